This design comes from an exercise in tuning for small area, a short achievable clock period and few clock cycles per item on the open sky130 flow, not from production work.
Where RTL was checked, it was by simulation tests only, not by an equivalence proof against the original.
Order is by start time. A run may have started before the one above it ended, and the first run may already hold edits.
Some runs may be left out. An edit can pass the tests and still lose a function that they never use.
Function not checked in runs 6 to 12, 18, 22 and 27: the RTL went through the layout flow alone.
No activity file was given, so power comes from the tool's default toggle rates.

<file path="run.sh">
#!/bin/bash
# synth_recipe.tcl (not shown) runs the flow's synth.tcl, then flattens the netlist and writes it again
# the make line also repeats each setting of config.mk as NAME=value (left out here)
make -C /OpenROAD-flow-scripts/flow DESIGN_CONFIG=/design/flow/config.mk WORK_HOME=/design/flow/orfs CLKGATE_MAP_FILE= SYNTH_SCRIPT=/design/flow/synth_recipe.tcl finish
</file>
<file path="config.mk">
export PLATFORM = sky130hd
export DESIGN_NAME = simple_modular_adder
export DESIGN_NICKNAME = simple_modular_adder
export VERILOG_FILES = /design/flow/design.v
export SDC_FILE = /design/flow/constraint.sdc
export NUM_CORES = 4
export LEC_CHECK = 0
export CAP_MARGIN = 20
export CORE_MARGIN = 2
export CORE_UTILIZATION = 40
export SLEW_MARGIN = 20
</file>
<file path="constraint.sdc">
create_clock -name core_clock -period 5.0 [get_ports {clk}]
set_input_delay 1.0000 -clock core_clock [delete_from_list [all_inputs] [get_ports {clk}]]
set_output_delay 1.0000 -clock core_clock [all_outputs]
set_load 0.01 [all_outputs]
</file>
<file path="design.v">
`timescale 1ns / 1ps
module adder_189(a,b,cin,sum,cout);
parameter w=64;
input [w-1:0] a,b;
input cin;
output [w-1:0] sum;
output cout;
wire [w:0] total;
assign total=a+b+cin;
assign sum=total[w-1:0];
assign cout=total[w];
endmodule
`timescale 1ns / 1ps
module subtractor_256_bit_old(a,b,cin,sum,cout);
parameter w=64;
input [w-1:0] a,b;
input cin;
output [w-1:0] sum;
output cout;
wire [w:0] diff;
assign diff=a-b-cin;
assign sum=diff[w-1:0];
assign cout=diff[w];
endmodule
`timescale 1ns / 1ps
module simple_modular_adder(a,b,clk,rst,out,done);
input [255:0] a,b;
input clk,rst;
output [255:0] out;
wire [255:0] prime;
wire [255:0] add_out,sub_out;
output done;
wire sign;
assign prime=256'h7fffffffffffffffffffffffffffffffffffffffffffffffffffffffffffffed;
reg [255:0] reg_a, reg_b;
wire [63:0] sum_3,sum_4;
wire cout_3,cout_4;
reg cin_3,cin_4,rst_r,rst_rr;
reg [255:0] reg_sum_3,reg_sum_4,reg_p;
wire sum_4_en,sum_3_en;
reg [4:0] count;
wire done;
always@(posedge clk)
begin
if(rst)
count<=0;
else if(count==4'd6)
count<=count;
else
count<=count+1;
end
assign done=(count==4'd5)?1:0;
assign sum_3_en=(count<4'd4)?1:0;
assign sum_4_en=(count<4'd5)?1:0;
always@(posedge clk)
begin
if(rst)
begin
reg_a<=a;reg_b<=b;
cin_3<=1'd0;
end
else
begin
reg_a<={64'd0,reg_a[255:64]};reg_b<={64'd0,reg_b[255:64]};
cin_3<=cout_3;
end
end
always@(posedge clk)
begin
if(rst)
begin
reg_sum_3<=0;
end
else if(sum_3_en)
begin
reg_sum_3<={sum_3,reg_sum_3[255:64]};
end
else
reg_sum_3<=reg_sum_3;
end
always@(posedge clk)
begin
if(rst)
begin
reg_sum_4<=0;
end
else if(sum_4_en)
begin
reg_sum_4<={sum_4,reg_sum_4[255:64]};
end
else
reg_sum_4<=reg_sum_4;
end
always@(posedge clk)
begin
rst_r<=rst;
rst_rr<=rst_r;
end
always@(posedge clk)
begin
if(rst|rst_r)
begin
reg_p<=prime;
cin_4<=1'd0;
end
else 
begin
reg_p<={64'h0,reg_p[255:64]};
cin_4<=cout_4;
end
end
adder_189 #(.w(64)) add2(reg_a[63:0],reg_b[63:0],cin_3,sum_3,cout_3);
subtractor_256_bit_old #(.w(64)) sub(reg_sum_3[255:192],reg_p[63:0],cin_4,sum_4,cout_4);
assign sign=cin_4;
assign add_out=reg_sum_3[255:0];
assign sub_out=reg_sum_4[255:0];
assign out=(sign)?add_out:sub_out;
endmodule
</file>
==> flow_summary_export.csv, run 1 <==
group,metric,value,unit
drt,vias,35700,
floorplanning,io_pins,771,
clocking,cts_setup_buffers,0,
setup_path,worstPathCellList,"inv_1 > fa_1 > inv_1 > ha_1 > or2_2 > fa_1 > nand2b_1 > a31o_2 > a211oi_1 > o21ai_0 > buf_4 > a31o_2 > a21o_1 > a211oi_2 > nor2_1 > a211oi_1 > xor2_1 > o21ai_0",
logic_synthesis,ys_types,69,
global_routing,first_global_vias,34900,
logic_synthesis,synth_edf_count,0,
sta,min_period_over_period,0.923,
finish,instances_no_fill,7128,
logic_synthesis,synth_area,45200,µm²
clocking,cts_buffer_depth,3,
clocking,root_buffer,"clkbuf_16",
clocking,h-tree-depth,3,
logic_synthesis,syn_nets,5617,
drt,wl,139,mm
logic_synthesis,ys_warn_count,1,
sta,setup-tns-final,0,ns
sta,worstMarginPinSlew,1.09,ns
placement,dp_cells,6914,
flow_run,max-cap-violations,0,
logic_synthesis,ys_seq_elements,1040,
logic_synthesis,async_flop_share,0,
sta,rsz0062_at_grt,"no",
setup_path,crit_fanout,4,
global_routing,grt_max_degree,200,
sta,fmax,217,MHz
clocking,cts.sinks,1040,
setup_path,cp.required,5.54,ns
power_and_ir_drop,power_density,485,nW/µm²
setup_path,worstSetupEndpointType,"flop",
global_routing,antenna_found_initial,17,
sta,maxSlewHeadroom,0.273,
setup_path,path_class,"reg -> reg",
floorplanning,die_w,340,µm
floorplanning,rows,123,
drt,antenna_left,0,
placement,io_buffers,770,
floorplanning,core_area,112000,µm²
sta,fin_skew,0.0246,ns
finish,utilization,0.517,
drt,drc_errors,0,
power_and_ir_drop,vdd_drop_max,0.268,mV
setup_path,cp.arrival,5.15,ns
global_routing,grt_pass1_wl,212,mm
drt,vias_per_cell,5.01,
logic_synthesis,synth_ff_type,"dfxtp_1",
clocking,clkLatencyLatePin,0.70,ns
worst_hold_path,hp-class,"reg -> reg",
global_routing,track_usage,0.233,
clocking,cts_resized,0,
drt,wl_per_cell,19.6,µm
drt,first_pass_iters,5,
run_status,status,"no timing/DRC/antenna violations",
floorplanning,fp.dieArea,116000,µm²
placement,dp_hpwl,101,mm
setup_path,crit_path_max_incr_delay,0.52,ns
sta,min_period,4.61,ns
logic_synthesis,seq_area_frac_synth,0.461,
sta,finalSetupViolations,0,
floorplanning,initial_core_util,0.403,
clocking,cts_tree,"built",
logic_synthesis,synthCells,4907,
power_and_ir_drop,power.leakage,23.3,nW
placement,place.gp.congestion,0.898,
sta,hold_viol,0,
finish,drive_gt1_frac,0.159,
setup_path,start_kind,"flop",
finish,post-route-cell-area,58000,µm²
setup_path,cpMaxStageDelayCell,"fa_1",
finish,fill_cells,10400,
placement,placed_cell_area,54100,µm²
clocking,clk_pin_slew_worst_paths,0.06,ns
sta,whs,0.402,ns
finish,area_growth,28.4,%
floorplanning,die_height,340,µm
logic_synthesis,synth_area_per_cell,9.21,µm²
drt,drtIter0Drc,2350,
clocking,numCtsBuffers,113,
sta,drv_slew,0,
finish,fin_nets,6239,
global_routing,grt_overflow_total,0,
clocking,holdBufCountCts,0,
## cells in the mapped netlist (all sizes together), types with 21 or more instances
| master | n | area (µm²) |
|---|---|---|
| o21ai | 96 | 480 |
| o21bai | 26 | 195 |
| clkbuf | 294 | 1100 |
| nand2 | 1031 | 3870 |
| xor2 | 44 | 385 |
| dfxtp | 1040 | 20800 |
| nor2 | 88 | 330 |
| nand3 | 35 | 175 |
| and2 | 139 | 870 |
| nor3 | 32 | 160 |
| a21o | 75 | 563 |
| inv | 218 | 818 |
| nand4 | 33 | 213 |
| ha | 192 | 2400 |
| a211oi | 21 | 158 |
| o21a | 24 | 180 |
| xnor2 | 67 | 587 |
| a21oi | 600 | 3000 |
| mux2 | 640 | 7210 |
## state kept, by name (all words and copies together), names as in the netlist
name and flops:
cin_3 1, reg_sum_3 256, reg_p 8, cin_4 1, reg_a 256, count 5
reg_sum_4 256, rst_r 1, reg_b 256
## placed cells by master (no fill, tap or decap), drive strengths merged, types with 88 or more instances in the layout
cell,instances
a21oi,600
and2,139
clkbuf,161
clkdlybuf4s50,769
dfxtp,1040
ha,192
inv,227
mux2,640
nand2,1031
nor2,88
o21ai,96
## worst max-delay path, delay by kind of cell, from the launching register on
family / cells / cell delay (ns)
adder cells (fa/ha/maj): 3 / 1.10
AND/OR/NAND/NOR: 3 / 0.55
flip-flops: 1 / 0.34
buffers and inverters: 3 / 0.30
XOR/XNOR: 1 / 0.18
AO/OA/AOI/OAI: 8 / 2.02
## cell type report
class                   instances  area [µm²]  area share
flip-flops and latches       1040       20800       0.359
well taps                    1500        1880      0.0324
clock inverters                52         673      0.0116
clock buffers                 160        3180      0.0549
repair buffers                812        8180       0.141
multi-input cells            3344       22400       0.387
inverters                     218         818      0.0141
diodes                          2        5.00   0.0000863
## per-stage QoR
stage                     worst slack, ns  total power, mW
after detailed placement            0.227             19.6
after CTS                           0.235             28.3
after floorplan                    0.0448             15.9
after global routing               0.0305             29.7
final                               0.386             28.1
after global placement              0.249             19.5
## path summary, 6_finish.rpt
check             startpoint  slack (ns)             end  depth (start not counted)
setup reg to reg       cin_4        0.39  reg_sum_4[228]                         18
hold reg to reg   reg_p[190]        0.40      reg_p[126]                          1
setup / recovery       cin_4        0.39  reg_sum_4[228]                         18
hold / removal    reg_p[190]        0.40      reg_p[126]                          1
## where the power goes
part / total (mW) / internal [mW] / switching [mW]
sequential: 10.2 / 9.38 / 0.868
combinational: 9.21 / 4.32 / 4.89
clock: 8.65 / 5.12 / 3.53
## logic make-up after synthesis
family                   Yosys count  share of synthesized area
AND/OR/NAND/NOR                 1442                      0.137
buffers and inverters            523                     0.0435
AO/OA/AOI/OAI                    954                      0.123
flip-flops                      1040                      0.461
XOR/XNOR                         111                     0.0215
multiplexers                     641                      0.160
adder cells (fa/ha/maj)          196                     0.0550
## metal layers
metal / share of wire / global-route usage / wire length, µm / up-vias
li1: - / - / - / 17900
met1: 0.46 / 0.320 / 63700 / 16700
met2: 0.46 / 0.376 / 64600 / 928
met3: 0.063 / 0.0500 / 8850 / 155
met4: 0.015 / 0.0510 / 2160 / 16
met5: 0.00063 / 0 / 88 / -
Testbench counts, summed over its fixed seeds: cycles 3,072, items 512.
==> run 2, diff against run 1 <==
==> design.v (replaced) <==
module ma_blk9(a, b, al, bl, hs, bg, bt);
  input [8:0] a, b;
  input al, bl;
  output [8:0] hs;
  output bg, bt;
  wire [8:0] x = a ^ b;
  wire [8:0] y = {a[7:0] & b[7:0], al & bl};
  wire [8:0] gp = x & y, tp = x | y, h = x ^ y;
  wire p0_1g = gp[1] | (tp[1] & gp[0]);
  wire p0_1t = tp[1] & tp[0];
  wire p0_3g = gp[3] | (tp[3] & gp[2]);
  wire p0_3t = tp[3] & tp[2];
  wire p0_5g = gp[5] | (tp[5] & gp[4]);
  wire p0_5t = tp[5] & tp[4];
  wire p0_7g = gp[7] | (tp[7] & gp[6]);
  wire p0_7t = tp[7] & tp[6];
  wire p1_2g = gp[2] | (tp[2] & p0_1g);
  wire p1_2t = tp[2] & p0_1t;
  wire p1_3g = p0_3g | (p0_3t & p0_1g);
  wire p1_3t = p0_3t & p0_1t;
  wire p1_6g = gp[6] | (tp[6] & p0_5g);
  wire p1_6t = tp[6] & p0_5t;
  wire p1_7g = p0_7g | (p0_7t & p0_5g);
  wire p1_7t = p0_7t & p0_5t;
  wire p2_4g = gp[4] | (tp[4] & p1_3g);
  wire p2_4t = tp[4] & p1_3t;
  wire p2_5g = p0_5g | (p0_5t & p1_3g);
  wire p2_5t = p0_5t & p1_3t;
  wire p2_6g = p1_6g | (p1_6t & p1_3g);
  wire p2_6t = p1_6t & p1_3t;
  wire p2_7g = p1_7g | (p1_7t & p1_3g);
  wire p2_7t = p1_7t & p1_3t;
  wire p3_8g = gp[8] | (tp[8] & p2_7g);
  wire p3_8t = tp[8] & p2_7t;
  assign hs[0] = h[0];
  assign hs[1] = h[1] ^ gp[0];
  assign hs[2] = h[2] ^ p0_1g;
  assign hs[3] = h[3] ^ p1_2g;
  assign hs[4] = h[4] ^ p1_3g;
  assign hs[5] = h[5] ^ p2_4g;
  assign hs[6] = h[6] ^ p2_5g;
  assign hs[7] = h[7] ^ p2_6g;
  assign hs[8] = h[8] ^ p2_7g;
  assign bg = p3_8g;
  assign bt = p3_8t;
endmodule
module mb_blk9(hs, cb, r);
  input [8:0] hs;
  input cb;
  output [8:0] r;
  wire f0_1 = hs[1] & hs[0];
  wire f0_3 = hs[3] & hs[2];
  wire f0_5 = hs[5] & hs[4];
  wire f0_7 = hs[7] & hs[6];
  wire f1_2 = hs[2] & f0_1;
  wire f1_3 = f0_3 & f0_1;
  wire f1_6 = hs[6] & f0_5;
  wire f1_7 = f0_7 & f0_5;
  wire f2_4 = hs[4] & f1_3;
  wire f2_5 = f0_5 & f1_3;
  wire f2_6 = f1_6 & f1_3;
  wire f2_7 = f1_7 & f1_3;
  wire f3_8 = hs[8] & f2_7;
  assign r[0] = hs[0] ^ cb;
  assign r[1] = hs[1] ^ (cb & hs[0]);
  assign r[2] = hs[2] ^ (cb & f0_1);
  assign r[3] = hs[3] ^ (cb & f1_2);
  assign r[4] = hs[4] ^ (cb & f1_3);
  assign r[5] = hs[5] ^ (cb & f2_4);
  assign r[6] = hs[6] ^ (cb & f2_5);
  assign r[7] = hs[7] ^ (cb & f2_6);
  assign r[8] = hs[8] ^ (cb & f2_7);
endmodule
module ma_blk16(a, b, al, bl, hs, bg, bt);
  input [15:0] a, b;
  input al, bl;
  output [15:0] hs;
  output bg, bt;
  wire [15:0] x = a ^ b;
  wire [15:0] y = {a[14:0] & b[14:0], al & bl};
  wire [15:0] gp = x & y, tp = x | y, h = x ^ y;
  wire p0_1g = gp[1] | (tp[1] & gp[0]);
  wire p0_1t = tp[1] & tp[0];
  wire p0_3g = gp[3] | (tp[3] & gp[2]);
  wire p0_3t = tp[3] & tp[2];
  wire p0_5g = gp[5] | (tp[5] & gp[4]);
  wire p0_5t = tp[5] & tp[4];
  wire p0_7g = gp[7] | (tp[7] & gp[6]);
  wire p0_7t = tp[7] & tp[6];
  wire p0_9g = gp[9] | (tp[9] & gp[8]);
  wire p0_9t = tp[9] & tp[8];
  wire p0_11g = gp[11] | (tp[11] & gp[10]);
  wire p0_11t = tp[11] & tp[10];
  wire p0_13g = gp[13] | (tp[13] & gp[12]);
  wire p0_13t = tp[13] & tp[12];
  wire p0_15g = gp[15] | (tp[15] & gp[14]);
  wire p0_15t = tp[15] & tp[14];
  wire p1_2g = gp[2] | (tp[2] & p0_1g);
  wire p1_2t = tp[2] & p0_1t;
  wire p1_3g = p0_3g | (p0_3t & p0_1g);
  wire p1_3t = p0_3t & p0_1t;
  wire p1_6g = gp[6] | (tp[6] & p0_5g);
  wire p1_6t = tp[6] & p0_5t;
  wire p1_7g = p0_7g | (p0_7t & p0_5g);
  wire p1_7t = p0_7t & p0_5t;
  wire p1_10g = gp[10] | (tp[10] & p0_9g);
  wire p1_10t = tp[10] & p0_9t;
  wire p1_11g = p0_11g | (p0_11t & p0_9g);
  wire p1_11t = p0_11t & p0_9t;
  wire p1_14g = gp[14] | (tp[14] & p0_13g);
  wire p1_14t = tp[14] & p0_13t;
  wire p1_15g = p0_15g | (p0_15t & p0_13g);
  wire p1_15t = p0_15t & p0_13t;
  wire p2_4g = gp[4] | (tp[4] & p1_3g);
  wire p2_4t = tp[4] & p1_3t;
  wire p2_5g = p0_5g | (p0_5t & p1_3g);
  wire p2_5t = p0_5t & p1_3t;
  wire p2_6g = p1_6g | (p1_6t & p1_3g);
  wire p2_6t = p1_6t & p1_3t;
  wire p2_7g = p1_7g | (p1_7t & p1_3g);
  wire p2_7t = p1_7t & p1_3t;
  wire p2_12g = gp[12] | (tp[12] & p1_11g);
  wire p2_12t = tp[12] & p1_11t;
  wire p2_13g = p0_13g | (p0_13t & p1_11g);
  wire p2_13t = p0_13t & p1_11t;
  wire p2_14g = p1_14g | (p1_14t & p1_11g);
  wire p2_14t = p1_14t & p1_11t;
  wire p2_15g = p1_15g | (p1_15t & p1_11g);
  wire p2_15t = p1_15t & p1_11t;
  wire p3_8g = gp[8] | (tp[8] & p2_7g);
  wire p3_8t = tp[8] & p2_7t;
  wire p3_9g = p0_9g | (p0_9t & p2_7g);
  wire p3_9t = p0_9t & p2_7t;
  wire p3_10g = p1_10g | (p1_10t & p2_7g);
  wire p3_10t = p1_10t & p2_7t;
  wire p3_11g = p1_11g | (p1_11t & p2_7g);
  wire p3_11t = p1_11t & p2_7t;
  wire p3_12g = p2_12g | (p2_12t & p2_7g);
  wire p3_12t = p2_12t & p2_7t;
  wire p3_13g = p2_13g | (p2_13t & p2_7g);
  wire p3_13t = p2_13t & p2_7t;
  wire p3_14g = p2_14g | (p2_14t & p2_7g);
  wire p3_14t = p2_14t & p2_7t;
  wire p3_15g = p2_15g | (p2_15t & p2_7g);
  wire p3_15t = p2_15t & p2_7t;
  assign hs[0] = h[0];
  assign hs[1] = h[1] ^ gp[0];
  assign hs[2] = h[2] ^ p0_1g;
  assign hs[3] = h[3] ^ p1_2g;
  assign hs[4] = h[4] ^ p1_3g;
  assign hs[5] = h[5] ^ p2_4g;
  assign hs[6] = h[6] ^ p2_5g;
  assign hs[7] = h[7] ^ p2_6g;
  assign hs[8] = h[8] ^ p2_7g;
  assign hs[9] = h[9] ^ p3_8g;
  assign hs[10] = h[10] ^ p3_9g;
  assign hs[11] = h[11] ^ p3_10g;
  assign hs[12] = h[12] ^ p3_11g;
  assign hs[13] = h[13] ^ p3_12g;
  assign hs[14] = h[14] ^ p3_13g;
  assign hs[15] = h[15] ^ p3_14g;
  assign bg = p3_15g;
  assign bt = p3_15t;
endmodule
module mb_blk16(hs, cb, r);
  input [15:0] hs;
  input cb;
  output [15:0] r;
  wire f0_1 = hs[1] & hs[0];
  wire f0_3 = hs[3] & hs[2];
  wire f0_5 = hs[5] & hs[4];
  wire f0_7 = hs[7] & hs[6];
  wire f0_9 = hs[9] & hs[8];
  wire f0_11 = hs[11] & hs[10];
  wire f0_13 = hs[13] & hs[12];
  wire f0_15 = hs[15] & hs[14];
  wire f1_2 = hs[2] & f0_1;
  wire f1_3 = f0_3 & f0_1;
  wire f1_6 = hs[6] & f0_5;
  wire f1_7 = f0_7 & f0_5;
  wire f1_10 = hs[10] & f0_9;
  wire f1_11 = f0_11 & f0_9;
  wire f1_14 = hs[14] & f0_13;
  wire f1_15 = f0_15 & f0_13;
  wire f2_4 = hs[4] & f1_3;
  wire f2_5 = f0_5 & f1_3;
  wire f2_6 = f1_6 & f1_3;
  wire f2_7 = f1_7 & f1_3;
  wire f2_12 = hs[12] & f1_11;
  wire f2_13 = f0_13 & f1_11;
  wire f2_14 = f1_14 & f1_11;
  wire f2_15 = f1_15 & f1_11;
  wire f3_8 = hs[8] & f2_7;
  wire f3_9 = f0_9 & f2_7;
  wire f3_10 = f1_10 & f2_7;
  wire f3_11 = f1_11 & f2_7;
  wire f3_12 = f2_12 & f2_7;
  wire f3_13 = f2_13 & f2_7;
  wire f3_14 = f2_14 & f2_7;
  wire f3_15 = f2_15 & f2_7;
  assign r[0] = hs[0] ^ cb;
  assign r[1] = hs[1] ^ (cb & hs[0]);
  assign r[2] = hs[2] ^ (cb & f0_1);
  assign r[3] = hs[3] ^ (cb & f1_2);
  assign r[4] = hs[4] ^ (cb & f1_3);
  assign r[5] = hs[5] ^ (cb & f2_4);
  assign r[6] = hs[6] ^ (cb & f2_5);
  assign r[7] = hs[7] ^ (cb & f2_6);
  assign r[8] = hs[8] ^ (cb & f2_7);
  assign r[9] = hs[9] ^ (cb & f3_8);
  assign r[10] = hs[10] ^ (cb & f3_9);
  assign r[11] = hs[11] ^ (cb & f3_10);
  assign r[12] = hs[12] ^ (cb & f3_11);
  assign r[13] = hs[13] ^ (cb & f3_12);
  assign r[14] = hs[14] ^ (cb & f3_13);
  assign r[15] = hs[15] ^ (cb & f3_14);
endmodule
module ma_low(a, b, x5, l0, l1, c0, c1);
  input [4:0] a, b;
  input x5;
  output [5:0] l0, l1;
  output c0, c1;
  wire [6:0] s0 = {2'b0, a} + {2'b0, b} + {1'b0, x5, 5'b0};
  wire [6:0] s1 = s0 + 7'd19;
  assign l0 = s0[5:0];
  assign l1 = s1[5:0];
  assign c0 = s0[6];
  assign c1 = s1[6];
endmodule
module mb_carry(bg, bt, c0, c1, y, sel, cb);
  input [15:0] bg, bt;
  input c0, c1, y;
  output sel;
  output [15:0] cb;
  wire q0_1g = bg[1] | (bt[1] & bg[0]);
  wire q0_1t = bt[1] & bt[0];
  wire q0_3g = bg[3] | (bt[3] & bg[2]);
  wire q0_3t = bt[3] & bt[2];
  wire q0_5g = bg[5] | (bt[5] & bg[4]);
  wire q0_5t = bt[5] & bt[4];
  wire q0_7g = bg[7] | (bt[7] & bg[6]);
  wire q0_7t = bt[7] & bt[6];
  wire q0_9g = bg[9] | (bt[9] & bg[8]);
  wire q0_9t = bt[9] & bt[8];
  wire q0_11g = bg[11] | (bt[11] & bg[10]);
  wire q0_11t = bt[11] & bt[10];
  wire q0_13g = bg[13] | (bt[13] & bg[12]);
  wire q0_13t = bt[13] & bt[12];
  wire q0_15g = bg[15] | (bt[15] & bg[14]);
  wire q0_15t = bt[15] & bt[14];
  wire q1_2g = bg[2] | (bt[2] & q0_1g);
  wire q1_2t = bt[2] & q0_1t;
  wire q1_3g = q0_3g | (q0_3t & q0_1g);
  wire q1_3t = q0_3t & q0_1t;
  wire q1_6g = bg[6] | (bt[6] & q0_5g);
  wire q1_6t = bt[6] & q0_5t;
  wire q1_7g = q0_7g | (q0_7t & q0_5g);
  wire q1_7t = q0_7t & q0_5t;
  wire q1_10g = bg[10] | (bt[10] & q0_9g);
  wire q1_10t = bt[10] & q0_9t;
  wire q1_11g = q0_11g | (q0_11t & q0_9g);
  wire q1_11t = q0_11t & q0_9t;
  wire q1_14g = bg[14] | (bt[14] & q0_13g);
  wire q1_14t = bt[14] & q0_13t;
  wire q1_15g = q0_15g | (q0_15t & q0_13g);
  wire q1_15t = q0_15t & q0_13t;
  wire q2_4g = bg[4] | (bt[4] & q1_3g);
  wire q2_4t = bt[4] & q1_3t;
  wire q2_5g = q0_5g | (q0_5t & q1_3g);
  wire q2_5t = q0_5t & q1_3t;
  wire q2_6g = q1_6g | (q1_6t & q1_3g);
  wire q2_6t = q1_6t & q1_3t;
  wire q2_7g = q1_7g | (q1_7t & q1_3g);
  wire q2_7t = q1_7t & q1_3t;
  wire q2_12g = bg[12] | (bt[12] & q1_11g);
  wire q2_12t = bt[12] & q1_11t;
  wire q2_13g = q0_13g | (q0_13t & q1_11g);
  wire q2_13t = q0_13t & q1_11t;
  wire q2_14g = q1_14g | (q1_14t & q1_11g);
  wire q2_14t = q1_14t & q1_11t;
  wire q2_15g = q1_15g | (q1_15t & q1_11g);
  wire q2_15t = q1_15t & q1_11t;
  wire q3_8g = bg[8] | (bt[8] & q2_7g);
  wire q3_8t = bt[8] & q2_7t;
  wire q3_9g = q0_9g | (q0_9t & q2_7g);
  wire q3_9t = q0_9t & q2_7t;
  wire q3_10g = q1_10g | (q1_10t & q2_7g);
  wire q3_10t = q1_10t & q2_7t;
  wire q3_11g = q1_11g | (q1_11t & q2_7g);
  wire q3_11t = q1_11t & q2_7t;
  wire q3_12g = q2_12g | (q2_12t & q2_7g);
  wire q3_12t = q2_12t & q2_7t;
  wire q3_13g = q2_13g | (q2_13t & q2_7g);
  wire q3_13t = q2_13t & q2_7t;
  wire q3_14g = q2_14g | (q2_14t & q2_7g);
  wire q3_14t = q2_14t & q2_7t;
  wire q3_15g = q2_15g | (q2_15t & q2_7g);
  wire q3_15t = q2_15t & q2_7t;
  assign sel = y | q3_15g | (q3_15t & c1);
  wire cin = c0 | (sel & c1);
  assign cb[0] = cin;
  assign cb[1] = bg[0] | (bt[0] & cin);
  assign cb[2] = q0_1g | (q0_1t & cin);
  assign cb[3] = q1_2g | (q1_2t & cin);
  assign cb[4] = q1_3g | (q1_3t & cin);
  assign cb[5] = q2_4g | (q2_4t & cin);
  assign cb[6] = q2_5g | (q2_5t & cin);
  assign cb[7] = q2_6g | (q2_6t & cin);
  assign cb[8] = q2_7g | (q2_7t & cin);
  assign cb[9] = q3_8g | (q3_8t & cin);
  assign cb[10] = q3_9g | (q3_9t & cin);
  assign cb[11] = q3_10g | (q3_10t & cin);
  assign cb[12] = q3_11g | (q3_11t & cin);
  assign cb[13] = q3_12g | (q3_12t & cin);
  assign cb[14] = q3_13g | (q3_13t & cin);
  assign cb[15] = q3_14g | (q3_14t & cin);
endmodule
module simple_modular_adder(a,b,clk,rst,out,done);
input [255:0] a,b;
input clk,rst;
output [255:0] out;
output done;
wire [254:6] hs;
wire [15:0] bg, bt;
wire [5:0] l0, l1;
wire c0, c1;
ma_low u_low(.a(a[4:0]), .b(b[4:0]), .x5(a[5] ^ b[5]), .l0(l0), .l1(l1), .c0(c0), .c1(c1));
ma_blk16 u_a0(.a(a[21:6]), .b(b[21:6]), .al(a[5]), .bl(b[5]), .hs(hs[21:6]), .bg(bg[0]), .bt(bt[0]));
ma_blk16 u_a1(.a(a[37:22]), .b(b[37:22]), .al(a[21]), .bl(b[21]), .hs(hs[37:22]), .bg(bg[1]), .bt(bt[1]));
ma_blk16 u_a2(.a(a[53:38]), .b(b[53:38]), .al(a[37]), .bl(b[37]), .hs(hs[53:38]), .bg(bg[2]), .bt(bt[2]));
ma_blk16 u_a3(.a(a[69:54]), .b(b[69:54]), .al(a[53]), .bl(b[53]), .hs(hs[69:54]), .bg(bg[3]), .bt(bt[3]));
ma_blk16 u_a4(.a(a[85:70]), .b(b[85:70]), .al(a[69]), .bl(b[69]), .hs(hs[85:70]), .bg(bg[4]), .bt(bt[4]));
ma_blk16 u_a5(.a(a[101:86]), .b(b[101:86]), .al(a[85]), .bl(b[85]), .hs(hs[101:86]), .bg(bg[5]), .bt(bt[5]));
ma_blk16 u_a6(.a(a[117:102]), .b(b[117:102]), .al(a[101]), .bl(b[101]), .hs(hs[117:102]), .bg(bg[6]), .bt(bt[6]));
ma_blk16 u_a7(.a(a[133:118]), .b(b[133:118]), .al(a[117]), .bl(b[117]), .hs(hs[133:118]), .bg(bg[7]), .bt(bt[7]));
ma_blk16 u_a8(.a(a[149:134]), .b(b[149:134]), .al(a[133]), .bl(b[133]), .hs(hs[149:134]), .bg(bg[8]), .bt(bt[8]));
ma_blk16 u_a9(.a(a[165:150]), .b(b[165:150]), .al(a[149]), .bl(b[149]), .hs(hs[165:150]), .bg(bg[9]), .bt(bt[9]));
ma_blk16 u_a10(.a(a[181:166]), .b(b[181:166]), .al(a[165]), .bl(b[165]), .hs(hs[181:166]), .bg(bg[10]), .bt(bt[10]));
ma_blk16 u_a11(.a(a[197:182]), .b(b[197:182]), .al(a[181]), .bl(b[181]), .hs(hs[197:182]), .bg(bg[11]), .bt(bt[11]));
ma_blk16 u_a12(.a(a[213:198]), .b(b[213:198]), .al(a[197]), .bl(b[197]), .hs(hs[213:198]), .bg(bg[12]), .bt(bt[12]));
ma_blk16 u_a13(.a(a[229:214]), .b(b[229:214]), .al(a[213]), .bl(b[213]), .hs(hs[229:214]), .bg(bg[13]), .bt(bt[13]));
ma_blk16 u_a14(.a(a[245:230]), .b(b[245:230]), .al(a[229]), .bl(b[229]), .hs(hs[245:230]), .bg(bg[14]), .bt(bt[14]));
ma_blk9 u_a15(.a(a[254:246]), .b(b[254:246]), .al(a[245]), .bl(b[245]), .hs(hs[254:246]), .bg(bg[15]), .bt(bt[15]));
reg [254:6] hs_r;
reg [15:0] bg_r, bt_r;
reg [5:0] l0_r, l1_r;
reg c0_r, c1_r, y_r;
always @(posedge clk) begin
  hs_r <= hs;
  bg_r <= bg;
  bt_r <= bt;
  l0_r <= l0;
  l1_r <= l1;
  c0_r <= c0;
  c1_r <= c1;
  y_r <= a[254] & b[254];
end
wire sel;
wire [15:0] cb;
wire [254:0] r;
mb_carry u_c(.bg(bg_r), .bt(bt_r), .c0(c0_r), .c1(c1_r), .y(y_r), .sel(sel), .cb(cb));
assign r[5:0] = sel ? l1_r : l0_r;
mb_blk16 u_b0(.hs(hs_r[21:6]), .cb(cb[0]), .r(r[21:6]));
mb_blk16 u_b1(.hs(hs_r[37:22]), .cb(cb[1]), .r(r[37:22]));
mb_blk16 u_b2(.hs(hs_r[53:38]), .cb(cb[2]), .r(r[53:38]));
mb_blk16 u_b3(.hs(hs_r[69:54]), .cb(cb[3]), .r(r[69:54]));
mb_blk16 u_b4(.hs(hs_r[85:70]), .cb(cb[4]), .r(r[85:70]));
mb_blk16 u_b5(.hs(hs_r[101:86]), .cb(cb[5]), .r(r[101:86]));
mb_blk16 u_b6(.hs(hs_r[117:102]), .cb(cb[6]), .r(r[117:102]));
mb_blk16 u_b7(.hs(hs_r[133:118]), .cb(cb[7]), .r(r[133:118]));
mb_blk16 u_b8(.hs(hs_r[149:134]), .cb(cb[8]), .r(r[149:134]));
mb_blk16 u_b9(.hs(hs_r[165:150]), .cb(cb[9]), .r(r[165:150]));
mb_blk16 u_b10(.hs(hs_r[181:166]), .cb(cb[10]), .r(r[181:166]));
mb_blk16 u_b11(.hs(hs_r[197:182]), .cb(cb[11]), .r(r[197:182]));
mb_blk16 u_b12(.hs(hs_r[213:198]), .cb(cb[12]), .r(r[213:198]));
mb_blk16 u_b13(.hs(hs_r[229:214]), .cb(cb[13]), .r(r[229:214]));
mb_blk16 u_b14(.hs(hs_r[245:230]), .cb(cb[14]), .r(r[245:230]));
mb_blk9 u_b15(.hs(hs_r[254:246]), .cb(cb[15]), .r(r[254:246]));
reg [254:0] res;
reg st, dn;
always @(posedge clk) begin
  res <= r;
  st <= rst;
  dn <= st & ~rst;
end
assign out = {1'b0, res};
assign done = dn;
endmodule
==> flow/run.sh (new file) <==
#!/bin/bash
# Layout flow: the standard ORFS flow (standard.sh) with two changes:
#  - the port buffers are the smallest plain buffer, sky130_fd_sc_hd__buf_1, instead of
#    the delay cell buffer_ports picks by default;
#  - synthesis maps no half/full adder cells (ADDER_MAP_FILE empty), so ABC maps all the
#    combinational logic itself.
# Registers are untouched: they come from the standard synthesis.
set -euo pipefail
export BUFFER_PORTS_ARGS="-buffer_cell sky130_fd_sc_hd__buf_1"
export ADDER_MAP_FILE=
bash standard.sh > standard.log 2>&1
==> standard.sh (new file) <==
#!/bin/bash
# synth_recipe.tcl (not shown) runs the flow's synth.tcl, then flattens the netlist and writes it again
# the make line also repeats each setting of config.mk as NAME=value (left out here)
make -C /OpenROAD-flow-scripts/flow DESIGN_CONFIG=/design/flow/config.mk WORK_HOME=/design/flow/orfs CLKGATE_MAP_FILE= SYNTH_SCRIPT=/design/flow/synth_recipe.tcl "${@:-finish}"
--- a/config.mk
+++ b/config.mk
@@ -10,2 +10,4 @@
 export CORE_UTILIZATION = 40
+export GPL_TIMING_DRIVEN = 0
 export SLEW_MARGIN = 20
+export SYNTH_HIERARCHICAL = 1
removed: run.sh
==> run 2 against run 1 <==
Still clean. Maximum frequency is 25% higher. Area after synthesis is 32% lower. Clock skew is 0.019 ns higher. Synthesized cell count is 33% lower. Clock-buffer cell count is 68 lower. Combinational power is 61% lower. Utilization is 3.2 points lower. Critical path type unchanged. Largest power group unchanged. Highest routed layer unchanged.
==> flow_summary_export.csv, run 2 <==
group,metric,value,unit
finish,drive_gt1_frac,0.108,
sta,setup-tns-final,0,ns
setup_path,ff2ff_path_depth,9,
clocking,cts_setup_buffers,0,
power_and_ir_drop,vdd_drop_max,0.224,mV
worst_hold_path,hp-class,"reg -> reg",
clocking,cts_resized,0,
logic_synthesis,synth_area,30900,µm²
logic_synthesis,synth_top_area_cell,"dfxtp_1",
power_and_ir_drop,power_density,391,nW/µm²
drt,drc_errors,0,
sta,min_period,3.68,ns
setup_path,reg2reg_from,"bt_r[9]",
global_routing,antenna_found_initial,42,
drt,vias,26800,
setup_path,crit_path_max_incr_delay,0.62,ns
sta,finalSetupViolations,0,
floorplanning,die_height,282,µm
sta,fin_skew,0.0436,ns
logic_synthesis,synthCells,3290,
finish,fin_nets,4576,
global_routing,grt_pass1_wl,139,mm
placement,place.gp.congestion,0.928,
finish,area_growth,19.7,%
global_routing,first_global_vias,24900,
setup_path,reg2reg_to,"res[148]",
worst_hold_path,hp-start,"hs_r[21]",
finish,largest_reg_flops,255,
logic_synthesis,ys_seq_elements,553,
logic_synthesis,synth_most_common_cell,"dfxtp_1",
setup_path,cp_top_family,"simple AND/OR/NAND/NOR gates",
sta,rsz0062_at_grt,"no",
clocking,cts.sinks,553,
logic_synthesis,syn_nets,3804,
logic_synthesis,netlist_top_cells_count,"553 x dfxtp_1, 427 x xnor2_1, 323 x nand2_1, 316 x xor2_1, 230 x a21oi_1",
setup_path,cpMaxStageDelayCell,"or4_1",
sta,drv_slew,0,
power_and_ir_drop,power.leakage,13.5,nW
placement,dp_hpwl,78.8,mm
clocking,root_buffer,"clkbuf_16",
clocking,cts_tree,"built",
clocking,h-tree-depth,3,
placement,place_ws,1.24,ns
drt,wl_per_cell,18.2,µm
sta,layout_setup_ws,1.32,ns
floorplanning,die_w,282,µm
worst_hold_path,worstHoldEndpoint,"res[21]",
drt,drtIter0Drc,1053,
finish,layout_commonest_cell,"buf_1",
drt,antenna_left,0,
sta,maxSlewHeadroom,0.450,
logic_synthesis,ys_top_cells_by_area,"dfxtp_1 36%, xnor2_1 12%, xor2_1 9.0%, nand2_1 3.9%, a21oi_1 3.7%",
sta,hold_viol,0,
global_routing,track_usage,0.225,
flow_run,max-cap-violations,0,
clocking,holdBufCountCts,0,
finish,instances_no_fill,5151,
worst_hold_path,hold_path_depth,1,
logic_synthesis,seq_area_frac_synth,0.359,
floorplanning,rows,101,
sta,fmax,272,MHz
run_status,status,"no timing/DRC/antenna violations",
clocking,cts_buffer_depth,3,
logic_synthesis,synth_edf_count,0,
drt,first_pass_iters,5,
clocking,numCtsBuffers,66,
floorplanning,fp.dieArea,79400,µm²
logic_synthesis,synth_top_area_share,0.359,
power_and_ir_drop,p_total,14.5,mW
clocking,clkLatencyLatePin,0.60,ns
placement,placed_cell_area,34800,µm²
logic_synthesis,synth_area_per_cell,9.39,µm²
floorplanning,initial_core_util,0.405,
setup_path,worstPathCellList,"nand4_1 > or4_1 > a22o_1 > a31oi_4 > nand2b_1 > a21o_1 > nand4_4 > nor4_1 > xor2_1",
global_routing,grt_overflow_total,0,
finish,largest_register,"res",
placement,dp_cells,5024,
setup_path,path_class,"reg -> reg",
placement,io_buffers,704,
logic_synthesis,ys_types,78,
sta,min_period_over_period,0.735,
finish,final_cell_mix,"704 x buf_1, 553 x dfxtp_1, 427 x xnor2_1, 323 x nand2_1, 316 x xor2_1",
setup_path,start_kind,"flop",
setup_path,cp.arrival,4.18,ns
finish,top_regs,"res x255, hs_r x249",
setup_path,crit_buf_inv,0,
finish,post-route-cell-area,37000,µm²
logic_synthesis,synth_ff_type,"dfxtp_1",
global_routing,grt_max_degree,14,
finish,fill_cells,7554,
setup_path,worstSetupEndpointType,"flop",
clocking,clk_pin_slew_worst_paths,0.06,ns
logic_synthesis,ys_warn_count,7,
setup_path,rrSetupSlack,1.32,ns
setup_path,cp.required,5.50,ns
drt,vias_per_cell,5.20,
setup_path,crit_fanout,10,
floorplanning,io_pins,771,
drt,wl,94.0,mm
floorplanning,core_area,76200,µm²
sta,worstMarginPinSlew,0.823,ns
logic_synthesis,async_flop_share,0,
## run 2: cell count changes after synthesis, moves of 46 or more
cell      previous run  this run
nand2_1           1031       323
mux2_2             640         0
dfxtp_1           1040       553
a21oi_1            600       230
xnor2_1             67       427
clkbuf_1           293         1
xor2_1              44       316
ha_1               192         0
inv_1              218        58
and2_1             139         5
nand3_1             35       129
nor4_1               7        93
maj3_1               0        47
buf_6                0        46
## run 2: kinds of logic after synthesis
kind of cell    Yosys count  share of synthesized area
compound gates          801                      0.191
xor+xnor                775                      0.228
fa+ha+maj                79                     0.0269
buf+inv                 124                     0.0284
flops                   553                      0.359
mux                       6                    0.00292
other cells               1                   0.000121
simple gates            951                      0.164
## run 2: final cells by class
class,instances,area (µm²),area share
Clock inverter,18,240,0.00650
Tap cell,1030,1290,0.0349
Antenna cell,17,42.5,0.00115
Inverter,58,218,0.00589
Buffer,66,659,0.0178
Clock buffer,92,1860,0.0504
Multi-Input combinational cell,2613,18900,0.512
Sequential cell,553,11100,0.300
Timing Repair Buffer,704,2640,0.0715
## run 2: modules after synthesis (local to each module, per instance)
module | area (µm²) | flops+latches | cells | copies in the design
ma_low | 343 | 0 | 43 | 1
mb_blk16 | 297 | 0 | 41 | 15
mb_carry | 435 | 0 | 69 | 1
ma_blk16 | 916 | 0 | 126 | 15
mb_blk9 | 155 | 0 | 21 | 1
simple_modular_adder | 11200 | 553 | 565 | 1
ma_blk9 | 553 | 0 | 87 | 1
## run 2: worst max-delay path by stage
stage | startpoint | endpoint | slack, ns | depth (start not counted)
after global placement | bt_r[8] | res[149] | 1.25 | 9
after detailed placement | bt_r[8] | res[149] | 1.24 | 9
after global routing | bt_r[8] | res[229] | 1.06 | 9
final | bt_r[9] | res[148] | 1.32 | 9
after floorplan | b[107] | hs_r[112] | 2.21 | 8
after CTS | bt_r[8] | res[148] | 1.24 | 9
## run 2: worst reg2reg max path: cells and delay by family (launching register included)
kind,cells,cell delay (ns)
DFF,1,0.42
AOI/OAI and AO/OA,3,0.90
xor gates and xnor gates,1,0.21
and+or+nand+nor,5,2.06
## run 2: power by group
part           switching (mW)  total, mW  internal (mW)
registers               0.707       6.13           5.43
clock network            1.86       4.71           2.85
logic                    2.11       3.61           1.49
## run 2: metal layers
metal	vias to the layer above	track usage	share of wire
met5	-	0	0.0034
met4	50	0.0893	0.034
met3	190	0.0689	0.073
met2	668	0.400	0.50
met1	12300	0.250	0.39
li1	13500	-	-
## run 2: stage by stage
step	hold WS, ns	util
floorplan	0.409	-
global placement	0.412	0.457
detailed placement	0.415	0.457
CTS	0.410	0.484
global route	0.434	0.485
finish	0.414	0.485
Testbench counts for the RTL of run 2, summed over its fixed seeds: cycles 1,024, items 512.
==> run 3, diff against run 2 <==
--- a/config.mk
+++ b/config.mk
@@ -10,3 +10,2 @@
 export CORE_UTILIZATION = 40
-export GPL_TIMING_DRIVEN = 0
 export SLEW_MARGIN = 20
==> run 3 against run 2 <==
Still clean. Combinational power is 2% lower. Clock-buffer cell count is 13 lower. Sequential cell count stayed put. Utilization is 0.40 points lower. Global-route usage is 0.33 points lower.
==> flow_summary_export.csv, run 3 <==
group,metric,value,unit
sta,drv_slew,0,
logic_synthesis,seq_area_frac_synth,0.359,
setup_path,crit_path_max_incr_delay,0.61,ns
setup_path,crit_buf_inv,0,
power_and_ir_drop,vdd_drop_max,0.260,mV
logic_synthesis,synth_most_common_cell,"dfxtp_1",
sta,fin_skew,0.0318,ns
power_and_ir_drop,power.leakage,13.2,nW
clocking,cts.sinks,553,
drt,drc_errors,0,
logic_synthesis,ys_seq_elements,553,
setup_path,worstSetupEndpointType,"flop",
finish,largest_register,"res",
worst_hold_path,hp-class,"reg -> reg",
logic_synthesis,ys_warn_count,7,
drt,vias,26700,
sta,whs,0.418,ns
finish,drive_gt1_frac,0.0958,
drt,first_pass_iters,5,
finish,instances_no_fill,5155,
clocking,clk_pin_slew_worst_paths,0.06,ns
clocking,holdBufCountCts,0,
logic_synthesis,synth_area,30900,µm²
finish,fin_nets,4567,
floorplanning,core_area,76200,µm²
clocking,h-tree-depth,2,
setup_path,worstPathCellList,"nand3_1 > or4_1 > a22o_1 > a31oi_4 > a21boi_2 > o21bai_1 > nand4_4 > nor4_1 > xor2_1",
logic_synthesis,syn_nets,3804,
finish,top_regs,"res x255, hs_r x249",
logic_synthesis,async_flop_share,0,
drt,drtIter0Drc,1137,
logic_synthesis,synth_edf_count,0,
sta,maxSlewHeadroom,0.393,
clocking,clkLatencyLatePin,0.62,ns
logic_synthesis,synth_area_per_cell,9.39,µm²
logic_synthesis,ys_types,78,
sta,min_period_over_period,0.693,
power_and_ir_drop,power_density,397,nW/µm²
logic_synthesis,synthCells,3290,
finish,post-route-cell-area,36600,µm²
placement,dp_hpwl,78.3,mm
logic_synthesis,synth_top_area_share,0.359,
power_and_ir_drop,p_total,14.6,mW
setup_path,cp.required,5.54,ns
sta,setup-tns-final,0,ns
drt,vias_per_cell,5.19,
global_routing,antenna_found_initial,46,
finish,area_growth,18.7,%
clocking,cts_tree,"built",
setup_path,path_class,"reg -> reg",
global_routing,grt_pass1_wl,138,mm
setup_path,start_kind,"flop",
placement,dp_cells,5021,
global_routing,grt_overflow_total,0,
floorplanning,fp.dieArea,79400,µm²
sta,worstMarginPinSlew,0.907,ns
placement,place.gp.congestion,0.946,
run_status,status,"no timing/DRC/antenna violations",
placement,io_buffers,767,
drt,antenna_left,0,
sta,finalSetupViolations,0,
logic_synthesis,synth_ff_type,"dfxtp_1",
setup_path,crit_fanout,10,
sta,hold_viol,0,
sta,rsz0062_at_grt,"no",
logic_synthesis,ys_top_cells_by_area,"dfxtp_1 36%, xnor2_1 12%, xor2_1 9.0%, nand2_1 3.9%, a21oi_1 3.7%",
setup_path,cpMaxStageDelayCell,"o21bai_1",
floorplanning,rows,101,
finish,fill_cells,7542,
sta,fmax,288,MHz
global_routing,track_usage,0.222,
clocking,cts_setup_buffers,0,
clocking,root_buffer,"clkbuf_16",
global_routing,grt_max_degree,16,
clocking,cts_buffer_depth,3,
floorplanning,initial_core_util,0.405,
setup_path,cp_top_family,"simple AND/OR/NAND/NOR gates",
flow_run,max-cap-violations,0,
global_routing,first_global_vias,24900,
placement,placed_cell_area,34400,µm²
drt,wl_per_cell,18.0,µm
floorplanning,die_height,282,µm
finish,final_cell_mix,"767 x buf_1, 553 x dfxtp_1, 427 x xnor2_1, 323 x nand2_1, 316 x xor2_1",
clocking,cts_resized,0,
floorplanning,die_w,282,µm
logic_synthesis,netlist_top_cells_count,"553 x dfxtp_1, 427 x xnor2_1, 323 x nand2_1, 316 x xor2_1, 230 x a21oi_1",
clocking,numCtsBuffers,60,
setup_path,cp.arrival,4.01,ns
floorplanning,io_pins,771,
logic_synthesis,synth_top_area_cell,"dfxtp_1",
finish,layout_commonest_cell,"buf_1",
finish,largest_reg_flops,255,
sta,min_period,3.47,ns
drt,wl,93.0,mm
-- run 3: worst register-to-register path, cell delays in order (launching register included) --
cell      delay, ns
dfxtp_1        0.38
nand3_1        0.26
or4_1          0.57
a22o_1         0.27
a31oi_4        0.23
a21boi_2       0.18
o21bai_1       0.61
nand4_4        0.29
nor4_1         0.41
xor2_1         0.19
-- run 3: routing by layer --
metal  vias to the layer above  track usage  wire [µm]
li1                      13500            -          -
met2                       677        0.403      46700
met5                         -            0        296
met3                       202       0.0641       6640
met4                        46       0.0816       3230
met1                     12300        0.244      36200
-- run 3: cell type report --
| type | count | area, µm² | area share |
|---|---|---|---|
| Multi-Input combinational cell | 2613 | 18900 | 0.517 |
| Clock inverter | 34 | 474 | 0.0129 |
| Inverter | 58 | 218 | 0.00594 |
| Clock buffer | 79 | 1730 | 0.0473 |
| Antenna cell | 21 | 52.6 | 0.00143 |
| Tap cell | 1030 | 1290 | 0.0352 |
| Timing Repair Buffer | 767 | 2880 | 0.0786 |
| Sequential cell | 553 | 11100 | 0.302 |
-- run 3: per-module statistics from Yosys, one instance, submodules excluded --
| module | cell area, µm² | cells | copies in the design | flip-flops and latches |
|---|---|---|---|---|
| mb_blk16 | 297 | 41 | 15 | 0 |
| ma_blk16 | 916 | 126 | 15 | 0 |
| mb_blk9 | 155 | 21 | 1 | 0 |
| ma_low | 343 | 43 | 1 | 0 |
| mb_carry | 435 | 69 | 1 | 0 |
| simple_modular_adder | 11200 | 565 | 1 | 553 |
| ma_blk9 | 553 | 87 | 1 | 0 |
-- run 3: worst paths after layout --
path,from,end,slack (ns),cells past startpoint
max reg2reg,bt_r[13],res[228],1.53,9
min reg2reg,hs_r[197],res[197],0.42,1
max,bt_r[13],res[228],1.53,9
min,hs_r[197],res[197],0.42,1
-- run 3: cells by family after synthesis --
family                     count (synthesis)  share of synthesized area
and+or+nand+nor                          951                      0.164
AOI/OAI and AO/OA                        801                      0.191
xor gates and xnor gates                 775                      0.228
DFF                                      553                      0.359
buffers and inverters                    124                     0.0284
adders and majority gates                 79                     0.0269
muxes                                      6                    0.00292
other                                      1                   0.000121
-- run 3: report_power, final --
part	switching, mW	total (mW)	internal [mW]
registers	0.747	6.17	5.43
logic	2.09	3.54	1.45
clock network	1.87	4.83	2.96
-- run 3: metrics by stage --
stage	worst slack (ns)	util
6_report	1.53	0.481
5_1_grt	1.27	0.481
4_1_cts	1.50	0.480
3_5_place_dp	1.53	0.451
3_3_place_gp	1.53	0.451
2_1_floorplan	2.21	-
==> run 4, diff against run 3 <==
--- a/config.mk
+++ b/config.mk
@@ -10,2 +10,3 @@
 export CORE_UTILIZATION = 40
+export SETUP_SLACK_MARGIN = 2.0
 export SLEW_MARGIN = 20
==> run 4 against run 3 <==
Still clean. Synthesized cell count stayed put. Hold slack worse by 0.0019 ns. Sequential share of layout area is 0.94 points lower. Area after synthesis stayed put. Wire length is 2.3% higher. Critical endpoint is now res[132]. Highest routed layer unchanged.
==> flow_summary_export.csv, run 4 <==
group,metric,value,unit
setup_path,crit_fanout,6,
power_and_ir_drop,power.leakage,13.9,nW
logic_synthesis,synth_edf_count,0,
clocking,cts.sinks,553,
clocking,cts_buffer_depth,3,
setup_path,ff2ff_path_depth,11,
logic_synthesis,async_flop_share,0,
power_and_ir_drop,cell_internal_pwr,9.90,mW
sta,finalSetupViolations,0,
sta,maxSlewHeadroom,0.433,
sta,fin_skew,0.0353,ns
power_and_ir_drop,sw_frac_of_total,0.329,
finish,largest_register,"res",
setup_path,worstSetupEndpointType,"flop",
logic_synthesis,synth_ff_type,"dfxtp_1",
placement,dp_cells,5021,
sta,rsz0062_at_grt,"yes",
power_and_ir_drop,seqPwrFrac,0.420,
drt,wl,95.2,mm
drt,drc_errors,0,
worst_hold_path,hp-start,"hs_r[197]",
clocking,numCtsBuffers,60,
sta,drv_slew,0,
finish,post-route-cell-area,37900,µm²
drt,wl_per_cell,18.3,µm
worst_hold_path,hp-class,"reg -> reg",
setup_path,cpMaxStageDelayCell,"or4_4",
logic_synthesis,ys_seq_elements,553,
logic_synthesis,netlist_top_cells_count,"553 x dfxtp_1, 427 x xnor2_1, 323 x nand2_1, 316 x xor2_1, 230 x a21oi_1",
floorplanning,rows,101,
global_routing,grt_max_degree,16,
finish,largest_reg_flops,255,
finish,top_regs,"res x255, hs_r x249",
sta,fmax,334,MHz
power_and_ir_drop,vdd_drop_max,0.262,mV
drt,first_pass_iters,5,
finish,drive_gt1_frac,0.123,
setup_path,crit_path_max_incr_delay,0.56,ns
sta,layout_setup_ws,2.01,ns
logic_synthesis,synth_most_common_cell,"dfxtp_1",
global_routing,first_global_vias,25200,
clocking,clk_pin_slew_worst_paths,0.06,ns
finish,area_growth,22.7,%
setup_path,path_class,"reg -> reg",
setup_path,start_kind,"flop",
logic_synthesis,synth_area,30900,µm²
run_status,status,"no timing/DRC/antenna violations",
power_and_ir_drop,p_total,14.8,mW
placement,place_ws,1.53,ns
setup_path,reg2reg_from,"bt_r[4]",
worst_hold_path,hold_path_depth,1,
finish,layout_commonest_cell,"buf_1",
sta,min_period,2.99,ns
logic_synthesis,synth_area_per_cell,9.39,µm²
finish,instances_no_fill,5195,
floorplanning,die_w,282,µm
setup_path,cp.required,5.53,ns
placement,place.gp.congestion,0.946,
clocking,h-tree-depth,2,
clocking,cts_tree,"built",
floorplanning,die_height,282,µm
logic_synthesis,synth_top_area_share,0.359,
setup_path,worstPathCellList,"nand4_1 > or4_4 > a22o_4 > a31oi_4 > buf_12 > a31o_4 > a21o_4 > nand4_4 > buf_4 > nor4_4 > xor2_1",
finish,fin_nets,4607,
sta,min_period_over_period,0.598,
placement,dp_hpwl,78.3,mm
setup_path,rrSetupSlack,2.01,ns
sta,worstMarginPinSlew,0.843,ns
floorplanning,core_area,76200,µm²
placement,placed_cell_area,34400,µm²
sta,hold_viol,0,
setup_path,cp.arrival,3.52,ns
finish,final_cell_mix,"767 x buf_1, 546 x dfxtp_1, 425 x xnor2_1, 322 x nand2_1, 316 x xor2_1",
power_and_ir_drop,power.switching,4.86,mW
floorplanning,io_pins,771,
floorplanning,initial_core_util,0.405,
worst_hold_path,worstHoldEndpoint,"res[197]",
sta,setup-tns-final,0,ns
logic_synthesis,ys_warn_count,7,
logic_synthesis,ys_top_cells_by_area,"dfxtp_1 36%, xnor2_1 12%, xor2_1 9.0%, nand2_1 3.9%, a21oi_1 3.7%",
clocking,clkLatencyLatePin,0.63,ns
global_routing,track_usage,0.224,
logic_synthesis,seq_area_frac_synth,0.359,
power_and_ir_drop,p_comb_frac,0.252,
logic_synthesis,ys_types,78,
floorplanning,fp.dieArea,79400,µm²
drt,vias_per_cell,5.21,
placement,io_buffers,767,
setup_path,reg2reg_to,"res[132]",
drt,vias,27000,
clocking,holdBufCountCts,0,
power_and_ir_drop,clockPowerShare,0.328,
logic_synthesis,syn_nets,3804,
logic_synthesis,synthCells,3290,
clocking,root_buffer,"clkbuf_16",
drt,drtIter0Drc,1060,
global_routing,grt_pass1_wl,139,mm
drt,antenna_left,0,
global_routing,grt_overflow_total,0,
logic_synthesis,synth_top_area_cell,"dfxtp_1",
power_and_ir_drop,power_density,390,nW/µm²
flow_run,max-cap-violations,0,
global_routing,antenna_found_initial,43,
[run 4: cell counts after synthesis]
No cell type changed its count.
[run 4: worst max-delay path by stage]
stage / start / to / slack [ns] / depth (start not counted)
3_3_place_gp: bt_r[13] / res[149] / 1.53 / 9
4_1_cts: bt_r[3] / res[213] / 1.97 / 9
3_5_place_dp: bt_r[13] / res[149] / 1.53 / 9
2_1_floorplan: b[107] / hs_r[112] / 2.21 / 8
6_report: bt_r[4] / res[132] / 2.01 / 11
5_1_grt: bt_r[4] / res[132] / 1.88 / 11
[run 4: timing repair]
| action | in CTS | in global routing |
|---|---|---|
| gates cloned | 1 | 4 |
| setup buffers | 7 | 28 |
| gates resized for setup | 45 | 96 |
| pin swaps | 3 | 42 |
| endpoints found under the setup margin | 158 | 103 |
| hold endpoints to repair | 0 | 0 |
[run 4: layout make-up]
| type | count | area, µm² |
|---|---|---|
| multi-input cells | 2618 | 19800 |
| clock inverters | 34 | 474 |
| well taps | 1030 | 1290 |
| diodes | 21 | 52.6 |
| repair buffers | 802 | 3220 |
| flip-flops and latches | 553 | 11100 |
| fillers | 7426 | 38300 |
| inverters | 58 | 218 |
| clock buffers | 79 | 1730 |
[run 4: power groups by stage]
stage	Combinational (mW)	Sequential, mW	Clock (mW)
after global routing	4.07	6.31	5.13
final	3.72	6.20	4.85
after floorplan	2.08	6.32	0
after detailed placement	3.55	6.26	0
after global placement	3.54	6.25	0
after CTS	3.62	6.18	4.95
[run 4: metrics by stage]
stage,util,hold slack [ns]
4_1_cts,0.485,0.411
6_report,0.497,0.416
5_1_grt,0.497,0.432
3_5_place_dp,0.451,0.414
3_3_place_gp,0.451,0.413
2_1_floorplan,-,0.409
[run 4: metal layers]
| layer | global-route usage | routed length [µm] |
|---|---|---|
| met5 | 0 | 264 |
| met4 | 0.0891 | 3670 |
| met3 | 0.0619 | 6440 |
| met2 | 0.404 | 47800 |
| met1 | 0.248 | 37000 |
[run 4: logic make-up (layout without fill, tap and decap cells)]
| family | after synthesis | count (layout) | share of synthesized area |
|---|---|---|---|
| multiplexers | 6 | 6 | 0.00292 |
| XOR/XNOR | 775 | 775 | 0.228 |
| other | 1 | 22 | 0.000121 |
| buffers and inverters | 124 | 973 | 0.0284 |
| AND/OR/NAND/NOR | 951 | 956 | 0.164 |
| adder cells (fa/ha/maj) | 79 | 79 | 0.0269 |
| flip-flops | 553 | 553 | 0.359 |
| AO/OA/AOI/OAI | 801 | 801 | 0.191 |
[run 4: critical path: cells and delay by family, from the launching register on]
kind | cells | cell delay [ns]
buffers and inverters | 2 | 0.36
DFF | 1 | 0.39
and+or+nand+nor | 4 | 1.01
AOI/OAI and AO/OA | 4 | 0.96
xor gates and xnor gates | 1 | 0.20
[run 4: Yosys stat by module, one instance, submodules excluded]
module	cells	cell area, µm²
mb_blk16	41	297
ma_low	43	343
ma_blk9	87	553
mb_blk9	21	155
ma_blk16	126	916
mb_carry	69	435
simple_modular_adder	565	11200
==> run 5, diff against run 4 <==
--- a/config.mk
+++ b/config.mk
@@ -10,3 +10,3 @@
 export CORE_UTILIZATION = 40
-export SETUP_SLACK_MARGIN = 2.0
+export SETUP_SLACK_MARGIN = 2.5
 export SLEW_MARGIN = 20
==> run 5 against run 4 <==
Sequential cell count stayed put. Hold slack better by 0.0017 ns. Sequential share of layout area is 2.7 points lower. Clock power is 4.1% lower. Critical path type unchanged.
==> flow_summary_export.csv, run 5 <==
group,metric,value,unit
setup_path,path_class,"reg -> reg",
finish,drive_gt1_frac,0.211,
global_routing,grt_use_met1,0.276,
finish,layout_commonest_cell,"buf_1",
floorplanning,fp.dieArea,79400,µm²
clocking,cts_buffer_depth,3,
logic_synthesis,synth_area,30900,µm²
drt,antenna_left,0,
clocking,root_buffer,"clkbuf_16",
power_and_ir_drop,p_comb_frac,0.283,
drt,drtIter0Drc,1334,
sta,finalSetupViolations,0,
finish,area_growth,34.9,%
setup_path,cpMaxStageDelayCell,"or4_4",
drt,vias_per_cell,5.30,
sta,worstMarginPinSlew,0.859,ns
setup_path,rrSetupSlack,2.11,ns
global_routing,use_met3,0.0571,
global_routing,use_met2,0.421,
placement,io_buffers,767,
sta,min_period,2.89,ns
power_and_ir_drop,sw_frac_of_total,0.342,
clocking,holdBufCountCts,0,
finish,largest_reg_flops,255,
power_and_ir_drop,cell_internal_pwr,10.0,mW
global_routing,grt_max_degree,15,
logic_synthesis,ys_warn_count,7,
global_routing,grt_pass1_wl,148,mm
worst_hold_path,hp-class,"reg -> reg",
sta,drv_slew,0,
power_and_ir_drop,power.switching,5.20,mW
clocking,clkLatencyLatePin,0.62,ns
finish,final_cell_mix,"713 x buf_1, 544 x dfxtp_1, 393 x xnor2_1, 311 x xor2_1, 294 x nand2_1",
finish,top_regs,"res x255, hs_r x249",
drt,vias,28200,
sta,maxSlewHeadroom,0.425,
setup_path,cp.required,5.53,ns
floorplanning,die_w,282,µm
drt,drc_errors,0,
global_routing,track_usage,0.238,
floorplanning,core_area,76200,µm²
worst_hold_path,hold_path_depth,1,
clocking,cts.sinks,553,
power_and_ir_drop,seqPwrFrac,0.412,
drt,wl,102,mm
logic_synthesis,async_flop_share,0,
setup_path,worstSetupEndpointType,"flop",
global_routing,grt.busiest_layer,"met2",
placement,place.gp.congestion,0.907,
logic_synthesis,ys_seq_elements,553,
logic_synthesis,synth_top_area_share,0.359,
logic_synthesis,seq_area_frac_synth,0.359,
setup_path,crit_fanout,5,
logic_synthesis,synth_most_common_cell,"dfxtp_1",
floorplanning,rows,101,
power_and_ir_drop,power.leakage,15.9,nW
sta,fin_skew,0.0164,ns
logic_synthesis,ys_top_cells_by_area,"dfxtp_1 36%, xnor2_1 12%, xor2_1 9.0%, nand2_1 3.9%, a21oi_1 3.7%",
setup_path,ff2ff_path_depth,11,
finish,largest_register,"res",
logic_synthesis,syn_nets,3804,
global_routing,grt_overflow_total,0,
clocking,numCtsBuffers,60,
floorplanning,initial_core_util,0.405,
clocking,h-tree-depth,2,
drt,wl_per_cell,19.1,µm
power_and_ir_drop,clockPowerShare,0.305,
drt,first_pass_iters,8,
sta,hold_viol,0,
setup_path,crit_path_max_incr_delay,0.57,ns
finish,fin_nets,4739,
placement,placed_cell_area,35200,µm²
global_routing,antenna_found_initial,31,
logic_synthesis,synth_edf_count,0,
sta,rsz0062_at_grt,"yes",
global_routing,first_global_vias,26200,
sta,setup-tns-final,0,ns
run_status,status,"no timing/DRC/antenna violations",
floorplanning,io_pins,771,
logic_synthesis,netlist_top_cells_count,"553 x dfxtp_1, 427 x xnor2_1, 323 x nand2_1, 316 x xor2_1, 230 x a21oi_1",
setup_path,start_kind,"flop",
sta,min_period_over_period,0.577,
power_and_ir_drop,power_density,366,nW/µm²
setup_path,cp.arrival,3.42,ns
logic_synthesis,ys_types,78,
logic_synthesis,synth_ff_type,"dfxtp_1",
power_and_ir_drop,vdd_drop_max,0.209,mV
logic_synthesis,synth_top_area_cell,"dfxtp_1",
clocking,cts_tree,"built",
logic_synthesis,synthCells,3290,
placement,dp_hpwl,79.4,mm
setup_path,worstPathCellList,"nand4_1 > or4_4 > a22o_4 > a31oi_4 > buf_12 > a21boi_4 > a21oi_4 > nand4_4 > buf_4 > nor4_4 > xor2_1",
sta,fmax,346,MHz
logic_synthesis,synth_area_per_cell,9.39,µm²
floorplanning,die_height,282,µm
clocking,clk_pin_slew_worst_paths,0.06,ns
flow_run,max-cap-violations,0,
finish,post-route-cell-area,41700,µm²
run 5: cell families after synthesis:
family / after synthesis / share of synthesized area
adders and majority gates: 79 / 0.0269
buffers and inverters: 124 / 0.0284
xor gates and xnor gates: 775 / 0.228
DFF: 553 / 0.359
and+or+nand+nor: 951 / 0.164
other: 1 / 0.000121
muxes: 6 / 0.00292
AOI/OAI and AO/OA: 801 / 0.191
run 5: metal layers:
metal | wire [µm] | part of all wire
met5 | 131 | 0.0013
met4 | 3880 | 0.038
met3 | 6480 | 0.064
met2 | 50600 | 0.50
met1 | 40600 | 0.40
run 5: area by class of cell:
cell class / count / area [µm²]
repair buffers: 928 / 4710
multi-input cells: 2624 / 22200
well taps: 1030 / 1290
inverters: 58 / 230
fillers: 6867 / 34500
diodes: 21 / 52.6
flip-flops and latches: 553 / 11100
clock buffers: 85 / 1770
clock inverters: 24 / 314
run 5: per-module statistics from Yosys, one instance, submodules excluded:
module                area (µm²)  flops+latches  copies in the design  cells
ma_blk16                     916              0                    15    126
ma_blk9                      553              0                     1     87
mb_carry                     435              0                     1     69
mb_blk9                      155              0                     1     21
simple_modular_adder       11200            553                     1    565
mb_blk16                     297              0                    15     41
ma_low                       343              0                     1     43
run 5: power by group through the flow:
stage               Combinational, mW  Sequential [mW]  Clock [mW]
floorplan                        2.19             6.33           0
global placement                 3.66             6.22           0
detailed placement               3.68             6.23           0
CTS                              4.06             6.23        4.75
global route                     4.66             6.39        4.92
finish                           4.31             6.28        4.65
run 5: timing repair:
item / 4_1_cts / 5_1_grt
pin swaps: 180 / 146
resized for setup: 310 / 246
gates cloned: 11 / 0
setup buffers: 92 / 69
setup endpoints to repair: 254 / 310
run 5: critical path, delay by kind of cell (launching register included):
| family | cells | cell delay, ns |
|---|---|---|
| and+or+nand+nor | 4 | 1.08 |
| AOI/OAI and AO/OA | 4 | 0.80 |
| buffers and inverters | 2 | 0.35 |
| xor gates and xnor gates | 1 | 0.21 |
| DFF | 1 | 0.36 |
run 5: path summary, 6_finish.rpt:
path | endpoint | from
worst max-delay path | res[242] | bt_r[9]
worst min-delay path | res[254] | hs_r[254]
worst max register to register | res[242] | bt_r[9]
worst min register to register | res[254] | hs_r[254]
run 5: metrics by stage:
stage | std cells | worst slack [ns] | utilization | hold slack (ns) | power (mW)
after floorplan | 3290 | 2.27 | - | 0.409 | 8.51
after global placement | 5021 | 1.63 | 0.462 | 0.411 | 9.89
after detailed placement | 5021 | 1.62 | 0.462 | 0.414 | 9.92
after CTS | 5233 | 2.12 | 0.525 | 0.416 | 15.0
after global routing | 5320 | 1.98 | 0.547 | 0.435 | 16.0
final | 5323 | 2.11 | 0.547 | 0.418 | 15.2
==> run 6, diff against run 5 <==
--- a/design.v
+++ b/design.v
@@ -229,7 +229,5 @@
 endmodule
-module mb_carry(bg, bt, c0, c1, y, sel, cb);
+module ma_pre(bg, bt, pg, pt);
   input [15:0] bg, bt;
-  input c0, c1, y;
-  output sel;
-  output [15:0] cb;
+  output [15:0] pg, pt;
   wire q0_1g = bg[1] | (bt[1] & bg[0]);
@@ -250,68 +248,106 @@
   wire q0_15t = bt[15] & bt[14];
-  wire q1_2g = bg[2] | (bt[2] & q0_1g);
-  wire q1_2t = bt[2] & q0_1t;
-  wire q1_3g = q0_3g | (q0_3t & q0_1g);
-  wire q1_3t = q0_3t & q0_1t;
-  wire q1_6g = bg[6] | (bt[6] & q0_5g);
-  wire q1_6t = bt[6] & q0_5t;
-  wire q1_7g = q0_7g | (q0_7t & q0_5g);
-  wire q1_7t = q0_7t & q0_5t;
-  wire q1_10g = bg[10] | (bt[10] & q0_9g);
-  wire q1_10t = bt[10] & q0_9t;
-  wire q1_11g = q0_11g | (q0_11t & q0_9g);
-  wire q1_11t = q0_11t & q0_9t;
-  wire q1_14g = bg[14] | (bt[14] & q0_13g);
-  wire q1_14t = bt[14] & q0_13t;
-  wire q1_15g = q0_15g | (q0_15t & q0_13g);
-  wire q1_15t = q0_15t & q0_13t;
-  wire q2_4g = bg[4] | (bt[4] & q1_3g);
-  wire q2_4t = bt[4] & q1_3t;
-  wire q2_5g = q0_5g | (q0_5t & q1_3g);
-  wire q2_5t = q0_5t & q1_3t;
-  wire q2_6g = q1_6g | (q1_6t & q1_3g);
-  wire q2_6t = q1_6t & q1_3t;
-  wire q2_7g = q1_7g | (q1_7t & q1_3g);
-  wire q2_7t = q1_7t & q1_3t;
-  wire q2_12g = bg[12] | (bt[12] & q1_11g);
-  wire q2_12t = bt[12] & q1_11t;
-  wire q2_13g = q0_13g | (q0_13t & q1_11g);
-  wire q2_13t = q0_13t & q1_11t;
-  wire q2_14g = q1_14g | (q1_14t & q1_11g);
-  wire q2_14t = q1_14t & q1_11t;
-  wire q2_15g = q1_15g | (q1_15t & q1_11g);
-  wire q2_15t = q1_15t & q1_11t;
-  wire q3_8g = bg[8] | (bt[8] & q2_7g);
-  wire q3_8t = bt[8] & q2_7t;
-  wire q3_9g = q0_9g | (q0_9t & q2_7g);
-  wire q3_9t = q0_9t & q2_7t;
-  wire q3_10g = q1_10g | (q1_10t & q2_7g);
-  wire q3_10t = q1_10t & q2_7t;
-  wire q3_11g = q1_11g | (q1_11t & q2_7g);
-  wire q3_11t = q1_11t & q2_7t;
-  wire q3_12g = q2_12g | (q2_12t & q2_7g);
-  wire q3_12t = q2_12t & q2_7t;
-  wire q3_13g = q2_13g | (q2_13t & q2_7g);
-  wire q3_13t = q2_13t & q2_7t;
-  wire q3_14g = q2_14g | (q2_14t & q2_7g);
-  wire q3_14t = q2_14t & q2_7t;
-  wire q3_15g = q2_15g | (q2_15t & q2_7g);
-  wire q3_15t = q2_15t & q2_7t;
-  assign sel = y | q3_15g | (q3_15t & c1);
+  assign pg[0] = bg[0];
+  assign pt[0] = bt[0];
+  assign pg[1] = q0_1g;
+  assign pt[1] = q0_1t;
+  assign pg[2] = bg[2];
+  assign pt[2] = bt[2];
+  assign pg[3] = q0_3g;
+  assign pt[3] = q0_3t;
+  assign pg[4] = bg[4];
+  assign pt[4] = bt[4];
+  assign pg[5] = q0_5g;
+  assign pt[5] = q0_5t;
+  assign pg[6] = bg[6];
+  assign pt[6] = bt[6];
+  assign pg[7] = q0_7g;
+  assign pt[7] = q0_7t;
+  assign pg[8] = bg[8];
+  assign pt[8] = bt[8];
+  assign pg[9] = q0_9g;
+  assign pt[9] = q0_9t;
+  assign pg[10] = bg[10];
+  assign pt[10] = bt[10];
+  assign pg[11] = q0_11g;
+  assign pt[11] = q0_11t;
+  assign pg[12] = bg[12];
+  assign pt[12] = bt[12];
+  assign pg[13] = q0_13g;
+  assign pt[13] = q0_13t;
+  assign pg[14] = bg[14];
+  assign pt[14] = bt[14];
+  assign pg[15] = q0_15g;
+  assign pt[15] = q0_15t;
+endmodule
+module mb_carry(pg, pt, c0, c1, y, sel, cb);
+  input [15:0] pg, pt;
+  input c0, c1, y;
+  output sel;
+  output [15:0] cb;
+  wire r1_2g = pg[2] | (pt[2] & pg[1]);
+  wire r1_2t = pt[2] & pt[1];
+  wire r1_3g = pg[3] | (pt[3] & pg[1]);
+  wire r1_3t = pt[3] & pt[1];
+  wire r1_6g = pg[6] | (pt[6] & pg[5]);
+  wire r1_6t = pt[6] & pt[5];
+  wire r1_7g = pg[7] | (pt[7] & pg[5]);
+  wire r1_7t = pt[7] & pt[5];
+  wire r1_10g = pg[10] | (pt[10] & pg[9]);
+  wire r1_10t = pt[10] & pt[9];
+  wire r1_11g = pg[11] | (pt[11] & pg[9]);
+  wire r1_11t = pt[11] & pt[9];
+  wire r1_14g = pg[14] | (pt[14] & pg[13]);
+  wire r1_14t = pt[14] & pt[13];
+  wire r1_15g = pg[15] | (pt[15] & pg[13]);
+  wire r1_15t = pt[15] & pt[13];
+  wire r2_4g = pg[4] | (pt[4] & r1_3g);
+  wire r2_4t = pt[4] & r1_3t;
+  wire r2_5g = pg[5] | (pt[5] & r1_3g);
+  wire r2_5t = pt[5] & r1_3t;
+  wire r2_6g = r1_6g | (r1_6t & r1_3g);
+  wire r2_6t = r1_6t & r1_3t;
+  wire r2_7g = r1_7g | (r1_7t & r1_3g);
+  wire r2_7t = r1_7t & r1_3t;
+  wire r2_12g = pg[12] | (pt[12] & r1_11g);
+  wire r2_12t = pt[12] & r1_11t;
+  wire r2_13g = pg[13] | (pt[13] & r1_11g);
+  wire r2_13t = pt[13] & r1_11t;
+  wire r2_14g = r1_14g | (r1_14t & r1_11g);
+  wire r2_14t = r1_14t & r1_11t;
+  wire r2_15g = r1_15g | (r1_15t & r1_11g);
+  wire r2_15t = r1_15t & r1_11t;
+  wire r3_8g = pg[8] | (pt[8] & r2_7g);
+  wire r3_8t = pt[8] & r2_7t;
+  wire r3_9g = pg[9] | (pt[9] & r2_7g);
+  wire r3_9t = pt[9] & r2_7t;
+  wire r3_10g = r1_10g | (r1_10t & r2_7g);
+  wire r3_10t = r1_10t & r2_7t;
+  wire r3_11g = r1_11g | (r1_11t & r2_7g);
+  wire r3_11t = r1_11t & r2_7t;
+  wire r3_12g = r2_12g | (r2_12t & r2_7g);
+  wire r3_12t = r2_12t & r2_7t;
+  wire r3_13g = r2_13g | (r2_13t & r2_7g);
+  wire r3_13t = r2_13t & r2_7t;
+  wire r3_14g = r2_14g | (r2_14t & r2_7g);
+  wire r3_14t = r2_14t & r2_7t;
+  wire r3_15g = r2_15g | (r2_15t & r2_7g);
+  wire r3_15t = r2_15t & r2_7t;
+  assign sel = y | r3_15g | (r3_15t & c1);
   wire cin = c0 | (sel & c1);
   assign cb[0] = cin;
-  assign cb[1] = bg[0] | (bt[0] & cin);
-  assign cb[2] = q0_1g | (q0_1t & cin);
-  assign cb[3] = q1_2g | (q1_2t & cin);
-  assign cb[4] = q1_3g | (q1_3t & cin);
-  assign cb[5] = q2_4g | (q2_4t & cin);
-  assign cb[6] = q2_5g | (q2_5t & cin);
-  assign cb[7] = q2_6g | (q2_6t & cin);
-  assign cb[8] = q2_7g | (q2_7t & cin);
-  assign cb[9] = q3_8g | (q3_8t & cin);
-  assign cb[10] = q3_9g | (q3_9t & cin);
-  assign cb[11] = q3_10g | (q3_10t & cin);
-  assign cb[12] = q3_11g | (q3_11t & cin);
-  assign cb[13] = q3_12g | (q3_12t & cin);
-  assign cb[14] = q3_13g | (q3_13t & cin);
-  assign cb[15] = q3_14g | (q3_14t & cin);
+  assign cb[1] = pg[0] | (pt[0] & cin);
+  assign cb[2] = pg[1] | (pt[1] & cin);
+  assign cb[3] = r1_2g | (r1_2t & cin);
+  assign cb[4] = r1_3g | (r1_3t & cin);
+  assign cb[5] = r2_4g | (r2_4t & cin);
+  assign cb[6] = r2_5g | (r2_5t & cin);
+  assign cb[7] = r2_6g | (r2_6t & cin);
+  assign cb[8] = r2_7g | (r2_7t & cin);
+  assign cb[9] = r3_8g | (r3_8t & cin);
+  assign cb[10] = r3_9g | (r3_9t & cin);
+  assign cb[11] = r3_10g | (r3_10t & cin);
+  assign cb[12] = r3_11g | (r3_11t & cin);
+  assign cb[13] = r3_12g | (r3_12t & cin);
+  assign cb[14] = r3_13g | (r3_13t & cin);
+  assign cb[15] = r3_14g | (r3_14t & cin);
 endmodule
@@ -324,2 +360,3 @@
 wire [15:0] bg, bt;
+wire [15:0] pg, pt;
 wire [5:0] l0, l1;
@@ -343,4 +380,5 @@
 ma_blk9 u_a15(.a(a[254:246]), .b(b[254:246]), .al(a[245]), .bl(b[245]), .hs(hs[254:246]), .bg(bg[15]), .bt(bt[15]));
+ma_pre u_p(.bg(bg), .bt(bt), .pg(pg), .pt(pt));
 reg [254:6] hs_r;
-reg [15:0] bg_r, bt_r;
+reg [15:0] pg_r, pt_r;
 reg [5:0] l0_r, l1_r;
@@ -349,4 +387,4 @@
   hs_r <= hs;
-  bg_r <= bg;
-  bt_r <= bt;
+  pg_r <= pg;
+  pt_r <= pt;
   l0_r <= l0;
@@ -360,3 +398,3 @@
 wire [254:0] r;
-mb_carry u_c(.bg(bg_r), .bt(bt_r), .c0(c0_r), .c1(c1_r), .y(y_r), .sel(sel), .cb(cb));
+mb_carry u_c(.pg(pg_r), .pt(pt_r), .c0(c0_r), .c1(c1_r), .y(y_r), .sel(sel), .cb(cb));
 assign r[5:0] = sel ? l1_r : l0_r;
==> flow/run.sh (replaced) <==
#!/bin/bash
# Layout flow: the standard ORFS flow (standard.sh) with three changes:
#  - the port buffers are the smallest plain buffer, sky130_fd_sc_hd__buf_1, instead of
#    the delay cell buffer_ports picks by default;
#  - synthesis maps no half/full adder cells (ADDER_MAP_FILE empty), so ABC maps all the
#    combinational logic itself;
#  - slow cells with long PMOS stacks (3- and 4-input OR/NOR and some complex gates) are
#    not used.
# Registers are untouched: they come from the standard synthesis.
set -euo pipefail
export BUFFER_PORTS_ARGS="-buffer_cell sky130_fd_sc_hd__buf_1"
export ADDER_MAP_FILE=
export DONT_USE_CELLS="sky130_fd_sc_hd__nor3_1 sky130_fd_sc_hd__nor3_2 sky130_fd_sc_hd__nor3_4 sky130_fd_sc_hd__nor3b_1 sky130_fd_sc_hd__nor3b_2 sky130_fd_sc_hd__nor3b_4 sky130_fd_sc_hd__nor4_1 sky130_fd_sc_hd__nor4_2 sky130_fd_sc_hd__nor4_4 sky130_fd_sc_hd__nor4b_1 sky130_fd_sc_hd__nor4b_2 sky130_fd_sc_hd__nor4b_4 sky130_fd_sc_hd__nor4bb_1 sky130_fd_sc_hd__nor4bb_2 sky130_fd_sc_hd__nor4bb_4 sky130_fd_sc_hd__or3_1 sky130_fd_sc_hd__or3_2 sky130_fd_sc_hd__or3_4 sky130_fd_sc_hd__or3b_1 sky130_fd_sc_hd__or3b_2 sky130_fd_sc_hd__or3b_4 sky130_fd_sc_hd__or4_1 sky130_fd_sc_hd__or4_2 sky130_fd_sc_hd__or4_4 sky130_fd_sc_hd__or4b_1 sky130_fd_sc_hd__or4b_2 sky130_fd_sc_hd__or4b_4 sky130_fd_sc_hd__or4bb_1 sky130_fd_sc_hd__or4bb_2 sky130_fd_sc_hd__or4bb_4  sky130_fd_sc_hd__a2111o_1 sky130_fd_sc_hd__a2111o_2 sky130_fd_sc_hd__a2111o_4 sky130_fd_sc_hd__a2111oi_0 sky130_fd_sc_hd__a2111oi_1 sky130_fd_sc_hd__a2111oi_2 sky130_fd_sc_hd__a2111oi_4 sky130_fd_sc_hd__a222oi_1 sky130_fd_sc_hd__a2bb2o_1 sky130_fd_sc_hd__a2bb2o_2 sky130_fd_sc_hd__a2bb2o_4 sky130_fd_sc_hd__a2bb2oi_1 sky130_fd_sc_hd__a2bb2oi_2 sky130_fd_sc_hd__a2bb2oi_4 sky130_fd_sc_hd__a311o_1 sky130_fd_sc_hd__a311o_2 sky130_fd_sc_hd__a311o_4 sky130_fd_sc_hd__a311oi_1 sky130_fd_sc_hd__a311oi_2 sky130_fd_sc_hd__a311oi_4 sky130_fd_sc_hd__a32o_1 sky130_fd_sc_hd__a32o_2 sky130_fd_sc_hd__a32o_4 sky130_fd_sc_hd__a32oi_1 sky130_fd_sc_hd__a32oi_2 sky130_fd_sc_hd__a32oi_4 sky130_fd_sc_hd__a41o_1 sky130_fd_sc_hd__a41o_2 sky130_fd_sc_hd__a41o_4 sky130_fd_sc_hd__a41oi_1 sky130_fd_sc_hd__a41oi_2 sky130_fd_sc_hd__a41oi_4 sky130_fd_sc_hd__o2111a_1 sky130_fd_sc_hd__o2111a_2 sky130_fd_sc_hd__o2111a_4 sky130_fd_sc_hd__o2111ai_1 sky130_fd_sc_hd__o2111ai_2 sky130_fd_sc_hd__o2111ai_4 sky130_fd_sc_hd__o2bb2a_1 sky130_fd_sc_hd__o2bb2a_2 sky130_fd_sc_hd__o2bb2a_4 sky130_fd_sc_hd__o2bb2ai_1 sky130_fd_sc_hd__o2bb2ai_2 sky130_fd_sc_hd__o2bb2ai_4 sky130_fd_sc_hd__o311a_1 sky130_fd_sc_hd__o311a_2 sky130_fd_sc_hd__o311a_4 sky130_fd_sc_hd__o311ai_0 sky130_fd_sc_hd__o311ai_1 sky130_fd_sc_hd__o311ai_2 sky130_fd_sc_hd__o311ai_4 sky130_fd_sc_hd__o32a_1 sky130_fd_sc_hd__o32a_2 sky130_fd_sc_hd__o32a_4 sky130_fd_sc_hd__o32ai_1 sky130_fd_sc_hd__o32ai_2 sky130_fd_sc_hd__o32ai_4 sky130_fd_sc_hd__o41a_1 sky130_fd_sc_hd__o41a_2 sky130_fd_sc_hd__o41a_4 sky130_fd_sc_hd__o41ai_1 sky130_fd_sc_hd__o41ai_2 sky130_fd_sc_hd__o41ai_4 "
bash standard.sh > standard.log 2>&1
--- a/config.mk
+++ b/config.mk
@@ -10,3 +10,2 @@
 export CORE_UTILIZATION = 40
-export SETUP_SLACK_MARGIN = 2.5
 export SLEW_MARGIN = 20
==> run 6 against run 5 <==
Still clean on timing, DRC and antenna. Combinational power fell by 16%. Sequential share of layout area rose by 3.4 points. Global-route usage fell by 1.6 points.
==> flow_summary_export.csv, run 6 <==
group,metric,value,unit
run_status,status,"no timing/DRC/antenna violations",
sta,rsz0062_at_grt,"no",
finish,layout_commonest_cell,"buf_1",
logic_synthesis,synth_area_per_cell,9.36,µm²
drt,vias,26900,
finish,fin_nets,4595,
clocking,cts_resized,0,
logic_synthesis,ys_seq_elements,553,
setup_path,path_class,"reg -> reg",
clocking,cts_buffer_depth,3,
sta,drv_slew,0,
drt,first_pass_iters,6,
power_and_ir_drop,p_total,14.7,mW
worst_hold_path,hp-class,"reg -> reg",
power_and_ir_drop,power.leakage,13.4,nW
logic_synthesis,synth_simple_gate_area_share,0.165,
logic_synthesis,synth_top_family_by_area,"XOR/XNOR gates",
clocking,holdBufCountCts,0,
floorplanning,die_height,284,µm
global_routing,track_usage,0.222,
sta,whs,0.417,ns
logic_synthesis,ys_top_cells_by_area,"dfxtp_1 35%, xnor2_1 12%, xor2_1 8.8%, nand2_1 3.9%, a21oi_1 3.7%",
setup_path,reg2reg_to,"res[117]",
flow_run,max-cap-violations,0,
clocking,clkLatencyLatePin,0.61,ns
clocking,h-tree-depth,3,
power_and_ir_drop,power_density,399,nW/µm²
setup_path,rrSetupSlack,2.05,ns
logic_synthesis,synth_ff_type,"dfxtp_1",
finish,multi_input_area,19100,µm²
logic_synthesis,synth_fa_ha_area_frac,0.0266,
logic_synthesis,synth_top_area_cell,"dfxtp_1",
clocking,cts_tree,"built",
logic_synthesis,seq_area_frac_synth,0.354,
setup_path,worstSetupEndpointType,"flop",
worst_hold_path,hp-start,"hs_r[69]",
floorplanning,fp.dieArea,80500,µm²
setup_path,start_kind,"flop",
clocking,cts_setup_buffers,0,
floorplanning,core_area,77500,µm²
drt,drc_errors,0,
finish,final_cell_mix,"767 x buf_1, 553 x dfxtp_1, 427 x xnor2_1, 321 x nand2_1, 316 x xor2_1",
logic_synthesis,synth_area,31300,µm²
sta,hold_viol,0,
logic_synthesis,synth_most_common_cell,"dfxtp_1",
global_routing,first_global_vias,25400,
setup_path,cp.required,5.53,ns
global_routing,antenna_found_initial,26,
logic_synthesis,ys_types,78,
global_routing,grt_overflow_total,0,
sta,worstMarginPinSlew,1.06,ns
finish,largest_register,"res",
finish,top_regs,"res x255, hs_r x249",
placement,io_buffers,767,
floorplanning,initial_core_util,0.404,
setup_path,ff2ff_path_depth,8,
finish,largest_reg_flops,255,
drt,drtIter0Drc,1061,
logic_synthesis,synth_xor_area_frac,0.225,
logic_synthesis,async_flop_share,0,
logic_synthesis,ys_warn_count,7,
clocking,numCtsBuffers,68,
placement,place.gp.congestion,0.962,
floorplanning,rows,102,
sta,layout_setup_ws,2.05,ns
sta,setup-tns-final,0,ns
drt,wl_per_cell,18.0,µm
placement,dp_hpwl,78.2,mm
placement,place_ws,1.68,ns
setup_path,crit_fanout,10,
logic_synthesis,synth_compound_area_frac,0.191,
sta,min_period_over_period,0.590,
logic_synthesis,netlist_top_cells_count,"553 x dfxtp_1, 427 x xnor2_1, 321 x nand2_1, 316 x xor2_1, 233 x a21oi_1",
finish,fill_cells,7744,
power_and_ir_drop,vdd_drop_max,0.288,mV
worst_hold_path,worstHoldEndpoint,"res[69]",
floorplanning,die_w,284,µm
logic_synthesis,syn_nets,3855,
logic_synthesis,synthCells,3341,
worst_hold_path,hold_path_depth,1,
finish,area_growth,18.0,%
clocking,clk_pin_slew_worst_paths,0.06,ns
clocking,root_buffer,"clkbuf_16",
sta,finalSetupViolations,0,
global_routing,grt_pass1_wl,142,mm
sta,maxSlewHeadroom,0.293,
drt,antenna_left,0,
finish,regArea,11100,µm²
drt,vias_per_cell,5.18,
floorplanning,io_pins,771,
sta,min_period,2.95,ns
drt,wl,93.5,mm
logic_synthesis,synth_top_area_share,0.354,
logic_synthesis,synth_mux_area_frac,0.00288,
finish,drive_gt1_frac,0.0975,
clocking,cts.sinks,553,
logic_synthesis,synth_edf_count,0,
sta,fmax,339,MHz
setup_path,cp.arrival,3.48,ns
setup_path,reg2reg_from,"pt_r[1]",
sta,fin_skew,0.0319,ns
global_routing,grt_max_degree,14,
run 6: cell types whose count changed after synthesis, moves of 3 or more:
cell / delta
a21oi_1: +3
buf_4: +32
o21ai_0: -5
a31oi_1: +6
and2_1: +7
a21o_2: +3
run 6: cell type report:
| class | count | area share |
|---|---|---|
| antenna | 19 | 0.00129 |
| multi-input combinational | 2630 | 0.517 |
| tap | 1040 | 0.0352 |
| inverter | 59 | 0.00600 |
| timing repair buffer | 769 | 0.0784 |
| clock inverter | 23 | 0.00864 |
| clock buffer | 98 | 0.0535 |
| sequential | 553 | 0.300 |
run 6: where the power goes:
part           switching, mW  internal [mW]
Clock                   1.92           3.07
Sequential             0.703           5.43
Combinational           2.13           1.47
Total                   4.76           9.97
run 6: how the worst max path moves through the flow:
stage | end | slack (ns) | depth (start not counted) | startpoint
after global placement | pt_r[11] | 1.67 | 6 | a[197]
after detailed placement | res[178] | 1.68 | 8 | pt_r[1]
after CTS | res[178] | 1.69 | 8 | pt_r[1]
after floorplan | hs_r[112] | 2.21 | 8 | b[107]
after global routing | res[195] | 1.74 | 8 | pt_r[1]
final | res[117] | 2.05 | 8 | pt_r[1]
run 6: cell families (layout without fill, tap and decap cells):
family | after synthesis | in the layout
other | 1 | 20
multiplexers | 6 | 6
AND/OR/NAND/NOR | 958 | 958
buffers and inverters | 158 | 949
AO/OA/AOI/OAI | 811 | 811
flip-flops | 553 | 553
adder cells (fa/ha/maj) | 79 | 79
XOR/XNOR | 775 | 775
run 6: through the flow:
step / std cells / util / cell area, µm²
after floorplan: 3341 / - / 31300
after global placement: 5051 / 0.446 / 34600
after detailed placement: 5051 / 0.446 / 34600
after CTS: 5172 / 0.476 / 36900
after global routing: 5190 / 0.477 / 36900
final: 5191 / 0.477 / 36900
run 6: per-module statistics from Yosys (local to each module, per instance):
| module | copies in the design | cells inside | cell area, µm² |
|---|---|---|---|
| ma_pre | 1 | 48 | 352 |
| ma_low | 1 | 43 | 343 |
| mb_blk16 | 15 | 41 | 297 |
| ma_blk16 | 15 | 126 | 916 |
| ma_blk9 | 1 | 87 | 553 |
| simple_modular_adder | 1 | 565 | 11200 |
| mb_blk9 | 1 | 21 | 155 |
| mb_carry | 1 | 72 | 494 |
run 6: critical path, stage by stage, from the launching register on:
cell and delay (ns):
dfxtp_1 0.47, nand4_4 0.20, o21ai_2 0.27, a211oi_4 0.12, buf_4 0.21, a31oi_1 0.65, nand4_4 0.33, nor4_1 0.46
xor2_1 0.17
run 6: layer usage:
| metal | share of wire | vias up | routed length, µm | global-route usage |
|---|---|---|---|---|
| li1 | - | 13600 | - | - |
| met1 | 0.41 | 12400 | 38400 | 0.255 |
| met2 | 0.49 | 673 | 46000 | 0.392 |
| met3 | 0.064 | 168 | 5960 | 0.0587 |
| met4 | 0.034 | 10 | 3170 | 0.0866 |
| met5 | 0.00073 | - | 68 | 0 |
==> run 7, diff against run 6 <==
--- a/design.v
+++ b/design.v
@@ -248,2 +248,18 @@
   wire q0_15t = bt[15] & bt[14];
+  wire q1_2g = bg[2] | (bt[2] & q0_1g);
+  wire q1_2t = bt[2] & q0_1t;
+  wire q1_3g = q0_3g | (q0_3t & q0_1g);
+  wire q1_3t = q0_3t & q0_1t;
+  wire q1_6g = bg[6] | (bt[6] & q0_5g);
+  wire q1_6t = bt[6] & q0_5t;
+  wire q1_7g = q0_7g | (q0_7t & q0_5g);
+  wire q1_7t = q0_7t & q0_5t;
+  wire q1_10g = bg[10] | (bt[10] & q0_9g);
+  wire q1_10t = bt[10] & q0_9t;
+  wire q1_11g = q0_11g | (q0_11t & q0_9g);
+  wire q1_11t = q0_11t & q0_9t;
+  wire q1_14g = bg[14] | (bt[14] & q0_13g);
+  wire q1_14t = bt[14] & q0_13t;
+  wire q1_15g = q0_15g | (q0_15t & q0_13g);
+  wire q1_15t = q0_15t & q0_13t;
   assign pg[0] = bg[0];
@@ -252,6 +268,6 @@
   assign pt[1] = q0_1t;
-  assign pg[2] = bg[2];
-  assign pt[2] = bt[2];
-  assign pg[3] = q0_3g;
-  assign pt[3] = q0_3t;
+  assign pg[2] = q1_2g;
+  assign pt[2] = q1_2t;
+  assign pg[3] = q1_3g;
+  assign pt[3] = q1_3t;
   assign pg[4] = bg[4];
@@ -260,6 +276,6 @@
   assign pt[5] = q0_5t;
-  assign pg[6] = bg[6];
-  assign pt[6] = bt[6];
-  assign pg[7] = q0_7g;
-  assign pt[7] = q0_7t;
+  assign pg[6] = q1_6g;
+  assign pt[6] = q1_6t;
+  assign pg[7] = q1_7g;
+  assign pt[7] = q1_7t;
   assign pg[8] = bg[8];
@@ -268,6 +284,6 @@
   assign pt[9] = q0_9t;
-  assign pg[10] = bg[10];
-  assign pt[10] = bt[10];
-  assign pg[11] = q0_11g;
-  assign pt[11] = q0_11t;
+  assign pg[10] = q1_10g;
+  assign pt[10] = q1_10t;
+  assign pg[11] = q1_11g;
+  assign pt[11] = q1_11t;
   assign pg[12] = bg[12];
@@ -276,6 +292,6 @@
   assign pt[13] = q0_13t;
-  assign pg[14] = bg[14];
-  assign pt[14] = bt[14];
-  assign pg[15] = q0_15g;
-  assign pt[15] = q0_15t;
+  assign pg[14] = q1_14g;
+  assign pt[14] = q1_14t;
+  assign pg[15] = q1_15g;
+  assign pt[15] = q1_15t;
 endmodule
@@ -286,34 +302,18 @@
   output [15:0] cb;
-  wire r1_2g = pg[2] | (pt[2] & pg[1]);
-  wire r1_2t = pt[2] & pt[1];
-  wire r1_3g = pg[3] | (pt[3] & pg[1]);
-  wire r1_3t = pt[3] & pt[1];
-  wire r1_6g = pg[6] | (pt[6] & pg[5]);
-  wire r1_6t = pt[6] & pt[5];
-  wire r1_7g = pg[7] | (pt[7] & pg[5]);
-  wire r1_7t = pt[7] & pt[5];
-  wire r1_10g = pg[10] | (pt[10] & pg[9]);
-  wire r1_10t = pt[10] & pt[9];
-  wire r1_11g = pg[11] | (pt[11] & pg[9]);
-  wire r1_11t = pt[11] & pt[9];
-  wire r1_14g = pg[14] | (pt[14] & pg[13]);
-  wire r1_14t = pt[14] & pt[13];
-  wire r1_15g = pg[15] | (pt[15] & pg[13]);
-  wire r1_15t = pt[15] & pt[13];
-  wire r2_4g = pg[4] | (pt[4] & r1_3g);
-  wire r2_4t = pt[4] & r1_3t;
-  wire r2_5g = pg[5] | (pt[5] & r1_3g);
-  wire r2_5t = pt[5] & r1_3t;
-  wire r2_6g = r1_6g | (r1_6t & r1_3g);
-  wire r2_6t = r1_6t & r1_3t;
-  wire r2_7g = r1_7g | (r1_7t & r1_3g);
-  wire r2_7t = r1_7t & r1_3t;
-  wire r2_12g = pg[12] | (pt[12] & r1_11g);
-  wire r2_12t = pt[12] & r1_11t;
-  wire r2_13g = pg[13] | (pt[13] & r1_11g);
-  wire r2_13t = pt[13] & r1_11t;
-  wire r2_14g = r1_14g | (r1_14t & r1_11g);
-  wire r2_14t = r1_14t & r1_11t;
-  wire r2_15g = r1_15g | (r1_15t & r1_11g);
-  wire r2_15t = r1_15t & r1_11t;
+  wire r2_4g = pg[4] | (pt[4] & pg[3]);
+  wire r2_4t = pt[4] & pt[3];
+  wire r2_5g = pg[5] | (pt[5] & pg[3]);
+  wire r2_5t = pt[5] & pt[3];
+  wire r2_6g = pg[6] | (pt[6] & pg[3]);
+  wire r2_6t = pt[6] & pt[3];
+  wire r2_7g = pg[7] | (pt[7] & pg[3]);
+  wire r2_7t = pt[7] & pt[3];
+  wire r2_12g = pg[12] | (pt[12] & pg[11]);
+  wire r2_12t = pt[12] & pt[11];
+  wire r2_13g = pg[13] | (pt[13] & pg[11]);
+  wire r2_13t = pt[13] & pt[11];
+  wire r2_14g = pg[14] | (pt[14] & pg[11]);
+  wire r2_14t = pt[14] & pt[11];
+  wire r2_15g = pg[15] | (pt[15] & pg[11]);
+  wire r2_15t = pt[15] & pt[11];
   wire r3_8g = pg[8] | (pt[8] & r2_7g);
@@ -322,6 +322,6 @@
   wire r3_9t = pt[9] & r2_7t;
-  wire r3_10g = r1_10g | (r1_10t & r2_7g);
-  wire r3_10t = r1_10t & r2_7t;
-  wire r3_11g = r1_11g | (r1_11t & r2_7g);
-  wire r3_11t = r1_11t & r2_7t;
+  wire r3_10g = pg[10] | (pt[10] & r2_7g);
+  wire r3_10t = pt[10] & r2_7t;
+  wire r3_11g = pg[11] | (pt[11] & r2_7g);
+  wire r3_11t = pt[11] & r2_7t;
   wire r3_12g = r2_12g | (r2_12t & r2_7g);
@@ -339,4 +339,4 @@
   assign cb[2] = pg[1] | (pt[1] & cin);
-  assign cb[3] = r1_2g | (r1_2t & cin);
-  assign cb[4] = r1_3g | (r1_3t & cin);
+  assign cb[3] = pg[2] | (pt[2] & cin);
+  assign cb[4] = pg[3] | (pt[3] & cin);
   assign cb[5] = r2_4g | (r2_4t & cin);
==> run 7 against run 6 <==
Still clean. Wire length about the same. Hold slack better by 0.0026 ns. Area after synthesis down 0.32%. Maximum frequency down 2.3%. Total power down 3.8%. Sequential share of layout area up 0.33 points. Critical path type unchanged.
==> flow_summary_export.csv, run 7 <==
group,metric,value,unit
logic_synthesis,synthCells,3327,
placement,place.gp.congestion,0.951,
floorplanning,fp.dieArea,80200,µm²
logic_synthesis,ys_types,74,
logic_synthesis,synth_area,31200,µm²
finish,largest_register,"res",
placement,placed_cell_area,34500,µm²
run_status,status,"no timing/DRC/antenna violations",
finish,final_cell_mix,"767 x buf_1, 553 x dfxtp_1, 427 x xnor2_1, 325 x nand2_1, 316 x xor2_1",
sta,setup-tns-final,0,ns
logic_synthesis,async_flop_share,0,
global_routing,grt_pass1_wl,141,mm
floorplanning,die_w,283,µm
global_routing,use_met3,0.0748,
logic_synthesis,netlist_top_cells_count,"553 x dfxtp_1, 427 x xnor2_1, 325 x nand2_1, 316 x xor2_1, 231 x a21oi_1",
clocking,root_buffer,"clkbuf_16",
sta,rsz0062_at_grt,"no",
global_routing,use_met2,0.383,
finish,layout_commonest_cell,"buf_1",
logic_synthesis,synth_top_area_share,0.355,
logic_synthesis,ys_top_cells_by_area,"dfxtp_1 35%, xnor2_1 12%, xor2_1 8.9%, nand2_1 3.9%, a21oi_1 3.7%",
logic_synthesis,ys_seq_elements,553,
finish,fill_cells,7718,
logic_synthesis,synth_ff_type,"dfxtp_1",
sta,maxSlewHeadroom,0.325,
clocking,clkLatencyLatePin,0.61,ns
global_routing,grt_overflow_total,0,
clocking,cts.sinks,553,
global_routing,grt_use_met1,0.250,
logic_synthesis,synth_edf_count,0,
finish,instances_no_fill,5169,
sta,worstMarginPinSlew,1.00,ns
power_and_ir_drop,power_density,388,nW/µm²
clocking,clk_pin_slew_worst_paths,0.06,ns
floorplanning,rows,102,
clocking,h-tree-depth,2,
setup_path,cp.arrival,3.54,ns
finish,top_regs,"res x255, hs_r x249",
sta,min_period_over_period,0.603,
finish,drive_gt1_frac,0.0942,
logic_synthesis,syn_nets,3841,
drt,vias,26900,
setup_path,crit_fanout,10,
finish,utilization,0.472,
drt,wl_per_cell,18.1,µm
worst_hold_path,hp-class,"reg -> reg",
clocking,cts_resized,0,
logic_synthesis,seq_area_frac_synth,0.355,
finish,post-route-cell-area,36500,µm²
power_and_ir_drop,p_total,14.2,mW
logic_synthesis,ys_warn_count,7,
drt,wl,93.5,mm
power_and_ir_drop,vdd_drop_max,0.183,mV
global_routing,grt_max_degree,15,
global_routing,first_global_vias,25100,
finish,area_growth,17.1,%
global_routing,grt.busiest_layer,"met2",
setup_path,path_class,"reg -> reg",
floorplanning,die_height,283,µm
logic_synthesis,synth_most_common_cell,"dfxtp_1",
floorplanning,initial_core_util,0.403,
sta,finalSetupViolations,0,
sta,min_period,3.02,ns
power_and_ir_drop,power.leakage,13.3,nW
global_routing,track_usage,0.222,
logic_synthesis,synth_area_per_cell,9.37,µm²
placement,dp_hpwl,78.2,mm
sta,fin_skew,0.0150,ns
clocking,cts_setup_buffers,0,
clocking,holdBufCountCts,0,
finish,largest_reg_flops,255,
sta,drv_slew,0,
placement,io_buffers,767,
placement,dp_cells,5037,
setup_path,cp.required,5.52,ns
flow_run,max-cap-violations,0,
sta,hold_viol,0,
drt,first_pass_iters,7,
floorplanning,io_pins,771,
drt,drtIter0Drc,1151,
clocking,cts_tree,"built",
clocking,cts_buffer_depth,3,
drt,antenna_left,0,
global_routing,antenna_found_initial,45,
clocking,numCtsBuffers,61,
drt,drc_errors,0,
drt,vias_per_cell,5.20,
floorplanning,core_area,77300,µm²
setup_path,rrSetupSlack,1.98,ns
setup_path,worstSetupEndpointType,"flop",
finish,fin_nets,4574,
setup_path,start_kind,"flop",
logic_synthesis,synth_top_area_cell,"dfxtp_1",
sta,fmax,331,MHz
-- run 7: changes by cell type after synthesis, moves of 3 or more --
cell / before / now
nor2_1: 128 / 121
nand2_1: 321 / 325
inv_1: 59 / 54
a31oi_1: 54 / 47
o21ai_1: 16 / 19
a21o_1: 56 / 67
a31o_1: 1 / 4
-- run 7: path summary, 6_finish.rpt --
| check | from | endpoint | cells past startpoint |
|---|---|---|---|
| hold reg to reg | hs_r[213] | res[213] | 1 |
| setup reg to reg | c0_r | res[225] | 7 |
| setup / recovery | c0_r | res[225] | 7 |
| hold / removal | hs_r[213] | res[213] | 1 |
-- run 7: cell type report --
class                   count  area, µm²  area share
inverters                  55        206     0.00565
multi-input cells        2621      19000       0.520
clock inverters            24        236     0.00647
repair buffers            768       2890      0.0790
diodes                     20       50.0     0.00137
clock buffers              88       1770      0.0484
flip-flops and latches    553      11100       0.303
well taps                1040       1300      0.0356
-- run 7: cells by family after synthesis --
logic type      synth area share
simple gates               0.163
compound gates             0.191
xor+xnor                   0.225
flops                      0.355
buf+inv                   0.0355
fa+ha+maj                 0.0266
mux                      0.00289
other cells             0.000120
-- run 7: critical path, stage by stage (launching register included) --
cell,delay (ns)
dfxtp_1,0.62
nor3_2,0.08
nand2_1,0.23
a31oi_4,0.19
o21ai_0,0.83
nand4_4,0.36
nor4_1,0.41
xor2_1,0.19
-- run 7: metal layers --
| metal | up-vias | routed length [µm] |
|---|---|---|
| li1 | 13500 | - |
| met3 | 221 | 8110 |
| met5 | - | 241 |
| met2 | 741 | 44900 |
| met4 | 38 | 3710 |
| met1 | 12300 | 36500 |
-- run 7: through the flow --
stage | worst slack, ns | hold WS, ns
floorplan | 2.16 | 0.409
global placement | 1.64 | 0.411
detailed placement | 1.63 | 0.418
CTS | 1.99 | 0.425
global route | 1.85 | 0.437
finish | 1.98 | 0.420
-- run 7: report_power, final --
| group | switching [mW] | internal [mW] |
|---|---|---|
| Combinational | 2.11 | 1.46 |
| Clock | 1.81 | 2.65 |
| Sequential | 0.703 | 5.43 |
-- run 7: per-module statistics from Yosys, one instance, submodules excluded --
module	cells	cell area [µm²]
ma_blk16	126	916
ma_blk9	87	553
ma_low	43	343
ma_pre	60	444
mb_blk16	41	297
mb_carry	46	300
simple_modular_adder	565	11200
mb_blk9	21	155
==> run 8, diff against run 7 <==
--- a/design.v
+++ b/design.v
@@ -6,22 +6,25 @@
   wire [8:0] x = a ^ b;
-  wire [8:0] y = {a[7:0] & b[7:0], al & bl};
-  wire [8:0] gp = x & y, tp = x | y, h = x ^ y;
-  wire p0_1g = gp[1] | (tp[1] & gp[0]);
-  wire p0_1t = tp[1] & tp[0];
-  wire p0_3g = gp[3] | (tp[3] & gp[2]);
-  wire p0_3t = tp[3] & tp[2];
-  wire p0_5g = gp[5] | (tp[5] & gp[4]);
-  wire p0_5t = tp[5] & tp[4];
-  wire p0_7g = gp[7] | (tp[7] & gp[6]);
-  wire p0_7t = tp[7] & tp[6];
-  wire p1_2g = gp[2] | (tp[2] & p0_1g);
-  wire p1_2t = tp[2] & p0_1t;
+  wire [8:0] g = a & b;
+  wire gl = al & bl;
+  wire [8:0] y = {g[7:0], gl};
+  wire p0_1g = g[0] | (x[0] & gl);
+  wire p0_1t = x[0] & 1'b0;
+  wire p0_3g = g[2] | (x[2] & g[1]);
+  wire p0_3t = x[2] & x[1];
+  wire p0_5g = g[4] | (x[4] & g[3]);
+  wire p0_5t = x[4] & x[3];
+  wire p0_7g = g[6] | (x[6] & g[5]);
+  wire p0_7t = x[6] & x[5];
+  wire p0_9g = g[8] | (x[8] & g[7]);
+  wire p0_9t = x[8] & x[7];
+  wire p1_2g = g[1] | (x[1] & p0_1g);
+  wire p1_2t = x[1] & p0_1t;
   wire p1_3g = p0_3g | (p0_3t & p0_1g);
   wire p1_3t = p0_3t & p0_1t;
-  wire p1_6g = gp[6] | (tp[6] & p0_5g);
-  wire p1_6t = tp[6] & p0_5t;
+  wire p1_6g = g[5] | (x[5] & p0_5g);
+  wire p1_6t = x[5] & p0_5t;
   wire p1_7g = p0_7g | (p0_7t & p0_5g);
   wire p1_7t = p0_7t & p0_5t;
-  wire p2_4g = gp[4] | (tp[4] & p1_3g);
-  wire p2_4t = tp[4] & p1_3t;
+  wire p2_4g = g[3] | (x[3] & p1_3g);
+  wire p2_4t = x[3] & p1_3t;
   wire p2_5g = p0_5g | (p0_5t & p1_3g);
@@ -32,15 +35,17 @@
   wire p2_7t = p1_7t & p1_3t;
-  wire p3_8g = gp[8] | (tp[8] & p2_7g);
-  wire p3_8t = tp[8] & p2_7t;
-  assign hs[0] = h[0];
-  assign hs[1] = h[1] ^ gp[0];
-  assign hs[2] = h[2] ^ p0_1g;
-  assign hs[3] = h[3] ^ p1_2g;
-  assign hs[4] = h[4] ^ p1_3g;
-  assign hs[5] = h[5] ^ p2_4g;
-  assign hs[6] = h[6] ^ p2_5g;
-  assign hs[7] = h[7] ^ p2_6g;
-  assign hs[8] = h[8] ^ p2_7g;
-  assign bg = p3_8g;
-  assign bt = p3_8t;
+  wire p3_8g = g[7] | (x[7] & p2_7g);
+  wire p3_8t = x[7] & p2_7t;
+  wire p3_9g = p0_9g | (p0_9t & p2_7g);
+  wire p3_9t = p0_9t & p2_7t;
+  assign hs[0] = x[0] ^ gl;
+  assign hs[1] = x[1] ^ p0_1g;
+  assign hs[2] = x[2] ^ p1_2g;
+  assign hs[3] = x[3] ^ p1_3g;
+  assign hs[4] = x[4] ^ p2_4g;
+  assign hs[5] = x[5] ^ p2_5g;
+  assign hs[6] = x[6] ^ p2_6g;
+  assign hs[7] = x[7] ^ p2_7g;
+  assign hs[8] = x[8] ^ p3_8g;
+  assign bg = p3_9g & ~g[8];
+  assign bt = &(x | y);
 endmodule
@@ -79,38 +84,39 @@
   wire [15:0] x = a ^ b;
-  wire [15:0] y = {a[14:0] & b[14:0], al & bl};
-  wire [15:0] gp = x & y, tp = x | y, h = x ^ y;
-  wire p0_1g = gp[1] | (tp[1] & gp[0]);
-  wire p0_1t = tp[1] & tp[0];
-  wire p0_3g = gp[3] | (tp[3] & gp[2]);
-  wire p0_3t = tp[3] & tp[2];
-  wire p0_5g = gp[5] | (tp[5] & gp[4]);
-  wire p0_5t = tp[5] & tp[4];
-  wire p0_7g = gp[7] | (tp[7] & gp[6]);
-  wire p0_7t = tp[7] & tp[6];
-  wire p0_9g = gp[9] | (tp[9] & gp[8]);
-  wire p0_9t = tp[9] & tp[8];
-  wire p0_11g = gp[11] | (tp[11] & gp[10]);
-  wire p0_11t = tp[11] & tp[10];
-  wire p0_13g = gp[13] | (tp[13] & gp[12]);
-  wire p0_13t = tp[13] & tp[12];
-  wire p0_15g = gp[15] | (tp[15] & gp[14]);
-  wire p0_15t = tp[15] & tp[14];
-  wire p1_2g = gp[2] | (tp[2] & p0_1g);
-  wire p1_2t = tp[2] & p0_1t;
+  wire [15:0] g = a & b;
+  wire gl = al & bl;
+  wire [15:0] y = {g[14:0], gl};
+  wire p0_1g = g[0] | (x[0] & gl);
+  wire p0_1t = x[0] & 1'b0;
+  wire p0_3g = g[2] | (x[2] & g[1]);
+  wire p0_3t = x[2] & x[1];
+  wire p0_5g = g[4] | (x[4] & g[3]);
+  wire p0_5t = x[4] & x[3];
+  wire p0_7g = g[6] | (x[6] & g[5]);
+  wire p0_7t = x[6] & x[5];
+  wire p0_9g = g[8] | (x[8] & g[7]);
+  wire p0_9t = x[8] & x[7];
+  wire p0_11g = g[10] | (x[10] & g[9]);
+  wire p0_11t = x[10] & x[9];
+  wire p0_13g = g[12] | (x[12] & g[11]);
+  wire p0_13t = x[12] & x[11];
+  wire p0_15g = g[14] | (x[14] & g[13]);
+  wire p0_15t = x[14] & x[13];
+  wire p1_2g = g[1] | (x[1] & p0_1g);
+  wire p1_2t = x[1] & p0_1t;
   wire p1_3g = p0_3g | (p0_3t & p0_1g);
   wire p1_3t = p0_3t & p0_1t;
-  wire p1_6g = gp[6] | (tp[6] & p0_5g);
-  wire p1_6t = tp[6] & p0_5t;
+  wire p1_6g = g[5] | (x[5] & p0_5g);
+  wire p1_6t = x[5] & p0_5t;
   wire p1_7g = p0_7g | (p0_7t & p0_5g);
   wire p1_7t = p0_7t & p0_5t;
-  wire p1_10g = gp[10] | (tp[10] & p0_9g);
-  wire p1_10t = tp[10] & p0_9t;
+  wire p1_10g = g[9] | (x[9] & p0_9g);
+  wire p1_10t = x[9] & p0_9t;
   wire p1_11g = p0_11g | (p0_11t & p0_9g);
   wire p1_11t = p0_11t & p0_9t;
-  wire p1_14g = gp[14] | (tp[14] & p0_13g);
-  wire p1_14t = tp[14] & p0_13t;
+  wire p1_14g = g[13] | (x[13] & p0_13g);
+  wire p1_14t = x[13] & p0_13t;
   wire p1_15g = p0_15g | (p0_15t & p0_13g);
   wire p1_15t = p0_15t & p0_13t;
-  wire p2_4g = gp[4] | (tp[4] & p1_3g);
-  wire p2_4t = tp[4] & p1_3t;
+  wire p2_4g = g[3] | (x[3] & p1_3g);
+  wire p2_4t = x[3] & p1_3t;
   wire p2_5g = p0_5g | (p0_5t & p1_3g);
@@ -121,4 +127,4 @@
   wire p2_7t = p1_7t & p1_3t;
-  wire p2_12g = gp[12] | (tp[12] & p1_11g);
-  wire p2_12t = tp[12] & p1_11t;
+  wire p2_12g = g[11] | (x[11] & p1_11g);
+  wire p2_12t = x[11] & p1_11t;
   wire p2_13g = p0_13g | (p0_13t & p1_11g);
@@ -129,4 +135,4 @@
   wire p2_15t = p1_15t & p1_11t;
-  wire p3_8g = gp[8] | (tp[8] & p2_7g);
-  wire p3_8t = tp[8] & p2_7t;
+  wire p3_8g = g[7] | (x[7] & p2_7g);
+  wire p3_8t = x[7] & p2_7t;
   wire p3_9g = p0_9g | (p0_9t & p2_7g);
@@ -145,20 +151,22 @@
   wire p3_15t = p2_15t & p2_7t;
-  assign hs[0] = h[0];
-  assign hs[1] = h[1] ^ gp[0];
-  assign hs[2] = h[2] ^ p0_1g;
-  assign hs[3] = h[3] ^ p1_2g;
-  assign hs[4] = h[4] ^ p1_3g;
-  assign hs[5] = h[5] ^ p2_4g;
-  assign hs[6] = h[6] ^ p2_5g;
-  assign hs[7] = h[7] ^ p2_6g;
-  assign hs[8] = h[8] ^ p2_7g;
-  assign hs[9] = h[9] ^ p3_8g;
-  assign hs[10] = h[10] ^ p3_9g;
-  assign hs[11] = h[11] ^ p3_10g;
-  assign hs[12] = h[12] ^ p3_11g;
-  assign hs[13] = h[13] ^ p3_12g;
-  assign hs[14] = h[14] ^ p3_13g;
-  assign hs[15] = h[15] ^ p3_14g;
-  assign bg = p3_15g;
-  assign bt = p3_15t;
+  wire p4_16g = g[15] | (x[15] & p3_15g);
+  wire p4_16t = x[15] & p3_15t;
+  assign hs[0] = x[0] ^ gl;
+  assign hs[1] = x[1] ^ p0_1g;
+  assign hs[2] = x[2] ^ p1_2g;
+  assign hs[3] = x[3] ^ p1_3g;
+  assign hs[4] = x[4] ^ p2_4g;
+  assign hs[5] = x[5] ^ p2_5g;
+  assign hs[6] = x[6] ^ p2_6g;
+  assign hs[7] = x[7] ^ p2_7g;
+  assign hs[8] = x[8] ^ p3_8g;
+  assign hs[9] = x[9] ^ p3_9g;
+  assign hs[10] = x[10] ^ p3_10g;
+  assign hs[11] = x[11] ^ p3_11g;
+  assign hs[12] = x[12] ^ p3_12g;
+  assign hs[13] = x[13] ^ p3_13g;
+  assign hs[14] = x[14] ^ p3_14g;
+  assign hs[15] = x[15] ^ p3_15g;
+  assign bg = p4_16g & ~g[15];
+  assign bt = &(x | y);
 endmodule
@@ -248,18 +256,2 @@
   wire q0_15t = bt[15] & bt[14];
-  wire q1_2g = bg[2] | (bt[2] & q0_1g);
-  wire q1_2t = bt[2] & q0_1t;
-  wire q1_3g = q0_3g | (q0_3t & q0_1g);
-  wire q1_3t = q0_3t & q0_1t;
-  wire q1_6g = bg[6] | (bt[6] & q0_5g);
-  wire q1_6t = bt[6] & q0_5t;
-  wire q1_7g = q0_7g | (q0_7t & q0_5g);
-  wire q1_7t = q0_7t & q0_5t;
-  wire q1_10g = bg[10] | (bt[10] & q0_9g);
-  wire q1_10t = bt[10] & q0_9t;
-  wire q1_11g = q0_11g | (q0_11t & q0_9g);
-  wire q1_11t = q0_11t & q0_9t;
-  wire q1_14g = bg[14] | (bt[14] & q0_13g);
-  wire q1_14t = bt[14] & q0_13t;
-  wire q1_15g = q0_15g | (q0_15t & q0_13g);
-  wire q1_15t = q0_15t & q0_13t;
   assign pg[0] = bg[0];
@@ -268,6 +260,6 @@
   assign pt[1] = q0_1t;
-  assign pg[2] = q1_2g;
-  assign pt[2] = q1_2t;
-  assign pg[3] = q1_3g;
-  assign pt[3] = q1_3t;
+  assign pg[2] = bg[2];
+  assign pt[2] = bt[2];
+  assign pg[3] = q0_3g;
+  assign pt[3] = q0_3t;
   assign pg[4] = bg[4];
@@ -276,6 +268,6 @@
   assign pt[5] = q0_5t;
-  assign pg[6] = q1_6g;
-  assign pt[6] = q1_6t;
-  assign pg[7] = q1_7g;
-  assign pt[7] = q1_7t;
+  assign pg[6] = bg[6];
+  assign pt[6] = bt[6];
+  assign pg[7] = q0_7g;
+  assign pt[7] = q0_7t;
   assign pg[8] = bg[8];
@@ -284,6 +276,6 @@
   assign pt[9] = q0_9t;
-  assign pg[10] = q1_10g;
-  assign pt[10] = q1_10t;
-  assign pg[11] = q1_11g;
-  assign pt[11] = q1_11t;
+  assign pg[10] = bg[10];
+  assign pt[10] = bt[10];
+  assign pg[11] = q0_11g;
+  assign pt[11] = q0_11t;
   assign pg[12] = bg[12];
@@ -292,6 +284,6 @@
   assign pt[13] = q0_13t;
-  assign pg[14] = q1_14g;
-  assign pt[14] = q1_14t;
-  assign pg[15] = q1_15g;
-  assign pt[15] = q1_15t;
+  assign pg[14] = bg[14];
+  assign pt[14] = bt[14];
+  assign pg[15] = q0_15g;
+  assign pt[15] = q0_15t;
 endmodule
@@ -302,18 +294,34 @@
   output [15:0] cb;
-  wire r2_4g = pg[4] | (pt[4] & pg[3]);
-  wire r2_4t = pt[4] & pt[3];
-  wire r2_5g = pg[5] | (pt[5] & pg[3]);
-  wire r2_5t = pt[5] & pt[3];
-  wire r2_6g = pg[6] | (pt[6] & pg[3]);
-  wire r2_6t = pt[6] & pt[3];
-  wire r2_7g = pg[7] | (pt[7] & pg[3]);
-  wire r2_7t = pt[7] & pt[3];
-  wire r2_12g = pg[12] | (pt[12] & pg[11]);
-  wire r2_12t = pt[12] & pt[11];
-  wire r2_13g = pg[13] | (pt[13] & pg[11]);
-  wire r2_13t = pt[13] & pt[11];
-  wire r2_14g = pg[14] | (pt[14] & pg[11]);
-  wire r2_14t = pt[14] & pt[11];
-  wire r2_15g = pg[15] | (pt[15] & pg[11]);
-  wire r2_15t = pt[15] & pt[11];
+  wire r1_2g = pg[2] | (pt[2] & pg[1]);
+  wire r1_2t = pt[2] & pt[1];
+  wire r1_3g = pg[3] | (pt[3] & pg[1]);
+  wire r1_3t = pt[3] & pt[1];
+  wire r1_6g = pg[6] | (pt[6] & pg[5]);
+  wire r1_6t = pt[6] & pt[5];
+  wire r1_7g = pg[7] | (pt[7] & pg[5]);
+  wire r1_7t = pt[7] & pt[5];
+  wire r1_10g = pg[10] | (pt[10] & pg[9]);
+  wire r1_10t = pt[10] & pt[9];
+  wire r1_11g = pg[11] | (pt[11] & pg[9]);
+  wire r1_11t = pt[11] & pt[9];
+  wire r1_14g = pg[14] | (pt[14] & pg[13]);
+  wire r1_14t = pt[14] & pt[13];
+  wire r1_15g = pg[15] | (pt[15] & pg[13]);
+  wire r1_15t = pt[15] & pt[13];
+  wire r2_4g = pg[4] | (pt[4] & r1_3g);
+  wire r2_4t = pt[4] & r1_3t;
+  wire r2_5g = pg[5] | (pt[5] & r1_3g);
+  wire r2_5t = pt[5] & r1_3t;
+  wire r2_6g = r1_6g | (r1_6t & r1_3g);
+  wire r2_6t = r1_6t & r1_3t;
+  wire r2_7g = r1_7g | (r1_7t & r1_3g);
+  wire r2_7t = r1_7t & r1_3t;
+  wire r2_12g = pg[12] | (pt[12] & r1_11g);
+  wire r2_12t = pt[12] & r1_11t;
+  wire r2_13g = pg[13] | (pt[13] & r1_11g);
+  wire r2_13t = pt[13] & r1_11t;
+  wire r2_14g = r1_14g | (r1_14t & r1_11g);
+  wire r2_14t = r1_14t & r1_11t;
+  wire r2_15g = r1_15g | (r1_15t & r1_11g);
+  wire r2_15t = r1_15t & r1_11t;
   wire r3_8g = pg[8] | (pt[8] & r2_7g);
@@ -322,6 +330,6 @@
   wire r3_9t = pt[9] & r2_7t;
-  wire r3_10g = pg[10] | (pt[10] & r2_7g);
-  wire r3_10t = pt[10] & r2_7t;
-  wire r3_11g = pg[11] | (pt[11] & r2_7g);
-  wire r3_11t = pt[11] & r2_7t;
+  wire r3_10g = r1_10g | (r1_10t & r2_7g);
+  wire r3_10t = r1_10t & r2_7t;
+  wire r3_11g = r1_11g | (r1_11t & r2_7g);
+  wire r3_11t = r1_11t & r2_7t;
   wire r3_12g = r2_12g | (r2_12t & r2_7g);
@@ -339,4 +347,4 @@
   assign cb[2] = pg[1] | (pt[1] & cin);
-  assign cb[3] = pg[2] | (pt[2] & cin);
-  assign cb[4] = pg[3] | (pt[3] & cin);
+  assign cb[3] = r1_2g | (r1_2t & cin);
+  assign cb[4] = r1_3g | (r1_3t & cin);
   assign cb[5] = r2_4g | (r2_4t & cin);
--- a/config.mk
+++ b/config.mk
@@ -10,2 +10,3 @@
 export CORE_UTILIZATION = 40
+export SETUP_SLACK_MARGIN = 2.0
 export SLEW_MARGIN = 20
==> run 8 against run 7 <==
Utilization grew 0.98 points. Clock skew grew 0.011 ns. Cell area shrank 1.9%. Hold slack gained 0.0021 ns. First-iteration DRC count grew 49%. Synthesized cell count grew 0.90%. Clock-buffer cell count shrank 4. Critical path depth is the same. Maximum frequency shrank 0.20%. Via count grew 1.1%. Largest power group unchanged. Highest routed layer unchanged.
==> flow_summary_export.csv, run 8 <==
group,metric,value,unit
logic_synthesis,synth_ff_type,"dfxtp_1",
global_routing,grt_pass1_wl,146,mm
clocking,holdBufCountCts,0,
logic_synthesis,ys_seq_elements,553,
finish,layout_commonest_cell,"buf_1",
logic_synthesis,syn_nets,3871,
sta,fin_skew,0.0256,ns
finish,final_cell_mix,"767 x buf_1, 553 x dfxtp_1, 457 x xnor2_1, 299 x xor2_1, 247 x nand2_1",
placement,place_ws,1.65,ns
drt,drc_errors,0,
drt,antenna_left,0,
sta,hold_viol,0,
floorplanning,die_height,278,µm
drt,wl_per_cell,18.9,µm
global_routing,grt_max_degree,16,
setup_path,reg2reg_to,"res[132]",
global_routing,first_global_vias,25300,
finish,top_regs,"res x255, hs_r x249",
run_status,status,"no timing/DRC/antenna violations",
drt,drtIter0Drc,1711,
finish,largest_register,"res",
logic_synthesis,seq_area_frac_synth,0.370,
power_and_ir_drop,power_density,398,nW/µm²
sta,drv_slew,0,
sta,min_period,3.02,ns
power_and_ir_drop,vdd_drop_max,0.240,mV
placement,dp_hpwl,81.0,mm
setup_path,rrSetupSlack,1.98,ns
placement,io_buffers,767,
logic_synthesis,ys_top_cells_by_area,"dfxtp_1 37%, xnor2_1 13%, xor2_1 8.7%, a21oi_1 3.8%, nand2_1 3.1%",
clocking,clk_pin_slew_worst_paths,0.06,ns
clocking,cts_tree,"built",
logic_synthesis,synth_most_common_cell,"dfxtp_1",
logic_synthesis,synth_top_area_share,0.370,
setup_path,worstSetupEndpointType,"flop",
floorplanning,die_w,278,µm
finish,fill_cells,7430,
setup_path,path_class,"reg -> reg",
worst_hold_path,hp-start,"hs_r[213]",
clocking,cts_buffer_depth,3,
logic_synthesis,netlist_top_cells_count,"553 x dfxtp_1, 457 x xnor2_1, 299 x xor2_1, 247 x nand2_1, 244 x nor2_1",
worst_hold_path,worstHoldEndpoint,"res[213]",
setup_path,cp.required,5.49,ns
logic_synthesis,synth_edf_count,0,
floorplanning,fp.dieArea,77100,µm²
sta,rsz0062_at_grt,"yes",
clocking,h-tree-depth,2,
sta,layout_setup_ws,1.98,ns
sta,whs,0.422,ns
setup_path,cp.arrival,3.52,ns
sta,setup-tns-final,0,ns
clocking,numCtsBuffers,61,
finish,area_growth,19.7,%
setup_path,crit_fanout,10,
drt,vias_per_cell,5.28,
setup_path,reg2reg_from,"pg_r[1]",
clocking,root_buffer,"clkbuf_16",
global_routing,track_usage,0.240,
sta,min_period_over_period,0.605,
sta,maxSlewHeadroom,0.452,
setup_path,start_kind,"flop",
clocking,clkLatencyLatePin,0.63,ns
worst_hold_path,hold_path_depth,1,
power_and_ir_drop,power.leakage,13.4,nW
setup_path,crit_start,"pg_r[1]",
logic_synthesis,synth_top_area_cell,"dfxtp_1",
finish,largest_reg_flops,255,
drt,vias,27200,
finish,fin_nets,4607,
logic_synthesis,synthCells,3357,
sta,worstMarginPinSlew,0.819,ns
clocking,cts.sinks,553,
floorplanning,initial_core_util,0.403,
floorplanning,rows,100,
drt,first_pass_iters,5,
finish,drive_gt1_frac,0.0683,
setup_path,ff2ff_path_depth,7,
floorplanning,core_area,74300,µm²
worst_hold_path,hp-class,"reg -> reg",
placement,place.gp.congestion,0.987,
power_and_ir_drop,p_total,14.3,mW
placement,placed_cell_area,33500,µm²
logic_synthesis,ys_warn_count,7,
finish,post-route-cell-area,35800,µm²
global_routing,antenna_found_initial,35,
logic_synthesis,ys_types,73,
logic_synthesis,synth_area_per_cell,8.92,µm²
floorplanning,io_pins,771,
drt,wl,97.0,mm
global_routing,grt_overflow_total,0,
logic_synthesis,synth_area,29900,µm²
flow_run,max-cap-violations,0,
sta,fmax,331,MHz
sta,finalSetupViolations,0,
logic_synthesis,async_flop_share,0,
-- run 8: where the power goes --
group,switching [mW],internal (mW)
clock,1.85,2.91
sequential,0.676,5.39
combinational,2.09,1.35
-- run 8: logic make-up (layout without fill, tap and decap cells) --
| kind of cell | after synthesis | count (layout) | share of synthesized area |
|---|---|---|---|
| xor+xnor | 761 | 761 | 0.224 |
| fa+ha+maj | 65 | 65 | 0.0231 |
| other cells | 1 | 32 | 0.000125 |
| mux | 6 | 6 | 0.00301 |
| flops | 553 | 553 | 0.370 |
| compound gates | 774 | 774 | 0.175 |
| simple gates | 1015 | 1015 | 0.177 |
| buf+inv | 182 | 969 | 0.0278 |
-- run 8: repair_timing --
item | CTS | global route
buffers inserted | 0 | 2
gates resized for setup | 5 | 2
pin swaps | 0 | 1
setup endpoints to repair | 23 | 49
-- run 8: worst max path at each step --
stage | end | slack (ns) | cells after the start
after floorplan | hs_r[111] | 2.31 | 7
after global placement | pg_r[7] | 1.65 | 9
after detailed placement | pg_r[7] | 1.65 | 9
after CTS | res[99] | 1.92 | 7
after global routing | res[65] | 1.76 | 7
final | res[132] | 1.98 | 7
-- run 8: Yosys stat by module, one instance, submodules excluded, a selection --
module	cells	flip-flops and latches	area [µm²]
ma_blk9	73	0	559
ma_pre	48	0	352
mb_blk16	41	0	297
mb_blk9	21	0	155
mb_carry	72	0	494
simple_modular_adder	565	553	11200
-- run 8: area by class of cell --
type | instances | area, µm² | share of cell area
antenna | 31 | 77.6 | 0.00217
sequential | 553 | 11100 | 0.309
clock inverter | 30 | 404 | 0.0113
multi-input combinational | 2622 | 18100 | 0.505
tap | 969 | 1210 | 0.0338
clock buffer | 84 | 1760 | 0.0490
inverter | 85 | 319 | 0.00890
timing repair buffer | 770 | 2900 | 0.0810
-- run 8: metal layers --
layer | share of wire | GRT usage | up-vias
li1 | - | - | 13500
met2 | 0.47 | 0.405 | 867
met5 | 0.00061 | 0 | -
met4 | 0.039 | 0.103 | 10
met1 | 0.41 | 0.285 | 12600
met3 | 0.079 | 0.0663 | 175
-- run 8: critical path, stage by stage (launching register included) --
cell,delay (ns)
dfxtp_1,0.49
a21oi_2,0.18
o21ai_4,0.26
nand4_4,0.28
a32oi_1,0.74
nand4_4,0.33
nor4_1,0.47
xor2_1,0.11
-- run 8: stage by stage --
| stage | instances | utilization |
|---|---|---|
| after global placement | 4997 | 0.451 |
| after global routing | 5141 | 0.482 |
| final | 5144 | 0.482 |
| after CTS | 5111 | 0.481 |
| after floorplan | 3357 | - |
| after detailed placement | 4997 | 0.451 |
==> run 9, diff against run 8 <==
==> flow/run.sh (replaced) <==
#!/bin/bash
# Layout flow: the standard ORFS flow (standard.sh, run on a config that includes
# the standard flow's config.mk) with three changes:
#  - the port buffers are the smallest plain buffer, sky130_fd_sc_hd__buf_1, instead of
#    the delay cell buffer_ports picks by default;
#  - synthesis maps no half/full adder cells (ADDER_MAP_FILE empty), so ABC maps all the
#    combinational logic itself;
#  - slow cells with long PMOS stacks (3- and 4-input OR/NOR and some complex gates) are
#    added to the don't-use list.
# Registers are untouched: they come from the standard synthesis.
set -euo pipefail
here=$(pwd)
cat > own.mk <<EOM
include $here/config.mk
export BUFFER_PORTS_ARGS = -buffer_cell sky130_fd_sc_hd__buf_1
export ADDER_MAP_FILE =
export DONT_USE_CELLS = sky130_fd_sc_hd__nor3_1 sky130_fd_sc_hd__nor3_2 sky130_fd_sc_hd__nor3_4 sky130_fd_sc_hd__nor3b_1 sky130_fd_sc_hd__nor3b_2 sky130_fd_sc_hd__nor3b_4 sky130_fd_sc_hd__nor4_1 sky130_fd_sc_hd__nor4_2 sky130_fd_sc_hd__nor4_4 sky130_fd_sc_hd__nor4b_1 sky130_fd_sc_hd__nor4b_2 sky130_fd_sc_hd__nor4b_4 sky130_fd_sc_hd__nor4bb_1 sky130_fd_sc_hd__nor4bb_2 sky130_fd_sc_hd__nor4bb_4 sky130_fd_sc_hd__or3_1 sky130_fd_sc_hd__or3_2 sky130_fd_sc_hd__or3_4 sky130_fd_sc_hd__or3b_1 sky130_fd_sc_hd__or3b_2 sky130_fd_sc_hd__or3b_4 sky130_fd_sc_hd__or4_1 sky130_fd_sc_hd__or4_2 sky130_fd_sc_hd__or4_4 sky130_fd_sc_hd__or4b_1 sky130_fd_sc_hd__or4b_2 sky130_fd_sc_hd__or4b_4 sky130_fd_sc_hd__or4bb_1 sky130_fd_sc_hd__or4bb_2 sky130_fd_sc_hd__or4bb_4  sky130_fd_sc_hd__a2111o_1 sky130_fd_sc_hd__a2111o_2 sky130_fd_sc_hd__a2111o_4 sky130_fd_sc_hd__a2111oi_0 sky130_fd_sc_hd__a2111oi_1 sky130_fd_sc_hd__a2111oi_2 sky130_fd_sc_hd__a2111oi_4 sky130_fd_sc_hd__a222oi_1 sky130_fd_sc_hd__a2bb2o_1 sky130_fd_sc_hd__a2bb2o_2 sky130_fd_sc_hd__a2bb2o_4 sky130_fd_sc_hd__a2bb2oi_1 sky130_fd_sc_hd__a2bb2oi_2 sky130_fd_sc_hd__a2bb2oi_4 sky130_fd_sc_hd__a311o_1 sky130_fd_sc_hd__a311o_2 sky130_fd_sc_hd__a311o_4 sky130_fd_sc_hd__a311oi_1 sky130_fd_sc_hd__a311oi_2 sky130_fd_sc_hd__a311oi_4 sky130_fd_sc_hd__a32o_1 sky130_fd_sc_hd__a32o_2 sky130_fd_sc_hd__a32o_4 sky130_fd_sc_hd__a32oi_1 sky130_fd_sc_hd__a32oi_2 sky130_fd_sc_hd__a32oi_4 sky130_fd_sc_hd__a41o_1 sky130_fd_sc_hd__a41o_2 sky130_fd_sc_hd__a41o_4 sky130_fd_sc_hd__a41oi_1 sky130_fd_sc_hd__a41oi_2 sky130_fd_sc_hd__a41oi_4 sky130_fd_sc_hd__o2111a_1 sky130_fd_sc_hd__o2111a_2 sky130_fd_sc_hd__o2111a_4 sky130_fd_sc_hd__o2111ai_1 sky130_fd_sc_hd__o2111ai_2 sky130_fd_sc_hd__o2111ai_4 sky130_fd_sc_hd__o2bb2a_1 sky130_fd_sc_hd__o2bb2a_2 sky130_fd_sc_hd__o2bb2a_4 sky130_fd_sc_hd__o2bb2ai_1 sky130_fd_sc_hd__o2bb2ai_2 sky130_fd_sc_hd__o2bb2ai_4 sky130_fd_sc_hd__o311a_1 sky130_fd_sc_hd__o311a_2 sky130_fd_sc_hd__o311a_4 sky130_fd_sc_hd__o311ai_0 sky130_fd_sc_hd__o311ai_1 sky130_fd_sc_hd__o311ai_2 sky130_fd_sc_hd__o311ai_4 sky130_fd_sc_hd__o32a_1 sky130_fd_sc_hd__o32a_2 sky130_fd_sc_hd__o32a_4 sky130_fd_sc_hd__o32ai_1 sky130_fd_sc_hd__o32ai_2 sky130_fd_sc_hd__o32ai_4 sky130_fd_sc_hd__o41a_1 sky130_fd_sc_hd__o41a_2 sky130_fd_sc_hd__o41a_4 sky130_fd_sc_hd__o41ai_1 sky130_fd_sc_hd__o41ai_2 sky130_fd_sc_hd__o41ai_4 
EOM
sed "s#DESIGN_CONFIG=[^ ]*#DESIGN_CONFIG=$here/own.mk#" standard.sh > own.sh
bash own.sh > standard.log 2>&1
==> run 9 against run 8 <==
Still clean on timing, DRC and antenna. First-iteration DRC count shrank 25%. Hold slack lost 0.0059 ns. Clock-buffer cell count grew 4. Maximum frequency grew 9.1%. Wire length grew 1.1%. Sequential cell count is the same. Largest cell class unchanged. Highest routed layer unchanged.
==> flow_summary_export.csv, run 9 <==
group,metric,value,unit
floorplanning,initial_core_util,0.404,
logic_synthesis,ys_top_cells_by_area,"dfxtp_1 36%, xnor2_1 13%, xor2_1 7.7%, a21oi_1 4.3%, nand2_1 2.8%",
power_and_ir_drop,power.leakage,13.3,nW
floorplanning,fp.dieArea,79100,µm²
logic_synthesis,async_flop_share,0,
logic_synthesis,ys_types,63,
sta,drv_slew,0,
flow_run,max-cap-violations,0,
finish,regArea,11100,µm²
setup_path,start_kind,"flop",
drt,first_pass_iters,5,
clocking,root_buffer,"clkbuf_16",
sta,rsz0062_at_grt,"no",
setup_path,cp.required,5.49,ns
finish,layout_commonest_cell,"buf_1",
clocking,cts_buffer_depth,3,
finish,multi_input_area,18700,µm²
finish,top_regs,"res x255, hs_r x249",
global_routing,track_usage,0.236,
logic_synthesis,synth_top_area_cell,"dfxtp_1",
logic_synthesis,ys_warn_count,7,
logic_synthesis,synthCells,3321,
floorplanning,die_w,281,µm
placement,io_buffers,767,
sta,layout_setup_ws,2.23,ns
clocking,clk_pin_slew_worst_paths,0.06,ns
setup_path,worstPathCellList,"nand4_2 > o21ai_2 > a211oi_4 > o31ai_1 > and4_4 > nand4_1 > xnor2_1",
run_status,status,"no timing/DRC/antenna violations",
sta,min_period,2.77,ns
setup_path,crit_fanout,13,
sta,fin_skew,0.0252,ns
sta,maxSlewHeadroom,0.388,
setup_path,crit_path_max_incr_delay,0.64,ns
logic_synthesis,netlist_top_cells_count,"553 x dfxtp_1, 457 x xnor2_1, 269 x xor2_1, 262 x a21oi_1, 227 x nand2_1",
sta,worstMarginPinSlew,0.915,ns
drt,wl,98.1,mm
logic_synthesis,synth_edf_count,0,
setup_path,worstSetupEndpointType,"flop",
floorplanning,core_area,76100,µm²
setup_path,cp_top_family,"compound AO/OA/AOI/OAI gates",
logic_synthesis,syn_nets,3835,
floorplanning,die_height,281,µm
setup_path,path_class,"reg -> reg",
finish,fill_cells,7579,
sta,hold_viol,0,
sta,setup-tns-final,0,ns
setup_path,crit_buf_inv,0,
global_routing,first_global_vias,25100,
clocking,cts_tree,"built",
placement,dp_hpwl,81.6,mm
drt,vias,26800,
floorplanning,rows,101,
finish,area_growth,18.7,%
finish,drive_gt1_frac,0.110,
logic_synthesis,synth_area_per_cell,9.26,µm²
global_routing,grt_max_degree,14,
placement,place.gp.congestion,0.944,
finish,post-route-cell-area,36500,µm²
finish,largest_reg_flops,255,
global_routing,grt_pass1_wl,144,mm
logic_synthesis,synth_top_area_share,0.360,
logic_synthesis,synth_most_common_cell,"dfxtp_1",
sta,fmax,361,MHz
setup_path,cp.arrival,3.26,ns
setup_path,cpMaxStageDelayCell,"o31ai_1",
drt,vias_per_cell,5.21,
drt,antenna_left,0,
drt,drc_errors,0,
logic_synthesis,synth_area,30800,µm²
drt,wl_per_cell,19.1,µm
placement,place_ws,1.82,ns
power_and_ir_drop,p_total,14.7,mW
finish,utilization,0.480,
power_and_ir_drop,vdd_drop_max,0.222,mV
power_and_ir_drop,power_density,403,nW/µm²
logic_synthesis,synth_ff_type,"dfxtp_1",
finish,final_cell_mix,"767 x buf_1, 553 x dfxtp_1, 457 x xnor2_1, 269 x xor2_1, 262 x a21oi_1",
logic_synthesis,ys_seq_elements,553,
logic_synthesis,seq_area_frac_synth,0.360,
global_routing,grt_overflow_total,0,
finish,largest_register,"res",
worst_hold_path,hp-class,"reg -> reg",
clocking,cts.sinks,553,
global_routing,antenna_found_initial,45,
placement,placed_cell_area,34000,µm²
sta,min_period_over_period,0.554,
finish,fin_nets,4545,
clocking,clkLatencyLatePin,0.60,ns
drt,drtIter0Drc,1278,
clocking,numCtsBuffers,67,
floorplanning,io_pins,771,
sta,finalSetupViolations,0,
clocking,h-tree-depth,3,
-- run 9: cell count changes in the layout (fill, tap and decap cells not counted), sizes merged, moves of 45 or more --
cell / before / now
a21oi: 228 / 308
nand4: 79 / 124
nor3: 96 / 0
o221ai: 16 / 61
and4: 16 / 78
nor4: 77 / 0
nor2: 245 / 183
a22oi: 46 / 0
inv: 86 / 28
-- run 9: repair_timing --
action / 4_1_cts / 5_1_grt
buffers inserted: 0 / 0
hold buffers: 0 / 0
resized for setup: 3 / 2
setup endpoints to repair: 20 / 42
-- run 9: final cells by class --
cell class / instances / area share
sequential: 553 / 0.303
antenna: 24 / 0.00165
tap: 1030 / 0.0353
clock inverter: 31 / 0.0140
timing repair buffer: 768 / 0.0791
clock buffer: 88 / 0.0526
multi-input combinational: 2617 / 0.512
inverter: 24 / 0.00247
-- run 9: final timing paths --
kind	endpoint	startpoint	slack, ns	cells after the start
worst min register to register	res[254]	hs_r[254]	0.42	1
worst max register to register	res[156]	pt_r[3]	2.23	7
worst max-delay path	res[156]	pt_r[3]	2.23	7
worst min-delay path	res[254]	hs_r[254]	0.42	1
-- run 9: worst reg2reg max path, stage by stage, from the launching register on --
cell and delay, ns:
dfxtp_1 0.46, nand4_2 0.24, o21ai_2 0.33, a211oi_4 0.25
o31ai_1 0.65, and4_4 0.48, nand4_1 0.14, xnor2_1 0.14
-- run 9: kinds of logic (layout without fill, tap and decap cells) --
family,Yosys count,count (layout),share of synthesized area
and+or+nand+nor,974,974,0.173
AOI/OAI and AO/OA,812,812,0.188
xor gates and xnor gates,730,730,0.209
DFF,553,553,0.360
buffers and inverters,151,911,0.0341
adders and majority gates,94,94,0.0331
muxes,6,6,0.00293
other,1,25,0.000122
-- run 9: per-stage QoR --
stage | hold slack, ns | cells
after global placement | 0.416 | 4992
final | 0.416 | 5135
after CTS | 0.416 | 5111
after floorplan | 0.412 | 3321
after global routing | 0.438 | 5132
after detailed placement | 0.419 | 4992
-- run 9: metal layers --
metal	up-vias	share of wire	GRT usage
met5	-	0.0024	0
met4	36	0.037	0.104
met3	208	0.084	0.0780
met2	802	0.48	0.398
met1	12300	0.40	0.270
li1	13400	-	-
-- run 9: Yosys stat by module, one instance, submodules excluded --
| module | flops+latches | times used |
|---|---|---|
| mb_blk9 | 0 | 1 |
| mb_blk16 | 0 | 15 |
| ma_blk16 | 0 | 15 |
| ma_blk9 | 0 | 1 |
| simple_modular_adder | 553 | 1 |
| mb_carry | 0 | 1 |
| ma_pre | 0 | 1 |
| ma_low | 0 | 1 |
-- run 9: power breakdown --
part / switching (mW) / internal, mW
combinational: 2.03 / 1.41
clock: 1.95 / 3.34
sequential: 0.592 / 5.38
total: 4.57 / 10.1
==> run 10: too many edits to list; what changed since run 9 <==
design.v: 434 -> 802 lines; modules unchanged: 1
  ma_blk1: new, 13 lines
  mb_blk1: new, 6 lines
  ma_blk4: new, 19 lines
  mb_blk4: new, 13 lines
  ma_pre: edited, 52 -> 254 lines, not shown
  mb_carry: edited, 72 -> 319 lines, not shown
  simple_modular_adder: edited, 73 -> 166 lines, not shown
  removed: ma_blk9, mb_blk9, ma_blk16, mb_blk16
==> module ma_blk1 as of run 10 <==
module ma_blk1(a, b, al, bl, hs, bg, bp);
  input [0:0] a, b;
  input al, bl;
  output [0:0] hs;
  output bg, bp;
  wire [1:0] c;
  assign c[0] = al & bl;
  assign hs[0] = a[0] ^ b[0] ^ c[0];
  assign c[1] = (a[0] & b[0]) | (c[0] & (a[0] ^ b[0]));
  wire ge = a[0] & b[0];
  assign bg = c[1] & ~ge;
  assign bp = (&hs) & ~(c[1] ^ ge);
endmodule
==> module mb_blk1 as of run 10 <==
module mb_blk1(hs, cb, r);
  input [0:0] hs;
  input cb;
  output [0:0] r;
  assign r[0] = hs[0] ^ cb;
endmodule
==> module ma_blk4 as of run 10 <==
module ma_blk4(a, b, al, bl, hs, bg, bp);
  input [3:0] a, b;
  input al, bl;
  output [3:0] hs;
  output bg, bp;
  wire [4:0] c;
  assign c[0] = al & bl;
  assign hs[0] = a[0] ^ b[0] ^ c[0];
  assign c[1] = (a[0] & b[0]) | (c[0] & (a[0] ^ b[0]));
  assign hs[1] = a[1] ^ b[1] ^ c[1];
  assign c[2] = (a[1] & b[1]) | (c[1] & (a[1] ^ b[1]));
  assign hs[2] = a[2] ^ b[2] ^ c[2];
  assign c[3] = (a[2] & b[2]) | (c[2] & (a[2] ^ b[2]));
  assign hs[3] = a[3] ^ b[3] ^ c[3];
  assign c[4] = (a[3] & b[3]) | (c[3] & (a[3] ^ b[3]));
  wire ge = a[3] & b[3];
  assign bg = c[4] & ~ge;
  assign bp = (&hs) & ~(c[4] ^ ge);
endmodule
==> module mb_blk4 as of run 10 <==
module mb_blk4(hs, cb, r);
  input [3:0] hs;
  input cb;
  output [3:0] r;
  wire f0_1 = hs[1] & hs[0];
  wire f0_3 = hs[3] & hs[2];
  wire f1_2 = hs[2] & f0_1;
  wire f1_3 = f0_3 & f0_1;
  assign r[0] = hs[0] ^ cb;
  assign r[1] = hs[1] ^ (cb & hs[0]);
  assign r[2] = hs[2] ^ (cb & f0_1);
  assign r[3] = hs[3] ^ (cb & f1_2);
endmodule
--- a/flow/run.sh
+++ b/flow/run.sh
@@ -2,7 +2,6 @@
 # Layout flow: the standard ORFS flow (standard.sh, run on a config that includes
-# the standard flow's config.mk) with three changes:
+# the standard flow's config.mk) with two changes:
 #  - the port buffers are the smallest plain buffer, sky130_fd_sc_hd__buf_1, instead of
 #    the delay cell buffer_ports picks by default;
-#  - synthesis maps no half/full adder cells (ADDER_MAP_FILE empty), so ABC maps all the
-#    combinational logic itself;
+#  - (adder cells are mapped as in the standard flow)
 #  - slow cells with long PMOS stacks (3- and 4-input OR/NOR and some complex gates) are
@@ -15,3 +14,2 @@
 export BUFFER_PORTS_ARGS = -buffer_cell sky130_fd_sc_hd__buf_1
-export ADDER_MAP_FILE =
 export DONT_USE_CELLS = sky130_fd_sc_hd__nor3_1 sky130_fd_sc_hd__nor3_2 sky130_fd_sc_hd__nor3_4 sky130_fd_sc_hd__nor3b_1 sky130_fd_sc_hd__nor3b_2 sky130_fd_sc_hd__nor3b_4 sky130_fd_sc_hd__nor4_1 sky130_fd_sc_hd__nor4_2 sky130_fd_sc_hd__nor4_4 sky130_fd_sc_hd__nor4b_1 sky130_fd_sc_hd__nor4b_2 sky130_fd_sc_hd__nor4b_4 sky130_fd_sc_hd__nor4bb_1 sky130_fd_sc_hd__nor4bb_2 sky130_fd_sc_hd__nor4bb_4 sky130_fd_sc_hd__or3_1 sky130_fd_sc_hd__or3_2 sky130_fd_sc_hd__or3_4 sky130_fd_sc_hd__or3b_1 sky130_fd_sc_hd__or3b_2 sky130_fd_sc_hd__or3b_4 sky130_fd_sc_hd__or4_1 sky130_fd_sc_hd__or4_2 sky130_fd_sc_hd__or4_4 sky130_fd_sc_hd__or4b_1 sky130_fd_sc_hd__or4b_2 sky130_fd_sc_hd__or4b_4 sky130_fd_sc_hd__or4bb_1 sky130_fd_sc_hd__or4bb_2 sky130_fd_sc_hd__or4bb_4  sky130_fd_sc_hd__a2111o_1 sky130_fd_sc_hd__a2111o_2 sky130_fd_sc_hd__a2111o_4 sky130_fd_sc_hd__a2111oi_0 sky130_fd_sc_hd__a2111oi_1 sky130_fd_sc_hd__a2111oi_2 sky130_fd_sc_hd__a2111oi_4 sky130_fd_sc_hd__a222oi_1 sky130_fd_sc_hd__a2bb2o_1 sky130_fd_sc_hd__a2bb2o_2 sky130_fd_sc_hd__a2bb2o_4 sky130_fd_sc_hd__a2bb2oi_1 sky130_fd_sc_hd__a2bb2oi_2 sky130_fd_sc_hd__a2bb2oi_4 sky130_fd_sc_hd__a311o_1 sky130_fd_sc_hd__a311o_2 sky130_fd_sc_hd__a311o_4 sky130_fd_sc_hd__a311oi_1 sky130_fd_sc_hd__a311oi_2 sky130_fd_sc_hd__a311oi_4 sky130_fd_sc_hd__a32o_1 sky130_fd_sc_hd__a32o_2 sky130_fd_sc_hd__a32o_4 sky130_fd_sc_hd__a32oi_1 sky130_fd_sc_hd__a32oi_2 sky130_fd_sc_hd__a32oi_4 sky130_fd_sc_hd__a41o_1 sky130_fd_sc_hd__a41o_2 sky130_fd_sc_hd__a41o_4 sky130_fd_sc_hd__a41oi_1 sky130_fd_sc_hd__a41oi_2 sky130_fd_sc_hd__a41oi_4 sky130_fd_sc_hd__o2111a_1 sky130_fd_sc_hd__o2111a_2 sky130_fd_sc_hd__o2111a_4 sky130_fd_sc_hd__o2111ai_1 sky130_fd_sc_hd__o2111ai_2 sky130_fd_sc_hd__o2111ai_4 sky130_fd_sc_hd__o2bb2a_1 sky130_fd_sc_hd__o2bb2a_2 sky130_fd_sc_hd__o2bb2a_4 sky130_fd_sc_hd__o2bb2ai_1 sky130_fd_sc_hd__o2bb2ai_2 sky130_fd_sc_hd__o2bb2ai_4 sky130_fd_sc_hd__o311a_1 sky130_fd_sc_hd__o311a_2 sky130_fd_sc_hd__o311a_4 sky130_fd_sc_hd__o311ai_0 sky130_fd_sc_hd__o311ai_1 sky130_fd_sc_hd__o311ai_2 sky130_fd_sc_hd__o311ai_4 sky130_fd_sc_hd__o32a_1 sky130_fd_sc_hd__o32a_2 sky130_fd_sc_hd__o32a_4 sky130_fd_sc_hd__o32ai_1 sky130_fd_sc_hd__o32ai_2 sky130_fd_sc_hd__o32ai_4 sky130_fd_sc_hd__o41a_1 sky130_fd_sc_hd__o41a_2 sky130_fd_sc_hd__o41a_4 sky130_fd_sc_hd__o41ai_1 sky130_fd_sc_hd__o41ai_2 sky130_fd_sc_hd__o41ai_4 
==> run 10 against run 9 <==
Still clean on timing, DRC and antenna. Clock skew is 0.0093 ns higher. Via count is 31% lower. Non-clock buffer count is 5 higher. Critical path depth is 3 higher. Critical path type is now in -> reg. Critical endpoint is now bp_r[19]. Largest power group unchanged.
==> flow_summary_export.csv, run 10 <==
group,metric,value,unit
run_status,status,"no timing/DRC/antenna violations",
logic_synthesis,netlist_top_cells_count,"647 x dfxtp_1, 322 x inv_1, 194 x ha_1, 187 x fa_1, 128 x buf_4",
clocking,numCtsBuffers,71,
finish,top_regs,"res x255, hs_r x249",
logic_synthesis,ys_seq_elements,647,
clocking,h-tree-depth,3,
drt,wl_per_cell,17.4,µm
sta,worstMarginPinSlew,0.716,ns
sta,rsz0062_at_grt,"yes",
sta,drv_slew,0,
floorplanning,core_area,69800,µm²
sta,maxSlewHeadroom,0.523,
setup_path,reg2reg_from,"bp_r[35]",
clocking,root_buffer,"clkbuf_16",
setup_path,path_class,"in -> reg",
floorplanning,die_height,269,µm
drt,wl,71.6,mm
logic_synthesis,ys_top_cells_by_area,"dfxtp_1 46%, fa_1 13%, ha_1 8.6%, inv_1 4.3%, xnor2_1 4.0%",
drt,drc_errors,0,
drt,vias,18500,
finish,area_growth,20.3,%
setup_path,worstPathCellList,"buf_1 > and2_1 > fa_2 > fa_1 > inv_1 > fa_1 > nand4b_1 > nor2_1 > and3_2 > and2_1",
logic_synthesis,synth_top_area_share,0.462,
logic_synthesis,synth_top_area_cell,"dfxtp_1",
clocking,cts.sinks,647,
logic_synthesis,syn_nets,3301,
setup_path,crit_path_max_incr_delay,0.42,ns
finish,fin_nets,4016,
global_routing,grt_overflow_total,0,
setup_path,cp.required,5.52,ns
flow_run,max-cap-violations,0,
worst_hold_path,hp-class,"reg -> reg",
placement,place.gp.congestion,0.865,
global_routing,grt_pass1_wl,104,mm
setup_path,reg2reg_to,"res[191]",
global_routing,grt_max_degree,14,
logic_synthesis,async_flop_share,0,
floorplanning,die_w,269,µm
sta,finalSetupViolations,0,
finish,final_cell_mix,"767 x buf_1, 647 x dfxtp_1, 298 x inv_1, 194 x ha_1, 127 x xnor2_1",
clocking,clk_pin_slew_worst_paths,0.06,ns
sta,setup-tns-final,0,ns
clocking,holdBufCountCts,0,
finish,largest_reg_flops,255,
sta,min_period,2.81,ns
power_and_ir_drop,power.leakage,14.9,nW
setup_path,start_kind,"input port",
logic_synthesis,synthCells,2406,
sta,layout_setup_ws,2.19,ns
setup_path,cpMaxStageDelayCell,"fa_1",
logic_synthesis,synth_area,28100,µm²
logic_synthesis,synth_most_common_cell,"dfxtp_1",
setup_path,rrSetupSlack,2.26,ns
finish,layout_commonest_cell,"buf_1",
drt,antenna_left,0,
worst_hold_path,hold_path_depth,1,
finish,largest_register,"res",
sta,fin_skew,0.0346,ns
setup_path,crit_fanout,3,
logic_synthesis,synth_edf_count,0,
sta,fmax,356,MHz
placement,dp_hpwl,61.0,mm
placement,place_ws,1.57,ns
drt,first_pass_iters,5,
finish,drive_gt1_frac,0.112,
placement,io_buffers,767,
power_and_ir_drop,vdd_drop_max,0.246,mV
floorplanning,rows,97,
setup_path,ff2ff_path_depth,8,
drt,vias_per_cell,4.49,
floorplanning,fp.dieArea,72300,µm²
logic_synthesis,synth_ff_type,"dfxtp_1",
clocking,cts_tree,"built",
logic_synthesis,ys_types,61,
logic_synthesis,synth_area_per_cell,11.7,µm²
setup_path,cp.arrival,3.33,ns
clocking,clkLatencyLatePin,0.60,ns
clocking,cts_buffer_depth,3,
power_and_ir_drop,power_density,428,nW/µm²
global_routing,antenna_found_initial,13,
setup_path,crit_start,"a[69]",
global_routing,track_usage,0.192,
floorplanning,initial_core_util,0.402,
floorplanning,io_pins,771,
logic_synthesis,ys_warn_count,7,
sta,hold_viol,0,
setup_path,worstSetupEndpointType,"flop",
setup_path,critPathCapture,"bp_r[19]",
global_routing,first_global_vias,18700,
drt,drtIter0Drc,590,
logic_synthesis,seq_area_frac_synth,0.462,
sta,min_period_over_period,0.563,
run 10: cell types whose count changed in the layout (fill, tap and decap cells not counted), sizes merged, moves of 68 or more:
| cell | previous run | this run |
|---|---|---|
| dfxtp | 553 | 647 |
| ha | 0 | 194 |
| nor2 | 183 | 115 |
| inv | 28 | 325 |
| o21ai | 100 | 20 |
| a21oi | 308 | 52 |
| and4 | 78 | 4 |
| maj3 | 94 | 0 |
| xnor2 | 457 | 127 |
| nand2 | 227 | 25 |
| xor2 | 273 | 66 |
| fa | 0 | 187 |
| a31oi | 87 | 10 |
run 10: cells by family (layout without fill, tap and decap cells):
logic type                 count (synthesis)  in the layout  share of synthesized area
DFF                                      647            647                      0.462
buffers and inverters                    453           1218                     0.0780
xor gates and xnor gates                 194            194                     0.0613
muxes                                      6              6                    0.00321
adders and majority gates                381            381                      0.220
and+or+nand+nor                          530            530                      0.127
other                                      1              6                   0.000134
AOI/OAI and AO/OA                        194            194                     0.0489
run 10: power breakdown:
group          total [mW]  switching, mW  internal, mW  leakage [nW]
clock                5.13           2.06          3.07          1.14
combinational        2.73           1.58          1.15          8.32
sequential           6.58          0.437          6.14          5.43
total                14.4           4.08          10.4          14.9
run 10: area by class of cell:
cell class	instances	area (µm²)
flip-flops and latches	647	13000
well taps	940	1180
inverters	322	1210
clock buffers	100	2020
multi-input cells	1306	13200
fillers	6552	36000
diodes	5	12.5
clock inverters	23	282
repair buffers	773	2920
run 10: per-stage QoR:
stage          cells  hold slack [ns]  power (mW)  utilization  instance area (µm²)
3_3_place_gp    3987            0.416        9.43        0.450                31400
6_report        4116            0.399        14.4        0.484                33800
4_1_cts         4111            0.406        14.6        0.483                33700
2_1_floorplan   2406            0.406        8.24            -                28300
3_5_place_dp    3987            0.419        9.45        0.450                31400
5_1_grt         4113            0.431        15.2        0.484                33800
run 10: how the worst min path moves through the flow:
stage / startpoint / endpoint / slack (ns)
3_5_place_dp: hs_r[225] / res[225] / 0.42
4_1_cts: hs_r[201] / res[201] / 0.41
2_1_floorplan: hs_r[254] / res[254] / 0.41
3_3_place_gp: hs_r[65] / res[65] / 0.42
6_report: hs_r[201] / res[201] / 0.40
5_1_grt: hs_r[201] / res[201] / 0.43
run 10: worst max-delay path, delay by kind of cell:
kind	cells	cell delay (ns)
and+or+nand+nor	5	1.04
adders and majority gates	3	1.14
buffers and inverters	2	0.15
run 10: what timing repair did:
| item | CTS | global route |
|---|---|---|
| endpoints found under the hold margin | 0 | 0 |
| buffers inserted | 1 | 0 |
| pin swaps | 1 | 0 |
| setup endpoints to repair | 37 | 3 |
| resized for setup | 3 | 2 |
run 10: metal layers:
metal	vias to the layer above	wire length [µm]	track usage
li1	9089	-	-
met1	8729	27900	0.211
met2	509	36900	0.355
met3	128	4770	0.0575
met4	16	1870	0.0578
met5	-	112	0
run 10: Yosys stat by module (local to each module, per instance):
| module | cells inside | times used | flops+latches | cell area [µm²] |
|---|---|---|---|---|
| simple_modular_adder | 659 | 1 | 647 | 13100 |
| ma_low | 47 | 1 | 0 | 404 |
| mb_blk4 | 6 | 62 | 0 | 50.0 |
| mb_carry | 219 | 1 | 0 | 1190 |
| ma_blk1 | 5 | 1 | 0 | 53.8 |
| mb_blk1 | 1 | 1 | 0 | 8.76 |
| ma_pre | 235 | 1 | 0 | 1760 |
| ma_blk4 | 14 | 62 | 0 | 136 |
==> run 11, diff against run 10 <==
--- a/design.v
+++ b/design.v
@@ -63,5 +63,7 @@
 endmodule
-module ma_pre(bg, bp, pg, pp);
+module mb_carry(bg, bp, c0, c1, y, sel, cb);
   input [62:0] bg, bp;
-  output [62:0] pg, pp;
+  input c0, c1, y;
+  output sel;
+  output [62:0] cb;
   wire q0_1g = bg[1] | (bp[1] & bg[0]);
@@ -190,383 +192,251 @@
   wire q1_62t = bp[62] & q0_61t;
-  assign pg[0] = bg[0];
-  assign pp[0] = bp[0];
-  assign pg[1] = q0_1g;
-  assign pp[1] = q0_1t;
-  assign pg[2] = q1_2g;
-  assign pp[2] = q1_2t;
-  assign pg[3] = q1_3g;
-  assign pp[3] = q1_3t;
-  assign pg[4] = bg[4];
-  assign pp[4] = bp[4];
-  assign pg[5] = q0_5g;
-  assign pp[5] = q0_5t;
-  assign pg[6] = q1_6g;
-  assign pp[6] = q1_6t;
-  assign pg[7] = q1_7g;
-  assign pp[7] = q1_7t;
-  assign pg[8] = bg[8];
-  assign pp[8] = bp[8];
-  assign pg[9] = q0_9g;
-  assign pp[9] = q0_9t;
-  assign pg[10] = q1_10g;
-  assign pp[10] = q1_10t;
-  assign pg[11] = q1_11g;
-  assign pp[11] = q1_11t;
-  assign pg[12] = bg[12];
-  assign pp[12] = bp[12];
-  assign pg[13] = q0_13g;
-  assign pp[13] = q0_13t;
-  assign pg[14] = q1_14g;
-  assign pp[14] = q1_14t;
-  assign pg[15] = q1_15g;
-  assign pp[15] = q1_15t;
-  assign pg[16] = bg[16];
-  assign pp[16] = bp[16];
-  assign pg[17] = q0_17g;
-  assign pp[17] = q0_17t;
-  assign pg[18] = q1_18g;
-  assign pp[18] = q1_18t;
-  assign pg[19] = q1_19g;
-  assign pp[19] = q1_19t;
-  assign pg[20] = bg[20];
-  assign pp[20] = bp[20];
-  assign pg[21] = q0_21g;
-  assign pp[21] = q0_21t;
-  assign pg[22] = q1_22g;
-  assign pp[22] = q1_22t;
-  assign pg[23] = q1_23g;
-  assign pp[23] = q1_23t;
-  assign pg[24] = bg[24];
-  assign pp[24] = bp[24];
-  assign pg[25] = q0_25g;
-  assign pp[25] = q0_25t;
-  assign pg[26] = q1_26g;
-  assign pp[26] = q1_26t;
-  assign pg[27] = q1_27g;
-  assign pp[27] = q1_27t;
-  assign pg[28] = bg[28];
-  assign pp[28] = bp[28];
-  assign pg[29] = q0_29g;
-  assign pp[29] = q0_29t;
-  assign pg[30] = q1_30g;
-  assign pp[30] = q1_30t;
-  assign pg[31] = q1_31g;
-  assign pp[31] = q1_31t;
-  assign pg[32] = bg[32];
-  assign pp[32] = bp[32];
-  assign pg[33] = q0_33g;
-  assign pp[33] = q0_33t;
-  assign pg[34] = q1_34g;
-  assign pp[34] = q1_34t;
-  assign pg[35] = q1_35g;
-  assign pp[35] = q1_35t;
-  assign pg[36] = bg[36];
-  assign pp[36] = bp[36];
-  assign pg[37] = q0_37g;
-  assign pp[37] = q0_37t;
-  assign pg[38] = q1_38g;
-  assign pp[38] = q1_38t;
-  assign pg[39] = q1_39g;
-  assign pp[39] = q1_39t;
-  assign pg[40] = bg[40];
-  assign pp[40] = bp[40];
-  assign pg[41] = q0_41g;
-  assign pp[41] = q0_41t;
-  assign pg[42] = q1_42g;
-  assign pp[42] = q1_42t;
-  assign pg[43] = q1_43g;
-  assign pp[43] = q1_43t;
-  assign pg[44] = bg[44];
-  assign pp[44] = bp[44];
-  assign pg[45] = q0_45g;
-  assign pp[45] = q0_45t;
-  assign pg[46] = q1_46g;
-  assign pp[46] = q1_46t;
-  assign pg[47] = q1_47g;
-  assign pp[47] = q1_47t;
-  assign pg[48] = bg[48];
-  assign pp[48] = bp[48];
-  assign pg[49] = q0_49g;
-  assign pp[49] = q0_49t;
-  assign pg[50] = q1_50g;
-  assign pp[50] = q1_50t;
-  assign pg[51] = q1_51g;
-  assign pp[51] = q1_51t;
-  assign pg[52] = bg[52];
-  assign pp[52] = bp[52];
-  assign pg[53] = q0_53g;
-  assign pp[53] = q0_53t;
-  assign pg[54] = q1_54g;
-  assign pp[54] = q1_54t;
-  assign pg[55] = q1_55g;
-  assign pp[55] = q1_55t;
-  assign pg[56] = bg[56];
-  assign pp[56] = bp[56];
-  assign pg[57] = q0_57g;
-  assign pp[57] = q0_57t;
-  assign pg[58] = q1_58g;
-  assign pp[58] = q1_58t;
-  assign pg[59] = q1_59g;
-  assign pp[59] = q1_59t;
-  assign pg[60] = bg[60];
-  assign pp[60] = bp[60];
-  assign pg[61] = q0_61g;
-  assign pp[61] = q0_61t;
-  assign pg[62] = q1_62g;
-  assign pp[62] = q1_62t;
-endmodule
-module mb_carry(bg, bp, c0, c1, y, sel, cb);
-  input [62:0] bg, bp;
-  input c0, c1, y;
-  output sel;
-  output [62:0] cb;
-  wire r2_4g = bg[4] | (bp[4] & bg[3]);
-  wire r2_4t = bp[4] & bp[3];
-  wire r2_5g = bg[5] | (bp[5] & bg[3]);
-  wire r2_5t = bp[5] & bp[3];
-  wire r2_6g = bg[6] | (bp[6] & bg[3]);
-  wire r2_6t = bp[6] & bp[3];
-  wire r2_7g = bg[7] | (bp[7] & bg[3]);
-  wire r2_7t = bp[7] & bp[3];
-  wire r2_12g = bg[12] | (bp[12] & bg[11]);
-  wire r2_12t = bp[12] & bp[11];
-  wire r2_13g = bg[13] | (bp[13] & bg[11]);
-  wire r2_13t = bp[13] & bp[11];
-  wire r2_14g = bg[14] | (bp[14] & bg[11]);
-  wire r2_14t = bp[14] & bp[11];
-  wire r2_15g = bg[15] | (bp[15] & bg[11]);
-  wire r2_15t = bp[15] & bp[11];
-  wire r2_20g = bg[20] | (bp[20] & bg[19]);
-  wire r2_20t = bp[20] & bp[19];
-  wire r2_21g = bg[21] | (bp[21] & bg[19]);
-  wire r2_21t = bp[21] & bp[19];
-  wire r2_22g = bg[22] | (bp[22] & bg[19]);
-  wire r2_22t = bp[22] & bp[19];
-  wire r2_23g = bg[23] | (bp[23] & bg[19]);
-  wire r2_23t = bp[23] & bp[19];
-  wire r2_28g = bg[28] | (bp[28] & bg[27]);
-  wire r2_28t = bp[28] & bp[27];
-  wire r2_29g = bg[29] | (bp[29] & bg[27]);
-  wire r2_29t = bp[29] & bp[27];
-  wire r2_30g = bg[30] | (bp[30] & bg[27]);
-  wire r2_30t = bp[30] & bp[27];
-  wire r2_31g = bg[31] | (bp[31] & bg[27]);
-  wire r2_31t = bp[31] & bp[27];
-  wire r2_36g = bg[36] | (bp[36] & bg[35]);
-  wire r2_36t = bp[36] & bp[35];
-  wire r2_37g = bg[37] | (bp[37] & bg[35]);
-  wire r2_37t = bp[37] & bp[35];
-  wire r2_38g = bg[38] | (bp[38] & bg[35]);
-  wire r2_38t = bp[38] & bp[35];
-  wire r2_39g = bg[39] | (bp[39] & bg[35]);
-  wire r2_39t = bp[39] & bp[35];
-  wire r2_44g = bg[44] | (bp[44] & bg[43]);
-  wire r2_44t = bp[44] & bp[43];
-  wire r2_45g = bg[45] | (bp[45] & bg[43]);
-  wire r2_45t = bp[45] & bp[43];
-  wire r2_46g = bg[46] | (bp[46] & bg[43]);
-  wire r2_46t = bp[46] & bp[43];
-  wire r2_47g = bg[47] | (bp[47] & bg[43]);
-  wire r2_47t = bp[47] & bp[43];
-  wire r2_52g = bg[52] | (bp[52] & bg[51]);
-  wire r2_52t = bp[52] & bp[51];
-  wire r2_53g = bg[53] | (bp[53] & bg[51]);
-  wire r2_53t = bp[53] & bp[51];
-  wire r2_54g = bg[54] | (bp[54] & bg[51]);
-  wire r2_54t = bp[54] & bp[51];
-  wire r2_55g = bg[55] | (bp[55] & bg[51]);
-  wire r2_55t = bp[55] & bp[51];
-  wire r2_60g = bg[60] | (bp[60] & bg[59]);
-  wire r2_60t = bp[60] & bp[59];
-  wire r2_61g = bg[61] | (bp[61] & bg[59]);
-  wire r2_61t = bp[61] & bp[59];
-  wire r2_62g = bg[62] | (bp[62] & bg[59]);
-  wire r2_62t = bp[62] & bp[59];
-  wire r3_8g = bg[8] | (bp[8] & r2_7g);
-  wire r3_8t = bp[8] & r2_7t;
-  wire r3_9g = bg[9] | (bp[9] & r2_7g);
-  wire r3_9t = bp[9] & r2_7t;
-  wire r3_10g = bg[10] | (bp[10] & r2_7g);
-  wire r3_10t = bp[10] & r2_7t;
-  wire r3_11g = bg[11] | (bp[11] & r2_7g);
-  wire r3_11t = bp[11] & r2_7t;
-  wire r3_12g = r2_12g | (r2_12t & r2_7g);
-  wire r3_12t = r2_12t & r2_7t;
-  wire r3_13g = r2_13g | (r2_13t & r2_7g);
-  wire r3_13t = r2_13t & r2_7t;
-  wire r3_14g = r2_14g | (r2_14t & r2_7g);
-  wire r3_14t = r2_14t & r2_7t;
-  wire r3_15g = r2_15g | (r2_15t & r2_7g);
-  wire r3_15t = r2_15t & r2_7t;
-  wire r3_24g = bg[24] | (bp[24] & r2_23g);
-  wire r3_24t = bp[24] & r2_23t;
-  wire r3_25g = bg[25] | (bp[25] & r2_23g);
-  wire r3_25t = bp[25] & r2_23t;
-  wire r3_26g = bg[26] | (bp[26] & r2_23g);
-  wire r3_26t = bp[26] & r2_23t;
-  wire r3_27g = bg[27] | (bp[27] & r2_23g);
-  wire r3_27t = bp[27] & r2_23t;
-  wire r3_28g = r2_28g | (r2_28t & r2_23g);
-  wire r3_28t = r2_28t & r2_23t;
-  wire r3_29g = r2_29g | (r2_29t & r2_23g);
-  wire r3_29t = r2_29t & r2_23t;
-  wire r3_30g = r2_30g | (r2_30t & r2_23g);
-  wire r3_30t = r2_30t & r2_23t;
-  wire r3_31g = r2_31g | (r2_31t & r2_23g);
-  wire r3_31t = r2_31t & r2_23t;
-  wire r3_40g = bg[40] | (bp[40] & r2_39g);
-  wire r3_40t = bp[40] & r2_39t;
-  wire r3_41g = bg[41] | (bp[41] & r2_39g);
-  wire r3_41t = bp[41] & r2_39t;
-  wire r3_42g = bg[42] | (bp[42] & r2_39g);
-  wire r3_42t = bp[42] & r2_39t;
-  wire r3_43g = bg[43] | (bp[43] & r2_39g);
-  wire r3_43t = bp[43] & r2_39t;
-  wire r3_44g = r2_44g | (r2_44t & r2_39g);
-  wire r3_44t = r2_44t & r2_39t;
-  wire r3_45g = r2_45g | (r2_45t & r2_39g);
-  wire r3_45t = r2_45t & r2_39t;
-  wire r3_46g = r2_46g | (r2_46t & r2_39g);
-  wire r3_46t = r2_46t & r2_39t;
-  wire r3_47g = r2_47g | (r2_47t & r2_39g);
-  wire r3_47t = r2_47t & r2_39t;
-  wire r3_56g = bg[56] | (bp[56] & r2_55g);
-  wire r3_56t = bp[56] & r2_55t;
-  wire r3_57g = bg[57] | (bp[57] & r2_55g);
-  wire r3_57t = bp[57] & r2_55t;
-  wire r3_58g = bg[58] | (bp[58] & r2_55g);
-  wire r3_58t = bp[58] & r2_55t;
-  wire r3_59g = bg[59] | (bp[59] & r2_55g);
-  wire r3_59t = bp[59] & r2_55t;
-  wire r3_60g = r2_60g | (r2_60t & r2_55g);
-  wire r3_60t = r2_60t & r2_55t;
-  wire r3_61g = r2_61g | (r2_61t & r2_55g);
-  wire r3_61t = r2_61t & r2_55t;
-  wire r3_62g = r2_62g | (r2_62t & r2_55g);
-  wire r3_62t = r2_62t & r2_55t;
-  wire r4_16g = bg[16] | (bp[16] & r3_15g);
-  wire r4_16t = bp[16] & r3_15t;
-  wire r4_17g = bg[17] | (bp[17] & r3_15g);
-  wire r4_17t = bp[17] & r3_15t;
-  wire r4_18g = bg[18] | (bp[18] & r3_15g);
-  wire r4_18t = bp[18] & r3_15t;
-  wire r4_19g = bg[19] | (bp[19] & r3_15g);
-  wire r4_19t = bp[19] & r3_15t;
-  wire r4_20g = r2_20g | (r2_20t & r3_15g);
-  wire r4_20t = r2_20t & r3_15t;
-  wire r4_21g = r2_21g | (r2_21t & r3_15g);
-  wire r4_21t = r2_21t & r3_15t;
-  wire r4_22g = r2_22g | (r2_22t & r3_15g);
-  wire r4_22t = r2_22t & r3_15t;
-  wire r4_23g = r2_23g | (r2_23t & r3_15g);
-  wire r4_23t = r2_23t & r3_15t;
-  wire r4_24g = r3_24g | (r3_24t & r3_15g);
-  wire r4_24t = r3_24t & r3_15t;
-  wire r4_25g = r3_25g | (r3_25t & r3_15g);
-  wire r4_25t = r3_25t & r3_15t;
-  wire r4_26g = r3_26g | (r3_26t & r3_15g);
-  wire r4_26t = r3_26t & r3_15t;
-  wire r4_27g = r3_27g | (r3_27t & r3_15g);
-  wire r4_27t = r3_27t & r3_15t;
-  wire r4_28g = r3_28g | (r3_28t & r3_15g);
-  wire r4_28t = r3_28t & r3_15t;
-  wire r4_29g = r3_29g | (r3_29t & r3_15g);
-  wire r4_29t = r3_29t & r3_15t;
-  wire r4_30g = r3_30g | (r3_30t & r3_15g);
-  wire r4_30t = r3_30t & r3_15t;
-  wire r4_31g = r3_31g | (r3_31t & r3_15g);
-  wire r4_31t = r3_31t & r3_15t;
-  wire r4_48g = bg[48] | (bp[48] & r3_47g);
-  wire r4_48t = bp[48] & r3_47t;
-  wire r4_49g = bg[49] | (bp[49] & r3_47g);
-  wire r4_49t = bp[49] & r3_47t;
-  wire r4_50g = bg[50] | (bp[50] & r3_47g);
-  wire r4_50t = bp[50] & r3_47t;
-  wire r4_51g = bg[51] | (bp[51] & r3_47g);
-  wire r4_51t = bp[51] & r3_47t;
-  wire r4_52g = r2_52g | (r2_52t & r3_47g);
-  wire r4_52t = r2_52t & r3_47t;
-  wire r4_53g = r2_53g | (r2_53t & r3_47g);
-  wire r4_53t = r2_53t & r3_47t;
-  wire r4_54g = r2_54g | (r2_54t & r3_47g);
-  wire r4_54t = r2_54t & r3_47t;
-  wire r4_55g = r2_55g | (r2_55t & r3_47g);
-  wire r4_55t = r2_55t & r3_47t;
-  wire r4_56g = r3_56g | (r3_56t & r3_47g);
-  wire r4_56t = r3_56t & r3_47t;
-  wire r4_57g = r3_57g | (r3_57t & r3_47g);
-  wire r4_57t = r3_57t & r3_47t;
-  wire r4_58g = r3_58g | (r3_58t & r3_47g);
-  wire r4_58t = r3_58t & r3_47t;
-  wire r4_59g = r3_59g | (r3_59t & r3_47g);
-  wire r4_59t = r3_59t & r3_47t;
-  wire r4_60g = r3_60g | (r3_60t & r3_47g);
-  wire r4_60t = r3_60t & r3_47t;
-  wire r4_61g = r3_61g | (r3_61t & r3_47g);
-  wire r4_61t = r3_61t & r3_47t;
-  wire r4_62g = r3_62g | (r3_62t & r3_47g);
-  wire r4_62t = r3_62t & r3_47t;
-  wire r5_32g = bg[32] | (bp[32] & r4_31g);
-  wire r5_32t = bp[32] & r4_31t;
-  wire r5_33g = bg[33] | (bp[33] & r4_31g);
-  wire r5_33t = bp[33] & r4_31t;
-  wire r5_34g = bg[34] | (bp[34] & r4_31g);
-  wire r5_34t = bp[34] & r4_31t;
-  wire r5_35g = bg[35] | (bp[35] & r4_31g);
-  wire r5_35t = bp[35] & r4_31t;
-  wire r5_36g = r2_36g | (r2_36t & r4_31g);
-  wire r5_36t = r2_36t & r4_31t;
-  wire r5_37g = r2_37g | (r2_37t & r4_31g);
-  wire r5_37t = r2_37t & r4_31t;
-  wire r5_38g = r2_38g | (r2_38t & r4_31g);
-  wire r5_38t = r2_38t & r4_31t;
-  wire r5_39g = r2_39g | (r2_39t & r4_31g);
-  wire r5_39t = r2_39t & r4_31t;
-  wire r5_40g = r3_40g | (r3_40t & r4_31g);
-  wire r5_40t = r3_40t & r4_31t;
-  wire r5_41g = r3_41g | (r3_41t & r4_31g);
-  wire r5_41t = r3_41t & r4_31t;
-  wire r5_42g = r3_42g | (r3_42t & r4_31g);
-  wire r5_42t = r3_42t & r4_31t;
-  wire r5_43g = r3_43g | (r3_43t & r4_31g);
-  wire r5_43t = r3_43t & r4_31t;
-  wire r5_44g = r3_44g | (r3_44t & r4_31g);
-  wire r5_44t = r3_44t & r4_31t;
-  wire r5_45g = r3_45g | (r3_45t & r4_31g);
-  wire r5_45t = r3_45t & r4_31t;
-  wire r5_46g = r3_46g | (r3_46t & r4_31g);
-  wire r5_46t = r3_46t & r4_31t;
-  wire r5_47g = r3_47g | (r3_47t & r4_31g);
-  wire r5_47t = r3_47t & r4_31t;
-  wire r5_48g = r4_48g | (r4_48t & r4_31g);
-  wire r5_48t = r4_48t & r4_31t;
-  wire r5_49g = r4_49g | (r4_49t & r4_31g);
-  wire r5_49t = r4_49t & r4_31t;
-  wire r5_50g = r4_50g | (r4_50t & r4_31g);
-  wire r5_50t = r4_50t & r4_31t;
-  wire r5_51g = r4_51g | (r4_51t & r4_31g);
-  wire r5_51t = r4_51t & r4_31t;
-  wire r5_52g = r4_52g | (r4_52t & r4_31g);
-  wire r5_52t = r4_52t & r4_31t;
-  wire r5_53g = r4_53g | (r4_53t & r4_31g);
-  wire r5_53t = r4_53t & r4_31t;
-  wire r5_54g = r4_54g | (r4_54t & r4_31g);
-  wire r5_54t = r4_54t & r4_31t;
-  wire r5_55g = r4_55g | (r4_55t & r4_31g);
-  wire r5_55t = r4_55t & r4_31t;
-  wire r5_56g = r4_56g | (r4_56t & r4_31g);
-  wire r5_56t = r4_56t & r4_31t;
-  wire r5_57g = r4_57g | (r4_57t & r4_31g);
-  wire r5_57t = r4_57t & r4_31t;
-  wire r5_58g = r4_58g | (r4_58t & r4_31g);
-  wire r5_58t = r4_58t & r4_31t;
-  wire r5_59g = r4_59g | (r4_59t & r4_31g);
-  wire r5_59t = r4_59t & r4_31t;
-  wire r5_60g = r4_60g | (r4_60t & r4_31g);
-  wire r5_60t = r4_60t & r4_31t;
-  wire r5_61g = r4_61g | (r4_61t & r4_31g);
-  wire r5_61t = r4_61t & r4_31t;
-  wire r5_62g = r4_62g | (r4_62t & r4_31g);
-  wire r5_62t = r4_62t & r4_31t;
-  assign sel = y | r5_62g | (r5_62t & c1);
+  wire q2_4g = bg[4] | (bp[4] & q1_3g);
+  wire q2_4t = bp[4] & q1_3t;
+  wire q2_5g = q0_5g | (q0_5t & q1_3g);
+  wire q2_5t = q0_5t & q1_3t;
+  wire q2_6g = q1_6g | (q1_6t & q1_3g);
+  wire q2_6t = q1_6t & q1_3t;
+  wire q2_7g = q1_7g | (q1_7t & q1_3g);
+  wire q2_7t = q1_7t & q1_3t;
+  wire q2_12g = bg[12] | (bp[12] & q1_11g);
+  wire q2_12t = bp[12] & q1_11t;
+  wire q2_13g = q0_13g | (q0_13t & q1_11g);
+  wire q2_13t = q0_13t & q1_11t;
+  wire q2_14g = q1_14g | (q1_14t & q1_11g);
+  wire q2_14t = q1_14t & q1_11t;
+  wire q2_15g = q1_15g | (q1_15t & q1_11g);
+  wire q2_15t = q1_15t & q1_11t;
+  wire q2_20g = bg[20] | (bp[20] & q1_19g);
+  wire q2_20t = bp[20] & q1_19t;
+  wire q2_21g = q0_21g | (q0_21t & q1_19g);
+  wire q2_21t = q0_21t & q1_19t;
+  wire q2_22g = q1_22g | (q1_22t & q1_19g);
+  wire q2_22t = q1_22t & q1_19t;
+  wire q2_23g = q1_23g | (q1_23t & q1_19g);
+  wire q2_23t = q1_23t & q1_19t;
+  wire q2_28g = bg[28] | (bp[28] & q1_27g);
+  wire q2_28t = bp[28] & q1_27t;
+  wire q2_29g = q0_29g | (q0_29t & q1_27g);
+  wire q2_29t = q0_29t & q1_27t;
+  wire q2_30g = q1_30g | (q1_30t & q1_27g);
+  wire q2_30t = q1_30t & q1_27t;
+  wire q2_31g = q1_31g | (q1_31t & q1_27g);
+  wire q2_31t = q1_31t & q1_27t;
+  wire q2_36g = bg[36] | (bp[36] & q1_35g);
+  wire q2_36t = bp[36] & q1_35t;
+  wire q2_37g = q0_37g | (q0_37t & q1_35g);
+  wire q2_37t = q0_37t & q1_35t;
+  wire q2_38g = q1_38g | (q1_38t & q1_35g);
+  wire q2_38t = q1_38t & q1_35t;
+  wire q2_39g = q1_39g | (q1_39t & q1_35g);
+  wire q2_39t = q1_39t & q1_35t;
+  wire q2_44g = bg[44] | (bp[44] & q1_43g);
+  wire q2_44t = bp[44] & q1_43t;
+  wire q2_45g = q0_45g | (q0_45t & q1_43g);
+  wire q2_45t = q0_45t & q1_43t;
+  wire q2_46g = q1_46g | (q1_46t & q1_43g);
+  wire q2_46t = q1_46t & q1_43t;
+  wire q2_47g = q1_47g | (q1_47t & q1_43g);
+  wire q2_47t = q1_47t & q1_43t;
+  wire q2_52g = bg[52] | (bp[52] & q1_51g);
+  wire q2_52t = bp[52] & q1_51t;
+  wire q2_53g = q0_53g | (q0_53t & q1_51g);
+  wire q2_53t = q0_53t & q1_51t;
+  wire q2_54g = q1_54g | (q1_54t & q1_51g);
+  wire q2_54t = q1_54t & q1_51t;
+  wire q2_55g = q1_55g | (q1_55t & q1_51g);
+  wire q2_55t = q1_55t & q1_51t;
+  wire q2_60g = bg[60] | (bp[60] & q1_59g);
+  wire q2_60t = bp[60] & q1_59t;
+  wire q2_61g = q0_61g | (q0_61t & q1_59g);
+  wire q2_61t = q0_61t & q1_59t;
+  wire q2_62g = q1_62g | (q1_62t & q1_59g);
+  wire q2_62t = q1_62t & q1_59t;
+  wire q3_8g = bg[8] | (bp[8] & q2_7g);
+  wire q3_8t = bp[8] & q2_7t;
+  wire q3_9g = q0_9g | (q0_9t & q2_7g);
+  wire q3_9t = q0_9t & q2_7t;
+  wire q3_10g = q1_10g | (q1_10t & q2_7g);
+  wire q3_10t = q1_10t & q2_7t;
+  wire q3_11g = q1_11g | (q1_11t & q2_7g);
+  wire q3_11t = q1_11t & q2_7t;
+  wire q3_12g = q2_12g | (q2_12t & q2_7g);
+  wire q3_12t = q2_12t & q2_7t;
+  wire q3_13g = q2_13g | (q2_13t & q2_7g);
+  wire q3_13t = q2_13t & q2_7t;
+  wire q3_14g = q2_14g | (q2_14t & q2_7g);
+  wire q3_14t = q2_14t & q2_7t;
+  wire q3_15g = q2_15g | (q2_15t & q2_7g);
+  wire q3_15t = q2_15t & q2_7t;
+  wire q3_24g = bg[24] | (bp[24] & q2_23g);
+  wire q3_24t = bp[24] & q2_23t;
+  wire q3_25g = q0_25g | (q0_25t & q2_23g);
+  wire q3_25t = q0_25t & q2_23t;
+  wire q3_26g = q1_26g | (q1_26t & q2_23g);
+  wire q3_26t = q1_26t & q2_23t;
+  wire q3_27g = q1_27g | (q1_27t & q2_23g);
+  wire q3_27t = q1_27t & q2_23t;
+  wire q3_28g = q2_28g | (q2_28t & q2_23g);
+  wire q3_28t = q2_28t & q2_23t;
+  wire q3_29g = q2_29g | (q2_29t & q2_23g);
+  wire q3_29t = q2_29t & q2_23t;
+  wire q3_30g = q2_30g | (q2_30t & q2_23g);
+  wire q3_30t = q2_30t & q2_23t;
+  wire q3_31g = q2_31g | (q2_31t & q2_23g);
+  wire q3_31t = q2_31t & q2_23t;
+  wire q3_40g = bg[40] | (bp[40] & q2_39g);
+  wire q3_40t = bp[40] & q2_39t;
+  wire q3_41g = q0_41g | (q0_41t & q2_39g);
+  wire q3_41t = q0_41t & q2_39t;
+  wire q3_42g = q1_42g | (q1_42t & q2_39g);
+  wire q3_42t = q1_42t & q2_39t;
+  wire q3_43g = q1_43g | (q1_43t & q2_39g);
+  wire q3_43t = q1_43t & q2_39t;
+  wire q3_44g = q2_44g | (q2_44t & q2_39g);
+  wire q3_44t = q2_44t & q2_39t;
+  wire q3_45g = q2_45g | (q2_45t & q2_39g);
+  wire q3_45t = q2_45t & q2_39t;
+  wire q3_46g = q2_46g | (q2_46t & q2_39g);
+  wire q3_46t = q2_46t & q2_39t;
+  wire q3_47g = q2_47g | (q2_47t & q2_39g);
+  wire q3_47t = q2_47t & q2_39t;
+  wire q3_56g = bg[56] | (bp[56] & q2_55g);
+  wire q3_56t = bp[56] & q2_55t;
+  wire q3_57g = q0_57g | (q0_57t & q2_55g);
+  wire q3_57t = q0_57t & q2_55t;
+  wire q3_58g = q1_58g | (q1_58t & q2_55g);
+  wire q3_58t = q1_58t & q2_55t;
+  wire q3_59g = q1_59g | (q1_59t & q2_55g);
+  wire q3_59t = q1_59t & q2_55t;
+  wire q3_60g = q2_60g | (q2_60t & q2_55g);
+  wire q3_60t = q2_60t & q2_55t;
+  wire q3_61g = q2_61g | (q2_61t & q2_55g);
+  wire q3_61t = q2_61t & q2_55t;
+  wire q3_62g = q2_62g | (q2_62t & q2_55g);
+  wire q3_62t = q2_62t & q2_55t;
+  wire q4_16g = bg[16] | (bp[16] & q3_15g);
+  wire q4_16t = bp[16] & q3_15t;
+  wire q4_17g = q0_17g | (q0_17t & q3_15g);
+  wire q4_17t = q0_17t & q3_15t;
+  wire q4_18g = q1_18g | (q1_18t & q3_15g);
+  wire q4_18t = q1_18t & q3_15t;
+  wire q4_19g = q1_19g | (q1_19t & q3_15g);
+  wire q4_19t = q1_19t & q3_15t;
+  wire q4_20g = q2_20g | (q2_20t & q3_15g);
+  wire q4_20t = q2_20t & q3_15t;
+  wire q4_21g = q2_21g | (q2_21t & q3_15g);
+  wire q4_21t = q2_21t & q3_15t;
+  wire q4_22g = q2_22g | (q2_22t & q3_15g);
+  wire q4_22t = q2_22t & q3_15t;
+  wire q4_23g = q2_23g | (q2_23t & q3_15g);
+  wire q4_23t = q2_23t & q3_15t;
+  wire q4_24g = q3_24g | (q3_24t & q3_15g);
+  wire q4_24t = q3_24t & q3_15t;
+  wire q4_25g = q3_25g | (q3_25t & q3_15g);
+  wire q4_25t = q3_25t & q3_15t;
+  wire q4_26g = q3_26g | (q3_26t & q3_15g);
+  wire q4_26t = q3_26t & q3_15t;
+  wire q4_27g = q3_27g | (q3_27t & q3_15g);
+  wire q4_27t = q3_27t & q3_15t;
+  wire q4_28g = q3_28g | (q3_28t & q3_15g);
+  wire q4_28t = q3_28t & q3_15t;
+  wire q4_29g = q3_29g | (q3_29t & q3_15g);
+  wire q4_29t = q3_29t & q3_15t;
+  wire q4_30g = q3_30g | (q3_30t & q3_15g);
+  wire q4_30t = q3_30t & q3_15t;
+  wire q4_31g = q3_31g | (q3_31t & q3_15g);
+  wire q4_31t = q3_31t & q3_15t;
+  wire q4_48g = bg[48] | (bp[48] & q3_47g);
+  wire q4_48t = bp[48] & q3_47t;
+  wire q4_49g = q0_49g | (q0_49t & q3_47g);
+  wire q4_49t = q0_49t & q3_47t;
+  wire q4_50g = q1_50g | (q1_50t & q3_47g);
+  wire q4_50t = q1_50t & q3_47t;
+  wire q4_51g = q1_51g | (q1_51t & q3_47g);
+  wire q4_51t = q1_51t & q3_47t;
+  wire q4_52g = q2_52g | (q2_52t & q3_47g);
+  wire q4_52t = q2_52t & q3_47t;
+  wire q4_53g = q2_53g | (q2_53t & q3_47g);
+  wire q4_53t = q2_53t & q3_47t;
+  wire q4_54g = q2_54g | (q2_54t & q3_47g);
+  wire q4_54t = q2_54t & q3_47t;
+  wire q4_55g = q2_55g | (q2_55t & q3_47g);
+  wire q4_55t = q2_55t & q3_47t;
+  wire q4_56g = q3_56g | (q3_56t & q3_47g);
+  wire q4_56t = q3_56t & q3_47t;
+  wire q4_57g = q3_57g | (q3_57t & q3_47g);
+  wire q4_57t = q3_57t & q3_47t;
+  wire q4_58g = q3_58g | (q3_58t & q3_47g);
+  wire q4_58t = q3_58t & q3_47t;
+  wire q4_59g = q3_59g | (q3_59t & q3_47g);
+  wire q4_59t = q3_59t & q3_47t;
+  wire q4_60g = q3_60g | (q3_60t & q3_47g);
+  wire q4_60t = q3_60t & q3_47t;
+  wire q4_61g = q3_61g | (q3_61t & q3_47g);
+  wire q4_61t = q3_61t & q3_47t;
+  wire q4_62g = q3_62g | (q3_62t & q3_47g);
+  wire q4_62t = q3_62t & q3_47t;
+  wire q5_32g = bg[32] | (bp[32] & q4_31g);
+  wire q5_32t = bp[32] & q4_31t;
+  wire q5_33g = q0_33g | (q0_33t & q4_31g);
+  wire q5_33t = q0_33t & q4_31t;
+  wire q5_34g = q1_34g | (q1_34t & q4_31g);
+  wire q5_34t = q1_34t & q4_31t;
+  wire q5_35g = q1_35g | (q1_35t & q4_31g);
+  wire q5_35t = q1_35t & q4_31t;
+  wire q5_36g = q2_36g | (q2_36t & q4_31g);
+  wire q5_36t = q2_36t & q4_31t;
+  wire q5_37g = q2_37g | (q2_37t & q4_31g);
+  wire q5_37t = q2_37t & q4_31t;
+  wire q5_38g = q2_38g | (q2_38t & q4_31g);
+  wire q5_38t = q2_38t & q4_31t;
+  wire q5_39g = q2_39g | (q2_39t & q4_31g);
+  wire q5_39t = q2_39t & q4_31t;
+  wire q5_40g = q3_40g | (q3_40t & q4_31g);
+  wire q5_40t = q3_40t & q4_31t;
+  wire q5_41g = q3_41g | (q3_41t & q4_31g);
+  wire q5_41t = q3_41t & q4_31t;
+  wire q5_42g = q3_42g | (q3_42t & q4_31g);
+  wire q5_42t = q3_42t & q4_31t;
+  wire q5_43g = q3_43g | (q3_43t & q4_31g);
+  wire q5_43t = q3_43t & q4_31t;
+  wire q5_44g = q3_44g | (q3_44t & q4_31g);
+  wire q5_44t = q3_44t & q4_31t;
+  wire q5_45g = q3_45g | (q3_45t & q4_31g);
+  wire q5_45t = q3_45t & q4_31t;
+  wire q5_46g = q3_46g | (q3_46t & q4_31g);
+  wire q5_46t = q3_46t & q4_31t;
+  wire q5_47g = q3_47g | (q3_47t & q4_31g);
+  wire q5_47t = q3_47t & q4_31t;
+  wire q5_48g = q4_48g | (q4_48t & q4_31g);
+  wire q5_48t = q4_48t & q4_31t;
+  wire q5_49g = q4_49g | (q4_49t & q4_31g);
+  wire q5_49t = q4_49t & q4_31t;
+  wire q5_50g = q4_50g | (q4_50t & q4_31g);
+  wire q5_50t = q4_50t & q4_31t;
+  wire q5_51g = q4_51g | (q4_51t & q4_31g);
+  wire q5_51t = q4_51t & q4_31t;
+  wire q5_52g = q4_52g | (q4_52t & q4_31g);
+  wire q5_52t = q4_52t & q4_31t;
+  wire q5_53g = q4_53g | (q4_53t & q4_31g);
+  wire q5_53t = q4_53t & q4_31t;
+  wire q5_54g = q4_54g | (q4_54t & q4_31g);
+  wire q5_54t = q4_54t & q4_31t;
+  wire q5_55g = q4_55g | (q4_55t & q4_31g);
+  wire q5_55t = q4_55t & q4_31t;
+  wire q5_56g = q4_56g | (q4_56t & q4_31g);
+  wire q5_56t = q4_56t & q4_31t;
+  wire q5_57g = q4_57g | (q4_57t & q4_31g);
+  wire q5_57t = q4_57t & q4_31t;
+  wire q5_58g = q4_58g | (q4_58t & q4_31g);
+  wire q5_58t = q4_58t & q4_31t;
+  wire q5_59g = q4_59g | (q4_59t & q4_31g);
+  wire q5_59t = q4_59t & q4_31t;
+  wire q5_60g = q4_60g | (q4_60t & q4_31g);
+  wire q5_60t = q4_60t & q4_31t;
+  wire q5_61g = q4_61g | (q4_61t & q4_31g);
+  wire q5_61t = q4_61t & q4_31t;
+  wire q5_62g = q4_62g | (q4_62t & q4_31g);
+  wire q5_62t = q4_62t & q4_31t;
+  assign sel = y | q5_62g | (q5_62t & c1);
   wire cin = c0 | (sel & c1);
@@ -574,63 +444,63 @@
   assign cb[1] = bg[0] | (bp[0] & cin);
-  assign cb[2] = bg[1] | (bp[1] & cin);
-  assign cb[3] = bg[2] | (bp[2] & cin);
-  assign cb[4] = bg[3] | (bp[3] & cin);
-  assign cb[5] = r2_4g | (r2_4t & cin);
-  assign cb[6] = r2_5g | (r2_5t & cin);
-  assign cb[7] = r2_6g | (r2_6t & cin);
-  assign cb[8] = r2_7g | (r2_7t & cin);
-  assign cb[9] = r3_8g | (r3_8t & cin);
-  assign cb[10] = r3_9g | (r3_9t & cin);
-  assign cb[11] = r3_10g | (r3_10t & cin);
-  assign cb[12] = r3_11g | (r3_11t & cin);
-  assign cb[13] = r3_12g | (r3_12t & cin);
-  assign cb[14] = r3_13g | (r3_13t & cin);
-  assign cb[15] = r3_14g | (r3_14t & cin);
-  assign cb[16] = r3_15g | (r3_15t & cin);
-  assign cb[17] = r4_16g | (r4_16t & cin);
-  assign cb[18] = r4_17g | (r4_17t & cin);
-  assign cb[19] = r4_18g | (r4_18t & cin);
-  assign cb[20] = r4_19g | (r4_19t & cin);
-  assign cb[21] = r4_20g | (r4_20t & cin);
-  assign cb[22] = r4_21g | (r4_21t & cin);
-  assign cb[23] = r4_22g | (r4_22t & cin);
-  assign cb[24] = r4_23g | (r4_23t & cin);
-  assign cb[25] = r4_24g | (r4_24t & cin);
-  assign cb[26] = r4_25g | (r4_25t & cin);
-  assign cb[27] = r4_26g | (r4_26t & cin);
-  assign cb[28] = r4_27g | (r4_27t & cin);
-  assign cb[29] = r4_28g | (r4_28t & cin);
-  assign cb[30] = r4_29g | (r4_29t & cin);
-  assign cb[31] = r4_30g | (r4_30t & cin);
-  assign cb[32] = r4_31g | (r4_31t & cin);
-  assign cb[33] = r5_32g | (r5_32t & cin);
-  assign cb[34] = r5_33g | (r5_33t & cin);
-  assign cb[35] = r5_34g | (r5_34t & cin);
-  assign cb[36] = r5_35g | (r5_35t & cin);
-  assign cb[37] = r5_36g | (r5_36t & cin);
-  assign cb[38] = r5_37g | (r5_37t & cin);
-  assign cb[39] = r5_38g | (r5_38t & cin);
-  assign cb[40] = r5_39g | (r5_39t & cin);
-  assign cb[41] = r5_40g | (r5_40t & cin);
-  assign cb[42] = r5_41g | (r5_41t & cin);
-  assign cb[43] = r5_42g | (r5_42t & cin);
-  assign cb[44] = r5_43g | (r5_43t & cin);
-  assign cb[45] = r5_44g | (r5_44t & cin);
-  assign cb[46] = r5_45g | (r5_45t & cin);
-  assign cb[47] = r5_46g | (r5_46t & cin);
-  assign cb[48] = r5_47g | (r5_47t & cin);
-  assign cb[49] = r5_48g | (r5_48t & cin);
-  assign cb[50] = r5_49g | (r5_49t & cin);
-  assign cb[51] = r5_50g | (r5_50t & cin);
-  assign cb[52] = r5_51g | (r5_51t & cin);
-  assign cb[53] = r5_52g | (r5_52t & cin);
-  assign cb[54] = r5_53g | (r5_53t & cin);
-  assign cb[55] = r5_54g | (r5_54t & cin);
-  assign cb[56] = r5_55g | (r5_55t & cin);
-  assign cb[57] = r5_56g | (r5_56t & cin);
-  assign cb[58] = r5_57g | (r5_57t & cin);
-  assign cb[59] = r5_58g | (r5_58t & cin);
-  assign cb[60] = r5_59g | (r5_59t & cin);
-  assign cb[61] = r5_60g | (r5_60t & cin);
-  assign cb[62] = r5_61g | (r5_61t & cin);
+  assign cb[2] = q0_1g | (q0_1t & cin);
+  assign cb[3] = q1_2g | (q1_2t & cin);
+  assign cb[4] = q1_3g | (q1_3t & cin);
+  assign cb[5] = q2_4g | (q2_4t & cin);
+  assign cb[6] = q2_5g | (q2_5t & cin);
+  assign cb[7] = q2_6g | (q2_6t & cin);
+  assign cb[8] = q2_7g | (q2_7t & cin);
+  assign cb[9] = q3_8g | (q3_8t & cin);
+  assign cb[10] = q3_9g | (q3_9t & cin);
+  assign cb[11] = q3_10g | (q3_10t & cin);
+  assign cb[12] = q3_11g | (q3_11t & cin);
+  assign cb[13] = q3_12g | (q3_12t & cin);
+  assign cb[14] = q3_13g | (q3_13t & cin);
+  assign cb[15] = q3_14g | (q3_14t & cin);
+  assign cb[16] = q3_15g | (q3_15t & cin);
+  assign cb[17] = q4_16g | (q4_16t & cin);
+  assign cb[18] = q4_17g | (q4_17t & cin);
+  assign cb[19] = q4_18g | (q4_18t & cin);
+  assign cb[20] = q4_19g | (q4_19t & cin);
+  assign cb[21] = q4_20g | (q4_20t & cin);
+  assign cb[22] = q4_21g | (q4_21t & cin);
+  assign cb[23] = q4_22g | (q4_22t & cin);
+  assign cb[24] = q4_23g | (q4_23t & cin);
+  assign cb[25] = q4_24g | (q4_24t & cin);
+  assign cb[26] = q4_25g | (q4_25t & cin);
+  assign cb[27] = q4_26g | (q4_26t & cin);
+  assign cb[28] = q4_27g | (q4_27t & cin);
+  assign cb[29] = q4_28g | (q4_28t & cin);
+  assign cb[30] = q4_29g | (q4_29t & cin);
+  assign cb[31] = q4_30g | (q4_30t & cin);
+  assign cb[32] = q4_31g | (q4_31t & cin);
+  assign cb[33] = q5_32g | (q5_32t & cin);
+  assign cb[34] = q5_33g | (q5_33t & cin);
+  assign cb[35] = q5_34g | (q5_34t & cin);
+  assign cb[36] = q5_35g | (q5_35t & cin);
+  assign cb[37] = q5_36g | (q5_36t & cin);
+  assign cb[38] = q5_37g | (q5_37t & cin);
+  assign cb[39] = q5_38g | (q5_38t & cin);
+  assign cb[40] = q5_39g | (q5_39t & cin);
+  assign cb[41] = q5_40g | (q5_40t & cin);
+  assign cb[42] = q5_41g | (q5_41t & cin);
+  assign cb[43] = q5_42g | (q5_42t & cin);
+  assign cb[44] = q5_43g | (q5_43t & cin);
+  assign cb[45] = q5_44g | (q5_44t & cin);
+  assign cb[46] = q5_45g | (q5_45t & cin);
+  assign cb[47] = q5_46g | (q5_46t & cin);
+  assign cb[48] = q5_47g | (q5_47t & cin);
+  assign cb[49] = q5_48g | (q5_48t & cin);
+  assign cb[50] = q5_49g | (q5_49t & cin);
+  assign cb[51] = q5_50g | (q5_50t & cin);
+  assign cb[52] = q5_51g | (q5_51t & cin);
+  assign cb[53] = q5_52g | (q5_52t & cin);
+  assign cb[54] = q5_53g | (q5_53t & cin);
+  assign cb[55] = q5_54g | (q5_54t & cin);
+  assign cb[56] = q5_55g | (q5_55t & cin);
+  assign cb[57] = q5_56g | (q5_56t & cin);
+  assign cb[58] = q5_57g | (q5_57t & cin);
+  assign cb[59] = q5_58g | (q5_58t & cin);
+  assign cb[60] = q5_59g | (q5_59t & cin);
+  assign cb[61] = q5_60g | (q5_60t & cin);
+  assign cb[62] = q5_61g | (q5_61t & cin);
 endmodule
@@ -642,3 +512,3 @@
 wire [254:6] hs;
-wire [62:0] bg, bp, pg, pp;
+wire [62:0] bg, bp;
 wire [5:0] l0, l1;
@@ -709,3 +579,2 @@
 ma_blk1 u_a62(.a(a[254:254]), .b(b[254:254]), .al(a[253]), .bl(b[253]), .hs(hs[254:254]), .bg(bg[62]), .bp(bp[62]));
-ma_pre u_p(.bg(bg), .bp(bp), .pg(pg), .pp(pp));
 reg [254:6] hs_r;
@@ -716,4 +585,4 @@
   hs_r <= hs;
-  bg_r <= pg;
-  bp_r <= pp;
+  bg_r <= bg;
+  bp_r <= bp;
   l0_r <= l0;
==> run 11 against run 10 <==
Sequential cell count unchanged. Final cell count decreased by 1.9%. Die area decreased by 4.2%. Total power increased by 3.7%. Critical endpoint is now res[85]. Synthesized cell count decreased by 7.2%. Clock-buffer cell count decreased by 3. Wire length increased by 7.9%.
==> flow_summary_export.csv, run 11 <==
group,metric,value,unit
finish,instances_no_fill,4038,
sta,layout_setup_ws,1.94,ns
clocking,cts_buffer_depth,3,
placement,io_buffers,767,
logic_synthesis,synthCells,2232,
finish,utilization,0.510,
placement,place_ws,1.06,ns
worst_hold_path,hp-class,"reg -> reg",
finish,largest_reg_flops,255,
sta,setup-tns-final,0,ns
finish,post-route-cell-area,34100,µm²
drt,drc_errors,0,
global_routing,grt_pass1_wl,115,mm
setup_path,crit_path_max_incr_delay,0.36,ns
finish,multi_input_area,13100,µm²
finish,top_regs,"res x255, hs_r x249",
finish,largest_register,"res",
logic_synthesis,synth_edf_count,0,
sta,worstMarginPinSlew,0.678,ns
logic_synthesis,synth_top_area_cell,"dfxtp_1",
setup_path,reg2reg_from,"bp_r[61]",
sta,fin_skew,0.0317,ns
logic_synthesis,ys_types,62,
power_and_ir_drop,sw_frac_of_total,0.284,
power_and_ir_drop,power.leakage,15.0,nW
logic_synthesis,synth_area_per_cell,12.0,µm²
floorplanning,fp.dieArea,69300,µm²
global_routing,grt_max_degree,15,
logic_synthesis,synth_area,26900,µm²
flow_run,max-cap-violations,0,
logic_synthesis,ys_warn_count,7,
placement,dp_hpwl,65.6,mm
clocking,holdBufCountCts,0,
global_routing,use_met2,0.390,
drt,wl,77.3,mm
power_and_ir_drop,power.switching,4.26,mW
finish,drive_gt1_frac,0.101,
drt,vias,18800,
setup_path,crit_fanout,4,
floorplanning,die_height,263,µm
finish,fin_nets,3992,
global_routing,antenna_found_initial,21,
global_routing,grt.busiest_layer,"met2",
power_and_ir_drop,p_total,15.0,mW
clocking,cts_tree,"built",
power_and_ir_drop,p_comb_frac,0.191,
logic_synthesis,synth_top_area_share,0.482,
floorplanning,rows,95,
logic_synthesis,netlist_top_cells_count,"647 x dfxtp_1, 329 x inv_1, 194 x ha_1, 187 x fa_1, 127 x xnor2_1",
logic_synthesis,ys_top_cells_by_area,"dfxtp_1 48%, fa_1 14%, ha_1 9.0%, inv_1 4.6%, xnor2_1 4.1%",
floorplanning,core_area,66800,µm²
clocking,numCtsBuffers,69,
global_routing,grt_overflow_total,0,
power_and_ir_drop,seqPwrFrac,0.449,
floorplanning,io_pins,771,
clocking,clk_pin_slew_worst_paths,0.06,ns
drt,wl_per_cell,19.1,µm
global_routing,track_usage,0.220,
sta,maxSlewHeadroom,0.547,
drt,first_pass_iters,5,
placement,dp_cells,3867,
setup_path,crit_start,"bp_r[61]",
setup_path,cp.arrival,3.58,ns
setup_path,cp_top_family,"compound AO/OA/AOI/OAI gates",
sta,min_period_over_period,0.612,
worst_hold_path,hp-start,"hs_r[169]",
floorplanning,die_w,263,µm
logic_synthesis,syn_nets,3127,
sta,drv_slew,0,
power_and_ir_drop,cell_internal_pwr,10.7,mW
global_routing,first_global_vias,20400,
drt,antenna_left,0,
logic_synthesis,seq_area_frac_synth,0.482,
global_routing,use_met3,0.0704,
clocking,root_buffer,"clkbuf_16",
finish,fill_cells,6113,
drt,drtIter0Drc,621,
sta,hold_viol,0,
placement,place.gp.congestion,1.00,
drt,vias_per_cell,4.66,
clocking,cts.sinks,647,
sta,finalSetupViolations,0,
finish,regArea,13000,µm²
finish,final_cell_mix,"767 x buf_1, 640 x dfxtp_1, 329 x inv_1, 187 x fa_1, 187 x ha_1",
sta,rsz0062_at_grt,"yes",
setup_path,start_kind,"flop",
global_routing,grt_use_met1,0.228,
power_and_ir_drop,vdd_drop_max,0.216,mV
finish,layout_commonest_cell,"buf_1",
finish,area_growth,26.8,%
logic_synthesis,synth_most_common_cell,"dfxtp_1",
setup_path,crit_top_cell,"buf_6",
floorplanning,initial_core_util,0.402,
clocking,h-tree-depth,3,
setup_path,crit_buf_inv,3,
placement,placed_cell_area,30800,µm²
setup_path,cp.required,5.51,ns
clocking,clkLatencyLatePin,0.60,ns
setup_path,worstPathCellList,"a21o_1 > a211oi_4 > a21boi_4 > a31oi_4 > a221oi_4 > o31ai_4 > buf_6 > buf_6 > a221o_1 > a31o_1 > buf_4 > nand4_1 > xnor2_1",
power_and_ir_drop,power_density,440,nW/µm²
sta,whs,0.423,ns
logic_synthesis,synth_ff_type,"dfxtp_1",
setup_path,path_class,"reg -> reg",
run_status,status,"no timing/DRC/antenna violations",
setup_path,worstSetupEndpointType,"flop",
sta,min_period,3.06,ns
setup_path,cpMaxStageDelayCell,"a211oi_4",
power_and_ir_drop,clockPowerShare,0.360,
logic_synthesis,async_flop_share,0,
logic_synthesis,ys_seq_elements,647,
sta,fmax,327,MHz
==> run 11: metal layers <==
metal	vias up	wire, µm
li1	9029	-
met1	8923	28300
met5	-	76
met4	14	4000
met3	190	5930
met2	643	39000
==> run 11: cell type report <==
cell class / count / share of cell area
tap: 873 / 0.0321
inverter: 329 / 0.0363
clock inverter: 28 / 0.0120
clock buffer: 97 / 0.0600
sequential: 647 / 0.380
antenna: 14 / 0.00103
timing repair buffer: 800 / 0.0928
multi-input combinational: 1250 / 0.385
==> run 11: timing repair <==
item	in CTS	in global routing
pin swaps	18	29
buffers inserted	19	13
resized for setup	51	56
endpoints found under the setup margin	219	163
==> run 11: cell families (layout without fill, tap and decap cells) <==
kind of cell,count (synthesis),after routing,share of synthesized area
AO/OA/AOI/OAI,171,171,0.0449
XOR/XNOR,194,194,0.0640
adder cells (fa/ha/maj),381,381,0.230
buffers and inverters,335,1254,0.0479
flip-flops,647,647,0.482
multiplexers,6,6,0.00335
other,1,15,0.000140
AND/OR/NAND/NOR,497,497,0.128
==> run 11: worst paths after layout <==
check,to,slack (ns),cells past startpoint
hold reg to reg,res[169],0.42,1
setup reg to reg,res[85],1.94,13
hold / removal,res[169],0.42,1
setup / recovery,res[85],1.94,13
==> run 11: power groups by stage <==
stage / sequential, mW / clock, mW / combinational (mW)
after global placement: 6.80 / 0 / 2.73
after global routing: 6.82 / 5.74 / 3.14
after CTS: 6.72 / 5.52 / 2.86
final: 6.73 / 5.40 / 2.85
after floorplan: 6.96 / 0 / 1.22
after detailed placement: 6.82 / 0 / 2.77
==> run 11: worst reg2reg max path, delay by kind of cell (launching register included) <==
kind,cells,cell delay [ns]
simple gates,1,0.10
buf+inv,3,0.41
xor+xnor,1,0.13
compound gates,8,2.02
flops,1,0.33
==> run 11: Yosys stat by module, one instance, submodules excluded, a selection <==
module	area (µm²)	cells inside	copies in the design	flip-flops and latches
mb_blk4	50.0	6	62	0
ma_blk1	53.8	5	1	0
mb_blk1	8.76	1	1	0
simple_modular_adder	13100	659	1	647
mb_carry	1760	280	1	0
ma_blk4	136	14	62	0
==> run 12: too many edits to list; what changed since run 11 <==
design.v: 671 -> 802 lines; modules unchanged: 3
  ma_blk1: edited, 13 -> 13 lines
  ma_blk4: edited, 19 -> 19 lines
  ma_pre: new, 254 lines, not shown
  mb_carry: edited, 443 -> 319 lines, shown in part
  simple_modular_adder: edited, 165 -> 166 lines
==> module ma_blk1, changes in run 12 <==
@@ -11,3 +11,3 @@
   assign bg = c[1] & ~ge;
-  assign bp = (&hs) & ~(c[1] ^ ge);
+  assign bp = &hs;
 endmodule
==> module ma_blk4, changes in run 12 <==
@@ -17,3 +17,3 @@
   assign bg = c[4] & ~ge;
-  assign bp = (&hs) & ~(c[4] ^ ge);
+  assign bp = &hs;
 endmodule
==> module mb_carry as of run 12, first 49 of 319 lines <==
module mb_carry(bg, bp, c0, c1, y, sel, cb);
  input [62:0] bg, bp;
  input c0, c1, y;
  output sel;
  output [62:0] cb;
  wire r2_4g = bg[4] | (bp[4] & bg[3]);
  wire r2_4t = bp[4] & bp[3];
  wire r2_5g = bg[5] | (bp[5] & bg[3]);
  wire r2_5t = bp[5] & bp[3];
  wire r2_6g = bg[6] | (bp[6] & bg[3]);
  wire r2_6t = bp[6] & bp[3];
  wire r2_7g = bg[7] | (bp[7] & bg[3]);
  wire r2_7t = bp[7] & bp[3];
  wire r2_12g = bg[12] | (bp[12] & bg[11]);
  wire r2_12t = bp[12] & bp[11];
  wire r2_13g = bg[13] | (bp[13] & bg[11]);
  wire r2_13t = bp[13] & bp[11];
  wire r2_14g = bg[14] | (bp[14] & bg[11]);
  wire r2_14t = bp[14] & bp[11];
  wire r2_15g = bg[15] | (bp[15] & bg[11]);
  wire r2_15t = bp[15] & bp[11];
  wire r2_20g = bg[20] | (bp[20] & bg[19]);
  wire r2_20t = bp[20] & bp[19];
  wire r2_21g = bg[21] | (bp[21] & bg[19]);
  wire r2_21t = bp[21] & bp[19];
  wire r2_22g = bg[22] | (bp[22] & bg[19]);
  wire r2_22t = bp[22] & bp[19];
  wire r2_23g = bg[23] | (bp[23] & bg[19]);
  wire r2_23t = bp[23] & bp[19];
  wire r2_28g = bg[28] | (bp[28] & bg[27]);
  wire r2_28t = bp[28] & bp[27];
  wire r2_29g = bg[29] | (bp[29] & bg[27]);
  wire r2_29t = bp[29] & bp[27];
  wire r2_30g = bg[30] | (bp[30] & bg[27]);
  wire r2_30t = bp[30] & bp[27];
  wire r2_31g = bg[31] | (bp[31] & bg[27]);
  wire r2_31t = bp[31] & bp[27];
  wire r2_36g = bg[36] | (bp[36] & bg[35]);
  wire r2_36t = bp[36] & bp[35];
  wire r2_37g = bg[37] | (bp[37] & bg[35]);
  wire r2_37t = bp[37] & bp[35];
  wire r2_38g = bg[38] | (bp[38] & bg[35]);
  wire r2_38t = bp[38] & bp[35];
  wire r2_39g = bg[39] | (bp[39] & bg[35]);
  wire r2_39t = bp[39] & bp[35];
  wire r2_44g = bg[44] | (bp[44] & bg[43]);
  wire r2_44t = bp[44] & bp[43];
  wire r2_45g = bg[45] | (bp[45] & bg[43]);
  wire r2_45t = bp[45] & bp[43];
==> module simple_modular_adder, changes in run 12 <==
@@ -6,3 +6,3 @@
 wire [254:6] hs;
-wire [62:0] bg, bp;
+wire [62:0] bg, bp, pg, pp;
 wire [5:0] l0, l1;
@@ -73,2 +73,3 @@
 ma_blk1 u_a62(.a(a[254:254]), .b(b[254:254]), .al(a[253]), .bl(b[253]), .hs(hs[254:254]), .bg(bg[62]), .bp(bp[62]));
+ma_pre u_p(.bg(bg), .bp(bp), .pg(pg), .pp(pp));
 reg [254:6] hs_r;
@@ -79,4 +80,4 @@
   hs_r <= hs;
-  bg_r <= bg;
-  bp_r <= bp;
+  bg_r <= pg;
+  bp_r <= pp;
   l0_r <= l0;
==> run 12 against run 11 <==
Critical path type unchanged. Cell area fell by 4.0%. Sequential share of layout area rose by 1.6 points. Setup slack improved by 0.15 ns.
==> flow_summary_export.csv, run 12 <==
group,metric,value,unit
setup_path,path_class,"reg -> reg",
clocking,cts_buffer_depth,3,
logic_synthesis,synth_edf_count,0,
floorplanning,core_area,64600,µm²
sta,rsz0062_at_grt,"yes",
setup_path,worstSetupEndpointType,"flop",
logic_synthesis,synth_area_per_cell,12.9,µm²
setup_path,reg2reg_from,"bg_r[51]",
setup_path,cp.arrival,3.40,ns
drt,drtIter0Drc,469,
sta,setup-tns-final,0,ns
finish,top_regs,"res x255, hs_r x249",
worst_hold_path,hold_path_depth,1,
logic_synthesis,ys_seq_elements,647,
finish,largest_register,"res",
drt,wl_per_cell,19.7,µm
finish,fin_nets,3639,
global_routing,first_global_vias,18800,
setup_path,start_kind,"flop",
logic_synthesis,syn_nets,2929,
drt,drc_errors,0,
drt,vias_per_cell,4.70,
setup_path,cpMaxStageDelayCell,"o211ai_1",
sta,maxSlewHeadroom,0.512,
power_and_ir_drop,power.leakage,13.0,nW
power_and_ir_drop,seqPwrFrac,0.456,
drt,antenna_left,0,
global_routing,grt_max_degree,15,
floorplanning,initial_core_util,0.406,
sta,fin_skew,0.0255,ns
clocking,root_buffer,"clkbuf_16",
power_and_ir_drop,power_density,443,nW/µm²
finish,fill_cells,5775,
drt,vias,17200,
logic_synthesis,ys_top_cells_by_area,"dfxtp_1 49%, fa_1 14%, ha_1 9.3%, xnor2_1 4.2%, buf_4 3.7%",
logic_synthesis,synth_top_area_share,0.494,
setup_path,reg2reg_to,"res[179]",
finish,multi_input_area,13400,µm²
logic_synthesis,synth_area,26200,µm²
placement,place_ws,1.58,ns
drt,first_pass_iters,4,
sta,layout_setup_ws,2.09,ns
finish,area_growth,24.8,%
logic_synthesis,async_flop_share,0,
sta,min_period_over_period,0.583,
sta,worstMarginPinSlew,0.727,ns
setup_path,crit_path_max_incr_delay,0.57,ns
power_and_ir_drop,cell_internal_pwr,10.5,mW
global_routing,track_usage,0.209,
setup_path,cp_num_cells,7,
floorplanning,rows,93,
logic_synthesis,netlist_top_cells_count,"647 x dfxtp_1, 194 x ha_1, 187 x fa_1, 129 x buf_4, 127 x xnor2_1",
flow_run,max-cap-violations,0,
sta,hold_viol,0,
clocking,cts.sinks,647,
floorplanning,fp.dieArea,67600,µm²
finish,drive_gt1_frac,0.150,
logic_synthesis,synth_ff_type,"dfxtp_1",
worst_hold_path,hp-class,"reg -> reg",
logic_synthesis,synth_most_common_cell,"dfxtp_1",
clocking,numCtsBuffers,69,
sta,finalSetupViolations,0,
floorplanning,die_height,260,µm
power_and_ir_drop,power.switching,4.04,mW
clocking,clkLatencyLatePin,0.59,ns
global_routing,antenna_found_initial,6,
setup_path,worstPathCellList,"a21o_1 > a211oi_1 > nand2_1 > o211ai_1 > a31oi_1 > ha_1 > xor2_1",
setup_path,rrSetupSlack,2.09,ns
clocking,clk_pin_slew_worst_paths,0.06,ns
logic_synthesis,seq_area_frac_synth,0.494,
finish,largest_reg_flops,255,
floorplanning,die_w,260,µm
finish,layout_commonest_cell,"buf_1",
setup_path,cp.required,5.48,ns
logic_synthesis,synthCells,2034,
setup_path,cp_top_family,"compound AO/OA/AOI/OAI gates",
power_and_ir_drop,vdd_drop_max,0.257,mV
logic_synthesis,synth_top_area_cell,"dfxtp_1",
power_and_ir_drop,p_comb_frac,0.189,
placement,place.gp.congestion,0.956,
finish,final_cell_mix,"767 x buf_1, 647 x dfxtp_1, 170 x fa_2, 148 x ha_1, 127 x xnor2_1",
run_status,status,"no timing/DRC/antenna violations",
clocking,cts_setup_buffers,0,
clocking,h-tree-depth,3,
placement,io_buffers,767,
sta,drv_slew,0,
sta,min_period,2.91,ns
setup_path,crit_buf_inv,0,
global_routing,grt_overflow_total,0,
logic_synthesis,ys_warn_count,7,
setup_path,crit_start,"bg_r[51]",
power_and_ir_drop,clockPowerShare,0.355,
drt,wl,71.8,mm
placement,dp_hpwl,61.6,mm
power_and_ir_drop,sw_frac_of_total,0.278,
logic_synthesis,ys_types,60,
finish,regArea,13000,µm²
setup_path,critPathCapture,"res[179]",
clocking,cts_tree,"built",
sta,fmax,343,MHz
setup_path,ff2ff_path_depth,7,
setup_path,crit_fanout,7,
floorplanning,io_pins,771,
global_routing,grt_pass1_wl,106,mm
## run 12: cell types whose count changed after synthesis, moves of 9 or more
cell      previous run  this run
and4_1              14        66
nand4_1             71        62
a21o_1              32        51
nor2_1              86        53
and3_2               0         9
inv_1              329        12
and2_1              69        89
a31o_1               4        15
nor2b_1              3        66
buf_4                2       129
nand4b_1            63         1
nor2b_4             63         1
a21o_2               1        10
and2_2               0         9
## run 12: worst reg2reg max path, stage by stage (launching register included)
cell and delay [ns]:
dfxtp_1 0.39, a21o_1 0.31, a211oi_1 0.47, nand2_1 0.31
o211ai_1 0.57, a31oi_1 0.27, ha_1 0.25, xor2_1 0.25
## run 12: cells by family (layout without fill, tap and decap cells)
group,Yosys count,in the layout,synth area share
other,1,4,0.000143
adders and majority gates,381,381,0.236
AOI/OAI and AO/OA,194,194,0.0524
DFF,647,647,0.494
muxes,6,6,0.00344
and+or+nand+nor,467,467,0.109
buffers and inverters,144,903,0.0394
xor gates and xnor gates,194,194,0.0657
## run 12: final cells by class
type                    instances  share of cell area
diodes                          3            0.000230
clock buffers                  95              0.0595
clock inverters                25              0.0116
inverters                      12             0.00138
multi-input cells            1243               0.409
flip-flops and latches        647               0.396
well taps                     855              0.0327
repair buffers                771              0.0890
## run 12: repair_timing
item / CTS / global route
setup endpoints to repair: 0 / 20
hold endpoints to repair: 0 / 0
hold buffers: 0 / 0
gates resized for setup: 0 / 4
## run 12: worst min-delay path by stage
| stage | start | endpoint |
|---|---|---|
| global placement | hs_r[254] | res[254] |
| global route | hs_r[125] | res[125] |
| CTS | hs_r[249] | res[249] |
| detailed placement | hs_r[254] | res[254] |
| floorplan | hs_r[254] | res[254] |
| finish | hs_r[249] | res[249] |
## run 12: power groups by stage
stage	clock network (mW)	logic (mW)	registers, mW
3_3_place_gp	0	2.71	6.69
4_1_cts	5.27	2.78	6.62
2_1_floorplan	0	1.25	6.89
6_report	5.15	2.73	6.61
3_5_place_dp	0	2.75	6.72
5_1_grt	5.50	3.00	6.71
## run 12: modules after synthesis, one instance, submodules excluded
module / times used / area, µm²
ma_blk4: 62 / 106
simple_modular_adder: 1 / 13100
ma_low: 1 / 404
mb_carry: 1 / 1190
ma_pre: 1 / 1760
ma_blk1: 1 / 52.6
mb_blk1: 1 / 8.76
mb_blk4: 62 / 50.0
## run 12: layer usage
layer	track usage	vias up	routed length (µm)	share of wire
met5	0	-	0	0
met4	0.0725	0	1960	0.027
met3	0.0501	102	4410	0.061
met2	0.382	506	37200	0.52
met1	0.236	8295	28200	0.39
li1	-	8264	-	-
## run 12: metrics by stage
| stage | area, µm² | hold WS, ns | power [mW] | std cells | util |
|---|---|---|---|---|---|
| after detailed placement | 30300 | 0.415 | 9.47 | 3528 | 0.470 |
| final | 32700 | 0.426 | 14.5 | 3651 | 0.506 |
| after global placement | 30300 | 0.409 | 9.40 | 3528 | 0.470 |
| after global routing | 32700 | 0.432 | 15.2 | 3651 | 0.506 |
| after CTS | 32700 | 0.426 | 14.7 | 3648 | 0.506 |
| after floorplan | 27400 | 0.406 | 8.14 | 2034 | - |
==> run 13, diff against run 12 <==
--- a/design.v
+++ b/design.v
@@ -128,64 +128,2 @@
   wire q0_61t = bp[61] & bp[60];
-  wire q1_2g = bg[2] | (bp[2] & q0_1g);
-  wire q1_2t = bp[2] & q0_1t;
-  wire q1_3g = q0_3g | (q0_3t & q0_1g);
-  wire q1_3t = q0_3t & q0_1t;
-  wire q1_6g = bg[6] | (bp[6] & q0_5g);
-  wire q1_6t = bp[6] & q0_5t;
-  wire q1_7g = q0_7g | (q0_7t & q0_5g);
-  wire q1_7t = q0_7t & q0_5t;
-  wire q1_10g = bg[10] | (bp[10] & q0_9g);
-  wire q1_10t = bp[10] & q0_9t;
-  wire q1_11g = q0_11g | (q0_11t & q0_9g);
-  wire q1_11t = q0_11t & q0_9t;
-  wire q1_14g = bg[14] | (bp[14] & q0_13g);
-  wire q1_14t = bp[14] & q0_13t;
-  wire q1_15g = q0_15g | (q0_15t & q0_13g);
-  wire q1_15t = q0_15t & q0_13t;
-  wire q1_18g = bg[18] | (bp[18] & q0_17g);
-  wire q1_18t = bp[18] & q0_17t;
-  wire q1_19g = q0_19g | (q0_19t & q0_17g);
-  wire q1_19t = q0_19t & q0_17t;
-  wire q1_22g = bg[22] | (bp[22] & q0_21g);
-  wire q1_22t = bp[22] & q0_21t;
-  wire q1_23g = q0_23g | (q0_23t & q0_21g);
-  wire q1_23t = q0_23t & q0_21t;
-  wire q1_26g = bg[26] | (bp[26] & q0_25g);
-  wire q1_26t = bp[26] & q0_25t;
-  wire q1_27g = q0_27g | (q0_27t & q0_25g);
-  wire q1_27t = q0_27t & q0_25t;
-  wire q1_30g = bg[30] | (bp[30] & q0_29g);
-  wire q1_30t = bp[30] & q0_29t;
-  wire q1_31g = q0_31g | (q0_31t & q0_29g);
-  wire q1_31t = q0_31t & q0_29t;
-  wire q1_34g = bg[34] | (bp[34] & q0_33g);
-  wire q1_34t = bp[34] & q0_33t;
-  wire q1_35g = q0_35g | (q0_35t & q0_33g);
-  wire q1_35t = q0_35t & q0_33t;
-  wire q1_38g = bg[38] | (bp[38] & q0_37g);
-  wire q1_38t = bp[38] & q0_37t;
-  wire q1_39g = q0_39g | (q0_39t & q0_37g);
-  wire q1_39t = q0_39t & q0_37t;
-  wire q1_42g = bg[42] | (bp[42] & q0_41g);
-  wire q1_42t = bp[42] & q0_41t;
-  wire q1_43g = q0_43g | (q0_43t & q0_41g);
-  wire q1_43t = q0_43t & q0_41t;
-  wire q1_46g = bg[46] | (bp[46] & q0_45g);
-  wire q1_46t = bp[46] & q0_45t;
-  wire q1_47g = q0_47g | (q0_47t & q0_45g);
-  wire q1_47t = q0_47t & q0_45t;
-  wire q1_50g = bg[50] | (bp[50] & q0_49g);
-  wire q1_50t = bp[50] & q0_49t;
-  wire q1_51g = q0_51g | (q0_51t & q0_49g);
-  wire q1_51t = q0_51t & q0_49t;
-  wire q1_54g = bg[54] | (bp[54] & q0_53g);
-  wire q1_54t = bp[54] & q0_53t;
-  wire q1_55g = q0_55g | (q0_55t & q0_53g);
-  wire q1_55t = q0_55t & q0_53t;
-  wire q1_58g = bg[58] | (bp[58] & q0_57g);
-  wire q1_58t = bp[58] & q0_57t;
-  wire q1_59g = q0_59g | (q0_59t & q0_57g);
-  wire q1_59t = q0_59t & q0_57t;
-  wire q1_62g = bg[62] | (bp[62] & q0_61g);
-  wire q1_62t = bp[62] & q0_61t;
   assign pg[0] = bg[0];
@@ -194,6 +132,6 @@
   assign pp[1] = q0_1t;
-  assign pg[2] = q1_2g;
-  assign pp[2] = q1_2t;
-  assign pg[3] = q1_3g;
-  assign pp[3] = q1_3t;
+  assign pg[2] = bg[2];
+  assign pp[2] = bp[2];
+  assign pg[3] = q0_3g;
+  assign pp[3] = q0_3t;
   assign pg[4] = bg[4];
@@ -202,6 +140,6 @@
   assign pp[5] = q0_5t;
-  assign pg[6] = q1_6g;
-  assign pp[6] = q1_6t;
-  assign pg[7] = q1_7g;
-  assign pp[7] = q1_7t;
+  assign pg[6] = bg[6];
+  assign pp[6] = bp[6];
+  assign pg[7] = q0_7g;
+  assign pp[7] = q0_7t;
   assign pg[8] = bg[8];
@@ -210,6 +148,6 @@
   assign pp[9] = q0_9t;
-  assign pg[10] = q1_10g;
-  assign pp[10] = q1_10t;
-  assign pg[11] = q1_11g;
-  assign pp[11] = q1_11t;
+  assign pg[10] = bg[10];
+  assign pp[10] = bp[10];
+  assign pg[11] = q0_11g;
+  assign pp[11] = q0_11t;
   assign pg[12] = bg[12];
@@ -218,6 +156,6 @@
   assign pp[13] = q0_13t;
-  assign pg[14] = q1_14g;
-  assign pp[14] = q1_14t;
-  assign pg[15] = q1_15g;
-  assign pp[15] = q1_15t;
+  assign pg[14] = bg[14];
+  assign pp[14] = bp[14];
+  assign pg[15] = q0_15g;
+  assign pp[15] = q0_15t;
   assign pg[16] = bg[16];
@@ -226,6 +164,6 @@
   assign pp[17] = q0_17t;
-  assign pg[18] = q1_18g;
-  assign pp[18] = q1_18t;
-  assign pg[19] = q1_19g;
-  assign pp[19] = q1_19t;
+  assign pg[18] = bg[18];
+  assign pp[18] = bp[18];
+  assign pg[19] = q0_19g;
+  assign pp[19] = q0_19t;
   assign pg[20] = bg[20];
@@ -234,6 +172,6 @@
   assign pp[21] = q0_21t;
-  assign pg[22] = q1_22g;
-  assign pp[22] = q1_22t;
-  assign pg[23] = q1_23g;
-  assign pp[23] = q1_23t;
+  assign pg[22] = bg[22];
+  assign pp[22] = bp[22];
+  assign pg[23] = q0_23g;
+  assign pp[23] = q0_23t;
   assign pg[24] = bg[24];
@@ -242,6 +180,6 @@
   assign pp[25] = q0_25t;
-  assign pg[26] = q1_26g;
-  assign pp[26] = q1_26t;
-  assign pg[27] = q1_27g;
-  assign pp[27] = q1_27t;
+  assign pg[26] = bg[26];
+  assign pp[26] = bp[26];
+  assign pg[27] = q0_27g;
+  assign pp[27] = q0_27t;
   assign pg[28] = bg[28];
@@ -250,6 +188,6 @@
   assign pp[29] = q0_29t;
-  assign pg[30] = q1_30g;
-  assign pp[30] = q1_30t;
-  assign pg[31] = q1_31g;
-  assign pp[31] = q1_31t;
+  assign pg[30] = bg[30];
+  assign pp[30] = bp[30];
+  assign pg[31] = q0_31g;
+  assign pp[31] = q0_31t;
   assign pg[32] = bg[32];
@@ -258,6 +196,6 @@
   assign pp[33] = q0_33t;
-  assign pg[34] = q1_34g;
-  assign pp[34] = q1_34t;
-  assign pg[35] = q1_35g;
-  assign pp[35] = q1_35t;
+  assign pg[34] = bg[34];
+  assign pp[34] = bp[34];
+  assign pg[35] = q0_35g;
+  assign pp[35] = q0_35t;
   assign pg[36] = bg[36];
@@ -266,6 +204,6 @@
   assign pp[37] = q0_37t;
-  assign pg[38] = q1_38g;
-  assign pp[38] = q1_38t;
-  assign pg[39] = q1_39g;
-  assign pp[39] = q1_39t;
+  assign pg[38] = bg[38];
+  assign pp[38] = bp[38];
+  assign pg[39] = q0_39g;
+  assign pp[39] = q0_39t;
   assign pg[40] = bg[40];
@@ -274,6 +212,6 @@
   assign pp[41] = q0_41t;
-  assign pg[42] = q1_42g;
-  assign pp[42] = q1_42t;
-  assign pg[43] = q1_43g;
-  assign pp[43] = q1_43t;
+  assign pg[42] = bg[42];
+  assign pp[42] = bp[42];
+  assign pg[43] = q0_43g;
+  assign pp[43] = q0_43t;
   assign pg[44] = bg[44];
@@ -282,6 +220,6 @@
   assign pp[45] = q0_45t;
-  assign pg[46] = q1_46g;
-  assign pp[46] = q1_46t;
-  assign pg[47] = q1_47g;
-  assign pp[47] = q1_47t;
+  assign pg[46] = bg[46];
+  assign pp[46] = bp[46];
+  assign pg[47] = q0_47g;
+  assign pp[47] = q0_47t;
   assign pg[48] = bg[48];
@@ -290,6 +228,6 @@
   assign pp[49] = q0_49t;
-  assign pg[50] = q1_50g;
-  assign pp[50] = q1_50t;
-  assign pg[51] = q1_51g;
-  assign pp[51] = q1_51t;
+  assign pg[50] = bg[50];
+  assign pp[50] = bp[50];
+  assign pg[51] = q0_51g;
+  assign pp[51] = q0_51t;
   assign pg[52] = bg[52];
@@ -298,6 +236,6 @@
   assign pp[53] = q0_53t;
-  assign pg[54] = q1_54g;
-  assign pp[54] = q1_54t;
-  assign pg[55] = q1_55g;
-  assign pp[55] = q1_55t;
+  assign pg[54] = bg[54];
+  assign pp[54] = bp[54];
+  assign pg[55] = q0_55g;
+  assign pp[55] = q0_55t;
   assign pg[56] = bg[56];
@@ -306,6 +244,6 @@
   assign pp[57] = q0_57t;
-  assign pg[58] = q1_58g;
-  assign pp[58] = q1_58t;
-  assign pg[59] = q1_59g;
-  assign pp[59] = q1_59t;
+  assign pg[58] = bg[58];
+  assign pp[58] = bp[58];
+  assign pg[59] = q0_59g;
+  assign pp[59] = q0_59t;
   assign pg[60] = bg[60];
@@ -314,4 +252,4 @@
   assign pp[61] = q0_61t;
-  assign pg[62] = q1_62g;
-  assign pp[62] = q1_62t;
+  assign pg[62] = bg[62];
+  assign pp[62] = bp[62];
 endmodule
@@ -322,64 +260,126 @@
   output [62:0] cb;
-  wire r2_4g = bg[4] | (bp[4] & bg[3]);
-  wire r2_4t = bp[4] & bp[3];
-  wire r2_5g = bg[5] | (bp[5] & bg[3]);
-  wire r2_5t = bp[5] & bp[3];
-  wire r2_6g = bg[6] | (bp[6] & bg[3]);
-  wire r2_6t = bp[6] & bp[3];
-  wire r2_7g = bg[7] | (bp[7] & bg[3]);
-  wire r2_7t = bp[7] & bp[3];
-  wire r2_12g = bg[12] | (bp[12] & bg[11]);
-  wire r2_12t = bp[12] & bp[11];
-  wire r2_13g = bg[13] | (bp[13] & bg[11]);
-  wire r2_13t = bp[13] & bp[11];
-  wire r2_14g = bg[14] | (bp[14] & bg[11]);
-  wire r2_14t = bp[14] & bp[11];
-  wire r2_15g = bg[15] | (bp[15] & bg[11]);
-  wire r2_15t = bp[15] & bp[11];
-  wire r2_20g = bg[20] | (bp[20] & bg[19]);
-  wire r2_20t = bp[20] & bp[19];
-  wire r2_21g = bg[21] | (bp[21] & bg[19]);
-  wire r2_21t = bp[21] & bp[19];
-  wire r2_22g = bg[22] | (bp[22] & bg[19]);
-  wire r2_22t = bp[22] & bp[19];
-  wire r2_23g = bg[23] | (bp[23] & bg[19]);
-  wire r2_23t = bp[23] & bp[19];
-  wire r2_28g = bg[28] | (bp[28] & bg[27]);
-  wire r2_28t = bp[28] & bp[27];
-  wire r2_29g = bg[29] | (bp[29] & bg[27]);
-  wire r2_29t = bp[29] & bp[27];
-  wire r2_30g = bg[30] | (bp[30] & bg[27]);
-  wire r2_30t = bp[30] & bp[27];
-  wire r2_31g = bg[31] | (bp[31] & bg[27]);
-  wire r2_31t = bp[31] & bp[27];
-  wire r2_36g = bg[36] | (bp[36] & bg[35]);
-  wire r2_36t = bp[36] & bp[35];
-  wire r2_37g = bg[37] | (bp[37] & bg[35]);
-  wire r2_37t = bp[37] & bp[35];
-  wire r2_38g = bg[38] | (bp[38] & bg[35]);
-  wire r2_38t = bp[38] & bp[35];
-  wire r2_39g = bg[39] | (bp[39] & bg[35]);
-  wire r2_39t = bp[39] & bp[35];
-  wire r2_44g = bg[44] | (bp[44] & bg[43]);
-  wire r2_44t = bp[44] & bp[43];
-  wire r2_45g = bg[45] | (bp[45] & bg[43]);
-  wire r2_45t = bp[45] & bp[43];
-  wire r2_46g = bg[46] | (bp[46] & bg[43]);
-  wire r2_46t = bp[46] & bp[43];
-  wire r2_47g = bg[47] | (bp[47] & bg[43]);
-  wire r2_47t = bp[47] & bp[43];
-  wire r2_52g = bg[52] | (bp[52] & bg[51]);
-  wire r2_52t = bp[52] & bp[51];
-  wire r2_53g = bg[53] | (bp[53] & bg[51]);
-  wire r2_53t = bp[53] & bp[51];
-  wire r2_54g = bg[54] | (bp[54] & bg[51]);
-  wire r2_54t = bp[54] & bp[51];
-  wire r2_55g = bg[55] | (bp[55] & bg[51]);
-  wire r2_55t = bp[55] & bp[51];
-  wire r2_60g = bg[60] | (bp[60] & bg[59]);
-  wire r2_60t = bp[60] & bp[59];
-  wire r2_61g = bg[61] | (bp[61] & bg[59]);
-  wire r2_61t = bp[61] & bp[59];
-  wire r2_62g = bg[62] | (bp[62] & bg[59]);
-  wire r2_62t = bp[62] & bp[59];
+  wire r1_2g = bg[2] | (bp[2] & bg[1]);
+  wire r1_2t = bp[2] & bp[1];
+  wire r1_3g = bg[3] | (bp[3] & bg[1]);
+  wire r1_3t = bp[3] & bp[1];
+  wire r1_6g = bg[6] | (bp[6] & bg[5]);
+  wire r1_6t = bp[6] & bp[5];
+  wire r1_7g = bg[7] | (bp[7] & bg[5]);
+  wire r1_7t = bp[7] & bp[5];
+  wire r1_10g = bg[10] | (bp[10] & bg[9]);
+  wire r1_10t = bp[10] & bp[9];
+  wire r1_11g = bg[11] | (bp[11] & bg[9]);
+  wire r1_11t = bp[11] & bp[9];
+  wire r1_14g = bg[14] | (bp[14] & bg[13]);
+  wire r1_14t = bp[14] & bp[13];
+  wire r1_15g = bg[15] | (bp[15] & bg[13]);
+  wire r1_15t = bp[15] & bp[13];
+  wire r1_18g = bg[18] | (bp[18] & bg[17]);
+  wire r1_18t = bp[18] & bp[17];
+  wire r1_19g = bg[19] | (bp[19] & bg[17]);
+  wire r1_19t = bp[19] & bp[17];
+  wire r1_22g = bg[22] | (bp[22] & bg[21]);
+  wire r1_22t = bp[22] & bp[21];
+  wire r1_23g = bg[23] | (bp[23] & bg[21]);
+  wire r1_23t = bp[23] & bp[21];
+  wire r1_26g = bg[26] | (bp[26] & bg[25]);
+  wire r1_26t = bp[26] & bp[25];
+  wire r1_27g = bg[27] | (bp[27] & bg[25]);
+  wire r1_27t = bp[27] & bp[25];
+  wire r1_30g = bg[30] | (bp[30] & bg[29]);
+  wire r1_30t = bp[30] & bp[29];
+  wire r1_31g = bg[31] | (bp[31] & bg[29]);
+  wire r1_31t = bp[31] & bp[29];
+  wire r1_34g = bg[34] | (bp[34] & bg[33]);
+  wire r1_34t = bp[34] & bp[33];
+  wire r1_35g = bg[35] | (bp[35] & bg[33]);
+  wire r1_35t = bp[35] & bp[33];
+  wire r1_38g = bg[38] | (bp[38] & bg[37]);
+  wire r1_38t = bp[38] & bp[37];
+  wire r1_39g = bg[39] | (bp[39] & bg[37]);
+  wire r1_39t = bp[39] & bp[37];
+  wire r1_42g = bg[42] | (bp[42] & bg[41]);
+  wire r1_42t = bp[42] & bp[41];
+  wire r1_43g = bg[43] | (bp[43] & bg[41]);
+  wire r1_43t = bp[43] & bp[41];
+  wire r1_46g = bg[46] | (bp[46] & bg[45]);
+  wire r1_46t = bp[46] & bp[45];
+  wire r1_47g = bg[47] | (bp[47] & bg[45]);
+  wire r1_47t = bp[47] & bp[45];
+  wire r1_50g = bg[50] | (bp[50] & bg[49]);
+  wire r1_50t = bp[50] & bp[49];
+  wire r1_51g = bg[51] | (bp[51] & bg[49]);
+  wire r1_51t = bp[51] & bp[49];
+  wire r1_54g = bg[54] | (bp[54] & bg[53]);
+  wire r1_54t = bp[54] & bp[53];
+  wire r1_55g = bg[55] | (bp[55] & bg[53]);
+  wire r1_55t = bp[55] & bp[53];
+  wire r1_58g = bg[58] | (bp[58] & bg[57]);
+  wire r1_58t = bp[58] & bp[57];
+  wire r1_59g = bg[59] | (bp[59] & bg[57]);
+  wire r1_59t = bp[59] & bp[57];
+  wire r1_62g = bg[62] | (bp[62] & bg[61]);
+  wire r1_62t = bp[62] & bp[61];
+  wire r2_4g = bg[4] | (bp[4] & r1_3g);
+  wire r2_4t = bp[4] & r1_3t;
+  wire r2_5g = bg[5] | (bp[5] & r1_3g);
+  wire r2_5t = bp[5] & r1_3t;
+  wire r2_6g = r1_6g | (r1_6t & r1_3g);
+  wire r2_6t = r1_6t & r1_3t;
+  wire r2_7g = r1_7g | (r1_7t & r1_3g);
+  wire r2_7t = r1_7t & r1_3t;
+  wire r2_12g = bg[12] | (bp[12] & r1_11g);
+  wire r2_12t = bp[12] & r1_11t;
+  wire r2_13g = bg[13] | (bp[13] & r1_11g);
+  wire r2_13t = bp[13] & r1_11t;
+  wire r2_14g = r1_14g | (r1_14t & r1_11g);
+  wire r2_14t = r1_14t & r1_11t;
+  wire r2_15g = r1_15g | (r1_15t & r1_11g);
+  wire r2_15t = r1_15t & r1_11t;
+  wire r2_20g = bg[20] | (bp[20] & r1_19g);
+  wire r2_20t = bp[20] & r1_19t;
+  wire r2_21g = bg[21] | (bp[21] & r1_19g);
+  wire r2_21t = bp[21] & r1_19t;
+  wire r2_22g = r1_22g | (r1_22t & r1_19g);
+  wire r2_22t = r1_22t & r1_19t;
+  wire r2_23g = r1_23g | (r1_23t & r1_19g);
+  wire r2_23t = r1_23t & r1_19t;
+  wire r2_28g = bg[28] | (bp[28] & r1_27g);
+  wire r2_28t = bp[28] & r1_27t;
+  wire r2_29g = bg[29] | (bp[29] & r1_27g);
+  wire r2_29t = bp[29] & r1_27t;
+  wire r2_30g = r1_30g | (r1_30t & r1_27g);
+  wire r2_30t = r1_30t & r1_27t;
+  wire r2_31g = r1_31g | (r1_31t & r1_27g);
+  wire r2_31t = r1_31t & r1_27t;
+  wire r2_36g = bg[36] | (bp[36] & r1_35g);
+  wire r2_36t = bp[36] & r1_35t;
+  wire r2_37g = bg[37] | (bp[37] & r1_35g);
+  wire r2_37t = bp[37] & r1_35t;
+  wire r2_38g = r1_38g | (r1_38t & r1_35g);
+  wire r2_38t = r1_38t & r1_35t;
+  wire r2_39g = r1_39g | (r1_39t & r1_35g);
+  wire r2_39t = r1_39t & r1_35t;
+  wire r2_44g = bg[44] | (bp[44] & r1_43g);
+  wire r2_44t = bp[44] & r1_43t;
+  wire r2_45g = bg[45] | (bp[45] & r1_43g);
+  wire r2_45t = bp[45] & r1_43t;
+  wire r2_46g = r1_46g | (r1_46t & r1_43g);
+  wire r2_46t = r1_46t & r1_43t;
+  wire r2_47g = r1_47g | (r1_47t & r1_43g);
+  wire r2_47t = r1_47t & r1_43t;
+  wire r2_52g = bg[52] | (bp[52] & r1_51g);
+  wire r2_52t = bp[52] & r1_51t;
+  wire r2_53g = bg[53] | (bp[53] & r1_51g);
+  wire r2_53t = bp[53] & r1_51t;
+  wire r2_54g = r1_54g | (r1_54t & r1_51g);
+  wire r2_54t = r1_54t & r1_51t;
+  wire r2_55g = r1_55g | (r1_55t & r1_51g);
+  wire r2_55t = r1_55t & r1_51t;
+  wire r2_60g = bg[60] | (bp[60] & r1_59g);
+  wire r2_60t = bp[60] & r1_59t;
+  wire r2_61g = bg[61] | (bp[61] & r1_59g);
+  wire r2_61t = bp[61] & r1_59t;
+  wire r2_62g = r1_62g | (r1_62t & r1_59g);
+  wire r2_62t = r1_62t & r1_59t;
   wire r3_8g = bg[8] | (bp[8] & r2_7g);
@@ -388,6 +388,6 @@
   wire r3_9t = bp[9] & r2_7t;
-  wire r3_10g = bg[10] | (bp[10] & r2_7g);
-  wire r3_10t = bp[10] & r2_7t;
-  wire r3_11g = bg[11] | (bp[11] & r2_7g);
-  wire r3_11t = bp[11] & r2_7t;
+  wire r3_10g = r1_10g | (r1_10t & r2_7g);
+  wire r3_10t = r1_10t & r2_7t;
+  wire r3_11g = r1_11g | (r1_11t & r2_7g);
+  wire r3_11t = r1_11t & r2_7t;
   wire r3_12g = r2_12g | (r2_12t & r2_7g);
@@ -404,6 +404,6 @@
   wire r3_25t = bp[25] & r2_23t;
-  wire r3_26g = bg[26] | (bp[26] & r2_23g);
-  wire r3_26t = bp[26] & r2_23t;
-  wire r3_27g = bg[27] | (bp[27] & r2_23g);
-  wire r3_27t = bp[27] & r2_23t;
+  wire r3_26g = r1_26g | (r1_26t & r2_23g);
+  wire r3_26t = r1_26t & r2_23t;
+  wire r3_27g = r1_27g | (r1_27t & r2_23g);
+  wire r3_27t = r1_27t & r2_23t;
   wire r3_28g = r2_28g | (r2_28t & r2_23g);
@@ -420,6 +420,6 @@
   wire r3_41t = bp[41] & r2_39t;
-  wire r3_42g = bg[42] | (bp[42] & r2_39g);
-  wire r3_42t = bp[42] & r2_39t;
-  wire r3_43g = bg[43] | (bp[43] & r2_39g);
-  wire r3_43t = bp[43] & r2_39t;
+  wire r3_42g = r1_42g | (r1_42t & r2_39g);
+  wire r3_42t = r1_42t & r2_39t;
+  wire r3_43g = r1_43g | (r1_43t & r2_39g);
+  wire r3_43t = r1_43t & r2_39t;
   wire r3_44g = r2_44g | (r2_44t & r2_39g);
@@ -436,6 +436,6 @@
   wire r3_57t = bp[57] & r2_55t;
-  wire r3_58g = bg[58] | (bp[58] & r2_55g);
-  wire r3_58t = bp[58] & r2_55t;
-  wire r3_59g = bg[59] | (bp[59] & r2_55g);
-  wire r3_59t = bp[59] & r2_55t;
+  wire r3_58g = r1_58g | (r1_58t & r2_55g);
+  wire r3_58t = r1_58t & r2_55t;
+  wire r3_59g = r1_59g | (r1_59t & r2_55g);
+  wire r3_59t = r1_59t & r2_55t;
   wire r3_60g = r2_60g | (r2_60t & r2_55g);
@@ -450,6 +450,6 @@
   wire r4_17t = bp[17] & r3_15t;
-  wire r4_18g = bg[18] | (bp[18] & r3_15g);
-  wire r4_18t = bp[18] & r3_15t;
-  wire r4_19g = bg[19] | (bp[19] & r3_15g);
-  wire r4_19t = bp[19] & r3_15t;
+  wire r4_18g = r1_18g | (r1_18t & r3_15g);
+  wire r4_18t = r1_18t & r3_15t;
+  wire r4_19g = r1_19g | (r1_19t & r3_15g);
+  wire r4_19t = r1_19t & r3_15t;
   wire r4_20g = r2_20g | (r2_20t & r3_15g);
@@ -482,6 +482,6 @@
   wire r4_49t = bp[49] & r3_47t;
-  wire r4_50g = bg[50] | (bp[50] & r3_47g);
-  wire r4_50t = bp[50] & r3_47t;
-  wire r4_51g = bg[51] | (bp[51] & r3_47g);
-  wire r4_51t = bp[51] & r3_47t;
+  wire r4_50g = r1_50g | (r1_50t & r3_47g);
+  wire r4_50t = r1_50t & r3_47t;
+  wire r4_51g = r1_51g | (r1_51t & r3_47g);
+  wire r4_51t = r1_51t & r3_47t;
   wire r4_52g = r2_52g | (r2_52t & r3_47g);
@@ -512,6 +512,6 @@
   wire r5_33t = bp[33] & r4_31t;
-  wire r5_34g = bg[34] | (bp[34] & r4_31g);
-  wire r5_34t = bp[34] & r4_31t;
-  wire r5_35g = bg[35] | (bp[35] & r4_31g);
-  wire r5_35t = bp[35] & r4_31t;
+  wire r5_34g = r1_34g | (r1_34t & r4_31g);
+  wire r5_34t = r1_34t & r4_31t;
+  wire r5_35g = r1_35g | (r1_35t & r4_31g);
+  wire r5_35t = r1_35t & r4_31t;
   wire r5_36g = r2_36g | (r2_36t & r4_31g);
@@ -575,4 +575,4 @@
   assign cb[2] = bg[1] | (bp[1] & cin);
-  assign cb[3] = bg[2] | (bp[2] & cin);
-  assign cb[4] = bg[3] | (bp[3] & cin);
+  assign cb[3] = r1_2g | (r1_2t & cin);
+  assign cb[4] = r1_3g | (r1_3t & cin);
   assign cb[5] = r2_4g | (r2_4t & cin);
==> run 13 against run 12 <==
Still clean. Clock-buffer cell count increased by 2. Via count decreased by 1.9%. Sequential power increased by 1%. Critical path depth increased by 4. Clock skew decreased by 0.0032 ns. Clock power decreased by 2%. Combinational power decreased by 5%. Maximum frequency increased by 1.5%. Final cell count decreased by 1.7%. Sequential cell count unchanged. Largest cell class is now registers. Largest power group unchanged.
==> flow_summary_export.csv, run 13 <==
group,metric,value,unit
run_status,status,"no timing/DRC/antenna violations",
floorplanning,rows,93,
finish,multi_input_area,12400,µm²
logic_synthesis,synth_compound_area_frac,0.0470,
logic_synthesis,ys_warn_count,7,
setup_path,cp.arrival,3.35,ns
floorplanning,initial_core_util,0.403,
sta,finalSetupViolations,0,
clocking,numCtsBuffers,69,
floorplanning,die_height,258,µm
sta,min_period_over_period,0.574,
drt,drtIter0Drc,634,
sta,rsz0062_at_grt,"no",
clocking,root_buffer,"clkbuf_16",
setup_path,crit_start,"bp_r[43]",
logic_synthesis,synth_area,25900,µm²
logic_synthesis,async_flop_share,0,
floorplanning,core_area,64200,µm²
power_and_ir_drop,power_density,451,nW/µm²
setup_path,path_class,"reg -> reg",
global_routing,grt_overflow_total,0,
placement,io_buffers,767,
logic_synthesis,synth_top_area_cell,"dfxtp_1",
sta,setup-tns-final,0,ns
finish,layout_commonest_cell,"buf_1",
setup_path,crit_buf_inv,2,
finish,drive_gt1_frac,0.121,
finish,area_growth,22.6,%
logic_synthesis,synth_fa_ha_area_frac,0.239,
logic_synthesis,synth_mux_area_frac,0.00348,
global_routing,antenna_found_initial,18,
logic_synthesis,synth_edf_count,0,
global_routing,first_global_vias,18400,
placement,place.gp.congestion,1.00,
setup_path,reg2reg_to,"res[251]",
clocking,cts.sinks,647,
clocking,h-tree-depth,3,
logic_synthesis,ys_top_cells_by_area,"dfxtp_1 50%, fa_1 14%, ha_1 9.4%, xnor2_1 4.3%, buf_4 3.7%",
setup_path,cp_top_family,"compound AO/OA/AOI/OAI gates",
logic_synthesis,synthCells,1959,
clocking,holdBufCountCts,0,
drt,antenna_left,0,
sta,worstMarginPinSlew,0.651,ns
finish,top_regs,"res x255, hs_r x249",
setup_path,worstPathCellList,"and4_4 > and4_4 > a211oi_4 > o22ai_2 > a211oi_4 > buf_12 > inv_2 > a221o_1 > a31o_1 > ha_1 > xor2_1",
setup_path,worstSetupEndpointType,"flop",
drt,wl,73.3,mm
worst_hold_path,worstHoldEndpoint,"res[85]",
global_routing,track_usage,0.217,
logic_synthesis,syn_nets,2854,
clocking,clkLatencyLatePin,0.60,ns
logic_synthesis,seq_area_frac_synth,0.501,
drt,wl_per_cell,20.4,µm
power_and_ir_drop,power.leakage,13.0,nW
logic_synthesis,synth_xor_area_frac,0.0665,
sta,fmax,348,MHz
power_and_ir_drop,p_total,14.3,mW
floorplanning,io_pins,771,
placement,dp_hpwl,62.8,mm
logic_synthesis,netlist_top_cells_count,"647 x dfxtp_1, 194 x ha_1, 187 x fa_1, 129 x buf_4, 127 x xnor2_1",
flow_run,max-cap-violations,0,
clocking,cts_buffer_depth,3,
logic_synthesis,synth_ff_type,"dfxtp_1",
logic_synthesis,ys_seq_elements,647,
sta,drv_slew,0,
clocking,cts_tree,"built",
sta,maxSlewHeadroom,0.564,
logic_synthesis,synth_top_area_share,0.501,
finish,fin_nets,3565,
floorplanning,fp.dieArea,66700,µm²
worst_hold_path,hp-class,"reg -> reg",
drt,drc_errors,0,
finish,regArea,13000,µm²
clocking,clk_pin_slew_worst_paths,0.06,ns
setup_path,crit_path_max_incr_delay,0.37,ns
sta,whs,0.410,ns
setup_path,ff2ff_path_depth,11,
logic_synthesis,synth_area_per_cell,13.2,µm²
setup_path,cpMaxStageDelayCell,"a221o_1",
drt,first_pass_iters,5,
setup_path,reg2reg_from,"bp_r[43]",
setup_path,rrSetupSlack,2.13,ns
power_and_ir_drop,vdd_drop_max,0.236,mV
sta,fin_skew,0.0223,ns
sta,min_period,2.87,ns
finish,largest_register,"res",
placement,place_ws,1.44,ns
setup_path,cp.required,5.48,ns
worst_hold_path,hold_path_depth,1,
setup_path,crit_fanout,8,
logic_synthesis,synth_simple_gate_area_share,0.104,
logic_synthesis,synth_top_family_by_area,"adder cells",
logic_synthesis,synth_most_common_cell,"dfxtp_1",
sta,layout_setup_ws,2.13,ns
global_routing,grt_pass1_wl,108,mm
sta,hold_viol,0,
worst_hold_path,hp-start,"hs_r[85]",
setup_path,start_kind,"flop",
floorplanning,die_w,258,µm
finish,final_cell_mix,"767 x buf_1, 647 x dfxtp_1, 192 x ha_1, 156 x fa_2, 127 x xnor2_1",
global_routing,grt_max_degree,15,
logic_synthesis,ys_types,56,
drt,vias_per_cell,4.69,
finish,largest_reg_flops,255,
finish,fill_cells,5877,
drt,vias,16800,
## run 13: final cells by class
cell class,count,share of cell area
inverters,7,0.000829
repair buffers,773,0.0927
diodes,15,0.00118
well taps,855,0.0338
clock buffers,97,0.0629
flip-flops and latches,647,0.409
clock inverters,24,0.00817
multi-input cells,1172,0.392
## run 13: stage by stage
step,cell area [µm²],instances,util
2_1_floorplan,26300,1959,-
3_3_place_gp,29200,3449,0.455
3_5_place_dp,29200,3449,0.455
4_1_cts,31600,3573,0.491
5_1_grt,31700,3586,0.493
6_report,31700,3590,0.493
## run 13: worst register-to-register path: stages (launching register included)
cell	delay (ns)
dfxtp_1	0.35
and4_4	0.25
and4_4	0.26
a211oi_4	0.27
o22ai_2	0.17
a211oi_4	0.22
buf_12	0.17
inv_2	0.11
a221o_1	0.37
a31o_1	0.25
ha_1	0.20
xor2_1	0.15
## run 13: worst max-delay path by stage
stage | endpoint | cells past startpoint
floorplan | bp_r[11] | 8
global placement | res[251] | 10
detailed placement | res[251] | 10
CTS | res[251] | 11
global route | res[251] | 11
finish | res[251] | 11
## run 13: cell families after synthesis
kind of cell | Yosys count
buf+inv | 140
mux | 6
other cells | 1
compound gates | 167
fa+ha+maj | 381
flops | 647
simple gates | 423
xor+xnor | 194
## run 13: layer usage
layer / GRT usage / vias to the layer above / part of all wire
li1: - / 8022 / -
met1: 0.253 / 8168 / 0.40
met2: 0.383 / 530 / 0.50
met3: 0.0557 / 114 / 0.063
met4: 0.0806 / 2 / 0.030
met5: 0 / - / 0.00018
## run 13: per-module statistics from Yosys, one instance, submodules excluded
| module | times used | flops+latches |
|---|---|---|
| ma_low | 1 | 0 |
| ma_pre | 1 | 0 |
| simple_modular_adder | 1 | 647 |
| ma_blk4 | 62 | 0 |
| mb_carry | 1 | 0 |
| mb_blk4 | 62 | 0 |
| ma_blk1 | 1 | 0 |
| mb_blk1 | 1 | 0 |
## run 13: what timing repair did
action,in CTS,in global routing
gates cloned,0,0
resized for setup,15,20
pin swaps,1,4
setup endpoints to repair,205,114
setup buffers,3,2
## run 13: power breakdown
group / internal [mW] / switching [mW] / leakage (nW)
sequential: 6.18 / 0.499 / 5.43
combinational: 1.08 / 1.50 / 6.45
clock: 3.00 / 2.03 / 1.12
total: 10.3 / 4.03 / 13.0
Testbench counts for the RTL of run 13, summed over its fixed seeds: cycles 1,024, items 512.
==> run 14, diff against run 13 <==
--- a/config.mk
+++ b/config.mk
@@ -9,3 +9,3 @@
 export CORE_MARGIN = 2
-export CORE_UTILIZATION = 40
+export CORE_UTILIZATION = 65
 export SETUP_SLACK_MARGIN = 2.0
==> run 14 against run 13 <==
The flow now stops in I/O pin placement (3_2_place_iop). Synthesized cell count stayed put. Area after synthesis is the same.
==> flow_summary_export.csv, run 14 <==
group,metric,value,unit
run_status,status,"stopped before the end",
run_status,haltStage,"I/O pin placement (3_2_place_iop)",
run_status,stop_error,"[ERROR PPL-0024] Number of IO pins (771) exceeds maximum number of available positions (730). Increase the die perimeter from 813.74um to 1048.56um.",
logic_synthesis,syn_nets,2854,
logic_synthesis,ys_warn_count,7,
floorplanning,die_height,203,µm
logic_synthesis,synth_area,25900,µm²
logic_synthesis,synthCells,1959,
floorplanning,initial_core_util,0.655,
logic_synthesis,netlist_top_cells_count,"647 x dfxtp_1, 194 x ha_1, 187 x fa_1, 129 x buf_4, 127 x xnor2_1",
logic_synthesis,ys_types,56,
floorplanning,rows,73,
logic_synthesis,synth_most_common_cell,"dfxtp_1",
logic_synthesis,ys_seq_elements,647,
logic_synthesis,synth_top_area_cell,"dfxtp_1",
logic_synthesis,synth_area_per_cell,13.2,µm²
logic_synthesis,ys_top_cells_by_area,"dfxtp_1 50%, fa_1 14%, ha_1 9.4%, xnor2_1 4.3%, buf_4 3.7%",
logic_synthesis,synth_edf_count,0,
logic_synthesis,async_flop_share,0,
logic_synthesis,synth_top_area_share,0.501,
logic_synthesis,synth_ff_type,"dfxtp_1",
floorplanning,die_w,203,µm
logic_synthesis,seq_area_frac_synth,0.501,
-- run 14: Yosys stat by module, one instance, submodules excluded --
module,flops+latches,copies in the design
ma_low,0,1
mb_blk4,0,62
ma_pre,0,1
mb_blk1,0,1
mb_carry,0,1
simple_modular_adder,647,1
ma_blk4,0,62
ma_blk1,0,1
-- run 14: kinds of logic after synthesis --
logic type	share of synthesized area
flip-flops	0.501
AND/OR/NAND/NOR	0.104
adder cells (fa/ha/maj)	0.239
XOR/XNOR	0.0665
AO/OA/AOI/OAI	0.0470
buffers and inverters	0.0396
multiplexers	0.00348
other	0.000145
==> run 15, diff against run 14 <==
--- a/config.mk
+++ b/config.mk
@@ -9,3 +9,4 @@
 export CORE_MARGIN = 2
-export CORE_UTILIZATION = 65
+export CORE_UTILIZATION = 40
+export CTS_BUF_LIST = sky130_fd_sc_hd__clkbuf_4 sky130_fd_sc_hd__clkbuf_8
 export SETUP_SLACK_MARGIN = 2.0
==> run 15 against run 14 <==
Area after synthesis unchanged. The run now finishes clean. Synthesized cell count unchanged.
==> flow_summary_export.csv, run 15 <==
group,metric,value,unit
setup_path,rrSetupSlack,2.12,ns
drt,vias,17100,
sta,fin_skew,0.0451,ns
setup_path,ff2ff_path_depth,11,
setup_path,crit_start,"bp_r[9]",
logic_synthesis,async_flop_share,0,
setup_path,crit_fanout,8,
power_and_ir_drop,vdd_drop_max,0.236,mV
finish,utilization,0.494,
logic_synthesis,netlist_top_cells_count,"647 x dfxtp_1, 194 x ha_1, 187 x fa_1, 129 x buf_4, 127 x xnor2_1",
setup_path,start_kind,"flop",
logic_synthesis,synth_edf_count,0,
setup_path,crit_path_max_incr_delay,0.37,ns
sta,maxSlewHeadroom,0.556,
global_routing,grt_max_degree,15,
sta,fmax,347,MHz
logic_synthesis,synth_area_per_cell,13.2,µm²
logic_synthesis,ys_top_cells_by_area,"dfxtp_1 50%, fa_1 14%, ha_1 9.4%, xnor2_1 4.3%, buf_4 3.7%",
setup_path,worstSetupEndpointType,"flop",
logic_synthesis,synth_top_family_by_area,"adder cells",
global_routing,grt_overflow_total,0,
logic_synthesis,synth_area,25900,µm²
global_routing,grt_pass1_wl,108,mm
drt,antenna_left,0,
logic_synthesis,seq_area_frac_synth,0.501,
drt,vias_per_cell,4.69,
clocking,root_buffer,"clkbuf_8",
global_routing,first_global_vias,18700,
setup_path,path_class,"reg -> reg",
clocking,h-tree-depth,3,
placement,dp_hpwl,62.8,mm
clocking,clk_pin_slew_worst_paths,0.06,ns
logic_synthesis,synth_top_area_cell,"dfxtp_1",
worst_hold_path,hp-start,"hs_r[69]",
placement,place.gp.congestion,1.00,
logic_synthesis,synth_simple_gate_area_share,0.104,
floorplanning,core_area,64200,µm²
finish,largest_register,"res",
clocking,clkLatencyLatePin,0.68,ns
power_and_ir_drop,power.leakage,13.1,nW
floorplanning,fp.dieArea,66700,µm²
setup_path,critPathCapture,"res[251]",
worst_hold_path,hp-class,"reg -> reg",
clocking,cts.sinks,647,
setup_path,cp.required,5.57,ns
finish,fill_cells,5907,
sta,worstMarginPinSlew,0.664,ns
setup_path,reg2reg_from,"bp_r[9]",
clocking,numCtsBuffers,106,
floorplanning,io_pins,771,
setup_path,cpMaxStageDelayCell,"a221o_1",
flow_run,max-cap-violations,0,
clocking,cts_buffer_depth,3,
floorplanning,initial_core_util,0.403,
logic_synthesis,ys_seq_elements,647,
setup_path,reg2reg_to,"res[251]",
finish,layout_commonest_cell,"buf_1",
global_routing,antenna_found_initial,16,
logic_synthesis,synth_most_common_cell,"dfxtp_1",
setup_path,worstPathCellList,"and4_1 > and2_1 > a221oi_4 > nand2_2 > a211oi_4 > buf_12 > inv_2 > a221o_1 > a31o_1 > ha_1 > xor2_1",
finish,final_cell_mix,"767 x buf_1, 647 x dfxtp_1, 192 x ha_1, 156 x fa_2, 131 x clkbuf_8",
sta,drv_slew,0,
sta,hold_viol,0,
sta,setup-tns-final,0,ns
finish,fin_nets,3602,
logic_synthesis,synth_fa_ha_area_frac,0.239,
sta,rsz0062_at_grt,"yes",
finish,area_growth,22.8,%
drt,drtIter0Drc,538,
floorplanning,rows,93,
logic_synthesis,synth_top_area_share,0.501,
global_routing,track_usage,0.217,
logic_synthesis,synthCells,1959,
sta,finalSetupViolations,0,
sta,min_period,2.88,ns
logic_synthesis,ys_warn_count,7,
drt,first_pass_iters,5,
sta,min_period_over_period,0.576,
logic_synthesis,syn_nets,2854,
drt,drc_errors,0,
finish,drive_gt1_frac,0.146,
logic_synthesis,ys_types,56,
floorplanning,die_w,258,µm
finish,top_regs,"res x255, hs_r x249",
logic_synthesis,synth_compound_area_frac,0.0470,
logic_synthesis,synth_ff_type,"dfxtp_1",
finish,largest_reg_flops,255,
placement,io_buffers,767,
clocking,cts_tree,"built",
drt,wl,73.8,mm
run_status,status,"no timing/DRC/antenna violations",
logic_synthesis,synth_mux_area_frac,0.00348,
setup_path,cp.arrival,3.45,ns
logic_synthesis,synth_xor_area_frac,0.0665,
floorplanning,die_height,258,µm
drt,wl_per_cell,20.2,µm
power_and_ir_drop,power_density,445,nW/µm²
-- run 15: cell counts after synthesis --
No cell type changed its count.
-- run 15: final cells by class --
cell class / count / area (µm²) / area share
sequential: 647 / 13000 / 0.408
clock buffer: 160 / 2020 / 0.0637
clock inverter: 22 / 275 / 0.00867
timing repair buffer: 773 / 2940 / 0.0925
tap: 855 / 1070 / 0.0337
antenna: 16 / 40.0 / 0.00126
inverter: 7 / 26.3 / 0.000828
multi-input combinational: 1172 / 12400 / 0.391
-- run 15: routing by layer --
layer / up-vias / part of all wire / GRT usage
met5: - / 0 / 0
met4: 0 / 0.043 / 0.105
met3: 156 / 0.068 / 0.0585
met2: 595 / 0.49 / 0.379
met1: 8252 / 0.39 / 0.247
li1: 8113 / - / -
-- run 15: modules after synthesis (local to each module, per instance) --
module	copies in the design	flops+latches	cells	area (µm²)
ma_low	1	0	47	404
ma_pre	1	0	188	1370
mb_blk4	62	0	6	50.0
ma_blk1	1	0	5	52.6
ma_blk4	62	0	8	106
mb_blk1	1	0	1	8.76
simple_modular_adder	1	647	659	13100
mb_carry	1	0	191	1230
-- run 15: repair_timing --
action	CTS	global route
gates resized for setup	14	23
hold buffers	0	0
setup buffers	3	2
setup endpoints to repair	202	111
cloned	0	0
pin swaps	3	4
-- run 15: worst min-delay path by stage --
| stage | endpoint | slack (ns) | cells after the start |
|---|---|---|---|
| after detailed placement | res[141] | 0.42 | 1 |
| after CTS | st | 0.38 | 1 |
| after floorplan | res[254] | 0.41 | 1 |
| final | res[69] | 0.39 | 1 |
| after global routing | st | 0.40 | 1 |
| after global placement | res[73] | 0.42 | 1 |
-- run 15: stage by stage --
stage,power [mW],instance area [µm²],std cells,setup slack [ns],hold slack (ns)
floorplan,8.07,26300,1959,2.00,0.406
global placement,9.30,29200,3449,1.44,0.416
detailed placement,9.36,29200,3449,1.44,0.420
CTS,14.3,31600,3634,1.92,0.377
global route,14.9,31700,3646,1.98,0.401
finish,14.1,31700,3652,2.12,0.394
-- run 15: cell families (layout without fill, tap and decap cells) --
group                      after synthesis  after routing
adders and majority gates              381            381
DFF                                    647            647
and+or+nand+nor                        423            423
buffers and inverters                  140            962
AOI/OAI and AO/OA                      167            167
xor gates and xnor gates               194            194
other                                    1             17
muxes                                    6              6
-- run 15: power breakdown --
part | switching, mW | internal (mW) | leakage [nW]
logic | 1.50 | 1.08 | 6.45
registers | 0.498 | 6.19 | 5.43
clock network | 2.04 | 2.83 | 1.20
total | 4.04 | 10.1 | 13.1
-- run 15: critical path: cells and delay by family, from the launching register on --
kind,cells,cell delay (ns)
simple gates,3,0.58
compound gates,4,1.20
buf+inv,2,0.29
flops,1,0.36
xor+xnor,1,0.15
fa+ha+maj,1,0.20
==> run 16, diff against run 15 <==
--- a/config.mk
+++ b/config.mk
@@ -10,4 +10,2 @@
 export CORE_UTILIZATION = 40
-export CTS_BUF_LIST = sky130_fd_sc_hd__clkbuf_4 sky130_fd_sc_hd__clkbuf_8
-export SETUP_SLACK_MARGIN = 2.0
 export SLEW_MARGIN = 20
==> run 16 against run 15 <==
Still clean. Synthesized cell count did not move. Sequential share of layout area rose by 0.68 points. Utilization fell by 0.81 points. Clock skew fell by 0.024 ns. Combinational power fell by 3%. Maximum frequency fell by 15%. Register-to-register slack got worse by 0.51 ns. Largest cell class unchanged. Highest routed layer is now met5.
==> flow_summary_export.csv, run 16 <==
group,metric,value,unit
sta,min_period_over_period,0.678,
logic_synthesis,async_flop_share,0,
sta,finalSetupViolations,0,
logic_synthesis,seq_area_frac_synth,0.501,
power_and_ir_drop,clockPowerShare,0.364,
logic_synthesis,syn_nets,2854,
clocking,cts_setup_buffers,0,
power_and_ir_drop,sw_frac_of_total,0.279,
setup_path,worstSetupEndpointType,"flop",
drt,wl,73.2,mm
logic_synthesis,synth_fa_ha_area_frac,0.239,
setup_path,start_kind,"flop",
floorplanning,die_height,258,µm
clocking,cts_tree,"built",
logic_synthesis,synth_edf_count,0,
sta,maxSlewHeadroom,0.410,
logic_synthesis,synth_compound_area_frac,0.0470,
sta,setup-tns-final,0,ns
floorplanning,core_area,64200,µm²
global_routing,track_usage,0.216,
setup_path,path_class,"reg -> reg",
placement,dp_hpwl,63.2,mm
finish,top_regs,"res x255, hs_r x249",
global_routing,grt_max_degree,15,
logic_synthesis,synth_mux_area_frac,0.00348,
logic_synthesis,synth_most_common_cell,"dfxtp_1",
floorplanning,fp.dieArea,66700,µm²
logic_synthesis,synth_area,25900,µm²
logic_synthesis,synth_top_family_by_area,"adder cells",
sta,min_period,3.39,ns
logic_synthesis,synth_simple_gate_area_share,0.104,
logic_synthesis,netlist_top_cells_count,"647 x dfxtp_1, 194 x ha_1, 187 x fa_1, 129 x buf_4, 127 x xnor2_1",
power_and_ir_drop,power_density,461,nW/µm²
sta,fmax,295,MHz
clocking,cts.sinks,647,
clocking,h-tree-depth,3,
sta,drv_slew,0,
drt,wl_per_cell,20.4,µm
drt,antenna_left,0,
finish,fin_nets,3560,
logic_synthesis,synth_top_area_share,0.501,
power_and_ir_drop,cell_internal_pwr,10.4,mW
clocking,cts_buffer_depth,3,
logic_synthesis,ys_seq_elements,647,
finish,area_growth,20.8,%
power_and_ir_drop,power.leakage,13.2,nW
drt,vias_per_cell,4.67,
logic_synthesis,synth_ff_type,"dfxtp_1",
floorplanning,io_pins,771,
finish,drive_gt1_frac,0.0577,
floorplanning,rows,93,
setup_path,crit_fanout,8,
worst_hold_path,hp-class,"reg -> reg",
global_routing,antenna_found_initial,7,
logic_synthesis,ys_types,56,
clocking,cts_resized,0,
power_and_ir_drop,vdd_drop_max,0.241,mV
global_routing,grt_overflow_total,0,
clocking,numCtsBuffers,69,
setup_path,cp.arrival,3.87,ns
setup_path,cp.required,5.47,ns
global_routing,first_global_vias,17800,
logic_synthesis,synthCells,1959,
floorplanning,initial_core_util,0.403,
sta,hold_viol,0,
logic_synthesis,ys_top_cells_by_area,"dfxtp_1 50%, fa_1 14%, ha_1 9.4%, xnor2_1 4.3%, buf_4 3.7%",
placement,io_buffers,767,
placement,place.gp.congestion,0.991,
power_and_ir_drop,power.switching,4.02,mW
power_and_ir_drop,p_total,14.4,mW
drt,first_pass_iters,4,
logic_synthesis,ys_warn_count,7,
finish,final_cell_mix,"767 x buf_1, 647 x dfxtp_1, 194 x ha_1, 187 x fa_1, 127 x xnor2_1",
power_and_ir_drop,p_comb_frac,0.174,
sta,rsz0062_at_grt,"no",
clocking,root_buffer,"clkbuf_16",
finish,layout_commonest_cell,"buf_1",
clocking,holdBufCountCts,0,
logic_synthesis,synth_area_per_cell,13.2,µm²
finish,largest_reg_flops,255,
run_status,status,"no timing/DRC/antenna violations",
power_and_ir_drop,seqPwrFrac,0.462,
finish,fill_cells,5942,
drt,vias,16700,
floorplanning,die_w,258,µm
finish,largest_register,"res",
logic_synthesis,synth_top_area_cell,"dfxtp_1",
sta,fin_skew,0.0212,ns
global_routing,grt_pass1_wl,107,mm
logic_synthesis,synth_xor_area_frac,0.0665,
flow_run,max-cap-violations,0,
clocking,clkLatencyLatePin,0.59,ns
clocking,clk_pin_slew_worst_paths,0.06,ns
sta,worstMarginPinSlew,0.876,ns
drt,drc_errors,0,
drt,drtIter0Drc,466,
run 16: cell counts after synthesis:
No cell type changed its count.
run 16: cell families (layout without fill, tap and decap cells):
| kind of cell | count (synthesis) | count (layout) |
|---|---|---|
| other | 1 | 6 |
| multiplexers | 6 | 6 |
| flip-flops | 647 | 647 |
| buffers and inverters | 140 | 900 |
| AND/OR/NAND/NOR | 423 | 423 |
| AO/OA/AOI/OAI | 167 | 167 |
| XOR/XNOR | 194 | 194 |
| adder cells (fa/ha/maj) | 381 | 381 |
run 16: per-module statistics from Yosys, one instance, submodules excluded:
module / flip-flops and latches / copies in the design / cell area [µm²]
simple_modular_adder: 647 / 1 / 13100
ma_pre: 0 / 1 / 1370
mb_carry: 0 / 1 / 1230
ma_low: 0 / 1 / 404
ma_blk4: 0 / 62 / 106
ma_blk1: 0 / 1 / 52.6
mb_blk4: 0 / 62 / 50.0
mb_blk1: 0 / 1 / 8.76
run 16: metrics by stage:
stage	util	area, µm²	hold slack, ns	setup WS, ns	cells
finish	0.486	31200	0.425	1.61	3579
global route	0.486	31200	0.428	1.29	3578
CTS	0.486	31200	0.424	1.42	3574
detailed placement	0.449	28800	0.415	1.42	3449
global placement	0.449	28800	0.416	1.41	3449
floorplan	-	25900	0.406	1.87	1959
run 16: area by class of cell:
cell class,instances,area (µm²),area share
timing repair buffer,768,2890,0.0925
clock buffer,98,2090,0.0669
inverter,7,26.3,0.000842
multi-input combinational,1172,11900,0.380
clock inverter,27,309,0.00990
sequential,647,13000,0.415
antenna,5,12.5,0.000401
tap,855,1070,0.0343
run 16: routing by layer:
metal,global-route usage,vias to the layer above,part of all wire
met5,0,-,0.00057
met4,0.0604,6,0.024
met3,0.0584,97,0.065
met2,0.402,509,0.53
met1,0.242,8077,0.38
li1,-,8012,-
run 16: worst max-delay path, cell delays in order, from the launching register on:
cell and delay (ns):
dfxtp_1 0.36, a21oi_1 0.16, o21ai_0 0.28, a221oi_2 0.44
nand2_1 0.21, a211oi_4 0.55, inv_2 0.24, a221o_1 0.42
a31o_1 0.26, ha_1 0.20, xor2_1 0.15
run 16: power groups by stage:
stage / clock [mW] / combinational (mW) / sequential [mW]
floorplan: 0 / 1.10 / 6.94
global placement: 0 / 2.50 / 6.73
detailed placement: 0 / 2.53 / 6.76
CTS: 5.38 / 2.55 / 6.66
global route: 5.61 / 2.77 / 6.75
finish: 5.25 / 2.51 / 6.65
run 16: path summary, 6_finish.rpt:
path                               start       end  slack (ns)  cells after the start
worst max register to register   bg_r[1]  res[251]        1.61                     10
worst min register to register  hs_r[93]   res[93]        0.42                      1
worst max-delay path             bg_r[1]  res[251]        1.61                     10
worst min-delay path            hs_r[93]   res[93]        0.42                      1
==> run 17, diff against run 16 <==
--- a/config.mk
+++ b/config.mk
@@ -10,2 +10,3 @@
 export CORE_UTILIZATION = 40
+export SETUP_SLACK_MARGIN = 2.3
 export SLEW_MARGIN = 20
==> run 17 against run 16 <==
Combinational power is 13% higher. Largest cell class is now multi-input gates. Utilization is 3.3 points higher. Global-route usage hardly changed. Wire length is 0.97% higher. Still clean. Critical endpoint unchanged. Maximum frequency is 26% higher.
==> flow_summary_export.csv, run 17 <==
group,metric,value,unit
global_routing,use_met2,0.384,
logic_synthesis,synth_edf_count,0,
floorplanning,rows,93,
placement,dp_cells,3449,
sta,rsz0062_at_grt,"yes",
global_routing,first_global_vias,18500,
floorplanning,core_area,64200,µm²
drt,drtIter0Drc,496,
setup_path,crit_fanout,8,
setup_path,ff2ff_path_depth,12,
clocking,holdBufCountCts,0,
drt,vias_per_cell,4.74,
global_routing,grt.busiest_layer,"met2",
setup_path,cp.required,5.46,ns
drt,drc_errors,0,
floorplanning,die_w,258,µm
global_routing,grt_overflow_total,0,
sta,hold_viol,0,
global_routing,grt_max_degree,15,
setup_path,path_class,"reg -> reg",
setup_path,cp.arrival,3.15,ns
logic_synthesis,synth_ff_type,"dfxtp_1",
logic_synthesis,synth_top_area_cell,"dfxtp_1",
drt,wl,73.9,mm
setup_path,crit_start,"bp_r[9]",
setup_path,reg2reg_to,"res[251]",
clocking,cts_tree,"built",
sta,worstMarginPinSlew,0.613,ns
worst_hold_path,hold_path_depth,1,
drt,vias,17100,
finish,fin_nets,3578,
finish,largest_reg_flops,255,
global_routing,grt_use_met1,0.245,
finish,instances_no_fill,3602,
sta,layout_setup_ws,2.31,ns
floorplanning,die_height,258,µm
setup_path,rrSetupSlack,2.31,ns
logic_synthesis,ys_warn_count,7,
drt,antenna_left,0,
placement,place.gp.congestion,0.997,
flow_run,max-cap-violations,0,
global_routing,use_met3,0.0626,
clocking,h-tree-depth,3,
power_and_ir_drop,power_density,449,nW/µm²
sta,maxSlewHeadroom,0.590,
clocking,cts_buffer_depth,3,
logic_synthesis,synthCells,1959,
logic_synthesis,ys_top_cells_by_area,"dfxtp_1 50%, fa_1 14%, ha_1 9.4%, xnor2_1 4.3%, buf_4 3.7%",
finish,area_growth,28.9,%
sta,whs,0.423,ns
clocking,clkLatencyLatePin,0.60,ns
logic_synthesis,synth_area_per_cell,13.2,µm²
logic_synthesis,synth_most_common_cell,"dfxtp_1",
finish,final_cell_mix,"767 x buf_1, 637 x dfxtp_1, 186 x fa_2, 131 x ha_1, 127 x xnor2_1",
placement,place_ws,1.48,ns
worst_hold_path,hp-class,"reg -> reg",
logic_synthesis,ys_types,56,
finish,regArea,13000,µm²
finish,drive_gt1_frac,0.202,
logic_synthesis,netlist_top_cells_count,"647 x dfxtp_1, 194 x ha_1, 187 x fa_1, 129 x buf_4, 127 x xnor2_1",
logic_synthesis,seq_area_frac_synth,0.501,
clocking,cts.sinks,647,
sta,fin_skew,0.0283,ns
worst_hold_path,worstHoldEndpoint,"res[17]",
logic_synthesis,synth_area,25900,µm²
clocking,root_buffer,"clkbuf_16",
sta,fmax,372,MHz
logic_synthesis,async_flop_share,0,
global_routing,track_usage,0.217,
placement,dp_hpwl,63.0,mm
floorplanning,initial_core_util,0.403,
floorplanning,fp.dieArea,66700,µm²
power_and_ir_drop,vdd_drop_max,0.250,mV
finish,fill_cells,5743,
sta,min_period_over_period,0.538,
drt,first_pass_iters,4,
finish,top_regs,"res x255, hs_r x249",
placement,io_buffers,767,
logic_synthesis,syn_nets,2854,
setup_path,worstSetupEndpointType,"flop",
global_routing,antenna_found_initial,21,
sta,min_period,2.69,ns
logic_synthesis,ys_seq_elements,647,
sta,finalSetupViolations,0,
setup_path,start_kind,"flop",
logic_synthesis,synth_top_area_share,0.501,
sta,setup-tns-final,0,ns
run_status,status,"no timing/DRC/antenna violations",
sta,drv_slew,0,
clocking,numCtsBuffers,70,
global_routing,grt_pass1_wl,108,mm
power_and_ir_drop,power.leakage,13.3,nW
finish,layout_commonest_cell,"buf_1",
finish,largest_register,"res",
worst_hold_path,hp-start,"hs_r[17]",
setup_path,reg2reg_from,"bp_r[9]",
clocking,clk_pin_slew_worst_paths,0.06,ns
floorplanning,io_pins,771,
finish,multi_input_area,13700,µm²
drt,wl_per_cell,20.5,µm
run 17: cell counts after synthesis:
No cell type changed its count.
run 17: area by class of cell:
type	count	area share
Sequential cell	647	0.389
Timing Repair Buffer	785	0.0906
Multi-Input combinational cell	1172	0.412
Clock buffer	95	0.0602
Inverter	7	0.00101
Antenna cell	12	0.000901
Tap cell	855	0.0321
Clock inverter	29	0.0139
run 17: metrics by stage:
step                 util  power (mW)  instance area, µm²
detailed placement  0.473        9.58               30400
global placement    0.473        9.53               30400
CTS                 0.515        15.1               33100
finish              0.519        15.0               33300
global route        0.519        15.7               33300
floorplan               -        8.26               27600
run 17: how the worst max path moves through the flow:
stage                to  slack [ns]
3_5_place_dp   res[251]        1.48
3_3_place_gp   res[251]        1.51
2_1_floorplan  bg_r[35]        2.02
4_1_cts        res[251]        2.25
5_1_grt        res[251]        2.24
6_report       res[251]        2.31
run 17: kinds of logic after synthesis:
family,Yosys count,share of synthesized area
buf+inv,140,0.0396
other cells,1,0.000145
compound gates,167,0.0470
simple gates,423,0.104
fa+ha+maj,381,0.239
mux,6,0.00348
xor+xnor,194,0.0665
flops,647,0.501
run 17: layer usage:
| layer | vias to the layer above | share of wire |
|---|---|---|
| met4 | 16 | 0.033 |
| met1 | 8314 | 0.39 |
| met2 | 535 | 0.50 |
| met5 | - | 0.0014 |
| met3 | 147 | 0.071 |
| li1 | 8057 | - |
run 17: repair_timing:
item	CTS	global route
buffers inserted	7	10
endpoints found under the setup margin	252	138
pin swaps	7	17
endpoints found under the hold margin	0	0
gates resized for setup	46	46
run 17: per-module statistics from Yosys (local to each module, per instance):
module	times used	cells inside	flops+latches	cell area, µm²
ma_pre	1	188	0	1370
mb_blk4	62	6	0	50.0
mb_blk1	1	1	0	8.76
ma_blk4	62	8	0	106
ma_low	1	47	0	404
simple_modular_adder	1	659	647	13100
mb_carry	1	191	0	1230
ma_blk1	1	5	0	52.6
run 17: power by group:
part	leakage [nW]	switching, mW	internal, mW
Combinational	6.67	1.62	1.23
Sequential	5.43	0.471	6.18
Clock	1.21	2.06	3.39
run 17: worst max-delay path, stage by stage (launching register included):
cell and delay [ns]:
dfxtp_2 0.33, and4_4 0.21, and2_4 0.16, a221oi_2 0.20, buf_4 0.18, nand2_4 0.06
a211oi_4 0.27, buf_6 0.16, inv_8 0.05, a221o_1 0.36, a31o_1 0.22, ha_2 0.19
xor2_1 0.15
==> run 18, diff against run 17 <==
--- a/design.v
+++ b/design.v
@@ -13,6 +13,7 @@
 endmodule
-module mb_blk1(hs, cb, r);
+module mb_blk1(hs, cz, cw, sel, r);
   input [0:0] hs;
-  input cb;
+  input cz, cw, sel;
   output [0:0] r;
+  wire cb = cz | (cw & sel);
   assign r[0] = hs[0] ^ cb;
@@ -38,6 +39,7 @@
 endmodule
-module mb_blk4(hs, cb, r);
+module mb_blk4(hs, cz, cw, sel, r);
   input [3:0] hs;
-  input cb;
+  input cz, cw, sel;
   output [3:0] r;
+  wire cb = cz | (cw & sel);
   wire f0_1 = hs[1] & hs[0];
@@ -255,3 +257,3 @@
 endmodule
-module mb_carry(bg, bp, c0, c1, y, sel, cb);
+module mb_carry(bg, bp, c0, c1, y, sel, cz, cw);
   input [62:0] bg, bp;
@@ -259,3 +261,3 @@
   output sel;
-  output [62:0] cb;
+  output [62:0] cz, cw;
   wire r1_2g = bg[2] | (bp[2] & bg[1]);
@@ -571,66 +573,128 @@
   assign sel = y | r5_62g | (r5_62t & c1);
-  wire cin = c0 | (sel & c1);
-  assign cb[0] = cin;
-  assign cb[1] = bg[0] | (bp[0] & cin);
-  assign cb[2] = bg[1] | (bp[1] & cin);
-  assign cb[3] = r1_2g | (r1_2t & cin);
-  assign cb[4] = r1_3g | (r1_3t & cin);
-  assign cb[5] = r2_4g | (r2_4t & cin);
-  assign cb[6] = r2_5g | (r2_5t & cin);
-  assign cb[7] = r2_6g | (r2_6t & cin);
-  assign cb[8] = r2_7g | (r2_7t & cin);
-  assign cb[9] = r3_8g | (r3_8t & cin);
-  assign cb[10] = r3_9g | (r3_9t & cin);
-  assign cb[11] = r3_10g | (r3_10t & cin);
-  assign cb[12] = r3_11g | (r3_11t & cin);
-  assign cb[13] = r3_12g | (r3_12t & cin);
-  assign cb[14] = r3_13g | (r3_13t & cin);
-  assign cb[15] = r3_14g | (r3_14t & cin);
-  assign cb[16] = r3_15g | (r3_15t & cin);
-  assign cb[17] = r4_16g | (r4_16t & cin);
-  assign cb[18] = r4_17g | (r4_17t & cin);
-  assign cb[19] = r4_18g | (r4_18t & cin);
-  assign cb[20] = r4_19g | (r4_19t & cin);
-  assign cb[21] = r4_20g | (r4_20t & cin);
-  assign cb[22] = r4_21g | (r4_21t & cin);
-  assign cb[23] = r4_22g | (r4_22t & cin);
-  assign cb[24] = r4_23g | (r4_23t & cin);
-  assign cb[25] = r4_24g | (r4_24t & cin);
-  assign cb[26] = r4_25g | (r4_25t & cin);
-  assign cb[27] = r4_26g | (r4_26t & cin);
-  assign cb[28] = r4_27g | (r4_27t & cin);
-  assign cb[29] = r4_28g | (r4_28t & cin);
-  assign cb[30] = r4_29g | (r4_29t & cin);
-  assign cb[31] = r4_30g | (r4_30t & cin);
-  assign cb[32] = r4_31g | (r4_31t & cin);
-  assign cb[33] = r5_32g | (r5_32t & cin);
-  assign cb[34] = r5_33g | (r5_33t & cin);
-  assign cb[35] = r5_34g | (r5_34t & cin);
-  assign cb[36] = r5_35g | (r5_35t & cin);
-  assign cb[37] = r5_36g | (r5_36t & cin);
-  assign cb[38] = r5_37g | (r5_37t & cin);
-  assign cb[39] = r5_38g | (r5_38t & cin);
-  assign cb[40] = r5_39g | (r5_39t & cin);
-  assign cb[41] = r5_40g | (r5_40t & cin);
-  assign cb[42] = r5_41g | (r5_41t & cin);
-  assign cb[43] = r5_42g | (r5_42t & cin);
-  assign cb[44] = r5_43g | (r5_43t & cin);
-  assign cb[45] = r5_44g | (r5_44t & cin);
-  assign cb[46] = r5_45g | (r5_45t & cin);
-  assign cb[47] = r5_46g | (r5_46t & cin);
-  assign cb[48] = r5_47g | (r5_47t & cin);
-  assign cb[49] = r5_48g | (r5_48t & cin);
-  assign cb[50] = r5_49g | (r5_49t & cin);
-  assign cb[51] = r5_50g | (r5_50t & cin);
-  assign cb[52] = r5_51g | (r5_51t & cin);
-  assign cb[53] = r5_52g | (r5_52t & cin);
-  assign cb[54] = r5_53g | (r5_53t & cin);
-  assign cb[55] = r5_54g | (r5_54t & cin);
-  assign cb[56] = r5_55g | (r5_55t & cin);
-  assign cb[57] = r5_56g | (r5_56t & cin);
-  assign cb[58] = r5_57g | (r5_57t & cin);
-  assign cb[59] = r5_58g | (r5_58t & cin);
-  assign cb[60] = r5_59g | (r5_59t & cin);
-  assign cb[61] = r5_60g | (r5_60t & cin);
-  assign cb[62] = r5_61g | (r5_61t & cin);
+  assign cz[0] = c0;
+  assign cw[0] = c1;
+  assign cz[1] = bg[0] | (bp[0] & c0);
+  assign cw[1] = bp[0] & c1;
+  assign cz[2] = bg[1] | (bp[1] & c0);
+  assign cw[2] = bp[1] & c1;
+  assign cz[3] = r1_2g | (r1_2t & c0);
+  assign cw[3] = r1_2t & c1;
+  assign cz[4] = r1_3g | (r1_3t & c0);
+  assign cw[4] = r1_3t & c1;
+  assign cz[5] = r2_4g | (r2_4t & c0);
+  assign cw[5] = r2_4t & c1;
+  assign cz[6] = r2_5g | (r2_5t & c0);
+  assign cw[6] = r2_5t & c1;
+  assign cz[7] = r2_6g | (r2_6t & c0);
+  assign cw[7] = r2_6t & c1;
+  assign cz[8] = r2_7g | (r2_7t & c0);
+  assign cw[8] = r2_7t & c1;
+  assign cz[9] = r3_8g | (r3_8t & c0);
+  assign cw[9] = r3_8t & c1;
+  assign cz[10] = r3_9g | (r3_9t & c0);
+  assign cw[10] = r3_9t & c1;
+  assign cz[11] = r3_10g | (r3_10t & c0);
+  assign cw[11] = r3_10t & c1;
+  assign cz[12] = r3_11g | (r3_11t & c0);
+  assign cw[12] = r3_11t & c1;
+  assign cz[13] = r3_12g | (r3_12t & c0);
+  assign cw[13] = r3_12t & c1;
+  assign cz[14] = r3_13g | (r3_13t & c0);
+  assign cw[14] = r3_13t & c1;
+  assign cz[15] = r3_14g | (r3_14t & c0);
+  assign cw[15] = r3_14t & c1;
+  assign cz[16] = r3_15g | (r3_15t & c0);
+  assign cw[16] = r3_15t & c1;
+  assign cz[17] = r4_16g | (r4_16t & c0);
+  assign cw[17] = r4_16t & c1;
+  assign cz[18] = r4_17g | (r4_17t & c0);
+  assign cw[18] = r4_17t & c1;
+  assign cz[19] = r4_18g | (r4_18t & c0);
+  assign cw[19] = r4_18t & c1;
+  assign cz[20] = r4_19g | (r4_19t & c0);
+  assign cw[20] = r4_19t & c1;
+  assign cz[21] = r4_20g | (r4_20t & c0);
+  assign cw[21] = r4_20t & c1;
+  assign cz[22] = r4_21g | (r4_21t & c0);
+  assign cw[22] = r4_21t & c1;
+  assign cz[23] = r4_22g | (r4_22t & c0);
+  assign cw[23] = r4_22t & c1;
+  assign cz[24] = r4_23g | (r4_23t & c0);
+  assign cw[24] = r4_23t & c1;
+  assign cz[25] = r4_24g | (r4_24t & c0);
+  assign cw[25] = r4_24t & c1;
+  assign cz[26] = r4_25g | (r4_25t & c0);
+  assign cw[26] = r4_25t & c1;
+  assign cz[27] = r4_26g | (r4_26t & c0);
+  assign cw[27] = r4_26t & c1;
+  assign cz[28] = r4_27g | (r4_27t & c0);
+  assign cw[28] = r4_27t & c1;
+  assign cz[29] = r4_28g | (r4_28t & c0);
+  assign cw[29] = r4_28t & c1;
+  assign cz[30] = r4_29g | (r4_29t & c0);
+  assign cw[30] = r4_29t & c1;
+  assign cz[31] = r4_30g | (r4_30t & c0);
+  assign cw[31] = r4_30t & c1;
+  assign cz[32] = r4_31g | (r4_31t & c0);
+  assign cw[32] = r4_31t & c1;
+  assign cz[33] = r5_32g | (r5_32t & c0);
+  assign cw[33] = r5_32t & c1;
+  assign cz[34] = r5_33g | (r5_33t & c0);
+  assign cw[34] = r5_33t & c1;
+  assign cz[35] = r5_34g | (r5_34t & c0);
+  assign cw[35] = r5_34t & c1;
+  assign cz[36] = r5_35g | (r5_35t & c0);
+  assign cw[36] = r5_35t & c1;
+  assign cz[37] = r5_36g | (r5_36t & c0);
+  assign cw[37] = r5_36t & c1;
+  assign cz[38] = r5_37g | (r5_37t & c0);
+  assign cw[38] = r5_37t & c1;
+  assign cz[39] = r5_38g | (r5_38t & c0);
+  assign cw[39] = r5_38t & c1;
+  assign cz[40] = r5_39g | (r5_39t & c0);
+  assign cw[40] = r5_39t & c1;
+  assign cz[41] = r5_40g | (r5_40t & c0);
+  assign cw[41] = r5_40t & c1;
+  assign cz[42] = r5_41g | (r5_41t & c0);
+  assign cw[42] = r5_41t & c1;
+  assign cz[43] = r5_42g | (r5_42t & c0);
+  assign cw[43] = r5_42t & c1;
+  assign cz[44] = r5_43g | (r5_43t & c0);
+  assign cw[44] = r5_43t & c1;
+  assign cz[45] = r5_44g | (r5_44t & c0);
+  assign cw[45] = r5_44t & c1;
+  assign cz[46] = r5_45g | (r5_45t & c0);
+  assign cw[46] = r5_45t & c1;
+  assign cz[47] = r5_46g | (r5_46t & c0);
+  assign cw[47] = r5_46t & c1;
+  assign cz[48] = r5_47g | (r5_47t & c0);
+  assign cw[48] = r5_47t & c1;
+  assign cz[49] = r5_48g | (r5_48t & c0);
+  assign cw[49] = r5_48t & c1;
+  assign cz[50] = r5_49g | (r5_49t & c0);
+  assign cw[50] = r5_49t & c1;
+  assign cz[51] = r5_50g | (r5_50t & c0);
+  assign cw[51] = r5_50t & c1;
+  assign cz[52] = r5_51g | (r5_51t & c0);
+  assign cw[52] = r5_51t & c1;
+  assign cz[53] = r5_52g | (r5_52t & c0);
+  assign cw[53] = r5_52t & c1;
+  assign cz[54] = r5_53g | (r5_53t & c0);
+  assign cw[54] = r5_53t & c1;
+  assign cz[55] = r5_54g | (r5_54t & c0);
+  assign cw[55] = r5_54t & c1;
+  assign cz[56] = r5_55g | (r5_55t & c0);
+  assign cw[56] = r5_55t & c1;
+  assign cz[57] = r5_56g | (r5_56t & c0);
+  assign cw[57] = r5_56t & c1;
+  assign cz[58] = r5_57g | (r5_57t & c0);
+  assign cw[58] = r5_57t & c1;
+  assign cz[59] = r5_58g | (r5_58t & c0);
+  assign cw[59] = r5_58t & c1;
+  assign cz[60] = r5_59g | (r5_59t & c0);
+  assign cw[60] = r5_59t & c1;
+  assign cz[61] = r5_60g | (r5_60t & c0);
+  assign cw[61] = r5_60t & c1;
+  assign cz[62] = r5_61g | (r5_61t & c0);
+  assign cw[62] = r5_61t & c1;
 endmodule
@@ -725,69 +789,69 @@
 wire sel;
-wire [62:0] cb;
+wire [62:0] cz, cw;
 wire [254:0] r;
-mb_carry u_c(.bg(bg_r), .bp(bp_r), .c0(c0_r), .c1(c1_r), .y(y_r), .sel(sel), .cb(cb));
+mb_carry u_c(.bg(bg_r), .bp(bp_r), .c0(c0_r), .c1(c1_r), .y(y_r), .sel(sel), .cz(cz), .cw(cw));
 assign r[5:0] = sel ? l1_r : l0_r;
-mb_blk4 u_b0(.hs(hs_r[9:6]), .cb(cb[0]), .r(r[9:6]));
-mb_blk4 u_b1(.hs(hs_r[13:10]), .cb(cb[1]), .r(r[13:10]));
-mb_blk4 u_b2(.hs(hs_r[17:14]), .cb(cb[2]), .r(r[17:14]));
-mb_blk4 u_b3(.hs(hs_r[21:18]), .cb(cb[3]), .r(r[21:18]));
-mb_blk4 u_b4(.hs(hs_r[25:22]), .cb(cb[4]), .r(r[25:22]));
-mb_blk4 u_b5(.hs(hs_r[29:26]), .cb(cb[5]), .r(r[29:26]));
-mb_blk4 u_b6(.hs(hs_r[33:30]), .cb(cb[6]), .r(r[33:30]));
-mb_blk4 u_b7(.hs(hs_r[37:34]), .cb(cb[7]), .r(r[37:34]));
-mb_blk4 u_b8(.hs(hs_r[41:38]), .cb(cb[8]), .r(r[41:38]));
-mb_blk4 u_b9(.hs(hs_r[45:42]), .cb(cb[9]), .r(r[45:42]));
-mb_blk4 u_b10(.hs(hs_r[49:46]), .cb(cb[10]), .r(r[49:46]));
-mb_blk4 u_b11(.hs(hs_r[53:50]), .cb(cb[11]), .r(r[53:50]));
-mb_blk4 u_b12(.hs(hs_r[57:54]), .cb(cb[12]), .r(r[57:54]));
-mb_blk4 u_b13(.hs(hs_r[61:58]), .cb(cb[13]), .r(r[61:58]));
-mb_blk4 u_b14(.hs(hs_r[65:62]), .cb(cb[14]), .r(r[65:62]));
-mb_blk4 u_b15(.hs(hs_r[69:66]), .cb(cb[15]), .r(r[69:66]));
-mb_blk4 u_b16(.hs(hs_r[73:70]), .cb(cb[16]), .r(r[73:70]));
-mb_blk4 u_b17(.hs(hs_r[77:74]), .cb(cb[17]), .r(r[77:74]));
-mb_blk4 u_b18(.hs(hs_r[81:78]), .cb(cb[18]), .r(r[81:78]));
-mb_blk4 u_b19(.hs(hs_r[85:82]), .cb(cb[19]), .r(r[85:82]));
-mb_blk4 u_b20(.hs(hs_r[89:86]), .cb(cb[20]), .r(r[89:86]));
-mb_blk4 u_b21(.hs(hs_r[93:90]), .cb(cb[21]), .r(r[93:90]));
-mb_blk4 u_b22(.hs(hs_r[97:94]), .cb(cb[22]), .r(r[97:94]));
-mb_blk4 u_b23(.hs(hs_r[101:98]), .cb(cb[23]), .r(r[101:98]));
-mb_blk4 u_b24(.hs(hs_r[105:102]), .cb(cb[24]), .r(r[105:102]));
-mb_blk4 u_b25(.hs(hs_r[109:106]), .cb(cb[25]), .r(r[109:106]));
-mb_blk4 u_b26(.hs(hs_r[113:110]), .cb(cb[26]), .r(r[113:110]));
-mb_blk4 u_b27(.hs(hs_r[117:114]), .cb(cb[27]), .r(r[117:114]));
-mb_blk4 u_b28(.hs(hs_r[121:118]), .cb(cb[28]), .r(r[121:118]));
-mb_blk4 u_b29(.hs(hs_r[125:122]), .cb(cb[29]), .r(r[125:122]));
-mb_blk4 u_b30(.hs(hs_r[129:126]), .cb(cb[30]), .r(r[129:126]));
-mb_blk4 u_b31(.hs(hs_r[133:130]), .cb(cb[31]), .r(r[133:130]));
-mb_blk4 u_b32(.hs(hs_r[137:134]), .cb(cb[32]), .r(r[137:134]));
-mb_blk4 u_b33(.hs(hs_r[141:138]), .cb(cb[33]), .r(r[141:138]));
-mb_blk4 u_b34(.hs(hs_r[145:142]), .cb(cb[34]), .r(r[145:142]));
-mb_blk4 u_b35(.hs(hs_r[149:146]), .cb(cb[35]), .r(r[149:146]));
-mb_blk4 u_b36(.hs(hs_r[153:150]), .cb(cb[36]), .r(r[153:150]));
-mb_blk4 u_b37(.hs(hs_r[157:154]), .cb(cb[37]), .r(r[157:154]));
-mb_blk4 u_b38(.hs(hs_r[161:158]), .cb(cb[38]), .r(r[161:158]));
-mb_blk4 u_b39(.hs(hs_r[165:162]), .cb(cb[39]), .r(r[165:162]));
-mb_blk4 u_b40(.hs(hs_r[169:166]), .cb(cb[40]), .r(r[169:166]));
-mb_blk4 u_b41(.hs(hs_r[173:170]), .cb(cb[41]), .r(r[173:170]));
-mb_blk4 u_b42(.hs(hs_r[177:174]), .cb(cb[42]), .r(r[177:174]));
-mb_blk4 u_b43(.hs(hs_r[181:178]), .cb(cb[43]), .r(r[181:178]));
-mb_blk4 u_b44(.hs(hs_r[185:182]), .cb(cb[44]), .r(r[185:182]));
-mb_blk4 u_b45(.hs(hs_r[189:186]), .cb(cb[45]), .r(r[189:186]));
-mb_blk4 u_b46(.hs(hs_r[193:190]), .cb(cb[46]), .r(r[193:190]));
-mb_blk4 u_b47(.hs(hs_r[197:194]), .cb(cb[47]), .r(r[197:194]));
-mb_blk4 u_b48(.hs(hs_r[201:198]), .cb(cb[48]), .r(r[201:198]));
-mb_blk4 u_b49(.hs(hs_r[205:202]), .cb(cb[49]), .r(r[205:202]));
-mb_blk4 u_b50(.hs(hs_r[209:206]), .cb(cb[50]), .r(r[209:206]));
-mb_blk4 u_b51(.hs(hs_r[213:210]), .cb(cb[51]), .r(r[213:210]));
-mb_blk4 u_b52(.hs(hs_r[217:214]), .cb(cb[52]), .r(r[217:214]));
-mb_blk4 u_b53(.hs(hs_r[221:218]), .cb(cb[53]), .r(r[221:218]));
-mb_blk4 u_b54(.hs(hs_r[225:222]), .cb(cb[54]), .r(r[225:222]));
-mb_blk4 u_b55(.hs(hs_r[229:226]), .cb(cb[55]), .r(r[229:226]));
-mb_blk4 u_b56(.hs(hs_r[233:230]), .cb(cb[56]), .r(r[233:230]));
-mb_blk4 u_b57(.hs(hs_r[237:234]), .cb(cb[57]), .r(r[237:234]));
-mb_blk4 u_b58(.hs(hs_r[241:238]), .cb(cb[58]), .r(r[241:238]));
-mb_blk4 u_b59(.hs(hs_r[245:242]), .cb(cb[59]), .r(r[245:242]));
-mb_blk4 u_b60(.hs(hs_r[249:246]), .cb(cb[60]), .r(r[249:246]));
-mb_blk4 u_b61(.hs(hs_r[253:250]), .cb(cb[61]), .r(r[253:250]));
-mb_blk1 u_b62(.hs(hs_r[254:254]), .cb(cb[62]), .r(r[254:254]));
+mb_blk4 u_b0(.hs(hs_r[9:6]), .cz(cz[0]), .cw(cw[0]), .sel(sel), .r(r[9:6]));
+mb_blk4 u_b1(.hs(hs_r[13:10]), .cz(cz[1]), .cw(cw[1]), .sel(sel), .r(r[13:10]));
+mb_blk4 u_b2(.hs(hs_r[17:14]), .cz(cz[2]), .cw(cw[2]), .sel(sel), .r(r[17:14]));
+mb_blk4 u_b3(.hs(hs_r[21:18]), .cz(cz[3]), .cw(cw[3]), .sel(sel), .r(r[21:18]));
+mb_blk4 u_b4(.hs(hs_r[25:22]), .cz(cz[4]), .cw(cw[4]), .sel(sel), .r(r[25:22]));
+mb_blk4 u_b5(.hs(hs_r[29:26]), .cz(cz[5]), .cw(cw[5]), .sel(sel), .r(r[29:26]));
+mb_blk4 u_b6(.hs(hs_r[33:30]), .cz(cz[6]), .cw(cw[6]), .sel(sel), .r(r[33:30]));
+mb_blk4 u_b7(.hs(hs_r[37:34]), .cz(cz[7]), .cw(cw[7]), .sel(sel), .r(r[37:34]));
+mb_blk4 u_b8(.hs(hs_r[41:38]), .cz(cz[8]), .cw(cw[8]), .sel(sel), .r(r[41:38]));
+mb_blk4 u_b9(.hs(hs_r[45:42]), .cz(cz[9]), .cw(cw[9]), .sel(sel), .r(r[45:42]));
+mb_blk4 u_b10(.hs(hs_r[49:46]), .cz(cz[10]), .cw(cw[10]), .sel(sel), .r(r[49:46]));
+mb_blk4 u_b11(.hs(hs_r[53:50]), .cz(cz[11]), .cw(cw[11]), .sel(sel), .r(r[53:50]));
+mb_blk4 u_b12(.hs(hs_r[57:54]), .cz(cz[12]), .cw(cw[12]), .sel(sel), .r(r[57:54]));
+mb_blk4 u_b13(.hs(hs_r[61:58]), .cz(cz[13]), .cw(cw[13]), .sel(sel), .r(r[61:58]));
+mb_blk4 u_b14(.hs(hs_r[65:62]), .cz(cz[14]), .cw(cw[14]), .sel(sel), .r(r[65:62]));
+mb_blk4 u_b15(.hs(hs_r[69:66]), .cz(cz[15]), .cw(cw[15]), .sel(sel), .r(r[69:66]));
+mb_blk4 u_b16(.hs(hs_r[73:70]), .cz(cz[16]), .cw(cw[16]), .sel(sel), .r(r[73:70]));
+mb_blk4 u_b17(.hs(hs_r[77:74]), .cz(cz[17]), .cw(cw[17]), .sel(sel), .r(r[77:74]));
+mb_blk4 u_b18(.hs(hs_r[81:78]), .cz(cz[18]), .cw(cw[18]), .sel(sel), .r(r[81:78]));
+mb_blk4 u_b19(.hs(hs_r[85:82]), .cz(cz[19]), .cw(cw[19]), .sel(sel), .r(r[85:82]));
+mb_blk4 u_b20(.hs(hs_r[89:86]), .cz(cz[20]), .cw(cw[20]), .sel(sel), .r(r[89:86]));
+mb_blk4 u_b21(.hs(hs_r[93:90]), .cz(cz[21]), .cw(cw[21]), .sel(sel), .r(r[93:90]));
+mb_blk4 u_b22(.hs(hs_r[97:94]), .cz(cz[22]), .cw(cw[22]), .sel(sel), .r(r[97:94]));
+mb_blk4 u_b23(.hs(hs_r[101:98]), .cz(cz[23]), .cw(cw[23]), .sel(sel), .r(r[101:98]));
+mb_blk4 u_b24(.hs(hs_r[105:102]), .cz(cz[24]), .cw(cw[24]), .sel(sel), .r(r[105:102]));
+mb_blk4 u_b25(.hs(hs_r[109:106]), .cz(cz[25]), .cw(cw[25]), .sel(sel), .r(r[109:106]));
+mb_blk4 u_b26(.hs(hs_r[113:110]), .cz(cz[26]), .cw(cw[26]), .sel(sel), .r(r[113:110]));
+mb_blk4 u_b27(.hs(hs_r[117:114]), .cz(cz[27]), .cw(cw[27]), .sel(sel), .r(r[117:114]));
+mb_blk4 u_b28(.hs(hs_r[121:118]), .cz(cz[28]), .cw(cw[28]), .sel(sel), .r(r[121:118]));
+mb_blk4 u_b29(.hs(hs_r[125:122]), .cz(cz[29]), .cw(cw[29]), .sel(sel), .r(r[125:122]));
+mb_blk4 u_b30(.hs(hs_r[129:126]), .cz(cz[30]), .cw(cw[30]), .sel(sel), .r(r[129:126]));
+mb_blk4 u_b31(.hs(hs_r[133:130]), .cz(cz[31]), .cw(cw[31]), .sel(sel), .r(r[133:130]));
+mb_blk4 u_b32(.hs(hs_r[137:134]), .cz(cz[32]), .cw(cw[32]), .sel(sel), .r(r[137:134]));
+mb_blk4 u_b33(.hs(hs_r[141:138]), .cz(cz[33]), .cw(cw[33]), .sel(sel), .r(r[141:138]));
+mb_blk4 u_b34(.hs(hs_r[145:142]), .cz(cz[34]), .cw(cw[34]), .sel(sel), .r(r[145:142]));
+mb_blk4 u_b35(.hs(hs_r[149:146]), .cz(cz[35]), .cw(cw[35]), .sel(sel), .r(r[149:146]));
+mb_blk4 u_b36(.hs(hs_r[153:150]), .cz(cz[36]), .cw(cw[36]), .sel(sel), .r(r[153:150]));
+mb_blk4 u_b37(.hs(hs_r[157:154]), .cz(cz[37]), .cw(cw[37]), .sel(sel), .r(r[157:154]));
+mb_blk4 u_b38(.hs(hs_r[161:158]), .cz(cz[38]), .cw(cw[38]), .sel(sel), .r(r[161:158]));
+mb_blk4 u_b39(.hs(hs_r[165:162]), .cz(cz[39]), .cw(cw[39]), .sel(sel), .r(r[165:162]));
+mb_blk4 u_b40(.hs(hs_r[169:166]), .cz(cz[40]), .cw(cw[40]), .sel(sel), .r(r[169:166]));
+mb_blk4 u_b41(.hs(hs_r[173:170]), .cz(cz[41]), .cw(cw[41]), .sel(sel), .r(r[173:170]));
+mb_blk4 u_b42(.hs(hs_r[177:174]), .cz(cz[42]), .cw(cw[42]), .sel(sel), .r(r[177:174]));
+mb_blk4 u_b43(.hs(hs_r[181:178]), .cz(cz[43]), .cw(cw[43]), .sel(sel), .r(r[181:178]));
+mb_blk4 u_b44(.hs(hs_r[185:182]), .cz(cz[44]), .cw(cw[44]), .sel(sel), .r(r[185:182]));
+mb_blk4 u_b45(.hs(hs_r[189:186]), .cz(cz[45]), .cw(cw[45]), .sel(sel), .r(r[189:186]));
+mb_blk4 u_b46(.hs(hs_r[193:190]), .cz(cz[46]), .cw(cw[46]), .sel(sel), .r(r[193:190]));
+mb_blk4 u_b47(.hs(hs_r[197:194]), .cz(cz[47]), .cw(cw[47]), .sel(sel), .r(r[197:194]));
+mb_blk4 u_b48(.hs(hs_r[201:198]), .cz(cz[48]), .cw(cw[48]), .sel(sel), .r(r[201:198]));
+mb_blk4 u_b49(.hs(hs_r[205:202]), .cz(cz[49]), .cw(cw[49]), .sel(sel), .r(r[205:202]));
+mb_blk4 u_b50(.hs(hs_r[209:206]), .cz(cz[50]), .cw(cw[50]), .sel(sel), .r(r[209:206]));
+mb_blk4 u_b51(.hs(hs_r[213:210]), .cz(cz[51]), .cw(cw[51]), .sel(sel), .r(r[213:210]));
+mb_blk4 u_b52(.hs(hs_r[217:214]), .cz(cz[52]), .cw(cw[52]), .sel(sel), .r(r[217:214]));
+mb_blk4 u_b53(.hs(hs_r[221:218]), .cz(cz[53]), .cw(cw[53]), .sel(sel), .r(r[221:218]));
+mb_blk4 u_b54(.hs(hs_r[225:222]), .cz(cz[54]), .cw(cw[54]), .sel(sel), .r(r[225:222]));
+mb_blk4 u_b55(.hs(hs_r[229:226]), .cz(cz[55]), .cw(cw[55]), .sel(sel), .r(r[229:226]));
+mb_blk4 u_b56(.hs(hs_r[233:230]), .cz(cz[56]), .cw(cw[56]), .sel(sel), .r(r[233:230]));
+mb_blk4 u_b57(.hs(hs_r[237:234]), .cz(cz[57]), .cw(cw[57]), .sel(sel), .r(r[237:234]));
+mb_blk4 u_b58(.hs(hs_r[241:238]), .cz(cz[58]), .cw(cw[58]), .sel(sel), .r(r[241:238]));
+mb_blk4 u_b59(.hs(hs_r[245:242]), .cz(cz[59]), .cw(cw[59]), .sel(sel), .r(r[245:242]));
+mb_blk4 u_b60(.hs(hs_r[249:246]), .cz(cz[60]), .cw(cw[60]), .sel(sel), .r(r[249:246]));
+mb_blk4 u_b61(.hs(hs_r[253:250]), .cz(cz[61]), .cw(cw[61]), .sel(sel), .r(r[253:250]));
+mb_blk1 u_b62(.hs(hs_r[254:254]), .cz(cz[62]), .cw(cw[62]), .sel(sel), .r(r[254:254]));
 reg [254:0] res;
--- a/config.mk
+++ b/config.mk
@@ -10,3 +10,3 @@
 export CORE_UTILIZATION = 40
-export SETUP_SLACK_MARGIN = 2.3
+export SETUP_SLACK_MARGIN = 2.0
 export SLEW_MARGIN = 20
==> run 18 against run 17 <==
Final cell count rose by 9.7%. Highest routed layer unchanged. Clock power fell by 3%. Wire length rose by 5.0%. Critical path depth rose by 1. Clock skew fell by 0.0011 ns. Sequential share of layout area fell by 0.73 points. Hold slack got worse by 0.014 ns. Combinational power fell by 2%. Non-clock buffer count fell by 8. Maximum frequency fell by 6.4%. Still clean. Die area rose by 7.3%. Utilization fell by 2.5 points.
==> flow_summary_export.csv, run 18 <==
group,metric,value,unit
setup_path,ff2ff_path_depth,13,
floorplanning,die_height,268,µm
setup_path,worstPathCellList,"a21oi_2 > o221ai_4 > a21boi_1 > buf_4 > o21a_2 > inv_4 > a21boi_4 > inv_2 > a31o_2 > a21oi_4 > inv_1 > ha_1 > xor2_1",
clocking,cts_buffer_depth,3,
setup_path,path_class,"reg -> reg",
floorplanning,rows,96,
worst_hold_path,hp-class,"reg -> reg",
setup_path,cp.required,5.49,ns
placement,placed_cell_area,31300,µm²
run_status,status,"no timing/DRC/antenna violations",
drt,drc_errors,0,
finish,fill_cells,6364,
setup_path,cp_top_family,"compound AO/OA/AOI/OAI gates",
sta,rsz0062_at_grt,"yes",
logic_synthesis,synth_ff_type,"dfxtp_1",
sta,layout_setup_ws,2.12,ns
setup_path,rrSetupSlack,2.12,ns
setup_path,cp.arrival,3.37,ns
sta,min_period_over_period,0.575,
worst_hold_path,worstHoldEndpoint,"res[57]",
logic_synthesis,ys_seq_elements,647,
logic_synthesis,synth_area_per_cell,12.3,µm²
placement,place.gp.congestion,0.971,
floorplanning,initial_core_util,0.404,
placement,io_buffers,767,
power_and_ir_drop,power_density,436,nW/µm²
logic_synthesis,ys_warn_count,7,
logic_synthesis,async_flop_share,0,
floorplanning,core_area,68700,µm²
finish,post-route-cell-area,33900,µm²
global_routing,grt_pass1_wl,111,mm
finish,final_cell_mix,"767 x buf_1, 644 x dfxtp_1, 190 x ha_1, 188 x xor2_1, 156 x fa_2",
finish,largest_reg_flops,255,
logic_synthesis,synth_top_area_share,0.466,
placement,place_ws,1.65,ns
drt,wl,77.6,mm
clocking,numCtsBuffers,70,
global_routing,grt_max_degree,36,
logic_synthesis,synth_edf_count,0,
clocking,holdBufCountCts,0,
sta,drv_slew,0,
finish,top_regs,"res x255, hs_r x249",
logic_synthesis,ys_types,59,
clocking,clk_pin_slew_worst_paths,0.06,ns
logic_synthesis,ys_top_cells_by_area,"dfxtp_1 47%, fa_1 13%, ha_1 8.7%, xor2_1 5.9%, buf_4 3.5%",
sta,hold_viol,0,
global_routing,track_usage,0.208,
drt,drtIter0Drc,555,
setup_path,reg2reg_to,"res[215]",
logic_synthesis,synthCells,2254,
setup_path,crit_buf_inv,4,
clocking,clkLatencyLatePin,0.61,ns
clocking,root_buffer,"clkbuf_16",
setup_path,crit_path_max_incr_delay,0.34,ns
logic_synthesis,netlist_top_cells_count,"647 x dfxtp_1, 194 x ha_1, 188 x xor2_1, 187 x fa_1, 130 x buf_4",
power_and_ir_drop,vdd_drop_max,0.266,mV
worst_hold_path,hold_path_depth,1,
floorplanning,io_pins,771,
power_and_ir_drop,power.leakage,14.7,nW
global_routing,first_global_vias,19500,
setup_path,worstSetupEndpointType,"flop",
floorplanning,fp.dieArea,71600,µm²
sta,whs,0.409,ns
sta,setup-tns-final,0,ns
worst_hold_path,hp-start,"hs_r[57]",
logic_synthesis,synth_most_common_cell,"dfxtp_1",
flow_run,max-cap-violations,0,
drt,antenna_left,0,
sta,worstMarginPinSlew,0.596,ns
setup_path,cpMaxStageDelayCell,"dfxtp_2",
logic_synthesis,syn_nets,3149,
logic_synthesis,synth_area,27800,µm²
setup_path,reg2reg_from,"bp_r[3]",
sta,min_period,2.88,ns
global_routing,antenna_found_initial,9,
global_routing,grt_overflow_total,0,
setup_path,start_kind,"flop",
finish,drive_gt1_frac,0.191,
drt,vias,18100,
clocking,h-tree-depth,3,
placement,dp_hpwl,64.5,mm
clocking,cts_tree,"built",
drt,vias_per_cell,4.59,
logic_synthesis,synth_top_area_cell,"dfxtp_1",
finish,layout_commonest_cell,"buf_1",
clocking,cts.sinks,647,
sta,finalSetupViolations,0,
sta,fmax,348,MHz
finish,area_growth,22.2,%
logic_synthesis,seq_area_frac_synth,0.466,
sta,maxSlewHeadroom,0.598,
power_and_ir_drop,p_total,14.8,mW
floorplanning,die_w,268,µm
sta,fin_skew,0.0272,ns
drt,first_pass_iters,4,
setup_path,crit_fanout,9,
finish,fin_nets,3860,
finish,largest_register,"res",
drt,wl_per_cell,19.6,µm
-- run 18: changes by cell type after synthesis, sizes merged, moves of 58 or more --
cell | previous run | this run
a21oi | 30 | 91
nor2 | 13 | 146
xnor2 | 127 | 4
inv | 7 | 80
nand4 | 65 | 2
xor2 | 66 | 189
nand2 | 19 | 77
-- run 18: cell type report --
class	instances	area (µm²)	area share
inverter	80	305	0.00900
clock buffer	97	2060	0.0606
tap	931	1160	0.0343
sequential	647	13000	0.382
multi-input combinational	1389	14100	0.415
timing repair buffer	777	3020	0.0890
clock inverter	26	348	0.0102
antenna	6	15.0	0.000442
-- run 18: worst max-delay path by stage --
stage	start	endpoint	slack [ns]	cells past startpoint
2_1_floorplan	bp_r[3]	res[0]	0.79	9
3_3_place_gp	a[193]	bp_r[47]	1.71	8
3_5_place_dp	b[45]	bp_r[11]	1.65	8
4_1_cts	bp_r[3]	res[215]	1.94	13
5_1_grt	bg_r[41]	res[79]	1.96	13
6_report	bp_r[3]	res[215]	2.12	13
-- run 18: what timing repair did --
item	4_1_cts	5_1_grt
gates resized for setup	14	19
pin swaps	2	2
endpoints found under the setup margin	141	84
buffers inserted	2	2
gates cloned	1	2
-- run 18: per-layer routing --
| metal | share of wire | track usage | vias to the layer above | routed length [µm] |
|---|---|---|---|---|
| met1 | 0.39 | 0.234 | 8704 | 30300 |
| met5 | 0.00027 | 0 | - | 21 |
| li1 | - | - | 8765 | - |
| met2 | 0.52 | 0.384 | 531 | 40500 |
| met4 | 0.028 | 0.0699 | 4 | 2190 |
| met3 | 0.059 | 0.0499 | 134 | 4610 |
-- run 18: worst register-to-register path: stages, from the launching register on --
cell and delay, ns:
dfxtp_2 0.34, a21oi_2 0.24, o221ai_4 0.21, a21boi_1 0.20
buf_4 0.19, o21a_2 0.21, inv_4 0.12, a21boi_4 0.27
inv_2 0.12, a31o_2 0.28, a21oi_4 0.19, inv_1 0.07
ha_1 0.19, xor2_1 0.15
-- run 18: metrics by stage --
step,cells,util
after floorplan,2254,-
after global placement,3817,0.455
after detailed placement,3817,0.455
after CTS,3943,0.492
after global routing,3951,0.494
final,3953,0.494
-- run 18: report_power, final --
part / internal (mW) / leakage (nW) / switching, mW / total [mW]
Sequential: 6.18 / 5.43 / 0.531 / 6.71
Clock: 3.16 / 1.17 / 2.11 / 5.28
Combinational: 1.11 / 8.07 / 1.68 / 2.79
Total: 10.5 / 14.7 / 4.32 / 14.8
-- run 18: cells by family after synthesis --
family	after synthesis	synth area share
flip-flops	647	0.466
AO/OA/AOI/OAI	211	0.0576
XOR/XNOR	194	0.0619
other	1	0.000135
buffers and inverters	218	0.0482
AND/OR/NAND/NOR	596	0.140
adder cells (fa/ha/maj)	381	0.222
multiplexers	6	0.00324
-- run 18: modules after synthesis, one instance, submodules excluded --
module	times used	cells	cell area (µm²)	flops+latches
ma_blk4	62	8	106	0
mb_carry	1	237	1440	0
mb_blk4	62	10	77.6	0
mb_blk1	1	2	17.5	0
simple_modular_adder	1	659	13100	647
ma_pre	1	188	1370	0
ma_low	1	47	404	0
ma_blk1	1	5	52.6	0
==> run 19, diff against run 18 <==
==> design.v: back to that of run 13 <==
--- a/config.mk
+++ b/config.mk
@@ -10,3 +10,3 @@
 export CORE_UTILIZATION = 40
-export SETUP_SLACK_MARGIN = 2.0
+export SETUP_SLACK_MARGIN = 2.6
 export SLEW_MARGIN = 20
==> run 19 against run 18 <==
Sequential cell count unchanged. First-iteration DRC count is 5.4% lower. Area after synthesis is 6.9% lower. Final cell count is 6.9% lower. Clock-buffer cell count is 1 lower. Critical path type unchanged. Critical endpoint is now res[251].
==> flow_summary_export.csv, run 19 <==
group,metric,value,unit
floorplanning,fp.dieArea,66700,µm²
floorplanning,die_height,258,µm
run_status,status,"no timing/DRC/antenna violations",
drt,wl,76.5,mm
clocking,cts.sinks,647,
global_routing,grt_overflow_total,0,
finish,regArea,13000,µm²
logic_synthesis,ys_seq_elements,647,
finish,largest_reg_flops,255,
logic_synthesis,synth_top_area_share,0.501,
logic_synthesis,ys_warn_count,7,
finish,largest_register,"res",
logic_synthesis,synthCells,1959,
clocking,h-tree-depth,3,
global_routing,antenna_found_initial,8,
setup_path,worstSetupEndpointType,"flop",
logic_synthesis,seq_area_frac_synth,0.501,
logic_synthesis,synth_ff_type,"dfxtp_1",
placement,placed_cell_area,30500,µm²
drt,drtIter0Drc,525,
logic_synthesis,synth_area_per_cell,13.2,µm²
global_routing,grt.busiest_layer,"met2",
sta,drv_slew,0,
floorplanning,core_area,64200,µm²
global_routing,grt_pass1_wl,111,mm
finish,area_growth,37.6,%
finish,fin_nets,3667,
sta,hold_viol,0,
power_and_ir_drop,vdd_drop_max,0.224,mV
logic_synthesis,syn_nets,2854,
sta,setup-tns-final,0,ns
clocking,clkLatencyLatePin,0.59,ns
sta,worstMarginPinSlew,0.682,ns
sta,fmax,381,MHz
finish,top_regs,"res x255, hs_r x249",
drt,drc_errors,0,
placement,place.gp.congestion,0.987,
finish,fill_cells,5479,
setup_path,cp.arrival,3.10,ns
clocking,numCtsBuffers,69,
floorplanning,die_w,258,µm
power_and_ir_drop,power_density,422,nW/µm²
global_routing,track_usage,0.222,
power_and_ir_drop,power.leakage,14.2,nW
sta,min_period,2.63,ns
clocking,cts_tree,"built",
clocking,root_buffer,"clkbuf_16",
clocking,clk_pin_slew_worst_paths,0.06,ns
global_routing,grt_max_degree,15,
sta,rsz0062_at_grt,"yes",
finish,multi_input_area,14900,µm²
logic_synthesis,async_flop_share,0,
floorplanning,initial_core_util,0.403,
global_routing,use_met2,0.403,
sta,fin_skew,0.0297,ns
clocking,cts_buffer_depth,3,
drt,wl_per_cell,20.8,µm
setup_path,start_kind,"flop",
logic_synthesis,ys_top_cells_by_area,"dfxtp_1 50%, fa_1 14%, ha_1 9.4%, xnor2_1 4.3%, buf_4 3.7%",
drt,vias_per_cell,4.75,
placement,dp_hpwl,63.9,mm
logic_synthesis,synth_edf_count,0,
finish,post-route-cell-area,35600,µm²
setup_path,cp.required,5.47,ns
floorplanning,io_pins,771,
drt,antenna_left,0,
finish,final_cell_mix,"705 x buf_1, 623 x dfxtp_1, 187 x fa_2, 113 x xnor2_1, 98 x ha_1",
worst_hold_path,hp-class,"reg -> reg",
setup_path,crit_fanout,4,
logic_synthesis,synth_most_common_cell,"dfxtp_1",
logic_synthesis,synth_area,25900,µm²
power_and_ir_drop,p_total,15.0,mW
logic_synthesis,synth_top_area_cell,"dfxtp_1",
finish,layout_commonest_cell,"buf_1",
sta,finalSetupViolations,0,
drt,vias,17500,
logic_synthesis,ys_types,56,
global_routing,use_met3,0.0563,
global_routing,first_global_vias,18800,
sta,min_period_over_period,0.525,
setup_path,path_class,"reg -> reg",
placement,io_buffers,767,
clocking,holdBufCountCts,0,
drt,first_pass_iters,4,
floorplanning,rows,93,
sta,maxSlewHeadroom,0.544,
finish,drive_gt1_frac,0.309,
logic_synthesis,netlist_top_cells_count,"647 x dfxtp_1, 194 x ha_1, 187 x fa_1, 129 x buf_4, 127 x xnor2_1",
global_routing,grt_use_met1,0.249,
flow_run,max-cap-violations,0,
## run 19: cell count changes after synthesis, sizes merged, moves of 31 or more
cell	before	now
and3	37	6
xor2	189	66
inv	80	7
nor2	146	13
nand2	77	19
xnor2	4	127
a21oi	91	30
nand4	2	65
## run 19: path summary, 6_finish.rpt
kind                                 from       end  slack [ns]  depth (start not counted)
worst max register to register   bp_r[47]  res[251]        2.37                         11
worst min-delay path            hs_r[165]  res[165]        0.42                          1
worst max-delay path             bp_r[47]  res[251]        2.37                         11
worst min register to register  hs_r[165]  res[165]        0.42                          1
## run 19: kinds of logic after synthesis
kind of cell	Yosys count	share of synthesized area
xor gates and xnor gates	194	0.0665
and+or+nand+nor	423	0.104
DFF	647	0.501
muxes	6	0.00348
AOI/OAI and AO/OA	167	0.0470
other	1	0.000145
adders and majority gates	381	0.239
buffers and inverters	140	0.0396
## run 19: critical path, stage by stage, from the launching register on
cell	delay, ns
dfxtp_2	0.34
and4_4	0.22
buf_4	0.15
a211oi_4	0.27
o22ai_4	0.13
a211oi_4	0.27
buf_6	0.16
inv_8	0.04
a221o_1	0.36
a31o_4	0.27
ha_4	0.16
xor2_1	0.13
## run 19: area by class of cell
type	count	area share
Tap cell	855	0.0301
Inverter	7	0.000950
Antenna cell	4	0.000281
Multi-Input combinational cell	1172	0.419
Timing Repair Buffer	875	0.120
Clock inverter	24	0.00982
Clock buffer	96	0.0551
Sequential cell	647	0.365
## run 19: through the flow
stage	util	worst slack, ns	hold WS, ns	std cells
after floorplan	-	2.03	0.406	1959
after global placement	0.474	1.65	0.418	3449
after detailed placement	0.474	1.66	0.419	3449
after CTS	0.533	2.32	0.424	3630
after global routing	0.554	2.26	0.436	3680
final	0.554	2.37	0.418	3680
## run 19: timing repair
action                                  in CTS  in global routing
endpoints found under the setup margin     304                276
pin swaps                                  191                197
gates cloned                                 0                  0
buffers inserted                            61                 46
gates resized for setup                    287                211
## run 19: layer usage
layer  share of wire  vias to the layer above
met5         0.00047                        -
met4           0.030                        6
met3           0.063                      124
met2            0.52                      535
met1            0.39                     8581
li1                -                     8225
## run 19: modules after synthesis (local to each module, per instance)
module / cells inside / flops+latches / times used / cell area, µm²
mb_blk4: 6 / 0 / 62 / 50.0
mb_carry: 191 / 0 / 1 / 1230
mb_blk1: 1 / 0 / 1 / 8.76
ma_low: 47 / 0 / 1 / 404
simple_modular_adder: 659 / 647 / 1 / 13100
ma_blk4: 8 / 0 / 62 / 106
ma_blk1: 5 / 0 / 1 / 52.6
ma_pre: 188 / 0 / 1 / 1370
## run 19: where the power goes
| part | internal (mW) | leakage (nW) | total [mW] | switching (mW) |
|---|---|---|---|---|
| Sequential | 6.18 | 5.44 | 6.72 | 0.537 |
| Clock | 3.11 | 1.13 | 5.15 | 2.04 |
| Combinational | 1.44 | 7.68 | 3.13 | 1.69 |
| Total | 10.7 | 14.2 | 15.0 | 4.26 |
Testbench counts for the RTL of run 19, summed over its fixed seeds: cycles 1,024, items 512.
==> run 20, diff against run 19 <==
--- a/config.mk
+++ b/config.mk
@@ -10,3 +10,3 @@
 export CORE_UTILIZATION = 40
-export SETUP_SLACK_MARGIN = 2.6
+export SETUP_SLACK_MARGIN = 2.45
 export SLEW_MARGIN = 20
==> run 20 against run 19 <==
Critical path type unchanged. Still clean. Setup slack better by 0.027 ns. Via count down 3.0%. Critical path depth up 1.
==> flow_summary_export.csv, run 20 <==
group,metric,value,unit
clocking,cts_tree,"built",
global_routing,grt_pass1_wl,108,mm
logic_synthesis,synth_area,25900,µm²
logic_synthesis,synth_edf_count,0,
worst_hold_path,hp-class,"reg -> reg",
finish,drive_gt1_frac,0.227,
clocking,cts_buffer_depth,3,
placement,place.gp.congestion,0.995,
drt,wl,74.7,mm
logic_synthesis,synth_top_area_cell,"dfxtp_1",
global_routing,grt_overflow_total,0,
logic_synthesis,synth_area_per_cell,13.2,µm²
clocking,numCtsBuffers,69,
sta,min_period_over_period,0.520,
setup_path,crit_fanout,8,
floorplanning,rows,93,
global_routing,track_usage,0.219,
sta,maxSlewHeadroom,0.560,
placement,place_ws,1.46,ns
drt,drc_errors,0,
logic_synthesis,synthCells,1959,
finish,final_cell_mix,"761 x buf_1, 635 x dfxtp_1, 186 x fa_2, 126 x xnor2_1, 121 x ha_1",
finish,layout_commonest_cell,"buf_1",
sta,finalSetupViolations,0,
setup_path,worstSetupEndpointType,"flop",
sta,fin_skew,0.0323,ns
flow_run,max-cap-violations,0,
placement,dp_hpwl,63.9,mm
floorplanning,core_area,64200,µm²
logic_synthesis,async_flop_share,0,
power_and_ir_drop,power.leakage,13.4,nW
logic_synthesis,synth_top_area_share,0.501,
clocking,h-tree-depth,3,
sta,setup-tns-final,0,ns
finish,fin_nets,3590,
logic_synthesis,ys_warn_count,7,
sta,hold_viol,0,
drt,drtIter0Drc,495,
sta,min_period,2.60,ns
logic_synthesis,syn_nets,2854,
finish,top_regs,"res x255, hs_r x249",
logic_synthesis,ys_types,56,
floorplanning,io_pins,771,
clocking,cts.sinks,647,
placement,io_buffers,767,
global_routing,first_global_vias,18400,
setup_path,path_class,"reg -> reg",
run_status,status,"no timing/DRC/antenna violations",
clocking,clk_pin_slew_worst_paths,0.06,ns
sta,layout_setup_ws,2.40,ns
clocking,root_buffer,"clkbuf_16",
global_routing,grt_max_degree,15,
drt,antenna_left,0,
finish,area_growth,30.2,%
logic_synthesis,seq_area_frac_synth,0.501,
floorplanning,die_height,258,µm
finish,largest_register,"res",
drt,vias_per_cell,4.70,
finish,largest_reg_flops,255,
clocking,clkLatencyLatePin,0.60,ns
setup_path,start_kind,"flop",
power_and_ir_drop,power_density,439,nW/µm²
finish,fill_cells,5662,
drt,wl_per_cell,20.7,µm
sta,worstMarginPinSlew,0.658,ns
setup_path,cp.arrival,3.06,ns
logic_synthesis,synth_most_common_cell,"dfxtp_1",
power_and_ir_drop,vdd_drop_max,0.216,mV
clocking,holdBufCountCts,0,
drt,first_pass_iters,6,
global_routing,antenna_found_initial,15,
floorplanning,fp.dieArea,66700,µm²
setup_path,cp.required,5.46,ns
logic_synthesis,ys_top_cells_by_area,"dfxtp_1 50%, fa_1 14%, ha_1 9.4%, xnor2_1 4.3%, buf_4 3.7%",
sta,fmax,385,MHz
sta,drv_slew,0,
sta,rsz0062_at_grt,"yes",
logic_synthesis,ys_seq_elements,647,
logic_synthesis,synth_ff_type,"dfxtp_1",
floorplanning,die_w,258,µm
logic_synthesis,netlist_top_cells_count,"647 x dfxtp_1, 194 x ha_1, 187 x fa_1, 129 x buf_4, 127 x xnor2_1",
drt,vias,16900,
floorplanning,initial_core_util,0.403,
-- run 20: critical path, stage by stage (launching register included) --
cell	delay, ns
dfxtp_1	0.33
a21oi_2	0.20
o21ai_2	0.09
buf_6	0.15
a211oi_4	0.24
o22ai_4	0.11
a211oi_4	0.24
buf_6	0.16
inv_8	0.05
a221o_1	0.34
a31o_4	0.25
ha_4	0.15
xor2_1	0.15
-- run 20: per-layer routing --
layer / wire [µm] / GRT usage / vias to the layer above
met4: 2550 / 0.0898 / 16
li1: - / - / 8078
met3: 5570 / 0.0681 / 127
met5: 99 / 0 / -
met1: 28500 / 0.241 / 8186
met2: 38000 / 0.390 / 539
-- run 20: power by group --
part	internal [mW]	leakage [nW]	switching, mW	total, mW
registers	6.18	5.43	0.487	6.67
clock network	3.11	1.14	2.07	5.18
logic	1.27	6.80	1.64	2.92
-- run 20: worst paths after layout --
| check | end | slack (ns) | startpoint | depth (start not counted) |
|---|---|---|---|---|
| worst min register to register | res[113] | 0.41 | hs_r[113] | 1 |
| worst min-delay path | res[113] | 0.41 | hs_r[113] | 1 |
| worst max register to register | res[251] | 2.40 | bg_r[33] | 12 |
| worst max-delay path | res[251] | 2.40 | bg_r[33] | 12 |
-- run 20: cell families (layout without fill, tap and decap cells) --
logic type               after synthesis  count (layout)  synth area share
flip-flops                           647             647             0.501
AND/OR/NAND/NOR                      423             423             0.104
adder cells (fa/ha/maj)              381             381             0.239
XOR/XNOR                             194             194            0.0665
AO/OA/AOI/OAI                        167             167            0.0470
buffers and inverters                140             927            0.0396
multiplexers                           6               6           0.00348
other                                  1               9          0.000145
-- run 20: timing repair --
| item | in CTS | in global routing |
|---|---|---|
| buffers inserted | 12 | 18 |
| setup endpoints to repair | 258 | 166 |
| pin swaps | 15 | 44 |
| resized for setup | 77 | 101 |
-- run 20: Yosys stat by module, one instance, submodules excluded --
module                copies in the design  cells
ma_pre                                   1    188
mb_carry                                 1    191
mb_blk4                                 62      6
simple_modular_adder                     1    659
ma_blk4                                 62      8
ma_low                                   1     47
mb_blk1                                  1      1
ma_blk1                                  1      5
-- run 20: layout make-up --
| type | count | area, µm² | share of cell area |
|---|---|---|---|
| tap | 855 | 1070 | 0.0318 |
| sequential | 647 | 13000 | 0.386 |
| inverter | 7 | 33.8 | 0.00100 |
| clock buffer | 91 | 1970 | 0.0586 |
| timing repair buffer | 798 | 3160 | 0.0938 |
| clock inverter | 31 | 363 | 0.0108 |
| antenna | 8 | 20.0 | 0.000595 |
| multi-input combinational | 1172 | 14100 | 0.418 |
-- run 20: through the flow --
step                power, mW  utilization  hold WS (ns)  instance area (µm²)  std cells
CTS                      14.9        0.515         0.407                33100       3583
detailed placement       9.61        0.473         0.420                30400       3449
floorplan                8.26            -         0.406                27600       1959
global route             15.5        0.524         0.421                33600       3604
finish                   14.8        0.524         0.411                33700       3609
global placement         9.55        0.473         0.417                30400       3449
==> run 21, diff against run 20 <==
--- a/config.mk
+++ b/config.mk
@@ -10,2 +10,4 @@
 export CORE_UTILIZATION = 40
+export CTS_CLUSTER_DIAMETER = 60
+export CTS_CLUSTER_SIZE = 25
 export SETUP_SLACK_MARGIN = 2.45
==> run 21 against run 20 <==
Highest routed layer unchanged. Setup slack got worse by 0.046 ns. Wire length fell by 1.1%. Non-clock buffer count did not move. Largest power group unchanged. Still clean on timing, DRC and antenna. Synthesized cell count did not move.
==> flow_summary_export.csv, run 21 <==
group,metric,value,unit
sta,maxSlewHeadroom,0.567,
placement,placed_cell_area,30400,µm²
clocking,clkLatencyLatePin,0.60,ns
logic_synthesis,synth_compound_area_frac,0.0470,
clocking,cts_buffer_depth,3,
floorplanning,initial_core_util,0.403,
logic_synthesis,synth_top_area_cell,"dfxtp_1",
global_routing,track_usage,0.216,
placement,io_buffers,767,
power_and_ir_drop,cell_internal_pwr,9.45,mW
logic_synthesis,synth_edf_count,0,
logic_synthesis,ys_top_cells_by_area,"dfxtp_1 50%, fa_1 14%, ha_1 9.4%, xnor2_1 4.3%, buf_4 3.7%",
drt,routed.top_layer,"met5",
sta,min_period_over_period,0.529,
logic_synthesis,syn_nets,2854,
logic_synthesis,seq_area_frac_synth,0.501,
clocking,cts.sinks,647,
power_and_ir_drop,power_density,415,nW/µm²
drt,first_pass_iters,4,
setup_path,cp.arrival,3.11,ns
finish,utilization,0.511,
clocking,h-tree-depth,2,
floorplanning,rows,93,
global_routing,grt_pass1_wl,107,mm
setup_path,start_kind,"flop",
logic_synthesis,ys_seq_elements,647,
logic_synthesis,synthCells,1959,
setup_path,cp.required,5.47,ns
clocking,cts_tree,"built",
power_and_ir_drop,seqPwrFrac,0.488,
floorplanning,fp.dieArea,66700,µm²
finish,fill_cells,5784,
logic_synthesis,async_flop_share,0,
finish,fin_nets,3566,
logic_synthesis,synth_most_common_cell,"dfxtp_1",
placement,dp_hpwl,63.9,mm
drt,wl_met2,37.7,mm
setup_path,path_class,"reg -> reg",
global_routing,first_global_vias,18100,
setup_path,worstPathCellList,"and4_4 > and4_4 > a211oi_4 > o22ai_4 > a211oi_4 > buf_6 > inv_8 > a221o_1 > a31o_1 > ha_1 > xor2_1",
drt,wl,73.9,mm
flow_run,max-cap-violations,0,
drt,antenna_left,0,
run_status,status,"no timing/DRC/antenna violations",
sta,setup-tns-final,0,ns
power_and_ir_drop,clockPowerShare,0.299,
setup_path,crit_fanout,8,
floorplanning,core_area,64200,µm²
sta,fmax,378,MHz
setup_path,crit_path_max_incr_delay,0.36,ns
global_routing,grt_overflow_total,0,
drt,drtIter0Drc,523,
logic_synthesis,ys_warn_count,7,
floorplanning,die_w,258,µm
power_and_ir_drop,power.leakage,13.0,nW
clocking,numCtsBuffers,45,
clocking,root_buffer,"clkbuf_16",
logic_synthesis,synth_simple_gate_area_share,0.104,
logic_synthesis,synth_area,25900,µm²
clocking,clk_pin_slew_worst_paths,0.09,ns
logic_synthesis,synth_area_per_cell,13.2,µm²
finish,top_regs,"res x255, hs_r x249",
logic_synthesis,synth_top_area_share,0.501,
logic_synthesis,synth_xor_area_frac,0.0665,
finish,layout_commonest_cell,"buf_1",
logic_synthesis,synth_top_family_by_area,"adder cells",
sta,drv_slew,0,
power_and_ir_drop,vdd_drop_max,0.227,mV
setup_path,worstSetupEndpointType,"flop",
placement,place.gp.congestion,0.995,
sta,rsz0062_at_grt,"yes",
setup_path,cpMaxStageDelayCell,"dfxtp_2",
power_and_ir_drop,p_total,13.6,mW
sta,worstMarginPinSlew,0.647,ns
power_and_ir_drop,p_comb_frac,0.213,
floorplanning,io_pins,771,
drt,drc_errors,0,
drt,vias_per_cell,4.69,
sta,min_period,2.64,ns
finish,largest_reg_flops,255,
logic_synthesis,ys_types,56,
global_routing,antenna_found_initial,15,
sta,hold_viol,0,
setup_path,cp_top_family,"compound AO/OA/AOI/OAI gates",
finish,largest_register,"res",
finish,drive_gt1_frac,0.210,
drt,wl_per_cell,20.7,µm
clocking,holdBufCountCts,0,
drt,met1_length,27.9,mm
drt,met3WireLength,5.56,mm
sta,fin_skew,0.0359,ns
logic_synthesis,synth_ff_type,"dfxtp_1",
finish,area_growth,27.1,%
setup_path,crit_buf_inv,2,
finish,final_cell_mix,"766 x buf_1, 634 x dfxtp_1, 186 x fa_2, 126 x xnor2_1, 125 x ha_1",
worst_hold_path,hp-class,"reg -> reg",
power_and_ir_drop,sw_frac_of_total,0.307,
finish,post-route-cell-area,32900,µm²
floorplanning,die_height,258,µm
drt,vias,16800,
sta,finalSetupViolations,0,
global_routing,grt_max_degree,26,
logic_synthesis,synth_mux_area_frac,0.00348,
power_and_ir_drop,power.switching,4.18,mW
logic_synthesis,synth_fa_ha_area_frac,0.239,
logic_synthesis,netlist_top_cells_count,"647 x dfxtp_1, 194 x ha_1, 187 x fa_1, 129 x buf_4, 127 x xnor2_1",
==> run 21: Yosys stat by module, one instance, submodules excluded <==
| module | cells inside | cell area (µm²) | flops+latches | copies in the design |
|---|---|---|---|---|
| ma_low | 47 | 404 | 0 | 1 |
| mb_carry | 191 | 1230 | 0 | 1 |
| simple_modular_adder | 659 | 13100 | 647 | 1 |
| ma_blk4 | 8 | 106 | 0 | 62 |
| mb_blk1 | 1 | 8.76 | 0 | 1 |
| mb_blk4 | 6 | 50.0 | 0 | 62 |
| ma_blk1 | 5 | 52.6 | 0 | 1 |
| ma_pre | 188 | 1370 | 0 | 1 |
==> run 21: final timing paths <==
check | start | endpoint | slack, ns | cells after the start
min reg2reg | hs_r[254] | res[254] | 0.41 | 1
max | bp_r[43] | res[251] | 2.36 | 11
max reg2reg | bp_r[43] | res[251] | 2.36 | 11
min | hs_r[254] | res[254] | 0.41 | 1
==> run 21: cells by family after synthesis <==
kind of cell	count (synthesis)
XOR/XNOR	194
multiplexers	6
adder cells (fa/ha/maj)	381
buffers and inverters	140
AO/OA/AOI/OAI	167
other	1
flip-flops	647
AND/OR/NAND/NOR	423
==> run 21: layout make-up <==
class | instances | area, µm² | area share
multi-input cells | 1172 | 13900 | 0.424
flip-flops and latches | 647 | 13000 | 0.395
repair buffers | 798 | 3140 | 0.0955
clock buffers | 48 | 1180 | 0.0359
well taps | 855 | 1070 | 0.0326
clock inverters | 35 | 493 | 0.0150
inverters | 7 | 33.8 | 0.00103
diodes | 8 | 20.0 | 0.000609
==> run 21: per-layer routing <==
metal  vias to the layer above  track usage
li1                       8017            -
met3                       133       0.0625
met1                      8064        0.240
met2                       521        0.390
met5                         -            0
met4                        16       0.0816
==> run 21: power groups by stage <==
stage / combinational [mW] / sequential, mW / clock [mW]
floorplan: 1.32 / 6.94 / 0
global placement: 2.80 / 6.74 / 0
detailed placement: 2.84 / 6.77 / 0
CTS: 2.91 / 6.66 / 4.19
global route: 3.18 / 6.76 / 4.38
finish: 2.90 / 6.66 / 4.08
==> run 21: worst register-to-register path, cell delays in order (launching register included) <==
cell,delay [ns]
dfxtp_2,0.36
and4_4,0.21
and4_4,0.18
a211oi_4,0.26
o22ai_4,0.12
a211oi_4,0.24
buf_6,0.16
inv_8,0.05
a221o_1,0.34
a31o_1,0.23
ha_1,0.20
xor2_1,0.16
==> run 21: through the flow <==
stage / instances / worst slack, ns / hold WS (ns)
2_1_floorplan: 1959 / 2.03 / 0.406
3_3_place_gp: 3449 / 1.52 / 0.417
4_1_cts: 3548 / 2.39 / 0.417
3_5_place_dp: 3449 / 1.46 / 0.420
6_report: 3570 / 2.36 / 0.413
5_1_grt: 3565 / 2.25 / 0.427
==> run 21: repair_timing <==
item,4_1_cts,5_1_grt
gates cloned,0,0
setup endpoints to repair,257,155
buffers inserted,16,14
resized for setup,83,60
pin swaps,18,27
## Run 22: large edit since run 21, in outline
design.v: 802 -> 734 lines; modules unchanged: 1
  ma_blk1: edited, 13 -> 11 lines
  mo_blk1: new, 6 lines
  ma_blk4: edited, 19 -> 17 lines
  mo_blk4: new, 13 lines
  mb_carry: edited, 381 -> 507 lines, shown in part
  simple_modular_adder: edited, 166 -> 168 lines, not shown
  removed: mb_blk1, mb_blk4, ma_pre
==> module ma_blk1 as of run 22 <==
module ma_blk1(a, b, al, bl, hs, bg);
  input [0:0] a, b;
  input al, bl;
  output [0:0] hs;
  output bg;
  wire [1:0] c;
  assign c[0] = al & bl;
  assign hs[0] = a[0] ^ b[0] ^ c[0];
  assign c[1] = (a[0] & b[0]) | (c[0] & (a[0] ^ b[0]));
  assign bg = c[1] & ~(a[0] & b[0]);
endmodule
==> module mo_blk1 as of run 22 <==
module mo_blk1(hs, cb, r);
  input [0:0] hs;
  input cb;
  output [0:0] r;
  assign r[0] = hs[0] ^ cb;
endmodule
==> module ma_blk4 as of run 22 <==
module ma_blk4(a, b, al, bl, hs, bg);
  input [3:0] a, b;
  input al, bl;
  output [3:0] hs;
  output bg;
  wire [4:0] c;
  assign c[0] = al & bl;
  assign hs[0] = a[0] ^ b[0] ^ c[0];
  assign c[1] = (a[0] & b[0]) | (c[0] & (a[0] ^ b[0]));
  assign hs[1] = a[1] ^ b[1] ^ c[1];
  assign c[2] = (a[1] & b[1]) | (c[1] & (a[1] ^ b[1]));
  assign hs[2] = a[2] ^ b[2] ^ c[2];
  assign c[3] = (a[2] & b[2]) | (c[2] & (a[2] ^ b[2]));
  assign hs[3] = a[3] ^ b[3] ^ c[3];
  assign c[4] = (a[3] & b[3]) | (c[3] & (a[3] ^ b[3]));
  assign bg = c[4] & ~(a[3] & b[3]);
endmodule
==> module mo_blk4 as of run 22 <==
module mo_blk4(hs, cb, r);
  input [3:0] hs;
  input cb;
  output [3:0] r;
  wire f0_1 = hs[1] & hs[0];
  wire f0_3 = hs[3] & hs[2];
  wire f1_2 = hs[2] & f0_1;
  wire f1_3 = f0_3 & f0_1;
  assign r[0] = hs[0] ^ cb;
  assign r[1] = hs[1] ^ (cb & hs[0]);
  assign r[2] = hs[2] ^ (cb & f0_1);
  assign r[3] = hs[3] ^ (cb & f1_2);
endmodule
==> module mb_carry as of run 22, first 67 of 507 lines <==
module mb_carry(bg, hs, c0, c1, y, sel, cb);
  input [62:0] bg;
  input [254:6] hs;
  input c0, c1, y;
  output sel;
  output [62:0] cb;
  wire bt0 = &hs[9:6];
  wire bt1 = &hs[13:10];
  wire bt2 = &hs[17:14];
  wire bt3 = &hs[21:18];
  wire bt4 = &hs[25:22];
  wire bt5 = &hs[29:26];
  wire bt6 = &hs[33:30];
  wire bt7 = &hs[37:34];
  wire bt8 = &hs[41:38];
  wire bt9 = &hs[45:42];
  wire bt10 = &hs[49:46];
  wire bt11 = &hs[53:50];
  wire bt12 = &hs[57:54];
  wire bt13 = &hs[61:58];
  wire bt14 = &hs[65:62];
  wire bt15 = &hs[69:66];
  wire bt16 = &hs[73:70];
  wire bt17 = &hs[77:74];
  wire bt18 = &hs[81:78];
  wire bt19 = &hs[85:82];
  wire bt20 = &hs[89:86];
  wire bt21 = &hs[93:90];
  wire bt22 = &hs[97:94];
  wire bt23 = &hs[101:98];
  wire bt24 = &hs[105:102];
  wire bt25 = &hs[109:106];
  wire bt26 = &hs[113:110];
  wire bt27 = &hs[117:114];
  wire bt28 = &hs[121:118];
  wire bt29 = &hs[125:122];
  wire bt30 = &hs[129:126];
  wire bt31 = &hs[133:130];
  wire bt32 = &hs[137:134];
  wire bt33 = &hs[141:138];
  wire bt34 = &hs[145:142];
  wire bt35 = &hs[149:146];
  wire bt36 = &hs[153:150];
  wire bt37 = &hs[157:154];
  wire bt38 = &hs[161:158];
  wire bt39 = &hs[165:162];
  wire bt40 = &hs[169:166];
  wire bt41 = &hs[173:170];
  wire bt42 = &hs[177:174];
  wire bt43 = &hs[181:178];
  wire bt44 = &hs[185:182];
  wire bt45 = &hs[189:186];
  wire bt46 = &hs[193:190];
  wire bt47 = &hs[197:194];
  wire bt48 = &hs[201:198];
  wire bt49 = &hs[205:202];
  wire bt50 = &hs[209:206];
  wire bt51 = &hs[213:210];
  wire bt52 = &hs[217:214];
  wire bt53 = &hs[221:218];
  wire bt54 = &hs[225:222];
  wire bt55 = &hs[229:226];
  wire bt56 = &hs[233:230];
  wire bt57 = &hs[237:234];
  wire bt58 = &hs[241:238];
  wire bt59 = &hs[245:242];
  wire bt60 = &hs[249:246];
--- a/config.mk
+++ b/config.mk
@@ -10,4 +10,2 @@
 export CORE_UTILIZATION = 40
-export CTS_CLUSTER_DIAMETER = 60
-export CTS_CLUSTER_SIZE = 25
 export SETUP_SLACK_MARGIN = 2.45
==> run 22 against run 21 <==
Global-route usage grew 3.0 points. Critical endpoint is now cb_r[14]. Critical path type unchanged. Via count increased by 9.3%. Final cell count increased by 4.1%. Still clean. Highest routed layer unchanged. Sequential power is 34% lower.
==> flow_summary_export.csv, run 22 <==
group,metric,value,unit
sta,finalSetupViolations,0,
logic_synthesis,ys_warn_count,7,
floorplanning,die_height,249,µm
sta,hold_viol,0,
logic_synthesis,synth_top_area_share,0.326,
drt,first_pass_iters,7,
setup_path,reg2reg_from,"hs_r[139]",
power_and_ir_drop,clockPowerShare,0.309,
finish,final_cell_mix,"560 x buf_1, 265 x inv_1, 261 x edfxtp_1, 187 x fa_2, 143 x ha_1",
sta,maxSlewHeadroom,0.449,
setup_path,crit_buf_inv,2,
sta,min_period,3.01,ns
setup_path,start_kind,"flop",
setup_path,reg2reg_to,"cb_r[14]",
floorplanning,core_area,59200,µm²
setup_path,path_class,"reg -> reg",
setup_path,ff2ff_path_depth,12,
finish,layout_commonest_cell,"buf_1",
power_and_ir_drop,p_comb_frac,0.287,
global_routing,grt_overflow_total,0,
worst_hold_path,hp-start,"bg_r[50]",
clocking,numCtsBuffers,47,
setup_path,cp.required,5.46,ns
placement,dp_hpwl,64.8,mm
drt,vias,18300,
finish,multi_input_area,14300,µm²
setup_path,worstSetupEndpointType,"flop",
logic_synthesis,seq_area_frac_synth,0.436,
floorplanning,die_w,249,µm
global_routing,grt_pass1_wl,114,mm
drt,wl_per_cell,21.3,µm
finish,regArea,10500,µm²
finish,largest_reg_flops,249,
sta,fin_skew,0.0207,ns
finish,fin_nets,3782,
logic_synthesis,synth_top_area_cell,"edfxtp_1",
setup_path,rrSetupSlack,1.99,ns
clocking,clk_pin_slew_worst_paths,0.06,ns
global_routing,antenna_found_initial,32,
logic_synthesis,syn_nets,2798,
sta,fmax,332,MHz
clocking,cts_buffer_depth,3,
setup_path,cp_top_family,"compound AO/OA/AOI/OAI gates",
global_routing,grt_max_degree,91,
setup_path,crit_fanout,4,
drt,wl,79.1,mm
sta,worstMarginPinSlew,0.826,ns
setup_path,crit_path_max_incr_delay,0.42,ns
finish,fill_cells,5139,
power_and_ir_drop,cell_internal_pwr,7.49,mW
clocking,cts_tree,"built",
setup_path,worstPathCellList,"and4_4 > a211oi_2 > nor2_2 > a221o_2 > a21o_1 > a22oi_2 > buf_6 > a21boi_4 > a21o_4 > a221o_1 > buf_4 > a21o_1",
floorplanning,initial_core_util,0.406,
power_and_ir_drop,power.leakage,14.0,nW
finish,top_regs,"hs_r x249, bg_r x63, cb_r x63",
setup_path,crit_top_cell,"a21o_1",
run_status,status,"no timing/DRC/antenna violations",
clocking,h-tree-depth,2,
logic_synthesis,ys_seq_elements,393,
drt,antenna_left,0,
clocking,root_buffer,"clkbuf_16",
sta,rsz0062_at_grt,"yes",
setup_path,cp.arrival,3.46,ns
sta,whs,0.428,ns
logic_synthesis,synthCells,1903,
setup_path,cpMaxStageDelayCell,"a221o_2",
logic_synthesis,synth_ff_type,"edfxtp_1",
logic_synthesis,ys_types,60,
clocking,holdBufCountCts,0,
logic_synthesis,synth_most_common_cell,"inv_1",
clocking,cts.sinks,393,
sta,drv_slew,0,
clocking,clkLatencyLatePin,0.58,ns
placement,place.gp.congestion,1.00,
worst_hold_path,worstHoldEndpoint,"cb_r[51]",
drt,drtIter0Drc,794,
sta,min_period_over_period,0.602,
finish,drive_gt1_frac,0.341,
logic_synthesis,synth_edf_count,261,
floorplanning,fp.dieArea,62100,µm²
worst_hold_path,hp-class,"reg -> reg",
worst_hold_path,hold_path_depth,1,
power_and_ir_drop,sw_frac_of_total,0.311,
power_and_ir_drop,power_density,324,nW/µm²
power_and_ir_drop,seqPwrFrac,0.404,
power_and_ir_drop,vdd_drop_max,0.229,mV
drt,vias_per_cell,4.93,
finish,area_growth,39.4,%
logic_synthesis,synth_area_per_cell,12.6,µm²
global_routing,first_global_vias,19400,
logic_synthesis,netlist_top_cells_count,"327 x inv_1, 261 x edfxtp_1, 194 x ha_1, 187 x fa_1, 132 x dfxtp_1",
flow_run,max-cap-violations,0,
finish,largest_register,"hs_r",
logic_synthesis,synth_area,24000,µm²
logic_synthesis,ys_top_cells_by_area,"edfxtp_1 33%, fa_1 16%, dfxtp_1 11%, ha_1 10%, inv_1 5.1%",
placement,io_buffers,767,
floorplanning,io_pins,771,
sta,setup-tns-final,0,ns
logic_synthesis,async_flop_share,0,
drt,drc_errors,0,
global_routing,track_usage,0.246,
power_and_ir_drop,power.switching,3.38,mW
floorplanning,rows,89,
run 22: cell types whose count changed in the layout (fill, tap and decap cells not counted), sizes merged, moves of 18 or more:
cell / delta
dfxtp: -515
a21o: -48
buf: +101
and2: -28
nand4: +18
clkbuf: +55
edfxtp: +261
inv: +307
run 22: layout make-up:
class | instances | area share
antenna | 18 | 0.00134
clock buffer | 61 | 0.0394
clock inverter | 25 | 0.00582
inverter | 328 | 0.0368
multi-input combinational | 1176 | 0.426
sequential | 393 | 0.313
tap | 773 | 0.0289
timing repair buffer | 941 | 0.149
run 22: worst register-to-register path: stages, from the launching register on:
cell and delay [ns]:
edfxtp_1 0.39, and4_4 0.22, a211oi_2 0.21, nor2_2 0.10
a221o_2 0.42, a21o_1 0.26, a22oi_2 0.19, buf_6 0.14
a21boi_4 0.07, a21o_4 0.25, a221o_1 0.33, buf_4 0.15
a21o_1 0.15
run 22: stage by stage:
| stage | utilization | cells | total power [mW] | setup slack (ns) | cell area [µm²] |
|---|---|---|---|---|---|
| final | 0.566 | 3715 | 10.9 | 1.99 | 33500 |
| after global routing | 0.566 | 3710 | 11.4 | 1.92 | 33500 |
| after CTS | 0.537 | 3623 | 10.6 | 2.03 | 31800 |
| after detailed placement | 0.480 | 3441 | 6.84 | 1.56 | 28400 |
| after global placement | 0.480 | 3441 | 6.78 | 1.59 | 28400 |
| after floorplan | - | 1903 | 5.66 | 2.27 | 24600 |
run 22: per-module statistics from Yosys (local to each module, per instance):
| module | cell area (µm²) | cells inside |
|---|---|---|
| ma_blk1 | 45.0 | 4 |
| ma_blk4 | 124 | 12 |
| ma_low | 404 | 47 |
| mb_carry | 2180 | 330 |
| mo_blk1 | 8.76 | 1 |
| mo_blk4 | 50.0 | 6 |
| simple_modular_adder | 10600 | 405 |
run 22: per-layer routing:
metal | up-vias | part of all wire | wire [µm] | GRT usage
met4 | 32 | 0.045 | 3580 | 0.111
met1 | 8926 | 0.36 | 28600 | 0.266
met3 | 210 | 0.075 | 5960 | 0.0780
met2 | 641 | 0.51 | 40700 | 0.440
met5 | - | 0.0035 | 274 | 0.00618
li1 | 8492 | - | - | -
run 22: cell families after synthesis:
kind of cell	synth area share
compound gates	0.0454
simple gates	0.133
mux	0.00375
flops	0.436
xor+xnor	0.0716
buf+inv	0.0529
fa+ha+maj	0.257
other cells	0.000156
run 22: how the worst max path moves through the flow:
stage | startpoint | end | cells after the start
6_report | hs_r[139] | cb_r[14] | 12
3_3_place_gp | hs_r[43] | cb_r[61] | 11
5_1_grt | hs_r[171] | cb_r[15] | 11
2_1_floorplan | hs_r[244] | cb_r[15] | 11
4_1_cts | hs_r[139] | cb_r[15] | 11
3_5_place_dp | hs_r[43] | cb_r[55] | 11
run 22: timing repair:
item                                   CTS  global route
endpoints found under the hold margin    0             0
buffers inserted                        96            74
gates resized for setup                342           327
pin swaps                               77            68
setup endpoints to repair              201           271
gates cloned                             0             0
run 22: power by group through the flow:
stage	logic (mW)	clock network, mW	registers [mW]
5_1_grt	3.39	3.58	4.45
3_3_place_gp	2.37	0	4.41
3_5_place_dp	2.40	0	4.44
6_report	3.12	3.36	4.39
4_1_cts	2.80	3.45	4.36
2_1_floorplan	1.33	0	4.33
==> run 23, diff against run 22 <==
==> design.v: back to that of run 13 <==
--- a/config.mk
+++ b/config.mk
@@ -10,2 +10,5 @@
 export CORE_UTILIZATION = 40
+export CTS_CLUSTER_DIAMETER = 60
+export CTS_CLUSTER_SIZE = 25
+export GPL_TIMING_DRIVEN = 0
 export SETUP_SLACK_MARGIN = 2.45
==> run 23 against run 22 <==
Maximum frequency grew 13%. Non-clock buffer count grew 12. Synthesized cell count grew 2.9%. Critical path depth is the same. Hold slack lost 0.0090 ns. Cell area grew 3.4%. Area after synthesis grew 7.6%. Die area grew 7.4%. Sequential cell count grew 254. Sequential power grew 52%. Critical path type unchanged.
==> flow_summary_export.csv, run 23 <==
group,metric,value,unit
run_status,status,"no timing/DRC/antenna violations",
drt,antenna_left,0,
sta,fin_skew,0.0299,ns
clocking,clkLatencyLatePin,0.60,ns
floorplanning,rows,93,
placement,io_buffers,767,
floorplanning,die_height,258,µm
power_and_ir_drop,power.leakage,14.1,nW
placement,place_ws,1.42,ns
floorplanning,core_area,64200,µm²
drt,drtIter0Drc,570,
finish,multi_input_area,14200,µm²
setup_path,worstSetupEndpointType,"flop",
setup_path,cpMaxStageDelayCell,"dfxtp_4",
drt,wl,76.0,mm
sta,drv_slew,0,
global_routing,grt_pass1_wl,110,mm
setup_path,crit_top_cell,"and4_4",
sta,min_period_over_period,0.532,
sta,worstMarginPinSlew,0.514,ns
logic_synthesis,seq_area_frac_synth,0.501,
placement,place.gp.congestion,0.967,
global_routing,antenna_found_initial,21,
global_routing,grt_overflow_total,0,
setup_path,ff2ff_path_depth,12,
sta,rsz0062_at_grt,"yes",
sta,layout_setup_ws,2.34,ns
setup_path,worstPathCellList,"and4_4 > and4_4 > buf_8 > a211oi_2 > o22ai_2 > a211oi_4 > buf_6 > inv_8 > a221o_1 > a31o_1 > ha_2 > xor2_1",
logic_synthesis,ys_top_cells_by_area,"dfxtp_1 50%, fa_1 14%, ha_1 9.4%, xnor2_1 4.3%, buf_4 3.7%",
logic_synthesis,synth_top_area_cell,"dfxtp_1",
floorplanning,initial_core_util,0.403,
finish,area_growth,34.1,%
clocking,numCtsBuffers,47,
finish,final_cell_mix,"724 x buf_1, 626 x dfxtp_1, 186 x fa_2, 143 x buf_4, 126 x ha_1",
logic_synthesis,ys_types,56,
logic_synthesis,synthCells,1959,
setup_path,cp.required,5.46,ns
global_routing,track_usage,0.220,
clocking,root_buffer,"clkbuf_16",
setup_path,crit_path_max_incr_delay,0.37,ns
clocking,cts_tree,"built",
logic_synthesis,synth_edf_count,0,
sta,setup-tns-final,0,ns
drt,drc_errors,0,
finish,fin_nets,3723,
drt,vias_per_cell,4.71,
logic_synthesis,async_flop_share,0,
clocking,holdBufCountCts,0,
clocking,cts_buffer_depth,3,
setup_path,rrSetupSlack,2.34,ns
worst_hold_path,hp-class,"reg -> reg",
flow_run,max-cap-violations,0,
finish,regArea,13000,µm²
finish,utilization,0.540,
finish,largest_reg_flops,255,
finish,fill_cells,5573,
setup_path,cp.arrival,3.12,ns
finish,layout_commonest_cell,"buf_1",
floorplanning,die_w,258,µm
floorplanning,io_pins,771,
logic_synthesis,synth_area_per_cell,13.2,µm²
drt,vias,17600,
clocking,cts.sinks,647,
power_and_ir_drop,vdd_drop_max,0.283,mV
logic_synthesis,synth_ff_type,"dfxtp_1",
sta,finalSetupViolations,0,
clocking,clk_pin_slew_worst_paths,0.09,ns
sta,min_period,2.66,ns
setup_path,path_class,"reg -> reg",
finish,post-route-cell-area,34700,µm²
floorplanning,fp.dieArea,66700,µm²
finish,drive_gt1_frac,0.293,
logic_synthesis,syn_nets,2854,
drt,first_pass_iters,4,
placement,dp_hpwl,65.3,mm
worst_hold_path,hold_path_depth,1,
sta,fmax,376,MHz
power_and_ir_drop,power_density,401,nW/µm²
placement,placed_cell_area,31500,µm²
global_routing,grt_max_degree,25,
logic_synthesis,synth_most_common_cell,"dfxtp_1",
finish,top_regs,"res x255, hs_r x249",
logic_synthesis,netlist_top_cells_count,"647 x dfxtp_1, 194 x ha_1, 187 x fa_1, 129 x buf_4, 127 x xnor2_1",
clocking,h-tree-depth,2,
global_routing,first_global_vias,18900,
sta,maxSlewHeadroom,0.659,
setup_path,crit_fanout,5,
logic_synthesis,synth_top_area_share,0.501,
finish,largest_register,"res",
drt,wl_per_cell,20.4,µm
logic_synthesis,ys_warn_count,7,
sta,whs,0.419,ns
logic_synthesis,synth_area,25900,µm²
setup_path,start_kind,"flop",
logic_synthesis,ys_seq_elements,647,
sta,hold_viol,0,
==> run 23: path summary, 6_finish.rpt <==
kind / start / end
setup / recovery: bp_r[43] / res[251]
hold / removal: hs_r[254] / res[254]
setup reg to reg: bp_r[43] / res[251]
hold reg to reg: hs_r[254] / res[254]
==> run 23: area by class of cell <==
class / instances / area share
Tap cell: 855 / 0.0309
Timing Repair Buffer: 820 / 0.102
Clock inverter: 33 / 0.0123
Sequential cell: 647 / 0.374
Multi-Input combinational cell: 1172 / 0.409
Buffer: 133 / 0.0329
Clock buffer: 54 / 0.0362
Antenna cell: 12 / 0.000866
Inverter: 7 / 0.000974
==> run 23: power by group <==
part | switching, mW | internal, mW
Sequential | 0.488 | 6.17
Combinational | 1.69 | 1.44
Clock | 2.09 | 2.02
Total | 4.27 | 9.63
==> run 23: per-layer routing <==
metal  track usage  vias up  share of wire
li1              -     8344              -
met1         0.242     8562           0.38
met2         0.403      518           0.52
met3        0.0613      141          0.068
met4        0.0822       20          0.034
met5             0        -         0.0018
==> run 23: cells by family (layout without fill, tap and decap cells) <==
kind of cell / after synthesis / in the layout / synth area share
AO/OA/AOI/OAI: 167 / 167 / 0.0470
XOR/XNOR: 194 / 194 / 0.0665
adder cells (fa/ha/maj): 381 / 381 / 0.239
buffers and inverters: 140 / 1047 / 0.0396
flip-flops: 647 / 647 / 0.501
multiplexers: 6 / 6 / 0.00348
other: 1 / 13 / 0.000145
AND/OR/NAND/NOR: 423 / 423 / 0.104
==> run 23: through the flow <==
stage	cells	power, mW
6_report	3733	13.9
5_1_grt	3727	14.6
4_1_cts	3692	14.0
3_5_place_dp	3581	9.73
3_3_place_gp	3581	9.66
2_1_floorplan	1959	8.26
==> run 23: worst max-delay path, delay by kind of cell (launching register included) <==
kind	cells	cell delay, ns
AND/OR/NAND/NOR	2	0.35
adder cells (fa/ha/maj)	1	0.18
buffers and inverters	3	0.34
AO/OA/AOI/OAI	5	1.11
XOR/XNOR	1	0.17
flip-flops	1	0.37
==> run 23: per-module statistics from Yosys (local to each module, per instance) <==
module	cell area, µm²	flops+latches	times used
mb_blk4	50.0	0	62
ma_blk1	52.6	0	1
ma_pre	1370	0	1
mb_blk1	8.76	0	1
simple_modular_adder	13100	647	1
ma_low	404	0	1
mb_carry	1230	0	1
ma_blk4	106	0	62
==> run 23: repair_timing <==
action | 4_1_cts | 5_1_grt
pin swaps | 82 | 157
setup endpoints to repair | 284 | 174
cloned | 0 | 0
gates resized for setup | 160 | 162
buffers inserted | 24 | 29
Testbench counts for the RTL of run 23, summed over its fixed seeds: cycles 1,024, items 512.
==> run 24, diff against run 23 <==
==> flow/run.sh (replaced) <==
#!/bin/bash
# Layout flow: the standard ORFS flow (standard.sh, run on a config that includes
# the standard flow's config.mk) with two changes:
#  - the port buffers are the smallest plain buffer, sky130_fd_sc_hd__buf_1, instead of
#    the delay cell buffer_ports picks by default;
#  - (adder cells are mapped as in the standard flow)
#  - slow cells with long PMOS stacks (3- and 4-input OR/NOR and some complex gates) are
#    added to the don't-use list.
# Registers are untouched: they come from the standard synthesis.
set -euo pipefail
here=$(pwd)
cat > own.mk <<EOM
include $here/config.mk
export BUFFER_PORTS_ARGS = -buffer_cell sky130_fd_sc_hd__buf_1
export DONT_USE_CELLS = sky130_fd_sc_hd__nor3_1 sky130_fd_sc_hd__nor3_2 sky130_fd_sc_hd__nor3_4 sky130_fd_sc_hd__nor3b_1 sky130_fd_sc_hd__nor3b_2 sky130_fd_sc_hd__nor3b_4 sky130_fd_sc_hd__nor4_1 sky130_fd_sc_hd__nor4_2 sky130_fd_sc_hd__nor4_4 sky130_fd_sc_hd__nor4b_1 sky130_fd_sc_hd__nor4b_2 sky130_fd_sc_hd__nor4b_4 sky130_fd_sc_hd__nor4bb_1 sky130_fd_sc_hd__nor4bb_2 sky130_fd_sc_hd__nor4bb_4 sky130_fd_sc_hd__or3_1 sky130_fd_sc_hd__or3_2 sky130_fd_sc_hd__or3_4 sky130_fd_sc_hd__or3b_1 sky130_fd_sc_hd__or3b_2 sky130_fd_sc_hd__or3b_4 sky130_fd_sc_hd__or4_1 sky130_fd_sc_hd__or4_2 sky130_fd_sc_hd__or4_4 sky130_fd_sc_hd__or4b_1 sky130_fd_sc_hd__or4b_2 sky130_fd_sc_hd__or4b_4 sky130_fd_sc_hd__or4bb_1 sky130_fd_sc_hd__or4bb_2 sky130_fd_sc_hd__or4bb_4 
EOM
sed "s#DESIGN_CONFIG=[^ ]*#DESIGN_CONFIG=$here/own.mk#" standard.sh > own.sh
bash own.sh > standard.log 2>&1
--- a/config.mk
+++ b/config.mk
@@ -12,3 +12,2 @@
 export CTS_CLUSTER_SIZE = 25
-export GPL_TIMING_DRIVEN = 0
 export SETUP_SLACK_MARGIN = 2.45
==> run 24 against run 23 <==
Register-to-register slack gained 0.07 ns. Sequential cell count is the same. Die area is essentially flat. Setup slack gained 0.069 ns. Wire length shrank 1.8%. Final cell count shrank 3.6%. Global-route usage shrank 0.11 points. Critical path depth is the same. Utilization shrank 1.6 points. Via count shrank 3.3%. Combinational power shrank 6%. Sequential share of layout area grew 1.2 points.
==> flow_summary_export.csv, run 24 <==
group,metric,value,unit
power_and_ir_drop,seqPwrFrac,0.484,
logic_synthesis,synth_edf_count,0,
power_and_ir_drop,p_comb_frac,0.214,
power_and_ir_drop,power_density,410,nW/µm²
sta,fin_skew,0.0311,ns
global_routing,antenna_found_initial,14,
setup_path,start_kind,"flop",
logic_synthesis,syn_nets,2861,
global_routing,grt_pass1_wl,109,mm
drt,wl_per_cell,20.7,µm
sta,rsz0062_at_grt,"yes",
global_routing,grt_max_degree,26,
clocking,h-tree-depth,2,
logic_synthesis,synthCells,1966,
clocking,numCtsBuffers,46,
power_and_ir_drop,clockPowerShare,0.302,
setup_path,cp.arrival,3.07,ns
setup_path,crit_fanout,5,
power_and_ir_drop,vdd_drop_max,0.234,mV
finish,largest_reg_flops,255,
setup_path,crit_start,"bp_r[51]",
worst_hold_path,hp-class,"reg -> reg",
logic_synthesis,ys_top_cells_by_area,"dfxtp_1 50%, fa_1 14%, ha_1 9.4%, xnor2_1 4.3%, buf_4 3.7%",
placement,dp_hpwl,64.0,mm
floorplanning,rows,93,
finish,final_cell_mix,"763 x buf_1, 636 x dfxtp_1, 187 x fa_2, 126 x xnor2_1, 93 x ha_1",
logic_synthesis,async_flop_share,0,
setup_path,path_class,"reg -> reg",
logic_synthesis,synth_top_area_cell,"dfxtp_1",
clocking,holdBufCountCts,0,
finish,largest_register,"res",
power_and_ir_drop,cell_internal_pwr,9.53,mW
drt,wl,74.6,mm
floorplanning,fp.dieArea,66700,µm²
finish,top_regs,"res x255, hs_r x249",
finish,layout_commonest_cell,"buf_1",
flow_run,max-cap-violations,0,
floorplanning,initial_core_util,0.403,
logic_synthesis,ys_warn_count,7,
sta,maxSlewHeadroom,0.439,
clocking,cts_tree,"built",
sta,fmax,386,MHz
logic_synthesis,synth_area,25800,µm²
logic_synthesis,ys_seq_elements,647,
sta,drv_slew,0,
clocking,clk_pin_slew_worst_paths,0.09,ns
floorplanning,io_pins,771,
clocking,cts.sinks,647,
sta,setup-tns-final,0,ns
sta,worstMarginPinSlew,0.839,ns
logic_synthesis,seq_area_frac_synth,0.501,
placement,place.gp.congestion,0.974,
global_routing,first_global_vias,18600,
sta,min_period_over_period,0.518,
global_routing,track_usage,0.219,
logic_synthesis,synth_most_common_cell,"dfxtp_1",
floorplanning,die_w,258,µm
logic_synthesis,netlist_top_cells_count,"647 x dfxtp_1, 194 x ha_1, 187 x fa_1, 129 x buf_4, 128 x xnor2_1",
drt,antenna_left,0,
sta,layout_setup_ws,2.41,ns
drt,vias,17000,
logic_synthesis,ys_types,54,
drt,first_pass_iters,5,
setup_path,reg2reg_from,"bp_r[51]",
drt,vias_per_cell,4.73,
clocking,clkLatencyLatePin,0.61,ns
setup_path,cp.required,5.48,ns
finish,drive_gt1_frac,0.231,
sta,hold_viol,0,
logic_synthesis,synth_top_area_share,0.501,
finish,fin_nets,3595,
power_and_ir_drop,power.switching,4.24,mW
power_and_ir_drop,p_total,13.8,mW
clocking,root_buffer,"clkbuf_16",
setup_path,worstSetupEndpointType,"flop",
worst_hold_path,hp-start,"hs_r[105]",
global_routing,grt_overflow_total,0,
sta,min_period,2.59,ns
drt,drc_errors,0,
drt,drtIter0Drc,498,
logic_synthesis,synth_ff_type,"dfxtp_1",
placement,io_buffers,767,
run_status,status,"no timing/DRC/antenna violations",
sta,finalSetupViolations,0,
power_and_ir_drop,sw_frac_of_total,0.308,
floorplanning,die_height,258,µm
placement,place_ws,1.20,ns
logic_synthesis,synth_area_per_cell,13.1,µm²
floorplanning,core_area,64100,µm²
clocking,cts_buffer_depth,3,
finish,area_growth,30.0,%
power_and_ir_drop,power.leakage,13.1,nW
## run 24: worst paths after layout
check / endpoint / slack [ns] / depth (start not counted)
worst max-delay path: res[163] / 2.41 / 12
worst min-delay path: res[105] / 0.42 / 1
worst max register to register: res[163] / 2.41 / 12
worst min register to register: res[105] / 0.42 / 1
## run 24: final cells by class
class | instances | area [µm²]
Fill cell | 5653 | 30500
Multi-Input combinational cell | 1174 | 14400
Sequential cell | 647 | 13000
Timing Repair Buffer | 818 | 3350
Clock buffer | 49 | 1180
Tap cell | 855 | 1070
Clock inverter | 36 | 526
Inverter | 13 | 51.3
Antenna cell | 5 | 12.5
## run 24: modules after synthesis (local to each module, per instance)
module                flip-flops and latches  cells inside  copies in the design  area [µm²]
ma_blk1                                    0             5                     1        52.6
simple_modular_adder                     647           659                     1       13100
mb_blk4                                    0             6                    62        50.0
ma_pre                                     0           188                     1        1370
ma_low                                     0            46                     1         383
mb_blk1                                    0             1                     1        8.76
mb_carry                                   0           199                     1        1240
ma_blk4                                    0             8                    62         106
## run 24: timing repair
action / in CTS / in global routing
cloned: 0 / 0
gates resized for setup: 138 / 111
pin swaps: 52 / 65
buffers inserted: 29 / 21
setup endpoints to repair: 256 / 177
## run 24: metal layers
metal / vias up / share of wire / global-route usage
met2: 489 / 0.52 / 0.404
met1: 8277 / 0.39 / 0.248
met3: 134 / 0.066 / 0.0588
met5: - / 0.0018 / 0
met4: 20 / 0.028 / 0.0605
li1: 8091 / - / -
## run 24: power groups by stage
stage	sequential (mW)	clock (mW)	combinational [mW]
final	6.67	4.16	2.95
after global routing	6.77	4.46	3.24
after CTS	6.65	4.27	2.91
after detailed placement	6.75	0	2.80
after global placement	6.73	0	2.76
after floorplan	6.94	0	1.31
## run 24: critical path, stage by stage (launching register included)
cell       delay [ns]
dfxtp_4          0.36
a21oi_4          0.18
o21ai_4          0.11
a2111oi_4        0.31
buf_6            0.17
o22ai_4          0.08
a211oi_4         0.30
buf_6            0.21
o21ai_4          0.07
buf_6            0.14
a31o_4           0.25
ha_4             0.16
xor2_1           0.13
## run 24: per-stage QoR
stage	utilization	instances	hold WS, ns	instance area, µm²
global placement	0.474	3457	0.414	30400
detailed placement	0.474	3457	0.419	30400
finish	0.524	3597	0.420	33600
floorplan	-	1966	0.406	27600
CTS	0.513	3571	0.426	32900
global route	0.524	3595	0.435	33600
## run 24: kinds of logic after synthesis
kind of cell,Yosys count,synth area share
simple gates,422,0.103
buf+inv,145,0.0404
other cells,1,0.000145
fa+ha+maj,381,0.239
compound gates,170,0.0467
xor+xnor,194,0.0666
flops,647,0.501
mux,6,0.00349
## Run 25: large edit since run 24, in outline
design.v: 802 -> 594 lines; modules unchanged: 5
  ma_pre: edited, 192 -> 100 lines, not shown
  mb_carry: edited, 381 -> 263 lines, shown in part
  simple_modular_adder: edited, 166 -> 168 lines
==> module mb_carry as of run 25, first 50 of 263 lines <==
module mb_carry(pg, pp, eg, hs, c0, c1, y, sel, cb);
  input [31:0] pg, pp, eg;
  input [254:6] hs;
  input c0, c1, y;
  output sel;
  output [62:0] cb;
  wire r0_1g = pg[1] | (pp[1] & pg[0]);
  wire r0_1t = pp[1] & pp[0];
  wire r0_3g = pg[3] | (pp[3] & pg[2]);
  wire r0_3t = pp[3] & pp[2];
  wire r0_5g = pg[5] | (pp[5] & pg[4]);
  wire r0_5t = pp[5] & pp[4];
  wire r0_7g = pg[7] | (pp[7] & pg[6]);
  wire r0_7t = pp[7] & pp[6];
  wire r0_9g = pg[9] | (pp[9] & pg[8]);
  wire r0_9t = pp[9] & pp[8];
  wire r0_11g = pg[11] | (pp[11] & pg[10]);
  wire r0_11t = pp[11] & pp[10];
  wire r0_13g = pg[13] | (pp[13] & pg[12]);
  wire r0_13t = pp[13] & pp[12];
  wire r0_15g = pg[15] | (pp[15] & pg[14]);
  wire r0_15t = pp[15] & pp[14];
  wire r0_17g = pg[17] | (pp[17] & pg[16]);
  wire r0_17t = pp[17] & pp[16];
  wire r0_19g = pg[19] | (pp[19] & pg[18]);
  wire r0_19t = pp[19] & pp[18];
  wire r0_21g = pg[21] | (pp[21] & pg[20]);
  wire r0_21t = pp[21] & pp[20];
  wire r0_23g = pg[23] | (pp[23] & pg[22]);
  wire r0_23t = pp[23] & pp[22];
  wire r0_25g = pg[25] | (pp[25] & pg[24]);
  wire r0_25t = pp[25] & pp[24];
  wire r0_27g = pg[27] | (pp[27] & pg[26]);
  wire r0_27t = pp[27] & pp[26];
  wire r0_29g = pg[29] | (pp[29] & pg[28]);
  wire r0_29t = pp[29] & pp[28];
  wire r0_31g = pg[31] | (pp[31] & pg[30]);
  wire r0_31t = pp[31] & pp[30];
  wire r1_2g = pg[2] | (pp[2] & r0_1g);
  wire r1_2t = pp[2] & r0_1t;
  wire r1_3g = r0_3g | (r0_3t & r0_1g);
  wire r1_3t = r0_3t & r0_1t;
  wire r1_6g = pg[6] | (pp[6] & r0_5g);
  wire r1_6t = pp[6] & r0_5t;
  wire r1_7g = r0_7g | (r0_7t & r0_5g);
  wire r1_7t = r0_7t & r0_5t;
  wire r1_10g = pg[10] | (pp[10] & r0_9g);
  wire r1_10t = pp[10] & r0_9t;
  wire r1_11g = r0_11g | (r0_11t & r0_9g);
  wire r1_11t = r0_11t & r0_9t;
==> module simple_modular_adder, changes in run 25 <==
@@ -6,3 +6,4 @@
 wire [254:6] hs;
-wire [62:0] bg, bp, pg, pp;
+wire [62:0] bg, bp;
+wire [31:0] pg, pp, eg;
 wire [5:0] l0, l1;
@@ -73,5 +74,5 @@
 ma_blk1 u_a62(.a(a[254:254]), .b(b[254:254]), .al(a[253]), .bl(b[253]), .hs(hs[254:254]), .bg(bg[62]), .bp(bp[62]));
-ma_pre u_p(.bg(bg), .bp(bp), .pg(pg), .pp(pp));
+ma_pre u_p(.bg(bg), .bp(bp), .pg(pg), .pp(pp), .eg(eg));
 reg [254:6] hs_r;
-reg [62:0] bg_r, bp_r;
+reg [31:0] pg_r, pp_r, eg_r;
 reg [5:0] l0_r, l1_r;
@@ -80,4 +81,5 @@
   hs_r <= hs;
-  bg_r <= pg;
-  bp_r <= pp;
+  pg_r <= pg;
+  pp_r <= pp;
+  eg_r <= eg;
   l0_r <= l0;
@@ -91,3 +93,3 @@
 wire [254:0] r;
-mb_carry u_c(.bg(bg_r), .bp(bp_r), .c0(c0_r), .c1(c1_r), .y(y_r), .sel(sel), .cb(cb));
+mb_carry u_c(.pg(pg_r), .pp(pp_r), .eg(eg_r), .hs(hs_r), .c0(c0_r), .c1(c1_r), .y(y_r), .sel(sel), .cb(cb));
 assign r[5:0] = sel ? l1_r : l0_r;
==> flow/run.sh (replaced) <==
#!/bin/bash
# Layout flow: the standard ORFS flow (standard.sh), run on a config (own.mk) that
# includes the standard flow's config.mk and adds two settings:
#  - the port buffers are the smallest plain buffer, sky130_fd_sc_hd__buf_1, instead of
#    the delay cell buffer_ports picks by default (every port still gets its buffer);
#  - slow cells with long PMOS stacks (3- and 4-input OR/NOR and some complex AOI/OAI
#    gates) are added to the platform's don't-use list.
# Synthesis, registers, floorplan, power grid, tap cells, CTS and routing are the standard
# flow's. The make output goes to standard.log; ORFS keeps each step's log under orfs/logs.
set -euo pipefail
here=$(pwd)
cat > own.mk <<EOM
include $here/config.mk
export BUFFER_PORTS_ARGS = -buffer_cell sky130_fd_sc_hd__buf_1
export DONT_USE_CELLS = sky130_fd_sc_hd__nor3_1 sky130_fd_sc_hd__nor3_2 sky130_fd_sc_hd__nor3_4 sky130_fd_sc_hd__nor3b_1 sky130_fd_sc_hd__nor3b_2 sky130_fd_sc_hd__nor3b_4 sky130_fd_sc_hd__nor4_1 sky130_fd_sc_hd__nor4_2 sky130_fd_sc_hd__nor4_4 sky130_fd_sc_hd__nor4b_1 sky130_fd_sc_hd__nor4b_2 sky130_fd_sc_hd__nor4b_4 sky130_fd_sc_hd__nor4bb_1 sky130_fd_sc_hd__nor4bb_2 sky130_fd_sc_hd__nor4bb_4 sky130_fd_sc_hd__or3_1 sky130_fd_sc_hd__or3_2 sky130_fd_sc_hd__or3_4 sky130_fd_sc_hd__or3b_1 sky130_fd_sc_hd__or3b_2 sky130_fd_sc_hd__or3b_4 sky130_fd_sc_hd__or4_1 sky130_fd_sc_hd__or4_2 sky130_fd_sc_hd__or4_4 sky130_fd_sc_hd__or4b_1 sky130_fd_sc_hd__or4b_2 sky130_fd_sc_hd__or4b_4 sky130_fd_sc_hd__or4bb_1 sky130_fd_sc_hd__or4bb_2 sky130_fd_sc_hd__or4bb_4  sky130_fd_sc_hd__a2111o_1 sky130_fd_sc_hd__a2111o_2 sky130_fd_sc_hd__a2111o_4 sky130_fd_sc_hd__a2111oi_0 sky130_fd_sc_hd__a2111oi_1 sky130_fd_sc_hd__a2111oi_2 sky130_fd_sc_hd__a2111oi_4 sky130_fd_sc_hd__a222oi_1 sky130_fd_sc_hd__a2bb2o_1 sky130_fd_sc_hd__a2bb2o_2 sky130_fd_sc_hd__a2bb2o_4 sky130_fd_sc_hd__a2bb2oi_1 sky130_fd_sc_hd__a2bb2oi_2 sky130_fd_sc_hd__a2bb2oi_4 sky130_fd_sc_hd__a311o_1 sky130_fd_sc_hd__a311o_2 sky130_fd_sc_hd__a311o_4 sky130_fd_sc_hd__a311oi_1 sky130_fd_sc_hd__a311oi_2 sky130_fd_sc_hd__a311oi_4 sky130_fd_sc_hd__a32o_1 sky130_fd_sc_hd__a32o_2 sky130_fd_sc_hd__a32o_4 sky130_fd_sc_hd__a32oi_1 sky130_fd_sc_hd__a32oi_2 sky130_fd_sc_hd__a32oi_4 sky130_fd_sc_hd__a41o_1 sky130_fd_sc_hd__a41o_2 sky130_fd_sc_hd__a41o_4 sky130_fd_sc_hd__a41oi_1 sky130_fd_sc_hd__a41oi_2 sky130_fd_sc_hd__a41oi_4 sky130_fd_sc_hd__o2111a_1 sky130_fd_sc_hd__o2111a_2 sky130_fd_sc_hd__o2111a_4 sky130_fd_sc_hd__o2111ai_1 sky130_fd_sc_hd__o2111ai_2 sky130_fd_sc_hd__o2111ai_4 sky130_fd_sc_hd__o2bb2a_1 sky130_fd_sc_hd__o2bb2a_2 sky130_fd_sc_hd__o2bb2a_4 sky130_fd_sc_hd__o2bb2ai_1 sky130_fd_sc_hd__o2bb2ai_2 sky130_fd_sc_hd__o2bb2ai_4 sky130_fd_sc_hd__o311a_1 sky130_fd_sc_hd__o311a_2 sky130_fd_sc_hd__o311a_4 sky130_fd_sc_hd__o311ai_0 sky130_fd_sc_hd__o311ai_1 sky130_fd_sc_hd__o311ai_2 sky130_fd_sc_hd__o311ai_4 sky130_fd_sc_hd__o32a_1 sky130_fd_sc_hd__o32a_2 sky130_fd_sc_hd__o32a_4 sky130_fd_sc_hd__o32ai_1 sky130_fd_sc_hd__o32ai_2 sky130_fd_sc_hd__o32ai_4 sky130_fd_sc_hd__o41a_1 sky130_fd_sc_hd__o41a_2 sky130_fd_sc_hd__o41a_4 sky130_fd_sc_hd__o41ai_1 sky130_fd_sc_hd__o41ai_2 sky130_fd_sc_hd__o41ai_4 
EOM
sed "s#DESIGN_CONFIG=[^ ]*#DESIGN_CONFIG=$here/own.mk#" standard.sh > own.sh
bash own.sh > standard.log 2>&1
==> run 25 against run 24 <==
Still clean. First-iteration DRC count grew 3.6%. Via count grew 0.37%. Wire length shrank 1.0%. Synthesized cell count shrank 5.4%. Total power shrank 3.8%. Clock skew grew 0.0019 ns. Utilization grew 1.8 points. Sequential cell count shrank 31.
==> flow_summary_export.csv, run 25 <==
group,metric,value,unit
power_and_ir_drop,power.switching,4.21,mW
finish,fill_cells,5317,
drt,first_pass_iters,4,
drt,vias,17100,
logic_synthesis,synthCells,1860,
power_and_ir_drop,p_comb_frac,0.230,
clocking,cts_tree,"built",
sta,fmax,378,MHz
placement,place_ws,1.44,ns
worst_hold_path,hp-class,"reg -> reg",
setup_path,crit_top_cell,"o21bai_4",
sta,fin_skew,0.0330,ns
sta,rsz0062_at_grt,"yes",
setup_path,worstSetupEndpointType,"flop",
setup_path,cpMaxStageDelayCell,"dfxtp_2",
global_routing,track_usage,0.223,
floorplanning,die_height,253,µm
power_and_ir_drop,p_total,13.3,mW
floorplanning,fp.dieArea,63900,µm²
logic_synthesis,ys_warn_count,7,
logic_synthesis,synth_area_per_cell,13.3,µm²
sta,finalSetupViolations,0,
sta,layout_setup_ws,2.36,ns
power_and_ir_drop,power_density,398,nW/µm²
global_routing,grt_max_degree,26,
drt,vias_per_cell,4.85,
finish,final_cell_mix,"765 x buf_1, 592 x dfxtp_1, 186 x fa_2, 119 x xnor2_1, 96 x ha_1",
clocking,cts.sinks,616,
run_status,status,"no timing/DRC/antenna violations",
sta,maxSlewHeadroom,0.484,
power_and_ir_drop,cell_internal_pwr,9.05,mW
finish,fin_nets,3588,
worst_hold_path,hp-start,"hs_r[133]",
logic_synthesis,synth_area,24700,µm²
setup_path,start_kind,"flop",
finish,largest_register,"res",
finish,layout_commonest_cell,"buf_1",
setup_path,cp.arrival,3.15,ns
setup_path,crit_fanout,5,
global_routing,grt_pass1_wl,107,mm
sta,worstMarginPinSlew,0.771,ns
power_and_ir_drop,clockPowerShare,0.282,
clocking,clk_pin_slew_worst_paths,0.09,ns
setup_path,worstPathCellList,"and4_4 > nand4_1 > or2_4 > o21ai_4 > a211oi_4 > buf_4 > o21bai_4 > buf_12 > a31oi_4 > buf_6 > o21bai_4 > ha_4 > xor2_4",
clocking,clkLatencyLatePin,0.59,ns
sta,setup-tns-final,0,ns
global_routing,first_global_vias,18400,
global_routing,antenna_found_initial,11,
power_and_ir_drop,seqPwrFrac,0.488,
clocking,holdBufCountCts,0,
finish,top_regs,"res x255, hs_r x249",
placement,io_buffers,767,
floorplanning,initial_core_util,0.402,
logic_synthesis,syn_nets,2755,
clocking,cts_buffer_depth,3,
flow_run,max-cap-violations,0,
setup_path,reg2reg_from,"pp_r[16]",
clocking,root_buffer,"clkbuf_16",
finish,multi_input_area,14900,µm²
sta,drv_slew,0,
placement,place.gp.congestion,1.01,
sta,min_period,2.64,ns
finish,regArea,12400,µm²
setup_path,cp.required,5.51,ns
drt,drc_errors,0,
power_and_ir_drop,sw_frac_of_total,0.317,
floorplanning,rows,91,
drt,antenna_left,0,
global_routing,grt_overflow_total,0,
floorplanning,die_w,253,µm
setup_path,crit_start,"pp_r[16]",
drt,wl_per_cell,21.0,µm
finish,largest_reg_flops,255,
sta,min_period_over_period,0.529,
setup_path,crit_path_max_incr_delay,0.38,ns
floorplanning,core_area,61500,µm²
sta,hold_viol,0,
drt,wl,73.9,mm
clocking,h-tree-depth,2,
floorplanning,io_pins,771,
placement,dp_hpwl,63.0,mm
power_and_ir_drop,vdd_drop_max,0.208,mV
clocking,numCtsBuffers,43,
setup_path,path_class,"reg -> reg",
drt,drtIter0Drc,516,
finish,area_growth,34.7,%
finish,drive_gt1_frac,0.241,
power_and_ir_drop,power.leakage,12.9,nW
[run 25: cell count changes in the layout (fill, tap and decap cells not counted), moves of 6 or more]
cell,change
ha_2,-12
o21ai_2,-6
xnor2_2,+6
a21oi_2,-6
dfxtp_1,-44
nand3_1,-12
ha_4,+9
dfxtp_2,+11
nand3_2,+7
a21o_1,-8
and4_1,+27
buf_6,+9
xnor2_1,-7
[run 25: critical path: cells and delay by family, from the launching register on]
kind	cells	cell delay (ns)
XOR/XNOR	1	0.18
AND/OR/NAND/NOR	3	0.69
AO/OA/AOI/OAI	5	0.69
buffers and inverters	3	0.43
adder cells (fa/ha/maj)	1	0.18
flip-flops	1	0.38
[run 25: repair_timing]
item / CTS / global route
endpoints found under the setup margin: 249 / 196
setup buffers: 39 / 21
pin swaps: 65 / 106
cloned: 0 / 0
resized for setup: 148 / 138
[run 25: final cells by class]
| type | count | area share |
|---|---|---|
| Timing Repair Buffer | 827 | 0.105 |
| Antenna cell | 8 | 0.000601 |
| Clock inverter | 30 | 0.0116 |
| Inverter | 16 | 0.00210 |
| Tap cell | 790 | 0.0297 |
| Multi-Input combinational cell | 1189 | 0.446 |
| Clock buffer | 47 | 0.0333 |
| Sequential cell | 616 | 0.371 |
[run 25: worst paths after layout]
path,end,slack [ns],depth (start not counted)
setup / recovery,res[155],2.36,13
hold reg to reg,res[133],0.41,1
setup reg to reg,res[155],2.36,13
hold / removal,res[133],0.41,1
[run 25: power groups by stage]
stage	combinational, mW	clock (mW)	sequential (mW)
after floorplan	1.26	0	6.68
after global placement	2.78	0	6.51
after detailed placement	2.83	0	6.54
after CTS	2.98	3.84	6.44
after global routing	3.35	4.03	6.58
final	3.05	3.73	6.47
[run 25: layer usage]
metal | up-vias | wire (µm) | track usage
met3 | 111 | 5250 | 0.0648
met4 | 8 | 2180 | 0.0681
li1 | 8100 | - | -
met5 | - | 45 | 0
met2 | 480 | 38700 | 0.417
met1 | 8375 | 27700 | 0.241
[run 25: metrics by stage]
| stage | util | hold WS, ns | std cells | instance area (µm²) |
|---|---|---|---|---|
| final | 0.542 | 0.414 | 3523 | 33300 |
| after floorplan | - | 0.406 | 1860 | 26500 |
| after CTS | 0.526 | 0.417 | 3494 | 32400 |
| after global routing | 0.542 | 0.422 | 3520 | 33300 |
| after global placement | 0.487 | 0.417 | 3378 | 29900 |
| after detailed placement | 0.487 | 0.420 | 3378 | 29900 |
Testbench counts for the RTL of run 25, summed over its fixed seeds: cycles 1,024, items 512.
==> run 26, diff against run 25 <==
--- a/config.mk
+++ b/config.mk
@@ -12,3 +12,3 @@
 export CTS_CLUSTER_SIZE = 25
-export SETUP_SLACK_MARGIN = 2.45
+export SETUP_SLACK_MARGIN = 2.3
 export SLEW_MARGIN = 20
==> run 26 against run 25 <==
Still clean on timing, DRC and antenna. Hold slack improved by 0.0062 ns. Synthesized cell count unchanged. Sequential share of layout area rose by 1.3 points. Clock-buffer cell count rose by 2. Register-to-register slack worse by 0.05 ns. Wire length fell by 2.6%. Area after synthesis stayed put. Clock skew up 0.0067 ns. Die area stayed put. Sequential power is 0.8% lower. Utilization fell by 1.9 points. Largest power group unchanged. Highest routed layer unchanged.
==> flow_summary_export.csv, run 26 <==
group,metric,value,unit
run_status,status,"no timing/DRC/antenna violations",
clocking,numCtsBuffers,44,
worst_hold_path,hold_path_depth,1,
logic_synthesis,synth_area,24700,µm²
finish,largest_register,"res",
power_and_ir_drop,power_density,411,nW/µm²
worst_hold_path,hp-class,"reg -> reg",
worst_hold_path,hp-start,"hs_r[205]",
power_and_ir_drop,p_total,13.2,mW
setup_path,worstSetupEndpointType,"flop",
finish,final_cell_mix,"767 x buf_1, 602 x dfxtp_1, 186 x fa_2, 126 x xnor2_1, 125 x ha_1",
power_and_ir_drop,vdd_drop_max,0.282,mV
sta,drv_slew,0,
setup_path,crit_top_cell,"a21o_1",
clocking,clk_pin_slew_worst_paths,0.09,ns
drt,vias,16800,
sta,maxSlewHeadroom,0.488,
logic_synthesis,ys_warn_count,7,
finish,layout_commonest_cell,"buf_1",
logic_synthesis,syn_nets,2755,
sta,rsz0062_at_grt,"yes",
setup_path,rrSetupSlack,2.31,ns
global_routing,grt_pass1_wl,105,mm
setup_path,cp.arrival,3.18,ns
power_and_ir_drop,power.leakage,12.7,nW
finish,drive_gt1_frac,0.192,
floorplanning,core_area,61500,µm²
placement,dp_hpwl,62.4,mm
setup_path,reg2reg_from,"pp_r[21]",
drt,drc_errors,0,
finish,area_growth,29.9,%
setup_path,crit_buf_inv,3,
setup_path,worstPathCellList,"a21o_1 > a31o_4 > a21oi_4 > nor2_4 > a211oi_2 > buf_4 > o21bai_4 > buf_12 > buf_6 > a21o_4 > a21o_1 > ha_2 > xor2_1",
sta,finalSetupViolations,0,
drt,wl_per_cell,20.6,µm
placement,place.gp.congestion,0.982,
clocking,h-tree-depth,2,
worst_hold_path,worstHoldEndpoint,"res[205]",
drt,first_pass_iters,5,
setup_path,start_kind,"flop",
setup_path,ff2ff_path_depth,13,
sta,min_period,2.69,ns
drt,drtIter0Drc,589,
drt,antenna_left,0,
sta,layout_setup_ws,2.31,ns
setup_path,cp_top_family,"compound AO/OA/AOI/OAI gates",
finish,top_regs,"res x255, hs_r x249",
finish,fin_nets,3554,
sta,setup-tns-final,0,ns
global_routing,grt_overflow_total,0,
floorplanning,die_w,253,µm
flow_run,max-cap-violations,0,
setup_path,cp.required,5.49,ns
clocking,clkLatencyLatePin,0.61,ns
global_routing,track_usage,0.221,
placement,io_buffers,767,
finish,largest_reg_flops,255,
clocking,cts_tree,"built",
sta,hold_viol,0,
setup_path,cpMaxStageDelayCell,"dfxtp_4",
global_routing,first_global_vias,18200,
clocking,cts_buffer_depth,3,
drt,wl,72.0,mm
clocking,cts.sinks,616,
floorplanning,die_height,253,µm
setup_path,crit_fanout,5,
sta,min_period_over_period,0.538,
sta,fmax,372,MHz
logic_synthesis,synthCells,1860,
global_routing,grt_max_degree,26,
placement,place_ws,1.46,ns
floorplanning,fp.dieArea,63900,µm²
sta,fin_skew,0.0398,ns
drt,vias_per_cell,4.81,
setup_path,reg2reg_to,"res[147]",
clocking,root_buffer,"clkbuf_16",
floorplanning,rows,91,
setup_path,crit_path_max_incr_delay,0.37,ns
sta,worstMarginPinSlew,0.765,ns
setup_path,path_class,"reg -> reg",
logic_synthesis,synth_area_per_cell,13.3,µm²
floorplanning,initial_core_util,0.402,
floorplanning,io_pins,771,
global_routing,antenna_found_initial,15,
run 26: how the worst max path moves through the flow:
stage	from	to	slack, ns	cells past startpoint
2_1_floorplan	a[105]	pg_r[12]	2.13	7
3_3_place_gp	pp_r[1]	res[67]	1.61	11
3_5_place_dp	pp_r[2]	res[101]	1.46	11
4_1_cts	pp_r[5]	res[55]	2.27	11
5_1_grt	pp_r[2]	res[245]	2.21	11
6_report	pp_r[21]	res[147]	2.31	13
run 26: final cells by class:
| class | instances | area (µm²) |
|---|---|---|
| tap | 790 | 988 |
| antenna | 7 | 17.5 |
| timing repair buffer | 792 | 3100 |
| multi-input combinational | 1189 | 14000 |
| clock inverter | 33 | 448 |
| fill | 5459 | 29300 |
| clock buffer | 49 | 1160 |
| sequential | 616 | 12400 |
| inverter | 16 | 67.6 |
run 26: power by group:
part	internal, mW	leakage (nW)	total, mW	switching [mW]
Combinational	1.26	6.71	2.88	1.62
Clock	1.89	0.780	3.90	2.01
Sequential	5.90	5.18	6.42	0.523
Total	9.05	12.7	13.2	4.15
run 26: what timing repair did:
action                     CTS  global route
setup buffers               12            13
pin swaps                   14            23
gates resized for setup     66            46
hold buffers                 0             0
setup endpoints to repair  236           128
run 26: stage by stage:
step           instance area [µm²]   util  hold slack (ns)  cells
2_1_floorplan                26400      -            0.406   1860
3_3_place_gp                 29900  0.486            0.417   3378
3_5_place_dp                 29900  0.486            0.419   3378
4_1_cts                      31900  0.518            0.425   3472
5_1_grt                      32100  0.523            0.436   3489
6_report                     32100  0.523            0.420   3492
run 26: metal layers:
| metal | part of all wire | routed length (µm) | vias to the layer above | track usage |
|---|---|---|---|---|
| met5 | 0.0015 | 109 | - | 0 |
| met4 | 0.046 | 3330 | 18 | 0.105 |
| met3 | 0.079 | 5700 | 160 | 0.0752 |
| met2 | 0.50 | 36200 | 551 | 0.391 |
| met1 | 0.37 | 26700 | 8027 | 0.236 |
| li1 | - | - | 8036 | - |
==> run 27, diff against run 26 <==
--- a/design.v
+++ b/design.v
@@ -1,4 +1,4 @@
-module ma_blk1(a, b, al, bl, hs, bg, bp);
+module ma_blk1(a, b, gl, ge, hs, bg, bp);
   input [0:0] a, b;
-  input al, bl;
+  input gl, ge;
   output [0:0] hs;
@@ -6,6 +6,5 @@
   wire [1:0] c;
-  assign c[0] = al & bl;
+  assign c[0] = gl;
   assign hs[0] = a[0] ^ b[0] ^ c[0];
   assign c[1] = (a[0] & b[0]) | (c[0] & (a[0] ^ b[0]));
-  wire ge = a[0] & b[0];
   assign bg = c[1] & ~ge;
@@ -19,5 +18,5 @@
 endmodule
-module ma_blk4(a, b, al, bl, hs, bg, bp);
+module ma_blk4(a, b, gl, ge, hs, bg, bp);
   input [3:0] a, b;
-  input al, bl;
+  input gl, ge;
   output [3:0] hs;
@@ -25,3 +24,3 @@
   wire [4:0] c;
-  assign c[0] = al & bl;
+  assign c[0] = gl;
   assign hs[0] = a[0] ^ b[0] ^ c[0];
@@ -34,3 +33,2 @@
   assign c[4] = (a[3] & b[3]) | (c[3] & (a[3] ^ b[3]));
-  wire ge = a[3] & b[3];
   assign bg = c[4] & ~ge;
@@ -437,65 +435,130 @@
 ma_low u_low(.a(a[4:0]), .b(b[4:0]), .x5(a[5] ^ b[5]), .l0(l0), .l1(l1), .c0(c0), .c1(c1));
-ma_blk4 u_a0(.a(a[9:6]), .b(b[9:6]), .al(a[5]), .bl(b[5]), .hs(hs[9:6]), .bg(bg[0]), .bp(bp[0]));
-ma_blk4 u_a1(.a(a[13:10]), .b(b[13:10]), .al(a[9]), .bl(b[9]), .hs(hs[13:10]), .bg(bg[1]), .bp(bp[1]));
-ma_blk4 u_a2(.a(a[17:14]), .b(b[17:14]), .al(a[13]), .bl(b[13]), .hs(hs[17:14]), .bg(bg[2]), .bp(bp[2]));
-ma_blk4 u_a3(.a(a[21:18]), .b(b[21:18]), .al(a[17]), .bl(b[17]), .hs(hs[21:18]), .bg(bg[3]), .bp(bp[3]));
-ma_blk4 u_a4(.a(a[25:22]), .b(b[25:22]), .al(a[21]), .bl(b[21]), .hs(hs[25:22]), .bg(bg[4]), .bp(bp[4]));
-ma_blk4 u_a5(.a(a[29:26]), .b(b[29:26]), .al(a[25]), .bl(b[25]), .hs(hs[29:26]), .bg(bg[5]), .bp(bp[5]));
-ma_blk4 u_a6(.a(a[33:30]), .b(b[33:30]), .al(a[29]), .bl(b[29]), .hs(hs[33:30]), .bg(bg[6]), .bp(bp[6]));
-ma_blk4 u_a7(.a(a[37:34]), .b(b[37:34]), .al(a[33]), .bl(b[33]), .hs(hs[37:34]), .bg(bg[7]), .bp(bp[7]));
-ma_blk4 u_a8(.a(a[41:38]), .b(b[41:38]), .al(a[37]), .bl(b[37]), .hs(hs[41:38]), .bg(bg[8]), .bp(bp[8]));
-ma_blk4 u_a9(.a(a[45:42]), .b(b[45:42]), .al(a[41]), .bl(b[41]), .hs(hs[45:42]), .bg(bg[9]), .bp(bp[9]));
-ma_blk4 u_a10(.a(a[49:46]), .b(b[49:46]), .al(a[45]), .bl(b[45]), .hs(hs[49:46]), .bg(bg[10]), .bp(bp[10]));
-ma_blk4 u_a11(.a(a[53:50]), .b(b[53:50]), .al(a[49]), .bl(b[49]), .hs(hs[53:50]), .bg(bg[11]), .bp(bp[11]));
-ma_blk4 u_a12(.a(a[57:54]), .b(b[57:54]), .al(a[53]), .bl(b[53]), .hs(hs[57:54]), .bg(bg[12]), .bp(bp[12]));
-ma_blk4 u_a13(.a(a[61:58]), .b(b[61:58]), .al(a[57]), .bl(b[57]), .hs(hs[61:58]), .bg(bg[13]), .bp(bp[13]));
-ma_blk4 u_a14(.a(a[65:62]), .b(b[65:62]), .al(a[61]), .bl(b[61]), .hs(hs[65:62]), .bg(bg[14]), .bp(bp[14]));
-ma_blk4 u_a15(.a(a[69:66]), .b(b[69:66]), .al(a[65]), .bl(b[65]), .hs(hs[69:66]), .bg(bg[15]), .bp(bp[15]));
-ma_blk4 u_a16(.a(a[73:70]), .b(b[73:70]), .al(a[69]), .bl(b[69]), .hs(hs[73:70]), .bg(bg[16]), .bp(bp[16]));
-ma_blk4 u_a17(.a(a[77:74]), .b(b[77:74]), .al(a[73]), .bl(b[73]), .hs(hs[77:74]), .bg(bg[17]), .bp(bp[17]));
-ma_blk4 u_a18(.a(a[81:78]), .b(b[81:78]), .al(a[77]), .bl(b[77]), .hs(hs[81:78]), .bg(bg[18]), .bp(bp[18]));
-ma_blk4 u_a19(.a(a[85:82]), .b(b[85:82]), .al(a[81]), .bl(b[81]), .hs(hs[85:82]), .bg(bg[19]), .bp(bp[19]));
-ma_blk4 u_a20(.a(a[89:86]), .b(b[89:86]), .al(a[85]), .bl(b[85]), .hs(hs[89:86]), .bg(bg[20]), .bp(bp[20]));
-ma_blk4 u_a21(.a(a[93:90]), .b(b[93:90]), .al(a[89]), .bl(b[89]), .hs(hs[93:90]), .bg(bg[21]), .bp(bp[21]));
-ma_blk4 u_a22(.a(a[97:94]), .b(b[97:94]), .al(a[93]), .bl(b[93]), .hs(hs[97:94]), .bg(bg[22]), .bp(bp[22]));
-ma_blk4 u_a23(.a(a[101:98]), .b(b[101:98]), .al(a[97]), .bl(b[97]), .hs(hs[101:98]), .bg(bg[23]), .bp(bp[23]));
-ma_blk4 u_a24(.a(a[105:102]), .b(b[105:102]), .al(a[101]), .bl(b[101]), .hs(hs[105:102]), .bg(bg[24]), .bp(bp[24]));
-ma_blk4 u_a25(.a(a[109:106]), .b(b[109:106]), .al(a[105]), .bl(b[105]), .hs(hs[109:106]), .bg(bg[25]), .bp(bp[25]));
-ma_blk4 u_a26(.a(a[113:110]), .b(b[113:110]), .al(a[109]), .bl(b[109]), .hs(hs[113:110]), .bg(bg[26]), .bp(bp[26]));
-ma_blk4 u_a27(.a(a[117:114]), .b(b[117:114]), .al(a[113]), .bl(b[113]), .hs(hs[117:114]), .bg(bg[27]), .bp(bp[27]));
-ma_blk4 u_a28(.a(a[121:118]), .b(b[121:118]), .al(a[117]), .bl(b[117]), .hs(hs[121:118]), .bg(bg[28]), .bp(bp[28]));
-ma_blk4 u_a29(.a(a[125:122]), .b(b[125:122]), .al(a[121]), .bl(b[121]), .hs(hs[125:122]), .bg(bg[29]), .bp(bp[29]));
-ma_blk4 u_a30(.a(a[129:126]), .b(b[129:126]), .al(a[125]), .bl(b[125]), .hs(hs[129:126]), .bg(bg[30]), .bp(bp[30]));
-ma_blk4 u_a31(.a(a[133:130]), .b(b[133:130]), .al(a[129]), .bl(b[129]), .hs(hs[133:130]), .bg(bg[31]), .bp(bp[31]));
-ma_blk4 u_a32(.a(a[137:134]), .b(b[137:134]), .al(a[133]), .bl(b[133]), .hs(hs[137:134]), .bg(bg[32]), .bp(bp[32]));
-ma_blk4 u_a33(.a(a[141:138]), .b(b[141:138]), .al(a[137]), .bl(b[137]), .hs(hs[141:138]), .bg(bg[33]), .bp(bp[33]));
-ma_blk4 u_a34(.a(a[145:142]), .b(b[145:142]), .al(a[141]), .bl(b[141]), .hs(hs[145:142]), .bg(bg[34]), .bp(bp[34]));
-ma_blk4 u_a35(.a(a[149:146]), .b(b[149:146]), .al(a[145]), .bl(b[145]), .hs(hs[149:146]), .bg(bg[35]), .bp(bp[35]));
-ma_blk4 u_a36(.a(a[153:150]), .b(b[153:150]), .al(a[149]), .bl(b[149]), .hs(hs[153:150]), .bg(bg[36]), .bp(bp[36]));
-ma_blk4 u_a37(.a(a[157:154]), .b(b[157:154]), .al(a[153]), .bl(b[153]), .hs(hs[157:154]), .bg(bg[37]), .bp(bp[37]));
-ma_blk4 u_a38(.a(a[161:158]), .b(b[161:158]), .al(a[157]), .bl(b[157]), .hs(hs[161:158]), .bg(bg[38]), .bp(bp[38]));
-ma_blk4 u_a39(.a(a[165:162]), .b(b[165:162]), .al(a[161]), .bl(b[161]), .hs(hs[165:162]), .bg(bg[39]), .bp(bp[39]));
-ma_blk4 u_a40(.a(a[169:166]), .b(b[169:166]), .al(a[165]), .bl(b[165]), .hs(hs[169:166]), .bg(bg[40]), .bp(bp[40]));
-ma_blk4 u_a41(.a(a[173:170]), .b(b[173:170]), .al(a[169]), .bl(b[169]), .hs(hs[173:170]), .bg(bg[41]), .bp(bp[41]));
-ma_blk4 u_a42(.a(a[177:174]), .b(b[177:174]), .al(a[173]), .bl(b[173]), .hs(hs[177:174]), .bg(bg[42]), .bp(bp[42]));
-ma_blk4 u_a43(.a(a[181:178]), .b(b[181:178]), .al(a[177]), .bl(b[177]), .hs(hs[181:178]), .bg(bg[43]), .bp(bp[43]));
-ma_blk4 u_a44(.a(a[185:182]), .b(b[185:182]), .al(a[181]), .bl(b[181]), .hs(hs[185:182]), .bg(bg[44]), .bp(bp[44]));
-ma_blk4 u_a45(.a(a[189:186]), .b(b[189:186]), .al(a[185]), .bl(b[185]), .hs(hs[189:186]), .bg(bg[45]), .bp(bp[45]));
-ma_blk4 u_a46(.a(a[193:190]), .b(b[193:190]), .al(a[189]), .bl(b[189]), .hs(hs[193:190]), .bg(bg[46]), .bp(bp[46]));
-ma_blk4 u_a47(.a(a[197:194]), .b(b[197:194]), .al(a[193]), .bl(b[193]), .hs(hs[197:194]), .bg(bg[47]), .bp(bp[47]));
-ma_blk4 u_a48(.a(a[201:198]), .b(b[201:198]), .al(a[197]), .bl(b[197]), .hs(hs[201:198]), .bg(bg[48]), .bp(bp[48]));
-ma_blk4 u_a49(.a(a[205:202]), .b(b[205:202]), .al(a[201]), .bl(b[201]), .hs(hs[205:202]), .bg(bg[49]), .bp(bp[49]));
-ma_blk4 u_a50(.a(a[209:206]), .b(b[209:206]), .al(a[205]), .bl(b[205]), .hs(hs[209:206]), .bg(bg[50]), .bp(bp[50]));
-ma_blk4 u_a51(.a(a[213:210]), .b(b[213:210]), .al(a[209]), .bl(b[209]), .hs(hs[213:210]), .bg(bg[51]), .bp(bp[51]));
-ma_blk4 u_a52(.a(a[217:214]), .b(b[217:214]), .al(a[213]), .bl(b[213]), .hs(hs[217:214]), .bg(bg[52]), .bp(bp[52]));
-ma_blk4 u_a53(.a(a[221:218]), .b(b[221:218]), .al(a[217]), .bl(b[217]), .hs(hs[221:218]), .bg(bg[53]), .bp(bp[53]));
-ma_blk4 u_a54(.a(a[225:222]), .b(b[225:222]), .al(a[221]), .bl(b[221]), .hs(hs[225:222]), .bg(bg[54]), .bp(bp[54]));
-ma_blk4 u_a55(.a(a[229:226]), .b(b[229:226]), .al(a[225]), .bl(b[225]), .hs(hs[229:226]), .bg(bg[55]), .bp(bp[55]));
-ma_blk4 u_a56(.a(a[233:230]), .b(b[233:230]), .al(a[229]), .bl(b[229]), .hs(hs[233:230]), .bg(bg[56]), .bp(bp[56]));
-ma_blk4 u_a57(.a(a[237:234]), .b(b[237:234]), .al(a[233]), .bl(b[233]), .hs(hs[237:234]), .bg(bg[57]), .bp(bp[57]));
-ma_blk4 u_a58(.a(a[241:238]), .b(b[241:238]), .al(a[237]), .bl(b[237]), .hs(hs[241:238]), .bg(bg[58]), .bp(bp[58]));
-ma_blk4 u_a59(.a(a[245:242]), .b(b[245:242]), .al(a[241]), .bl(b[241]), .hs(hs[245:242]), .bg(bg[59]), .bp(bp[59]));
-ma_blk4 u_a60(.a(a[249:246]), .b(b[249:246]), .al(a[245]), .bl(b[245]), .hs(hs[249:246]), .bg(bg[60]), .bp(bp[60]));
-ma_blk4 u_a61(.a(a[253:250]), .b(b[253:250]), .al(a[249]), .bl(b[249]), .hs(hs[253:250]), .bg(bg[61]), .bp(bp[61]));
-ma_blk1 u_a62(.a(a[254:254]), .b(b[254:254]), .al(a[253]), .bl(b[253]), .hs(hs[254:254]), .bg(bg[62]), .bp(bp[62]));
+wire [63:0] gb;
+assign gb[0] = a[5] & b[5];
+assign gb[1] = a[9] & b[9];
+assign gb[2] = a[13] & b[13];
+assign gb[3] = a[17] & b[17];
+assign gb[4] = a[21] & b[21];
+assign gb[5] = a[25] & b[25];
+assign gb[6] = a[29] & b[29];
+assign gb[7] = a[33] & b[33];
+assign gb[8] = a[37] & b[37];
+assign gb[9] = a[41] & b[41];
+assign gb[10] = a[45] & b[45];
+assign gb[11] = a[49] & b[49];
+assign gb[12] = a[53] & b[53];
+assign gb[13] = a[57] & b[57];
+assign gb[14] = a[61] & b[61];
+assign gb[15] = a[65] & b[65];
+assign gb[16] = a[69] & b[69];
+assign gb[17] = a[73] & b[73];
+assign gb[18] = a[77] & b[77];
+assign gb[19] = a[81] & b[81];
+assign gb[20] = a[85] & b[85];
+assign gb[21] = a[89] & b[89];
+assign gb[22] = a[93] & b[93];
+assign gb[23] = a[97] & b[97];
+assign gb[24] = a[101] & b[101];
+assign gb[25] = a[105] & b[105];
+assign gb[26] = a[109] & b[109];
+assign gb[27] = a[113] & b[113];
+assign gb[28] = a[117] & b[117];
+assign gb[29] = a[121] & b[121];
+assign gb[30] = a[125] & b[125];
+assign gb[31] = a[129] & b[129];
+assign gb[32] = a[133] & b[133];
+assign gb[33] = a[137] & b[137];
+assign gb[34] = a[141] & b[141];
+assign gb[35] = a[145] & b[145];
+assign gb[36] = a[149] & b[149];
+assign gb[37] = a[153] & b[153];
+assign gb[38] = a[157] & b[157];
+assign gb[39] = a[161] & b[161];
+assign gb[40] = a[165] & b[165];
+assign gb[41] = a[169] & b[169];
+assign gb[42] = a[173] & b[173];
+assign gb[43] = a[177] & b[177];
+assign gb[44] = a[181] & b[181];
+assign gb[45] = a[185] & b[185];
+assign gb[46] = a[189] & b[189];
+assign gb[47] = a[193] & b[193];
+assign gb[48] = a[197] & b[197];
+assign gb[49] = a[201] & b[201];
+assign gb[50] = a[205] & b[205];
+assign gb[51] = a[209] & b[209];
+assign gb[52] = a[213] & b[213];
+assign gb[53] = a[217] & b[217];
+assign gb[54] = a[221] & b[221];
+assign gb[55] = a[225] & b[225];
+assign gb[56] = a[229] & b[229];
+assign gb[57] = a[233] & b[233];
+assign gb[58] = a[237] & b[237];
+assign gb[59] = a[241] & b[241];
+assign gb[60] = a[245] & b[245];
+assign gb[61] = a[249] & b[249];
+assign gb[62] = a[253] & b[253];
+assign gb[63] = a[254] & b[254];
+ma_blk4 u_a0(.a(a[9:6]), .b(b[9:6]), .gl(gb[0]), .ge(gb[1]), .hs(hs[9:6]), .bg(bg[0]), .bp(bp[0]));
+ma_blk4 u_a1(.a(a[13:10]), .b(b[13:10]), .gl(gb[1]), .ge(gb[2]), .hs(hs[13:10]), .bg(bg[1]), .bp(bp[1]));
+ma_blk4 u_a2(.a(a[17:14]), .b(b[17:14]), .gl(gb[2]), .ge(gb[3]), .hs(hs[17:14]), .bg(bg[2]), .bp(bp[2]));
+ma_blk4 u_a3(.a(a[21:18]), .b(b[21:18]), .gl(gb[3]), .ge(gb[4]), .hs(hs[21:18]), .bg(bg[3]), .bp(bp[3]));
+ma_blk4 u_a4(.a(a[25:22]), .b(b[25:22]), .gl(gb[4]), .ge(gb[5]), .hs(hs[25:22]), .bg(bg[4]), .bp(bp[4]));
+ma_blk4 u_a5(.a(a[29:26]), .b(b[29:26]), .gl(gb[5]), .ge(gb[6]), .hs(hs[29:26]), .bg(bg[5]), .bp(bp[5]));
+ma_blk4 u_a6(.a(a[33:30]), .b(b[33:30]), .gl(gb[6]), .ge(gb[7]), .hs(hs[33:30]), .bg(bg[6]), .bp(bp[6]));
+ma_blk4 u_a7(.a(a[37:34]), .b(b[37:34]), .gl(gb[7]), .ge(gb[8]), .hs(hs[37:34]), .bg(bg[7]), .bp(bp[7]));
+ma_blk4 u_a8(.a(a[41:38]), .b(b[41:38]), .gl(gb[8]), .ge(gb[9]), .hs(hs[41:38]), .bg(bg[8]), .bp(bp[8]));
+ma_blk4 u_a9(.a(a[45:42]), .b(b[45:42]), .gl(gb[9]), .ge(gb[10]), .hs(hs[45:42]), .bg(bg[9]), .bp(bp[9]));
+ma_blk4 u_a10(.a(a[49:46]), .b(b[49:46]), .gl(gb[10]), .ge(gb[11]), .hs(hs[49:46]), .bg(bg[10]), .bp(bp[10]));
+ma_blk4 u_a11(.a(a[53:50]), .b(b[53:50]), .gl(gb[11]), .ge(gb[12]), .hs(hs[53:50]), .bg(bg[11]), .bp(bp[11]));
+ma_blk4 u_a12(.a(a[57:54]), .b(b[57:54]), .gl(gb[12]), .ge(gb[13]), .hs(hs[57:54]), .bg(bg[12]), .bp(bp[12]));
+ma_blk4 u_a13(.a(a[61:58]), .b(b[61:58]), .gl(gb[13]), .ge(gb[14]), .hs(hs[61:58]), .bg(bg[13]), .bp(bp[13]));
+ma_blk4 u_a14(.a(a[65:62]), .b(b[65:62]), .gl(gb[14]), .ge(gb[15]), .hs(hs[65:62]), .bg(bg[14]), .bp(bp[14]));
+ma_blk4 u_a15(.a(a[69:66]), .b(b[69:66]), .gl(gb[15]), .ge(gb[16]), .hs(hs[69:66]), .bg(bg[15]), .bp(bp[15]));
+ma_blk4 u_a16(.a(a[73:70]), .b(b[73:70]), .gl(gb[16]), .ge(gb[17]), .hs(hs[73:70]), .bg(bg[16]), .bp(bp[16]));
+ma_blk4 u_a17(.a(a[77:74]), .b(b[77:74]), .gl(gb[17]), .ge(gb[18]), .hs(hs[77:74]), .bg(bg[17]), .bp(bp[17]));
+ma_blk4 u_a18(.a(a[81:78]), .b(b[81:78]), .gl(gb[18]), .ge(gb[19]), .hs(hs[81:78]), .bg(bg[18]), .bp(bp[18]));
+ma_blk4 u_a19(.a(a[85:82]), .b(b[85:82]), .gl(gb[19]), .ge(gb[20]), .hs(hs[85:82]), .bg(bg[19]), .bp(bp[19]));
+ma_blk4 u_a20(.a(a[89:86]), .b(b[89:86]), .gl(gb[20]), .ge(gb[21]), .hs(hs[89:86]), .bg(bg[20]), .bp(bp[20]));
+ma_blk4 u_a21(.a(a[93:90]), .b(b[93:90]), .gl(gb[21]), .ge(gb[22]), .hs(hs[93:90]), .bg(bg[21]), .bp(bp[21]));
+ma_blk4 u_a22(.a(a[97:94]), .b(b[97:94]), .gl(gb[22]), .ge(gb[23]), .hs(hs[97:94]), .bg(bg[22]), .bp(bp[22]));
+ma_blk4 u_a23(.a(a[101:98]), .b(b[101:98]), .gl(gb[23]), .ge(gb[24]), .hs(hs[101:98]), .bg(bg[23]), .bp(bp[23]));
+ma_blk4 u_a24(.a(a[105:102]), .b(b[105:102]), .gl(gb[24]), .ge(gb[25]), .hs(hs[105:102]), .bg(bg[24]), .bp(bp[24]));
+ma_blk4 u_a25(.a(a[109:106]), .b(b[109:106]), .gl(gb[25]), .ge(gb[26]), .hs(hs[109:106]), .bg(bg[25]), .bp(bp[25]));
+ma_blk4 u_a26(.a(a[113:110]), .b(b[113:110]), .gl(gb[26]), .ge(gb[27]), .hs(hs[113:110]), .bg(bg[26]), .bp(bp[26]));
+ma_blk4 u_a27(.a(a[117:114]), .b(b[117:114]), .gl(gb[27]), .ge(gb[28]), .hs(hs[117:114]), .bg(bg[27]), .bp(bp[27]));
+ma_blk4 u_a28(.a(a[121:118]), .b(b[121:118]), .gl(gb[28]), .ge(gb[29]), .hs(hs[121:118]), .bg(bg[28]), .bp(bp[28]));
+ma_blk4 u_a29(.a(a[125:122]), .b(b[125:122]), .gl(gb[29]), .ge(gb[30]), .hs(hs[125:122]), .bg(bg[29]), .bp(bp[29]));
+ma_blk4 u_a30(.a(a[129:126]), .b(b[129:126]), .gl(gb[30]), .ge(gb[31]), .hs(hs[129:126]), .bg(bg[30]), .bp(bp[30]));
+ma_blk4 u_a31(.a(a[133:130]), .b(b[133:130]), .gl(gb[31]), .ge(gb[32]), .hs(hs[133:130]), .bg(bg[31]), .bp(bp[31]));
+ma_blk4 u_a32(.a(a[137:134]), .b(b[137:134]), .gl(gb[32]), .ge(gb[33]), .hs(hs[137:134]), .bg(bg[32]), .bp(bp[32]));
+ma_blk4 u_a33(.a(a[141:138]), .b(b[141:138]), .gl(gb[33]), .ge(gb[34]), .hs(hs[141:138]), .bg(bg[33]), .bp(bp[33]));
+ma_blk4 u_a34(.a(a[145:142]), .b(b[145:142]), .gl(gb[34]), .ge(gb[35]), .hs(hs[145:142]), .bg(bg[34]), .bp(bp[34]));
+ma_blk4 u_a35(.a(a[149:146]), .b(b[149:146]), .gl(gb[35]), .ge(gb[36]), .hs(hs[149:146]), .bg(bg[35]), .bp(bp[35]));
+ma_blk4 u_a36(.a(a[153:150]), .b(b[153:150]), .gl(gb[36]), .ge(gb[37]), .hs(hs[153:150]), .bg(bg[36]), .bp(bp[36]));
+ma_blk4 u_a37(.a(a[157:154]), .b(b[157:154]), .gl(gb[37]), .ge(gb[38]), .hs(hs[157:154]), .bg(bg[37]), .bp(bp[37]));
+ma_blk4 u_a38(.a(a[161:158]), .b(b[161:158]), .gl(gb[38]), .ge(gb[39]), .hs(hs[161:158]), .bg(bg[38]), .bp(bp[38]));
+ma_blk4 u_a39(.a(a[165:162]), .b(b[165:162]), .gl(gb[39]), .ge(gb[40]), .hs(hs[165:162]), .bg(bg[39]), .bp(bp[39]));
+ma_blk4 u_a40(.a(a[169:166]), .b(b[169:166]), .gl(gb[40]), .ge(gb[41]), .hs(hs[169:166]), .bg(bg[40]), .bp(bp[40]));
+ma_blk4 u_a41(.a(a[173:170]), .b(b[173:170]), .gl(gb[41]), .ge(gb[42]), .hs(hs[173:170]), .bg(bg[41]), .bp(bp[41]));
+ma_blk4 u_a42(.a(a[177:174]), .b(b[177:174]), .gl(gb[42]), .ge(gb[43]), .hs(hs[177:174]), .bg(bg[42]), .bp(bp[42]));
+ma_blk4 u_a43(.a(a[181:178]), .b(b[181:178]), .gl(gb[43]), .ge(gb[44]), .hs(hs[181:178]), .bg(bg[43]), .bp(bp[43]));
+ma_blk4 u_a44(.a(a[185:182]), .b(b[185:182]), .gl(gb[44]), .ge(gb[45]), .hs(hs[185:182]), .bg(bg[44]), .bp(bp[44]));
+ma_blk4 u_a45(.a(a[189:186]), .b(b[189:186]), .gl(gb[45]), .ge(gb[46]), .hs(hs[189:186]), .bg(bg[45]), .bp(bp[45]));
+ma_blk4 u_a46(.a(a[193:190]), .b(b[193:190]), .gl(gb[46]), .ge(gb[47]), .hs(hs[193:190]), .bg(bg[46]), .bp(bp[46]));
+ma_blk4 u_a47(.a(a[197:194]), .b(b[197:194]), .gl(gb[47]), .ge(gb[48]), .hs(hs[197:194]), .bg(bg[47]), .bp(bp[47]));
+ma_blk4 u_a48(.a(a[201:198]), .b(b[201:198]), .gl(gb[48]), .ge(gb[49]), .hs(hs[201:198]), .bg(bg[48]), .bp(bp[48]));
+ma_blk4 u_a49(.a(a[205:202]), .b(b[205:202]), .gl(gb[49]), .ge(gb[50]), .hs(hs[205:202]), .bg(bg[49]), .bp(bp[49]));
+ma_blk4 u_a50(.a(a[209:206]), .b(b[209:206]), .gl(gb[50]), .ge(gb[51]), .hs(hs[209:206]), .bg(bg[50]), .bp(bp[50]));
+ma_blk4 u_a51(.a(a[213:210]), .b(b[213:210]), .gl(gb[51]), .ge(gb[52]), .hs(hs[213:210]), .bg(bg[51]), .bp(bp[51]));
+ma_blk4 u_a52(.a(a[217:214]), .b(b[217:214]), .gl(gb[52]), .ge(gb[53]), .hs(hs[217:214]), .bg(bg[52]), .bp(bp[52]));
+ma_blk4 u_a53(.a(a[221:218]), .b(b[221:218]), .gl(gb[53]), .ge(gb[54]), .hs(hs[221:218]), .bg(bg[53]), .bp(bp[53]));
+ma_blk4 u_a54(.a(a[225:222]), .b(b[225:222]), .gl(gb[54]), .ge(gb[55]), .hs(hs[225:222]), .bg(bg[54]), .bp(bp[54]));
+ma_blk4 u_a55(.a(a[229:226]), .b(b[229:226]), .gl(gb[55]), .ge(gb[56]), .hs(hs[229:226]), .bg(bg[55]), .bp(bp[55]));
+ma_blk4 u_a56(.a(a[233:230]), .b(b[233:230]), .gl(gb[56]), .ge(gb[57]), .hs(hs[233:230]), .bg(bg[56]), .bp(bp[56]));
+ma_blk4 u_a57(.a(a[237:234]), .b(b[237:234]), .gl(gb[57]), .ge(gb[58]), .hs(hs[237:234]), .bg(bg[57]), .bp(bp[57]));
+ma_blk4 u_a58(.a(a[241:238]), .b(b[241:238]), .gl(gb[58]), .ge(gb[59]), .hs(hs[241:238]), .bg(bg[58]), .bp(bp[58]));
+ma_blk4 u_a59(.a(a[245:242]), .b(b[245:242]), .gl(gb[59]), .ge(gb[60]), .hs(hs[245:242]), .bg(bg[59]), .bp(bp[59]));
+ma_blk4 u_a60(.a(a[249:246]), .b(b[249:246]), .gl(gb[60]), .ge(gb[61]), .hs(hs[249:246]), .bg(bg[60]), .bp(bp[60]));
+ma_blk4 u_a61(.a(a[253:250]), .b(b[253:250]), .gl(gb[61]), .ge(gb[62]), .hs(hs[253:250]), .bg(bg[61]), .bp(bp[61]));
+ma_blk1 u_a62(.a(a[254:254]), .b(b[254:254]), .gl(gb[62]), .ge(gb[63]), .hs(hs[254:254]), .bg(bg[62]), .bp(bp[62]));
 ma_pre u_p(.bg(bg), .bp(bp), .pg(pg), .pp(pp), .eg(eg));
@@ -514,3 +577,3 @@
   c1_r <= c1;
-  y_r <= a[254] & b[254];
+  y_r <= gb[63];
 end
==> run 27 against run 26 <==
Total power increased by 3.6%. Wire length decreased by 0.11%. Register-to-register slack about the same. First-iteration DRC count decreased by 9.8%. Sequential cell count unchanged. Combinational power increased by about 10%. Non-clock buffer count increased by 43. Via count increased by 3.4%. Critical path type is now in -> reg. Critical endpoint is now pg_r[7]. Largest cell class unchanged.
==> flow_summary_export.csv, run 27 <==
group,metric,value,unit
run_status,status,"no timing/DRC/antenna violations",
clocking,cts_tree,"built",
floorplanning,die_w,255,µm
setup_path,ff2ff_path_depth,12,
power_and_ir_drop,power.leakage,13.7,nW
setup_path,crit_buf_inv,2,
logic_synthesis,synth_area_per_cell,12.4,µm²
sta,setup-tns-final,0,ns
setup_path,reg2reg_to,"res[125]",
power_and_ir_drop,power_density,421,nW/µm²
drt,vias_per_cell,4.61,
setup_path,path_class,"in -> reg",
drt,antenna_left,0,
sta,min_period,2.78,ns
global_routing,grt_overflow_total,0,
drt,wl,71.9,mm
global_routing,grt_max_degree,26,
global_routing,first_global_vias,18800,
setup_path,worstPathCellList,"buf_1 > and2_4 > fa_2 > fa_2 > fa_2 > inv_2 > fa_1 > and4b_1 > a21o_1",
drt,drtIter0Drc,531,
finish,area_growth,28.7,%
sta,fin_skew,0.0359,ns
finish,largest_reg_flops,255,
clocking,clkLatencyLatePin,0.59,ns
drt,first_pass_iters,5,
worst_hold_path,hp-class,"reg -> reg",
finish,post-route-cell-area,32500,µm²
clocking,cts.sinks,616,
floorplanning,fp.dieArea,65200,µm²
global_routing,antenna_found_initial,9,
placement,placed_cell_area,29400,µm²
logic_synthesis,syn_nets,2877,
flow_run,max-cap-violations,0,
clocking,root_buffer,"clkbuf_16",
power_and_ir_drop,cell_internal_pwr,9.43,mW
worst_hold_path,hp-start,"hs_r[29]",
setup_path,reg2reg_from,"pp_r[21]",
setup_path,cp_top_family,"adder cells",
logic_synthesis,ys_warn_count,7,
logic_synthesis,synthCells,2044,
finish,final_cell_mix,"744 x buf_1, 600 x dfxtp_1, 214 x inv_1, 175 x fa_2, 123 x xnor2_1",
setup_path,crit_top_cell,"fa_2",
placement,dp_cells,3618,
global_routing,grt_pass1_wl,109,mm
finish,instances_no_fill,3770,
sta,rsz0062_at_grt,"yes",
setup_path,cp_num_cells,9,
floorplanning,initial_core_util,0.403,
sta,layout_setup_ws,2.22,ns
floorplanning,core_area,62700,µm²
clocking,numCtsBuffers,44,
clocking,clk_pin_slew_worst_paths,0.10,ns
setup_path,cp.arrival,3.29,ns
floorplanning,die_height,255,µm
finish,top_regs,"res x255, hs_r x249",
drt,vias,17400,
power_and_ir_drop,vdd_drop_max,0.239,mV
setup_path,cp.required,5.51,ns
finish,largest_register,"res",
logic_synthesis,synth_area,25300,µm²
setup_path,start_kind,"input port",
power_and_ir_drop,p_comb_frac,0.232,
finish,fin_nets,3719,
clocking,holdBufCountCts,0,
power_and_ir_drop,power.switching,4.26,mW
setup_path,rrSetupSlack,2.31,ns
setup_path,cpMaxStageDelayCell,"fa_1",
worst_hold_path,worstHoldEndpoint,"res[29]",
sta,hold_viol,0,
placement,place_ws,1.46,ns
setup_path,worstSetupEndpointType,"flop",
placement,io_buffers,767,
finish,layout_commonest_cell,"buf_1",
worst_hold_path,hold_path_depth,1,
setup_path,crit_fanout,2,
finish,fill_cells,5695,
power_and_ir_drop,seqPwrFrac,0.478,
floorplanning,rows,92,
placement,dp_hpwl,61.6,mm
sta,maxSlewHeadroom,0.648,
drt,drc_errors,0,
finish,drive_gt1_frac,0.198,
placement,place.gp.congestion,1.02,
drt,wl_per_cell,19.1,µm
setup_path,crit_path_max_incr_delay,0.44,ns
clocking,h-tree-depth,2,
clocking,cts_buffer_depth,3,
sta,finalSetupViolations,0,
global_routing,track_usage,0.218,
sta,drv_slew,0,
floorplanning,io_pins,771,
finish,utilization,0.519,
power_and_ir_drop,sw_frac_of_total,0.311,
power_and_ir_drop,clockPowerShare,0.291,
sta,fmax,359,MHz
sta,worstMarginPinSlew,0.531,ns
sta,min_period_over_period,0.557,
-- run 27: worst max-delay path by stage --
stage,start,endpoint,slack (ns)
after global placement,a[5],pp_r[0],1.47
after global routing,pp_r[20],res[133],2.18
after CTS,pp_r[25],res[63],2.25
after floorplan,a[5],pp_r[0],1.92
after detailed placement,a[5],pp_r[0],1.46
final,a[65],pg_r[7],2.22
-- run 27: power by group through the flow --
stage | logic (mW) | registers (mW) | clock network (mW)
2_1_floorplan | 1.29 | 6.83 | 0
3_3_place_gp | 2.91 | 6.61 | 0
3_5_place_dp | 2.94 | 6.64 | 0
4_1_cts | 3.07 | 6.53 | 4.07
5_1_grt | 3.49 | 6.66 | 4.27
6_report | 3.17 | 6.54 | 3.98
-- run 27: routing by layer --
layer  vias to the layer above  share of wire  GRT usage
li1                       8303              -          -
met1                      8389           0.37      0.236
met2                       531           0.53      0.400
met3                       137          0.064     0.0592
met4                         6          0.039     0.0889
met5                         -        0.00060          0
-- run 27: cell type report --
cell class,instances,area [µm²],share of cell area
Clock buffer,49,1170,0.0360
Multi-Input combinational cell,1125,12900,0.396
Timing Repair Buffer,835,3620,0.111
Tap cell,846,1060,0.0325
Clock inverter,29,444,0.0137
Antenna cell,6,15.0,0.000461
Sequential cell,616,12400,0.380
Inverter,264,1000,0.0308
-- run 27: through the flow --
stage	hold WS, ns	power [mW]
floorplan	0.406	8.12
global placement	0.409	9.52
detailed placement	0.420	9.58
CTS	0.423	13.7
global route	0.428	14.4
finish	0.422	13.7
-- run 27: what timing repair did --
item / CTS / global route
setup endpoints to repair: 251 / 202
pin swaps: 34 / 93
gates resized for setup: 121 / 162
setup buffers: 23 / 45
hold endpoints to repair: 0 / 0
==> run 28, diff against run 27 <==
==> design.v: back to that of run 25 <==
--- a/config.mk
+++ b/config.mk
@@ -12,2 +12,3 @@
 export CTS_CLUSTER_SIZE = 25
+export PLACE_DENSITY = 0.8
 export SETUP_SLACK_MARGIN = 2.3
==> run 28 against run 27 <==
Clock skew down 0.0056 ns. Final cell count decreased by 7.7%. Largest power group unchanged. Critical path type is now reg -> reg. Sequential power is 2% lower. Combinational power shrank about 10%.
==> flow_summary_export.csv, run 28 <==
group,metric,value,unit
drt,wl,68.3,mm
setup_path,path_class,"reg -> reg",
floorplanning,rows,91,
drt,drc_errors,0,
drt,vias,16700,
sta,whs,0.422,ns
floorplanning,io_pins,771,
logic_synthesis,synth_area,24700,µm²
logic_synthesis,ys_warn_count,7,
placement,place.gp.congestion,0.947,
drt,first_pass_iters,5,
drt,wl_per_cell,19.6,µm
power_and_ir_drop,power_density,403,nW/µm²
sta,hold_viol,0,
global_routing,track_usage,0.207,
clocking,cts_buffer_depth,3,
floorplanning,initial_core_util,0.402,
placement,dp_hpwl,57.5,mm
power_and_ir_drop,p_comb_frac,0.221,
floorplanning,die_w,253,µm
finish,largest_reg_flops,255,
sta,drv_slew,0,
power_and_ir_drop,clockPowerShare,0.283,
global_routing,grt_pass1_wl,98.8,mm
power_and_ir_drop,vdd_drop_max,0.232,mV
power_and_ir_drop,cell_internal_pwr,8.91,mW
setup_path,worstSetupEndpointType,"flop",
logic_synthesis,syn_nets,2755,
clocking,h-tree-depth,2,
power_and_ir_drop,sw_frac_of_total,0.309,
logic_synthesis,synth_area_per_cell,13.3,µm²
finish,instances_no_fill,3478,
clocking,clkLatencyLatePin,0.59,ns
global_routing,first_global_vias,17600,
placement,dp_cells,3378,
finish,utilization,0.521,
sta,min_period_over_period,0.540,
sta,layout_setup_ws,2.30,ns
sta,finalSetupViolations,0,
drt,antenna_left,0,
flow_run,max-cap-violations,0,
sta,worstMarginPinSlew,0.832,ns
finish,layout_commonest_cell,"buf_1",
global_routing,antenna_found_initial,9,
power_and_ir_drop,seqPwrFrac,0.497,
setup_path,cp.arrival,3.21,ns
clocking,root_buffer,"clkbuf_16",
finish,top_regs,"res x255, hs_r x249",
worst_hold_path,hp-class,"reg -> reg",
clocking,cts_tree,"built",
run_status,status,"no timing/DRC/antenna violations",
global_routing,grt_max_degree,26,
setup_path,start_kind,"flop",
floorplanning,core_area,61500,µm²
floorplanning,die_height,253,µm
power_and_ir_drop,power.leakage,12.6,nW
floorplanning,fp.dieArea,63900,µm²
clocking,clk_pin_slew_worst_paths,0.09,ns
sta,maxSlewHeadroom,0.444,
drt,drtIter0Drc,527,
setup_path,cp.required,5.51,ns
sta,fmax,371,MHz
clocking,numCtsBuffers,40,
power_and_ir_drop,power.switching,3.99,mW
finish,fin_nets,3543,
setup_path,crit_fanout,6,
finish,area_growth,29.4,%
sta,rsz0062_at_grt,"yes",
finish,largest_register,"res",
sta,setup-tns-final,0,ns
clocking,cts.sinks,616,
placement,io_buffers,767,
sta,min_period,2.70,ns
logic_synthesis,synthCells,1860,
global_routing,grt_overflow_total,0,
finish,final_cell_mix,"767 x buf_1, 593 x dfxtp_1, 186 x fa_2, 124 x ha_1, 124 x xnor2_1",
sta,fin_skew,0.0303,ns
placement,place_ws,1.45,ns
drt,vias_per_cell,4.81,
finish,drive_gt1_frac,0.191,
run 28: final cells by class:
cell class	count	area (µm²)
inverters	16	67.6
clock inverters	27	398
flip-flops and latches	616	12400
diodes	11	27.5
multi-input cells	1189	14100
well taps	790	988
clock buffers	44	1060
fillers	5089	29500
repair buffers	785	3060
run 28: critical path: stages, from the launching register on:
cell and delay, ns:
dfxtp_1 0.35, a21o_1 0.21, a21oi_4 0.20, o221a_4 0.26, o21ai_4 0.08, a211oi_4 0.22
and2_4 0.29, inv_8 0.07, a221oi_4 0.35, nand2b_1 0.17, buf_4 0.18, nand4_1 0.11
xnor2_1 0.13
run 28: final timing paths:
check | to | slack (ns) | depth (start not counted) | startpoint
max reg2reg | res[57] | 2.30 | 12 | pg_r[24]
max | res[57] | 2.30 | 12 | pg_r[24]
min | res[13] | 0.42 | 1 | hs_r[13]
min reg2reg | res[13] | 0.42 | 1 | hs_r[13]
run 28: metrics by stage:
step                power, mW  cell area (µm²)
global placement         9.17            29900
CTS                      13.0            31700
detailed placement       9.25            29900
floorplan                7.94            26400
finish                   12.9            32000
global route             13.5            32000
run 28: routing by layer:
metal / wire, µm / up-vias / global-route usage
li1: - / 8021 / -
met1: 26100 / 7976 / 0.229
met2: 34500 / 594 / 0.369
met3: 4310 / 154 / 0.0487
met4: 3380 / 0 / 0.105
met5: 0 / - / 0
run 28: timing repair:
| action | in CTS | in global routing |
|---|---|---|
| buffers inserted | 10 | 8 |
| setup endpoints to repair | 250 | 120 |
| gates resized for setup | 68 | 61 |
| hold buffers | 0 | 0 |
| pin swaps | 19 | 37 |
| hold endpoints to repair | 0 | 0 |
run 28: power by group through the flow:
stage          Clock [mW]  Combinational (mW)  Sequential [mW]
2_1_floorplan           0                1.26             6.68
3_3_place_gp            0                2.69             6.48
3_5_place_dp            0                2.75             6.50
4_1_cts              3.74                2.84             6.41
5_1_grt              3.92                3.12             6.51
6_report             3.65                2.85             6.41
Testbench counts for the RTL of run 28, summed over its fixed seeds: cycles 1,024, items 512.
==> run 29, diff against run 28 <==
--- a/config.mk
+++ b/config.mk
@@ -10,5 +10,4 @@
 export CORE_UTILIZATION = 40
-export CTS_CLUSTER_DIAMETER = 60
-export CTS_CLUSTER_SIZE = 25
-export PLACE_DENSITY = 0.8
+export CTS_CLUSTER_DIAMETER = 70
+export CTS_CLUSTER_SIZE = 30
 export SETUP_SLACK_MARGIN = 2.3
==> run 29 against run 28 <==
Hold slack improved by 0.0040 ns. Die area stayed put. Clock skew grew 0.0079 ns. Highest routed layer is now met5. First-iteration DRC count up 9.9%. Cell area down 0.37%. Sequential share of layout area up 0.097 points. Utilization is 0.19 points lower. Setup slack gained 0.027 ns. Maximum frequency rose by 1.0%. Combinational power is essentially flat.
==> flow_summary_export.csv, run 29 <==
group,metric,value,unit
floorplanning,die_height,253,µm
setup_path,worstPathCellList,"a21o_1 > a21o_1 > a221oi_4 > o21ai_4 > nand3b_1 > and2_4 > inv_8 > a211o_4 > a21o_1 > ha_2 > xor2_1",
setup_path,start_kind,"flop",
placement,dp_cells,3378,
power_and_ir_drop,seqPwrFrac,0.498,
placement,place.gp.congestion,0.982,
clocking,clkLatencyLatePin,0.59,ns
drt,vias_per_cell,4.80,
setup_path,cp.required,5.48,ns
logic_synthesis,syn_nets,2755,
setup_path,path_class,"reg -> reg",
placement,io_buffers,767,
sta,worstMarginPinSlew,0.745,ns
finish,instances_no_fill,3470,
setup_path,ff2ff_path_depth,11,
drt,vias,16600,
power_and_ir_drop,p_comb_frac,0.223,
floorplanning,initial_core_util,0.402,
finish,fin_nets,3540,
finish,largest_reg_flops,255,
clocking,cts_buffer_depth,3,
clocking,numCtsBuffers,38,
setup_path,crit_fanout,8,
power_and_ir_drop,p_total,12.9,mW
drt,drtIter0Drc,579,
logic_synthesis,synth_area_per_cell,13.3,µm²
finish,area_growth,28.9,%
finish,drive_gt1_frac,0.183,
finish,regArea,12400,µm²
clocking,clk_pin_slew_worst_paths,0.11,ns
finish,final_cell_mix,"767 x buf_1, 603 x dfxtp_1, 186 x fa_2, 127 x ha_1, 126 x xnor2_1",
power_and_ir_drop,sw_frac_of_total,0.316,
sta,fin_skew,0.0382,ns
sta,min_period_over_period,0.534,
power_and_ir_drop,cell_internal_pwr,8.82,mW
power_and_ir_drop,power.switching,4.08,mW
sta,min_period,2.67,ns
worst_hold_path,worstHoldEndpoint,"res[205]",
run_status,status,"no timing/DRC/antenna violations",
setup_path,reg2reg_from,"pp_r[5]",
setup_path,cpMaxStageDelayCell,"a221oi_4",
logic_synthesis,ys_warn_count,7,
global_routing,grt_max_degree,31,
clocking,root_buffer,"clkbuf_16",
sta,drv_slew,0,
setup_path,rrSetupSlack,2.33,ns
setup_path,crit_top_cell,"a21o_1",
floorplanning,die_w,253,µm
finish,layout_commonest_cell,"buf_1",
setup_path,cp_top_family,"compound AO/OA/AOI/OAI gates",
setup_path,crit_start,"pp_r[5]",
floorplanning,io_pins,771,
global_routing,grt_use_met1,0.236,
worst_hold_path,hp-class,"reg -> reg",
setup_path,crit_path_max_incr_delay,0.41,ns
clocking,h-tree-depth,2,
setup_path,worstSetupEndpointType,"flop",
sta,finalSetupViolations,0,
drt,drc_errors,0,
power_and_ir_drop,power_density,404,nW/µm²
sta,setup-tns-final,0,ns
power_and_ir_drop,power.leakage,12.5,nW
placement,dp_hpwl,62.4,mm
floorplanning,rows,91,
sta,rsz0062_at_grt,"yes",
power_and_ir_drop,vdd_drop_max,0.264,mV
drt,first_pass_iters,5,
setup_path,cp.arrival,3.16,ns
drt,wl,71.8,mm
global_routing,antenna_found_initial,15,
finish,largest_register,"res",
logic_synthesis,synth_area,24700,µm²
sta,maxSlewHeadroom,0.502,
clocking,cts.sinks,616,
worst_hold_path,hp-start,"hs_r[205]",
global_routing,grt_pass1_wl,105,mm
global_routing,grt.busiest_layer,"met2",
global_routing,track_usage,0.221,
drt,wl_per_cell,20.7,µm
drt,antenna_left,0,
clocking,cts_tree,"built",
floorplanning,fp.dieArea,63900,µm²
power_and_ir_drop,clockPowerShare,0.280,
finish,multi_input_area,14000,µm²
setup_path,crit_buf_inv,1,
flow_run,max-cap-violations,0,
worst_hold_path,hold_path_depth,1,
logic_synthesis,synthCells,1860,
placement,placed_cell_area,29900,µm²
sta,fmax,374,MHz
global_routing,grt_overflow_total,0,
global_routing,use_met2,0.392,
finish,fill_cells,5474,
global_routing,first_global_vias,18100,
finish,post-route-cell-area,31900,µm²
finish,top_regs,"res x255, hs_r x249",
floorplanning,core_area,61500,µm²
sta,hold_viol,0,
setup_path,reg2reg_to,"res[91]",
global_routing,use_met3,0.0684,
[run 29: power by group through the flow]
| stage | Combinational, mW | Sequential [mW] | Clock [mW] |
|---|---|---|---|
| final | 2.87 | 6.42 | 3.61 |
| after global routing | 3.16 | 6.53 | 3.92 |
| after CTS | 2.89 | 6.43 | 3.73 |
| after detailed placement | 2.82 | 6.54 | 0 |
| after global placement | 2.78 | 6.51 | 0 |
| after floorplan | 1.26 | 6.68 | 0 |
[run 29: layout make-up]
class                           count  area share
Antenna cell                        5    0.000392
Clock buffer                       42      0.0326
Clock inverter                     28      0.0128
Inverter                           16     0.00212
Multi-Input combinational cell   1189       0.439
Sequential cell                   616       0.387
Tap cell                          790      0.0310
Timing Repair Buffer              784      0.0947
[run 29: worst max-delay path by stage]
stage,endpoint,slack (ns),cells past startpoint
after CTS,res[131],2.26,11
after global routing,res[91],2.22,11
final,res[91],2.33,11
after detailed placement,res[101],1.46,11
after global placement,res[67],1.61,11
after floorplan,pg_r[12],2.13,7
[run 29: stage by stage]
step           hold WS, ns  utilization  worst slack (ns)
2_1_floorplan        0.406            -              2.13
3_5_place_dp         0.419        0.486              1.46
6_report             0.426        0.519              2.33
5_1_grt              0.442        0.519              2.22
4_1_cts              0.431        0.514              2.26
3_3_place_gp         0.417        0.486              1.61
[run 29: repair_timing]
item                       CTS  global route
setup buffers               10             7
hold buffers                 0             0
pin swaps                   11            26
setup endpoints to repair  242           135
resized for setup           53            53
[run 29: metal layers]
layer,wire length (µm),up-vias,part of all wire
li1,-,7999,-
met1,26600,7917,0.37
met2,36000,547,0.50
met3,5630,161,0.078
met4,3440,20,0.048
met5,125,-,0.0017
==> run 30, diff against run 29 <==
--- a/config.mk
+++ b/config.mk
@@ -15 +15,2 @@
 export SYNTH_HIERARCHICAL = 1
+export SYNTH_MINIMUM_KEEP_SIZE = 200
==> run 30 against run 29 <==
Hold slack worse by 0.012 ns. Die area is 3.2% higher. Utilization is 1.9 points lower. Final cell count is 14% higher. Cell area is 1.2% lower. Area after synthesis is 3.2% higher. Maximum frequency is 0.56% lower. Total power is 1.6% lower. Combinational power is 4% lower. Setup slack worse by 0.015 ns. Synthesized cell count is 22% higher. Via count is 9.5% higher. Critical endpoint is now res[55]. Largest cell class is now registers.
==> flow_summary_export.csv, run 30 <==
group,metric,value,unit
clocking,holdBufCountCts,0,
setup_path,crit_fanout,8,
global_routing,track_usage,0.228,
drt,vias,18200,
drt,first_pass_iters,4,
sta,drv_slew,0,
worst_hold_path,hp-class,"reg -> reg",
finish,fin_nets,3984,
clocking,clkLatencyLatePin,0.58,ns
logic_synthesis,syn_nets,3157,
sta,fmax,372,MHz
drt,drc_errors,0,
run_status,status,"no timing/DRC/antenna violations",
sta,hold_viol,0,
finish,drive_gt1_frac,0.0726,
finish,largest_reg_flops,255,
finish,final_cell_mix,"767 x buf_1, 597 x dfxtp_1, 544 x inv_1, 191 x ha_1, 156 x fa_1",
placement,place.gp.congestion,1.02,
floorplanning,initial_core_util,0.405,
power_and_ir_drop,clockPowerShare,0.277,
clocking,cts.sinks,615,
finish,top_regs,"res x255, hs_r x249, pg_r x32",
logic_synthesis,synth_ff_type,"dfxtp_1",
logic_synthesis,synth_most_common_cell,"dfxtp_1",
global_routing,grt_pass1_wl,114,mm
finish,area_growth,23.4,%
clocking,cts_buffer_depth,3,
logic_synthesis,synth_edf_count,0,
global_routing,grt_max_degree,31,
sta,setup-tns-final,0,ns
logic_synthesis,synth_top_area_cell,"dfxtp_1",
finish,multi_input_area,11600,µm²
finish,fill_cells,5971,
logic_synthesis,async_flop_share,0,
placement,place_ws,1.45,ns
finish,utilization,0.500,
floorplanning,io_pins,771,
sta,maxSlewHeadroom,0.660,
placement,dp_hpwl,66.9,mm
drt,wl_per_cell,19.2,µm
logic_synthesis,synth_area,25500,µm²
logic_synthesis,ys_top_cells_by_area,"dfxtp_1 48%, fa_1 15%, ha_1 9.6%, inv_1 8.0%, xnor2_1 4.4%",
finish,layout_commonest_cell,"buf_1",
sta,layout_setup_ws,2.31,ns
sta,fin_skew,0.0310,ns
sta,rsz0062_at_grt,"yes",
setup_path,rrSetupSlack,2.31,ns
setup_path,crit_path_max_incr_delay,0.38,ns
setup_path,cp.required,5.48,ns
power_and_ir_drop,p_total,12.7,mW
power_and_ir_drop,seqPwrFrac,0.506,
global_routing,antenna_found_initial,13,
logic_synthesis,seq_area_frac_synth,0.482,
drt,vias_per_cell,4.59,
power_and_ir_drop,vdd_drop_max,0.218,mV
power_and_ir_drop,power.leakage,14.4,nW
floorplanning,core_area,63100,µm²
logic_synthesis,ys_seq_elements,615,
sta,min_period,2.69,ns
clocking,clk_pin_slew_worst_paths,0.10,ns
logic_synthesis,ys_warn_count,7,
sta,min_period_over_period,0.537,
logic_synthesis,netlist_top_cells_count,"615 x dfxtp_1, 546 x inv_1, 195 x ha_1, 187 x fa_1, 133 x nand4_1",
drt,drtIter0Drc,517,
setup_path,worstSetupEndpointType,"flop",
clocking,cts_tree,"built",
floorplanning,die_w,257,µm
floorplanning,die_height,257,µm
clocking,numCtsBuffers,37,
power_and_ir_drop,power.switching,4.02,mW
logic_synthesis,synth_area_per_cell,11.3,µm²
setup_path,start_kind,"flop",
power_and_ir_drop,p_comb_frac,0.218,
logic_synthesis,synth_top_area_share,0.482,
power_and_ir_drop,sw_frac_of_total,0.317,
setup_path,worstPathCellList,"a21o_1 > a21o_1 > a221oi_4 > o21ai_2 > nand3b_1 > and2_4 > inv_8 > a221oi_4 > nand2b_1 > ha_2 > xor2_1",
power_and_ir_drop,cell_internal_pwr,8.67,mW
global_routing,grt_overflow_total,0,
floorplanning,fp.dieArea,65900,µm²
setup_path,path_class,"reg -> reg",
sta,worstMarginPinSlew,0.512,ns
finish,largest_register,"res",
placement,io_buffers,767,
flow_run,max-cap-violations,0,
logic_synthesis,ys_types,59,
floorplanning,rows,92,
logic_synthesis,synthCells,2261,
sta,finalSetupViolations,0,
setup_path,cp.arrival,3.16,ns
setup_path,cpMaxStageDelayCell,"a221oi_4",
clocking,root_buffer,"clkbuf_16",
drt,antenna_left,0,
drt,wl,76.3,mm
clocking,h-tree-depth,2,
finish,regArea,12300,µm²
power_and_ir_drop,power_density,402,nW/µm²
global_routing,first_global_vias,19600,
-- run 30: kinds of logic (layout without fill, tap and decap cells) --
| kind of cell | Yosys count | count (layout) | synth area share |
|---|---|---|---|
| multiplexers | 6 | 6 | 0.00265 |
| adder cells (fa/ha/maj) | 382 | 382 | 0.242 |
| buffers and inverters | 551 | 1404 | 0.0817 |
| AO/OA/AOI/OAI | 152 | 152 | 0.0430 |
| flip-flops | 615 | 615 | 0.482 |
| XOR/XNOR | 194 | 194 | 0.0668 |
| AND/OR/NAND/NOR | 360 | 360 | 0.0817 |
| other | 1 | 7 | 0.000147 |
-- run 30: power by group through the flow --
stage	registers, mW	logic (mW)	clock network, mW
after floorplan	6.68	1.15	0
after global placement	6.49	2.68	0
after detailed placement	6.52	2.71	0
after CTS	6.42	2.79	3.62
after global routing	6.52	3.06	3.79
final	6.41	2.76	3.51
-- run 30: critical path: cells and delay by family (launching register included) --
kind            cells  cell delay [ns]
flops               1             0.36
xor+xnor            1             0.15
simple gates        3             0.50
buf+inv             1             0.07
compound gates      5             1.27
fa+ha+maj           1             0.23
-- run 30: cell type report --
cell class              instances  area share
flip-flops and latches        615       0.391
well taps                     846      0.0336
repair buffers                792      0.0981
clock inverters                26      0.0134
inverters                     547      0.0654
multi-input cells            1095       0.368
diodes                          6    0.000476
clock buffers                  39      0.0299
-- run 30: worst paths after layout --
kind,to,start,cells past startpoint
setup reg to reg,res[55],pp_r[5],11
hold reg to reg,res[21],hs_r[21],1
hold / removal,res[21],hs_r[21],1
setup / recovery,res[55],pp_r[5],11
-- run 30: repair_timing --
action                     in CTS  in global routing
buffers inserted                9                 16
setup endpoints to repair     220                104
gates resized for setup        63                 43
pin swaps                      18                 22
-- run 30: metrics by stage --
step                      instances  cell area [µm²]  hold slack, ns
final                          3966            31500           0.414
after CTS                      3944            31200           0.416
after detailed placement       3870            29500           0.419
after floorplan                2261            25600           0.413
after global placement         3870            29500           0.417
after global routing           3961            31500           0.421
-- run 30: per-module statistics from Yosys (local to each module, per instance) --
module | cells | copies in the design
simple_modular_adder | 2045 | 1
mb_carry | 216 | 1
-- run 30: layer usage --
metal  GRT usage  wire length (µm)
met5           0                92
met2       0.429             40200
met4      0.0727              2370
met3      0.0514              4570
met1       0.253             29100
==> run 31, diff against run 30 <==
--- a/config.mk
+++ b/config.mk
@@ -12,3 +12,3 @@
 export CTS_CLUSTER_SIZE = 30
-export SETUP_SLACK_MARGIN = 2.3
+export SETUP_SLACK_MARGIN = 2.45
 export SLEW_MARGIN = 20
==> run 31 against run 30 <==
Still clean on timing, DRC and antenna. First-iteration DRC count up 25%. Via count grew 1.5%. Sequential cell count unchanged. Critical path depth rose by 4. Utilization up 4.1 points. Maximum frequency decreased by 0.79%. Clock-buffer cell count is 6 higher. Cell area grew 8.3%. Global-route usage barely moved. Hold slack gained 0.012 ns. Critical path type unchanged. Largest power group unchanged. Highest routed layer unchanged.
==> flow_summary_export.csv, run 31 <==
group,metric,value,unit
run_status,status,"no timing/DRC/antenna violations",
placement,placed_cell_area,30600,µm²
clocking,numCtsBuffers,40,
clocking,h-tree-depth,2,
power_and_ir_drop,power_density,386,nW/µm²
logic_synthesis,synthCells,2261,
drt,drtIter0Drc,647,
finish,drive_gt1_frac,0.205,
global_routing,antenna_found_initial,24,
logic_synthesis,synth_top_area_share,0.482,
logic_synthesis,synth_xor_area_frac,0.0668,
drt,drc_errors,0,
logic_synthesis,synth_compound_area_frac,0.0430,
sta,drv_slew,0,
worst_hold_path,hp-start,"hs_r[13]",
logic_synthesis,ys_warn_count,7,
setup_path,cp.arrival,3.17,ns
logic_synthesis,synth_mux_area_frac,0.00265,
global_routing,track_usage,0.228,
sta,setup-tns-final,0,ns
setup_path,worstSetupEndpointType,"flop",
sta,min_period,2.71,ns
logic_synthesis,synth_top_area_cell,"dfxtp_1",
clocking,clkLatencyLatePin,0.59,ns
floorplanning,fp.dieArea,65900,µm²
finish,layout_commonest_cell,"buf_1",
sta,rsz0062_at_grt,"yes",
setup_path,cp.required,5.47,ns
finish,largest_reg_flops,255,
logic_synthesis,synth_ff_type,"dfxtp_1",
floorplanning,die_height,257,µm
drt,first_pass_iters,4,
logic_synthesis,seq_area_frac_synth,0.482,
logic_synthesis,netlist_top_cells_count,"615 x dfxtp_1, 546 x inv_1, 195 x ha_1, 187 x fa_1, 133 x nand4_1",
floorplanning,rows,92,
finish,top_regs,"res x255, hs_r x249, pg_r x32",
setup_path,reg2reg_from,"pg_r[24]",
setup_path,start_kind,"flop",
sta,fin_skew,0.0389,ns
sta,hold_viol,0,
logic_synthesis,synth_most_common_cell,"dfxtp_1",
logic_synthesis,synth_area,25500,µm²
drt,vias_per_cell,4.60,
finish,final_cell_mix,"765 x buf_1, 594 x dfxtp_1, 449 x inv_1, 141 x fa_2, 133 x nand4_1",
placement,dp_hpwl,66.1,mm
setup_path,crit_fanout,3,
finish,area_growth,33.7,%
sta,finalSetupViolations,0,
placement,place.gp.congestion,1.01,
drt,antenna_left,0,
global_routing,grt_max_degree,30,
clocking,clk_pin_slew_worst_paths,0.09,ns
setup_path,path_class,"reg -> reg",
logic_synthesis,syn_nets,3157,
sta,fmax,369,MHz
global_routing,grt_overflow_total,0,
global_routing,first_global_vias,19900,
logic_synthesis,synth_edf_count,0,
floorplanning,io_pins,771,
power_and_ir_drop,power.leakage,14.7,nW
floorplanning,initial_core_util,0.405,
logic_synthesis,synth_area_per_cell,11.3,µm²
logic_synthesis,synth_top_family_by_area,"adder cells",
drt,wl_per_cell,19.2,µm
finish,largest_register,"res",
placement,io_buffers,767,
setup_path,crit_start,"pg_r[24]",
logic_synthesis,synth_fa_ha_area_frac,0.242,
sta,worstMarginPinSlew,0.575,ns
floorplanning,core_area,63100,µm²
power_and_ir_drop,vdd_drop_max,0.222,mV
finish,instances_no_fill,4024,
finish,fin_nets,4031,
logic_synthesis,ys_top_cells_by_area,"dfxtp_1 48%, fa_1 15%, ha_1 9.6%, inv_1 8.0%, xnor2_1 4.4%",
global_routing,grt_pass1_wl,114,mm
flow_run,max-cap-violations,0,
worst_hold_path,hold_path_depth,1,
setup_path,ff2ff_path_depth,15,
drt,wl,77.2,mm
logic_synthesis,ys_seq_elements,615,
finish,post-route-cell-area,34100,µm²
clocking,root_buffer,"clkbuf_16",
drt,vias,18500,
worst_hold_path,hp-class,"reg -> reg",
clocking,cts.sinks,615,
placement,dp_cells,3870,
logic_synthesis,async_flop_share,0,
floorplanning,die_w,257,µm
logic_synthesis,synth_simple_gate_area_share,0.0817,
clocking,cts_tree,"built",
clocking,cts_buffer_depth,3,
sta,min_period_over_period,0.542,
sta,maxSlewHeadroom,0.613,
logic_synthesis,ys_types,59,
==> run 31: changes by cell type in the layout (fill, tap and decap cells not counted), moves of 8 or more <==
| cell | before | now |
|---|---|---|
| ha_1 | 191 | 89 |
| inv_2 | 2 | 96 |
| o21ai_4 | 1 | 10 |
| buf_4 | 23 | 38 |
| buf_6 | 0 | 25 |
| nand3_2 | 2 | 32 |
| ha_4 | 1 | 95 |
| ha_2 | 3 | 11 |
| nand3_1 | 68 | 34 |
| inv_1 | 544 | 449 |
| fa_1 | 156 | 46 |
| fa_2 | 31 | 141 |
==> run 31: layer usage <==
| layer | global-route usage | wire, µm | vias up | share of wire |
|---|---|---|---|---|
| li1 | - | - | 8920 | - |
| met2 | 0.404 | 38700 | 532 | 0.50 |
| met4 | 0.102 | 3490 | 30 | 0.045 |
| met5 | 0 | 197 | - | 0.0026 |
| met3 | 0.0680 | 5590 | 175 | 0.072 |
| met1 | 0.252 | 29300 | 8841 | 0.38 |
==> run 31: stage by stage <==
stage                     setup WS [ns]  utilization  power, mW  hold slack [ns]
after CTS                          2.34        0.522       13.1            0.425
after global routing               2.18        0.541       13.9            0.423
after detailed placement           1.44        0.485       9.31            0.419
after floorplan                    2.36            -       7.90            0.413
after global placement             1.49        0.485       9.26            0.419
final                              2.29        0.541       13.2            0.426
==> run 31: timing repair <==
action                     in CTS  in global routing
setup endpoints to repair     249                201
buffers inserted               37                 32
pin swaps                      59                117
gates resized for setup       130                170
cloned                          0                  0
hold buffers                    0                  0
==> run 31: cell families (layout without fill, tap and decap cells) <==
group | Yosys count | in the layout
compound gates | 152 | 152
xor+xnor | 194 | 194
fa+ha+maj | 382 | 382
buf+inv | 551 | 1457
flops | 615 | 615
mux | 6 | 6
other cells | 1 | 12
simple gates | 360 | 360
==> run 31: power breakdown <==
group	internal, mW	leakage, nW	switching (mW)
sequential	5.89	5.18	0.578
combinational	1.27	8.77	1.75
clock	1.76	0.701	1.93
==> run 31: path summary, 6_finish.rpt <==
path	endpoint	slack, ns
max reg2reg	res[143]	2.29
min	res[13]	0.43
min reg2reg	res[13]	0.43
max	res[143]	2.29
==> run 31: worst max-delay path: stages (launching register included) <==
cell and delay [ns]:
dfxtp_2 0.33, a21o_1 0.20, a21oi_4 0.19, o221a_4 0.23, o21ai_4 0.06, a211oi_2 0.26
buf_4 0.17, o21bai_4 0.07, buf_12 0.14, buf_6 0.11, buf_8 0.11, a21o_1 0.17
buf_4 0.14, buf_6 0.11, ha_4 0.14, xor2_1 0.15
==> run 31: Yosys stat by module, one instance, submodules excluded <==
module | cell area [µm²] | flops+latches | times used
simple_modular_adder | 24100 | 615 | 1
mb_carry | 1440 | 0 | 1
==> run 31: cell type report <==
class,instances,area (µm²)
Multi-Input combinational cell,1095,13600
Tap cell,846,1060
Inverter,547,2070
Timing Repair Buffer,836,3560
Clock inverter,29,424
Antenna cell,11,27.5
Fill cell,5710,28900
Sequential cell,615,12400
Clock buffer,45,1050
==> run 32, diff against run 31 <==
--- a/config.mk
+++ b/config.mk
@@ -10,5 +10,5 @@
 export CORE_UTILIZATION = 40
-export CTS_CLUSTER_DIAMETER = 70
-export CTS_CLUSTER_SIZE = 30
-export SETUP_SLACK_MARGIN = 2.45
+export CTS_CLUSTER_DIAMETER = 60
+export CTS_CLUSTER_SIZE = 25
+export SETUP_SLACK_MARGIN = 2.3
 export SLEW_MARGIN = 20
==> run 32 against run 31 <==
Sequential share of layout area is 2.6 points higher. Total power is 1.4% lower. Setup slack better by 0.047 ns. Clock-buffer cell count is 1 lower. Synthesized cell count stayed put. Critical path depth is 5 lower. Critical path type unchanged. Largest power group unchanged. Highest routed layer unchanged.
==> flow_summary_export.csv, run 32 <==
group,metric,value,unit
global_routing,track_usage,0.231,
drt,wl_per_cell,19.3,µm
setup_path,cpMaxStageDelayCell,"a221oi_4",
logic_synthesis,syn_nets,3157,
finish,fill_cells,5969,
floorplanning,rows,92,
sta,whs,0.422,ns
worst_hold_path,worstHoldEndpoint,"res[93]",
sta,rsz0062_at_grt,"yes",
setup_path,path_class,"reg -> reg",
floorplanning,die_height,257,µm
logic_synthesis,ys_top_cells_by_area,"dfxtp_1 48%, fa_1 15%, ha_1 9.6%, inv_1 8.0%, xnor2_1 4.4%",
sta,setup-tns-final,0,ns
logic_synthesis,synth_area_per_cell,11.3,µm²
setup_path,crit_buf_inv,1,
logic_synthesis,synth_compound_area_frac,0.0430,
setup_path,cp.required,5.49,ns
power_and_ir_drop,vdd_drop_max,0.248,mV
placement,place.gp.congestion,1.02,
global_routing,grt_overflow_total,0,
logic_synthesis,ys_types,59,
sta,maxSlewHeadroom,0.661,
setup_path,start_kind,"flop",
floorplanning,fp.dieArea,65900,µm²
run_status,status,"no timing/DRC/antenna violations",
sta,worstMarginPinSlew,0.503,ns
finish,top_regs,"res x255, hs_r x249, pg_r x32",
logic_synthesis,netlist_top_cells_count,"615 x dfxtp_1, 546 x inv_1, 195 x ha_1, 187 x fa_1, 133 x nand4_1",
drt,first_pass_iters,5,
logic_synthesis,ys_seq_elements,615,
logic_synthesis,synth_fa_ha_area_frac,0.242,
logic_synthesis,synth_top_area_cell,"dfxtp_1",
clocking,cts_tree,"built",
logic_synthesis,synth_area,25500,µm²
drt,wl,76.8,mm
sta,hold_viol,0,
clocking,cts_buffer_depth,3,
sta,drv_slew,0,
setup_path,cp.arrival,3.15,ns
sta,layout_setup_ws,2.34,ns
clocking,clk_pin_slew_worst_paths,0.09,ns
clocking,cts.sinks,615,
sta,fin_skew,0.0296,ns
finish,layout_commonest_cell,"buf_1",
sta,finalSetupViolations,0,
clocking,h-tree-depth,2,
drt,antenna_left,0,
placement,io_buffers,767,
logic_synthesis,synth_xor_area_frac,0.0668,
logic_synthesis,synth_top_area_share,0.482,
global_routing,grt_pass1_wl,115,mm
logic_synthesis,ys_warn_count,7,
drt,drc_errors,0,
finish,largest_register,"res",
finish,fin_nets,3995,
power_and_ir_drop,power.leakage,14.6,nW
finish,utilization,0.504,
finish,final_cell_mix,"767 x buf_1, 597 x dfxtp_1, 544 x inv_1, 189 x ha_1, 156 x fa_1",
global_routing,grt_max_degree,26,
placement,placed_cell_area,29500,µm²
clocking,numCtsBuffers,43,
global_routing,antenna_found_initial,13,
logic_synthesis,synth_simple_gate_area_share,0.0817,
logic_synthesis,synth_top_family_by_area,"adder cells",
logic_synthesis,synthCells,2261,
logic_synthesis,synth_mux_area_frac,0.00265,
finish,multi_input_area,11700,µm²
finish,regArea,12300,µm²
setup_path,crit_path_max_incr_delay,0.37,ns
floorplanning,die_w,257,µm
placement,place_ws,1.45,ns
finish,area_growth,24.6,%
setup_path,cp_top_family,"simple AND/OR/NAND/NOR gates",
power_and_ir_drop,p_total,13.0,mW
setup_path,reg2reg_from,"pp_r[1]",
finish,drive_gt1_frac,0.0785,
setup_path,cp_num_cells,10,
sta,min_period,2.66,ns
worst_hold_path,hp-class,"reg -> reg",
clocking,clkLatencyLatePin,0.60,ns
floorplanning,initial_core_util,0.405,
placement,dp_cells,3870,
logic_synthesis,synth_ff_type,"dfxtp_1",
logic_synthesis,synth_edf_count,0,
finish,post-route-cell-area,31800,µm²
drt,vias,18300,
clocking,root_buffer,"clkbuf_16",
finish,instances_no_fill,3984,
setup_path,worstPathCellList,"and4_2 > nand2_1 > o21ai_4 > a211oi_4 > and2_4 > inv_8 > a221oi_4 > nand2b_1 > ha_2 > xor2_1",
worst_hold_path,hold_path_depth,1,
floorplanning,io_pins,771,
setup_path,reg2reg_to,"res[55]",
setup_path,worstSetupEndpointType,"flop",
logic_synthesis,synth_most_common_cell,"dfxtp_1",
power_and_ir_drop,power_density,409,nW/µm²
sta,fmax,376,MHz
setup_path,ff2ff_path_depth,10,
drt,drtIter0Drc,554,
setup_path,crit_fanout,8,
drt,vias_per_cell,4.59,
sta,min_period_over_period,0.532,
setup_path,rrSetupSlack,2.34,ns
logic_synthesis,async_flop_share,0,
worst_hold_path,hp-start,"hs_r[93]",
placement,dp_hpwl,66.9,mm
floorplanning,core_area,63100,µm²
flow_run,max-cap-violations,0,
finish,largest_reg_flops,255,
logic_synthesis,seq_area_frac_synth,0.482,
global_routing,first_global_vias,19800,
## run 32: cell counts after synthesis
No cell type changed its count.
## run 32: area by class of cell
| cell class | count | share of cell area |
|---|---|---|
| multi-input combinational | 1095 | 0.367 |
| clock buffer | 44 | 0.0339 |
| inverter | 547 | 0.0648 |
| sequential | 615 | 0.388 |
| timing repair buffer | 797 | 0.0986 |
| tap | 846 | 0.0333 |
| antenna | 6 | 0.000472 |
| clock inverter | 34 | 0.0141 |
## run 32: what timing repair did
item                                    in CTS  in global routing
cloned                                       0                  0
setup buffers                               15                 15
endpoints found under the hold margin        0                  0
hold buffers                                 0                  0
resized for setup                           62                 62
pin swaps                                   23                 29
endpoints found under the setup margin     220                146
## run 32: power by group
group          internal (mW)  switching, mW  leakage (nW)
clock network           1.87           1.94         0.741
registers               5.89          0.521          5.18
logic                   1.09           1.69          8.66
total                   8.85           4.15          14.6
## run 32: cell families (layout without fill, tap and decap cells)
kind of cell               Yosys count  after routing
AOI/OAI and AO/OA                  152            152
xor gates and xnor gates           194            194
adders and majority gates          382            382
buffers and inverters              551           1422
DFF                                615            615
muxes                                6              6
other                                1              7
and+or+nand+nor                    360            360
## run 32: worst max path at each step
stage	to	startpoint	slack (ns)
4_1_cts	res[55]	pp_r[25]	2.26
6_report	res[55]	pp_r[1]	2.34
3_3_place_gp	res[91]	pp_r[1]	1.59
3_5_place_dp	res[67]	pp_r[1]	1.45
2_1_floorplan	pg_r[15]	a[129]	2.30
5_1_grt	res[56]	pp_r[5]	2.20
## run 32: per-layer routing
metal | vias up | track usage | wire, µm
met1 | 8777 | 0.257 | 29300
li1 | 8833 | - | -
met3 | 111 | 0.0540 | 4630
met5 | - | 0 | 93
met4 | 14 | 0.0656 | 2110
met2 | 533 | 0.434 | 40700
## run 32: modules after synthesis (local to each module, per instance)
module	times used	cells inside	area (µm²)	flops+latches
mb_carry	1	216	1440	0
simple_modular_adder	1	2045	24100	615
==> run 33, diff against run 32 <==
--- a/config.mk
+++ b/config.mk
@@ -14,3 +14,2 @@
 export SLEW_MARGIN = 20
-export SYNTH_HIERARCHICAL = 1
-export SYNTH_MINIMUM_KEEP_SIZE = 200
+export SYNTH_HIERARCHICAL = 0
==> run 33 against run 32 <==
Still clean on timing, DRC and antenna. Setup slack worse by 0.043 ns. Non-clock buffer count increased by 24. Area after synthesis grew 1.3%. Combinational power decreased by 3%. Largest power group unchanged.
==> flow_summary_export.csv, run 33 <==
group,metric,value,unit
sta,min_period_over_period,0.541,
finish,top_regs,"res x255, hs_r x249, pg_r x32",
power_and_ir_drop,cell_internal_pwr,8.84,mW
global_routing,use_met2,0.378,
finish,drive_gt1_frac,0.0974,
logic_synthesis,ys_types,48,
placement,io_buffers,767,
setup_path,crit_top_cell,"buf_4",
sta,setup-tns-final,0,ns
placement,dp_hpwl,59.9,mm
flow_run,max-cap-violations,0,
sta,fmax,370,MHz
floorplanning,core_area,64200,µm²
power_and_ir_drop,power.leakage,15.2,nW
logic_synthesis,synth_simple_gate_area_share,0.0759,
power_and_ir_drop,power.switching,4.09,mW
logic_synthesis,synth_top_family_by_area,"adder cells",
setup_path,reg2reg_from,"pp_r[17]",
logic_synthesis,netlist_top_cells_count,"615 x dfxtp_1, 560 x inv_1, 196 x ha_1, 187 x fa_1, 108 x xor2_1",
floorplanning,die_w,258,µm
sta,fin_skew,0.0424,ns
clocking,root_buffer,"clkbuf_16",
finish,multi_input_area,12200,µm²
sta,whs,0.416,ns
sta,finalSetupViolations,0,
placement,dp_cells,3971,
clocking,h-tree-depth,2,
logic_synthesis,synth_top_area_cell,"dfxtp_1",
placement,placed_cell_area,29900,µm²
setup_path,cp.required,5.51,ns
drt,wl,70.5,mm
setup_path,ff2ff_path_depth,12,
global_routing,grt_max_degree,26,
setup_path,cpMaxStageDelayCell,"a211o_4",
global_routing,grt.busiest_layer,"met2",
global_routing,use_met3,0.0548,
floorplanning,die_height,258,µm
placement,place.gp.congestion,0.914,
finish,fin_nets,4115,
setup_path,critPathCapture,"res[237]",
logic_synthesis,synth_mux_area_frac,0.00261,
clocking,clk_pin_slew_worst_paths,0.09,ns
setup_path,cp.arrival,3.22,ns
run_status,status,"no timing/DRC/antenna violations",
logic_synthesis,ys_warn_count,1,
logic_synthesis,seq_area_frac_synth,0.476,
logic_synthesis,synth_ff_type,"dfxtp_1",
logic_synthesis,synth_edf_count,0,
global_routing,track_usage,0.205,
power_and_ir_drop,p_comb_frac,0.210,
logic_synthesis,ys_seq_elements,615,
floorplanning,initial_core_util,0.403,
sta,worstMarginPinSlew,0.692,ns
global_routing,first_global_vias,18500,
clocking,cts_tree,"built",
logic_synthesis,synth_xor_area_frac,0.0657,
global_routing,grt_pass1_wl,103,mm
logic_synthesis,synth_top_area_share,0.476,
drt,drc_errors,0,
logic_synthesis,synth_fa_ha_area_frac,0.240,
logic_synthesis,synth_area,25900,µm²
finish,instances_no_fill,4112,
sta,maxSlewHeadroom,0.538,
setup_path,crit_path_max_incr_delay,0.40,ns
sta,hold_viol,0,
logic_synthesis,synth_area_per_cell,11.0,µm²
global_routing,grt_overflow_total,0,
global_routing,grt_use_met1,0.228,
setup_path,start_kind,"flop",
logic_synthesis,syn_nets,3249,
floorplanning,fp.dieArea,66700,µm²
finish,largest_register,"res",
clocking,cts_buffer_depth,3,
drt,vias,18300,
drt,antenna_left,0,
power_and_ir_drop,power_density,395,nW/µm²
finish,regArea,12400,µm²
power_and_ir_drop,clockPowerShare,0.297,
floorplanning,io_pins,771,
floorplanning,rows,93,
logic_synthesis,ys_top_cells_by_area,"dfxtp_1 48%, fa_1 14%, ha_1 9.5%, inv_1 8.1%, xor2_1 3.7%",
power_and_ir_drop,sw_frac_of_total,0.316,
finish,final_cell_mix,"767 x buf_1, 591 x dfxtp_1, 560 x inv_1, 183 x ha_1, 156 x fa_1",
setup_path,crit_fanout,7,
finish,largest_reg_flops,255,
finish,post-route-cell-area,32700,µm²
setup_path,reg2reg_to,"res[237]",
logic_synthesis,synthCells,2352,
clocking,numCtsBuffers,45,
logic_synthesis,synth_most_common_cell,"dfxtp_1",
clocking,clkLatencyLatePin,0.61,ns
finish,fill_cells,6057,
drt,first_pass_iters,5,
logic_synthesis,synth_compound_area_frac,0.0580,
sta,min_period,2.70,ns
drt,vias_per_cell,4.45,
global_routing,antenna_found_initial,4,
setup_path,worstSetupEndpointType,"flop",
drt,wl_per_cell,17.1,µm
setup_path,crit_start,"pp_r[17]",
power_and_ir_drop,seqPwrFrac,0.493,
finish,layout_commonest_cell,"buf_1",
sta,drv_slew,0,
power_and_ir_drop,vdd_drop_max,0.277,mV
finish,area_growth,26.5,%
worst_hold_path,hp-class,"reg -> reg",
drt,drtIter0Drc,549,
setup_path,worstPathCellList,"a21o_1 > a31oi_4 > o221ai_2 > a211o_4 > o211ai_4 > buf_12 > a211oi_4 > o21a_1 > buf_4 > buf_4 > o211ai_1 > xnor2_1",
setup_path,path_class,"reg -> reg",
sta,rsz0062_at_grt,"yes",
logic_synthesis,async_flop_share,0,
clocking,cts.sinks,615,
setup_path,rrSetupSlack,2.30,ns
## run 33: kinds of logic after synthesis
family          count (synthesis)
simple gates                  369
compound gates                220
buf+inv                       564
xor+xnor                      194
other cells                     1
mux                             6
fa+ha+maj                     383
flops                         615
## run 33: stage by stage
| step | power, mW | worst slack (ns) | utilization |
|---|---|---|---|
| floorplan | 7.80 | 2.30 | - |
| global placement | 9.09 | 1.37 | 0.465 |
| detailed placement | 9.11 | 1.40 | 0.465 |
| CTS | 13.0 | 2.23 | 0.501 |
| global route | 13.6 | 2.20 | 0.509 |
| finish | 12.9 | 2.30 | 0.509 |
## run 33: final cells by class
class,instances,area share
sequential,615,0.378
inverter,561,0.0644
clock inverter,33,0.0116
antenna,2,0.000153
timing repair buffer,821,0.103
tap,855,0.0327
clock buffer,51,0.0367
multi-input combinational,1174,0.374
## run 33: metal layers
metal	vias up	part of all wire
met2	480	0.52
met4	6	0.030
li1	9111	-
met1	8608	0.39
met3	110	0.067
met5	-	0.00050
## run 33: worst max-delay path: cells and delay by family, from the launching register on
family / cells / cell delay [ns]
AO/OA/AOI/OAI: 8 / 1.69
flip-flops: 1 / 0.37
buffers and inverters: 3 / 0.43
XOR/XNOR: 1 / 0.14
## run 33: what timing repair did
item / 4_1_cts / 5_1_grt
setup endpoints to repair: 243 / 102
resized for setup: 103 / 85
buffers inserted: 33 / 21
pin swaps: 41 / 71
cloned: 1 / 0
hold buffers: 0 / 0
hold endpoints to repair: 0 / 0
## run 33: worst min-delay path by stage
stage / from / to / depth (start not counted)
2_1_floorplan: hs_r[229] / res[229] / 1
3_3_place_gp: hs_r[229] / res[229] / 1
3_5_place_dp: hs_r[181] / res[181] / 1
4_1_cts: hs_r[21] / res[21] / 1
5_1_grt: hs_r[45] / res[45] / 1
6_report: hs_r[21] / res[21] / 1
## run 33: power by group through the flow
| stage | combinational, mW | sequential, mW | clock [mW] |
|---|---|---|---|
| final | 2.71 | 6.37 | 3.84 |
| after global placement | 2.64 | 6.45 | 0 |
| after CTS | 2.72 | 6.37 | 3.95 |
| after floorplan | 1.14 | 6.66 | 0 |
| after global routing | 3.02 | 6.48 | 4.14 |
| after detailed placement | 2.64 | 6.47 | 0 |

afterwards: timing with drivers on the ports:
Ports are ideal in the flow. The routed layouts listed here were re-timed in OpenROAD. Step 1 assumes that a clkbuf_16 drives the clock port and a buf_2 every other input. Step 2 also shifts input and output timing later by t, the mid clock arrival at the registers, as if the neighbouring blocks saw the same clock. Three values: ideal, step 1, step 2; two values: the first two.
run | t (ns) | setup slack, ns | worst setup path after step 2 | latest minus earliest clock arrival (ns) | worst data-port slew with drivers (ns)
run 1 | 0.762 | 0.386 / 0.386 / 0.386 | register to register | 0.027 / 0.027 | 0.13
run 2 | 0.641 | 1.323 / 1.323 / 1.323 | register to register | 0.044 / 0.044 | 0.13
run 3 | 0.672 | 1.533 / 1.533 / 1.533 | register to register | 0.032 / 0.032 | 0.12
run 4 | 0.675 | 2.009 / 2.009 / 1.681 | input to register | 0.036 / 0.036 | 0.13
run 5 | 0.672 | 2.113 / 2.113 / 1.902 | input to register | 0.018 / 0.018 | 0.15
run 6 | 0.656 | 2.052 / 2.052 / 1.736 | input to register | 0.032 / 0.032 | 0.13
run 7 | 0.667 | 1.983 / 1.983 / 1.588 | input to register | 0.018 / 0.018 | 0.26
run 8 | 0.673 | 1.977 / 1.977 / 1.557 | input to register | 0.027 / 0.026 | 0.16
run 9 | 0.644 | 2.230 / 2.230 / 1.760 | input to register | 0.025 / 0.026 | 0.15
run 10 | 0.643 | 2.187 / 2.216 / 1.574 | input to register | 0.035 / 0.035 | 0.12
run 11 | 0.647 | 1.938 / 1.938 / 1.804 | input to register | 0.032 / 0.031 | 0.12
run 12 | 0.644 | 2.086 / 2.086 / 1.583 | input to register | 0.026 / 0.026 | 0.09
run 13 | 0.644 | 2.129 / 2.129 / 1.592 | input to register | 0.024 / 0.024 | 0.12
run 15 | 0.720 | 2.121 / 2.121 / 1.611 | input to register | 0.048 / 0.048 | 0.12
run 16 | 0.641 | 1.608 / 1.608 / 1.608 | register to register | 0.024 / 0.024 | 0.11
run 17 | 0.649 | 2.309 / 2.309 / 1.774 | input to register | 0.030 / 0.029 | 0.11
run 18 | 0.656 | 2.125 / 2.125 / 1.649 | input to register | 0.028 / 0.028 | 0.11
run 19 | 0.641 | 2.375 / 2.375 / 1.841 | input to register | 0.030 / 0.030 | 0.12
run 20 | 0.644 | 2.402 / 2.402 / 1.836 | input to register | 0.032 / 0.032 | 0.12
run 21 | 0.647 | 2.356 / 2.356 / 1.812 | input to register | 0.037 / 0.037 | 0.12
run 22 | 0.629 | 1.992 / 1.992 / 1.992 | register to register | 0.021 / 0.021 | 0.14
run 23 | 0.644 | 2.340 / 2.340 / 1.786 | input to register | 0.030 / 0.030 | 0.11
run 24 | 0.659 | 2.409 / 2.409 / 1.824 | input to register | 0.033 / 0.032 | 0.14
run 25 | 0.629 | 2.356 / 2.356 / 1.862 | input to register | 0.033 / 0.033 | 0.12
run 26 | 0.647 | 2.310 / 2.310 / 1.800 | input to register | 0.041 / 0.041 | 0.14
run 27 | 0.630 | 2.216 / 2.246 / 1.616 | input to register | 0.036 / 0.036 | 0.14
run 28 | 0.634 | 2.301 / 2.301 / 1.777 | input to register | 0.031 / 0.032 | 0.13
run 29 | 0.630 | 2.328 / 2.328 / 1.818 | input to register | 0.038 / 0.038 | 0.13
run 30 | 0.623 | 2.313 / 2.313 / 1.797 | input to register | 0.031 / 0.032 | 0.12
run 31 | 0.635 | 2.291 / 2.291 / 1.885 | input to register | 0.043 / 0.042 | 0.11
run 32 | 0.642 | 2.338 / 2.338 / 1.787 | input to register | 0.031 / 0.030 | 0.12
run 33 | 0.643 | 2.296 / 2.296 / 1.763 | input to register | 0.042 / 0.043 | 0.09
After both steps every run listed still meets setup and hold. The setup slack of run 10, which loses most, moves by +0.029 ns with the drivers and by -0.613 ns with both steps.
